This is an optimization exercise on Yosys and OpenROAD, whose aim is small area, a short achievable clock period and few clock cycles, not a production implementation.
At most, simulation tests tie the RTL to the original design; equivalence was not proved.
Runs are listed by start time; runs that overlapped did not see each other's results, and the first one shown may already differ from the original design.
Not every run is shown, and edits may drop behaviour that the tests do not exercise.
Only the layout flow was run in run 3; the RTL was not checked for function there.
Power is estimated from default activity; no workload was simulated.

File: config.mk
export PLATFORM = sky130hd
export DESIGN_NAME = flappy_cpu
export DESIGN_NICKNAME = flappy_cpu
export VERILOG_FILES = /design/flow/design.v
export SDC_FILE = /design/flow/constraint.sdc
export NUM_CORES = 4
export LEC_CHECK = 0
export CAP_MARGIN = 20
export CORE_MARGIN = 2
export CORE_UTILIZATION = 40
export SLEW_MARGIN = 20
File: constraint.sdc
create_clock -name core_clock -period 25.0 [get_ports {clk}]
set_input_delay 5.0000 -clock core_clock [delete_from_list [all_inputs] [get_ports {clk}]]
set_output_delay 5.0000 -clock core_clock [all_outputs]
set_load 0.01 [all_outputs]
File: design.v
`timescale 1ns/1ps
module ALU( AluOP,
            LOGISIM_CLOCK_TREE_0,
            X,
            Y,
            Equal,
            Result,
            Result_2,
            bigger_equal,
            smaller);
   input[3:0]  AluOP;
   input[4:0]  LOGISIM_CLOCK_TREE_0;
   input[31:0]  X;
   input[31:0]  Y;
   output Equal;
   output[31:0] Result;
   output[31:0] Result_2;
   output bigger_equal;
   output smaller;
   wire[31:0] s_LOGISIM_BUS_0;
   wire[31:0] s_LOGISIM_BUS_1;
   wire[31:0] s_LOGISIM_BUS_10;
   wire[31:0] s_LOGISIM_BUS_11;
   wire[31:0] s_LOGISIM_BUS_12;
   wire[31:0] s_LOGISIM_BUS_14;
   wire[31:0] s_LOGISIM_BUS_17;
   wire[31:0] s_LOGISIM_BUS_18;
   wire[31:0] s_LOGISIM_BUS_19;
   wire[31:0] s_LOGISIM_BUS_2;
   wire[31:0] s_LOGISIM_BUS_22;
   wire[31:0] s_LOGISIM_BUS_24;
   wire[31:0] s_LOGISIM_BUS_25;
   wire[3:0] s_LOGISIM_BUS_26;
   wire[31:0] s_LOGISIM_BUS_6;
   wire[31:0] s_LOGISIM_BUS_7;
   wire[31:0] s_LOGISIM_BUS_8;
   wire[31:0] s_LOGISIM_BUS_9;
   wire[31:0] s_LOGISIM_BUS_1000;
   wire s_LOGISIM_NET_13;
   wire s_LOGISIM_NET_15;
   wire s_LOGISIM_NET_20;
   wire s_LOGISIM_NET_3;
   assign s_LOGISIM_BUS_26[3:0]              = AluOP;
   assign s_LOGISIM_BUS_25[31:0]             = X;
   assign s_LOGISIM_BUS_24[31:0]             = Y;
   assign Result_2                           = s_LOGISIM_BUS_18[31:0];
   assign Equal                              = s_LOGISIM_NET_20;
   assign bigger_equal                       = s_LOGISIM_NET_13;
   assign smaller                            = s_LOGISIM_NET_15;
   assign Result                             = s_LOGISIM_BUS_19[31:0];
   assign s_LOGISIM_BUS_17[31:1] = 31'd0;
   assign s_LOGISIM_BUS_1[31:0] = 32'd0;
   assign s_LOGISIM_BUS_7[31:1] = 31'd0;
   assign s_LOGISIM_NET_3 = 1'd0;
   assign s_LOGISIM_BUS_2[31:0] = 32'd0;
   Multiplexer_bus_16 #(.NrOfBits(32))
      MUX_1 (.Enable(1'b1),
             .MuxIn_0(s_LOGISIM_BUS_22[31:0]),
             .MuxIn_1(s_LOGISIM_BUS_10[31:0]),
             .MuxIn_10(s_LOGISIM_BUS_14[31:0]),
             .MuxIn_11(s_LOGISIM_BUS_7[31:0]),
             .MuxIn_12(s_LOGISIM_BUS_17[31:0]),
             .MuxIn_13(s_LOGISIM_BUS_2[31:0]),
             .MuxIn_14(s_LOGISIM_BUS_2[31:0]),
             .MuxIn_15(s_LOGISIM_BUS_2[31:0]),
             .MuxIn_2(s_LOGISIM_BUS_0[31:0]),
             .MuxIn_3(s_LOGISIM_BUS_1000[31:0]), 
             .MuxIn_4(s_LOGISIM_BUS_25[31:0]),
             .MuxIn_5(s_LOGISIM_BUS_8[31:0]),
             .MuxIn_6(s_LOGISIM_BUS_9[31:0]),
             .MuxIn_7(s_LOGISIM_BUS_6[31:0]),
             .MuxIn_8(s_LOGISIM_BUS_11[31:0]),
             .MuxIn_9(s_LOGISIM_BUS_12[31:0]),
             .MuxOut(s_LOGISIM_BUS_19[31:0]),
             .Sel(s_LOGISIM_BUS_26[3:0]));
   Comparator #(.NrOfBits(32),
                .TwosComplement(1))
      Comparator_1 (.A_EQ_B(s_LOGISIM_NET_20),
                    .A_GT_B(),
                    .A_LT_B(s_LOGISIM_BUS_7[0]),
                    .DataA(s_LOGISIM_BUS_25[31:0]),
                    .DataB(s_LOGISIM_BUS_24[31:0]));
   Comparator #(.NrOfBits(32),
                .TwosComplement(0))
      Comparator_2 (.A_EQ_B(),
                    .A_GT_B(),
                    .A_LT_B(s_LOGISIM_BUS_17[0]),
                    .DataA(s_LOGISIM_BUS_25[31:0]),
                    .DataB(s_LOGISIM_BUS_24[31:0]));
   NOT_GATE      GATE_1 (.Input_1(s_LOGISIM_NET_15),
                         .Result(s_LOGISIM_NET_13));
   AND_GATE_BUS #(.BubblesMask(0),
                  .NrOfBits(32))
      GATE_2 (.Input_1(s_LOGISIM_BUS_25[31:0]),
              .Input_2(s_LOGISIM_BUS_24[31:0]),
              .Result(s_LOGISIM_BUS_6[31:0]));
   Shifter_32_bit #(.ShifterMode(3))
      Shifter_1 (.DataA(s_LOGISIM_BUS_25[31:0]),
                 .Result(s_LOGISIM_BUS_10[31:0]),
                 .ShiftAmount(s_LOGISIM_BUS_24[4:0]));
   Shifter_32_bit #(.ShifterMode(2))
      Shifter_2 (.DataA(s_LOGISIM_BUS_25[31:0]),
                 .Result(s_LOGISIM_BUS_0[31:0]),
                 .ShiftAmount(s_LOGISIM_BUS_24[4:0]));
   Multiplexer_bus_16 #(.NrOfBits(32))
      MUX_2 (.Enable(1'b1),
             .MuxIn_0(s_LOGISIM_BUS_1[31:0]),
             .MuxIn_1(s_LOGISIM_BUS_1[31:0]),
             .MuxIn_10(s_LOGISIM_BUS_1[31:0]),
             .MuxIn_11(s_LOGISIM_BUS_1[31:0]),
             .MuxIn_12(s_LOGISIM_BUS_1[31:0]),
             .MuxIn_13(s_LOGISIM_BUS_1[31:0]),
             .MuxIn_14(s_LOGISIM_BUS_1[31:0]),
             .MuxIn_15(s_LOGISIM_BUS_1[31:0]),
             .MuxIn_2(s_LOGISIM_BUS_1[31:0]),
             .MuxIn_3(s_LOGISIM_BUS_24[31:0]),
             .MuxIn_4(s_LOGISIM_BUS_24[31:0]),
             .MuxIn_5(s_LOGISIM_BUS_1[31:0]),
             .MuxIn_6(s_LOGISIM_BUS_1[31:0]),
             .MuxIn_7(s_LOGISIM_BUS_1[31:0]),
             .MuxIn_8(s_LOGISIM_BUS_1[31:0]),
             .MuxIn_9(s_LOGISIM_BUS_1[31:0]),
             .MuxOut(s_LOGISIM_BUS_18[31:0]),
             .Sel(s_LOGISIM_BUS_26[3:0]));
   Shifter_32_bit #(.ShifterMode(0))
      Shifter_3 (.DataA(s_LOGISIM_BUS_25[31:0]),
                 .Result(s_LOGISIM_BUS_22[31:0]),
                 .ShiftAmount(s_LOGISIM_BUS_24[4:0]));
   Multiplexer_16      MUX_3 (.Enable(1'b1),
                              .MuxIn_0(s_LOGISIM_NET_3),
                              .MuxIn_1(s_LOGISIM_NET_3),
                              .MuxIn_10(s_LOGISIM_NET_3),
                              .MuxIn_11(s_LOGISIM_BUS_7[0]),
                              .MuxIn_12(s_LOGISIM_BUS_17[0]),
                              .MuxIn_13(s_LOGISIM_NET_3),
                              .MuxIn_14(s_LOGISIM_NET_3),
                              .MuxIn_15(s_LOGISIM_NET_3),
                              .MuxIn_2(s_LOGISIM_NET_3),
                              .MuxIn_3(s_LOGISIM_NET_3),
                              .MuxIn_4(s_LOGISIM_NET_3),
                              .MuxIn_5(s_LOGISIM_NET_3),
                              .MuxIn_6(s_LOGISIM_NET_3),
                              .MuxIn_7(s_LOGISIM_NET_3),
                              .MuxIn_8(s_LOGISIM_NET_3),
                              .MuxIn_9(s_LOGISIM_NET_3),
                              .MuxOut(s_LOGISIM_NET_15),
                              .Sel(s_LOGISIM_BUS_26[3:0]));
   XOR_GATE_BUS #(.BubblesMask(0),
                  .NrOfBits(32))
      GATE_3 (.Input_1(s_LOGISIM_BUS_25[31:0]),
              .Input_2(s_LOGISIM_BUS_24[31:0]),
              .Result(s_LOGISIM_BUS_12[31:0]));
   Adder #(.ExtendedBits(33),
           .NrOfBits(32))
      ADDER2C_1 (.CarryIn(1'b0),
                 .CarryOut(),
                 .DataA(s_LOGISIM_BUS_25[31:0]),
                 .DataB(s_LOGISIM_BUS_24[31:0]),
                 .Result(s_LOGISIM_BUS_8[31:0]));
   Subtractor #(.ExtendedBits(33),
                .NrOfBits(32))
      SUBTRACTOR2C_1 (.BorrowIn(1'b0),
                      .BorrowOut(),
                      .DataA(s_LOGISIM_BUS_25[31:0]),
                      .DataB(s_LOGISIM_BUS_24[31:0]),
                      .Result(s_LOGISIM_BUS_9[31:0]));
   NOR_GATE_BUS #(.BubblesMask(0),
                  .NrOfBits(32))
      GATE_4 (.Input_1(s_LOGISIM_BUS_25[31:0]),
              .Input_2(s_LOGISIM_BUS_24[31:0]),
              .Result(s_LOGISIM_BUS_14[31:0]));
   OR_GATE_BUS #(.BubblesMask(0),
                 .NrOfBits(32))
      GATE_5 (.Input_1(s_LOGISIM_BUS_25[31:0]),
              .Input_2(s_LOGISIM_BUS_24[31:0]),
              .Result(s_LOGISIM_BUS_11[31:0]));
   MULL #(.NrOfBits(32))
      Muler (.DataA(s_LOGISIM_BUS_25[31:0]),
             .DataB(s_LOGISIM_BUS_24[31:0]),
             .Result(s_LOGISIM_BUS_1000[31:0]));
endmodule
`timescale 1ns/1ps
module AND_GATE( Input_1,
                 Input_2,
                 Result);
   parameter BubblesMask = 1;
   input  Input_1;
   input  Input_2;
   output Result;
   wire s_real_input_1;
   wire s_real_input_2;
   wire[1:0] s_signal_invert_mask;
   assign s_signal_invert_mask = BubblesMask;
   assign s_real_input_1 = (s_signal_invert_mask[0]) ? ~Input_1: Input_1;
   assign s_real_input_2 = (s_signal_invert_mask[1]) ? ~Input_2: Input_2;
   assign Result = s_real_input_1 &
                   s_real_input_2;
endmodule
`timescale 1ns/1ps
module AND_GATE_10_INPUTS( Input_1,
                           Input_10,
                           Input_2,
                           Input_3,
                           Input_4,
                           Input_5,
                           Input_6,
                           Input_7,
                           Input_8,
                           Input_9,
                           Result);
   parameter BubblesMask = 1;
   input  Input_1;
   input  Input_10;
   input  Input_2;
   input  Input_3;
   input  Input_4;
   input  Input_5;
   input  Input_6;
   input  Input_7;
   input  Input_8;
   input  Input_9;
   output Result;
   wire s_real_input_1;
   wire s_real_input_10;
   wire s_real_input_2;
   wire s_real_input_3;
   wire s_real_input_4;
   wire s_real_input_5;
   wire s_real_input_6;
   wire s_real_input_7;
   wire s_real_input_8;
   wire s_real_input_9;
   wire[9:0] s_signal_invert_mask;
   assign s_signal_invert_mask = BubblesMask;
   assign s_real_input_1 = (s_signal_invert_mask[0]) ? ~Input_1: Input_1;
   assign s_real_input_2 = (s_signal_invert_mask[1]) ? ~Input_2: Input_2;
   assign s_real_input_3 = (s_signal_invert_mask[2]) ? ~Input_3: Input_3;
   assign s_real_input_4 = (s_signal_invert_mask[3]) ? ~Input_4: Input_4;
   assign s_real_input_5 = (s_signal_invert_mask[4]) ? ~Input_5: Input_5;
   assign s_real_input_6 = (s_signal_invert_mask[5]) ? ~Input_6: Input_6;
   assign s_real_input_7 = (s_signal_invert_mask[6]) ? ~Input_7: Input_7;
   assign s_real_input_8 = (s_signal_invert_mask[7]) ? ~Input_8: Input_8;
   assign s_real_input_9 = (s_signal_invert_mask[8]) ? ~Input_9: Input_9;
   assign s_real_input_10 = (s_signal_invert_mask[9]) ? ~Input_10: Input_10;
   assign Result = s_real_input_1 &
                   s_real_input_2 &
                   s_real_input_3 &
                   s_real_input_4 &
                   s_real_input_5 &
                   s_real_input_6 &
                   s_real_input_7 &
                   s_real_input_8 &
                   s_real_input_9 &
                   s_real_input_10;
endmodule
`timescale 1ns/1ps
module AND_GATE_5_INPUTS( Input_1,
                          Input_2,
                          Input_3,
                          Input_4,
                          Input_5,
                          Result);
   parameter BubblesMask = 1;
   input  Input_1;
   input  Input_2;
   input  Input_3;
   input  Input_4;
   input  Input_5;
   output Result;
   wire s_real_input_1;
   wire s_real_input_2;
   wire s_real_input_3;
   wire s_real_input_4;
   wire s_real_input_5;
   wire[4:0] s_signal_invert_mask;
   assign s_signal_invert_mask = BubblesMask;
   assign s_real_input_1 = (s_signal_invert_mask[0]) ? ~Input_1: Input_1;
   assign s_real_input_2 = (s_signal_invert_mask[1]) ? ~Input_2: Input_2;
   assign s_real_input_3 = (s_signal_invert_mask[2]) ? ~Input_3: Input_3;
   assign s_real_input_4 = (s_signal_invert_mask[3]) ? ~Input_4: Input_4;
   assign s_real_input_5 = (s_signal_invert_mask[4]) ? ~Input_5: Input_5;
   assign Result = s_real_input_1 &
                   s_real_input_2 &
                   s_real_input_3 &
                   s_real_input_4 &
                   s_real_input_5;
endmodule
`timescale 1ns/1ps
module AND_GATE_6_INPUTS( Input_1,
                          Input_2,
                          Input_3,
                          Input_4,
                          Input_5,
                          Input_6,
                          Result);
   parameter BubblesMask = 1;
   input  Input_1;
   input  Input_2;
   input  Input_3;
   input  Input_4;
   input  Input_5;
   input  Input_6;
   output Result;
   wire s_real_input_1;
   wire s_real_input_2;
   wire s_real_input_3;
   wire s_real_input_4;
   wire s_real_input_5;
   wire s_real_input_6;
   wire[5:0] s_signal_invert_mask;
   assign s_signal_invert_mask = BubblesMask;
   assign s_real_input_1 = (s_signal_invert_mask[0]) ? ~Input_1: Input_1;
   assign s_real_input_2 = (s_signal_invert_mask[1]) ? ~Input_2: Input_2;
   assign s_real_input_3 = (s_signal_invert_mask[2]) ? ~Input_3: Input_3;
   assign s_real_input_4 = (s_signal_invert_mask[3]) ? ~Input_4: Input_4;
   assign s_real_input_5 = (s_signal_invert_mask[4]) ? ~Input_5: Input_5;
   assign s_real_input_6 = (s_signal_invert_mask[5]) ? ~Input_6: Input_6;
   assign Result = s_real_input_1 &
                   s_real_input_2 &
                   s_real_input_3 &
                   s_real_input_4 &
                   s_real_input_5 &
                   s_real_input_6;
endmodule
`timescale 1ns/1ps
module AND_GATE_7_INPUTS( Input_1,
                          Input_2,
                          Input_3,
                          Input_4,
                          Input_5,
                          Input_6,
                          Input_7,
                          Result);
   parameter BubblesMask = 1;
   input  Input_1;
   input  Input_2;
   input  Input_3;
   input  Input_4;
   input  Input_5;
   input  Input_6;
   input  Input_7;
   output Result;
   wire s_real_input_1;
   wire s_real_input_2;
   wire s_real_input_3;
   wire s_real_input_4;
   wire s_real_input_5;
   wire s_real_input_6;
   wire s_real_input_7;
   wire[6:0] s_signal_invert_mask;
   assign s_signal_invert_mask = BubblesMask;
   assign s_real_input_1 = (s_signal_invert_mask[0]) ? ~Input_1: Input_1;
   assign s_real_input_2 = (s_signal_invert_mask[1]) ? ~Input_2: Input_2;
   assign s_real_input_3 = (s_signal_invert_mask[2]) ? ~Input_3: Input_3;
   assign s_real_input_4 = (s_signal_invert_mask[3]) ? ~Input_4: Input_4;
   assign s_real_input_5 = (s_signal_invert_mask[4]) ? ~Input_5: Input_5;
   assign s_real_input_6 = (s_signal_invert_mask[5]) ? ~Input_6: Input_6;
   assign s_real_input_7 = (s_signal_invert_mask[6]) ? ~Input_7: Input_7;
   assign Result = s_real_input_1 &
                   s_real_input_2 &
                   s_real_input_3 &
                   s_real_input_4 &
                   s_real_input_5 &
                   s_real_input_6 &
                   s_real_input_7;
endmodule
`timescale 1ns/1ps
module AND_GATE_8_INPUTS( Input_1,
                          Input_2,
                          Input_3,
                          Input_4,
                          Input_5,
                          Input_6,
                          Input_7,
                          Input_8,
                          Result);
   parameter BubblesMask = 1;
   input  Input_1;
   input  Input_2;
   input  Input_3;
   input  Input_4;
   input  Input_5;
   input  Input_6;
   input  Input_7;
   input  Input_8;
   output Result;
   wire s_real_input_1;
   wire s_real_input_2;
   wire s_real_input_3;
   wire s_real_input_4;
   wire s_real_input_5;
   wire s_real_input_6;
   wire s_real_input_7;
   wire s_real_input_8;
   wire[7:0] s_signal_invert_mask;
   assign s_signal_invert_mask = BubblesMask;
   assign s_real_input_1 = (s_signal_invert_mask[0]) ? ~Input_1: Input_1;
   assign s_real_input_2 = (s_signal_invert_mask[1]) ? ~Input_2: Input_2;
   assign s_real_input_3 = (s_signal_invert_mask[2]) ? ~Input_3: Input_3;
   assign s_real_input_4 = (s_signal_invert_mask[3]) ? ~Input_4: Input_4;
   assign s_real_input_5 = (s_signal_invert_mask[4]) ? ~Input_5: Input_5;
   assign s_real_input_6 = (s_signal_invert_mask[5]) ? ~Input_6: Input_6;
   assign s_real_input_7 = (s_signal_invert_mask[6]) ? ~Input_7: Input_7;
   assign s_real_input_8 = (s_signal_invert_mask[7]) ? ~Input_8: Input_8;
   assign Result = s_real_input_1 &
                   s_real_input_2 &
                   s_real_input_3 &
                   s_real_input_4 &
                   s_real_input_5 &
                   s_real_input_6 &
                   s_real_input_7 &
                   s_real_input_8;
endmodule
`timescale 1ns/1ps
module AND_GATE_9_INPUTS( Input_1,
                          Input_2,
                          Input_3,
                          Input_4,
                          Input_5,
                          Input_6,
                          Input_7,
                          Input_8,
                          Input_9,
                          Result);
   parameter BubblesMask = 1;
   input  Input_1;
   input  Input_2;
   input  Input_3;
   input  Input_4;
   input  Input_5;
   input  Input_6;
   input  Input_7;
   input  Input_8;
   input  Input_9;
   output Result;
   wire s_real_input_1;
   wire s_real_input_2;
   wire s_real_input_3;
   wire s_real_input_4;
   wire s_real_input_5;
   wire s_real_input_6;
   wire s_real_input_7;
   wire s_real_input_8;
   wire s_real_input_9;
   wire[8:0] s_signal_invert_mask;
   assign s_signal_invert_mask = BubblesMask;
   assign s_real_input_1 = (s_signal_invert_mask[0]) ? ~Input_1: Input_1;
   assign s_real_input_2 = (s_signal_invert_mask[1]) ? ~Input_2: Input_2;
   assign s_real_input_3 = (s_signal_invert_mask[2]) ? ~Input_3: Input_3;
   assign s_real_input_4 = (s_signal_invert_mask[3]) ? ~Input_4: Input_4;
   assign s_real_input_5 = (s_signal_invert_mask[4]) ? ~Input_5: Input_5;
   assign s_real_input_6 = (s_signal_invert_mask[5]) ? ~Input_6: Input_6;
   assign s_real_input_7 = (s_signal_invert_mask[6]) ? ~Input_7: Input_7;
   assign s_real_input_8 = (s_signal_invert_mask[7]) ? ~Input_8: Input_8;
   assign s_real_input_9 = (s_signal_invert_mask[8]) ? ~Input_9: Input_9;
   assign Result = s_real_input_1 &
                   s_real_input_2 &
                   s_real_input_3 &
                   s_real_input_4 &
                   s_real_input_5 &
                   s_real_input_6 &
                   s_real_input_7 &
                   s_real_input_8 &
                   s_real_input_9;
endmodule
`timescale 1ns/1ps
module AND_GATE_BUS( Input_1,
                     Input_2,
                     Result);
   parameter BubblesMask = 1;
   parameter NrOfBits = 1;
   input[NrOfBits-1:0]  Input_1;
   input[NrOfBits-1:0]  Input_2;
   output[NrOfBits-1:0] Result;
   wire[NrOfBits-1:0] s_real_input_1;
   wire[NrOfBits-1:0] s_real_input_2;
   wire[1:0] s_signal_invert_mask;
   assign s_signal_invert_mask = BubblesMask;
   assign s_real_input_1 = (s_signal_invert_mask[0]) ? ~Input_1: Input_1;
   assign s_real_input_2 = (s_signal_invert_mask[1]) ? ~Input_2: Input_2;
   assign Result = s_real_input_1 &
                   s_real_input_2;
endmodule
`timescale 1ns/1ps
module Adder( CarryIn,
              DataA,
              DataB,
              CarryOut,
              Result);
   parameter ExtendedBits = 1;
   parameter NrOfBits = 1;
   input  CarryIn;
   input[NrOfBits-1:0]  DataA;
   input[NrOfBits-1:0]  DataB;
   output CarryOut;
   output[NrOfBits-1:0] Result;
   wire[ExtendedBits-1:0] s_extended_dataA;
   wire[ExtendedBits-1:0] s_extended_dataB;
   wire[ExtendedBits-1:0] s_sum_result;
    assign   {CarryOut,Result} = DataA + DataB + CarryIn;
endmodule
`timescale 1ns/1ps
module Bit_Extender_12_32_SIGN( imm_in,
                                imm_out);
   input[11:0]  imm_in;
   output reg [31:0] imm_out;
	always @(*) begin
		imm_out = {{(20){imm_in[11]}}, imm_in};
	end
endmodule
`timescale 1ns/1ps
module Bit_Extender_20_32_SIGN( imm_in,
                                imm_out);
   input[19:0]  imm_in;
   output reg [31:0] imm_out;
	always @(*) begin
		imm_out = {{(12){imm_in[19]}}, imm_in};
	end
endmodule
`timescale 1ns/1ps
module Bit_Extender_8_32( imm_in,
                          imm_out);
   input[7:0]  imm_in;
   output reg [31:0] imm_out;
	always @(*) begin
		imm_out = {{(24){1'b0}}, imm_in};
	end
endmodule
`timescale 1ns/1ps
module Comparator( DataA,
                   DataB,
                   A_EQ_B,
                   A_GT_B,
                   A_LT_B);
   parameter TwosComplement = 1;
   parameter NrOfBits = 1;
   input[NrOfBits-1:0]  DataA;
   input[NrOfBits-1:0]  DataB;
   output A_EQ_B;
   output A_GT_B;
   output A_LT_B;
   wire s_signed_greater;
   wire s_signed_less;
   wire s_unsigned_greater;
   wire s_unsigned_less;
   assign s_signed_less      = ($signed(DataA) < $signed(DataB));
   assign s_unsigned_less    = (DataA < DataB);
   assign s_signed_greater   = ($signed(DataA) > $signed(DataB));
   assign s_unsigned_greater = (DataA > DataB);
   assign A_EQ_B = (DataA == DataB);
   assign A_GT_B = (TwosComplement==1) ? s_signed_greater : s_unsigned_greater;
   assign A_LT_B = (TwosComplement==1) ? s_signed_less : s_unsigned_less;
endmodule
`timescale 1ns / 1ps
module MULL(
              DataA,
              DataB,
              Result);
   parameter NrOfBits = 1;
   input[NrOfBits-1:0]  DataA;
   input[NrOfBits-1:0]  DataB;
   output[NrOfBits-1:0] Result;
    assign   Result = DataA * DataB ;
endmodule
`timescale 1ns/1ps
module Multiplexer_16( Enable,
                       MuxIn_0,
                       MuxIn_1,
                       MuxIn_10,
                       MuxIn_11,
                       MuxIn_12,
                       MuxIn_13,
                       MuxIn_14,
                       MuxIn_15,
                       MuxIn_2,
                       MuxIn_3,
                       MuxIn_4,
                       MuxIn_5,
                       MuxIn_6,
                       MuxIn_7,
                       MuxIn_8,
                       MuxIn_9,
                       Sel,
                       MuxOut);
   input  Enable;
   input  MuxIn_0;
   input  MuxIn_1;
   input  MuxIn_10;
   input  MuxIn_11;
   input  MuxIn_12;
   input  MuxIn_13;
   input  MuxIn_14;
   input  MuxIn_15;
   input  MuxIn_2;
   input  MuxIn_3;
   input  MuxIn_4;
   input  MuxIn_5;
   input  MuxIn_6;
   input  MuxIn_7;
   input  MuxIn_8;
   input  MuxIn_9;
   input[3:0]  Sel;
   output MuxOut;
   reg s_selected_vector;
   assign MuxOut = s_selected_vector;
   always @(*)
   begin
      if (~Enable) s_selected_vector <= 0;
      else case (Sel)
         4'b0000:
            s_selected_vector <= MuxIn_0;
         4'b0001:
            s_selected_vector <= MuxIn_1;
         4'b0010:
            s_selected_vector <= MuxIn_2;
         4'b0011:
            s_selected_vector <= MuxIn_3;
         4'b0100:
            s_selected_vector <= MuxIn_4;
         4'b0101:
            s_selected_vector <= MuxIn_5;
         4'b0110:
            s_selected_vector <= MuxIn_6;
         4'b0111:
            s_selected_vector <= MuxIn_7;
         4'b1000:
            s_selected_vector <= MuxIn_8;
         4'b1001:
            s_selected_vector <= MuxIn_9;
         4'b1010:
            s_selected_vector <= MuxIn_10;
         4'b1011:
            s_selected_vector <= MuxIn_11;
         4'b1100:
            s_selected_vector <= MuxIn_12;
         4'b1101:
            s_selected_vector <= MuxIn_13;
         4'b1110:
            s_selected_vector <= MuxIn_14;
         default:
            s_selected_vector <= MuxIn_15;
      endcase
   end
endmodule
`timescale 1ns/1ps
module Multiplexer_bus_16( Enable,
                           MuxIn_0,
                           MuxIn_1,
                           MuxIn_10,
                           MuxIn_11,
                           MuxIn_12,
                           MuxIn_13,
                           MuxIn_14,
                           MuxIn_15,
                           MuxIn_2,
                           MuxIn_3,
                           MuxIn_4,
                           MuxIn_5,
                           MuxIn_6,
                           MuxIn_7,
                           MuxIn_8,
                           MuxIn_9,
                           Sel,
                           MuxOut);
   parameter NrOfBits = 1;
   input  Enable;
   input[NrOfBits-1:0]  MuxIn_0;
   input[NrOfBits-1:0]  MuxIn_1;
   input[NrOfBits-1:0]  MuxIn_10;
   input[NrOfBits-1:0]  MuxIn_11;
   input[NrOfBits-1:0]  MuxIn_12;
   input[NrOfBits-1:0]  MuxIn_13;
   input[NrOfBits-1:0]  MuxIn_14;
   input[NrOfBits-1:0]  MuxIn_15;
   input[NrOfBits-1:0]  MuxIn_2;
   input[NrOfBits-1:0]  MuxIn_3;
   input[NrOfBits-1:0]  MuxIn_4;
   input[NrOfBits-1:0]  MuxIn_5;
   input[NrOfBits-1:0]  MuxIn_6;
   input[NrOfBits-1:0]  MuxIn_7;
   input[NrOfBits-1:0]  MuxIn_8;
   input[NrOfBits-1:0]  MuxIn_9;
   input[3:0]  Sel;
   output[NrOfBits-1:0] MuxOut;
   reg[NrOfBits-1:0] s_selected_vector;
   assign MuxOut = s_selected_vector;
   always @(*)
   begin
      if (~Enable) s_selected_vector <= 0;
      else case (Sel)
         4'b0000:
            s_selected_vector <= MuxIn_0;
         4'b0001:
            s_selected_vector <= MuxIn_1;
         4'b0010:
            s_selected_vector <= MuxIn_2;
         4'b0011:
            s_selected_vector <= MuxIn_3;
         4'b0100:
            s_selected_vector <= MuxIn_4;
         4'b0101:
            s_selected_vector <= MuxIn_5;
         4'b0110:
            s_selected_vector <= MuxIn_6;
         4'b0111:
            s_selected_vector <= MuxIn_7;
         4'b1000:
            s_selected_vector <= MuxIn_8;
         4'b1001:
            s_selected_vector <= MuxIn_9;
         4'b1010:
            s_selected_vector <= MuxIn_10;
         4'b1011:
            s_selected_vector <= MuxIn_11;
         4'b1100:
            s_selected_vector <= MuxIn_12;
         4'b1101:
            s_selected_vector <= MuxIn_13;
         4'b1110:
            s_selected_vector <= MuxIn_14;
         default:
            s_selected_vector <= MuxIn_15;
      endcase
   end
endmodule
`timescale 1ns/1ps
module Multiplexer_bus_2( Enable,
                          MuxIn_0,
                          MuxIn_1,
                          Sel,
                          MuxOut);
   parameter NrOfBits = 1;
   input  Enable;
   input[NrOfBits-1:0]  MuxIn_0;
   input[NrOfBits-1:0]  MuxIn_1;
   input  Sel;
   output[NrOfBits-1:0] MuxOut;
   reg[NrOfBits-1:0] s_selected_vector;
   assign MuxOut = s_selected_vector;
   always @(*)
   begin
      if (~Enable) s_selected_vector <= 0;
      else case (Sel)
         1'b0:
            s_selected_vector <= MuxIn_0;
         default:
            s_selected_vector <= MuxIn_1;
      endcase
   end
endmodule
`timescale 1ns/1ps
module Multiplexer_bus_32( Enable,
                           MuxIn_0,
                           MuxIn_1,
                           MuxIn_10,
                           MuxIn_11,
                           MuxIn_12,
                           MuxIn_13,
                           MuxIn_14,
                           MuxIn_15,
                           MuxIn_16,
                           MuxIn_17,
                           MuxIn_18,
                           MuxIn_19,
                           MuxIn_2,
                           MuxIn_20,
                           MuxIn_21,
                           MuxIn_22,
                           MuxIn_23,
                           MuxIn_24,
                           MuxIn_25,
                           MuxIn_26,
                           MuxIn_27,
                           MuxIn_28,
                           MuxIn_29,
                           MuxIn_3,
                           MuxIn_30,
                           MuxIn_31,
                           MuxIn_4,
                           MuxIn_5,
                           MuxIn_6,
                           MuxIn_7,
                           MuxIn_8,
                           MuxIn_9,
                           Sel,
                           MuxOut);
   parameter NrOfBits = 1;
   input  Enable;
   input[NrOfBits-1:0]  MuxIn_0;
   input[NrOfBits-1:0]  MuxIn_1;
   input[NrOfBits-1:0]  MuxIn_10;
   input[NrOfBits-1:0]  MuxIn_11;
   input[NrOfBits-1:0]  MuxIn_12;
   input[NrOfBits-1:0]  MuxIn_13;
   input[NrOfBits-1:0]  MuxIn_14;
   input[NrOfBits-1:0]  MuxIn_15;
   input[NrOfBits-1:0]  MuxIn_16;
   input[NrOfBits-1:0]  MuxIn_17;
   input[NrOfBits-1:0]  MuxIn_18;
   input[NrOfBits-1:0]  MuxIn_19;
   input[NrOfBits-1:0]  MuxIn_2;
   input[NrOfBits-1:0]  MuxIn_20;
   input[NrOfBits-1:0]  MuxIn_21;
   input[NrOfBits-1:0]  MuxIn_22;
   input[NrOfBits-1:0]  MuxIn_23;
   input[NrOfBits-1:0]  MuxIn_24;
   input[NrOfBits-1:0]  MuxIn_25;
   input[NrOfBits-1:0]  MuxIn_26;
   input[NrOfBits-1:0]  MuxIn_27;
   input[NrOfBits-1:0]  MuxIn_28;
   input[NrOfBits-1:0]  MuxIn_29;
   input[NrOfBits-1:0]  MuxIn_3;
   input[NrOfBits-1:0]  MuxIn_30;
   input[NrOfBits-1:0]  MuxIn_31;
   input[NrOfBits-1:0]  MuxIn_4;
   input[NrOfBits-1:0]  MuxIn_5;
   input[NrOfBits-1:0]  MuxIn_6;
   input[NrOfBits-1:0]  MuxIn_7;
   input[NrOfBits-1:0]  MuxIn_8;
   input[NrOfBits-1:0]  MuxIn_9;
   input[4:0]  Sel;
   output[NrOfBits-1:0] MuxOut;
   reg[NrOfBits-1:0] s_selected_vector;
   assign MuxOut = s_selected_vector;
   always @(*)
   begin
      if (~Enable) s_selected_vector <= 0;
      else case (Sel)
         5'b00000:
            s_selected_vector <= MuxIn_0;
         5'b00001:
            s_selected_vector <= MuxIn_1;
         5'b00010:
            s_selected_vector <= MuxIn_2;
         5'b00011:
            s_selected_vector <= MuxIn_3;
         5'b00100:
            s_selected_vector <= MuxIn_4;
         5'b00101:
            s_selected_vector <= MuxIn_5;
         5'b00110:
            s_selected_vector <= MuxIn_6;
         5'b00111:
            s_selected_vector <= MuxIn_7;
         5'b01000:
            s_selected_vector <= MuxIn_8;
         5'b01001:
            s_selected_vector <= MuxIn_9;
         5'b01010:
            s_selected_vector <= MuxIn_10;
         5'b01011:
            s_selected_vector <= MuxIn_11;
         5'b01100:
            s_selected_vector <= MuxIn_12;
         5'b01101:
            s_selected_vector <= MuxIn_13;
         5'b01110:
            s_selected_vector <= MuxIn_14;
         5'b01111:
            s_selected_vector <= MuxIn_15;
         5'b10000:
            s_selected_vector <= MuxIn_16;
         5'b10001:
            s_selected_vector <= MuxIn_17;
         5'b10010:
            s_selected_vector <= MuxIn_18;
         5'b10011:
            s_selected_vector <= MuxIn_19;
         5'b10100:
            s_selected_vector <= MuxIn_20;
         5'b10101:
            s_selected_vector <= MuxIn_21;
         5'b10110:
            s_selected_vector <= MuxIn_22;
         5'b10111:
            s_selected_vector <= MuxIn_23;
         5'b11000:
            s_selected_vector <= MuxIn_24;
         5'b11001:
            s_selected_vector <= MuxIn_25;
         5'b11010:
            s_selected_vector <= MuxIn_26;
         5'b11011:
            s_selected_vector <= MuxIn_27;
         5'b11100:
            s_selected_vector <= MuxIn_28;
         5'b11101:
            s_selected_vector <= MuxIn_29;
         5'b11110:
            s_selected_vector <= MuxIn_30;
         default:
            s_selected_vector <= MuxIn_31;
      endcase
   end
endmodule
`timescale 1ns/1ps
module Multiplexer_bus_4( Enable,
                          MuxIn_0,
                          MuxIn_1,
                          MuxIn_2,
                          MuxIn_3,
                          Sel,
                          MuxOut);
   parameter NrOfBits = 1;
   input  Enable;
   input[NrOfBits-1:0]  MuxIn_0;
   input[NrOfBits-1:0]  MuxIn_1;
   input[NrOfBits-1:0]  MuxIn_2;
   input[NrOfBits-1:0]  MuxIn_3;
   input[1:0]  Sel;
   output[NrOfBits-1:0] MuxOut;
   reg[NrOfBits-1:0] s_selected_vector;
   assign MuxOut = s_selected_vector;
   always @(*)
   begin
      if (~Enable) s_selected_vector <= 0;
      else case (Sel)
         2'b00:
            s_selected_vector <= MuxIn_0;
         2'b01:
            s_selected_vector <= MuxIn_1;
         2'b10:
            s_selected_vector <= MuxIn_2;
         default:
            s_selected_vector <= MuxIn_3;
      endcase
   end
endmodule
`timescale 1ns/1ps
module NOR_GATE_BUS( Input_1,
                     Input_2,
                     Result);
   parameter BubblesMask = 1;
   parameter NrOfBits = 1;
   input[NrOfBits-1:0]  Input_1;
   input[NrOfBits-1:0]  Input_2;
   output[NrOfBits-1:0] Result;
   wire[NrOfBits-1:0] s_real_input_1;
   wire[NrOfBits-1:0] s_real_input_2;
   wire[1:0] s_signal_invert_mask;
   assign s_signal_invert_mask = BubblesMask;
   assign s_real_input_1 = (s_signal_invert_mask[0]) ? ~Input_1: Input_1;
   assign s_real_input_2 = (s_signal_invert_mask[1]) ? ~Input_2: Input_2;
   assign Result = ~(s_real_input_1 |
                     s_real_input_2);
endmodule
`timescale 1ns/1ps
module NOT_GATE( Input_1,
                 Result);
   input  Input_1;
   output Result;
   assign Result = ~(Input_1);
endmodule
`timescale 1ns/1ps
module OR_GATE( Input_1,
                Input_2,
                Result);
   parameter BubblesMask = 1;
   input  Input_1;
   input  Input_2;
   output Result;
   wire s_real_input_1;
   wire s_real_input_2;
   wire[1:0] s_signal_invert_mask;
   assign s_signal_invert_mask = BubblesMask;
   assign s_real_input_1 = (s_signal_invert_mask[0]) ? ~Input_1: Input_1;
   assign s_real_input_2 = (s_signal_invert_mask[1]) ? ~Input_2: Input_2;
   assign Result = s_real_input_1 |
                   s_real_input_2;
endmodule
`timescale 1ns/1ps
module OR_GATE_10_INPUTS( Input_1,
                          Input_10,
                          Input_2,
                          Input_3,
                          Input_4,
                          Input_5,
                          Input_6,
                          Input_7,
                          Input_8,
                          Input_9,
                          Result);
   parameter BubblesMask = 1;
   input  Input_1;
   input  Input_10;
   input  Input_2;
   input  Input_3;
   input  Input_4;
   input  Input_5;
   input  Input_6;
   input  Input_7;
   input  Input_8;
   input  Input_9;
   output Result;
   wire s_real_input_1;
   wire s_real_input_10;
   wire s_real_input_2;
   wire s_real_input_3;
   wire s_real_input_4;
   wire s_real_input_5;
   wire s_real_input_6;
   wire s_real_input_7;
   wire s_real_input_8;
   wire s_real_input_9;
   wire[9:0] s_signal_invert_mask;
   assign s_signal_invert_mask = BubblesMask;
   assign s_real_input_1 = (s_signal_invert_mask[0]) ? ~Input_1: Input_1;
   assign s_real_input_2 = (s_signal_invert_mask[1]) ? ~Input_2: Input_2;
   assign s_real_input_3 = (s_signal_invert_mask[2]) ? ~Input_3: Input_3;
   assign s_real_input_4 = (s_signal_invert_mask[3]) ? ~Input_4: Input_4;
   assign s_real_input_5 = (s_signal_invert_mask[4]) ? ~Input_5: Input_5;
   assign s_real_input_6 = (s_signal_invert_mask[5]) ? ~Input_6: Input_6;
   assign s_real_input_7 = (s_signal_invert_mask[6]) ? ~Input_7: Input_7;
   assign s_real_input_8 = (s_signal_invert_mask[7]) ? ~Input_8: Input_8;
   assign s_real_input_9 = (s_signal_invert_mask[8]) ? ~Input_9: Input_9;
   assign s_real_input_10 = (s_signal_invert_mask[9]) ? ~Input_10: Input_10;
   assign Result = s_real_input_1 |
                   s_real_input_2 |
                   s_real_input_3 |
                   s_real_input_4 |
                   s_real_input_5 |
                   s_real_input_6 |
                   s_real_input_7 |
                   s_real_input_8 |
                   s_real_input_9 |
                   s_real_input_10;
endmodule
`timescale 1ns/1ps
module OR_GATE_11_INPUTS( Input_1,
                          Input_10,
                          Input_11,
                          Input_2,
                          Input_3,
                          Input_4,
                          Input_5,
                          Input_6,
                          Input_7,
                          Input_8,
                          Input_9,
                          Result);
   parameter BubblesMask = 1;
   input  Input_1;
   input  Input_10;
   input  Input_11;
   input  Input_2;
   input  Input_3;
   input  Input_4;
   input  Input_5;
   input  Input_6;
   input  Input_7;
   input  Input_8;
   input  Input_9;
   output Result;
   wire s_real_input_1;
   wire s_real_input_10;
   wire s_real_input_11;
   wire s_real_input_2;
   wire s_real_input_3;
   wire s_real_input_4;
   wire s_real_input_5;
   wire s_real_input_6;
   wire s_real_input_7;
   wire s_real_input_8;
   wire s_real_input_9;
   wire[10:0] s_signal_invert_mask;
   assign s_signal_invert_mask = BubblesMask;
   assign s_real_input_1 = (s_signal_invert_mask[0]) ? ~Input_1: Input_1;
   assign s_real_input_2 = (s_signal_invert_mask[1]) ? ~Input_2: Input_2;
   assign s_real_input_3 = (s_signal_invert_mask[2]) ? ~Input_3: Input_3;
   assign s_real_input_4 = (s_signal_invert_mask[3]) ? ~Input_4: Input_4;
   assign s_real_input_5 = (s_signal_invert_mask[4]) ? ~Input_5: Input_5;
   assign s_real_input_6 = (s_signal_invert_mask[5]) ? ~Input_6: Input_6;
   assign s_real_input_7 = (s_signal_invert_mask[6]) ? ~Input_7: Input_7;
   assign s_real_input_8 = (s_signal_invert_mask[7]) ? ~Input_8: Input_8;
   assign s_real_input_9 = (s_signal_invert_mask[8]) ? ~Input_9: Input_9;
   assign s_real_input_10 = (s_signal_invert_mask[9]) ? ~Input_10: Input_10;
   assign s_real_input_11 = (s_signal_invert_mask[10]) ? ~Input_11: Input_11;
   assign Result = s_real_input_1 |
                   s_real_input_2 |
                   s_real_input_3 |
                   s_real_input_4 |
                   s_real_input_5 |
                   s_real_input_6 |
                   s_real_input_7 |
                   s_real_input_8 |
                   s_real_input_9 |
                   s_real_input_10 |
                   s_real_input_11;
endmodule
`timescale 1ns/1ps
module OR_GATE_15_INPUTS( Input_1,
                          Input_10,
                          Input_11,
                          Input_12,
                          Input_13,
                          Input_14,
                          Input_15,
                          Input_2,
                          Input_3,
                          Input_4,
                          Input_5,
                          Input_6,
                          Input_7,
                          Input_8,
                          Input_9,
                          Result);
   parameter BubblesMask = 1;
   input  Input_1;
   input  Input_10;
   input  Input_11;
   input  Input_12;
   input  Input_13;
   input  Input_14;
   input  Input_15;
   input  Input_2;
   input  Input_3;
   input  Input_4;
   input  Input_5;
   input  Input_6;
   input  Input_7;
   input  Input_8;
   input  Input_9;
   output Result;
   wire s_real_input_1;
   wire s_real_input_10;
   wire s_real_input_11;
   wire s_real_input_12;
   wire s_real_input_13;
   wire s_real_input_14;
   wire s_real_input_15;
   wire s_real_input_2;
   wire s_real_input_3;
   wire s_real_input_4;
   wire s_real_input_5;
   wire s_real_input_6;
   wire s_real_input_7;
   wire s_real_input_8;
   wire s_real_input_9;
   wire[14:0] s_signal_invert_mask;
   assign s_signal_invert_mask = BubblesMask;
   assign s_real_input_1 = (s_signal_invert_mask[0]) ? ~Input_1: Input_1;
   assign s_real_input_2 = (s_signal_invert_mask[1]) ? ~Input_2: Input_2;
   assign s_real_input_3 = (s_signal_invert_mask[2]) ? ~Input_3: Input_3;
   assign s_real_input_4 = (s_signal_invert_mask[3]) ? ~Input_4: Input_4;
   assign s_real_input_5 = (s_signal_invert_mask[4]) ? ~Input_5: Input_5;
   assign s_real_input_6 = (s_signal_invert_mask[5]) ? ~Input_6: Input_6;
   assign s_real_input_7 = (s_signal_invert_mask[6]) ? ~Input_7: Input_7;
   assign s_real_input_8 = (s_signal_invert_mask[7]) ? ~Input_8: Input_8;
   assign s_real_input_9 = (s_signal_invert_mask[8]) ? ~Input_9: Input_9;
   assign s_real_input_10 = (s_signal_invert_mask[9]) ? ~Input_10: Input_10;
   assign s_real_input_11 = (s_signal_invert_mask[10]) ? ~Input_11: Input_11;
   assign s_real_input_12 = (s_signal_invert_mask[11]) ? ~Input_12: Input_12;
   assign s_real_input_13 = (s_signal_invert_mask[12]) ? ~Input_13: Input_13;
   assign s_real_input_14 = (s_signal_invert_mask[13]) ? ~Input_14: Input_14;
   assign s_real_input_15 = (s_signal_invert_mask[14]) ? ~Input_15: Input_15;
   assign Result = s_real_input_1 |
                   s_real_input_2 |
                   s_real_input_3 |
                   s_real_input_4 |
                   s_real_input_5 |
                   s_real_input_6 |
                   s_real_input_7 |
                   s_real_input_8 |
                   s_real_input_9 |
                   s_real_input_10 |
                   s_real_input_11 |
                   s_real_input_12 |
                   s_real_input_13 |
                   s_real_input_14 |
                   s_real_input_15;
endmodule
`timescale 1ns/1ps
module OR_GATE_21_INPUTS( Input_1,
                          Input_10,
                          Input_11,
                          Input_12,
                          Input_13,
                          Input_14,
                          Input_15,
                          Input_16,
                          Input_17,
                          Input_18,
                          Input_19,
                          Input_2,
                          Input_20,
                          Input_21,
                          Input_3,
                          Input_4,
                          Input_5,
                          Input_6,
                          Input_7,
                          Input_8,
                          Input_9,
                          Result);
   parameter BubblesMask = 1;
   input  Input_1;
   input  Input_10;
   input  Input_11;
   input  Input_12;
   input  Input_13;
   input  Input_14;
   input  Input_15;
   input  Input_16;
   input  Input_17;
   input  Input_18;
   input  Input_19;
   input  Input_2;
   input  Input_20;
   input  Input_21;
   input  Input_3;
   input  Input_4;
   input  Input_5;
   input  Input_6;
   input  Input_7;
   input  Input_8;
   input  Input_9;
   output Result;
   wire s_real_input_1;
   wire s_real_input_10;
   wire s_real_input_11;
   wire s_real_input_12;
   wire s_real_input_13;
   wire s_real_input_14;
   wire s_real_input_15;
   wire s_real_input_16;
   wire s_real_input_17;
   wire s_real_input_18;
   wire s_real_input_19;
   wire s_real_input_2;
   wire s_real_input_20;
   wire s_real_input_21;
   wire s_real_input_3;
   wire s_real_input_4;
   wire s_real_input_5;
   wire s_real_input_6;
   wire s_real_input_7;
   wire s_real_input_8;
   wire s_real_input_9;
   wire[20:0] s_signal_invert_mask;
   assign s_signal_invert_mask = BubblesMask;
   assign s_real_input_1 = (s_signal_invert_mask[0]) ? ~Input_1: Input_1;
   assign s_real_input_2 = (s_signal_invert_mask[1]) ? ~Input_2: Input_2;
   assign s_real_input_3 = (s_signal_invert_mask[2]) ? ~Input_3: Input_3;
   assign s_real_input_4 = (s_signal_invert_mask[3]) ? ~Input_4: Input_4;
   assign s_real_input_5 = (s_signal_invert_mask[4]) ? ~Input_5: Input_5;
   assign s_real_input_6 = (s_signal_invert_mask[5]) ? ~Input_6: Input_6;
   assign s_real_input_7 = (s_signal_invert_mask[6]) ? ~Input_7: Input_7;
   assign s_real_input_8 = (s_signal_invert_mask[7]) ? ~Input_8: Input_8;
   assign s_real_input_9 = (s_signal_invert_mask[8]) ? ~Input_9: Input_9;
   assign s_real_input_10 = (s_signal_invert_mask[9]) ? ~Input_10: Input_10;
   assign s_real_input_11 = (s_signal_invert_mask[10]) ? ~Input_11: Input_11;
   assign s_real_input_12 = (s_signal_invert_mask[11]) ? ~Input_12: Input_12;
   assign s_real_input_13 = (s_signal_invert_mask[12]) ? ~Input_13: Input_13;
   assign s_real_input_14 = (s_signal_invert_mask[13]) ? ~Input_14: Input_14;
   assign s_real_input_15 = (s_signal_invert_mask[14]) ? ~Input_15: Input_15;
   assign s_real_input_16 = (s_signal_invert_mask[15]) ? ~Input_16: Input_16;
   assign s_real_input_17 = (s_signal_invert_mask[16]) ? ~Input_17: Input_17;
   assign s_real_input_18 = (s_signal_invert_mask[17]) ? ~Input_18: Input_18;
   assign s_real_input_19 = (s_signal_invert_mask[18]) ? ~Input_19: Input_19;
   assign s_real_input_20 = (s_signal_invert_mask[19]) ? ~Input_20: Input_20;
   assign s_real_input_21 = (s_signal_invert_mask[20]) ? ~Input_21: Input_21;
   assign Result = s_real_input_1 |
                   s_real_input_2 |
                   s_real_input_3 |
                   s_real_input_4 |
                   s_real_input_5 |
                   s_real_input_6 |
                   s_real_input_7 |
                   s_real_input_8 |
                   s_real_input_9 |
                   s_real_input_10 |
                   s_real_input_11 |
                   s_real_input_12 |
                   s_real_input_13 |
                   s_real_input_14 |
                   s_real_input_15 |
                   s_real_input_16 |
                   s_real_input_17 |
                   s_real_input_18 |
                   s_real_input_19 |
                   s_real_input_20 |
                   s_real_input_21;
endmodule
`timescale 1ns/1ps
module OR_GATE_3_INPUTS( Input_1,
                         Input_2,
                         Input_3,
                         Result);
   parameter BubblesMask = 1;
   input  Input_1;
   input  Input_2;
   input  Input_3;
   output Result;
   wire s_real_input_1;
   wire s_real_input_2;
   wire s_real_input_3;
   wire[2:0] s_signal_invert_mask;
   assign s_signal_invert_mask = BubblesMask;
   assign s_real_input_1 = (s_signal_invert_mask[0]) ? ~Input_1: Input_1;
   assign s_real_input_2 = (s_signal_invert_mask[1]) ? ~Input_2: Input_2;
   assign s_real_input_3 = (s_signal_invert_mask[2]) ? ~Input_3: Input_3;
   assign Result = s_real_input_1 |
                   s_real_input_2 |
                   s_real_input_3;
endmodule
`timescale 1ns/1ps
module OR_GATE_6_INPUTS( Input_1,
                         Input_2,
                         Input_3,
                         Input_4,
                         Input_5,
                         Input_6,
                         Result);
   parameter BubblesMask = 1;
   input  Input_1;
   input  Input_2;
   input  Input_3;
   input  Input_4;
   input  Input_5;
   input  Input_6;
   output Result;
   wire s_real_input_1;
   wire s_real_input_2;
   wire s_real_input_3;
   wire s_real_input_4;
   wire s_real_input_5;
   wire s_real_input_6;
   wire[5:0] s_signal_invert_mask;
   assign s_signal_invert_mask = BubblesMask;
   assign s_real_input_1 = (s_signal_invert_mask[0]) ? ~Input_1: Input_1;
   assign s_real_input_2 = (s_signal_invert_mask[1]) ? ~Input_2: Input_2;
   assign s_real_input_3 = (s_signal_invert_mask[2]) ? ~Input_3: Input_3;
   assign s_real_input_4 = (s_signal_invert_mask[3]) ? ~Input_4: Input_4;
   assign s_real_input_5 = (s_signal_invert_mask[4]) ? ~Input_5: Input_5;
   assign s_real_input_6 = (s_signal_invert_mask[5]) ? ~Input_6: Input_6;
   assign Result = s_real_input_1 |
                   s_real_input_2 |
                   s_real_input_3 |
                   s_real_input_4 |
                   s_real_input_5 |
                   s_real_input_6;
endmodule
`timescale 1ns/1ps
module OR_GATE_7_INPUTS( Input_1,
                         Input_2,
                         Input_3,
                         Input_4,
                         Input_5,
                         Input_6,
                         Input_7,
                         Result);
   parameter BubblesMask = 1;
   input  Input_1;
   input  Input_2;
   input  Input_3;
   input  Input_4;
   input  Input_5;
   input  Input_6;
   input  Input_7;
   output Result;
   wire s_real_input_1;
   wire s_real_input_2;
   wire s_real_input_3;
   wire s_real_input_4;
   wire s_real_input_5;
   wire s_real_input_6;
   wire s_real_input_7;
   wire[6:0] s_signal_invert_mask;
   assign s_signal_invert_mask = BubblesMask;
   assign s_real_input_1 = (s_signal_invert_mask[0]) ? ~Input_1: Input_1;
   assign s_real_input_2 = (s_signal_invert_mask[1]) ? ~Input_2: Input_2;
   assign s_real_input_3 = (s_signal_invert_mask[2]) ? ~Input_3: Input_3;
   assign s_real_input_4 = (s_signal_invert_mask[3]) ? ~Input_4: Input_4;
   assign s_real_input_5 = (s_signal_invert_mask[4]) ? ~Input_5: Input_5;
   assign s_real_input_6 = (s_signal_invert_mask[5]) ? ~Input_6: Input_6;
   assign s_real_input_7 = (s_signal_invert_mask[6]) ? ~Input_7: Input_7;
   assign Result = s_real_input_1 |
                   s_real_input_2 |
                   s_real_input_3 |
                   s_real_input_4 |
                   s_real_input_5 |
                   s_real_input_6 |
                   s_real_input_7;
endmodule
`timescale 1ns/1ps
module OR_GATE_8_INPUTS( Input_1,
                         Input_2,
                         Input_3,
                         Input_4,
                         Input_5,
                         Input_6,
                         Input_7,
                         Input_8,
                         Result);
   parameter BubblesMask = 1;
   input  Input_1;
   input  Input_2;
   input  Input_3;
   input  Input_4;
   input  Input_5;
   input  Input_6;
   input  Input_7;
   input  Input_8;
   output Result;
   wire s_real_input_1;
   wire s_real_input_2;
   wire s_real_input_3;
   wire s_real_input_4;
   wire s_real_input_5;
   wire s_real_input_6;
   wire s_real_input_7;
   wire s_real_input_8;
   wire[7:0] s_signal_invert_mask;
   assign s_signal_invert_mask = BubblesMask;
   assign s_real_input_1 = (s_signal_invert_mask[0]) ? ~Input_1: Input_1;
   assign s_real_input_2 = (s_signal_invert_mask[1]) ? ~Input_2: Input_2;
   assign s_real_input_3 = (s_signal_invert_mask[2]) ? ~Input_3: Input_3;
   assign s_real_input_4 = (s_signal_invert_mask[3]) ? ~Input_4: Input_4;
   assign s_real_input_5 = (s_signal_invert_mask[4]) ? ~Input_5: Input_5;
   assign s_real_input_6 = (s_signal_invert_mask[5]) ? ~Input_6: Input_6;
   assign s_real_input_7 = (s_signal_invert_mask[6]) ? ~Input_7: Input_7;
   assign s_real_input_8 = (s_signal_invert_mask[7]) ? ~Input_8: Input_8;
   assign Result = s_real_input_1 |
                   s_real_input_2 |
                   s_real_input_3 |
                   s_real_input_4 |
                   s_real_input_5 |
                   s_real_input_6 |
                   s_real_input_7 |
                   s_real_input_8;
endmodule
`timescale 1ns/1ps
module OR_GATE_BUS( Input_1,
                    Input_2,
                    Result);
   parameter BubblesMask = 1;
   parameter NrOfBits = 1;
   input[NrOfBits-1:0]  Input_1;
   input[NrOfBits-1:0]  Input_2;
   output[NrOfBits-1:0] Result;
   wire[NrOfBits-1:0] s_real_input_1;
   wire[NrOfBits-1:0] s_real_input_2;
   wire[1:0] s_signal_invert_mask;
   assign s_signal_invert_mask = BubblesMask;
   assign s_real_input_1 = (s_signal_invert_mask[0]) ? ~Input_1: Input_1;
   assign s_real_input_2 = (s_signal_invert_mask[1]) ? ~Input_2: Input_2;
   assign Result = s_real_input_1 |
                   s_real_input_2;
endmodule
`timescale 1ns/1ps
module REGISTER_FLIP_FLOP( Clock,
                           ClockEnable,
                           D,
                           Reset,
                           Tick,
                           cs,
                           pre,
                           Q);
   parameter ActiveLevel = 1;
   parameter NrOfBits = 1;
   input  Clock;
   input  ClockEnable;
   input[NrOfBits-1:0]  D;
   input  Reset;
   input  Tick;
   input  cs;
   input  pre;
   output[NrOfBits-1:0] Q;
   reg[NrOfBits-1:0] s_state_reg;
   assign Q = s_state_reg;
   always @(posedge Clock)
   begin
      if (Reset) s_state_reg <= 0;
      else if(pre) s_state_reg <= {NrOfBits{1'b1}};
      else if (ClockEnable&Tick) s_state_reg <= D;
   end
endmodule
`timescale 1ns/1ps
module REGISTER_FLIP_FLOP_PC( Clock,
                              ClockEnable,
                              D,
                              Reset,
                              Tick,
                              cs,
                              pre,
                              Q);
   parameter ActiveLevel = 1;
   parameter NrOfBits = 1;
   input  Clock;
   input  ClockEnable;
   input[NrOfBits-1:0]  D;
   input  Reset;
   input  Tick;
   input  cs;
   input  pre;
   output[NrOfBits-1:0] Q;
   reg[NrOfBits-1:0] s_state_reg;
   assign Q = s_state_reg;
   always @(posedge Clock)
   begin
      if (Reset) s_state_reg <= 0;
      else if(pre) s_state_reg <= {NrOfBits{1'b1}};
      else if (ClockEnable&Tick) s_state_reg <= D;
   end
endmodule
`timescale 1ns/1ps
module Shifter_32_bit( DataA,
                       ShiftAmount,
                       Result);
   parameter ShifterMode = 1;
   input[31:0]  DataA;
   input[4:0]  ShiftAmount;
   output reg [31:0] Result;
   always @* begin
       case(ShifterMode)
	       0: Result = DataA << ShiftAmount;
		   1: Result = {DataA[30:0],DataA[31]};
		   2: Result = DataA >> ShiftAmount;
		   3: Result = ($signed(DataA)) >>> ShiftAmount;
		   4: Result = {DataA[0],DataA[31:1]};
		   default: Result = DataA;
	   endcase
   end
endmodule
`timescale 1ns/1ps
module Subtractor( BorrowIn,
                   DataA,
                   DataB,
                   BorrowOut,
                   Result);
   parameter ExtendedBits = 1;
   parameter NrOfBits = 1;
   input  BorrowIn;
   input[NrOfBits-1:0]  DataA;
   input[NrOfBits-1:0]  DataB;
   output BorrowOut;
   output[NrOfBits-1:0] Result;
   wire[ExtendedBits-1:0] s_extended_dataA;
   wire[ExtendedBits-1:0] s_extended_dataB;
   wire[NrOfBits-1:0] s_inverted_dataB;
   wire[ExtendedBits-1:0] s_sum_result;
     assign Result=DataA-DataB-BorrowIn;
     assign BorrowOut=(DataA<(DataB+1));
endmodule
`timescale 1ns/1ps
module XOR_GATE_BUS( Input_1,
                     Input_2,
                     Result);
   parameter BubblesMask = 1;
   parameter NrOfBits = 1;
   input[NrOfBits-1:0]  Input_1;
   input[NrOfBits-1:0]  Input_2;
   output[NrOfBits-1:0] Result;
   wire[NrOfBits-1:0] s_real_input_1;
   wire[NrOfBits-1:0] s_real_input_2;
   wire[1:0] s_signal_invert_mask;
   assign s_signal_invert_mask = BubblesMask;
   assign s_real_input_1 = (s_signal_invert_mask[0]) ? ~Input_1: Input_1;
   assign s_real_input_2 = (s_signal_invert_mask[1]) ? ~Input_2: Input_2;
   genvar n;
   generate
      for (n = 0 ; n < NrOfBits ; n = n + 1)
         begin: gen_bit
            assign Result[n] = s_real_input_1[n]^
                               s_real_input_2[n];
         end
   endgenerate
endmodule
`timescale 1ns/1ps
module arithmetic_controller( F12,
                              F13,
                              F14,
                              F25,
                              F30,
                              LOGISIM_CLOCK_TREE_0,
                              OP2,
                              OP3,
                              OP4,
                              OP5,
                              OP6,
                              S0,
                              S1,
                              S2,
                              S3);
   input  F12;
   input  F13;
   input  F14;
   input  F25;
   input  F30;
   input[4:0]  LOGISIM_CLOCK_TREE_0;
   input  OP2;
   input  OP3;
   input  OP4;
   input  OP5;
   input  OP6;
   output S0;
   output S1;
   output S2;
   output S3;
   wire s_LOGISIM_NET_0;
   wire s_LOGISIM_NET_1;
   wire s_LOGISIM_NET_10;
   wire s_LOGISIM_NET_100;
   wire s_LOGISIM_NET_101;
   wire s_LOGISIM_NET_102;
   wire s_LOGISIM_NET_103;
   wire s_LOGISIM_NET_104;
   wire s_LOGISIM_NET_105;
   wire s_LOGISIM_NET_106;
   wire s_LOGISIM_NET_107;
   wire s_LOGISIM_NET_108;
   wire s_LOGISIM_NET_109;
   wire s_LOGISIM_NET_11;
   wire s_LOGISIM_NET_110;
   wire s_LOGISIM_NET_111;
   wire s_LOGISIM_NET_112;
   wire s_LOGISIM_NET_113;
   wire s_LOGISIM_NET_114;
   wire s_LOGISIM_NET_115;
   wire s_LOGISIM_NET_116;
   wire s_LOGISIM_NET_117;
   wire s_LOGISIM_NET_118;
   wire s_LOGISIM_NET_119;
   wire s_LOGISIM_NET_12;
   wire s_LOGISIM_NET_120;
   wire s_LOGISIM_NET_121;
   wire s_LOGISIM_NET_122;
   wire s_LOGISIM_NET_123;
   wire s_LOGISIM_NET_124;
   wire s_LOGISIM_NET_125;
   wire s_LOGISIM_NET_126;
   wire s_LOGISIM_NET_127;
   wire s_LOGISIM_NET_128;
   wire s_LOGISIM_NET_129;
   wire s_LOGISIM_NET_13;
   wire s_LOGISIM_NET_130;
   wire s_LOGISIM_NET_131;
   wire s_LOGISIM_NET_132;
   wire s_LOGISIM_NET_133;
   wire s_LOGISIM_NET_134;
   wire s_LOGISIM_NET_135;
   wire s_LOGISIM_NET_136;
   wire s_LOGISIM_NET_137;
   wire s_LOGISIM_NET_138;
   wire s_LOGISIM_NET_139;
   wire s_LOGISIM_NET_14;
   wire s_LOGISIM_NET_140;
   wire s_LOGISIM_NET_141;
   wire s_LOGISIM_NET_142;
   wire s_LOGISIM_NET_143;
   wire s_LOGISIM_NET_144;
   wire s_LOGISIM_NET_145;
   wire s_LOGISIM_NET_146;
   wire s_LOGISIM_NET_147;
   wire s_LOGISIM_NET_148;
   wire s_LOGISIM_NET_149;
   wire s_LOGISIM_NET_15;
   wire s_LOGISIM_NET_150;
   wire s_LOGISIM_NET_151;
   wire s_LOGISIM_NET_152;
   wire s_LOGISIM_NET_153;
   wire s_LOGISIM_NET_154;
   wire s_LOGISIM_NET_155;
   wire s_LOGISIM_NET_156;
   wire s_LOGISIM_NET_157;
   wire s_LOGISIM_NET_158;
   wire s_LOGISIM_NET_159;
   wire s_LOGISIM_NET_16;
   wire s_LOGISIM_NET_160;
   wire s_LOGISIM_NET_161;
   wire s_LOGISIM_NET_162;
   wire s_LOGISIM_NET_163;
   wire s_LOGISIM_NET_164;
   wire s_LOGISIM_NET_165;
   wire s_LOGISIM_NET_166;
   wire s_LOGISIM_NET_167;
   wire s_LOGISIM_NET_168;
   wire s_LOGISIM_NET_169;
   wire s_LOGISIM_NET_17;
   wire s_LOGISIM_NET_170;
   wire s_LOGISIM_NET_171;
   wire s_LOGISIM_NET_172;
   wire s_LOGISIM_NET_173;
   wire s_LOGISIM_NET_174;
   wire s_LOGISIM_NET_175;
   wire s_LOGISIM_NET_176;
   wire s_LOGISIM_NET_177;
   wire s_LOGISIM_NET_178;
   wire s_LOGISIM_NET_179;
   wire s_LOGISIM_NET_18;
   wire s_LOGISIM_NET_180;
   wire s_LOGISIM_NET_181;
   wire s_LOGISIM_NET_182;
   wire s_LOGISIM_NET_183;
   wire s_LOGISIM_NET_184;
   wire s_LOGISIM_NET_185;
   wire s_LOGISIM_NET_186;
   wire s_LOGISIM_NET_187;
   wire s_LOGISIM_NET_188;
   wire s_LOGISIM_NET_189;
   wire s_LOGISIM_NET_19;
   wire s_LOGISIM_NET_190;
   wire s_LOGISIM_NET_191;
   wire s_LOGISIM_NET_192;
   wire s_LOGISIM_NET_193;
   wire s_LOGISIM_NET_194;
   wire s_LOGISIM_NET_195;
   wire s_LOGISIM_NET_196;
   wire s_LOGISIM_NET_197;
   wire s_LOGISIM_NET_198;
   wire s_LOGISIM_NET_199;
   wire s_LOGISIM_NET_2;
   wire s_LOGISIM_NET_20;
   wire s_LOGISIM_NET_200;
   wire s_LOGISIM_NET_201;
   wire s_LOGISIM_NET_202;
   wire s_LOGISIM_NET_203;
   wire s_LOGISIM_NET_204;
   wire s_LOGISIM_NET_205;
   wire s_LOGISIM_NET_206;
   wire s_LOGISIM_NET_207;
   wire s_LOGISIM_NET_208;
   wire s_LOGISIM_NET_209;
   wire s_LOGISIM_NET_21;
   wire s_LOGISIM_NET_210;
   wire s_LOGISIM_NET_211;
   wire s_LOGISIM_NET_212;
   wire s_LOGISIM_NET_213;
   wire s_LOGISIM_NET_214;
   wire s_LOGISIM_NET_215;
   wire s_LOGISIM_NET_216;
   wire s_LOGISIM_NET_217;
   wire s_LOGISIM_NET_218;
   wire s_LOGISIM_NET_219;
   wire s_LOGISIM_NET_22;
   wire s_LOGISIM_NET_220;
   wire s_LOGISIM_NET_221;
   wire s_LOGISIM_NET_222;
   wire s_LOGISIM_NET_223;
   wire s_LOGISIM_NET_224;
   wire s_LOGISIM_NET_225;
   wire s_LOGISIM_NET_226;
   wire s_LOGISIM_NET_227;
   wire s_LOGISIM_NET_228;
   wire s_LOGISIM_NET_229;
   wire s_LOGISIM_NET_23;
   wire s_LOGISIM_NET_230;
   wire s_LOGISIM_NET_231;
   wire s_LOGISIM_NET_232;
   wire s_LOGISIM_NET_233;
   wire s_LOGISIM_NET_234;
   wire s_LOGISIM_NET_235;
   wire s_LOGISIM_NET_236;
   wire s_LOGISIM_NET_237;
   wire s_LOGISIM_NET_238;
   wire s_LOGISIM_NET_239;
   wire s_LOGISIM_NET_24;
   wire s_LOGISIM_NET_240;
   wire s_LOGISIM_NET_241;
   wire s_LOGISIM_NET_242;
   wire s_LOGISIM_NET_243;
   wire s_LOGISIM_NET_244;
   wire s_LOGISIM_NET_245;
   wire s_LOGISIM_NET_246;
   wire s_LOGISIM_NET_247;
   wire s_LOGISIM_NET_248;
   wire s_LOGISIM_NET_249;
   wire s_LOGISIM_NET_25;
   wire s_LOGISIM_NET_250;
   wire s_LOGISIM_NET_251;
   wire s_LOGISIM_NET_252;
   wire s_LOGISIM_NET_253;
   wire s_LOGISIM_NET_254;
   wire s_LOGISIM_NET_255;
   wire s_LOGISIM_NET_256;
   wire s_LOGISIM_NET_257;
   wire s_LOGISIM_NET_258;
   wire s_LOGISIM_NET_259;
   wire s_LOGISIM_NET_26;
   wire s_LOGISIM_NET_260;
   wire s_LOGISIM_NET_261;
   wire s_LOGISIM_NET_262;
   wire s_LOGISIM_NET_263;
   wire s_LOGISIM_NET_264;
   wire s_LOGISIM_NET_265;
   wire s_LOGISIM_NET_266;
   wire s_LOGISIM_NET_267;
   wire s_LOGISIM_NET_268;
   wire s_LOGISIM_NET_269;
   wire s_LOGISIM_NET_27;
   wire s_LOGISIM_NET_270;
   wire s_LOGISIM_NET_271;
   wire s_LOGISIM_NET_272;
   wire s_LOGISIM_NET_273;
   wire s_LOGISIM_NET_274;
   wire s_LOGISIM_NET_275;
   wire s_LOGISIM_NET_276;
   wire s_LOGISIM_NET_277;
   wire s_LOGISIM_NET_278;
   wire s_LOGISIM_NET_279;
   wire s_LOGISIM_NET_28;
   wire s_LOGISIM_NET_280;
   wire s_LOGISIM_NET_281;
   wire s_LOGISIM_NET_282;
   wire s_LOGISIM_NET_283;
   wire s_LOGISIM_NET_284;
   wire s_LOGISIM_NET_285;
   wire s_LOGISIM_NET_286;
   wire s_LOGISIM_NET_287;
   wire s_LOGISIM_NET_288;
   wire s_LOGISIM_NET_289;
   wire s_LOGISIM_NET_29;
   wire s_LOGISIM_NET_290;
   wire s_LOGISIM_NET_291;
   wire s_LOGISIM_NET_292;
   wire s_LOGISIM_NET_293;
   wire s_LOGISIM_NET_294;
   wire s_LOGISIM_NET_295;
   wire s_LOGISIM_NET_3;
   wire s_LOGISIM_NET_30;
   wire s_LOGISIM_NET_31;
   wire s_LOGISIM_NET_32;
   wire s_LOGISIM_NET_33;
   wire s_LOGISIM_NET_34;
   wire s_LOGISIM_NET_35;
   wire s_LOGISIM_NET_36;
   wire s_LOGISIM_NET_37;
   wire s_LOGISIM_NET_38;
   wire s_LOGISIM_NET_39;
   wire s_LOGISIM_NET_4;
   wire s_LOGISIM_NET_40;
   wire s_LOGISIM_NET_41;
   wire s_LOGISIM_NET_42;
   wire s_LOGISIM_NET_43;
   wire s_LOGISIM_NET_44;
   wire s_LOGISIM_NET_45;
   wire s_LOGISIM_NET_46;
   wire s_LOGISIM_NET_47;
   wire s_LOGISIM_NET_48;
   wire s_LOGISIM_NET_49;
   wire s_LOGISIM_NET_5;
   wire s_LOGISIM_NET_50;
   wire s_LOGISIM_NET_51;
   wire s_LOGISIM_NET_52;
   wire s_LOGISIM_NET_53;
   wire s_LOGISIM_NET_54;
   wire s_LOGISIM_NET_55;
   wire s_LOGISIM_NET_56;
   wire s_LOGISIM_NET_57;
   wire s_LOGISIM_NET_58;
   wire s_LOGISIM_NET_59;
   wire s_LOGISIM_NET_6;
   wire s_LOGISIM_NET_60;
   wire s_LOGISIM_NET_61;
   wire s_LOGISIM_NET_62;
   wire s_LOGISIM_NET_63;
   wire s_LOGISIM_NET_64;
   wire s_LOGISIM_NET_65;
   wire s_LOGISIM_NET_66;
   wire s_LOGISIM_NET_67;
   wire s_LOGISIM_NET_68;
   wire s_LOGISIM_NET_69;
   wire s_LOGISIM_NET_7;
   wire s_LOGISIM_NET_70;
   wire s_LOGISIM_NET_71;
   wire s_LOGISIM_NET_72;
   wire s_LOGISIM_NET_73;
   wire s_LOGISIM_NET_74;
   wire s_LOGISIM_NET_75;
   wire s_LOGISIM_NET_76;
   wire s_LOGISIM_NET_77;
   wire s_LOGISIM_NET_78;
   wire s_LOGISIM_NET_79;
   wire s_LOGISIM_NET_8;
   wire s_LOGISIM_NET_80;
   wire s_LOGISIM_NET_81;
   wire s_LOGISIM_NET_82;
   wire s_LOGISIM_NET_83;
   wire s_LOGISIM_NET_84;
   wire s_LOGISIM_NET_85;
   wire s_LOGISIM_NET_86;
   wire s_LOGISIM_NET_87;
   wire s_LOGISIM_NET_88;
   wire s_LOGISIM_NET_89;
   wire s_LOGISIM_NET_9;
   wire s_LOGISIM_NET_90;
   wire s_LOGISIM_NET_91;
   wire s_LOGISIM_NET_92;
   wire s_LOGISIM_NET_93;
   wire s_LOGISIM_NET_94;
   wire s_LOGISIM_NET_95;
   wire s_LOGISIM_NET_96;
   wire s_LOGISIM_NET_97;
   wire s_LOGISIM_NET_98;
   wire s_LOGISIM_NET_99;
   assign s_LOGISIM_NET_9                    = OP4;
   assign s_LOGISIM_NET_35                   = OP6;
   assign s_LOGISIM_NET_10                   = F30;
   assign s_LOGISIM_NET_8                    = F14;
   assign s_LOGISIM_NET_11                   = F25;
   assign s_LOGISIM_NET_25                   = OP3;
   assign s_LOGISIM_NET_18                   = F12;
   assign s_LOGISIM_NET_13                   = OP2;
   assign s_LOGISIM_NET_2                    = OP5;
   assign s_LOGISIM_NET_17                   = F13;
   assign S1                                 = s_LOGISIM_NET_180;
   assign S3                                 = s_LOGISIM_NET_198;
   assign S2                                 = s_LOGISIM_NET_139;
   assign S0                                 = s_LOGISIM_NET_235;
   NOT_GATE      GATE_1 (.Input_1(s_LOGISIM_NET_35),
                         .Result(s_LOGISIM_NET_207));
   NOT_GATE      GATE_2 (.Input_1(s_LOGISIM_NET_9),
                         .Result(s_LOGISIM_NET_0));
   NOT_GATE      GATE_3 (.Input_1(s_LOGISIM_NET_35),
                         .Result(s_LOGISIM_NET_288));
   AND_GATE_8_INPUTS #(.BubblesMask(0))
      GATE_4 (.Input_1(s_LOGISIM_NET_155),
              .Input_2(s_LOGISIM_NET_192),
              .Input_3(s_LOGISIM_NET_50),
              .Input_4(s_LOGISIM_NET_75),
              .Input_5(s_LOGISIM_NET_275),
              .Input_6(s_LOGISIM_NET_9),
              .Input_7(s_LOGISIM_NET_226),
              .Input_8(s_LOGISIM_NET_67),
              .Result(s_LOGISIM_NET_110));
   NOT_GATE      GATE_5 (.Input_1(s_LOGISIM_NET_17),
                         .Result(s_LOGISIM_NET_98));
   NOT_GATE      GATE_6 (.Input_1(s_LOGISIM_NET_10),
                         .Result(s_LOGISIM_NET_33));
   NOT_GATE      GATE_7 (.Input_1(s_LOGISIM_NET_35),
                         .Result(s_LOGISIM_NET_21));
   NOT_GATE      GATE_8 (.Input_1(s_LOGISIM_NET_13),
                         .Result(s_LOGISIM_NET_73));
   NOT_GATE      GATE_9 (.Input_1(s_LOGISIM_NET_2),
                         .Result(s_LOGISIM_NET_5));
   NOT_GATE      GATE_10 (.Input_1(s_LOGISIM_NET_18),
                          .Result(s_LOGISIM_NET_267));
   NOT_GATE      GATE_11 (.Input_1(s_LOGISIM_NET_18),
                          .Result(s_LOGISIM_NET_213));
   NOT_GATE      GATE_12 (.Input_1(s_LOGISIM_NET_35),
                          .Result(s_LOGISIM_NET_86));
   NOT_GATE      GATE_13 (.Input_1(s_LOGISIM_NET_2),
                          .Result(s_LOGISIM_NET_204));
   NOT_GATE      GATE_14 (.Input_1(s_LOGISIM_NET_8),
                          .Result(s_LOGISIM_NET_29));
   AND_GATE_8_INPUTS #(.BubblesMask(0))
      GATE_15 (.Input_1(s_LOGISIM_NET_8),
               .Input_2(s_LOGISIM_NET_98),
               .Input_3(s_LOGISIM_NET_213),
               .Input_4(s_LOGISIM_NET_293),
               .Input_5(s_LOGISIM_NET_215),
               .Input_6(s_LOGISIM_NET_9),
               .Input_7(s_LOGISIM_NET_149),
               .Input_8(s_LOGISIM_NET_31),
               .Result(s_LOGISIM_NET_34));
   NOT_GATE      GATE_16 (.Input_1(s_LOGISIM_NET_25),
                          .Result(s_LOGISIM_NET_131));
   NOT_GATE      GATE_17 (.Input_1(s_LOGISIM_NET_35),
                          .Result(s_LOGISIM_NET_203));
   NOT_GATE      GATE_18 (.Input_1(s_LOGISIM_NET_13),
                          .Result(s_LOGISIM_NET_72));
   NOT_GATE      GATE_19 (.Input_1(s_LOGISIM_NET_35),
                          .Result(s_LOGISIM_NET_176));
   NOT_GATE      GATE_20 (.Input_1(s_LOGISIM_NET_11),
                          .Result(s_LOGISIM_NET_12));
   AND_GATE_8_INPUTS #(.BubblesMask(0))
      GATE_21 (.Input_1(s_LOGISIM_NET_6),
               .Input_2(s_LOGISIM_NET_70),
               .Input_3(s_LOGISIM_NET_190),
               .Input_4(s_LOGISIM_NET_290),
               .Input_5(s_LOGISIM_NET_197),
               .Input_6(s_LOGISIM_NET_9),
               .Input_7(s_LOGISIM_NET_131),
               .Input_8(s_LOGISIM_NET_258),
               .Result(s_LOGISIM_NET_252));
   NOT_GATE      GATE_22 (.Input_1(s_LOGISIM_NET_11),
                          .Result(s_LOGISIM_NET_76));
   NOT_GATE      GATE_23 (.Input_1(s_LOGISIM_NET_25),
                          .Result(s_LOGISIM_NET_253));
   NOT_GATE      GATE_24 (.Input_1(s_LOGISIM_NET_17),
                          .Result(s_LOGISIM_NET_70));
   NOT_GATE      GATE_25 (.Input_1(s_LOGISIM_NET_35),
                          .Result(s_LOGISIM_NET_240));
   NOT_GATE      GATE_26 (.Input_1(s_LOGISIM_NET_35),
                          .Result(s_LOGISIM_NET_293));
   NOT_GATE      GATE_27 (.Input_1(s_LOGISIM_NET_25),
                          .Result(s_LOGISIM_NET_226));
   NOT_GATE      GATE_28 (.Input_1(s_LOGISIM_NET_13),
                          .Result(s_LOGISIM_NET_147));
   NOT_GATE      GATE_29 (.Input_1(s_LOGISIM_NET_13),
                          .Result(s_LOGISIM_NET_77));
   NOT_GATE      GATE_30 (.Input_1(s_LOGISIM_NET_13),
                          .Result(s_LOGISIM_NET_40));
   NOT_GATE      GATE_31 (.Input_1(s_LOGISIM_NET_2),
                          .Result(s_LOGISIM_NET_148));
   NOT_GATE      GATE_32 (.Input_1(s_LOGISIM_NET_25),
                          .Result(s_LOGISIM_NET_101));
   NOT_GATE      GATE_33 (.Input_1(s_LOGISIM_NET_11),
                          .Result(s_LOGISIM_NET_166));
   NOT_GATE      GATE_34 (.Input_1(s_LOGISIM_NET_10),
                          .Result(s_LOGISIM_NET_170));
   NOT_GATE      GATE_35 (.Input_1(s_LOGISIM_NET_13),
                          .Result(s_LOGISIM_NET_65));
   NOT_GATE      GATE_36 (.Input_1(s_LOGISIM_NET_13),
                          .Result(s_LOGISIM_NET_32));
   NOT_GATE      GATE_37 (.Input_1(s_LOGISIM_NET_18),
                          .Result(s_LOGISIM_NET_248));
   NOT_GATE      GATE_38 (.Input_1(s_LOGISIM_NET_8),
                          .Result(s_LOGISIM_NET_28));
   NOT_GATE      GATE_39 (.Input_1(s_LOGISIM_NET_13),
                          .Result(s_LOGISIM_NET_105));
   NOT_GATE      GATE_40 (.Input_1(s_LOGISIM_NET_25),
                          .Result(s_LOGISIM_NET_137));
   NOT_GATE      GATE_41 (.Input_1(s_LOGISIM_NET_2),
                          .Result(s_LOGISIM_NET_107));
   NOT_GATE      GATE_42 (.Input_1(s_LOGISIM_NET_17),
                          .Result(s_LOGISIM_NET_3));
   NOT_GATE      GATE_43 (.Input_1(s_LOGISIM_NET_8),
                          .Result(s_LOGISIM_NET_23));
   NOT_GATE      GATE_44 (.Input_1(s_LOGISIM_NET_35),
                          .Result(s_LOGISIM_NET_152));
   NOT_GATE      GATE_45 (.Input_1(s_LOGISIM_NET_18),
                          .Result(s_LOGISIM_NET_43));
   AND_GATE_10_INPUTS #(.BubblesMask(0))
      GATE_46 (.Input_1(s_LOGISIM_NET_10),
               .Input_10(s_LOGISIM_NET_105),
               .Input_2(s_LOGISIM_NET_160),
               .Input_3(s_LOGISIM_NET_54),
               .Input_4(s_LOGISIM_NET_218),
               .Input_5(s_LOGISIM_NET_238),
               .Input_6(s_LOGISIM_NET_146),
               .Input_7(s_LOGISIM_NET_2),
               .Input_8(s_LOGISIM_NET_9),
               .Input_9(s_LOGISIM_NET_199),
               .Result(s_LOGISIM_NET_171));
   NOT_GATE      GATE_47 (.Input_1(s_LOGISIM_NET_13),
                          .Result(s_LOGISIM_NET_245));
   NOT_GATE      GATE_48 (.Input_1(s_LOGISIM_NET_10),
                          .Result(s_LOGISIM_NET_153));
   AND_GATE_10_INPUTS #(.BubblesMask(0))
      GATE_49 (.Input_1(s_LOGISIM_NET_189),
               .Input_10(s_LOGISIM_NET_82),
               .Input_2(s_LOGISIM_NET_53),
               .Input_3(s_LOGISIM_NET_29),
               .Input_4(s_LOGISIM_NET_17),
               .Input_5(s_LOGISIM_NET_18),
               .Input_6(s_LOGISIM_NET_284),
               .Input_7(s_LOGISIM_NET_2),
               .Input_8(s_LOGISIM_NET_9),
               .Input_9(s_LOGISIM_NET_247),
               .Result(s_LOGISIM_NET_109));
   NOT_GATE      GATE_50 (.Input_1(s_LOGISIM_NET_17),
                          .Result(s_LOGISIM_NET_79));
   NOT_GATE      GATE_51 (.Input_1(s_LOGISIM_NET_11),
                          .Result(s_LOGISIM_NET_89));
   NOT_GATE      GATE_52 (.Input_1(s_LOGISIM_NET_25),
                          .Result(s_LOGISIM_NET_88));
   NOT_GATE      GATE_53 (.Input_1(s_LOGISIM_NET_9),
                          .Result(s_LOGISIM_NET_138));
   NOT_GATE      GATE_54 (.Input_1(s_LOGISIM_NET_10),
                          .Result(s_LOGISIM_NET_61));
   NOT_GATE      GATE_55 (.Input_1(s_LOGISIM_NET_18),
                          .Result(s_LOGISIM_NET_292));
   NOT_GATE      GATE_56 (.Input_1(s_LOGISIM_NET_11),
                          .Result(s_LOGISIM_NET_106));
   NOT_GATE      GATE_57 (.Input_1(s_LOGISIM_NET_8),
                          .Result(s_LOGISIM_NET_169));
   NOT_GATE      GATE_58 (.Input_1(s_LOGISIM_NET_18),
                          .Result(s_LOGISIM_NET_219));
   NOT_GATE      GATE_59 (.Input_1(s_LOGISIM_NET_2),
                          .Result(s_LOGISIM_NET_187));
   NOT_GATE      GATE_60 (.Input_1(s_LOGISIM_NET_8),
                          .Result(s_LOGISIM_NET_262));
   NOT_GATE      GATE_61 (.Input_1(s_LOGISIM_NET_17),
                          .Result(s_LOGISIM_NET_113));
   NOT_GATE      GATE_62 (.Input_1(s_LOGISIM_NET_25),
                          .Result(s_LOGISIM_NET_216));
   NOT_GATE      GATE_63 (.Input_1(s_LOGISIM_NET_25),
                          .Result(s_LOGISIM_NET_120));
   NOT_GATE      GATE_64 (.Input_1(s_LOGISIM_NET_18),
                          .Result(s_LOGISIM_NET_190));
   NOT_GATE      GATE_65 (.Input_1(s_LOGISIM_NET_13),
                          .Result(s_LOGISIM_NET_243));
   NOT_GATE      GATE_66 (.Input_1(s_LOGISIM_NET_13),
                          .Result(s_LOGISIM_NET_268));
   NOT_GATE      GATE_67 (.Input_1(s_LOGISIM_NET_13),
                          .Result(s_LOGISIM_NET_178));
   NOT_GATE      GATE_68 (.Input_1(s_LOGISIM_NET_2),
                          .Result(s_LOGISIM_NET_275));
   NOT_GATE      GATE_69 (.Input_1(s_LOGISIM_NET_25),
                          .Result(s_LOGISIM_NET_225));
   AND_GATE_8_INPUTS #(.BubblesMask(0))
      GATE_70 (.Input_1(s_LOGISIM_NET_263),
               .Input_2(s_LOGISIM_NET_17),
               .Input_3(s_LOGISIM_NET_231),
               .Input_4(s_LOGISIM_NET_250),
               .Input_5(s_LOGISIM_NET_2),
               .Input_6(s_LOGISIM_NET_241),
               .Input_7(s_LOGISIM_NET_121),
               .Input_8(s_LOGISIM_NET_78),
               .Result(s_LOGISIM_NET_188));
   NOT_GATE      GATE_71 (.Input_1(s_LOGISIM_NET_11),
                          .Result(s_LOGISIM_NET_51));
   NOT_GATE      GATE_72 (.Input_1(s_LOGISIM_NET_35),
                          .Result(s_LOGISIM_NET_186));
   NOT_GATE      GATE_73 (.Input_1(s_LOGISIM_NET_25),
                          .Result(s_LOGISIM_NET_119));
   NOT_GATE      GATE_74 (.Input_1(s_LOGISIM_NET_9),
                          .Result(s_LOGISIM_NET_281));
   NOT_GATE      GATE_75 (.Input_1(s_LOGISIM_NET_18),
                          .Result(s_LOGISIM_NET_294));
   NOT_GATE      GATE_76 (.Input_1(s_LOGISIM_NET_25),
                          .Result(s_LOGISIM_NET_111));
   NOT_GATE      GATE_77 (.Input_1(s_LOGISIM_NET_9),
                          .Result(s_LOGISIM_NET_69));
   AND_GATE_8_INPUTS #(.BubblesMask(0))
      GATE_78 (.Input_1(s_LOGISIM_NET_8),
               .Input_2(s_LOGISIM_NET_114),
               .Input_3(s_LOGISIM_NET_248),
               .Input_4(s_LOGISIM_NET_35),
               .Input_5(s_LOGISIM_NET_2),
               .Input_6(s_LOGISIM_NET_138),
               .Input_7(s_LOGISIM_NET_156),
               .Input_8(s_LOGISIM_NET_40),
               .Result(s_LOGISIM_NET_104));
   NOT_GATE      GATE_79 (.Input_1(s_LOGISIM_NET_8),
                          .Result(s_LOGISIM_NET_102));
   NOT_GATE      GATE_80 (.Input_1(s_LOGISIM_NET_11),
                          .Result(s_LOGISIM_NET_242));
   NOT_GATE      GATE_81 (.Input_1(s_LOGISIM_NET_13),
                          .Result(s_LOGISIM_NET_82));
   NOT_GATE      GATE_82 (.Input_1(s_LOGISIM_NET_25),
                          .Result(s_LOGISIM_NET_141));
   NOT_GATE      GATE_83 (.Input_1(s_LOGISIM_NET_8),
                          .Result(s_LOGISIM_NET_115));
   NOT_GATE      GATE_84 (.Input_1(s_LOGISIM_NET_18),
                          .Result(s_LOGISIM_NET_287));
   NOT_GATE      GATE_85 (.Input_1(s_LOGISIM_NET_13),
                          .Result(s_LOGISIM_NET_55));
   NOT_GATE      GATE_86 (.Input_1(s_LOGISIM_NET_9),
                          .Result(s_LOGISIM_NET_49));
   NOT_GATE      GATE_87 (.Input_1(s_LOGISIM_NET_2),
                          .Result(s_LOGISIM_NET_197));
   NOT_GATE      GATE_88 (.Input_1(s_LOGISIM_NET_18),
                          .Result(s_LOGISIM_NET_231));
   NOT_GATE      GATE_89 (.Input_1(s_LOGISIM_NET_13),
                          .Result(s_LOGISIM_NET_211));
   NOT_GATE      GATE_90 (.Input_1(s_LOGISIM_NET_18),
                          .Result(s_LOGISIM_NET_163));
   NOT_GATE      GATE_91 (.Input_1(s_LOGISIM_NET_18),
                          .Result(s_LOGISIM_NET_276));
   NOT_GATE      GATE_92 (.Input_1(s_LOGISIM_NET_25),
                          .Result(s_LOGISIM_NET_124));
   AND_GATE_10_INPUTS #(.BubblesMask(0))
      GATE_93 (.Input_1(s_LOGISIM_NET_61),
               .Input_10(s_LOGISIM_NET_72),
               .Input_2(s_LOGISIM_NET_106),
               .Input_3(s_LOGISIM_NET_8),
               .Input_4(s_LOGISIM_NET_17),
               .Input_5(s_LOGISIM_NET_18),
               .Input_6(s_LOGISIM_NET_289),
               .Input_7(s_LOGISIM_NET_2),
               .Input_8(s_LOGISIM_NET_9),
               .Input_9(s_LOGISIM_NET_4),
               .Result(s_LOGISIM_NET_80));
   NOT_GATE      GATE_94 (.Input_1(s_LOGISIM_NET_18),
                          .Result(s_LOGISIM_NET_209));
   NOT_GATE      GATE_95 (.Input_1(s_LOGISIM_NET_13),
                          .Result(s_LOGISIM_NET_52));
   NOT_GATE      GATE_96 (.Input_1(s_LOGISIM_NET_11),
                          .Result(s_LOGISIM_NET_160));
   NOT_GATE      GATE_97 (.Input_1(s_LOGISIM_NET_10),
                          .Result(s_LOGISIM_NET_193));
   NOT_GATE      GATE_98 (.Input_1(s_LOGISIM_NET_17),
                          .Result(s_LOGISIM_NET_183));
   AND_GATE_8_INPUTS #(.BubblesMask(0))
      GATE_99 (.Input_1(s_LOGISIM_NET_8),
               .Input_2(s_LOGISIM_NET_96),
               .Input_3(s_LOGISIM_NET_219),
               .Input_4(s_LOGISIM_NET_239),
               .Input_5(s_LOGISIM_NET_173),
               .Input_6(s_LOGISIM_NET_224),
               .Input_7(s_LOGISIM_NET_100),
               .Input_8(s_LOGISIM_NET_147),
               .Result(s_LOGISIM_NET_191));
   AND_GATE_8_INPUTS #(.BubblesMask(0))
      GATE_100 (.Input_1(s_LOGISIM_NET_123),
                .Input_2(s_LOGISIM_NET_17),
                .Input_3(s_LOGISIM_NET_97),
                .Input_4(s_LOGISIM_NET_282),
                .Input_5(s_LOGISIM_NET_107),
                .Input_6(s_LOGISIM_NET_281),
                .Input_7(s_LOGISIM_NET_111),
                .Input_8(s_LOGISIM_NET_245),
                .Result(s_LOGISIM_NET_44));
   NOT_GATE      GATE_101 (.Input_1(s_LOGISIM_NET_17),
                           .Result(s_LOGISIM_NET_182));
   NOT_GATE      GATE_102 (.Input_1(s_LOGISIM_NET_35),
                           .Result(s_LOGISIM_NET_184));
   AND_GATE_8_INPUTS #(.BubblesMask(0))
      GATE_103 (.Input_1(s_LOGISIM_NET_8),
                .Input_2(s_LOGISIM_NET_79),
                .Input_3(s_LOGISIM_NET_163),
                .Input_4(s_LOGISIM_NET_35),
                .Input_5(s_LOGISIM_NET_2),
                .Input_6(s_LOGISIM_NET_283),
                .Input_7(s_LOGISIM_NET_36),
                .Input_8(s_LOGISIM_NET_206),
                .Result(s_LOGISIM_NET_19));
   NOT_GATE      GATE_104 (.Input_1(s_LOGISIM_NET_17),
                           .Result(s_LOGISIM_NET_192));
   NOT_GATE      GATE_105 (.Input_1(s_LOGISIM_NET_25),
                           .Result(s_LOGISIM_NET_15));
   NOT_GATE      GATE_106 (.Input_1(s_LOGISIM_NET_17),
                           .Result(s_LOGISIM_NET_200));
   NOT_GATE      GATE_107 (.Input_1(s_LOGISIM_NET_2),
                           .Result(s_LOGISIM_NET_215));
   NOT_GATE      GATE_108 (.Input_1(s_LOGISIM_NET_11),
                           .Result(s_LOGISIM_NET_14));
   NOT_GATE      GATE_109 (.Input_1(s_LOGISIM_NET_18),
                           .Result(s_LOGISIM_NET_37));
   NOT_GATE      GATE_110 (.Input_1(s_LOGISIM_NET_8),
                           .Result(s_LOGISIM_NET_66));
   NOT_GATE      GATE_111 (.Input_1(s_LOGISIM_NET_18),
                           .Result(s_LOGISIM_NET_238));
   NOT_GATE      GATE_112 (.Input_1(s_LOGISIM_NET_17),
                           .Result(s_LOGISIM_NET_92));
   NOT_GATE      GATE_113 (.Input_1(s_LOGISIM_NET_8),
                           .Result(s_LOGISIM_NET_221));
   NOT_GATE      GATE_114 (.Input_1(s_LOGISIM_NET_2),
                           .Result(s_LOGISIM_NET_174));
   NOT_GATE      GATE_115 (.Input_1(s_LOGISIM_NET_11),
                           .Result(s_LOGISIM_NET_208));
   NOT_GATE      GATE_116 (.Input_1(s_LOGISIM_NET_25),
                           .Result(s_LOGISIM_NET_38));
   NOT_GATE      GATE_117 (.Input_1(s_LOGISIM_NET_25),
                           .Result(s_LOGISIM_NET_71));
   OR_GATE_7_INPUTS #(.BubblesMask(0))
      GATE_118 (.Input_1(s_LOGISIM_NET_181),
                .Input_2(s_LOGISIM_NET_85),
                .Input_3(s_LOGISIM_NET_109),
                .Input_4(s_LOGISIM_NET_269),
                .Input_5(s_LOGISIM_NET_42),
                .Input_6(s_LOGISIM_NET_236),
                .Input_7(s_LOGISIM_NET_104),
                .Result(s_LOGISIM_NET_198));
   NOT_GATE      GATE_119 (.Input_1(s_LOGISIM_NET_25),
                           .Result(s_LOGISIM_NET_272));
   NOT_GATE      GATE_120 (.Input_1(s_LOGISIM_NET_25),
                           .Result(s_LOGISIM_NET_156));
   NOT_GATE      GATE_121 (.Input_1(s_LOGISIM_NET_25),
                           .Result(s_LOGISIM_NET_232));
   NOT_GATE      GATE_122 (.Input_1(s_LOGISIM_NET_25),
                           .Result(s_LOGISIM_NET_150));
   NOT_GATE      GATE_123 (.Input_1(s_LOGISIM_NET_35),
                           .Result(s_LOGISIM_NET_289));
   NOT_GATE      GATE_124 (.Input_1(s_LOGISIM_NET_2),
                           .Result(s_LOGISIM_NET_173));
   NOT_GATE      GATE_125 (.Input_1(s_LOGISIM_NET_25),
                           .Result(s_LOGISIM_NET_144));
   AND_GATE_10_INPUTS #(.BubblesMask(0))
      GATE_126 (.Input_1(s_LOGISIM_NET_266),
                .Input_10(s_LOGISIM_NET_126),
                .Input_2(s_LOGISIM_NET_166),
                .Input_3(s_LOGISIM_NET_112),
                .Input_4(s_LOGISIM_NET_17),
                .Input_5(s_LOGISIM_NET_287),
                .Input_6(s_LOGISIM_NET_117),
                .Input_7(s_LOGISIM_NET_2),
                .Input_8(s_LOGISIM_NET_9),
                .Input_9(s_LOGISIM_NET_119),
                .Result(s_LOGISIM_NET_85));
   AND_GATE_8_INPUTS #(.BubblesMask(0))
      GATE_127 (.Input_1(s_LOGISIM_NET_8),
                .Input_2(s_LOGISIM_NET_183),
                .Input_3(s_LOGISIM_NET_39),
                .Input_4(s_LOGISIM_NET_35),
                .Input_5(s_LOGISIM_NET_2),
                .Input_6(s_LOGISIM_NET_47),
                .Input_7(s_LOGISIM_NET_222),
                .Input_8(s_LOGISIM_NET_55),
                .Result(s_LOGISIM_NET_108));
   NOT_GATE      GATE_128 (.Input_1(s_LOGISIM_NET_25),
                           .Result(s_LOGISIM_NET_121));
   NOT_GATE      GATE_129 (.Input_1(s_LOGISIM_NET_25),
                           .Result(s_LOGISIM_NET_16));
   AND_GATE_10_INPUTS #(.BubblesMask(0))
      GATE_130 (.Input_1(s_LOGISIM_NET_193),
                .Input_10(s_LOGISIM_NET_84),
                .Input_2(s_LOGISIM_NET_51),
                .Input_3(s_LOGISIM_NET_134),
                .Input_4(s_LOGISIM_NET_265),
                .Input_5(s_LOGISIM_NET_274),
                .Input_6(s_LOGISIM_NET_201),
                .Input_7(s_LOGISIM_NET_2),
                .Input_8(s_LOGISIM_NET_9),
                .Input_9(s_LOGISIM_NET_246),
                .Result(s_LOGISIM_NET_94));
   NOT_GATE      GATE_131 (.Input_1(s_LOGISIM_NET_13),
                           .Result(s_LOGISIM_NET_260));
   NOT_GATE      GATE_132 (.Input_1(s_LOGISIM_NET_18),
                           .Result(s_LOGISIM_NET_50));
   NOT_GATE      GATE_133 (.Input_1(s_LOGISIM_NET_35),
                           .Result(s_LOGISIM_NET_185));
   NOT_GATE      GATE_134 (.Input_1(s_LOGISIM_NET_13),
                           .Result(s_LOGISIM_NET_84));
   NOT_GATE      GATE_135 (.Input_1(s_LOGISIM_NET_10),
                           .Result(s_LOGISIM_NET_20));
   NOT_GATE      GATE_136 (.Input_1(s_LOGISIM_NET_2),
                           .Result(s_LOGISIM_NET_135));
   NOT_GATE      GATE_137 (.Input_1(s_LOGISIM_NET_18),
                           .Result(s_LOGISIM_NET_230));
   NOT_GATE      GATE_138 (.Input_1(s_LOGISIM_NET_35),
                           .Result(s_LOGISIM_NET_68));
   AND_GATE_8_INPUTS #(.BubblesMask(0))
      GATE_139 (.Input_1(s_LOGISIM_NET_8),
                .Input_2(s_LOGISIM_NET_17),
                .Input_3(s_LOGISIM_NET_18),
                .Input_4(s_LOGISIM_NET_86),
                .Input_5(s_LOGISIM_NET_279),
                .Input_6(s_LOGISIM_NET_9),
                .Input_7(s_LOGISIM_NET_233),
                .Input_8(s_LOGISIM_NET_74),
                .Result(s_LOGISIM_NET_30));
   AND_GATE_8_INPUTS #(.BubblesMask(0))
      GATE_140 (.Input_1(s_LOGISIM_NET_234),
                .Input_2(s_LOGISIM_NET_17),
                .Input_3(s_LOGISIM_NET_209),
                .Input_4(s_LOGISIM_NET_217),
                .Input_5(s_LOGISIM_NET_2),
                .Input_6(s_LOGISIM_NET_212),
                .Input_7(s_LOGISIM_NET_71),
                .Input_8(s_LOGISIM_NET_24),
                .Result(s_LOGISIM_NET_175));
   NOT_GATE      GATE_141 (.Input_1(s_LOGISIM_NET_8),
                           .Result(s_LOGISIM_NET_134));
   NOT_GATE      GATE_142 (.Input_1(s_LOGISIM_NET_35),
                           .Result(s_LOGISIM_NET_282));
   NOT_GATE      GATE_143 (.Input_1(s_LOGISIM_NET_25),
                           .Result(s_LOGISIM_NET_222));
   NOT_GATE      GATE_144 (.Input_1(s_LOGISIM_NET_10),
                           .Result(s_LOGISIM_NET_177));
   NOT_GATE      GATE_145 (.Input_1(s_LOGISIM_NET_25),
                           .Result(s_LOGISIM_NET_41));
   NOT_GATE      GATE_146 (.Input_1(s_LOGISIM_NET_8),
                           .Result(s_LOGISIM_NET_130));
   NOT_GATE      GATE_147 (.Input_1(s_LOGISIM_NET_35),
                           .Result(s_LOGISIM_NET_201));
   NOT_GATE      GATE_148 (.Input_1(s_LOGISIM_NET_18),
                           .Result(s_LOGISIM_NET_125));
   AND_GATE_8_INPUTS #(.BubblesMask(0))
      GATE_149 (.Input_1(s_LOGISIM_NET_8),
                .Input_2(s_LOGISIM_NET_182),
                .Input_3(s_LOGISIM_NET_37),
                .Input_4(s_LOGISIM_NET_68),
                .Input_5(s_LOGISIM_NET_270),
                .Input_6(s_LOGISIM_NET_49),
                .Input_7(s_LOGISIM_NET_272),
                .Input_8(s_LOGISIM_NET_57),
                .Result(s_LOGISIM_NET_27));
   NOT_GATE      GATE_150 (.Input_1(s_LOGISIM_NET_35),
                           .Result(s_LOGISIM_NET_75));
   NOT_GATE      GATE_151 (.Input_1(s_LOGISIM_NET_13),
                           .Result(s_LOGISIM_NET_195));
   NOT_GATE      GATE_152 (.Input_1(s_LOGISIM_NET_13),
                           .Result(s_LOGISIM_NET_57));
   AND_GATE_8_INPUTS #(.BubblesMask(0))
      GATE_153 (.Input_1(s_LOGISIM_NET_8),
                .Input_2(s_LOGISIM_NET_17),
                .Input_3(s_LOGISIM_NET_168),
                .Input_4(s_LOGISIM_NET_185),
                .Input_5(s_LOGISIM_NET_118),
                .Input_6(s_LOGISIM_NET_9),
                .Input_7(s_LOGISIM_NET_16),
                .Input_8(s_LOGISIM_NET_179),
                .Result(s_LOGISIM_NET_269));
   AND_GATE_10_INPUTS #(.BubblesMask(0))
      GATE_154 (.Input_1(s_LOGISIM_NET_154),
                .Input_10(s_LOGISIM_NET_259),
                .Input_2(s_LOGISIM_NET_95),
                .Input_3(s_LOGISIM_NET_8),
                .Input_4(s_LOGISIM_NET_45),
                .Input_5(s_LOGISIM_NET_18),
                .Input_6(s_LOGISIM_NET_159),
                .Input_7(s_LOGISIM_NET_81),
                .Input_8(s_LOGISIM_NET_9),
                .Input_9(s_LOGISIM_NET_144),
                .Result(s_LOGISIM_NET_140));
   NOT_GATE      GATE_155 (.Input_1(s_LOGISIM_NET_25),
                           .Result(s_LOGISIM_NET_63));
   AND_GATE_8_INPUTS #(.BubblesMask(0))
      GATE_156 (.Input_1(s_LOGISIM_NET_46),
                .Input_2(s_LOGISIM_NET_17),
                .Input_3(s_LOGISIM_NET_145),
                .Input_4(s_LOGISIM_NET_286),
                .Input_5(s_LOGISIM_NET_148),
                .Input_6(s_LOGISIM_NET_26),
                .Input_7(s_LOGISIM_NET_150),
                .Input_8(s_LOGISIM_NET_268),
                .Result(s_LOGISIM_NET_196));
   NOT_GATE      GATE_157 (.Input_1(s_LOGISIM_NET_35),
                           .Result(s_LOGISIM_NET_116));
   NOT_GATE      GATE_158 (.Input_1(s_LOGISIM_NET_8),
                           .Result(s_LOGISIM_NET_46));
   NOT_GATE      GATE_159 (.Input_1(s_LOGISIM_NET_35),
                           .Result(s_LOGISIM_NET_164));
   NOT_GATE      GATE_160 (.Input_1(s_LOGISIM_NET_2),
                           .Result(s_LOGISIM_NET_279));
   NOT_GATE      GATE_161 (.Input_1(s_LOGISIM_NET_8),
                           .Result(s_LOGISIM_NET_6));
   NOT_GATE      GATE_162 (.Input_1(s_LOGISIM_NET_18),
                           .Result(s_LOGISIM_NET_202));
   NOT_GATE      GATE_163 (.Input_1(s_LOGISIM_NET_13),
                           .Result(s_LOGISIM_NET_273));
   NOT_GATE      GATE_164 (.Input_1(s_LOGISIM_NET_8),
                           .Result(s_LOGISIM_NET_254));
   NOT_GATE      GATE_165 (.Input_1(s_LOGISIM_NET_17),
                           .Result(s_LOGISIM_NET_265));
   NOT_GATE      GATE_166 (.Input_1(s_LOGISIM_NET_25),
                           .Result(s_LOGISIM_NET_149));
   OR_GATE_10_INPUTS #(.BubblesMask(0))
      GATE_167 (.Input_1(s_LOGISIM_NET_94),
                .Input_10(s_LOGISIM_NET_191),
                .Input_2(s_LOGISIM_NET_171),
                .Input_3(s_LOGISIM_NET_7),
                .Input_4(s_LOGISIM_NET_99),
                .Input_5(s_LOGISIM_NET_252),
                .Input_6(s_LOGISIM_NET_30),
                .Input_7(s_LOGISIM_NET_44),
                .Input_8(s_LOGISIM_NET_175),
                .Input_9(s_LOGISIM_NET_128),
                .Result(s_LOGISIM_NET_139));
   NOT_GATE      GATE_168 (.Input_1(s_LOGISIM_NET_8),
                           .Result(s_LOGISIM_NET_162));
   NOT_GATE      GATE_169 (.Input_1(s_LOGISIM_NET_25),
                           .Result(s_LOGISIM_NET_60));
   NOT_GATE      GATE_170 (.Input_1(s_LOGISIM_NET_18),
                           .Result(s_LOGISIM_NET_274));
   NOT_GATE      GATE_171 (.Input_1(s_LOGISIM_NET_8),
                           .Result(s_LOGISIM_NET_112));
   NOT_GATE      GATE_172 (.Input_1(s_LOGISIM_NET_13),
                           .Result(s_LOGISIM_NET_31));
   AND_GATE_10_INPUTS #(.BubblesMask(0))
      GATE_173 (.Input_1(s_LOGISIM_NET_170),
                .Input_10(s_LOGISIM_NET_52),
                .Input_2(s_LOGISIM_NET_14),
                .Input_3(s_LOGISIM_NET_102),
                .Input_4(s_LOGISIM_NET_251),
                .Input_5(s_LOGISIM_NET_264),
                .Input_6(s_LOGISIM_NET_176),
                .Input_7(s_LOGISIM_NET_2),
                .Input_8(s_LOGISIM_NET_9),
                .Input_9(s_LOGISIM_NET_225),
                .Result(s_LOGISIM_NET_151));
   NOT_GATE      GATE_174 (.Input_1(s_LOGISIM_NET_13),
                           .Result(s_LOGISIM_NET_278));
   NOT_GATE      GATE_175 (.Input_1(s_LOGISIM_NET_25),
                           .Result(s_LOGISIM_NET_247));
   NOT_GATE      GATE_176 (.Input_1(s_LOGISIM_NET_18),
                           .Result(s_LOGISIM_NET_132));
   OR_GATE_15_INPUTS #(.BubblesMask(0))
      GATE_177 (.Input_1(s_LOGISIM_NET_151),
                .Input_10(s_LOGISIM_NET_188),
                .Input_11(s_LOGISIM_NET_127),
                .Input_12(s_LOGISIM_NET_223),
                .Input_13(s_LOGISIM_NET_27),
                .Input_14(s_LOGISIM_NET_19),
                .Input_15(s_LOGISIM_NET_56),
                .Input_2(s_LOGISIM_NET_261),
                .Input_3(s_LOGISIM_NET_157),
                .Input_4(s_LOGISIM_NET_110),
                .Input_5(s_LOGISIM_NET_227),
                .Input_6(s_LOGISIM_NET_34),
                .Input_7(s_LOGISIM_NET_91),
                .Input_8(s_LOGISIM_NET_271),
                .Input_9(s_LOGISIM_NET_196),
                .Result(s_LOGISIM_NET_235));
   NOT_GATE      GATE_178 (.Input_1(s_LOGISIM_NET_2),
                           .Result(s_LOGISIM_NET_136));
   NOT_GATE      GATE_179 (.Input_1(s_LOGISIM_NET_13),
                           .Result(s_LOGISIM_NET_255));
   NOT_GATE      GATE_180 (.Input_1(s_LOGISIM_NET_13),
                           .Result(s_LOGISIM_NET_258));
   NOT_GATE      GATE_181 (.Input_1(s_LOGISIM_NET_35),
                           .Result(s_LOGISIM_NET_286));
   NOT_GATE      GATE_182 (.Input_1(s_LOGISIM_NET_9),
                           .Result(s_LOGISIM_NET_224));
   NOT_GATE      GATE_183 (.Input_1(s_LOGISIM_NET_17),
                           .Result(s_LOGISIM_NET_83));
   NOT_GATE      GATE_184 (.Input_1(s_LOGISIM_NET_35),
                           .Result(s_LOGISIM_NET_172));
   NOT_GATE      GATE_185 (.Input_1(s_LOGISIM_NET_18),
                           .Result(s_LOGISIM_NET_220));
   NOT_GATE      GATE_186 (.Input_1(s_LOGISIM_NET_35),
                           .Result(s_LOGISIM_NET_117));
   NOT_GATE      GATE_187 (.Input_1(s_LOGISIM_NET_11),
                           .Result(s_LOGISIM_NET_143));
   AND_GATE_8_INPUTS #(.BubblesMask(0))
      GATE_188 (.Input_1(s_LOGISIM_NET_254),
                .Input_2(s_LOGISIM_NET_17),
                .Input_3(s_LOGISIM_NET_220),
                .Input_4(s_LOGISIM_NET_237),
                .Input_5(s_LOGISIM_NET_174),
                .Input_6(s_LOGISIM_NET_9),
                .Input_7(s_LOGISIM_NET_101),
                .Input_8(s_LOGISIM_NET_58),
                .Result(s_LOGISIM_NET_236));
   NOT_GATE      GATE_189 (.Input_1(s_LOGISIM_NET_25),
                           .Result(s_LOGISIM_NET_100));
   NOT_GATE      GATE_190 (.Input_1(s_LOGISIM_NET_25),
                           .Result(s_LOGISIM_NET_36));
   AND_GATE_8_INPUTS #(.BubblesMask(0))
      GATE_191 (.Input_1(s_LOGISIM_NET_23),
                .Input_2(s_LOGISIM_NET_17),
                .Input_3(s_LOGISIM_NET_132),
                .Input_4(s_LOGISIM_NET_285),
                .Input_5(s_LOGISIM_NET_136),
                .Input_6(s_LOGISIM_NET_9),
                .Input_7(s_LOGISIM_NET_38),
                .Input_8(s_LOGISIM_NET_205),
                .Result(s_LOGISIM_NET_1));
   AND_GATE_10_INPUTS #(.BubblesMask(0))
      GATE_192 (.Input_1(s_LOGISIM_NET_10),
                .Input_10(s_LOGISIM_NET_73),
                .Input_2(s_LOGISIM_NET_133),
                .Input_3(s_LOGISIM_NET_8),
                .Input_4(s_LOGISIM_NET_113),
                .Input_5(s_LOGISIM_NET_18),
                .Input_6(s_LOGISIM_NET_288),
                .Input_7(s_LOGISIM_NET_280),
                .Input_8(s_LOGISIM_NET_9),
                .Input_9(s_LOGISIM_NET_120),
                .Result(s_LOGISIM_NET_271));
   NOT_GATE      GATE_193 (.Input_1(s_LOGISIM_NET_13),
                           .Result(s_LOGISIM_NET_179));
   NOT_GATE      GATE_194 (.Input_1(s_LOGISIM_NET_13),
                           .Result(s_LOGISIM_NET_126));
   AND_GATE_10_INPUTS #(.BubblesMask(0))
      GATE_195 (.Input_1(s_LOGISIM_NET_10),
                .Input_10(s_LOGISIM_NET_277),
                .Input_2(s_LOGISIM_NET_143),
                .Input_3(s_LOGISIM_NET_8),
                .Input_4(s_LOGISIM_NET_93),
                .Input_5(s_LOGISIM_NET_18),
                .Input_6(s_LOGISIM_NET_194),
                .Input_7(s_LOGISIM_NET_2),
                .Input_8(s_LOGISIM_NET_9),
                .Input_9(s_LOGISIM_NET_59),
                .Result(s_LOGISIM_NET_223));
   NOT_GATE      GATE_196 (.Input_1(s_LOGISIM_NET_2),
                           .Result(s_LOGISIM_NET_280));
   NOT_GATE      GATE_197 (.Input_1(s_LOGISIM_NET_13),
                           .Result(s_LOGISIM_NET_206));
   NOT_GATE      GATE_198 (.Input_1(s_LOGISIM_NET_11),
                           .Result(s_LOGISIM_NET_167));
   AND_GATE_8_INPUTS #(.BubblesMask(0))
      GATE_199 (.Input_1(s_LOGISIM_NET_66),
                .Input_2(s_LOGISIM_NET_200),
                .Input_3(s_LOGISIM_NET_62),
                .Input_4(s_LOGISIM_NET_35),
                .Input_5(s_LOGISIM_NET_2),
                .Input_6(s_LOGISIM_NET_69),
                .Input_7(s_LOGISIM_NET_232),
                .Input_8(s_LOGISIM_NET_13),
                .Result(s_LOGISIM_NET_127));
   NOT_GATE      GATE_200 (.Input_1(s_LOGISIM_NET_13),
                           .Result(s_LOGISIM_NET_74));
   NOT_GATE      GATE_201 (.Input_1(s_LOGISIM_NET_35),
                           .Result(s_LOGISIM_NET_159));
   AND_GATE_10_INPUTS #(.BubblesMask(0))
      GATE_202 (.Input_1(s_LOGISIM_NET_33),
                .Input_10(s_LOGISIM_NET_142),
                .Input_2(s_LOGISIM_NET_76),
                .Input_3(s_LOGISIM_NET_28),
                .Input_4(s_LOGISIM_NET_17),
                .Input_5(s_LOGISIM_NET_18),
                .Input_6(s_LOGISIM_NET_295),
                .Input_7(s_LOGISIM_NET_2),
                .Input_8(s_LOGISIM_NET_9),
                .Input_9(s_LOGISIM_NET_88),
                .Result(s_LOGISIM_NET_99));
   NOT_GATE      GATE_203 (.Input_1(s_LOGISIM_NET_35),
                           .Result(s_LOGISIM_NET_290));
   NOT_GATE      GATE_204 (.Input_1(s_LOGISIM_NET_35),
                           .Result(s_LOGISIM_NET_291));
   NOT_GATE      GATE_205 (.Input_1(s_LOGISIM_NET_10),
                           .Result(s_LOGISIM_NET_189));
   NOT_GATE      GATE_206 (.Input_1(s_LOGISIM_NET_10),
                           .Result(s_LOGISIM_NET_244));
   NOT_GATE      GATE_207 (.Input_1(s_LOGISIM_NET_18),
                           .Result(s_LOGISIM_NET_39));
   NOT_GATE      GATE_208 (.Input_1(s_LOGISIM_NET_9),
                           .Result(s_LOGISIM_NET_47));
   NOT_GATE      GATE_209 (.Input_1(s_LOGISIM_NET_17),
                           .Result(s_LOGISIM_NET_218));
   NOT_GATE      GATE_210 (.Input_1(s_LOGISIM_NET_17),
                           .Result(s_LOGISIM_NET_165));
   AND_GATE_8_INPUTS #(.BubblesMask(0))
      GATE_211 (.Input_1(s_LOGISIM_NET_8),
                .Input_2(s_LOGISIM_NET_17),
                .Input_3(s_LOGISIM_NET_18),
                .Input_4(s_LOGISIM_NET_116),
                .Input_5(s_LOGISIM_NET_5),
                .Input_6(s_LOGISIM_NET_9),
                .Input_7(s_LOGISIM_NET_253),
                .Input_8(s_LOGISIM_NET_103),
                .Result(s_LOGISIM_NET_64));
   NOT_GATE      GATE_212 (.Input_1(s_LOGISIM_NET_25),
                           .Result(s_LOGISIM_NET_210));
   AND_GATE_8_INPUTS #(.BubblesMask(0))
      GATE_213 (.Input_1(s_LOGISIM_NET_8),
                .Input_2(s_LOGISIM_NET_83),
                .Input_3(s_LOGISIM_NET_202),
                .Input_4(s_LOGISIM_NET_291),
                .Input_5(s_LOGISIM_NET_204),
                .Input_6(s_LOGISIM_NET_9),
                .Input_7(s_LOGISIM_NET_137),
                .Input_8(s_LOGISIM_NET_260),
                .Result(s_LOGISIM_NET_42));
   NOT_GATE      GATE_214 (.Input_1(s_LOGISIM_NET_18),
                           .Result(s_LOGISIM_NET_168));
   NOT_GATE      GATE_215 (.Input_1(s_LOGISIM_NET_35),
                           .Result(s_LOGISIM_NET_217));
   OR_GATE_8_INPUTS #(.BubblesMask(0))
      GATE_216 (.Input_1(s_LOGISIM_NET_228),
                .Input_2(s_LOGISIM_NET_80),
                .Input_3(s_LOGISIM_NET_90),
                .Input_4(s_LOGISIM_NET_64),
                .Input_5(s_LOGISIM_NET_1),
                .Input_6(s_LOGISIM_NET_140),
                .Input_7(s_LOGISIM_NET_108),
                .Input_8(s_LOGISIM_NET_22),
                .Result(s_LOGISIM_NET_180));
   NOT_GATE      GATE_217 (.Input_1(s_LOGISIM_NET_17),
                           .Result(s_LOGISIM_NET_114));
   NOT_GATE      GATE_218 (.Input_1(s_LOGISIM_NET_9),
                           .Result(s_LOGISIM_NET_212));
   NOT_GATE      GATE_219 (.Input_1(s_LOGISIM_NET_17),
                           .Result(s_LOGISIM_NET_93));
   AND_GATE_10_INPUTS #(.BubblesMask(0))
      GATE_220 (.Input_1(s_LOGISIM_NET_20),
                .Input_10(s_LOGISIM_NET_211),
                .Input_2(s_LOGISIM_NET_129),
                .Input_3(s_LOGISIM_NET_130),
                .Input_4(s_LOGISIM_NET_17),
                .Input_5(s_LOGISIM_NET_294),
                .Input_6(s_LOGISIM_NET_207),
                .Input_7(s_LOGISIM_NET_2),
                .Input_8(s_LOGISIM_NET_9),
                .Input_9(s_LOGISIM_NET_63),
                .Result(s_LOGISIM_NET_157));
   AND_GATE_10_INPUTS #(.BubblesMask(0))
      GATE_221 (.Input_1(s_LOGISIM_NET_10),
                .Input_10(s_LOGISIM_NET_243),
                .Input_2(s_LOGISIM_NET_89),
                .Input_3(s_LOGISIM_NET_169),
                .Input_4(s_LOGISIM_NET_3),
                .Input_5(s_LOGISIM_NET_43),
                .Input_6(s_LOGISIM_NET_240),
                .Input_7(s_LOGISIM_NET_2),
                .Input_8(s_LOGISIM_NET_9),
                .Input_9(s_LOGISIM_NET_122),
                .Result(s_LOGISIM_NET_228));
   NOT_GATE      GATE_222 (.Input_1(s_LOGISIM_NET_17),
                           .Result(s_LOGISIM_NET_257));
   NOT_GATE      GATE_223 (.Input_1(s_LOGISIM_NET_17),
                           .Result(s_LOGISIM_NET_96));
   NOT_GATE      GATE_224 (.Input_1(s_LOGISIM_NET_11),
                           .Result(s_LOGISIM_NET_53));
   NOT_GATE      GATE_225 (.Input_1(s_LOGISIM_NET_35),
                           .Result(s_LOGISIM_NET_194));
   NOT_GATE      GATE_226 (.Input_1(s_LOGISIM_NET_10),
                           .Result(s_LOGISIM_NET_214));
   NOT_GATE      GATE_227 (.Input_1(s_LOGISIM_NET_9),
                           .Result(s_LOGISIM_NET_283));
   NOT_GATE      GATE_228 (.Input_1(s_LOGISIM_NET_2),
                           .Result(s_LOGISIM_NET_81));
   AND_GATE_10_INPUTS #(.BubblesMask(0))
      GATE_229 (.Input_1(s_LOGISIM_NET_214),
                .Input_10(s_LOGISIM_NET_255),
                .Input_2(s_LOGISIM_NET_167),
                .Input_3(s_LOGISIM_NET_8),
                .Input_4(s_LOGISIM_NET_17),
                .Input_5(s_LOGISIM_NET_18),
                .Input_6(s_LOGISIM_NET_152),
                .Input_7(s_LOGISIM_NET_2),
                .Input_8(s_LOGISIM_NET_9),
                .Input_9(s_LOGISIM_NET_141),
                .Result(s_LOGISIM_NET_7));
   NOT_GATE      GATE_230 (.Input_1(s_LOGISIM_NET_13),
                           .Result(s_LOGISIM_NET_277));
   NOT_GATE      GATE_231 (.Input_1(s_LOGISIM_NET_13),
                           .Result(s_LOGISIM_NET_142));
   NOT_GATE      GATE_232 (.Input_1(s_LOGISIM_NET_17),
                           .Result(s_LOGISIM_NET_45));
   AND_GATE_10_INPUTS #(.BubblesMask(0))
      GATE_233 (.Input_1(s_LOGISIM_NET_244),
                .Input_10(s_LOGISIM_NET_273),
                .Input_2(s_LOGISIM_NET_208),
                .Input_3(s_LOGISIM_NET_8),
                .Input_4(s_LOGISIM_NET_17),
                .Input_5(s_LOGISIM_NET_18),
                .Input_6(s_LOGISIM_NET_186),
                .Input_7(s_LOGISIM_NET_2),
                .Input_8(s_LOGISIM_NET_9),
                .Input_9(s_LOGISIM_NET_48),
                .Result(s_LOGISIM_NET_261));
   NOT_GATE      GATE_234 (.Input_1(s_LOGISIM_NET_17),
                           .Result(s_LOGISIM_NET_251));
   NOT_GATE      GATE_235 (.Input_1(s_LOGISIM_NET_8),
                           .Result(s_LOGISIM_NET_123));
   NOT_GATE      GATE_236 (.Input_1(s_LOGISIM_NET_25),
                           .Result(s_LOGISIM_NET_233));
   NOT_GATE      GATE_237 (.Input_1(s_LOGISIM_NET_25),
                           .Result(s_LOGISIM_NET_122));
   NOT_GATE      GATE_238 (.Input_1(s_LOGISIM_NET_35),
                           .Result(s_LOGISIM_NET_285));
   NOT_GATE      GATE_239 (.Input_1(s_LOGISIM_NET_13),
                           .Result(s_LOGISIM_NET_24));
   NOT_GATE      GATE_240 (.Input_1(s_LOGISIM_NET_18),
                           .Result(s_LOGISIM_NET_264));
   NOT_GATE      GATE_241 (.Input_1(s_LOGISIM_NET_2),
                           .Result(s_LOGISIM_NET_118));
   NOT_GATE      GATE_242 (.Input_1(s_LOGISIM_NET_13),
                           .Result(s_LOGISIM_NET_259));
   NOT_GATE      GATE_243 (.Input_1(s_LOGISIM_NET_35),
                           .Result(s_LOGISIM_NET_295));
   NOT_GATE      GATE_244 (.Input_1(s_LOGISIM_NET_11),
                           .Result(s_LOGISIM_NET_95));
   NOT_GATE      GATE_245 (.Input_1(s_LOGISIM_NET_10),
                           .Result(s_LOGISIM_NET_154));
   NOT_GATE      GATE_246 (.Input_1(s_LOGISIM_NET_18),
                           .Result(s_LOGISIM_NET_62));
   AND_GATE_8_INPUTS #(.BubblesMask(0))
      GATE_247 (.Input_1(s_LOGISIM_NET_262),
                .Input_2(s_LOGISIM_NET_17),
                .Input_3(s_LOGISIM_NET_230),
                .Input_4(s_LOGISIM_NET_249),
                .Input_5(s_LOGISIM_NET_187),
                .Input_6(s_LOGISIM_NET_9),
                .Input_7(s_LOGISIM_NET_124),
                .Input_8(s_LOGISIM_NET_77),
                .Result(s_LOGISIM_NET_91));
   NOT_GATE      GATE_248 (.Input_1(s_LOGISIM_NET_18),
                           .Result(s_LOGISIM_NET_145));
   NOT_GATE      GATE_249 (.Input_1(s_LOGISIM_NET_35),
                           .Result(s_LOGISIM_NET_146));
   NOT_GATE      GATE_250 (.Input_1(s_LOGISIM_NET_10),
                           .Result(s_LOGISIM_NET_266));
   NOT_GATE      GATE_251 (.Input_1(s_LOGISIM_NET_25),
                           .Result(s_LOGISIM_NET_199));
   NOT_GATE      GATE_252 (.Input_1(s_LOGISIM_NET_8),
                           .Result(s_LOGISIM_NET_155));
   NOT_GATE      GATE_253 (.Input_1(s_LOGISIM_NET_35),
                           .Result(s_LOGISIM_NET_284));
   NOT_GATE      GATE_254 (.Input_1(s_LOGISIM_NET_13),
                           .Result(s_LOGISIM_NET_205));
   NOT_GATE      GATE_255 (.Input_1(s_LOGISIM_NET_25),
                           .Result(s_LOGISIM_NET_59));
   NOT_GATE      GATE_256 (.Input_1(s_LOGISIM_NET_13),
                           .Result(s_LOGISIM_NET_78));
   AND_GATE_10_INPUTS #(.BubblesMask(0))
      GATE_257 (.Input_1(s_LOGISIM_NET_87),
                .Input_10(s_LOGISIM_NET_178),
                .Input_2(s_LOGISIM_NET_12),
                .Input_3(s_LOGISIM_NET_8),
                .Input_4(s_LOGISIM_NET_17),
                .Input_5(s_LOGISIM_NET_292),
                .Input_6(s_LOGISIM_NET_172),
                .Input_7(s_LOGISIM_NET_2),
                .Input_8(s_LOGISIM_NET_9),
                .Input_9(s_LOGISIM_NET_15),
                .Result(s_LOGISIM_NET_181));
   NOT_GATE      GATE_258 (.Input_1(s_LOGISIM_NET_25),
                           .Result(s_LOGISIM_NET_229));
   NOT_GATE      GATE_259 (.Input_1(s_LOGISIM_NET_35),
                           .Result(s_LOGISIM_NET_249));
   NOT_GATE      GATE_260 (.Input_1(s_LOGISIM_NET_18),
                           .Result(s_LOGISIM_NET_256));
   NOT_GATE      GATE_261 (.Input_1(s_LOGISIM_NET_35),
                           .Result(s_LOGISIM_NET_250));
   NOT_GATE      GATE_262 (.Input_1(s_LOGISIM_NET_9),
                           .Result(s_LOGISIM_NET_241));
   NOT_GATE      GATE_263 (.Input_1(s_LOGISIM_NET_11),
                           .Result(s_LOGISIM_NET_129));
   NOT_GATE      GATE_264 (.Input_1(s_LOGISIM_NET_25),
                           .Result(s_LOGISIM_NET_4));
   NOT_GATE      GATE_265 (.Input_1(s_LOGISIM_NET_8),
                           .Result(s_LOGISIM_NET_54));
   AND_GATE_10_INPUTS #(.BubblesMask(0))
      GATE_266 (.Input_1(s_LOGISIM_NET_153),
                .Input_10(s_LOGISIM_NET_278),
                .Input_2(s_LOGISIM_NET_11),
                .Input_3(s_LOGISIM_NET_221),
                .Input_4(s_LOGISIM_NET_92),
                .Input_5(s_LOGISIM_NET_125),
                .Input_6(s_LOGISIM_NET_21),
                .Input_7(s_LOGISIM_NET_2),
                .Input_8(s_LOGISIM_NET_9),
                .Input_9(s_LOGISIM_NET_60),
                .Result(s_LOGISIM_NET_56));
   NOT_GATE      GATE_267 (.Input_1(s_LOGISIM_NET_11),
                           .Result(s_LOGISIM_NET_133));
   NOT_GATE      GATE_268 (.Input_1(s_LOGISIM_NET_8),
                           .Result(s_LOGISIM_NET_161));
   NOT_GATE      GATE_269 (.Input_1(s_LOGISIM_NET_18),
                           .Result(s_LOGISIM_NET_97));
   NOT_GATE      GATE_270 (.Input_1(s_LOGISIM_NET_8),
                           .Result(s_LOGISIM_NET_234));
   NOT_GATE      GATE_271 (.Input_1(s_LOGISIM_NET_2),
                           .Result(s_LOGISIM_NET_270));
   NOT_GATE      GATE_272 (.Input_1(s_LOGISIM_NET_13),
                           .Result(s_LOGISIM_NET_103));
   AND_GATE_10_INPUTS #(.BubblesMask(0))
      GATE_273 (.Input_1(s_LOGISIM_NET_158),
                .Input_10(s_LOGISIM_NET_32),
                .Input_2(s_LOGISIM_NET_242),
                .Input_3(s_LOGISIM_NET_162),
                .Input_4(s_LOGISIM_NET_17),
                .Input_5(s_LOGISIM_NET_256),
                .Input_6(s_LOGISIM_NET_164),
                .Input_7(s_LOGISIM_NET_2),
                .Input_8(s_LOGISIM_NET_9),
                .Input_9(s_LOGISIM_NET_216),
                .Result(s_LOGISIM_NET_90));
   NOT_GATE      GATE_274 (.Input_1(s_LOGISIM_NET_35),
                           .Result(s_LOGISIM_NET_237));
   NOT_GATE      GATE_275 (.Input_1(s_LOGISIM_NET_25),
                           .Result(s_LOGISIM_NET_246));
   NOT_GATE      GATE_276 (.Input_1(s_LOGISIM_NET_9),
                           .Result(s_LOGISIM_NET_26));
   AND_GATE_8_INPUTS #(.BubblesMask(0))
      GATE_277 (.Input_1(s_LOGISIM_NET_161),
                .Input_2(s_LOGISIM_NET_165),
                .Input_3(s_LOGISIM_NET_276),
                .Input_4(s_LOGISIM_NET_35),
                .Input_5(s_LOGISIM_NET_2),
                .Input_6(s_LOGISIM_NET_0),
                .Input_7(s_LOGISIM_NET_210),
                .Input_8(s_LOGISIM_NET_13),
                .Result(s_LOGISIM_NET_128));
   AND_GATE_8_INPUTS #(.BubblesMask(0))
      GATE_278 (.Input_1(s_LOGISIM_NET_8),
                .Input_2(s_LOGISIM_NET_17),
                .Input_3(s_LOGISIM_NET_18),
                .Input_4(s_LOGISIM_NET_203),
                .Input_5(s_LOGISIM_NET_135),
                .Input_6(s_LOGISIM_NET_9),
                .Input_7(s_LOGISIM_NET_41),
                .Input_8(s_LOGISIM_NET_195),
                .Result(s_LOGISIM_NET_227));
   AND_GATE_10_INPUTS #(.BubblesMask(0))
      GATE_279 (.Input_1(s_LOGISIM_NET_177),
                .Input_10(s_LOGISIM_NET_65),
                .Input_2(s_LOGISIM_NET_11),
                .Input_3(s_LOGISIM_NET_115),
                .Input_4(s_LOGISIM_NET_257),
                .Input_5(s_LOGISIM_NET_267),
                .Input_6(s_LOGISIM_NET_184),
                .Input_7(s_LOGISIM_NET_2),
                .Input_8(s_LOGISIM_NET_9),
                .Input_9(s_LOGISIM_NET_229),
                .Result(s_LOGISIM_NET_22));
   NOT_GATE      GATE_280 (.Input_1(s_LOGISIM_NET_10),
                           .Result(s_LOGISIM_NET_87));
   NOT_GATE      GATE_281 (.Input_1(s_LOGISIM_NET_13),
                           .Result(s_LOGISIM_NET_58));
   NOT_GATE      GATE_282 (.Input_1(s_LOGISIM_NET_13),
                           .Result(s_LOGISIM_NET_67));
   NOT_GATE      GATE_283 (.Input_1(s_LOGISIM_NET_10),
                           .Result(s_LOGISIM_NET_158));
   NOT_GATE      GATE_284 (.Input_1(s_LOGISIM_NET_25),
                           .Result(s_LOGISIM_NET_48));
   NOT_GATE      GATE_285 (.Input_1(s_LOGISIM_NET_35),
                           .Result(s_LOGISIM_NET_239));
   NOT_GATE      GATE_286 (.Input_1(s_LOGISIM_NET_8),
                           .Result(s_LOGISIM_NET_263));
endmodule
`timescale 1ns/1ps
module hardwired_controller( Funct,
                             IR21,
                             LOGISIM_CLOCK_TREE_0,
                             OP,
                             ALU_OP,
                             ALU_SRC,
                             AUIPC,
                             BLT,
                             Beq,
                             Bne,
                             CSRRCI,
                             CSRRSI,
                             JAL,
                             Jalr,
                             LBU,
                             MemToReg,
                             MemWrite,
                             RegWrite,
                             SRA,
                             S_type,
                             ecall,
                             rs1_used,
                             rs2_used,
                             uret);
   input[4:0]  Funct;
   input  IR21;
   input[4:0]  LOGISIM_CLOCK_TREE_0;
   input[4:0]  OP;
   output[3:0] ALU_OP;
   output ALU_SRC;
   output AUIPC;
   output BLT;
   output Beq;
   output Bne;
   output CSRRCI;
   output CSRRSI;
   output JAL;
   output Jalr;
   output LBU;
   output MemToReg;
   output MemWrite;
   output RegWrite;
   output SRA;
   output S_type;
   output ecall;
   output rs1_used;
   output rs2_used;
   output uret;
   wire[3:0] s_LOGISIM_BUS_33;
   wire[4:0] s_LOGISIM_BUS_34;
   wire[4:0] s_LOGISIM_BUS_37;
   wire s_LOGISIM_NET_10;
   wire s_LOGISIM_NET_11;
   wire s_LOGISIM_NET_12;
   wire s_LOGISIM_NET_13;
   wire s_LOGISIM_NET_14;
   wire s_LOGISIM_NET_17;
   wire s_LOGISIM_NET_18;
   wire s_LOGISIM_NET_19;
   wire s_LOGISIM_NET_20;
   wire s_LOGISIM_NET_21;
   wire s_LOGISIM_NET_22;
   wire s_LOGISIM_NET_35;
   wire s_LOGISIM_NET_36;
   wire s_LOGISIM_NET_38;
   wire s_LOGISIM_NET_39;
   wire s_LOGISIM_NET_42;
   wire s_LOGISIM_NET_43;
   wire s_LOGISIM_NET_44;
   wire s_LOGISIM_NET_45;
   wire s_LOGISIM_NET_46;
   wire s_LOGISIM_NET_47;
   assign s_LOGISIM_BUS_34[4:0]              = Funct;
   assign s_LOGISIM_NET_43                   = IR21;
   assign s_LOGISIM_BUS_37[4:0]              = OP;
   assign rs1_used                           = s_LOGISIM_NET_19;
   assign S_type                             = s_LOGISIM_NET_12;
   assign JAL                                = s_LOGISIM_NET_17;
   assign uret                               = s_LOGISIM_NET_39;
   assign Beq                                = s_LOGISIM_NET_44;
   assign ecall                              = s_LOGISIM_NET_14;
   assign MemWrite                           = s_LOGISIM_NET_20;
   assign rs2_used                           = s_LOGISIM_NET_11;
   assign SRA                                = s_LOGISIM_NET_18;
   assign Jalr                               = s_LOGISIM_NET_35;
   assign RegWrite                           = s_LOGISIM_NET_36;
   assign Bne                                = s_LOGISIM_NET_21;
   assign ALU_OP                             = s_LOGISIM_BUS_33[3:0];
   assign MemToReg                           = s_LOGISIM_NET_46;
   assign ALU_SRC                            = s_LOGISIM_NET_22;
   assign CSRRSI                             = s_LOGISIM_NET_47;
   assign AUIPC                              = s_LOGISIM_NET_42;
   assign BLT                                = s_LOGISIM_NET_10;
   assign CSRRCI                             = s_LOGISIM_NET_45;
   assign LBU                                = s_LOGISIM_NET_38;
   AND_GATE #(.BubblesMask(0))
      GATE_1 (.Input_1(s_LOGISIM_NET_43),
              .Input_2(s_LOGISIM_NET_13),
              .Result(s_LOGISIM_NET_39));
   AND_GATE #(.BubblesMask(1))
      GATE_2 (.Input_1(s_LOGISIM_NET_43),
              .Input_2(s_LOGISIM_NET_13),
              .Result(s_LOGISIM_NET_14));
   arithmetic_controller      arithmetic_controller_1 (.F12(s_LOGISIM_BUS_34[0]),
                                                       .F13(s_LOGISIM_BUS_34[1]),
                                                       .F14(s_LOGISIM_BUS_34[2]),
                                                       .F25(s_LOGISIM_BUS_34[3]),
                                                       .F30(s_LOGISIM_BUS_34[4]),
                                                       .LOGISIM_CLOCK_TREE_0(LOGISIM_CLOCK_TREE_0),
                                                       .OP2(s_LOGISIM_BUS_37[0]),
                                                       .OP3(s_LOGISIM_BUS_37[1]),
                                                       .OP4(s_LOGISIM_BUS_37[2]),
                                                       .OP5(s_LOGISIM_BUS_37[3]),
                                                       .OP6(s_LOGISIM_BUS_37[4]),
                                                       .S0(s_LOGISIM_BUS_33[0]),
                                                       .S1(s_LOGISIM_BUS_33[1]),
                                                       .S2(s_LOGISIM_BUS_33[2]),
                                                       .S3(s_LOGISIM_BUS_33[3]));
   signal_generator      signal_generator_1 (.ALU_SRC(s_LOGISIM_NET_22),
                                             .AUIPC(s_LOGISIM_NET_42),
                                             .BEQ(s_LOGISIM_NET_44),
                                             .BLT(s_LOGISIM_NET_10),
                                             .BNE(s_LOGISIM_NET_21),
                                             .CSRRCI(),
                                             .CSRRSI(),
                                             .F12(s_LOGISIM_BUS_34[0]),
                                             .F13(s_LOGISIM_BUS_34[1]),
                                             .F14(s_LOGISIM_BUS_34[2]),
                                             .F25(s_LOGISIM_BUS_34[3]),
                                             .F30(s_LOGISIM_BUS_34[4]),
                                             .JAL(s_LOGISIM_NET_17),
                                             .JALR(s_LOGISIM_NET_35),
                                             .LBU(s_LOGISIM_NET_38),
                                             .LOGISIM_CLOCK_TREE_0(LOGISIM_CLOCK_TREE_0),
                                             .MemToReg(s_LOGISIM_NET_46),
                                             .MemWrite(s_LOGISIM_NET_20),
                                             .OP2(s_LOGISIM_BUS_37[0]),
                                             .OP3(s_LOGISIM_BUS_37[1]),
                                             .OP4(s_LOGISIM_BUS_37[2]),
                                             .OP5(s_LOGISIM_BUS_37[3]),
                                             .OP6(s_LOGISIM_BUS_37[4]),
                                             .RegWrite(s_LOGISIM_NET_36),
                                             .SRA(s_LOGISIM_NET_18),
                                             .S_Type(s_LOGISIM_NET_12),
                                             .ecall(s_LOGISIM_NET_13),
                                             .r1_used(s_LOGISIM_NET_19),
                                             .r2_used(s_LOGISIM_NET_11));
endmodule
`timescale 1ns / 1ps
module regfile1(
    input             clk,
    input             wen, 
    input            tick,
    input      [4 :0] raddr1, 
    input      [4 :0] raddr2,
    input      [4 :0] waddr, 
    input      [31:0] wdata,
    output     [31:0] rdata1, 
    output     [31:0] rdata2,
    input             butOn);
    reg [31:0] rf[30:0];
    reg [31:0] rf31;
    integer i;
    always @(posedge clk)
    if(wen && tick && waddr!=5'd0 && waddr!=5'd31)
    begin
          rf[waddr] <= wdata;
    end
    always @(posedge clk)
    if(wen && tick && waddr==5'd31)
        rf31 <= wdata ;
    else if(butOn)
        rf31<=32'd1;
    assign rdata1 = (raddr1==5'd0) ? 32'd0 : ((raddr1==5'd31) ?rf31:rf[raddr1]);
    assign rdata2 = (raddr2==5'd0) ? 32'd0 :  ((raddr2==5'd31) ?rf31:rf[raddr2]);
endmodule
`timescale 1ns/1ps
module signal_generator( F12,
                         F13,
                         F14,
                         F25,
                         F30,
                         LOGISIM_CLOCK_TREE_0,
                         OP2,
                         OP3,
                         OP4,
                         OP5,
                         OP6,
                         ALU_SRC,
                         AUIPC,
                         BEQ,
                         BLT,
                         BNE,
                         CSRRCI,
                         CSRRSI,
                         JAL,
                         JALR,
                         LBU,
                         MemToReg,
                         MemWrite,
                         RegWrite,
                         SRA,
                         S_Type,
                         ecall,
                         r1_used,
                         r2_used);
   input  F12;
   input  F13;
   input  F14;
   input  F25;
   input  F30;
   input[4:0]  LOGISIM_CLOCK_TREE_0;
   input  OP2;
   input  OP3;
   input  OP4;
   input  OP5;
   input  OP6;
   output ALU_SRC;
   output AUIPC;
   output BEQ;
   output BLT;
   output BNE;
   output CSRRCI;
   output CSRRSI;
   output JAL;
   output JALR;
   output LBU;
   output MemToReg;
   output MemWrite;
   output RegWrite;
   output SRA;
   output S_Type;
   output ecall;
   output r1_used;
   output r2_used;
   wire s_LOGISIM_NET_0;
   wire s_LOGISIM_NET_1;
   wire s_LOGISIM_NET_10;
   wire s_LOGISIM_NET_100;
   wire s_LOGISIM_NET_101;
   wire s_LOGISIM_NET_102;
   wire s_LOGISIM_NET_103;
   wire s_LOGISIM_NET_104;
   wire s_LOGISIM_NET_105;
   wire s_LOGISIM_NET_106;
   wire s_LOGISIM_NET_107;
   wire s_LOGISIM_NET_108;
   wire s_LOGISIM_NET_109;
   wire s_LOGISIM_NET_11;
   wire s_LOGISIM_NET_110;
   wire s_LOGISIM_NET_111;
   wire s_LOGISIM_NET_112;
   wire s_LOGISIM_NET_113;
   wire s_LOGISIM_NET_114;
   wire s_LOGISIM_NET_115;
   wire s_LOGISIM_NET_116;
   wire s_LOGISIM_NET_117;
   wire s_LOGISIM_NET_118;
   wire s_LOGISIM_NET_119;
   wire s_LOGISIM_NET_12;
   wire s_LOGISIM_NET_120;
   wire s_LOGISIM_NET_121;
   wire s_LOGISIM_NET_122;
   wire s_LOGISIM_NET_123;
   wire s_LOGISIM_NET_124;
   wire s_LOGISIM_NET_125;
   wire s_LOGISIM_NET_126;
   wire s_LOGISIM_NET_127;
   wire s_LOGISIM_NET_128;
   wire s_LOGISIM_NET_129;
   wire s_LOGISIM_NET_13;
   wire s_LOGISIM_NET_130;
   wire s_LOGISIM_NET_131;
   wire s_LOGISIM_NET_132;
   wire s_LOGISIM_NET_133;
   wire s_LOGISIM_NET_134;
   wire s_LOGISIM_NET_135;
   wire s_LOGISIM_NET_136;
   wire s_LOGISIM_NET_137;
   wire s_LOGISIM_NET_138;
   wire s_LOGISIM_NET_139;
   wire s_LOGISIM_NET_14;
   wire s_LOGISIM_NET_140;
   wire s_LOGISIM_NET_141;
   wire s_LOGISIM_NET_142;
   wire s_LOGISIM_NET_143;
   wire s_LOGISIM_NET_144;
   wire s_LOGISIM_NET_145;
   wire s_LOGISIM_NET_146;
   wire s_LOGISIM_NET_147;
   wire s_LOGISIM_NET_148;
   wire s_LOGISIM_NET_149;
   wire s_LOGISIM_NET_15;
   wire s_LOGISIM_NET_150;
   wire s_LOGISIM_NET_151;
   wire s_LOGISIM_NET_152;
   wire s_LOGISIM_NET_153;
   wire s_LOGISIM_NET_154;
   wire s_LOGISIM_NET_155;
   wire s_LOGISIM_NET_156;
   wire s_LOGISIM_NET_157;
   wire s_LOGISIM_NET_158;
   wire s_LOGISIM_NET_159;
   wire s_LOGISIM_NET_16;
   wire s_LOGISIM_NET_160;
   wire s_LOGISIM_NET_161;
   wire s_LOGISIM_NET_162;
   wire s_LOGISIM_NET_163;
   wire s_LOGISIM_NET_164;
   wire s_LOGISIM_NET_165;
   wire s_LOGISIM_NET_166;
   wire s_LOGISIM_NET_167;
   wire s_LOGISIM_NET_168;
   wire s_LOGISIM_NET_169;
   wire s_LOGISIM_NET_17;
   wire s_LOGISIM_NET_170;
   wire s_LOGISIM_NET_171;
   wire s_LOGISIM_NET_172;
   wire s_LOGISIM_NET_173;
   wire s_LOGISIM_NET_174;
   wire s_LOGISIM_NET_175;
   wire s_LOGISIM_NET_176;
   wire s_LOGISIM_NET_177;
   wire s_LOGISIM_NET_178;
   wire s_LOGISIM_NET_179;
   wire s_LOGISIM_NET_18;
   wire s_LOGISIM_NET_180;
   wire s_LOGISIM_NET_181;
   wire s_LOGISIM_NET_182;
   wire s_LOGISIM_NET_183;
   wire s_LOGISIM_NET_184;
   wire s_LOGISIM_NET_185;
   wire s_LOGISIM_NET_186;
   wire s_LOGISIM_NET_187;
   wire s_LOGISIM_NET_188;
   wire s_LOGISIM_NET_189;
   wire s_LOGISIM_NET_19;
   wire s_LOGISIM_NET_190;
   wire s_LOGISIM_NET_191;
   wire s_LOGISIM_NET_192;
   wire s_LOGISIM_NET_193;
   wire s_LOGISIM_NET_194;
   wire s_LOGISIM_NET_195;
   wire s_LOGISIM_NET_196;
   wire s_LOGISIM_NET_197;
   wire s_LOGISIM_NET_198;
   wire s_LOGISIM_NET_199;
   wire s_LOGISIM_NET_2;
   wire s_LOGISIM_NET_20;
   wire s_LOGISIM_NET_200;
   wire s_LOGISIM_NET_201;
   wire s_LOGISIM_NET_202;
   wire s_LOGISIM_NET_203;
   wire s_LOGISIM_NET_204;
   wire s_LOGISIM_NET_205;
   wire s_LOGISIM_NET_206;
   wire s_LOGISIM_NET_207;
   wire s_LOGISIM_NET_208;
   wire s_LOGISIM_NET_209;
   wire s_LOGISIM_NET_21;
   wire s_LOGISIM_NET_210;
   wire s_LOGISIM_NET_211;
   wire s_LOGISIM_NET_212;
   wire s_LOGISIM_NET_213;
   wire s_LOGISIM_NET_214;
   wire s_LOGISIM_NET_215;
   wire s_LOGISIM_NET_216;
   wire s_LOGISIM_NET_217;
   wire s_LOGISIM_NET_218;
   wire s_LOGISIM_NET_219;
   wire s_LOGISIM_NET_22;
   wire s_LOGISIM_NET_220;
   wire s_LOGISIM_NET_221;
   wire s_LOGISIM_NET_222;
   wire s_LOGISIM_NET_223;
   wire s_LOGISIM_NET_224;
   wire s_LOGISIM_NET_225;
   wire s_LOGISIM_NET_226;
   wire s_LOGISIM_NET_227;
   wire s_LOGISIM_NET_228;
   wire s_LOGISIM_NET_229;
   wire s_LOGISIM_NET_23;
   wire s_LOGISIM_NET_230;
   wire s_LOGISIM_NET_231;
   wire s_LOGISIM_NET_232;
   wire s_LOGISIM_NET_233;
   wire s_LOGISIM_NET_234;
   wire s_LOGISIM_NET_235;
   wire s_LOGISIM_NET_236;
   wire s_LOGISIM_NET_237;
   wire s_LOGISIM_NET_238;
   wire s_LOGISIM_NET_239;
   wire s_LOGISIM_NET_24;
   wire s_LOGISIM_NET_240;
   wire s_LOGISIM_NET_241;
   wire s_LOGISIM_NET_242;
   wire s_LOGISIM_NET_243;
   wire s_LOGISIM_NET_244;
   wire s_LOGISIM_NET_245;
   wire s_LOGISIM_NET_246;
   wire s_LOGISIM_NET_247;
   wire s_LOGISIM_NET_248;
   wire s_LOGISIM_NET_249;
   wire s_LOGISIM_NET_25;
   wire s_LOGISIM_NET_250;
   wire s_LOGISIM_NET_251;
   wire s_LOGISIM_NET_252;
   wire s_LOGISIM_NET_253;
   wire s_LOGISIM_NET_254;
   wire s_LOGISIM_NET_255;
   wire s_LOGISIM_NET_256;
   wire s_LOGISIM_NET_257;
   wire s_LOGISIM_NET_258;
   wire s_LOGISIM_NET_259;
   wire s_LOGISIM_NET_26;
   wire s_LOGISIM_NET_260;
   wire s_LOGISIM_NET_261;
   wire s_LOGISIM_NET_262;
   wire s_LOGISIM_NET_263;
   wire s_LOGISIM_NET_264;
   wire s_LOGISIM_NET_265;
   wire s_LOGISIM_NET_266;
   wire s_LOGISIM_NET_267;
   wire s_LOGISIM_NET_268;
   wire s_LOGISIM_NET_269;
   wire s_LOGISIM_NET_27;
   wire s_LOGISIM_NET_270;
   wire s_LOGISIM_NET_271;
   wire s_LOGISIM_NET_272;
   wire s_LOGISIM_NET_273;
   wire s_LOGISIM_NET_274;
   wire s_LOGISIM_NET_275;
   wire s_LOGISIM_NET_276;
   wire s_LOGISIM_NET_277;
   wire s_LOGISIM_NET_278;
   wire s_LOGISIM_NET_279;
   wire s_LOGISIM_NET_28;
   wire s_LOGISIM_NET_280;
   wire s_LOGISIM_NET_281;
   wire s_LOGISIM_NET_282;
   wire s_LOGISIM_NET_283;
   wire s_LOGISIM_NET_284;
   wire s_LOGISIM_NET_285;
   wire s_LOGISIM_NET_286;
   wire s_LOGISIM_NET_287;
   wire s_LOGISIM_NET_288;
   wire s_LOGISIM_NET_289;
   wire s_LOGISIM_NET_29;
   wire s_LOGISIM_NET_290;
   wire s_LOGISIM_NET_291;
   wire s_LOGISIM_NET_292;
   wire s_LOGISIM_NET_293;
   wire s_LOGISIM_NET_294;
   wire s_LOGISIM_NET_295;
   wire s_LOGISIM_NET_296;
   wire s_LOGISIM_NET_297;
   wire s_LOGISIM_NET_298;
   wire s_LOGISIM_NET_299;
   wire s_LOGISIM_NET_3;
   wire s_LOGISIM_NET_30;
   wire s_LOGISIM_NET_300;
   wire s_LOGISIM_NET_301;
   wire s_LOGISIM_NET_302;
   wire s_LOGISIM_NET_303;
   wire s_LOGISIM_NET_304;
   wire s_LOGISIM_NET_305;
   wire s_LOGISIM_NET_306;
   wire s_LOGISIM_NET_307;
   wire s_LOGISIM_NET_308;
   wire s_LOGISIM_NET_309;
   wire s_LOGISIM_NET_31;
   wire s_LOGISIM_NET_310;
   wire s_LOGISIM_NET_311;
   wire s_LOGISIM_NET_312;
   wire s_LOGISIM_NET_313;
   wire s_LOGISIM_NET_314;
   wire s_LOGISIM_NET_315;
   wire s_LOGISIM_NET_316;
   wire s_LOGISIM_NET_317;
   wire s_LOGISIM_NET_318;
   wire s_LOGISIM_NET_319;
   wire s_LOGISIM_NET_32;
   wire s_LOGISIM_NET_320;
   wire s_LOGISIM_NET_321;
   wire s_LOGISIM_NET_322;
   wire s_LOGISIM_NET_323;
   wire s_LOGISIM_NET_324;
   wire s_LOGISIM_NET_325;
   wire s_LOGISIM_NET_326;
   wire s_LOGISIM_NET_327;
   wire s_LOGISIM_NET_328;
   wire s_LOGISIM_NET_329;
   wire s_LOGISIM_NET_33;
   wire s_LOGISIM_NET_330;
   wire s_LOGISIM_NET_331;
   wire s_LOGISIM_NET_332;
   wire s_LOGISIM_NET_333;
   wire s_LOGISIM_NET_334;
   wire s_LOGISIM_NET_335;
   wire s_LOGISIM_NET_336;
   wire s_LOGISIM_NET_337;
   wire s_LOGISIM_NET_338;
   wire s_LOGISIM_NET_339;
   wire s_LOGISIM_NET_34;
   wire s_LOGISIM_NET_340;
   wire s_LOGISIM_NET_341;
   wire s_LOGISIM_NET_342;
   wire s_LOGISIM_NET_343;
   wire s_LOGISIM_NET_344;
   wire s_LOGISIM_NET_345;
   wire s_LOGISIM_NET_346;
   wire s_LOGISIM_NET_347;
   wire s_LOGISIM_NET_348;
   wire s_LOGISIM_NET_349;
   wire s_LOGISIM_NET_35;
   wire s_LOGISIM_NET_350;
   wire s_LOGISIM_NET_351;
   wire s_LOGISIM_NET_352;
   wire s_LOGISIM_NET_353;
   wire s_LOGISIM_NET_354;
   wire s_LOGISIM_NET_355;
   wire s_LOGISIM_NET_356;
   wire s_LOGISIM_NET_357;
   wire s_LOGISIM_NET_358;
   wire s_LOGISIM_NET_359;
   wire s_LOGISIM_NET_36;
   wire s_LOGISIM_NET_360;
   wire s_LOGISIM_NET_361;
   wire s_LOGISIM_NET_362;
   wire s_LOGISIM_NET_363;
   wire s_LOGISIM_NET_364;
   wire s_LOGISIM_NET_365;
   wire s_LOGISIM_NET_366;
   wire s_LOGISIM_NET_367;
   wire s_LOGISIM_NET_368;
   wire s_LOGISIM_NET_369;
   wire s_LOGISIM_NET_37;
   wire s_LOGISIM_NET_370;
   wire s_LOGISIM_NET_371;
   wire s_LOGISIM_NET_372;
   wire s_LOGISIM_NET_373;
   wire s_LOGISIM_NET_374;
   wire s_LOGISIM_NET_375;
   wire s_LOGISIM_NET_376;
   wire s_LOGISIM_NET_377;
   wire s_LOGISIM_NET_378;
   wire s_LOGISIM_NET_379;
   wire s_LOGISIM_NET_38;
   wire s_LOGISIM_NET_380;
   wire s_LOGISIM_NET_381;
   wire s_LOGISIM_NET_382;
   wire s_LOGISIM_NET_383;
   wire s_LOGISIM_NET_384;
   wire s_LOGISIM_NET_385;
   wire s_LOGISIM_NET_386;
   wire s_LOGISIM_NET_387;
   wire s_LOGISIM_NET_388;
   wire s_LOGISIM_NET_389;
   wire s_LOGISIM_NET_39;
   wire s_LOGISIM_NET_390;
   wire s_LOGISIM_NET_391;
   wire s_LOGISIM_NET_392;
   wire s_LOGISIM_NET_393;
   wire s_LOGISIM_NET_394;
   wire s_LOGISIM_NET_395;
   wire s_LOGISIM_NET_396;
   wire s_LOGISIM_NET_397;
   wire s_LOGISIM_NET_398;
   wire s_LOGISIM_NET_399;
   wire s_LOGISIM_NET_4;
   wire s_LOGISIM_NET_40;
   wire s_LOGISIM_NET_400;
   wire s_LOGISIM_NET_401;
   wire s_LOGISIM_NET_402;
   wire s_LOGISIM_NET_403;
   wire s_LOGISIM_NET_41;
   wire s_LOGISIM_NET_42;
   wire s_LOGISIM_NET_43;
   wire s_LOGISIM_NET_44;
   wire s_LOGISIM_NET_45;
   wire s_LOGISIM_NET_46;
   wire s_LOGISIM_NET_47;
   wire s_LOGISIM_NET_48;
   wire s_LOGISIM_NET_49;
   wire s_LOGISIM_NET_5;
   wire s_LOGISIM_NET_50;
   wire s_LOGISIM_NET_51;
   wire s_LOGISIM_NET_52;
   wire s_LOGISIM_NET_53;
   wire s_LOGISIM_NET_54;
   wire s_LOGISIM_NET_55;
   wire s_LOGISIM_NET_56;
   wire s_LOGISIM_NET_57;
   wire s_LOGISIM_NET_58;
   wire s_LOGISIM_NET_59;
   wire s_LOGISIM_NET_6;
   wire s_LOGISIM_NET_60;
   wire s_LOGISIM_NET_61;
   wire s_LOGISIM_NET_62;
   wire s_LOGISIM_NET_63;
   wire s_LOGISIM_NET_64;
   wire s_LOGISIM_NET_65;
   wire s_LOGISIM_NET_66;
   wire s_LOGISIM_NET_67;
   wire s_LOGISIM_NET_68;
   wire s_LOGISIM_NET_69;
   wire s_LOGISIM_NET_7;
   wire s_LOGISIM_NET_70;
   wire s_LOGISIM_NET_71;
   wire s_LOGISIM_NET_72;
   wire s_LOGISIM_NET_73;
   wire s_LOGISIM_NET_74;
   wire s_LOGISIM_NET_75;
   wire s_LOGISIM_NET_76;
   wire s_LOGISIM_NET_77;
   wire s_LOGISIM_NET_78;
   wire s_LOGISIM_NET_79;
   wire s_LOGISIM_NET_8;
   wire s_LOGISIM_NET_80;
   wire s_LOGISIM_NET_81;
   wire s_LOGISIM_NET_82;
   wire s_LOGISIM_NET_83;
   wire s_LOGISIM_NET_84;
   wire s_LOGISIM_NET_85;
   wire s_LOGISIM_NET_86;
   wire s_LOGISIM_NET_87;
   wire s_LOGISIM_NET_88;
   wire s_LOGISIM_NET_89;
   wire s_LOGISIM_NET_9;
   wire s_LOGISIM_NET_90;
   wire s_LOGISIM_NET_91;
   wire s_LOGISIM_NET_92;
   wire s_LOGISIM_NET_93;
   wire s_LOGISIM_NET_94;
   wire s_LOGISIM_NET_95;
   wire s_LOGISIM_NET_96;
   wire s_LOGISIM_NET_97;
   wire s_LOGISIM_NET_98;
   wire s_LOGISIM_NET_99;
   assign s_LOGISIM_NET_18                   = F30;
   assign s_LOGISIM_NET_7                    = F13;
   assign s_LOGISIM_NET_5                    = F14;
   assign s_LOGISIM_NET_22                   = OP3;
   assign s_LOGISIM_NET_10                   = F25;
   assign s_LOGISIM_NET_35                   = F12;
   assign s_LOGISIM_NET_31                   = OP6;
   assign s_LOGISIM_NET_9                    = OP4;
   assign s_LOGISIM_NET_14                   = OP2;
   assign s_LOGISIM_NET_32                   = OP5;
   assign RegWrite                           = s_LOGISIM_NET_389;
   assign CSRRCI                             = s_LOGISIM_NET_394;
   assign ALU_SRC                            = s_LOGISIM_NET_359;
   assign JAL                                = s_LOGISIM_NET_381;
   assign CSRRSI                             = s_LOGISIM_NET_373;
   assign SRA                                = s_LOGISIM_NET_399;
   assign S_Type                             = s_LOGISIM_NET_392;
   assign BLT                                = s_LOGISIM_NET_369;
   assign r2_used                            = s_LOGISIM_NET_383;
   assign LBU                                = s_LOGISIM_NET_26;
   assign r1_used                            = s_LOGISIM_NET_372;
   assign BEQ                                = s_LOGISIM_NET_284;
   assign MemToReg                           = s_LOGISIM_NET_377;
   assign AUIPC                              = s_LOGISIM_NET_401;
   assign MemWrite                           = s_LOGISIM_NET_386;
   assign JALR                               = s_LOGISIM_NET_268;
   assign BNE                                = s_LOGISIM_NET_2;
   assign ecall                              = s_LOGISIM_NET_184;
   NOT_GATE      GATE_1 (.Input_1(s_LOGISIM_NET_7),
                         .Result(s_LOGISIM_NET_54));
   AND_GATE_8_INPUTS #(.BubblesMask(0))
      GATE_2 (.Input_1(s_LOGISIM_NET_14),
              .Input_2(s_LOGISIM_NET_279),
              .Input_3(s_LOGISIM_NET_93),
              .Input_4(s_LOGISIM_NET_32),
              .Input_5(s_LOGISIM_NET_31),
              .Input_6(s_LOGISIM_NET_102),
              .Input_7(s_LOGISIM_NET_320),
              .Input_8(s_LOGISIM_NET_114),
              .Result(s_LOGISIM_NET_268));
   NOT_GATE      GATE_3 (.Input_1(s_LOGISIM_NET_14),
                         .Result(s_LOGISIM_NET_92));
   NOT_GATE      GATE_4 (.Input_1(s_LOGISIM_NET_14),
                         .Result(s_LOGISIM_NET_110));
   AND_GATE_10_INPUTS #(.BubblesMask(0))
      GATE_5 (.Input_1(s_LOGISIM_NET_156),
              .Input_10(s_LOGISIM_NET_18),
              .Input_2(s_LOGISIM_NET_339),
              .Input_3(s_LOGISIM_NET_9),
              .Input_4(s_LOGISIM_NET_32),
              .Input_5(s_LOGISIM_NET_300),
              .Input_6(s_LOGISIM_NET_35),
              .Input_7(s_LOGISIM_NET_240),
              .Input_8(s_LOGISIM_NET_5),
              .Input_9(s_LOGISIM_NET_244),
              .Result(s_LOGISIM_NET_399));
   AND_GATE_5_INPUTS #(.BubblesMask(0))
      GATE_6 (.Input_1(s_LOGISIM_NET_40),
              .Input_2(s_LOGISIM_NET_325),
              .Input_3(s_LOGISIM_NET_9),
              .Input_4(s_LOGISIM_NET_86),
              .Input_5(s_LOGISIM_NET_14),
              .Result(s_LOGISIM_NET_361));
   NOT_GATE      GATE_7 (.Input_1(s_LOGISIM_NET_35),
                         .Result(s_LOGISIM_NET_171));
   NOT_GATE      GATE_8 (.Input_1(s_LOGISIM_NET_14),
                         .Result(s_LOGISIM_NET_76));
   AND_GATE_7_INPUTS #(.BubblesMask(0))
      GATE_9 (.Input_1(s_LOGISIM_NET_192),
              .Input_2(s_LOGISIM_NET_6),
              .Input_3(s_LOGISIM_NET_124),
              .Input_4(s_LOGISIM_NET_32),
              .Input_5(s_LOGISIM_NET_31),
              .Input_6(s_LOGISIM_NET_351),
              .Input_7(s_LOGISIM_NET_70),
              .Result(s_LOGISIM_NET_158));
   NOT_GATE      GATE_10 (.Input_1(s_LOGISIM_NET_31),
                          .Result(s_LOGISIM_NET_328));
   NOT_GATE      GATE_11 (.Input_1(s_LOGISIM_NET_14),
                          .Result(s_LOGISIM_NET_224));
   NOT_GATE      GATE_12 (.Input_1(s_LOGISIM_NET_35),
                          .Result(s_LOGISIM_NET_338));
   NOT_GATE      GATE_13 (.Input_1(s_LOGISIM_NET_14),
                          .Result(s_LOGISIM_NET_21));
   NOT_GATE      GATE_14 (.Input_1(s_LOGISIM_NET_7),
                          .Result(s_LOGISIM_NET_185));
   NOT_GATE      GATE_15 (.Input_1(s_LOGISIM_NET_22),
                          .Result(s_LOGISIM_NET_122));
   NOT_GATE      GATE_16 (.Input_1(s_LOGISIM_NET_35),
                          .Result(s_LOGISIM_NET_62));
   AND_GATE_8_INPUTS #(.BubblesMask(0))
      GATE_17 (.Input_1(s_LOGISIM_NET_5),
               .Input_2(s_LOGISIM_NET_172),
               .Input_3(s_LOGISIM_NET_312),
               .Input_4(s_LOGISIM_NET_327),
               .Input_5(s_LOGISIM_NET_262),
               .Input_6(s_LOGISIM_NET_319),
               .Input_7(s_LOGISIM_NET_169),
               .Input_8(s_LOGISIM_NET_224),
               .Result(s_LOGISIM_NET_41));
   NOT_GATE      GATE_18 (.Input_1(s_LOGISIM_NET_35),
                          .Result(s_LOGISIM_NET_89));
   AND_GATE_7_INPUTS #(.BubblesMask(0))
      GATE_19 (.Input_1(s_LOGISIM_NET_337),
               .Input_2(s_LOGISIM_NET_219),
               .Input_3(s_LOGISIM_NET_340),
               .Input_4(s_LOGISIM_NET_285),
               .Input_5(s_LOGISIM_NET_134),
               .Input_6(s_LOGISIM_NET_273),
               .Input_7(s_LOGISIM_NET_5),
               .Result(s_LOGISIM_NET_164));
   NOT_GATE      GATE_20 (.Input_1(s_LOGISIM_NET_14),
                          .Result(s_LOGISIM_NET_23));
   NOT_GATE      GATE_21 (.Input_1(s_LOGISIM_NET_9),
                          .Result(s_LOGISIM_NET_334));
   NOT_GATE      GATE_22 (.Input_1(s_LOGISIM_NET_31),
                          .Result(s_LOGISIM_NET_384));
   NOT_GATE      GATE_23 (.Input_1(s_LOGISIM_NET_7),
                          .Result(s_LOGISIM_NET_203));
   NOT_GATE      GATE_24 (.Input_1(s_LOGISIM_NET_22),
                          .Result(s_LOGISIM_NET_84));
   NOT_GATE      GATE_25 (.Input_1(s_LOGISIM_NET_31),
                          .Result(s_LOGISIM_NET_403));
   NOT_GATE      GATE_26 (.Input_1(s_LOGISIM_NET_32),
                          .Result(s_LOGISIM_NET_402));
   NOT_GATE      GATE_27 (.Input_1(s_LOGISIM_NET_22),
                          .Result(s_LOGISIM_NET_219));
   NOT_GATE      GATE_28 (.Input_1(s_LOGISIM_NET_22),
                          .Result(s_LOGISIM_NET_135));
   OR_GATE_7_INPUTS #(.BubblesMask(0))
      GATE_29 (.Input_1(s_LOGISIM_NET_188),
               .Input_2(s_LOGISIM_NET_290),
               .Input_3(s_LOGISIM_NET_104),
               .Input_4(s_LOGISIM_NET_333),
               .Input_5(s_LOGISIM_NET_3),
               .Input_6(s_LOGISIM_NET_207),
               .Input_7(s_LOGISIM_NET_87),
               .Result(s_LOGISIM_NET_359));
   NOT_GATE      GATE_30 (.Input_1(s_LOGISIM_NET_22),
                          .Result(s_LOGISIM_NET_37));
   NOT_GATE      GATE_31 (.Input_1(s_LOGISIM_NET_10),
                          .Result(s_LOGISIM_NET_1));
   NOT_GATE      GATE_32 (.Input_1(s_LOGISIM_NET_14),
                          .Result(s_LOGISIM_NET_258));
   NOT_GATE      GATE_33 (.Input_1(s_LOGISIM_NET_14),
                          .Result(s_LOGISIM_NET_45));
   NOT_GATE      GATE_34 (.Input_1(s_LOGISIM_NET_9),
                          .Result(s_LOGISIM_NET_296));
   AND_GATE_8_INPUTS #(.BubblesMask(0))
      GATE_35 (.Input_1(s_LOGISIM_NET_162),
               .Input_2(s_LOGISIM_NET_7),
               .Input_3(s_LOGISIM_NET_83),
               .Input_4(s_LOGISIM_NET_115),
               .Input_5(s_LOGISIM_NET_357),
               .Input_6(s_LOGISIM_NET_9),
               .Input_7(s_LOGISIM_NET_311),
               .Input_8(s_LOGISIM_NET_99),
               .Result(s_LOGISIM_NET_398));
   NOT_GATE      GATE_36 (.Input_1(s_LOGISIM_NET_31),
                          .Result(s_LOGISIM_NET_378));
   NOT_GATE      GATE_37 (.Input_1(s_LOGISIM_NET_32),
                          .Result(s_LOGISIM_NET_229));
   NOT_GATE      GATE_38 (.Input_1(s_LOGISIM_NET_35),
                          .Result(s_LOGISIM_NET_29));
   NOT_GATE      GATE_39 (.Input_1(s_LOGISIM_NET_9),
                          .Result(s_LOGISIM_NET_289));
   NOT_GATE      GATE_40 (.Input_1(s_LOGISIM_NET_5),
                          .Result(s_LOGISIM_NET_59));
   NOT_GATE      GATE_41 (.Input_1(s_LOGISIM_NET_9),
                          .Result(s_LOGISIM_NET_319));
   NOT_GATE      GATE_42 (.Input_1(s_LOGISIM_NET_7),
                          .Result(s_LOGISIM_NET_106));
   NOT_GATE      GATE_43 (.Input_1(s_LOGISIM_NET_31),
                          .Result(s_LOGISIM_NET_395));
   NOT_GATE      GATE_44 (.Input_1(s_LOGISIM_NET_18),
                          .Result(s_LOGISIM_NET_209));
   NOT_GATE      GATE_45 (.Input_1(s_LOGISIM_NET_7),
                          .Result(s_LOGISIM_NET_68));
   NOT_GATE      GATE_46 (.Input_1(s_LOGISIM_NET_9),
                          .Result(s_LOGISIM_NET_121));
   AND_GATE_8_INPUTS #(.BubblesMask(0))
      GATE_47 (.Input_1(s_LOGISIM_NET_144),
               .Input_2(s_LOGISIM_NET_36),
               .Input_3(s_LOGISIM_NET_182),
               .Input_4(s_LOGISIM_NET_31),
               .Input_5(s_LOGISIM_NET_32),
               .Input_6(s_LOGISIM_NET_362),
               .Input_7(s_LOGISIM_NET_123),
               .Input_8(s_LOGISIM_NET_14),
               .Result(s_LOGISIM_NET_356));
   AND_GATE_10_INPUTS #(.BubblesMask(0))
      GATE_48 (.Input_1(s_LOGISIM_NET_237),
               .Input_10(s_LOGISIM_NET_77),
               .Input_2(s_LOGISIM_NET_12),
               .Input_3(s_LOGISIM_NET_5),
               .Input_4(s_LOGISIM_NET_28),
               .Input_5(s_LOGISIM_NET_35),
               .Input_6(s_LOGISIM_NET_371),
               .Input_7(s_LOGISIM_NET_305),
               .Input_8(s_LOGISIM_NET_9),
               .Input_9(s_LOGISIM_NET_306),
               .Result(s_LOGISIM_NET_69));
   NOT_GATE      GATE_49 (.Input_1(s_LOGISIM_NET_9),
                          .Result(s_LOGISIM_NET_343));
   AND_GATE_7_INPUTS #(.BubblesMask(0))
      GATE_50 (.Input_1(s_LOGISIM_NET_303),
               .Input_2(s_LOGISIM_NET_145),
               .Input_3(s_LOGISIM_NET_334),
               .Input_4(s_LOGISIM_NET_32),
               .Input_5(s_LOGISIM_NET_31),
               .Input_6(s_LOGISIM_NET_201),
               .Input_7(s_LOGISIM_NET_353),
               .Result(s_LOGISIM_NET_177));
   NOT_GATE      GATE_51 (.Input_1(s_LOGISIM_NET_32),
                          .Result(s_LOGISIM_NET_325));
   AND_GATE_9_INPUTS #(.BubblesMask(0))
      GATE_52 (.Input_1(s_LOGISIM_NET_215),
               .Input_2(s_LOGISIM_NET_74),
               .Input_3(s_LOGISIM_NET_9),
               .Input_4(s_LOGISIM_NET_32),
               .Input_5(s_LOGISIM_NET_238),
               .Input_6(s_LOGISIM_NET_62),
               .Input_7(s_LOGISIM_NET_181),
               .Input_8(s_LOGISIM_NET_376),
               .Input_9(s_LOGISIM_NET_80),
               .Result(s_LOGISIM_NET_127));
   NOT_GATE      GATE_53 (.Input_1(s_LOGISIM_NET_31),
                          .Result(s_LOGISIM_NET_246));
   NOT_GATE      GATE_54 (.Input_1(s_LOGISIM_NET_31),
                          .Result(s_LOGISIM_NET_302));
   NOT_GATE      GATE_55 (.Input_1(s_LOGISIM_NET_9),
                          .Result(s_LOGISIM_NET_8));
   NOT_GATE      GATE_56 (.Input_1(s_LOGISIM_NET_31),
                          .Result(s_LOGISIM_NET_238));
   NOT_GATE      GATE_57 (.Input_1(s_LOGISIM_NET_31),
                          .Result(s_LOGISIM_NET_226));
   NOT_GATE      GATE_58 (.Input_1(s_LOGISIM_NET_14),
                          .Result(s_LOGISIM_NET_282));
   NOT_GATE      GATE_59 (.Input_1(s_LOGISIM_NET_35),
                          .Result(s_LOGISIM_NET_264));
   AND_GATE_10_INPUTS #(.BubblesMask(0))
      GATE_60 (.Input_1(s_LOGISIM_NET_150),
               .Input_10(s_LOGISIM_NET_332),
               .Input_2(s_LOGISIM_NET_10),
               .Input_3(s_LOGISIM_NET_254),
               .Input_4(s_LOGISIM_NET_50),
               .Input_5(s_LOGISIM_NET_89),
               .Input_6(s_LOGISIM_NET_328),
               .Input_7(s_LOGISIM_NET_32),
               .Input_8(s_LOGISIM_NET_9),
               .Input_9(s_LOGISIM_NET_190),
               .Result(s_LOGISIM_NET_34));
   NOT_GATE      GATE_61 (.Input_1(s_LOGISIM_NET_14),
                          .Result(s_LOGISIM_NET_337));
   AND_GATE_7_INPUTS #(.BubblesMask(0))
      GATE_62 (.Input_1(s_LOGISIM_NET_101),
               .Input_2(s_LOGISIM_NET_314),
               .Input_3(s_LOGISIM_NET_13),
               .Input_4(s_LOGISIM_NET_350),
               .Input_5(s_LOGISIM_NET_29),
               .Input_6(s_LOGISIM_NET_341),
               .Input_7(s_LOGISIM_NET_5),
               .Result(s_LOGISIM_NET_188));
   NOT_GATE      GATE_63 (.Input_1(s_LOGISIM_NET_18),
                          .Result(s_LOGISIM_NET_222));
   NOT_GATE      GATE_64 (.Input_1(s_LOGISIM_NET_18),
                          .Result(s_LOGISIM_NET_278));
   NOT_GATE      GATE_65 (.Input_1(s_LOGISIM_NET_31),
                          .Result(s_LOGISIM_NET_307));
   NOT_GATE      GATE_66 (.Input_1(s_LOGISIM_NET_31),
                          .Result(s_LOGISIM_NET_299));
   AND_GATE_10_INPUTS #(.BubblesMask(0))
      GATE_67 (.Input_1(s_LOGISIM_NET_21),
               .Input_10(s_LOGISIM_NET_140),
               .Input_2(s_LOGISIM_NET_175),
               .Input_3(s_LOGISIM_NET_9),
               .Input_4(s_LOGISIM_NET_32),
               .Input_5(s_LOGISIM_NET_31),
               .Input_6(s_LOGISIM_NET_400),
               .Input_7(s_LOGISIM_NET_364),
               .Input_8(s_LOGISIM_NET_56),
               .Input_9(s_LOGISIM_NET_277),
               .Result(s_LOGISIM_NET_184));
   AND_GATE_8_INPUTS #(.BubblesMask(0))
      GATE_68 (.Input_1(s_LOGISIM_NET_14),
               .Input_2(s_LOGISIM_NET_179),
               .Input_3(s_LOGISIM_NET_289),
               .Input_4(s_LOGISIM_NET_32),
               .Input_5(s_LOGISIM_NET_31),
               .Input_6(s_LOGISIM_NET_292),
               .Input_7(s_LOGISIM_NET_108),
               .Input_8(s_LOGISIM_NET_51),
               .Result(s_LOGISIM_NET_87));
   NOT_GATE      GATE_69 (.Input_1(s_LOGISIM_NET_31),
                          .Result(s_LOGISIM_NET_73));
   NOT_GATE      GATE_70 (.Input_1(s_LOGISIM_NET_31),
                          .Result(s_LOGISIM_NET_147));
   NOT_GATE      GATE_71 (.Input_1(s_LOGISIM_NET_14),
                          .Result(s_LOGISIM_NET_308));
   NOT_GATE      GATE_72 (.Input_1(s_LOGISIM_NET_14),
                          .Result(s_LOGISIM_NET_130));
   NOT_GATE      GATE_73 (.Input_1(s_LOGISIM_NET_32),
                          .Result(s_LOGISIM_NET_396));
   NOT_GATE      GATE_74 (.Input_1(s_LOGISIM_NET_5),
                          .Result(s_LOGISIM_NET_78));
   NOT_GATE      GATE_75 (.Input_1(s_LOGISIM_NET_35),
                          .Result(s_LOGISIM_NET_223));
   NOT_GATE      GATE_76 (.Input_1(s_LOGISIM_NET_7),
                          .Result(s_LOGISIM_NET_28));
   NOT_GATE      GATE_77 (.Input_1(s_LOGISIM_NET_22),
                          .Result(s_LOGISIM_NET_24));
   NOT_GATE      GATE_78 (.Input_1(s_LOGISIM_NET_5),
                          .Result(s_LOGISIM_NET_376));
   AND_GATE_10_INPUTS #(.BubblesMask(0))
      GATE_79 (.Input_1(s_LOGISIM_NET_278),
               .Input_10(s_LOGISIM_NET_143),
               .Input_2(s_LOGISIM_NET_95),
               .Input_3(s_LOGISIM_NET_5),
               .Input_4(s_LOGISIM_NET_7),
               .Input_5(s_LOGISIM_NET_360),
               .Input_6(s_LOGISIM_NET_291),
               .Input_7(s_LOGISIM_NET_32),
               .Input_8(s_LOGISIM_NET_9),
               .Input_9(s_LOGISIM_NET_336),
               .Result(s_LOGISIM_NET_91));
   NOT_GATE      GATE_80 (.Input_1(s_LOGISIM_NET_9),
                          .Result(s_LOGISIM_NET_142));
   NOT_GATE      GATE_81 (.Input_1(s_LOGISIM_NET_31),
                          .Result(s_LOGISIM_NET_371));
   NOT_GATE      GATE_82 (.Input_1(s_LOGISIM_NET_31),
                          .Result(s_LOGISIM_NET_199));
   NOT_GATE      GATE_83 (.Input_1(s_LOGISIM_NET_14),
                          .Result(s_LOGISIM_NET_216));
   NOT_GATE      GATE_84 (.Input_1(s_LOGISIM_NET_22),
                          .Result(s_LOGISIM_NET_86));
   NOT_GATE      GATE_85 (.Input_1(s_LOGISIM_NET_5),
                          .Result(s_LOGISIM_NET_144));
   NOT_GATE      GATE_86 (.Input_1(s_LOGISIM_NET_5),
                          .Result(s_LOGISIM_NET_212));
   NOT_GATE      GATE_87 (.Input_1(s_LOGISIM_NET_22),
                          .Result(s_LOGISIM_NET_248));
   NOT_GATE      GATE_88 (.Input_1(s_LOGISIM_NET_31),
                          .Result(s_LOGISIM_NET_397));
   NOT_GATE      GATE_89 (.Input_1(s_LOGISIM_NET_14),
                          .Result(s_LOGISIM_NET_25));
   AND_GATE_8_INPUTS #(.BubblesMask(0))
      GATE_90 (.Input_1(s_LOGISIM_NET_5),
               .Input_2(s_LOGISIM_NET_7),
               .Input_3(s_LOGISIM_NET_35),
               .Input_4(s_LOGISIM_NET_355),
               .Input_5(s_LOGISIM_NET_65),
               .Input_6(s_LOGISIM_NET_9),
               .Input_7(s_LOGISIM_NET_71),
               .Input_8(s_LOGISIM_NET_195),
               .Result(s_LOGISIM_NET_17));
   NOT_GATE      GATE_91 (.Input_1(s_LOGISIM_NET_22),
                          .Result(s_LOGISIM_NET_169));
   NOT_GATE      GATE_92 (.Input_1(s_LOGISIM_NET_22),
                          .Result(s_LOGISIM_NET_367));
   NOT_GATE      GATE_93 (.Input_1(s_LOGISIM_NET_32),
                          .Result(s_LOGISIM_NET_193));
   NOT_GATE      GATE_94 (.Input_1(s_LOGISIM_NET_7),
                          .Result(s_LOGISIM_NET_233));
   NOT_GATE      GATE_95 (.Input_1(s_LOGISIM_NET_32),
                          .Result(s_LOGISIM_NET_340));
   NOT_GATE      GATE_96 (.Input_1(s_LOGISIM_NET_14),
                          .Result(s_LOGISIM_NET_370));
   NOT_GATE      GATE_97 (.Input_1(s_LOGISIM_NET_10),
                          .Result(s_LOGISIM_NET_382));
   NOT_GATE      GATE_98 (.Input_1(s_LOGISIM_NET_7),
                          .Result(s_LOGISIM_NET_231));
   NOT_GATE      GATE_99 (.Input_1(s_LOGISIM_NET_7),
                          .Result(s_LOGISIM_NET_243));
   NOT_GATE      GATE_100 (.Input_1(s_LOGISIM_NET_10),
                           .Result(s_LOGISIM_NET_80));
   NOT_GATE      GATE_101 (.Input_1(s_LOGISIM_NET_22),
                           .Result(s_LOGISIM_NET_280));
   NOT_GATE      GATE_102 (.Input_1(s_LOGISIM_NET_22),
                           .Result(s_LOGISIM_NET_71));
   NOT_GATE      GATE_103 (.Input_1(s_LOGISIM_NET_9),
                           .Result(s_LOGISIM_NET_194));
   NOT_GATE      GATE_104 (.Input_1(s_LOGISIM_NET_10),
                           .Result(s_LOGISIM_NET_345));
   NOT_GATE      GATE_105 (.Input_1(s_LOGISIM_NET_7),
                           .Result(s_LOGISIM_NET_160));
   NOT_GATE      GATE_106 (.Input_1(s_LOGISIM_NET_5),
                           .Result(s_LOGISIM_NET_120));
   NOT_GATE      GATE_107 (.Input_1(s_LOGISIM_NET_10),
                           .Result(s_LOGISIM_NET_380));
   NOT_GATE      GATE_108 (.Input_1(s_LOGISIM_NET_22),
                           .Result(s_LOGISIM_NET_60));
   NOT_GATE      GATE_109 (.Input_1(s_LOGISIM_NET_18),
                           .Result(s_LOGISIM_NET_189));
   NOT_GATE      GATE_110 (.Input_1(s_LOGISIM_NET_22),
                           .Result(s_LOGISIM_NET_176));
   NOT_GATE      GATE_111 (.Input_1(s_LOGISIM_NET_31),
                           .Result(s_LOGISIM_NET_98));
   NOT_GATE      GATE_112 (.Input_1(s_LOGISIM_NET_22),
                           .Result(s_LOGISIM_NET_4));
   NOT_GATE      GATE_113 (.Input_1(s_LOGISIM_NET_31),
                           .Result(s_LOGISIM_NET_250));
   NOT_GATE      GATE_114 (.Input_1(s_LOGISIM_NET_22),
                           .Result(s_LOGISIM_NET_159));
   NOT_GATE      GATE_115 (.Input_1(s_LOGISIM_NET_22),
                           .Result(s_LOGISIM_NET_145));
   AND_GATE_8_INPUTS #(.BubblesMask(0))
      GATE_116 (.Input_1(s_LOGISIM_NET_130),
                .Input_2(s_LOGISIM_NET_297),
                .Input_3(s_LOGISIM_NET_121),
                .Input_4(s_LOGISIM_NET_32),
                .Input_5(s_LOGISIM_NET_31),
                .Input_6(s_LOGISIM_NET_132),
                .Input_7(s_LOGISIM_NET_330),
                .Input_8(s_LOGISIM_NET_148),
                .Result(s_LOGISIM_NET_284));
   NOT_GATE      GATE_117 (.Input_1(s_LOGISIM_NET_35),
                           .Result(s_LOGISIM_NET_344));
   NOT_GATE      GATE_118 (.Input_1(s_LOGISIM_NET_5),
                           .Result(s_LOGISIM_NET_118));
   NOT_GATE      GATE_119 (.Input_1(s_LOGISIM_NET_32),
                           .Result(s_LOGISIM_NET_305));
   NOT_GATE      GATE_120 (.Input_1(s_LOGISIM_NET_22),
                           .Result(s_LOGISIM_NET_16));
   AND_GATE_7_INPUTS #(.BubblesMask(0))
      GATE_121 (.Input_1(s_LOGISIM_NET_298),
                .Input_2(s_LOGISIM_NET_161),
                .Input_3(s_LOGISIM_NET_8),
                .Input_4(s_LOGISIM_NET_395),
                .Input_5(s_LOGISIM_NET_264),
                .Input_6(s_LOGISIM_NET_7),
                .Input_7(s_LOGISIM_NET_212),
                .Result(s_LOGISIM_NET_323));
   NOT_GATE      GATE_122 (.Input_1(s_LOGISIM_NET_22),
                           .Result(s_LOGISIM_NET_288));
   NOT_GATE      GATE_123 (.Input_1(s_LOGISIM_NET_7),
                           .Result(s_LOGISIM_NET_214));
   NOT_GATE      GATE_124 (.Input_1(s_LOGISIM_NET_32),
                           .Result(s_LOGISIM_NET_163));
   NOT_GATE      GATE_125 (.Input_1(s_LOGISIM_NET_9),
                           .Result(s_LOGISIM_NET_274));
   NOT_GATE      GATE_126 (.Input_1(s_LOGISIM_NET_32),
                           .Result(s_LOGISIM_NET_109));
   NOT_GATE      GATE_127 (.Input_1(s_LOGISIM_NET_14),
                           .Result(s_LOGISIM_NET_61));
   NOT_GATE      GATE_128 (.Input_1(s_LOGISIM_NET_5),
                           .Result(s_LOGISIM_NET_51));
   NOT_GATE      GATE_129 (.Input_1(s_LOGISIM_NET_22),
                           .Result(s_LOGISIM_NET_313));
   NOT_GATE      GATE_130 (.Input_1(s_LOGISIM_NET_7),
                           .Result(s_LOGISIM_NET_273));
   AND_GATE_7_INPUTS #(.BubblesMask(0))
      GATE_131 (.Input_1(s_LOGISIM_NET_155),
                .Input_2(s_LOGISIM_NET_256),
                .Input_3(s_LOGISIM_NET_9),
                .Input_4(s_LOGISIM_NET_396),
                .Input_5(s_LOGISIM_NET_265),
                .Input_6(s_LOGISIM_NET_7),
                .Input_7(s_LOGISIM_NET_5),
                .Result(s_LOGISIM_NET_335));
   NOT_GATE      GATE_132 (.Input_1(s_LOGISIM_NET_22),
                           .Result(s_LOGISIM_NET_314));
   NOT_GATE      GATE_133 (.Input_1(s_LOGISIM_NET_22),
                           .Result(s_LOGISIM_NET_272));
   AND_GATE_10_INPUTS #(.BubblesMask(0))
      GATE_134 (.Input_1(s_LOGISIM_NET_286),
                .Input_10(s_LOGISIM_NET_18),
                .Input_2(s_LOGISIM_NET_227),
                .Input_3(s_LOGISIM_NET_9),
                .Input_4(s_LOGISIM_NET_32),
                .Input_5(s_LOGISIM_NET_147),
                .Input_6(s_LOGISIM_NET_35),
                .Input_7(s_LOGISIM_NET_48),
                .Input_8(s_LOGISIM_NET_5),
                .Input_9(s_LOGISIM_NET_53),
                .Result(s_LOGISIM_NET_257));
   NOT_GATE      GATE_135 (.Input_1(s_LOGISIM_NET_5),
                           .Result(s_LOGISIM_NET_276));
   NOT_GATE      GATE_136 (.Input_1(s_LOGISIM_NET_10),
                           .Result(s_LOGISIM_NET_277));
   NOT_GATE      GATE_137 (.Input_1(s_LOGISIM_NET_10),
                           .Result(s_LOGISIM_NET_221));
   NOT_GATE      GATE_138 (.Input_1(s_LOGISIM_NET_35),
                           .Result(s_LOGISIM_NET_400));
   NOT_GATE      GATE_139 (.Input_1(s_LOGISIM_NET_31),
                           .Result(s_LOGISIM_NET_40));
   NOT_GATE      GATE_140 (.Input_1(s_LOGISIM_NET_32),
                           .Result(s_LOGISIM_NET_27));
   NOT_GATE      GATE_141 (.Input_1(s_LOGISIM_NET_5),
                           .Result(s_LOGISIM_NET_310));
   NOT_GATE      GATE_142 (.Input_1(s_LOGISIM_NET_7),
                           .Result(s_LOGISIM_NET_48));
   NOT_GATE      GATE_143 (.Input_1(s_LOGISIM_NET_14),
                           .Result(s_LOGISIM_NET_143));
   NOT_GATE      GATE_144 (.Input_1(s_LOGISIM_NET_35),
                           .Result(s_LOGISIM_NET_102));
   NOT_GATE      GATE_145 (.Input_1(s_LOGISIM_NET_14),
                           .Result(s_LOGISIM_NET_332));
   NOT_GATE      GATE_146 (.Input_1(s_LOGISIM_NET_31),
                           .Result(s_LOGISIM_NET_88));
   NOT_GATE      GATE_147 (.Input_1(s_LOGISIM_NET_10),
                           .Result(s_LOGISIM_NET_154));
   NOT_GATE      GATE_148 (.Input_1(s_LOGISIM_NET_14),
                           .Result(s_LOGISIM_NET_20));
   NOT_GATE      GATE_149 (.Input_1(s_LOGISIM_NET_7),
                           .Result(s_LOGISIM_NET_172));
   NOT_GATE      GATE_150 (.Input_1(s_LOGISIM_NET_35),
                           .Result(s_LOGISIM_NET_94));
   NOT_GATE      GATE_151 (.Input_1(s_LOGISIM_NET_9),
                           .Result(s_LOGISIM_NET_362));
   NOT_GATE      GATE_152 (.Input_1(s_LOGISIM_NET_22),
                           .Result(s_LOGISIM_NET_137));
   NOT_GATE      GATE_153 (.Input_1(s_LOGISIM_NET_9),
                           .Result(s_LOGISIM_NET_186));
   NOT_GATE      GATE_154 (.Input_1(s_LOGISIM_NET_14),
                           .Result(s_LOGISIM_NET_111));
   NOT_GATE      GATE_155 (.Input_1(s_LOGISIM_NET_10),
                           .Result(s_LOGISIM_NET_352));
   NOT_GATE      GATE_156 (.Input_1(s_LOGISIM_NET_14),
                           .Result(s_LOGISIM_NET_303));
   NOT_GATE      GATE_157 (.Input_1(s_LOGISIM_NET_31),
                           .Result(s_LOGISIM_NET_47));
   NOT_GATE      GATE_158 (.Input_1(s_LOGISIM_NET_22),
                           .Result(s_LOGISIM_NET_179));
   NOT_GATE      GATE_159 (.Input_1(s_LOGISIM_NET_22),
                           .Result(s_LOGISIM_NET_39));
   AND_GATE_10_INPUTS #(.BubblesMask(0))
      GATE_160 (.Input_1(s_LOGISIM_NET_18),
                .Input_10(s_LOGISIM_NET_20),
                .Input_2(s_LOGISIM_NET_234),
                .Input_3(s_LOGISIM_NET_5),
                .Input_4(s_LOGISIM_NET_185),
                .Input_5(s_LOGISIM_NET_35),
                .Input_6(s_LOGISIM_NET_299),
                .Input_7(s_LOGISIM_NET_139),
                .Input_8(s_LOGISIM_NET_9),
                .Input_9(s_LOGISIM_NET_146),
                .Result(s_LOGISIM_NET_331));
   NOT_GATE      GATE_161 (.Input_1(s_LOGISIM_NET_31),
                           .Result(s_LOGISIM_NET_355));
   NOT_GATE      GATE_162 (.Input_1(s_LOGISIM_NET_35),
                           .Result(s_LOGISIM_NET_309));
   NOT_GATE      GATE_163 (.Input_1(s_LOGISIM_NET_14),
                           .Result(s_LOGISIM_NET_100));
   NOT_GATE      GATE_164 (.Input_1(s_LOGISIM_NET_7),
                           .Result(s_LOGISIM_NET_181));
   NOT_GATE      GATE_165 (.Input_1(s_LOGISIM_NET_32),
                           .Result(s_LOGISIM_NET_368));
   AND_GATE_7_INPUTS #(.BubblesMask(0))
      GATE_166 (.Input_1(s_LOGISIM_NET_135),
                .Input_2(s_LOGISIM_NET_247),
                .Input_3(s_LOGISIM_NET_32),
                .Input_4(s_LOGISIM_NET_31),
                .Input_5(s_LOGISIM_NET_202),
                .Input_6(s_LOGISIM_NET_379),
                .Input_7(s_LOGISIM_NET_205),
                .Result(s_LOGISIM_NET_217));
   NOT_GATE      GATE_167 (.Input_1(s_LOGISIM_NET_22),
                           .Result(s_LOGISIM_NET_157));
   NOT_GATE      GATE_168 (.Input_1(s_LOGISIM_NET_35),
                           .Result(s_LOGISIM_NET_178));
   NOT_GATE      GATE_169 (.Input_1(s_LOGISIM_NET_18),
                           .Result(s_LOGISIM_NET_237));
   AND_GATE_10_INPUTS #(.BubblesMask(0))
      GATE_170 (.Input_1(s_LOGISIM_NET_189),
                .Input_10(s_LOGISIM_NET_149),
                .Input_2(s_LOGISIM_NET_221),
                .Input_3(s_LOGISIM_NET_78),
                .Input_4(s_LOGISIM_NET_301),
                .Input_5(s_LOGISIM_NET_316),
                .Input_6(s_LOGISIM_NET_198),
                .Input_7(s_LOGISIM_NET_32),
                .Input_8(s_LOGISIM_NET_9),
                .Input_9(s_LOGISIM_NET_270),
                .Result(s_LOGISIM_NET_293));
   NOT_GATE      GATE_171 (.Input_1(s_LOGISIM_NET_32),
                           .Result(s_LOGISIM_NET_393));
   AND_GATE_7_INPUTS #(.BubblesMask(0))
      GATE_172 (.Input_1(s_LOGISIM_NET_42),
                .Input_2(s_LOGISIM_NET_197),
                .Input_3(s_LOGISIM_NET_9),
                .Input_4(s_LOGISIM_NET_267),
                .Input_5(s_LOGISIM_NET_103),
                .Input_6(s_LOGISIM_NET_5),
                .Input_7(s_LOGISIM_NET_380),
                .Result(s_LOGISIM_NET_3));
   NOT_GATE      GATE_173 (.Input_1(s_LOGISIM_NET_35),
                           .Result(s_LOGISIM_NET_321));
   AND_GATE_9_INPUTS #(.BubblesMask(0))
      GATE_174 (.Input_1(s_LOGISIM_NET_216),
                .Input_2(s_LOGISIM_NET_137),
                .Input_3(s_LOGISIM_NET_9),
                .Input_4(s_LOGISIM_NET_246),
                .Input_5(s_LOGISIM_NET_35),
                .Input_6(s_LOGISIM_NET_203),
                .Input_7(s_LOGISIM_NET_5),
                .Input_8(s_LOGISIM_NET_82),
                .Input_9(s_LOGISIM_NET_18),
                .Result(s_LOGISIM_NET_44));
   NOT_GATE      GATE_175 (.Input_1(s_LOGISIM_NET_14),
                           .Result(s_LOGISIM_NET_52));
   AND_GATE_6_INPUTS #(.BubblesMask(0))
      GATE_176 (.Input_1(s_LOGISIM_NET_72),
                .Input_2(s_LOGISIM_NET_170),
                .Input_3(s_LOGISIM_NET_9),
                .Input_4(s_LOGISIM_NET_283),
                .Input_5(s_LOGISIM_NET_226),
                .Input_6(s_LOGISIM_NET_375),
                .Result(s_LOGISIM_NET_104));
   NOT_GATE      GATE_177 (.Input_1(s_LOGISIM_NET_31),
                           .Result(s_LOGISIM_NET_350));
   AND_GATE_8_INPUTS #(.BubblesMask(0))
      GATE_178 (.Input_1(s_LOGISIM_NET_105),
                .Input_2(s_LOGISIM_NET_248),
                .Input_3(s_LOGISIM_NET_9),
                .Input_4(s_LOGISIM_NET_79),
                .Input_5(s_LOGISIM_NET_342),
                .Input_6(s_LOGISIM_NET_54),
                .Input_7(s_LOGISIM_NET_345),
                .Input_8(s_LOGISIM_NET_67),
                .Result(s_LOGISIM_NET_295));
   NOT_GATE      GATE_179 (.Input_1(s_LOGISIM_NET_22),
                           .Result(s_LOGISIM_NET_74));
   NOT_GATE      GATE_180 (.Input_1(s_LOGISIM_NET_7),
                           .Result(s_LOGISIM_NET_50));
   NOT_GATE      GATE_181 (.Input_1(s_LOGISIM_NET_10),
                           .Result(s_LOGISIM_NET_141));
   NOT_GATE      GATE_182 (.Input_1(s_LOGISIM_NET_22),
                           .Result(s_LOGISIM_NET_253));
   NOT_GATE      GATE_183 (.Input_1(s_LOGISIM_NET_7),
                           .Result(s_LOGISIM_NET_230));
   NOT_GATE      GATE_184 (.Input_1(s_LOGISIM_NET_31),
                           .Result(s_LOGISIM_NET_63));
   NOT_GATE      GATE_185 (.Input_1(s_LOGISIM_NET_35),
                           .Result(s_LOGISIM_NET_55));
   NOT_GATE      GATE_186 (.Input_1(s_LOGISIM_NET_14),
                           .Result(s_LOGISIM_NET_187));
   NOT_GATE      GATE_187 (.Input_1(s_LOGISIM_NET_9),
                           .Result(s_LOGISIM_NET_167));
   NOT_GATE      GATE_188 (.Input_1(s_LOGISIM_NET_14),
                           .Result(s_LOGISIM_NET_125));
   NOT_GATE      GATE_189 (.Input_1(s_LOGISIM_NET_18),
                           .Result(s_LOGISIM_NET_58));
   NOT_GATE      GATE_190 (.Input_1(s_LOGISIM_NET_35),
                           .Result(s_LOGISIM_NET_292));
   NOT_GATE      GATE_191 (.Input_1(s_LOGISIM_NET_22),
                           .Result(s_LOGISIM_NET_336));
   NOT_GATE      GATE_192 (.Input_1(s_LOGISIM_NET_31),
                           .Result(s_LOGISIM_NET_103));
   NOT_GATE      GATE_193 (.Input_1(s_LOGISIM_NET_5),
                           .Result(s_LOGISIM_NET_225));
   NOT_GATE      GATE_194 (.Input_1(s_LOGISIM_NET_7),
                           .Result(s_LOGISIM_NET_341));
   NOT_GATE      GATE_195 (.Input_1(s_LOGISIM_NET_14),
                           .Result(s_LOGISIM_NET_156));
   NOT_GATE      GATE_196 (.Input_1(s_LOGISIM_NET_18),
                           .Result(s_LOGISIM_NET_64));
   NOT_GATE      GATE_197 (.Input_1(s_LOGISIM_NET_31),
                           .Result(s_LOGISIM_NET_294));
   NOT_GATE      GATE_198 (.Input_1(s_LOGISIM_NET_18),
                           .Result(s_LOGISIM_NET_75));
   AND_GATE_10_INPUTS #(.BubblesMask(0))
      GATE_199 (.Input_1(s_LOGISIM_NET_18),
                .Input_10(s_LOGISIM_NET_111),
                .Input_2(s_LOGISIM_NET_1),
                .Input_3(s_LOGISIM_NET_5),
                .Input_4(s_LOGISIM_NET_168),
                .Input_5(s_LOGISIM_NET_35),
                .Input_6(s_LOGISIM_NET_397),
                .Input_7(s_LOGISIM_NET_32),
                .Input_8(s_LOGISIM_NET_9),
                .Input_9(s_LOGISIM_NET_24),
                .Result(s_LOGISIM_NET_131));
   NOT_GATE      GATE_200 (.Input_1(s_LOGISIM_NET_14),
                           .Result(s_LOGISIM_NET_15));
   NOT_GATE      GATE_201 (.Input_1(s_LOGISIM_NET_22),
                           .Result(s_LOGISIM_NET_33));
   NOT_GATE      GATE_202 (.Input_1(s_LOGISIM_NET_35),
                           .Result(s_LOGISIM_NET_316));
   NOT_GATE      GATE_203 (.Input_1(s_LOGISIM_NET_32),
                           .Result(s_LOGISIM_NET_267));
   NOT_GATE      GATE_204 (.Input_1(s_LOGISIM_NET_9),
                           .Result(s_LOGISIM_NET_30));
   NOT_GATE      GATE_205 (.Input_1(s_LOGISIM_NET_7),
                           .Result(s_LOGISIM_NET_43));
   NOT_GATE      GATE_206 (.Input_1(s_LOGISIM_NET_22),
                           .Result(s_LOGISIM_NET_146));
   NOT_GATE      GATE_207 (.Input_1(s_LOGISIM_NET_22),
                           .Result(s_LOGISIM_NET_196));
   NOT_GATE      GATE_208 (.Input_1(s_LOGISIM_NET_35),
                           .Result(s_LOGISIM_NET_11));
   NOT_GATE      GATE_209 (.Input_1(s_LOGISIM_NET_22),
                           .Result(s_LOGISIM_NET_197));
   NOT_GATE      GATE_210 (.Input_1(s_LOGISIM_NET_22),
                           .Result(s_LOGISIM_NET_306));
   NOT_GATE      GATE_211 (.Input_1(s_LOGISIM_NET_35),
                           .Result(s_LOGISIM_NET_202));
   AND_GATE_5_INPUTS #(.BubblesMask(0))
      GATE_212 (.Input_1(s_LOGISIM_NET_31),
                .Input_2(s_LOGISIM_NET_32),
                .Input_3(s_LOGISIM_NET_261),
                .Input_4(s_LOGISIM_NET_22),
                .Input_5(s_LOGISIM_NET_14),
                .Result(s_LOGISIM_NET_66));
   NOT_GATE      GATE_213 (.Input_1(s_LOGISIM_NET_32),
                           .Result(s_LOGISIM_NET_151));
   NOT_GATE      GATE_214 (.Input_1(s_LOGISIM_NET_35),
                           .Result(s_LOGISIM_NET_317));
   NOT_GATE      GATE_215 (.Input_1(s_LOGISIM_NET_5),
                           .Result(s_LOGISIM_NET_363));
   NOT_GATE      GATE_216 (.Input_1(s_LOGISIM_NET_32),
                           .Result(s_LOGISIM_NET_324));
   NOT_GATE      GATE_217 (.Input_1(s_LOGISIM_NET_35),
                           .Result(s_LOGISIM_NET_326));
   NOT_GATE      GATE_218 (.Input_1(s_LOGISIM_NET_22),
                           .Result(s_LOGISIM_NET_275));
   NOT_GATE      GATE_219 (.Input_1(s_LOGISIM_NET_5),
                           .Result(s_LOGISIM_NET_162));
   NOT_GATE      GATE_220 (.Input_1(s_LOGISIM_NET_35),
                           .Result(s_LOGISIM_NET_83));
   AND_GATE_7_INPUTS #(.BubblesMask(0))
      GATE_221 (.Input_1(s_LOGISIM_NET_281),
                .Input_2(s_LOGISIM_NET_126),
                .Input_3(s_LOGISIM_NET_9),
                .Input_4(s_LOGISIM_NET_368),
                .Input_5(s_LOGISIM_NET_136),
                .Input_6(s_LOGISIM_NET_7),
                .Input_7(s_LOGISIM_NET_5),
                .Result(s_LOGISIM_NET_207));
   NOT_GATE      GATE_222 (.Input_1(s_LOGISIM_NET_31),
                           .Result(s_LOGISIM_NET_349));
   NOT_GATE      GATE_223 (.Input_1(s_LOGISIM_NET_14),
                           .Result(s_LOGISIM_NET_255));
   NOT_GATE      GATE_224 (.Input_1(s_LOGISIM_NET_10),
                           .Result(s_LOGISIM_NET_12));
   NOT_GATE      GATE_225 (.Input_1(s_LOGISIM_NET_35),
                           .Result(s_LOGISIM_NET_245));
   NOT_GATE      GATE_226 (.Input_1(s_LOGISIM_NET_22),
                           .Result(s_LOGISIM_NET_365));
   NOT_GATE      GATE_227 (.Input_1(s_LOGISIM_NET_7),
                           .Result(s_LOGISIM_NET_108));
   AND_GATE_8_INPUTS #(.BubblesMask(0))
      GATE_228 (.Input_1(s_LOGISIM_NET_25),
                .Input_2(s_LOGISIM_NET_39),
                .Input_3(s_LOGISIM_NET_274),
                .Input_4(s_LOGISIM_NET_32),
                .Input_5(s_LOGISIM_NET_31),
                .Input_6(s_LOGISIM_NET_35),
                .Input_7(s_LOGISIM_NET_231),
                .Input_8(s_LOGISIM_NET_232),
                .Result(s_LOGISIM_NET_2));
   AND_GATE_8_INPUTS #(.BubblesMask(0))
      GATE_229 (.Input_1(s_LOGISIM_NET_255),
                .Input_2(s_LOGISIM_NET_60),
                .Input_3(s_LOGISIM_NET_236),
                .Input_4(s_LOGISIM_NET_393),
                .Input_5(s_LOGISIM_NET_241),
                .Input_6(s_LOGISIM_NET_94),
                .Input_7(s_LOGISIM_NET_242),
                .Input_8(s_LOGISIM_NET_5),
                .Result(s_LOGISIM_NET_26));
   NOT_GATE      GATE_230 (.Input_1(s_LOGISIM_NET_7),
                           .Result(s_LOGISIM_NET_168));
   NOT_GATE      GATE_231 (.Input_1(s_LOGISIM_NET_35),
                           .Result(s_LOGISIM_NET_360));
   NOT_GATE      GATE_232 (.Input_1(s_LOGISIM_NET_31),
                           .Result(s_LOGISIM_NET_300));
   AND_GATE_5_INPUTS #(.BubblesMask(0))
      GATE_233 (.Input_1(s_LOGISIM_NET_14),
                .Input_2(s_LOGISIM_NET_22),
                .Input_3(s_LOGISIM_NET_153),
                .Input_4(s_LOGISIM_NET_32),
                .Input_5(s_LOGISIM_NET_31),
                .Result(s_LOGISIM_NET_381));
   AND_GATE_8_INPUTS #(.BubblesMask(0))
      GATE_234 (.Input_1(s_LOGISIM_NET_276),
                .Input_2(s_LOGISIM_NET_7),
                .Input_3(s_LOGISIM_NET_228),
                .Input_4(s_LOGISIM_NET_250),
                .Input_5(s_LOGISIM_NET_151),
                .Input_6(s_LOGISIM_NET_235),
                .Input_7(s_LOGISIM_NET_387),
                .Input_8(s_LOGISIM_NET_92),
                .Result(s_LOGISIM_NET_318));
   NOT_GATE      GATE_235 (.Input_1(s_LOGISIM_NET_35),
                           .Result(s_LOGISIM_NET_132));
   NOT_GATE      GATE_236 (.Input_1(s_LOGISIM_NET_14),
                           .Result(s_LOGISIM_NET_149));
   NOT_GATE      GATE_237 (.Input_1(s_LOGISIM_NET_5),
                           .Result(s_LOGISIM_NET_232));
   NOT_GATE      GATE_238 (.Input_1(s_LOGISIM_NET_31),
                           .Result(s_LOGISIM_NET_390));
   NOT_GATE      GATE_239 (.Input_1(s_LOGISIM_NET_31),
                           .Result(s_LOGISIM_NET_391));
   NOT_GATE      GATE_240 (.Input_1(s_LOGISIM_NET_14),
                           .Result(s_LOGISIM_NET_174));
   AND_GATE_10_INPUTS #(.BubblesMask(0))
      GATE_241 (.Input_1(s_LOGISIM_NET_38),
                .Input_10(s_LOGISIM_NET_370),
                .Input_2(s_LOGISIM_NET_252),
                .Input_3(s_LOGISIM_NET_120),
                .Input_4(s_LOGISIM_NET_7),
                .Input_5(s_LOGISIM_NET_35),
                .Input_6(s_LOGISIM_NET_307),
                .Input_7(s_LOGISIM_NET_32),
                .Input_8(s_LOGISIM_NET_9),
                .Input_9(s_LOGISIM_NET_166),
                .Result(s_LOGISIM_NET_133));
   NOT_GATE      GATE_242 (.Input_1(s_LOGISIM_NET_35),
                           .Result(s_LOGISIM_NET_375));
   NOT_GATE      GATE_243 (.Input_1(s_LOGISIM_NET_22),
                           .Result(s_LOGISIM_NET_270));
   NOT_GATE      GATE_244 (.Input_1(s_LOGISIM_NET_5),
                           .Result(s_LOGISIM_NET_148));
   NOT_GATE      GATE_245 (.Input_1(s_LOGISIM_NET_7),
                           .Result(s_LOGISIM_NET_240));
   NOT_GATE      GATE_246 (.Input_1(s_LOGISIM_NET_7),
                           .Result(s_LOGISIM_NET_220));
   NOT_GATE      GATE_247 (.Input_1(s_LOGISIM_NET_7),
                           .Result(s_LOGISIM_NET_353));
   NOT_GATE      GATE_248 (.Input_1(s_LOGISIM_NET_31),
                           .Result(s_LOGISIM_NET_198));
   NOT_GATE      GATE_249 (.Input_1(s_LOGISIM_NET_5),
                           .Result(s_LOGISIM_NET_70));
   AND_GATE_7_INPUTS #(.BubblesMask(0))
      GATE_250 (.Input_1(s_LOGISIM_NET_322),
                .Input_2(s_LOGISIM_NET_183),
                .Input_3(s_LOGISIM_NET_343),
                .Input_4(s_LOGISIM_NET_32),
                .Input_5(s_LOGISIM_NET_31),
                .Input_6(s_LOGISIM_NET_230),
                .Input_7(s_LOGISIM_NET_363),
                .Result(s_LOGISIM_NET_269));
   NOT_GATE      GATE_251 (.Input_1(s_LOGISIM_NET_31),
                           .Result(s_LOGISIM_NET_291));
   NOT_GATE      GATE_252 (.Input_1(s_LOGISIM_NET_7),
                           .Result(s_LOGISIM_NET_330));
   AND_GATE_8_INPUTS #(.BubblesMask(0))
      GATE_253 (.Input_1(s_LOGISIM_NET_358),
                .Input_2(s_LOGISIM_NET_4),
                .Input_3(s_LOGISIM_NET_9),
                .Input_4(s_LOGISIM_NET_32),
                .Input_5(s_LOGISIM_NET_31),
                .Input_6(s_LOGISIM_NET_317),
                .Input_7(s_LOGISIM_NET_7),
                .Input_8(s_LOGISIM_NET_5),
                .Result(s_LOGISIM_NET_373));
   NOT_GATE      GATE_254 (.Input_1(s_LOGISIM_NET_9),
                           .Result(s_LOGISIM_NET_261));
   NOT_GATE      GATE_255 (.Input_1(s_LOGISIM_NET_9),
                           .Result(s_LOGISIM_NET_124));
   NOT_GATE      GATE_256 (.Input_1(s_LOGISIM_NET_5),
                           .Result(s_LOGISIM_NET_56));
   NOT_GATE      GATE_257 (.Input_1(s_LOGISIM_NET_22),
                           .Result(s_LOGISIM_NET_297));
   OR_GATE #(.BubblesMask(0))
      GATE_258 (.Input_1(s_LOGISIM_NET_128),
                .Input_2(s_LOGISIM_NET_388),
                .Result(s_LOGISIM_NET_377));
   NOT_GATE      GATE_259 (.Input_1(s_LOGISIM_NET_22),
                           .Result(s_LOGISIM_NET_117));
   AND_GATE_8_INPUTS #(.BubblesMask(0))
      GATE_260 (.Input_1(s_LOGISIM_NET_23),
                .Input_2(s_LOGISIM_NET_176),
                .Input_3(s_LOGISIM_NET_9),
                .Input_4(s_LOGISIM_NET_32),
                .Input_5(s_LOGISIM_NET_31),
                .Input_6(s_LOGISIM_NET_35),
                .Input_7(s_LOGISIM_NET_7),
                .Input_8(s_LOGISIM_NET_5),
                .Result(s_LOGISIM_NET_394));
   NOT_GATE      GATE_261 (.Input_1(s_LOGISIM_NET_7),
                           .Result(s_LOGISIM_NET_379));
   NOT_GATE      GATE_262 (.Input_1(s_LOGISIM_NET_5),
                           .Result(s_LOGISIM_NET_200));
   AND_GATE_7_INPUTS #(.BubblesMask(0))
      GATE_263 (.Input_1(s_LOGISIM_NET_125),
                .Input_2(s_LOGISIM_NET_280),
                .Input_3(s_LOGISIM_NET_194),
                .Input_4(s_LOGISIM_NET_32),
                .Input_5(s_LOGISIM_NET_31),
                .Input_6(s_LOGISIM_NET_171),
                .Input_7(s_LOGISIM_NET_243),
                .Result(s_LOGISIM_NET_348));
   NOT_GATE      GATE_264 (.Input_1(s_LOGISIM_NET_22),
                           .Result(s_LOGISIM_NET_6));
   NOT_GATE      GATE_265 (.Input_1(s_LOGISIM_NET_22),
                           .Result(s_LOGISIM_NET_287));
   NOT_GATE      GATE_266 (.Input_1(s_LOGISIM_NET_14),
                           .Result(s_LOGISIM_NET_358));
   NOT_GATE      GATE_267 (.Input_1(s_LOGISIM_NET_14),
                           .Result(s_LOGISIM_NET_155));
   NOT_GATE      GATE_268 (.Input_1(s_LOGISIM_NET_7),
                           .Result(s_LOGISIM_NET_374));
   NOT_GATE      GATE_269 (.Input_1(s_LOGISIM_NET_14),
                           .Result(s_LOGISIM_NET_99));
   NOT_GATE      GATE_270 (.Input_1(s_LOGISIM_NET_31),
                           .Result(s_LOGISIM_NET_327));
   NOT_GATE      GATE_271 (.Input_1(s_LOGISIM_NET_9),
                           .Result(s_LOGISIM_NET_153));
   NOT_GATE      GATE_272 (.Input_1(s_LOGISIM_NET_7),
                           .Result(s_LOGISIM_NET_242));
   NOT_GATE      GATE_273 (.Input_1(s_LOGISIM_NET_22),
                           .Result(s_LOGISIM_NET_227));
   NOT_GATE      GATE_274 (.Input_1(s_LOGISIM_NET_9),
                           .Result(s_LOGISIM_NET_49));
   NOT_GATE      GATE_275 (.Input_1(s_LOGISIM_NET_9),
                           .Result(s_LOGISIM_NET_93));
   AND_GATE_6_INPUTS #(.BubblesMask(0))
      GATE_276 (.Input_1(s_LOGISIM_NET_208),
                .Input_2(s_LOGISIM_NET_365),
                .Input_3(s_LOGISIM_NET_9),
                .Input_4(s_LOGISIM_NET_163),
                .Input_5(s_LOGISIM_NET_73),
                .Input_6(s_LOGISIM_NET_329),
                .Result(s_LOGISIM_NET_46));
   AND_GATE_10_INPUTS #(.BubblesMask(0))
      GATE_277 (.Input_1(s_LOGISIM_NET_222),
                .Input_10(s_LOGISIM_NET_282),
                .Input_2(s_LOGISIM_NET_154),
                .Input_3(s_LOGISIM_NET_5),
                .Input_4(s_LOGISIM_NET_7),
                .Input_5(s_LOGISIM_NET_35),
                .Input_6(s_LOGISIM_NET_113),
                .Input_7(s_LOGISIM_NET_32),
                .Input_8(s_LOGISIM_NET_9),
                .Input_9(s_LOGISIM_NET_84),
                .Result(s_LOGISIM_NET_211));
   NOT_GATE      GATE_278 (.Input_1(s_LOGISIM_NET_35),
                           .Result(s_LOGISIM_NET_182));
   NOT_GATE      GATE_279 (.Input_1(s_LOGISIM_NET_32),
                           .Result(s_LOGISIM_NET_173));
   NOT_GATE      GATE_280 (.Input_1(s_LOGISIM_NET_14),
                           .Result(s_LOGISIM_NET_90));
   NOT_GATE      GATE_281 (.Input_1(s_LOGISIM_NET_7),
                           .Result(s_LOGISIM_NET_320));
   NOT_GATE      GATE_282 (.Input_1(s_LOGISIM_NET_5),
                           .Result(s_LOGISIM_NET_213));
   NOT_GATE      GATE_283 (.Input_1(s_LOGISIM_NET_10),
                           .Result(s_LOGISIM_NET_252));
   NOT_GATE      GATE_284 (.Input_1(s_LOGISIM_NET_14),
                           .Result(s_LOGISIM_NET_77));
   NOT_GATE      GATE_285 (.Input_1(s_LOGISIM_NET_32),
                           .Result(s_LOGISIM_NET_346));
   NOT_GATE      GATE_286 (.Input_1(s_LOGISIM_NET_14),
                           .Result(s_LOGISIM_NET_96));
   NOT_GATE      GATE_287 (.Input_1(s_LOGISIM_NET_32),
                           .Result(s_LOGISIM_NET_79));
   NOT_GATE      GATE_288 (.Input_1(s_LOGISIM_NET_14),
                           .Result(s_LOGISIM_NET_72));
   NOT_GATE      GATE_289 (.Input_1(s_LOGISIM_NET_31),
                           .Result(s_LOGISIM_NET_210));
   NOT_GATE      GATE_290 (.Input_1(s_LOGISIM_NET_31),
                           .Result(s_LOGISIM_NET_342));
   NOT_GATE      GATE_291 (.Input_1(s_LOGISIM_NET_22),
                           .Result(s_LOGISIM_NET_161));
   NOT_GATE      GATE_292 (.Input_1(s_LOGISIM_NET_18),
                           .Result(s_LOGISIM_NET_304));
   NOT_GATE      GATE_293 (.Input_1(s_LOGISIM_NET_31),
                           .Result(s_LOGISIM_NET_285));
   AND_GATE_8_INPUTS #(.BubblesMask(0))
      GATE_294 (.Input_1(s_LOGISIM_NET_96),
                .Input_2(s_LOGISIM_NET_287),
                .Input_3(s_LOGISIM_NET_142),
                .Input_4(s_LOGISIM_NET_32),
                .Input_5(s_LOGISIM_NET_384),
                .Input_6(s_LOGISIM_NET_354),
                .Input_7(s_LOGISIM_NET_7),
                .Input_8(s_LOGISIM_NET_152),
                .Result(s_LOGISIM_NET_392));
   NOT_GATE      GATE_295 (.Input_1(s_LOGISIM_NET_14),
                           .Result(s_LOGISIM_NET_259));
   NOT_GATE      GATE_296 (.Input_1(s_LOGISIM_NET_14),
                           .Result(s_LOGISIM_NET_19));
   AND_GATE_8_INPUTS #(.BubblesMask(0))
      GATE_297 (.Input_1(s_LOGISIM_NET_5),
                .Input_2(s_LOGISIM_NET_220),
                .Input_3(s_LOGISIM_NET_11),
                .Input_4(s_LOGISIM_NET_349),
                .Input_5(s_LOGISIM_NET_27),
                .Input_6(s_LOGISIM_NET_9),
                .Input_7(s_LOGISIM_NET_33),
                .Input_8(s_LOGISIM_NET_174),
                .Result(s_LOGISIM_NET_191));
   NOT_GATE      GATE_298 (.Input_1(s_LOGISIM_NET_31),
                           .Result(s_LOGISIM_NET_241));
   NOT_GATE      GATE_299 (.Input_1(s_LOGISIM_NET_14),
                           .Result(s_LOGISIM_NET_298));
   NOT_GATE      GATE_300 (.Input_1(s_LOGISIM_NET_22),
                           .Result(s_LOGISIM_NET_206));
   NOT_GATE      GATE_301 (.Input_1(s_LOGISIM_NET_22),
                           .Result(s_LOGISIM_NET_170));
   NOT_GATE      GATE_302 (.Input_1(s_LOGISIM_NET_31),
                           .Result(s_LOGISIM_NET_218));
   NOT_GATE      GATE_303 (.Input_1(s_LOGISIM_NET_14),
                           .Result(s_LOGISIM_NET_322));
   NOT_GATE      GATE_304 (.Input_1(s_LOGISIM_NET_22),
                           .Result(s_LOGISIM_NET_123));
   OR_GATE_6_INPUTS #(.BubblesMask(0))
      GATE_305 (.Input_1(s_LOGISIM_NET_138),
                .Input_2(s_LOGISIM_NET_348),
                .Input_3(s_LOGISIM_NET_269),
                .Input_4(s_LOGISIM_NET_127),
                .Input_5(s_LOGISIM_NET_385),
                .Input_6(s_LOGISIM_NET_257),
                .Result(s_LOGISIM_NET_383));
   NOT_GATE      GATE_306 (.Input_1(s_LOGISIM_NET_22),
                           .Result(s_LOGISIM_NET_256));
   NOT_GATE      GATE_307 (.Input_1(s_LOGISIM_NET_18),
                           .Result(s_LOGISIM_NET_150));
   NOT_GATE      GATE_308 (.Input_1(s_LOGISIM_NET_9),
                           .Result(s_LOGISIM_NET_107));
   NOT_GATE      GATE_309 (.Input_1(s_LOGISIM_NET_10),
                           .Result(s_LOGISIM_NET_82));
   NOT_GATE      GATE_310 (.Input_1(s_LOGISIM_NET_5),
                           .Result(s_LOGISIM_NET_271));
   OR_GATE_21_INPUTS #(.BubblesMask(0))
      GATE_311 (.Input_1(s_LOGISIM_NET_293),
                .Input_10(s_LOGISIM_NET_191),
                .Input_11(s_LOGISIM_NET_398),
                .Input_12(s_LOGISIM_NET_366),
                .Input_13(s_LOGISIM_NET_69),
                .Input_14(s_LOGISIM_NET_331),
                .Input_15(s_LOGISIM_NET_318),
                .Input_16(s_LOGISIM_NET_66),
                .Input_17(s_LOGISIM_NET_356),
                .Input_18(s_LOGISIM_NET_131),
                .Input_19(s_LOGISIM_NET_361),
                .Input_2(s_LOGISIM_NET_85),
                .Input_20(s_LOGISIM_NET_41),
                .Input_21(s_LOGISIM_NET_34),
                .Input_3(s_LOGISIM_NET_211),
                .Input_4(s_LOGISIM_NET_91),
                .Input_5(s_LOGISIM_NET_116),
                .Input_6(s_LOGISIM_NET_133),
                .Input_7(s_LOGISIM_NET_239),
                .Input_8(s_LOGISIM_NET_17),
                .Input_9(s_LOGISIM_NET_112),
                .Result(s_LOGISIM_NET_389));
   NOT_GATE      GATE_312 (.Input_1(s_LOGISIM_NET_32),
                           .Result(s_LOGISIM_NET_262));
   AND_GATE_8_INPUTS #(.BubblesMask(0))
      GATE_313 (.Input_1(s_LOGISIM_NET_308),
                .Input_2(s_LOGISIM_NET_206),
                .Input_3(s_LOGISIM_NET_49),
                .Input_4(s_LOGISIM_NET_32),
                .Input_5(s_LOGISIM_NET_31),
                .Input_6(s_LOGISIM_NET_309),
                .Input_7(s_LOGISIM_NET_160),
                .Input_8(s_LOGISIM_NET_5),
                .Result(s_LOGISIM_NET_369));
   NOT_GATE      GATE_314 (.Input_1(s_LOGISIM_NET_9),
                           .Result(s_LOGISIM_NET_235));
   NOT_GATE      GATE_315 (.Input_1(s_LOGISIM_NET_5),
                           .Result(s_LOGISIM_NET_57));
   NOT_GATE      GATE_316 (.Input_1(s_LOGISIM_NET_35),
                           .Result(s_LOGISIM_NET_134));
   NOT_GATE      GATE_317 (.Input_1(s_LOGISIM_NET_14),
                           .Result(s_LOGISIM_NET_42));
   NOT_GATE      GATE_318 (.Input_1(s_LOGISIM_NET_22),
                           .Result(s_LOGISIM_NET_311));
   NOT_GATE      GATE_319 (.Input_1(s_LOGISIM_NET_10),
                           .Result(s_LOGISIM_NET_129));
   NOT_GATE      GATE_320 (.Input_1(s_LOGISIM_NET_5),
                           .Result(s_LOGISIM_NET_152));
   NOT_GATE      GATE_321 (.Input_1(s_LOGISIM_NET_7),
                           .Result(s_LOGISIM_NET_301));
   NOT_GATE      GATE_322 (.Input_1(s_LOGISIM_NET_22),
                           .Result(s_LOGISIM_NET_190));
   NOT_GATE      GATE_323 (.Input_1(s_LOGISIM_NET_31),
                           .Result(s_LOGISIM_NET_119));
   NOT_GATE      GATE_324 (.Input_1(s_LOGISIM_NET_14),
                           .Result(s_LOGISIM_NET_281));
   AND_GATE_10_INPUTS #(.BubblesMask(0))
      GATE_325 (.Input_1(s_LOGISIM_NET_209),
                .Input_10(s_LOGISIM_NET_15),
                .Input_2(s_LOGISIM_NET_315),
                .Input_3(s_LOGISIM_NET_213),
                .Input_4(s_LOGISIM_NET_7),
                .Input_5(s_LOGISIM_NET_326),
                .Input_6(s_LOGISIM_NET_218),
                .Input_7(s_LOGISIM_NET_32),
                .Input_8(s_LOGISIM_NET_9),
                .Input_9(s_LOGISIM_NET_288),
                .Result(s_LOGISIM_NET_116));
   NOT_GATE      GATE_326 (.Input_1(s_LOGISIM_NET_18),
                           .Result(s_LOGISIM_NET_38));
   NOT_GATE      GATE_327 (.Input_1(s_LOGISIM_NET_7),
                           .Result(s_LOGISIM_NET_36));
   NOT_GATE      GATE_328 (.Input_1(s_LOGISIM_NET_5),
                           .Result(s_LOGISIM_NET_205));
   NOT_GATE      GATE_329 (.Input_1(s_LOGISIM_NET_14),
                           .Result(s_LOGISIM_NET_101));
   AND_GATE_8_INPUTS #(.BubblesMask(0))
      GATE_330 (.Input_1(s_LOGISIM_NET_258),
                .Input_2(s_LOGISIM_NET_122),
                .Input_3(s_LOGISIM_NET_9),
                .Input_4(s_LOGISIM_NET_229),
                .Input_5(s_LOGISIM_NET_119),
                .Input_6(s_LOGISIM_NET_214),
                .Input_7(s_LOGISIM_NET_382),
                .Input_8(s_LOGISIM_NET_64),
                .Result(s_LOGISIM_NET_333));
   OR_GATE_11_INPUTS #(.BubblesMask(0))
      GATE_331 (.Input_1(s_LOGISIM_NET_164),
                .Input_10(s_LOGISIM_NET_44),
                .Input_11(s_LOGISIM_NET_251),
                .Input_2(s_LOGISIM_NET_323),
                .Input_3(s_LOGISIM_NET_177),
                .Input_4(s_LOGISIM_NET_158),
                .Input_5(s_LOGISIM_NET_217),
                .Input_6(s_LOGISIM_NET_46),
                .Input_7(s_LOGISIM_NET_295),
                .Input_8(s_LOGISIM_NET_204),
                .Input_9(s_LOGISIM_NET_335),
                .Result(s_LOGISIM_NET_372));
   NOT_GATE      GATE_332 (.Input_1(s_LOGISIM_NET_5),
                           .Result(s_LOGISIM_NET_114));
   NOT_GATE      GATE_333 (.Input_1(s_LOGISIM_NET_10),
                           .Result(s_LOGISIM_NET_263));
   NOT_GATE      GATE_334 (.Input_1(s_LOGISIM_NET_5),
                           .Result(s_LOGISIM_NET_254));
   NOT_GATE      GATE_335 (.Input_1(s_LOGISIM_NET_22),
                           .Result(s_LOGISIM_NET_126));
   NOT_GATE      GATE_336 (.Input_1(s_LOGISIM_NET_5),
                           .Result(s_LOGISIM_NET_347));
   AND_GATE_8_INPUTS #(.BubblesMask(0))
      GATE_337 (.Input_1(s_LOGISIM_NET_100),
                .Input_2(s_LOGISIM_NET_313),
                .Input_3(s_LOGISIM_NET_167),
                .Input_4(s_LOGISIM_NET_193),
                .Input_5(s_LOGISIM_NET_63),
                .Input_6(s_LOGISIM_NET_178),
                .Input_7(s_LOGISIM_NET_374),
                .Input_8(s_LOGISIM_NET_5),
                .Result(s_LOGISIM_NET_128));
   NOT_GATE      GATE_338 (.Input_1(s_LOGISIM_NET_14),
                           .Result(s_LOGISIM_NET_81));
   NOT_GATE      GATE_339 (.Input_1(s_LOGISIM_NET_31),
                           .Result(s_LOGISIM_NET_266));
   NOT_GATE      GATE_340 (.Input_1(s_LOGISIM_NET_10),
                           .Result(s_LOGISIM_NET_315));
   NOT_GATE      GATE_341 (.Input_1(s_LOGISIM_NET_9),
                           .Result(s_LOGISIM_NET_236));
   AND_GATE_7_INPUTS #(.BubblesMask(0))
      GATE_342 (.Input_1(s_LOGISIM_NET_180),
                .Input_2(s_LOGISIM_NET_275),
                .Input_3(s_LOGISIM_NET_186),
                .Input_4(s_LOGISIM_NET_47),
                .Input_5(s_LOGISIM_NET_338),
                .Input_6(s_LOGISIM_NET_7),
                .Input_7(s_LOGISIM_NET_310),
                .Result(s_LOGISIM_NET_290));
   NOT_GATE      GATE_343 (.Input_1(s_LOGISIM_NET_32),
                           .Result(s_LOGISIM_NET_139));
   AND_GATE_8_INPUTS #(.BubblesMask(0))
      GATE_344 (.Input_1(s_LOGISIM_NET_45),
                .Input_2(s_LOGISIM_NET_249),
                .Input_3(s_LOGISIM_NET_30),
                .Input_4(s_LOGISIM_NET_32),
                .Input_5(s_LOGISIM_NET_199),
                .Input_6(s_LOGISIM_NET_55),
                .Input_7(s_LOGISIM_NET_7),
                .Input_8(s_LOGISIM_NET_57),
                .Result(s_LOGISIM_NET_138));
   NOT_GATE      GATE_345 (.Input_1(s_LOGISIM_NET_14),
                           .Result(s_LOGISIM_NET_286));
   AND_GATE_8_INPUTS #(.BubblesMask(0))
      GATE_346 (.Input_1(s_LOGISIM_NET_81),
                .Input_2(s_LOGISIM_NET_157),
                .Input_3(s_LOGISIM_NET_296),
                .Input_4(s_LOGISIM_NET_402),
                .Input_5(s_LOGISIM_NET_302),
                .Input_6(s_LOGISIM_NET_97),
                .Input_7(s_LOGISIM_NET_7),
                .Input_8(s_LOGISIM_NET_59),
                .Result(s_LOGISIM_NET_388));
   NOT_GATE      GATE_347 (.Input_1(s_LOGISIM_NET_35),
                           .Result(s_LOGISIM_NET_260));
   NOT_GATE      GATE_348 (.Input_1(s_LOGISIM_NET_22),
                           .Result(s_LOGISIM_NET_279));
   NOT_GATE      GATE_349 (.Input_1(s_LOGISIM_NET_35),
                           .Result(s_LOGISIM_NET_329));
   NOT_GATE      GATE_350 (.Input_1(s_LOGISIM_NET_10),
                           .Result(s_LOGISIM_NET_234));
   NOT_GATE      GATE_351 (.Input_1(s_LOGISIM_NET_14),
                           .Result(s_LOGISIM_NET_105));
   NOT_GATE      GATE_352 (.Input_1(s_LOGISIM_NET_9),
                           .Result(s_LOGISIM_NET_247));
   NOT_GATE      GATE_353 (.Input_1(s_LOGISIM_NET_10),
                           .Result(s_LOGISIM_NET_53));
   AND_GATE_10_INPUTS #(.BubblesMask(0))
      GATE_354 (.Input_1(s_LOGISIM_NET_304),
                .Input_10(s_LOGISIM_NET_61),
                .Input_2(s_LOGISIM_NET_141),
                .Input_3(s_LOGISIM_NET_271),
                .Input_4(s_LOGISIM_NET_106),
                .Input_5(s_LOGISIM_NET_35),
                .Input_6(s_LOGISIM_NET_391),
                .Input_7(s_LOGISIM_NET_346),
                .Input_8(s_LOGISIM_NET_9),
                .Input_9(s_LOGISIM_NET_117),
                .Result(s_LOGISIM_NET_366));
   NOT_GATE      GATE_355 (.Input_1(s_LOGISIM_NET_35),
                           .Result(s_LOGISIM_NET_312));
   NOT_GATE      GATE_356 (.Input_1(s_LOGISIM_NET_32),
                           .Result(s_LOGISIM_NET_13));
   NOT_GATE      GATE_357 (.Input_1(s_LOGISIM_NET_14),
                           .Result(s_LOGISIM_NET_215));
   NOT_GATE      GATE_358 (.Input_1(s_LOGISIM_NET_14),
                           .Result(s_LOGISIM_NET_192));
   NOT_GATE      GATE_359 (.Input_1(s_LOGISIM_NET_10),
                           .Result(s_LOGISIM_NET_165));
   NOT_GATE      GATE_360 (.Input_1(s_LOGISIM_NET_14),
                           .Result(s_LOGISIM_NET_208));
   AND_GATE_5_INPUTS #(.BubblesMask(0))
      GATE_361 (.Input_1(s_LOGISIM_NET_14),
                .Input_2(s_LOGISIM_NET_367),
                .Input_3(s_LOGISIM_NET_9),
                .Input_4(s_LOGISIM_NET_109),
                .Input_5(s_LOGISIM_NET_294),
                .Result(s_LOGISIM_NET_401));
   NOT_GATE      GATE_362 (.Input_1(s_LOGISIM_NET_14),
                           .Result(s_LOGISIM_NET_180));
   NOT_GATE      GATE_363 (.Input_1(s_LOGISIM_NET_32),
                           .Result(s_LOGISIM_NET_283));
   NOT_GATE      GATE_364 (.Input_1(s_LOGISIM_NET_35),
                           .Result(s_LOGISIM_NET_201));
   NOT_GATE      GATE_365 (.Input_1(s_LOGISIM_NET_35),
                           .Result(s_LOGISIM_NET_97));
   NOT_GATE      GATE_366 (.Input_1(s_LOGISIM_NET_35),
                           .Result(s_LOGISIM_NET_354));
   NOT_GATE      GATE_367 (.Input_1(s_LOGISIM_NET_32),
                           .Result(s_LOGISIM_NET_65));
   NOT_GATE      GATE_368 (.Input_1(s_LOGISIM_NET_31),
                           .Result(s_LOGISIM_NET_136));
   AND_GATE_8_INPUTS #(.BubblesMask(0))
      GATE_369 (.Input_1(s_LOGISIM_NET_52),
                .Input_2(s_LOGISIM_NET_159),
                .Input_3(s_LOGISIM_NET_9),
                .Input_4(s_LOGISIM_NET_32),
                .Input_5(s_LOGISIM_NET_88),
                .Input_6(s_LOGISIM_NET_7),
                .Input_7(s_LOGISIM_NET_165),
                .Input_8(s_LOGISIM_NET_58),
                .Result(s_LOGISIM_NET_385));
   NOT_GATE      GATE_370 (.Input_1(s_LOGISIM_NET_31),
                           .Result(s_LOGISIM_NET_265));
   NOT_GATE      GATE_371 (.Input_1(s_LOGISIM_NET_22),
                           .Result(s_LOGISIM_NET_166));
   NOT_GATE      GATE_372 (.Input_1(s_LOGISIM_NET_22),
                           .Result(s_LOGISIM_NET_183));
   NOT_GATE      GATE_373 (.Input_1(s_LOGISIM_NET_22),
                           .Result(s_LOGISIM_NET_175));
   NOT_GATE      GATE_374 (.Input_1(s_LOGISIM_NET_18),
                           .Result(s_LOGISIM_NET_140));
   NOT_GATE      GATE_375 (.Input_1(s_LOGISIM_NET_22),
                           .Result(s_LOGISIM_NET_387));
   NOT_GATE      GATE_376 (.Input_1(s_LOGISIM_NET_22),
                           .Result(s_LOGISIM_NET_249));
   NOT_GATE      GATE_377 (.Input_1(s_LOGISIM_NET_10),
                           .Result(s_LOGISIM_NET_95));
   AND_GATE_8_INPUTS #(.BubblesMask(0))
      GATE_378 (.Input_1(s_LOGISIM_NET_200),
                .Input_2(s_LOGISIM_NET_43),
                .Input_3(s_LOGISIM_NET_245),
                .Input_4(s_LOGISIM_NET_266),
                .Input_5(s_LOGISIM_NET_173),
                .Input_6(s_LOGISIM_NET_9),
                .Input_7(s_LOGISIM_NET_37),
                .Input_8(s_LOGISIM_NET_259),
                .Result(s_LOGISIM_NET_239));
   NOT_GATE      GATE_379 (.Input_1(s_LOGISIM_NET_7),
                           .Result(s_LOGISIM_NET_364));
   NOT_GATE      GATE_380 (.Input_1(s_LOGISIM_NET_31),
                           .Result(s_LOGISIM_NET_115));
   NOT_GATE      GATE_381 (.Input_1(s_LOGISIM_NET_32),
                           .Result(s_LOGISIM_NET_357));
   NOT_GATE      GATE_382 (.Input_1(s_LOGISIM_NET_7),
                           .Result(s_LOGISIM_NET_351));
   NOT_GATE      GATE_383 (.Input_1(s_LOGISIM_NET_18),
                           .Result(s_LOGISIM_NET_67));
   NOT_GATE      GATE_384 (.Input_1(s_LOGISIM_NET_31),
                           .Result(s_LOGISIM_NET_113));
   NOT_GATE      GATE_385 (.Input_1(s_LOGISIM_NET_14),
                           .Result(s_LOGISIM_NET_195));
   NOT_GATE      GATE_386 (.Input_1(s_LOGISIM_NET_10),
                           .Result(s_LOGISIM_NET_244));
   AND_GATE_8_INPUTS #(.BubblesMask(0))
      GATE_387 (.Input_1(s_LOGISIM_NET_187),
                .Input_2(s_LOGISIM_NET_0),
                .Input_3(s_LOGISIM_NET_9),
                .Input_4(s_LOGISIM_NET_32),
                .Input_5(s_LOGISIM_NET_210),
                .Input_6(s_LOGISIM_NET_7),
                .Input_7(s_LOGISIM_NET_263),
                .Input_8(s_LOGISIM_NET_75),
                .Result(s_LOGISIM_NET_251));
   NOT_GATE      GATE_388 (.Input_1(s_LOGISIM_NET_22),
                           .Result(s_LOGISIM_NET_0));
   AND_GATE_8_INPUTS #(.BubblesMask(0))
      GATE_389 (.Input_1(s_LOGISIM_NET_90),
                .Input_2(s_LOGISIM_NET_16),
                .Input_3(s_LOGISIM_NET_9),
                .Input_4(s_LOGISIM_NET_390),
                .Input_5(s_LOGISIM_NET_223),
                .Input_6(s_LOGISIM_NET_68),
                .Input_7(s_LOGISIM_NET_225),
                .Input_8(s_LOGISIM_NET_352),
                .Result(s_LOGISIM_NET_204));
   AND_GATE_8_INPUTS #(.BubblesMask(0))
      GATE_390 (.Input_1(s_LOGISIM_NET_5),
                .Input_2(s_LOGISIM_NET_7),
                .Input_3(s_LOGISIM_NET_321),
                .Input_4(s_LOGISIM_NET_403),
                .Input_5(s_LOGISIM_NET_324),
                .Input_6(s_LOGISIM_NET_9),
                .Input_7(s_LOGISIM_NET_253),
                .Input_8(s_LOGISIM_NET_110),
                .Result(s_LOGISIM_NET_112));
   NOT_GATE      GATE_391 (.Input_1(s_LOGISIM_NET_22),
                           .Result(s_LOGISIM_NET_339));
   AND_GATE_10_INPUTS #(.BubblesMask(0))
      GATE_392 (.Input_1(s_LOGISIM_NET_18),
                .Input_10(s_LOGISIM_NET_19),
                .Input_2(s_LOGISIM_NET_129),
                .Input_3(s_LOGISIM_NET_347),
                .Input_4(s_LOGISIM_NET_233),
                .Input_5(s_LOGISIM_NET_260),
                .Input_6(s_LOGISIM_NET_98),
                .Input_7(s_LOGISIM_NET_32),
                .Input_8(s_LOGISIM_NET_9),
                .Input_9(s_LOGISIM_NET_196),
                .Result(s_LOGISIM_NET_85));
   NOT_GATE      GATE_393 (.Input_1(s_LOGISIM_NET_35),
                           .Result(s_LOGISIM_NET_228));
   AND_GATE_8_INPUTS #(.BubblesMask(0))
      GATE_394 (.Input_1(s_LOGISIM_NET_76),
                .Input_2(s_LOGISIM_NET_272),
                .Input_3(s_LOGISIM_NET_107),
                .Input_4(s_LOGISIM_NET_32),
                .Input_5(s_LOGISIM_NET_378),
                .Input_6(s_LOGISIM_NET_344),
                .Input_7(s_LOGISIM_NET_7),
                .Input_8(s_LOGISIM_NET_118),
                .Result(s_LOGISIM_NET_386));
endmodule
`timescale 1ns/1ps
module flappy_cpu( clk,
                   rst,
                   button,
                   imem_addr,
                   imem_rdata,
                   dmem_addr,
                   dmem_wdata,
                   dmem_we,
                   dmem_rdata,
                   led,
                   halted);
   input  clk;
   input  rst;
   input  button;
   output[19:0] imem_addr;
   input[31:0]  imem_rdata;
   output[11:0] dmem_addr;
   output[31:0] dmem_wdata;
   output dmem_we;
   input[31:0]  dmem_rdata;
   output[31:0] led;
   output halted;
   wire[4:0] LOGISIM_CLOCK_TREE_0;
   assign LOGISIM_CLOCK_TREE_0 = {clk, 1'b1, 1'b1, 2'b00};
   wire RST = rst;
   wire[3:0] s_LOGISIM_BUS_0;
   wire[11:0] s_LOGISIM_BUS_1;
   wire[31:0] s_LOGISIM_BUS_102;
   wire[31:0] s_LOGISIM_BUS_103;
   wire[4:0] s_LOGISIM_BUS_106;
   wire[31:0] s_LOGISIM_BUS_107;
   wire[19:0] s_LOGISIM_BUS_108;
   wire[31:0] s_LOGISIM_BUS_113;
   wire[4:0] s_LOGISIM_BUS_114;
   wire[4:0] s_LOGISIM_BUS_115;
   wire[31:0] s_LOGISIM_BUS_116;
   wire[2:0] s_LOGISIM_BUS_118;
   wire[4:0] s_LOGISIM_BUS_122;
   wire[6:0] s_LOGISIM_BUS_123;
   wire[5:0] s_LOGISIM_BUS_124;
   wire[3:0] s_LOGISIM_BUS_125;
   wire[31:0] s_LOGISIM_BUS_2;
   wire[31:0] s_LOGISIM_BUS_3;
   wire[31:0] s_LOGISIM_BUS_33;
   wire[11:0] s_LOGISIM_BUS_36;
   wire[4:0] s_LOGISIM_BUS_38;
   wire[31:0] s_LOGISIM_BUS_39;
   wire[31:0] s_LOGISIM_BUS_4;
   wire[31:0] s_LOGISIM_BUS_40;
   wire[4:0] s_LOGISIM_BUS_48;
   wire[31:0] s_LOGISIM_BUS_49;
   wire[31:0] s_LOGISIM_BUS_5;
   wire[31:0] s_LOGISIM_BUS_51;
   wire[31:0] s_LOGISIM_BUS_54;
   wire[31:0] s_LOGISIM_BUS_57;
   wire[7:0] s_LOGISIM_BUS_59;
   wire[31:0] s_LOGISIM_BUS_6;
   wire[4:0] s_LOGISIM_BUS_60;
   wire[31:0] s_LOGISIM_BUS_61;
   wire[31:0] s_LOGISIM_BUS_63;
   wire[15:0] s_LOGISIM_BUS_64;
   wire[31:0] s_LOGISIM_BUS_65;
   wire[31:0] s_LOGISIM_BUS_66;
   wire[31:0] s_LOGISIM_BUS_70;
   wire[11:0] s_LOGISIM_BUS_71;
   wire[7:0] s_LOGISIM_BUS_74;
   wire[31:0] s_LOGISIM_BUS_78;
   wire[31:0] s_LOGISIM_BUS_79;
   wire[7:0] s_LOGISIM_BUS_8;
   wire[9:0] s_LOGISIM_BUS_80;
   wire[31:0] s_LOGISIM_BUS_81;
   wire[31:0] s_LOGISIM_BUS_82;
   wire[31:0] s_LOGISIM_BUS_85;
   wire[31:0] s_LOGISIM_BUS_88;
   wire[4:0] s_LOGISIM_BUS_89;
   wire[19:0] s_LOGISIM_BUS_91;
   wire[31:0] s_LOGISIM_BUS_92;
   wire[31:0] s_LOGISIM_BUS_95;
   wire[15:0] s_LOGISIM_BUS_96;
   wire[7:0] s_LOGISIM_BUS_98;
   wire s_LOGISIM_NET_10;
   wire s_LOGISIM_NET_100;
   wire s_LOGISIM_NET_101;
   wire s_LOGISIM_NET_104;
   wire s_LOGISIM_NET_105;
   wire s_LOGISIM_NET_109;
   wire s_LOGISIM_NET_11;
   wire s_LOGISIM_NET_110;
   wire s_LOGISIM_NET_111;
   wire s_LOGISIM_NET_119;
   wire s_LOGISIM_NET_12;
   wire s_LOGISIM_NET_121;
   wire s_LOGISIM_NET_13;
   wire s_LOGISIM_NET_15;
   wire s_LOGISIM_NET_16;
   wire s_LOGISIM_NET_17;
   wire s_LOGISIM_NET_18;
   wire s_LOGISIM_NET_19;
   wire s_LOGISIM_NET_20;
   wire s_LOGISIM_NET_21;
   wire s_LOGISIM_NET_23;
   wire s_LOGISIM_NET_24;
   wire s_LOGISIM_NET_25;
   wire s_LOGISIM_NET_27;
   wire s_LOGISIM_NET_28;
   wire s_LOGISIM_NET_29;
   wire s_LOGISIM_NET_30;
   wire s_LOGISIM_NET_31;
   wire s_LOGISIM_NET_32;
   wire s_LOGISIM_NET_34;
   wire s_LOGISIM_NET_37;
   wire s_LOGISIM_NET_43;
   wire s_LOGISIM_NET_44;
   wire s_LOGISIM_NET_45;
   wire s_LOGISIM_NET_46;
   wire s_LOGISIM_NET_50;
   wire s_LOGISIM_NET_52;
   wire s_LOGISIM_NET_55;
   wire s_LOGISIM_NET_56;
   wire s_LOGISIM_NET_62;
   wire s_LOGISIM_NET_67;
   wire s_LOGISIM_NET_68;
   wire s_LOGISIM_NET_7;
   wire s_LOGISIM_NET_72;
   wire s_LOGISIM_NET_73;
   wire s_LOGISIM_NET_75;
   wire s_LOGISIM_NET_76;
   wire s_LOGISIM_NET_77;
   wire s_LOGISIM_NET_83;
   wire s_LOGISIM_NET_84;
   wire s_LOGISIM_NET_86;
   wire s_LOGISIM_NET_87;
   wire s_LOGISIM_NET_90;
   wire s_LOGISIM_NET_94;
   wire s_LOGISIM_NET_97;
   wire s_LOGISIM_NET_99;
   assign s_LOGISIM_NET_13                   = s_LOGISIM_BUS_2[20];
   assign s_LOGISIM_BUS_108[10]              = s_LOGISIM_NET_13;
   assign s_LOGISIM_NET_43                   = s_LOGISIM_BUS_2[31];
   assign s_LOGISIM_BUS_1[11]                = s_LOGISIM_NET_43;
   assign s_LOGISIM_BUS_59[0]                = s_LOGISIM_BUS_2[12];
   assign s_LOGISIM_BUS_108[11]              = s_LOGISIM_BUS_59[0];
   assign s_LOGISIM_BUS_59[1]                = s_LOGISIM_BUS_2[13];
   assign s_LOGISIM_BUS_108[12]              = s_LOGISIM_BUS_59[1];
   assign s_LOGISIM_BUS_59[2]                = s_LOGISIM_BUS_2[14];
   assign s_LOGISIM_BUS_108[13]              = s_LOGISIM_BUS_59[2];
   assign s_LOGISIM_BUS_59[3]                = s_LOGISIM_BUS_2[15];
   assign s_LOGISIM_BUS_108[14]              = s_LOGISIM_BUS_59[3];
   assign s_LOGISIM_BUS_59[4]                = s_LOGISIM_BUS_2[16];
   assign s_LOGISIM_BUS_108[15]              = s_LOGISIM_BUS_59[4];
   assign s_LOGISIM_BUS_59[5]                = s_LOGISIM_BUS_2[17];
   assign s_LOGISIM_BUS_108[16]              = s_LOGISIM_BUS_59[5];
   assign s_LOGISIM_BUS_59[6]                = s_LOGISIM_BUS_2[18];
   assign s_LOGISIM_BUS_108[17]              = s_LOGISIM_BUS_59[6];
   assign s_LOGISIM_BUS_59[7]                = s_LOGISIM_BUS_2[19];
   assign s_LOGISIM_BUS_108[18]              = s_LOGISIM_BUS_59[7];
   assign s_LOGISIM_BUS_80[0]                = s_LOGISIM_BUS_2[21];
   assign s_LOGISIM_BUS_108[0]               = s_LOGISIM_BUS_80[0];
   assign s_LOGISIM_BUS_80[1]                = s_LOGISIM_BUS_2[22];
   assign s_LOGISIM_BUS_108[1]               = s_LOGISIM_BUS_80[1];
   assign s_LOGISIM_BUS_80[2]                = s_LOGISIM_BUS_2[23];
   assign s_LOGISIM_BUS_108[2]               = s_LOGISIM_BUS_80[2];
   assign s_LOGISIM_BUS_80[3]                = s_LOGISIM_BUS_2[24];
   assign s_LOGISIM_BUS_108[3]               = s_LOGISIM_BUS_80[3];
   assign s_LOGISIM_BUS_80[4]                = s_LOGISIM_BUS_2[25];
   assign s_LOGISIM_BUS_108[4]               = s_LOGISIM_BUS_80[4];
   assign s_LOGISIM_BUS_80[5]                = s_LOGISIM_BUS_2[26];
   assign s_LOGISIM_BUS_108[5]               = s_LOGISIM_BUS_80[5];
   assign s_LOGISIM_BUS_80[6]                = s_LOGISIM_BUS_2[27];
   assign s_LOGISIM_BUS_108[6]               = s_LOGISIM_BUS_80[6];
   assign s_LOGISIM_BUS_80[7]                = s_LOGISIM_BUS_2[28];
   assign s_LOGISIM_BUS_108[7]               = s_LOGISIM_BUS_80[7];
   assign s_LOGISIM_BUS_80[8]                = s_LOGISIM_BUS_2[29];
   assign s_LOGISIM_BUS_108[8]               = s_LOGISIM_BUS_80[8];
   assign s_LOGISIM_BUS_80[9]                = s_LOGISIM_BUS_2[30];
   assign s_LOGISIM_BUS_108[9]               = s_LOGISIM_BUS_80[9];
   assign s_LOGISIM_NET_90                   = s_LOGISIM_BUS_2[31];
   assign s_LOGISIM_BUS_108[19]              = s_LOGISIM_NET_90;
   assign s_LOGISIM_BUS_91[0]                = s_LOGISIM_BUS_2[12];
   assign s_LOGISIM_BUS_78[12]               = s_LOGISIM_BUS_91[0];
   assign s_LOGISIM_BUS_91[1]                = s_LOGISIM_BUS_2[13];
   assign s_LOGISIM_BUS_78[13]               = s_LOGISIM_BUS_91[1];
   assign s_LOGISIM_BUS_91[2]                = s_LOGISIM_BUS_2[14];
   assign s_LOGISIM_BUS_78[14]               = s_LOGISIM_BUS_91[2];
   assign s_LOGISIM_BUS_91[3]                = s_LOGISIM_BUS_2[15];
   assign s_LOGISIM_BUS_78[15]               = s_LOGISIM_BUS_91[3];
   assign s_LOGISIM_BUS_91[4]                = s_LOGISIM_BUS_2[16];
   assign s_LOGISIM_BUS_78[16]               = s_LOGISIM_BUS_91[4];
   assign s_LOGISIM_BUS_91[5]                = s_LOGISIM_BUS_2[17];
   assign s_LOGISIM_BUS_78[17]               = s_LOGISIM_BUS_91[5];
   assign s_LOGISIM_BUS_91[6]                = s_LOGISIM_BUS_2[18];
   assign s_LOGISIM_BUS_78[18]               = s_LOGISIM_BUS_91[6];
   assign s_LOGISIM_BUS_91[7]                = s_LOGISIM_BUS_2[19];
   assign s_LOGISIM_BUS_78[19]               = s_LOGISIM_BUS_91[7];
   assign s_LOGISIM_BUS_91[8]                = s_LOGISIM_BUS_2[20];
   assign s_LOGISIM_BUS_78[20]               = s_LOGISIM_BUS_91[8];
   assign s_LOGISIM_BUS_91[9]                = s_LOGISIM_BUS_2[21];
   assign s_LOGISIM_BUS_78[21]               = s_LOGISIM_BUS_91[9];
   assign s_LOGISIM_BUS_91[10]               = s_LOGISIM_BUS_2[22];
   assign s_LOGISIM_BUS_78[22]               = s_LOGISIM_BUS_91[10];
   assign s_LOGISIM_BUS_91[11]               = s_LOGISIM_BUS_2[23];
   assign s_LOGISIM_BUS_78[23]               = s_LOGISIM_BUS_91[11];
   assign s_LOGISIM_BUS_91[12]               = s_LOGISIM_BUS_2[24];
   assign s_LOGISIM_BUS_78[24]               = s_LOGISIM_BUS_91[12];
   assign s_LOGISIM_BUS_91[13]               = s_LOGISIM_BUS_2[25];
   assign s_LOGISIM_BUS_78[25]               = s_LOGISIM_BUS_91[13];
   assign s_LOGISIM_BUS_91[14]               = s_LOGISIM_BUS_2[26];
   assign s_LOGISIM_BUS_78[26]               = s_LOGISIM_BUS_91[14];
   assign s_LOGISIM_BUS_91[15]               = s_LOGISIM_BUS_2[27];
   assign s_LOGISIM_BUS_78[27]               = s_LOGISIM_BUS_91[15];
   assign s_LOGISIM_BUS_91[16]               = s_LOGISIM_BUS_2[28];
   assign s_LOGISIM_BUS_78[28]               = s_LOGISIM_BUS_91[16];
   assign s_LOGISIM_BUS_91[17]               = s_LOGISIM_BUS_2[29];
   assign s_LOGISIM_BUS_78[29]               = s_LOGISIM_BUS_91[17];
   assign s_LOGISIM_BUS_91[18]               = s_LOGISIM_BUS_2[30];
   assign s_LOGISIM_BUS_78[30]               = s_LOGISIM_BUS_91[18];
   assign s_LOGISIM_BUS_91[19]               = s_LOGISIM_BUS_2[31];
   assign s_LOGISIM_BUS_78[31]               = s_LOGISIM_BUS_91[19];
   assign s_LOGISIM_NET_99                   = s_LOGISIM_BUS_2[7];
   assign s_LOGISIM_BUS_1[10]                = s_LOGISIM_NET_99;
   assign s_LOGISIM_BUS_118[0]               = s_LOGISIM_BUS_2[12];
   assign s_LOGISIM_BUS_38[0]                = s_LOGISIM_BUS_118[0];
   assign s_LOGISIM_BUS_118[1]               = s_LOGISIM_BUS_2[13];
   assign s_LOGISIM_BUS_38[1]                = s_LOGISIM_BUS_118[1];
   assign s_LOGISIM_BUS_118[2]               = s_LOGISIM_BUS_2[14];
   assign s_LOGISIM_BUS_38[2]                = s_LOGISIM_BUS_118[2];
   assign s_LOGISIM_NET_119                  = s_LOGISIM_BUS_2[25];
   assign s_LOGISIM_BUS_38[3]                = s_LOGISIM_NET_119;
   assign s_LOGISIM_NET_121                  = s_LOGISIM_BUS_2[30];
   assign s_LOGISIM_BUS_38[4]                = s_LOGISIM_NET_121;
   assign s_LOGISIM_BUS_122[0]               = s_LOGISIM_BUS_2[7];
   assign s_LOGISIM_BUS_71[0]                = s_LOGISIM_BUS_122[0];
   assign s_LOGISIM_BUS_122[1]               = s_LOGISIM_BUS_2[8];
   assign s_LOGISIM_BUS_71[1]                = s_LOGISIM_BUS_122[1];
   assign s_LOGISIM_BUS_122[2]               = s_LOGISIM_BUS_2[9];
   assign s_LOGISIM_BUS_71[2]                = s_LOGISIM_BUS_122[2];
   assign s_LOGISIM_BUS_122[3]               = s_LOGISIM_BUS_2[10];
   assign s_LOGISIM_BUS_71[3]                = s_LOGISIM_BUS_122[3];
   assign s_LOGISIM_BUS_122[4]               = s_LOGISIM_BUS_2[11];
   assign s_LOGISIM_BUS_71[4]                = s_LOGISIM_BUS_122[4];
   assign s_LOGISIM_BUS_123[0]               = s_LOGISIM_BUS_2[25];
   assign s_LOGISIM_BUS_71[5]                = s_LOGISIM_BUS_123[0];
   assign s_LOGISIM_BUS_123[1]               = s_LOGISIM_BUS_2[26];
   assign s_LOGISIM_BUS_71[6]                = s_LOGISIM_BUS_123[1];
   assign s_LOGISIM_BUS_123[2]               = s_LOGISIM_BUS_2[27];
   assign s_LOGISIM_BUS_71[7]                = s_LOGISIM_BUS_123[2];
   assign s_LOGISIM_BUS_123[3]               = s_LOGISIM_BUS_2[28];
   assign s_LOGISIM_BUS_71[8]                = s_LOGISIM_BUS_123[3];
   assign s_LOGISIM_BUS_123[4]               = s_LOGISIM_BUS_2[29];
   assign s_LOGISIM_BUS_71[9]                = s_LOGISIM_BUS_123[4];
   assign s_LOGISIM_BUS_123[5]               = s_LOGISIM_BUS_2[30];
   assign s_LOGISIM_BUS_71[10]               = s_LOGISIM_BUS_123[5];
   assign s_LOGISIM_BUS_123[6]               = s_LOGISIM_BUS_2[31];
   assign s_LOGISIM_BUS_71[11]               = s_LOGISIM_BUS_123[6];
   assign s_LOGISIM_BUS_124[0]               = s_LOGISIM_BUS_2[25];
   assign s_LOGISIM_BUS_1[4]                 = s_LOGISIM_BUS_124[0];
   assign s_LOGISIM_BUS_124[1]               = s_LOGISIM_BUS_2[26];
   assign s_LOGISIM_BUS_1[5]                 = s_LOGISIM_BUS_124[1];
   assign s_LOGISIM_BUS_124[2]               = s_LOGISIM_BUS_2[27];
   assign s_LOGISIM_BUS_1[6]                 = s_LOGISIM_BUS_124[2];
   assign s_LOGISIM_BUS_124[3]               = s_LOGISIM_BUS_2[28];
   assign s_LOGISIM_BUS_1[7]                 = s_LOGISIM_BUS_124[3];
   assign s_LOGISIM_BUS_124[4]               = s_LOGISIM_BUS_2[29];
   assign s_LOGISIM_BUS_1[8]                 = s_LOGISIM_BUS_124[4];
   assign s_LOGISIM_BUS_124[5]               = s_LOGISIM_BUS_2[30];
   assign s_LOGISIM_BUS_1[9]                 = s_LOGISIM_BUS_124[5];
   assign s_LOGISIM_BUS_125[0]               = s_LOGISIM_BUS_2[8];
   assign s_LOGISIM_BUS_1[0]                 = s_LOGISIM_BUS_125[0];
   assign s_LOGISIM_BUS_125[1]               = s_LOGISIM_BUS_2[9];
   assign s_LOGISIM_BUS_1[1]                 = s_LOGISIM_BUS_125[1];
   assign s_LOGISIM_BUS_125[2]               = s_LOGISIM_BUS_2[10];
   assign s_LOGISIM_BUS_1[2]                 = s_LOGISIM_BUS_125[2];
   assign s_LOGISIM_BUS_125[3]               = s_LOGISIM_BUS_2[11];
   assign s_LOGISIM_BUS_1[3]                 = s_LOGISIM_BUS_125[3];
   assign s_LOGISIM_NET_87                   = RST;
   assign s_LOGISIM_BUS_2[31:0]              = imem_rdata;
   assign imem_addr                          = s_LOGISIM_BUS_107[21:2];
   assign s_LOGISIM_BUS_57[31:0]             = dmem_rdata;
   assign dmem_addr                          = s_LOGISIM_BUS_61[13:2];
   assign dmem_wdata                         = s_LOGISIM_BUS_88[31:0];
   assign dmem_we                            = s_LOGISIM_NET_15 & ~s_LOGISIM_NET_75 & ~rst;
   assign led                                = s_LOGISIM_BUS_81[31:0];
   assign halted                             = s_LOGISIM_NET_75;
   assign s_LOGISIM_NET_72 = 1'd0;
   assign s_LOGISIM_BUS_106[4:0] = 5'd10;
   assign s_LOGISIM_BUS_85[31:0] = 32'd34;
   assign s_LOGISIM_NET_44 = 1'd1;
   assign s_LOGISIM_BUS_115[4:0] = 5'd1;
   assign s_LOGISIM_NET_86 = 1'd1;
   assign s_LOGISIM_NET_84 = 1'd0;
   assign s_LOGISIM_NET_100 = 1'd0;
   assign s_LOGISIM_NET_109 = 1'd1;
   assign s_LOGISIM_BUS_78[11:0] = 12'd0;
   assign s_LOGISIM_NET_68 = 1'd0;
   assign s_LOGISIM_BUS_116[31:0] = 32'd4;
   assign s_LOGISIM_NET_73 = 1'd0;
   assign s_LOGISIM_BUS_82[31:0] = 32'h fffffffe;
   assign s_LOGISIM_NET_52 = 1'd0;
   assign s_LOGISIM_BUS_96[15:0] = 16'd0;
   assign s_LOGISIM_NET_37 = 1'd0;
   assign s_LOGISIM_NET_27 = 1'd0;
   assign s_LOGISIM_NET_28 = 1'd0;
   assign s_LOGISIM_BUS_89[4:0] = 5'd17;
   assign s_LOGISIM_BUS_114[4:0] = 5'd1;
   assign s_LOGISIM_NET_76 = 1'd0;
   assign s_LOGISIM_NET_56 = 1'd1;
   assign s_LOGISIM_NET_46 = 1'd0;
   assign s_LOGISIM_NET_45 = 1'd0;
   assign s_LOGISIM_NET_94 = 1'd0;
   Comparator #(.NrOfBits(32),
                .TwosComplement(1))
      Comparator_1 (.A_EQ_B(s_LOGISIM_NET_16),
                    .A_GT_B(),
                    .A_LT_B(),
                    .DataA(s_LOGISIM_BUS_95[31:0]),
                    .DataB(s_LOGISIM_BUS_85[31:0]));
   Multiplexer_bus_2 #(.NrOfBits(32))
      MUX_1 (.Enable(1'b1),
             .MuxIn_0(s_LOGISIM_BUS_49[31:0]),
             .MuxIn_1(s_LOGISIM_BUS_51[31:0]),
             .MuxOut(s_LOGISIM_BUS_63[31:0]),
             .Sel(s_LOGISIM_NET_19));
   OR_GATE #(.BubblesMask(0))
      GATE_1 (.Input_1(s_LOGISIM_NET_11),
              .Input_2(s_LOGISIM_NET_19),
              .Result(s_LOGISIM_NET_50));
   Bit_Extender_8_32      BitExtender_1 (.imm_in(s_LOGISIM_BUS_8[7:0]),
                                         .imm_out(s_LOGISIM_BUS_70[31:0]));
   Adder #(.ExtendedBits(33),
           .NrOfBits(32))
      ADDER2C_1 (.CarryIn(s_LOGISIM_NET_27),
                 .CarryOut(),
                 .DataA(s_LOGISIM_BUS_107[31:0]),
                 .DataB(s_LOGISIM_BUS_116[31:0]),
                 .Result(s_LOGISIM_BUS_66[31:0]));
   Multiplexer_bus_2 #(.NrOfBits(32))
      MUX_2 (.Enable(1'b1),
             .MuxIn_0(s_LOGISIM_BUS_4[31:0]),
             .MuxIn_1(s_LOGISIM_BUS_66[31:0]),
             .MuxOut(s_LOGISIM_BUS_79[31:0]),
             .Sel(s_LOGISIM_NET_50));
   Multiplexer_bus_4 #(.NrOfBits(8))
      MUX_3 (.Enable(1'b1),
             .MuxIn_0(s_LOGISIM_BUS_57[7:0]),
             .MuxIn_1(s_LOGISIM_BUS_57[15:8]),
             .MuxIn_2(s_LOGISIM_BUS_57[23:16]),
             .MuxIn_3(s_LOGISIM_BUS_57[31:24]),
             .MuxOut(s_LOGISIM_BUS_8[7:0]),
             .Sel(s_LOGISIM_BUS_61[1:0]));
   AND_GATE_BUS #(.BubblesMask(0),
                  .NrOfBits(32))
      GATE_2 (.Input_1(s_LOGISIM_BUS_61[31:0]),
              .Input_2(s_LOGISIM_BUS_82[31:0]),
              .Result(s_LOGISIM_BUS_51[31:0]));
   OR_GATE_3_INPUTS #(.BubblesMask(0))
      GATE_3 (.Input_1(s_LOGISIM_NET_67),
              .Input_2(s_LOGISIM_NET_7),
              .Input_3(s_LOGISIM_NET_25),
              .Result(s_LOGISIM_NET_104));
   Multiplexer_bus_2 #(.NrOfBits(32))
      MUX_4 (.Enable(1'b1),
             .MuxIn_0(s_LOGISIM_BUS_66[31:0]),
             .MuxIn_1(s_LOGISIM_BUS_40[31:0]),
             .MuxOut(s_LOGISIM_BUS_92[31:0]),
             .Sel(s_LOGISIM_NET_104));
   Multiplexer_bus_2 #(.NrOfBits(32))
      MUX_5 (.Enable(1'b1),
             .MuxIn_0(s_LOGISIM_BUS_61[31:0]),
             .MuxIn_1(s_LOGISIM_BUS_57[31:0]),
             .MuxOut(s_LOGISIM_BUS_4[31:0]),
             .Sel(s_LOGISIM_NET_21));
   AND_GATE #(.BubblesMask(1))
      GATE_4 (.Input_1(s_LOGISIM_NET_10),
              .Input_2(s_LOGISIM_NET_17),
              .Result(s_LOGISIM_NET_7));
   Multiplexer_bus_2 #(.NrOfBits(5))
      MUX_6 (.Enable(1'b1),
             .MuxIn_0(s_LOGISIM_BUS_2[24:20]),
             .MuxIn_1(s_LOGISIM_BUS_106[4:0]),
             .MuxOut(s_LOGISIM_BUS_60[4:0]),
             .Sel(s_LOGISIM_NET_29));
   NOT_GATE      GATE_5 (.Input_1(s_LOGISIM_NET_75),
                         .Result(s_LOGISIM_NET_30));
   Multiplexer_bus_2 #(.NrOfBits(32))
      MUX_7 (.Enable(1'b1),
             .MuxIn_0(s_LOGISIM_BUS_79[31:0]),
             .MuxIn_1(s_LOGISIM_BUS_70[31:0]),
             .MuxOut(s_LOGISIM_BUS_33[31:0]),
             .Sel(s_LOGISIM_NET_55));
   REGISTER_FLIP_FLOP_PC #(.ActiveLevel(1),
                           .NrOfBits(32))
      REGISTER_FILE_1 (.Clock(LOGISIM_CLOCK_TREE_0[4]),
                       .ClockEnable(s_LOGISIM_NET_30),
                       .D(s_LOGISIM_BUS_63[31:0]),
                       .Q(s_LOGISIM_BUS_107[31:0]),
                       .Reset(s_LOGISIM_NET_87),
                       .Tick(LOGISIM_CLOCK_TREE_0[2]),
                       .cs(s_LOGISIM_NET_94),
                       .pre(s_LOGISIM_NET_28));
   AND_GATE #(.BubblesMask(0))
      GATE_6 (.Input_1(s_LOGISIM_NET_83),
              .Input_2(s_LOGISIM_NET_77),
              .Result(s_LOGISIM_NET_25));
   AND_GATE #(.BubblesMask(0))
      GATE_7 (.Input_1(s_LOGISIM_NET_16),
              .Input_2(s_LOGISIM_NET_29),
              .Result(s_LOGISIM_NET_18));
   Bit_Extender_12_32_SIGN      BitExtender_2 (.imm_in(s_LOGISIM_BUS_36[11:0]),
                                               .imm_out(s_LOGISIM_BUS_54[31:0]));
   AND_GATE #(.BubblesMask(0))
      GATE_8 (.Input_1(s_LOGISIM_NET_10),
              .Input_2(s_LOGISIM_NET_101),
              .Result(s_LOGISIM_NET_67));
   Multiplexer_bus_2 #(.NrOfBits(32))
      MUX_8 (.Enable(1'b1),
             .MuxIn_0(s_LOGISIM_BUS_33[31:0]),
             .MuxIn_1(s_LOGISIM_BUS_65[31:0]),
             .MuxOut(s_LOGISIM_BUS_113[31:0]),
             .Sel(s_LOGISIM_NET_62));
   Multiplexer_bus_2 #(.NrOfBits(5))
      MUX_9 (.Enable(1'b1),
             .MuxIn_0(s_LOGISIM_BUS_2[19:15]),
             .MuxIn_1(s_LOGISIM_BUS_89[4:0]),
             .MuxOut(s_LOGISIM_BUS_48[4:0]),
             .Sel(s_LOGISIM_NET_29));
   Bit_Extender_20_32_SIGN      BitExtender_3 (.imm_in(s_LOGISIM_BUS_108[19:0]),
                                               .imm_out(s_LOGISIM_BUS_102[31:0]));
   REGISTER_FLIP_FLOP #(.ActiveLevel(1),
                        .NrOfBits(32))
      REGISTER_FILE_2 (.Clock(LOGISIM_CLOCK_TREE_0[4]),
                       .ClockEnable(s_LOGISIM_NET_18 & ~s_LOGISIM_NET_75),
                       .D(s_LOGISIM_BUS_88[31:0]),
                       .Q(s_LOGISIM_BUS_81[31:0]),
                       .Reset(s_LOGISIM_NET_87),
                       .Tick(LOGISIM_CLOCK_TREE_0[2]),
                       .cs(s_LOGISIM_NET_68),
                       .pre(s_LOGISIM_NET_100));
   Adder #(.ExtendedBits(33),
           .NrOfBits(32))
      ADDER2C_2 (.CarryIn(s_LOGISIM_NET_73),
                 .CarryOut(),
                 .DataA(s_LOGISIM_BUS_6[31:0]),
                 .DataB(s_LOGISIM_BUS_107[31:0]),
                 .Result(s_LOGISIM_BUS_40[31:0]));
   Bit_Extender_12_32_SIGN      BitExtender_4 (.imm_in(s_LOGISIM_BUS_1[11:0]),
                                               .imm_out(s_LOGISIM_BUS_103[31:0]));
   REGISTER_FLIP_FLOP_PC #(.ActiveLevel(1),
                           .NrOfBits(1))
      REGISTER_FILE_3 (.Clock(LOGISIM_CLOCK_TREE_0[4]),
                       .ClockEnable(s_LOGISIM_NET_20),
                       .D(s_LOGISIM_NET_109),
                       .Q(s_LOGISIM_NET_75),
                       .Reset(s_LOGISIM_NET_34),
                       .Tick(LOGISIM_CLOCK_TREE_0[3]),
                       .cs(s_LOGISIM_NET_46),
                       .pre(s_LOGISIM_NET_76));
   Adder #(.ExtendedBits(33),
           .NrOfBits(32))
      ADDER2C_3 (.CarryIn(s_LOGISIM_NET_84),
                 .CarryOut(),
                 .DataA(s_LOGISIM_BUS_78[31:0]),
                 .DataB(s_LOGISIM_BUS_107[31:0]),
                 .Result(s_LOGISIM_BUS_65[31:0]));
   Adder #(.ExtendedBits(33),
           .NrOfBits(32))
      ADDER2C_4 (.CarryIn(s_LOGISIM_NET_72),
                 .CarryOut(),
                 .DataA(s_LOGISIM_BUS_5[31:0]),
                 .DataB(s_LOGISIM_BUS_107[31:0]),
                 .Result(s_LOGISIM_BUS_3[31:0]));
   Multiplexer_bus_2 #(.NrOfBits(32))
      MUX_10 (.Enable(1'b1),
              .MuxIn_0(s_LOGISIM_BUS_92[31:0]),
              .MuxIn_1(s_LOGISIM_BUS_3[31:0]),
              .MuxOut(s_LOGISIM_BUS_49[31:0]),
              .Sel(s_LOGISIM_NET_11));
   Shifter_32_bit #(.ShifterMode(0))
      Shifter_1 (.DataA(s_LOGISIM_BUS_102[31:0]),
                 .Result(s_LOGISIM_BUS_5[31:0]),
                 .ShiftAmount(s_LOGISIM_BUS_114[4:0]));
   Multiplexer_bus_2 #(.NrOfBits(12))
      MUX_11 (.Enable(1'b1),
              .MuxIn_0(s_LOGISIM_BUS_2[31:20]),
              .MuxIn_1(s_LOGISIM_BUS_71[11:0]),
              .MuxOut(s_LOGISIM_BUS_36[11:0]),
              .Sel(s_LOGISIM_NET_12));
   OR_GATE #(.BubblesMask(0))
      GATE_9 (.Input_1(1'b0),
              .Input_2(s_LOGISIM_NET_87),
              .Result(s_LOGISIM_NET_34));
   Multiplexer_bus_2 #(.NrOfBits(32))
      MUX_12 (.Enable(1'b1),
              .MuxIn_0(s_LOGISIM_BUS_88[31:0]),
              .MuxIn_1(s_LOGISIM_BUS_54[31:0]),
              .MuxOut(s_LOGISIM_BUS_39[31:0]),
              .Sel(s_LOGISIM_NET_24));
   NOT_GATE      GATE_10 (.Input_1(s_LOGISIM_NET_75),
                          .Result(s_LOGISIM_NET_31));
   NOT_GATE      GATE_11 (.Input_1(s_LOGISIM_NET_16),
                          .Result(s_LOGISIM_NET_111));
   AND_GATE #(.BubblesMask(0))
      GATE_12 (.Input_1(s_LOGISIM_NET_29),
               .Input_2(s_LOGISIM_NET_111),
               .Result(s_LOGISIM_NET_20));
   Shifter_32_bit #(.ShifterMode(0))
      Shifter_2 (.DataA(s_LOGISIM_BUS_103[31:0]),
                 .Result(s_LOGISIM_BUS_6[31:0]),
                 .ShiftAmount(s_LOGISIM_BUS_115[4:0]));
   ALU      ALU_1 (.AluOP(s_LOGISIM_BUS_0[3:0]),
                   .Equal(s_LOGISIM_NET_10),
                   .LOGISIM_CLOCK_TREE_0(LOGISIM_CLOCK_TREE_0),
                   .Result(s_LOGISIM_BUS_61[31:0]),
                   .Result_2(),
                   .X(s_LOGISIM_BUS_95[31:0]),
                   .Y(s_LOGISIM_BUS_39[31:0]),
                   .bigger_equal(),
                   .smaller(s_LOGISIM_NET_77));
   hardwired_controller      hardwired_controller_1 (.ALU_OP(s_LOGISIM_BUS_0[3:0]),
                                                     .ALU_SRC(s_LOGISIM_NET_24),
                                                     .AUIPC(s_LOGISIM_NET_62),
                                                     .BLT(s_LOGISIM_NET_83),
                                                     .Beq(s_LOGISIM_NET_101),
                                                     .Bne(s_LOGISIM_NET_17),
                                                     .CSRRCI(),
                                                     .CSRRSI(),
                                                     .Funct(s_LOGISIM_BUS_38[4:0]),
                                                     .IR21(s_LOGISIM_BUS_2[21]),
                                                     .JAL(s_LOGISIM_NET_11),
                                                     .Jalr(s_LOGISIM_NET_19),
                                                     .LBU(s_LOGISIM_NET_55),
                                                     .LOGISIM_CLOCK_TREE_0(LOGISIM_CLOCK_TREE_0),
                                                     .MemToReg(s_LOGISIM_NET_21),
                                                     .MemWrite(s_LOGISIM_NET_15),
                                                     .OP(s_LOGISIM_BUS_2[6:2]),
                                                     .RegWrite(s_LOGISIM_NET_23),
                                                     .SRA(s_LOGISIM_NET_97),
                                                     .S_type(s_LOGISIM_NET_12),
                                                     .ecall(s_LOGISIM_NET_29),
                                                     .rs1_used(),
                                                     .rs2_used(),
                                                     .uret(s_LOGISIM_NET_32));
 regfile1      regfile0(.clk(LOGISIM_CLOCK_TREE_0[4]),
                           .wdata(s_LOGISIM_BUS_113[31:0]),
                           .wen(s_LOGISIM_NET_23 & ~s_LOGISIM_NET_75 & ~rst),
                           .tick(LOGISIM_CLOCK_TREE_0[2]),
                           .rdata1(s_LOGISIM_BUS_95[31:0]),
                           .raddr1(s_LOGISIM_BUS_48[4:0]),
                           .rdata2(s_LOGISIM_BUS_88[31:0]),
                           .raddr2(s_LOGISIM_BUS_60[4:0]),
                           .waddr(s_LOGISIM_BUS_2[11:7]),
                           .butOn(button));
endmodule
File: run.sh
#!/bin/bash
# synth_recipe.tcl (not shown) runs the flow's synth.tcl, then flattens the netlist and writes it again
# the make line also repeats each setting of config.mk as NAME=value (left out here)
make -C /OpenROAD-flow-scripts/flow DESIGN_CONFIG=/design/flow/config.mk WORK_HOME=/design/flow/orfs CLKGATE_MAP_FILE= SYNTH_SCRIPT=/design/flow/synth_recipe.tcl finish
==> reports/qor.txt, run 1 <==
initial DRC count - 15.22k
CP arrival - 17.71 ns
CP max stage delay - 1.08 ns
CTS Buf Count - 109
commonest cells after routing, fill and taps aside - edfxtp_1, nand2_1, nor2_1
Post-CTS Resized - 0
async set-reset flop share out of synthesis - 0%
TritonRoute pass-1 iters - 7
commonest non-fill, non-tap cell in the layout - edfxtp_1
RSZ-0062 raised after global routing - false
first-pass GRT wire length - 617.9 mm
initial antenna violation count - 47
cells after synthesis - 8497
Initial Util - 40.27%
count of cell types in the netlist - 115
# IOs - 165
adder-cell area share of the yosys netlist - 14.03%
xor/xnor cell area share of the yosys netlist - 1.878%
clk slew on worst S/H paths - 0.06 ns
Required @ worst endpoint - 20.00 ns
worst path bufs/invs - 11
layout cell share with drive strength beyond 1 - 11.06%
synthesized cell area - 83470 sq um
vias in the first global route - 75.16k
DRC viols - 0
Routed wire per std cell - 39.86 microns
Syn-to-layout area delta - 11.94%
final clock skew - 0.05405 ns
Simple-Gate Fraction of Synth Area - 12.97%
Overflow after GRT - 0
outcome - timing/DRC/antenna clean
Hold WC Path Type - reg2reg
Hold Violations, Final - 0
final wirelength - 458.4 mm
Seq/Total Area, Yosys - 38.37%
# Post-CTS Setup Buffers - 0
Die W - 460.8 microns
row count - 167
main combinational cell family by area after synthesis - compound AO/OA/AOI/OAI gates
IO Port Bufs - 162
fin nets - 9323
Synth Register Bits - 1088
Longest Clk Path Bufs - 3
Rel. slew slack - 6.215%
number of synthesized flops with an enable pin - 1024
vias - 80.95k
Clock Sinks - 1088
synthesis warning total - 16
Crit path max-delay family - adder cells
CP Max Fanout - 21
Slew Viols, Final - 0
max reg flops - 992
Startpoint Class - primary input
Die Footprint - 212300 sq um
hold buffer count at CTS - 0
DP HPWL - 303.1 mm
Final TNS setup - 0 ns
Worst setup EP type - output port
total of max-cap violations - 0
compound-cell area share of the yosys netlist - 19.36%
Root Driver - clkbuf_16
minimum clock period - 22.71 ns
Antenna Violating Nets Remaining - 0
Die Ht - 460.8 microns
Clock Latency Late Sink - 0.80 ns
most used cell, CP - fa_1
Fmax - 44.03 MHz
total core area - 207300 sq um
vias per inst - 7.039
Final period util - 90.84%
synthesized area per cell - 9.823 sq um
Slowest-stage cell, CP - a211oi_2
Max H-tree Level - 3
fraction of synthesized area in multiplexers - 6.877%
GR Util All Layers - 42.00%
CTS tree - yes
Final setup viols - 0
top_reg_cell synth - edfxtp_1
crit path kind - in2out
pin count of the biggest net entering global routing - 88
gpl congestion - 1.034
Tightest Pin Transition - 1.404 ns
[worst paths after layout]
check	start	endpoint	slack, ns	cells past startpoint
max reg2reg	regfile0.rf[24][11]	regfile0.rf[9][31]	12.09	35
max	imem_rdata[5]	dmem_addr[11]	2.29	34
min	REGISTER_FILE_2.s_state_reg[30]	REGISTER_FILE_2.s_state_reg[30]	0.49	2
min reg2reg	REGISTER_FILE_2.s_state_reg[30]	REGISTER_FILE_2.s_state_reg[30]	0.49	2
[logic make-up after synthesis]
family / Yosys count
flip-flops: 1088
buffers and inverters: 1298
AND/OR/NAND/NOR: 2366
multiplexers: 534
XOR/XNOR: 166
AO/OA/AOI/OAI: 2356
adder cells (fa/ha/maj): 688
other: 1
[Yosys cell counts (59+ instances only)]
library cell  instances  area share (%)
a211oi_1            121             1.1
a21o_1               71            0.64
a21oi_1             525             3.1
a221oi_1            139             1.5
a22oi_1             119             1.1
a31oi_1              90            0.67
and2_1               59            0.44
buf_1                65            0.29
buf_2               172             1.0
buf_4                74            0.67
clkbuf_1            318             1.4
dfxtp_1              64             1.5
edfxtp_1           1024              37
fa_1                413             9.9
ha_1                275             4.1
inv_1               636             2.9
mux2_2              132             1.8
mux2i_1             382             4.6
nand2_1             716             3.2
nand3_1             264             1.6
nor2_1              748             3.4
nor2b_1              62            0.46
nor3_1              171             1.0
o211ai_1            126             1.1
o21ai_0             425             2.5
o221ai_1             69            0.72
o22ai_1             127            0.95
xnor2_1             100             1.0
[through the flow]
step	cell area [sq um]	worst slack [ns]	utilization [%]	instances	hold slack, ns
5_1_grt	93320	2.559	45.02	11450	0.5318
3_5_place_dp	89740	2.980	43.29	11240	0.4886
3_3_place_gp	89700	3.006	43.27	11240	0.4749
4_1_cts	93210	2.920	44.97	11440	0.5033
2_1_floorplan	83590	5.948	-	8528	0.4991
6_report	93430	2.290	45.08	11500	0.4949
[final cells by class]
class	instances	area (sq um)
multi-input combinational	6142	47020
fill	19660	113800
timing repair buffer	568	4807
clock buffer	139	2923
inverter	659	2479
clock inverter	60	546.8
tap	2788	3488
antenna	56	140.1
sequential	1088	32030
[worst min-delay path: cells and delay by family, from the launching register on]
kind / cells / cell delay, ns
flops: 1 / 0.32
mux: 1 / 0.07
simple gates: 1 / 0.07
[metal layers]
metal | GRT usage (%) | routed length [microns]
met1 | 50.59 | 158300
met2 | 58.59 | 184200
met3 | 16.76 | 68790
met4 | 34.63 | 46620
met5 | 0.6889 | 416
Testbench counts, summed over its fixed seeds: cycles 129,762.
Power of run 1 is not shown: default switching activity piles up to over one toggle a cycle in this logic, so the estimate is an artifact.
==> run 2, diff against run 1 <==
==> design.v (replaced) <==
module mul_pp(
    input  [31:0] a,
    input  [31:0] b,
    output [31:0] r0,
    output [31:0] r1,
    output [31:0] r2,
    output [31:0] r3);
   wire one0 = b[0] ^ 1'b0;
   wire two0 = (b[1] & ~b[0] & ~1'b0) | (~b[1] & b[0] & 1'b0);
   wire neg0 = b[1];
   wire p0_0 = (one0 & a[0]) ^ neg0;
   wire p0_1 = ((one0 & a[1]) | (two0 & a[0])) ^ neg0;
   wire p0_2 = ((one0 & a[2]) | (two0 & a[1])) ^ neg0;
   wire p0_3 = ((one0 & a[3]) | (two0 & a[2])) ^ neg0;
   wire p0_4 = ((one0 & a[4]) | (two0 & a[3])) ^ neg0;
   wire p0_5 = ((one0 & a[5]) | (two0 & a[4])) ^ neg0;
   wire p0_6 = ((one0 & a[6]) | (two0 & a[5])) ^ neg0;
   wire p0_7 = ((one0 & a[7]) | (two0 & a[6])) ^ neg0;
   wire p0_8 = ((one0 & a[8]) | (two0 & a[7])) ^ neg0;
   wire p0_9 = ((one0 & a[9]) | (two0 & a[8])) ^ neg0;
   wire p0_10 = ((one0 & a[10]) | (two0 & a[9])) ^ neg0;
   wire p0_11 = ((one0 & a[11]) | (two0 & a[10])) ^ neg0;
   wire p0_12 = ((one0 & a[12]) | (two0 & a[11])) ^ neg0;
   wire p0_13 = ((one0 & a[13]) | (two0 & a[12])) ^ neg0;
   wire p0_14 = ((one0 & a[14]) | (two0 & a[13])) ^ neg0;
   wire p0_15 = ((one0 & a[15]) | (two0 & a[14])) ^ neg0;
   wire p0_16 = ((one0 & a[16]) | (two0 & a[15])) ^ neg0;
   wire p0_17 = ((one0 & a[17]) | (two0 & a[16])) ^ neg0;
   wire p0_18 = ((one0 & a[18]) | (two0 & a[17])) ^ neg0;
   wire p0_19 = ((one0 & a[19]) | (two0 & a[18])) ^ neg0;
   wire p0_20 = ((one0 & a[20]) | (two0 & a[19])) ^ neg0;
   wire p0_21 = ((one0 & a[21]) | (two0 & a[20])) ^ neg0;
   wire p0_22 = ((one0 & a[22]) | (two0 & a[21])) ^ neg0;
   wire p0_23 = ((one0 & a[23]) | (two0 & a[22])) ^ neg0;
   wire p0_24 = ((one0 & a[24]) | (two0 & a[23])) ^ neg0;
   wire p0_25 = ((one0 & a[25]) | (two0 & a[24])) ^ neg0;
   wire p0_26 = ((one0 & a[26]) | (two0 & a[25])) ^ neg0;
   wire p0_27 = ((one0 & a[27]) | (two0 & a[26])) ^ neg0;
   wire p0_28 = ((one0 & a[28]) | (two0 & a[27])) ^ neg0;
   wire p0_29 = ((one0 & a[29]) | (two0 & a[28])) ^ neg0;
   wire p0_30 = ((one0 & a[30]) | (two0 & a[29])) ^ neg0;
   wire p0_31 = ((one0 & a[31]) | (two0 & a[30])) ^ neg0;
   wire one1 = b[2] ^ b[1];
   wire two1 = (b[3] & ~b[2] & ~b[1]) | (~b[3] & b[2] & b[1]);
   wire neg1 = b[3];
   wire p1_0 = (one1 & a[0]) ^ neg1;
   wire p1_1 = ((one1 & a[1]) | (two1 & a[0])) ^ neg1;
   wire p1_2 = ((one1 & a[2]) | (two1 & a[1])) ^ neg1;
   wire p1_3 = ((one1 & a[3]) | (two1 & a[2])) ^ neg1;
   wire p1_4 = ((one1 & a[4]) | (two1 & a[3])) ^ neg1;
   wire p1_5 = ((one1 & a[5]) | (two1 & a[4])) ^ neg1;
   wire p1_6 = ((one1 & a[6]) | (two1 & a[5])) ^ neg1;
   wire p1_7 = ((one1 & a[7]) | (two1 & a[6])) ^ neg1;
   wire p1_8 = ((one1 & a[8]) | (two1 & a[7])) ^ neg1;
   wire p1_9 = ((one1 & a[9]) | (two1 & a[8])) ^ neg1;
   wire p1_10 = ((one1 & a[10]) | (two1 & a[9])) ^ neg1;
   wire p1_11 = ((one1 & a[11]) | (two1 & a[10])) ^ neg1;
   wire p1_12 = ((one1 & a[12]) | (two1 & a[11])) ^ neg1;
   wire p1_13 = ((one1 & a[13]) | (two1 & a[12])) ^ neg1;
   wire p1_14 = ((one1 & a[14]) | (two1 & a[13])) ^ neg1;
   wire p1_15 = ((one1 & a[15]) | (two1 & a[14])) ^ neg1;
   wire p1_16 = ((one1 & a[16]) | (two1 & a[15])) ^ neg1;
   wire p1_17 = ((one1 & a[17]) | (two1 & a[16])) ^ neg1;
   wire p1_18 = ((one1 & a[18]) | (two1 & a[17])) ^ neg1;
   wire p1_19 = ((one1 & a[19]) | (two1 & a[18])) ^ neg1;
   wire p1_20 = ((one1 & a[20]) | (two1 & a[19])) ^ neg1;
   wire p1_21 = ((one1 & a[21]) | (two1 & a[20])) ^ neg1;
   wire p1_22 = ((one1 & a[22]) | (two1 & a[21])) ^ neg1;
   wire p1_23 = ((one1 & a[23]) | (two1 & a[22])) ^ neg1;
   wire p1_24 = ((one1 & a[24]) | (two1 & a[23])) ^ neg1;
   wire p1_25 = ((one1 & a[25]) | (two1 & a[24])) ^ neg1;
   wire p1_26 = ((one1 & a[26]) | (two1 & a[25])) ^ neg1;
   wire p1_27 = ((one1 & a[27]) | (two1 & a[26])) ^ neg1;
   wire p1_28 = ((one1 & a[28]) | (two1 & a[27])) ^ neg1;
   wire p1_29 = ((one1 & a[29]) | (two1 & a[28])) ^ neg1;
   wire one2 = b[4] ^ b[3];
   wire two2 = (b[5] & ~b[4] & ~b[3]) | (~b[5] & b[4] & b[3]);
   wire neg2 = b[5];
   wire p2_0 = (one2 & a[0]) ^ neg2;
   wire p2_1 = ((one2 & a[1]) | (two2 & a[0])) ^ neg2;
   wire p2_2 = ((one2 & a[2]) | (two2 & a[1])) ^ neg2;
   wire p2_3 = ((one2 & a[3]) | (two2 & a[2])) ^ neg2;
   wire p2_4 = ((one2 & a[4]) | (two2 & a[3])) ^ neg2;
   wire p2_5 = ((one2 & a[5]) | (two2 & a[4])) ^ neg2;
   wire p2_6 = ((one2 & a[6]) | (two2 & a[5])) ^ neg2;
   wire p2_7 = ((one2 & a[7]) | (two2 & a[6])) ^ neg2;
   wire p2_8 = ((one2 & a[8]) | (two2 & a[7])) ^ neg2;
   wire p2_9 = ((one2 & a[9]) | (two2 & a[8])) ^ neg2;
   wire p2_10 = ((one2 & a[10]) | (two2 & a[9])) ^ neg2;
   wire p2_11 = ((one2 & a[11]) | (two2 & a[10])) ^ neg2;
   wire p2_12 = ((one2 & a[12]) | (two2 & a[11])) ^ neg2;
   wire p2_13 = ((one2 & a[13]) | (two2 & a[12])) ^ neg2;
   wire p2_14 = ((one2 & a[14]) | (two2 & a[13])) ^ neg2;
   wire p2_15 = ((one2 & a[15]) | (two2 & a[14])) ^ neg2;
   wire p2_16 = ((one2 & a[16]) | (two2 & a[15])) ^ neg2;
   wire p2_17 = ((one2 & a[17]) | (two2 & a[16])) ^ neg2;
   wire p2_18 = ((one2 & a[18]) | (two2 & a[17])) ^ neg2;
   wire p2_19 = ((one2 & a[19]) | (two2 & a[18])) ^ neg2;
   wire p2_20 = ((one2 & a[20]) | (two2 & a[19])) ^ neg2;
   wire p2_21 = ((one2 & a[21]) | (two2 & a[20])) ^ neg2;
   wire p2_22 = ((one2 & a[22]) | (two2 & a[21])) ^ neg2;
   wire p2_23 = ((one2 & a[23]) | (two2 & a[22])) ^ neg2;
   wire p2_24 = ((one2 & a[24]) | (two2 & a[23])) ^ neg2;
   wire p2_25 = ((one2 & a[25]) | (two2 & a[24])) ^ neg2;
   wire p2_26 = ((one2 & a[26]) | (two2 & a[25])) ^ neg2;
   wire p2_27 = ((one2 & a[27]) | (two2 & a[26])) ^ neg2;
   wire one3 = b[6] ^ b[5];
   wire two3 = (b[7] & ~b[6] & ~b[5]) | (~b[7] & b[6] & b[5]);
   wire neg3 = b[7];
   wire p3_0 = (one3 & a[0]) ^ neg3;
   wire p3_1 = ((one3 & a[1]) | (two3 & a[0])) ^ neg3;
   wire p3_2 = ((one3 & a[2]) | (two3 & a[1])) ^ neg3;
   wire p3_3 = ((one3 & a[3]) | (two3 & a[2])) ^ neg3;
   wire p3_4 = ((one3 & a[4]) | (two3 & a[3])) ^ neg3;
   wire p3_5 = ((one3 & a[5]) | (two3 & a[4])) ^ neg3;
   wire p3_6 = ((one3 & a[6]) | (two3 & a[5])) ^ neg3;
   wire p3_7 = ((one3 & a[7]) | (two3 & a[6])) ^ neg3;
   wire p3_8 = ((one3 & a[8]) | (two3 & a[7])) ^ neg3;
   wire p3_9 = ((one3 & a[9]) | (two3 & a[8])) ^ neg3;
   wire p3_10 = ((one3 & a[10]) | (two3 & a[9])) ^ neg3;
   wire p3_11 = ((one3 & a[11]) | (two3 & a[10])) ^ neg3;
   wire p3_12 = ((one3 & a[12]) | (two3 & a[11])) ^ neg3;
   wire p3_13 = ((one3 & a[13]) | (two3 & a[12])) ^ neg3;
   wire p3_14 = ((one3 & a[14]) | (two3 & a[13])) ^ neg3;
   wire p3_15 = ((one3 & a[15]) | (two3 & a[14])) ^ neg3;
   wire p3_16 = ((one3 & a[16]) | (two3 & a[15])) ^ neg3;
   wire p3_17 = ((one3 & a[17]) | (two3 & a[16])) ^ neg3;
   wire p3_18 = ((one3 & a[18]) | (two3 & a[17])) ^ neg3;
   wire p3_19 = ((one3 & a[19]) | (two3 & a[18])) ^ neg3;
   wire p3_20 = ((one3 & a[20]) | (two3 & a[19])) ^ neg3;
   wire p3_21 = ((one3 & a[21]) | (two3 & a[20])) ^ neg3;
   wire p3_22 = ((one3 & a[22]) | (two3 & a[21])) ^ neg3;
   wire p3_23 = ((one3 & a[23]) | (two3 & a[22])) ^ neg3;
   wire p3_24 = ((one3 & a[24]) | (two3 & a[23])) ^ neg3;
   wire p3_25 = ((one3 & a[25]) | (two3 & a[24])) ^ neg3;
   wire one4 = b[8] ^ b[7];
   wire two4 = (b[9] & ~b[8] & ~b[7]) | (~b[9] & b[8] & b[7]);
   wire neg4 = b[9];
   wire p4_0 = (one4 & a[0]) ^ neg4;
   wire p4_1 = ((one4 & a[1]) | (two4 & a[0])) ^ neg4;
   wire p4_2 = ((one4 & a[2]) | (two4 & a[1])) ^ neg4;
   wire p4_3 = ((one4 & a[3]) | (two4 & a[2])) ^ neg4;
   wire p4_4 = ((one4 & a[4]) | (two4 & a[3])) ^ neg4;
   wire p4_5 = ((one4 & a[5]) | (two4 & a[4])) ^ neg4;
   wire p4_6 = ((one4 & a[6]) | (two4 & a[5])) ^ neg4;
   wire p4_7 = ((one4 & a[7]) | (two4 & a[6])) ^ neg4;
   wire p4_8 = ((one4 & a[8]) | (two4 & a[7])) ^ neg4;
   wire p4_9 = ((one4 & a[9]) | (two4 & a[8])) ^ neg4;
   wire p4_10 = ((one4 & a[10]) | (two4 & a[9])) ^ neg4;
   wire p4_11 = ((one4 & a[11]) | (two4 & a[10])) ^ neg4;
   wire p4_12 = ((one4 & a[12]) | (two4 & a[11])) ^ neg4;
   wire p4_13 = ((one4 & a[13]) | (two4 & a[12])) ^ neg4;
   wire p4_14 = ((one4 & a[14]) | (two4 & a[13])) ^ neg4;
   wire p4_15 = ((one4 & a[15]) | (two4 & a[14])) ^ neg4;
   wire p4_16 = ((one4 & a[16]) | (two4 & a[15])) ^ neg4;
   wire p4_17 = ((one4 & a[17]) | (two4 & a[16])) ^ neg4;
   wire p4_18 = ((one4 & a[18]) | (two4 & a[17])) ^ neg4;
   wire p4_19 = ((one4 & a[19]) | (two4 & a[18])) ^ neg4;
   wire p4_20 = ((one4 & a[20]) | (two4 & a[19])) ^ neg4;
   wire p4_21 = ((one4 & a[21]) | (two4 & a[20])) ^ neg4;
   wire p4_22 = ((one4 & a[22]) | (two4 & a[21])) ^ neg4;
   wire p4_23 = ((one4 & a[23]) | (two4 & a[22])) ^ neg4;
   wire one5 = b[10] ^ b[9];
   wire two5 = (b[11] & ~b[10] & ~b[9]) | (~b[11] & b[10] & b[9]);
   wire neg5 = b[11];
   wire p5_0 = (one5 & a[0]) ^ neg5;
   wire p5_1 = ((one5 & a[1]) | (two5 & a[0])) ^ neg5;
   wire p5_2 = ((one5 & a[2]) | (two5 & a[1])) ^ neg5;
   wire p5_3 = ((one5 & a[3]) | (two5 & a[2])) ^ neg5;
   wire p5_4 = ((one5 & a[4]) | (two5 & a[3])) ^ neg5;
   wire p5_5 = ((one5 & a[5]) | (two5 & a[4])) ^ neg5;
   wire p5_6 = ((one5 & a[6]) | (two5 & a[5])) ^ neg5;
   wire p5_7 = ((one5 & a[7]) | (two5 & a[6])) ^ neg5;
   wire p5_8 = ((one5 & a[8]) | (two5 & a[7])) ^ neg5;
   wire p5_9 = ((one5 & a[9]) | (two5 & a[8])) ^ neg5;
   wire p5_10 = ((one5 & a[10]) | (two5 & a[9])) ^ neg5;
   wire p5_11 = ((one5 & a[11]) | (two5 & a[10])) ^ neg5;
   wire p5_12 = ((one5 & a[12]) | (two5 & a[11])) ^ neg5;
   wire p5_13 = ((one5 & a[13]) | (two5 & a[12])) ^ neg5;
   wire p5_14 = ((one5 & a[14]) | (two5 & a[13])) ^ neg5;
   wire p5_15 = ((one5 & a[15]) | (two5 & a[14])) ^ neg5;
   wire p5_16 = ((one5 & a[16]) | (two5 & a[15])) ^ neg5;
   wire p5_17 = ((one5 & a[17]) | (two5 & a[16])) ^ neg5;
   wire p5_18 = ((one5 & a[18]) | (two5 & a[17])) ^ neg5;
   wire p5_19 = ((one5 & a[19]) | (two5 & a[18])) ^ neg5;
   wire p5_20 = ((one5 & a[20]) | (two5 & a[19])) ^ neg5;
   wire p5_21 = ((one5 & a[21]) | (two5 & a[20])) ^ neg5;
   wire one6 = b[12] ^ b[11];
   wire two6 = (b[13] & ~b[12] & ~b[11]) | (~b[13] & b[12] & b[11]);
   wire neg6 = b[13];
   wire p6_0 = (one6 & a[0]) ^ neg6;
   wire p6_1 = ((one6 & a[1]) | (two6 & a[0])) ^ neg6;
   wire p6_2 = ((one6 & a[2]) | (two6 & a[1])) ^ neg6;
   wire p6_3 = ((one6 & a[3]) | (two6 & a[2])) ^ neg6;
   wire p6_4 = ((one6 & a[4]) | (two6 & a[3])) ^ neg6;
   wire p6_5 = ((one6 & a[5]) | (two6 & a[4])) ^ neg6;
   wire p6_6 = ((one6 & a[6]) | (two6 & a[5])) ^ neg6;
   wire p6_7 = ((one6 & a[7]) | (two6 & a[6])) ^ neg6;
   wire p6_8 = ((one6 & a[8]) | (two6 & a[7])) ^ neg6;
   wire p6_9 = ((one6 & a[9]) | (two6 & a[8])) ^ neg6;
   wire p6_10 = ((one6 & a[10]) | (two6 & a[9])) ^ neg6;
   wire p6_11 = ((one6 & a[11]) | (two6 & a[10])) ^ neg6;
   wire p6_12 = ((one6 & a[12]) | (two6 & a[11])) ^ neg6;
   wire p6_13 = ((one6 & a[13]) | (two6 & a[12])) ^ neg6;
   wire p6_14 = ((one6 & a[14]) | (two6 & a[13])) ^ neg6;
   wire p6_15 = ((one6 & a[15]) | (two6 & a[14])) ^ neg6;
   wire p6_16 = ((one6 & a[16]) | (two6 & a[15])) ^ neg6;
   wire p6_17 = ((one6 & a[17]) | (two6 & a[16])) ^ neg6;
   wire p6_18 = ((one6 & a[18]) | (two6 & a[17])) ^ neg6;
   wire p6_19 = ((one6 & a[19]) | (two6 & a[18])) ^ neg6;
   wire one7 = b[14] ^ b[13];
   wire two7 = (b[15] & ~b[14] & ~b[13]) | (~b[15] & b[14] & b[13]);
   wire neg7 = b[15];
   wire p7_0 = (one7 & a[0]) ^ neg7;
   wire p7_1 = ((one7 & a[1]) | (two7 & a[0])) ^ neg7;
   wire p7_2 = ((one7 & a[2]) | (two7 & a[1])) ^ neg7;
   wire p7_3 = ((one7 & a[3]) | (two7 & a[2])) ^ neg7;
   wire p7_4 = ((one7 & a[4]) | (two7 & a[3])) ^ neg7;
   wire p7_5 = ((one7 & a[5]) | (two7 & a[4])) ^ neg7;
   wire p7_6 = ((one7 & a[6]) | (two7 & a[5])) ^ neg7;
   wire p7_7 = ((one7 & a[7]) | (two7 & a[6])) ^ neg7;
   wire p7_8 = ((one7 & a[8]) | (two7 & a[7])) ^ neg7;
   wire p7_9 = ((one7 & a[9]) | (two7 & a[8])) ^ neg7;
   wire p7_10 = ((one7 & a[10]) | (two7 & a[9])) ^ neg7;
   wire p7_11 = ((one7 & a[11]) | (two7 & a[10])) ^ neg7;
   wire p7_12 = ((one7 & a[12]) | (two7 & a[11])) ^ neg7;
   wire p7_13 = ((one7 & a[13]) | (two7 & a[12])) ^ neg7;
   wire p7_14 = ((one7 & a[14]) | (two7 & a[13])) ^ neg7;
   wire p7_15 = ((one7 & a[15]) | (two7 & a[14])) ^ neg7;
   wire p7_16 = ((one7 & a[16]) | (two7 & a[15])) ^ neg7;
   wire p7_17 = ((one7 & a[17]) | (two7 & a[16])) ^ neg7;
   wire one8 = b[16] ^ b[15];
   wire two8 = (b[17] & ~b[16] & ~b[15]) | (~b[17] & b[16] & b[15]);
   wire neg8 = b[17];
   wire p8_0 = (one8 & a[0]) ^ neg8;
   wire p8_1 = ((one8 & a[1]) | (two8 & a[0])) ^ neg8;
   wire p8_2 = ((one8 & a[2]) | (two8 & a[1])) ^ neg8;
   wire p8_3 = ((one8 & a[3]) | (two8 & a[2])) ^ neg8;
   wire p8_4 = ((one8 & a[4]) | (two8 & a[3])) ^ neg8;
   wire p8_5 = ((one8 & a[5]) | (two8 & a[4])) ^ neg8;
   wire p8_6 = ((one8 & a[6]) | (two8 & a[5])) ^ neg8;
   wire p8_7 = ((one8 & a[7]) | (two8 & a[6])) ^ neg8;
   wire p8_8 = ((one8 & a[8]) | (two8 & a[7])) ^ neg8;
   wire p8_9 = ((one8 & a[9]) | (two8 & a[8])) ^ neg8;
   wire p8_10 = ((one8 & a[10]) | (two8 & a[9])) ^ neg8;
   wire p8_11 = ((one8 & a[11]) | (two8 & a[10])) ^ neg8;
   wire p8_12 = ((one8 & a[12]) | (two8 & a[11])) ^ neg8;
   wire p8_13 = ((one8 & a[13]) | (two8 & a[12])) ^ neg8;
   wire p8_14 = ((one8 & a[14]) | (two8 & a[13])) ^ neg8;
   wire p8_15 = ((one8 & a[15]) | (two8 & a[14])) ^ neg8;
   wire one9 = b[18] ^ b[17];
   wire two9 = (b[19] & ~b[18] & ~b[17]) | (~b[19] & b[18] & b[17]);
   wire neg9 = b[19];
   wire p9_0 = (one9 & a[0]) ^ neg9;
   wire p9_1 = ((one9 & a[1]) | (two9 & a[0])) ^ neg9;
   wire p9_2 = ((one9 & a[2]) | (two9 & a[1])) ^ neg9;
   wire p9_3 = ((one9 & a[3]) | (two9 & a[2])) ^ neg9;
   wire p9_4 = ((one9 & a[4]) | (two9 & a[3])) ^ neg9;
   wire p9_5 = ((one9 & a[5]) | (two9 & a[4])) ^ neg9;
   wire p9_6 = ((one9 & a[6]) | (two9 & a[5])) ^ neg9;
   wire p9_7 = ((one9 & a[7]) | (two9 & a[6])) ^ neg9;
   wire p9_8 = ((one9 & a[8]) | (two9 & a[7])) ^ neg9;
   wire p9_9 = ((one9 & a[9]) | (two9 & a[8])) ^ neg9;
   wire p9_10 = ((one9 & a[10]) | (two9 & a[9])) ^ neg9;
   wire p9_11 = ((one9 & a[11]) | (two9 & a[10])) ^ neg9;
   wire p9_12 = ((one9 & a[12]) | (two9 & a[11])) ^ neg9;
   wire p9_13 = ((one9 & a[13]) | (two9 & a[12])) ^ neg9;
   wire one10 = b[20] ^ b[19];
   wire two10 = (b[21] & ~b[20] & ~b[19]) | (~b[21] & b[20] & b[19]);
   wire neg10 = b[21];
   wire p10_0 = (one10 & a[0]) ^ neg10;
   wire p10_1 = ((one10 & a[1]) | (two10 & a[0])) ^ neg10;
   wire p10_2 = ((one10 & a[2]) | (two10 & a[1])) ^ neg10;
   wire p10_3 = ((one10 & a[3]) | (two10 & a[2])) ^ neg10;
   wire p10_4 = ((one10 & a[4]) | (two10 & a[3])) ^ neg10;
   wire p10_5 = ((one10 & a[5]) | (two10 & a[4])) ^ neg10;
   wire p10_6 = ((one10 & a[6]) | (two10 & a[5])) ^ neg10;
   wire p10_7 = ((one10 & a[7]) | (two10 & a[6])) ^ neg10;
   wire p10_8 = ((one10 & a[8]) | (two10 & a[7])) ^ neg10;
   wire p10_9 = ((one10 & a[9]) | (two10 & a[8])) ^ neg10;
   wire p10_10 = ((one10 & a[10]) | (two10 & a[9])) ^ neg10;
   wire p10_11 = ((one10 & a[11]) | (two10 & a[10])) ^ neg10;
   wire one11 = b[22] ^ b[21];
   wire two11 = (b[23] & ~b[22] & ~b[21]) | (~b[23] & b[22] & b[21]);
   wire neg11 = b[23];
   wire p11_0 = (one11 & a[0]) ^ neg11;
   wire p11_1 = ((one11 & a[1]) | (two11 & a[0])) ^ neg11;
   wire p11_2 = ((one11 & a[2]) | (two11 & a[1])) ^ neg11;
   wire p11_3 = ((one11 & a[3]) | (two11 & a[2])) ^ neg11;
   wire p11_4 = ((one11 & a[4]) | (two11 & a[3])) ^ neg11;
   wire p11_5 = ((one11 & a[5]) | (two11 & a[4])) ^ neg11;
   wire p11_6 = ((one11 & a[6]) | (two11 & a[5])) ^ neg11;
   wire p11_7 = ((one11 & a[7]) | (two11 & a[6])) ^ neg11;
   wire p11_8 = ((one11 & a[8]) | (two11 & a[7])) ^ neg11;
   wire p11_9 = ((one11 & a[9]) | (two11 & a[8])) ^ neg11;
   wire one12 = b[24] ^ b[23];
   wire two12 = (b[25] & ~b[24] & ~b[23]) | (~b[25] & b[24] & b[23]);
   wire neg12 = b[25];
   wire p12_0 = (one12 & a[0]) ^ neg12;
   wire p12_1 = ((one12 & a[1]) | (two12 & a[0])) ^ neg12;
   wire p12_2 = ((one12 & a[2]) | (two12 & a[1])) ^ neg12;
   wire p12_3 = ((one12 & a[3]) | (two12 & a[2])) ^ neg12;
   wire p12_4 = ((one12 & a[4]) | (two12 & a[3])) ^ neg12;
   wire p12_5 = ((one12 & a[5]) | (two12 & a[4])) ^ neg12;
   wire p12_6 = ((one12 & a[6]) | (two12 & a[5])) ^ neg12;
   wire p12_7 = ((one12 & a[7]) | (two12 & a[6])) ^ neg12;
   wire one13 = b[26] ^ b[25];
   wire two13 = (b[27] & ~b[26] & ~b[25]) | (~b[27] & b[26] & b[25]);
   wire neg13 = b[27];
   wire p13_0 = (one13 & a[0]) ^ neg13;
   wire p13_1 = ((one13 & a[1]) | (two13 & a[0])) ^ neg13;
   wire p13_2 = ((one13 & a[2]) | (two13 & a[1])) ^ neg13;
   wire p13_3 = ((one13 & a[3]) | (two13 & a[2])) ^ neg13;
   wire p13_4 = ((one13 & a[4]) | (two13 & a[3])) ^ neg13;
   wire p13_5 = ((one13 & a[5]) | (two13 & a[4])) ^ neg13;
   wire one14 = b[28] ^ b[27];
   wire two14 = (b[29] & ~b[28] & ~b[27]) | (~b[29] & b[28] & b[27]);
   wire neg14 = b[29];
   wire p14_0 = (one14 & a[0]) ^ neg14;
   wire p14_1 = ((one14 & a[1]) | (two14 & a[0])) ^ neg14;
   wire p14_2 = ((one14 & a[2]) | (two14 & a[1])) ^ neg14;
   wire p14_3 = ((one14 & a[3]) | (two14 & a[2])) ^ neg14;
   wire one15 = b[30] ^ b[29];
   wire two15 = (b[31] & ~b[30] & ~b[29]) | (~b[31] & b[30] & b[29]);
   wire neg15 = b[31];
   wire p15_0 = (one15 & a[0]) ^ neg15;
   wire p15_1 = ((one15 & a[1]) | (two15 & a[0])) ^ neg15;
   wire s1 = p0_24 ^ p1_22;
   wire c2 = p0_24 & p1_22;
   wire s3 = p0_25 ^ p1_23;
   wire c4 = p0_25 & p1_23;
   wire s5 = p0_26 ^ p1_24 ^ p2_22;
   wire c6 = (p0_26 & p1_24) | (p0_26 & p2_22) | (p1_24 & p2_22);
   wire s7 = p3_20 ^ p4_18;
   wire c8 = p3_20 & p4_18;
   wire s9 = p0_27 ^ p1_25 ^ p2_23;
   wire c10 = (p0_27 & p1_25) | (p0_27 & p2_23) | (p1_25 & p2_23);
   wire s11 = p3_21 ^ p4_19;
   wire c12 = p3_21 & p4_19;
   wire s13 = p0_28 ^ p1_26 ^ p2_24;
   wire c14 = (p0_28 & p1_26) | (p0_28 & p2_24) | (p1_26 & p2_24);
   wire s15 = p3_22 ^ p4_20 ^ p5_18;
   wire c16 = (p3_22 & p4_20) | (p3_22 & p5_18) | (p4_20 & p5_18);
   wire s17 = p6_16 ^ p7_14;
   wire c18 = p6_16 & p7_14;
   wire s19 = p0_29 ^ p1_27 ^ p2_25;
   wire c20 = (p0_29 & p1_27) | (p0_29 & p2_25) | (p1_27 & p2_25);
   wire s21 = p3_23 ^ p4_21 ^ p5_19;
   wire c22 = (p3_23 & p4_21) | (p3_23 & p5_19) | (p4_21 & p5_19);
   wire s23 = p6_17 ^ p7_15;
   wire c24 = p6_17 & p7_15;
   wire s25 = p0_30 ^ p1_28 ^ p2_26;
   wire c26 = (p0_30 & p1_28) | (p0_30 & p2_26) | (p1_28 & p2_26);
   wire s27 = p3_24 ^ p4_22 ^ p5_20;
   wire c28 = (p3_24 & p4_22) | (p3_24 & p5_20) | (p4_22 & p5_20);
   wire s29 = p6_18 ^ p7_16 ^ p8_14;
   wire c30 = (p6_18 & p7_16) | (p6_18 & p8_14) | (p7_16 & p8_14);
   wire s31 = p9_12 ^ p10_10;
   wire c32 = p9_12 & p10_10;
   wire s33 = p0_31 ^ p1_29 ^ p2_27;
   wire c34 = (p0_31 & p1_29) | (p0_31 & p2_27) | (p1_29 & p2_27);
   wire s35 = p3_25 ^ p4_23 ^ p5_21;
   wire c36 = (p3_25 & p4_23) | (p3_25 & p5_21) | (p4_23 & p5_21);
   wire s37 = p6_19 ^ p7_17 ^ p8_15;
   wire c38 = (p6_19 & p7_17) | (p6_19 & p8_15) | (p7_17 & p8_15);
   wire s39 = p9_13 ^ p10_11;
   wire c40 = p9_13 & p10_11;
   wire s41 = p0_16 ^ p1_14;
   wire c42 = p0_16 & p1_14;
   wire s43 = p0_17 ^ p1_15;
   wire c44 = p0_17 & p1_15;
   wire s45 = p0_18 ^ p1_16 ^ p2_14;
   wire c46 = (p0_18 & p1_16) | (p0_18 & p2_14) | (p1_16 & p2_14);
   wire s47 = p3_12 ^ p4_10;
   wire c48 = p3_12 & p4_10;
   wire s49 = p0_19 ^ p1_17 ^ p2_15;
   wire c50 = (p0_19 & p1_17) | (p0_19 & p2_15) | (p1_17 & p2_15);
   wire s51 = p3_13 ^ p4_11;
   wire c52 = p3_13 & p4_11;
   wire s53 = p0_20 ^ p1_18 ^ p2_16;
   wire c54 = (p0_20 & p1_18) | (p0_20 & p2_16) | (p1_18 & p2_16);
   wire s55 = p3_14 ^ p4_12 ^ p5_10;
   wire c56 = (p3_14 & p4_12) | (p3_14 & p5_10) | (p4_12 & p5_10);
   wire s57 = p6_8 ^ p7_6;
   wire c58 = p6_8 & p7_6;
   wire s59 = p0_21 ^ p1_19 ^ p2_17;
   wire c60 = (p0_21 & p1_19) | (p0_21 & p2_17) | (p1_19 & p2_17);
   wire s61 = p3_15 ^ p4_13 ^ p5_11;
   wire c62 = (p3_15 & p4_13) | (p3_15 & p5_11) | (p4_13 & p5_11);
   wire s63 = p6_9 ^ p7_7;
   wire c64 = p6_9 & p7_7;
   wire s65 = p0_22 ^ p1_20 ^ p2_18;
   wire c66 = (p0_22 & p1_20) | (p0_22 & p2_18) | (p1_20 & p2_18);
   wire s67 = p3_16 ^ p4_14 ^ p5_12;
   wire c68 = (p3_16 & p4_14) | (p3_16 & p5_12) | (p4_14 & p5_12);
   wire s69 = p6_10 ^ p7_8 ^ p8_6;
   wire c70 = (p6_10 & p7_8) | (p6_10 & p8_6) | (p7_8 & p8_6);
   wire s71 = p9_4 ^ p10_2;
   wire c72 = p9_4 & p10_2;
   wire s73 = p0_23 ^ p1_21 ^ p2_19;
   wire c74 = (p0_23 & p1_21) | (p0_23 & p2_19) | (p1_21 & p2_19);
   wire s75 = p3_17 ^ p4_15 ^ p5_13;
   wire c76 = (p3_17 & p4_15) | (p3_17 & p5_13) | (p4_15 & p5_13);
   wire s77 = p6_11 ^ p7_9 ^ p8_7;
   wire c78 = (p6_11 & p7_9) | (p6_11 & p8_7) | (p7_9 & p8_7);
   wire s79 = p9_5 ^ p10_3;
   wire c80 = p9_5 & p10_3;
   wire s81 = p2_20 ^ p3_18 ^ p4_16;
   wire c82 = (p2_20 & p3_18) | (p2_20 & p4_16) | (p3_18 & p4_16);
   wire s83 = p5_14 ^ p6_12 ^ p7_10;
   wire c84 = (p5_14 & p6_12) | (p5_14 & p7_10) | (p6_12 & p7_10);
   wire s85 = p8_8 ^ p9_6 ^ p10_4;
   wire c86 = (p8_8 & p9_6) | (p8_8 & p10_4) | (p9_6 & p10_4);
   wire s87 = p11_2 ^ p12_0 ^ neg12;
   wire c88 = (p11_2 & p12_0) | (p11_2 & neg12) | (p12_0 & neg12);
   wire s89 = p2_21 ^ p3_19 ^ p4_17;
   wire c90 = (p2_21 & p3_19) | (p2_21 & p4_17) | (p3_19 & p4_17);
   wire s91 = p5_15 ^ p6_13 ^ p7_11;
   wire c92 = (p5_15 & p6_13) | (p5_15 & p7_11) | (p6_13 & p7_11);
   wire s93 = p8_9 ^ p9_7 ^ p10_5;
   wire c94 = (p8_9 & p9_7) | (p8_9 & p10_5) | (p9_7 & p10_5);
   wire s95 = p11_3 ^ p12_1 ^ s3;
   wire c96 = (p11_3 & p12_1) | (p11_3 & s3) | (p12_1 & s3);
   wire s97 = p5_16 ^ p6_14 ^ p7_12;
   wire c98 = (p5_16 & p6_14) | (p5_16 & p7_12) | (p6_14 & p7_12);
   wire s99 = p8_10 ^ p9_8 ^ p10_6;
   wire c100 = (p8_10 & p9_8) | (p8_10 & p10_6) | (p9_8 & p10_6);
   wire s101 = p11_4 ^ p12_2 ^ p13_0;
   wire c102 = (p11_4 & p12_2) | (p11_4 & p13_0) | (p12_2 & p13_0);
   wire s103 = neg13 ^ s5 ^ s7;
   wire c104 = (neg13 & s5) | (neg13 & s7) | (s5 & s7);
   wire s105 = p5_17 ^ p6_15 ^ p7_13;
   wire c106 = (p5_17 & p6_15) | (p5_17 & p7_13) | (p6_15 & p7_13);
   wire s107 = p8_11 ^ p9_9 ^ p10_7;
   wire c108 = (p8_11 & p9_9) | (p8_11 & p10_7) | (p9_9 & p10_7);
   wire s109 = p11_5 ^ p12_3 ^ p13_1;
   wire c110 = (p11_5 & p12_3) | (p11_5 & p13_1) | (p12_3 & p13_1);
   wire s111 = s9 ^ s11 ^ c6;
   wire c112 = (s9 & s11) | (s9 & c6) | (s11 & c6);
   wire s113 = p8_12 ^ p9_10 ^ p10_8;
   wire c114 = (p8_12 & p9_10) | (p8_12 & p10_8) | (p9_10 & p10_8);
   wire s115 = p11_6 ^ p12_4 ^ p13_2;
   wire c116 = (p11_6 & p12_4) | (p11_6 & p13_2) | (p12_4 & p13_2);
   wire s117 = p14_0 ^ neg14 ^ s13;
   wire c118 = (p14_0 & neg14) | (p14_0 & s13) | (neg14 & s13);
   wire s119 = s15 ^ s17 ^ c10;
   wire c120 = (s15 & s17) | (s15 & c10) | (s17 & c10);
   wire s121 = p8_13 ^ p9_11 ^ p10_9;
   wire c122 = (p8_13 & p9_11) | (p8_13 & p10_9) | (p9_11 & p10_9);
   wire s123 = p11_7 ^ p12_5 ^ p13_3;
   wire c124 = (p11_7 & p12_5) | (p11_7 & p13_3) | (p12_5 & p13_3);
   wire s125 = p14_1 ^ s19 ^ s21;
   wire c126 = (p14_1 & s19) | (p14_1 & s21) | (s19 & s21);
   wire s127 = s23 ^ c14 ^ c16;
   wire c128 = (s23 & c14) | (s23 & c16) | (c14 & c16);
   wire s129 = p11_8 ^ p12_6 ^ p13_4;
   wire c130 = (p11_8 & p12_6) | (p11_8 & p13_4) | (p12_6 & p13_4);
   wire s131 = p14_2 ^ p15_0 ^ neg15;
   wire c132 = (p14_2 & p15_0) | (p14_2 & neg15) | (p15_0 & neg15);
   wire s133 = s25 ^ s27 ^ s29;
   wire c134 = (s25 & s27) | (s25 & s29) | (s27 & s29);
   wire s135 = s31 ^ c20 ^ c22;
   wire c136 = (s31 & c20) | (s31 & c22) | (c20 & c22);
   wire s137 = p11_9 ^ p12_7 ^ p13_5;
   wire c138 = (p11_9 & p12_7) | (p11_9 & p13_5) | (p12_7 & p13_5);
   wire s139 = p14_3 ^ p15_1 ^ s33;
   wire c140 = (p14_3 & p15_1) | (p14_3 & s33) | (p15_1 & s33);
   wire s141 = s35 ^ s37 ^ s39;
   wire c142 = (s35 & s37) | (s35 & s39) | (s37 & s39);
   wire s143 = c26 ^ c28 ^ c30;
   wire c144 = (c26 & c28) | (c26 & c30) | (c28 & c30);
   wire s145 = p0_10 ^ p1_8;
   wire c146 = p0_10 & p1_8;
   wire s147 = p0_11 ^ p1_9;
   wire c148 = p0_11 & p1_9;
   wire s149 = p0_12 ^ p1_10 ^ p2_8;
   wire c150 = (p0_12 & p1_10) | (p0_12 & p2_8) | (p1_10 & p2_8);
   wire s151 = p3_6 ^ p4_4;
   wire c152 = p3_6 & p4_4;
   wire s153 = p0_13 ^ p1_11 ^ p2_9;
   wire c154 = (p0_13 & p1_11) | (p0_13 & p2_9) | (p1_11 & p2_9);
   wire s155 = p3_7 ^ p4_5;
   wire c156 = p3_7 & p4_5;
   wire s157 = p0_14 ^ p1_12 ^ p2_10;
   wire c158 = (p0_14 & p1_12) | (p0_14 & p2_10) | (p1_12 & p2_10);
   wire s159 = p3_8 ^ p4_6 ^ p5_4;
   wire c160 = (p3_8 & p4_6) | (p3_8 & p5_4) | (p4_6 & p5_4);
   wire s161 = p6_2 ^ p7_0;
   wire c162 = p6_2 & p7_0;
   wire s163 = p0_15 ^ p1_13 ^ p2_11;
   wire c164 = (p0_15 & p1_13) | (p0_15 & p2_11) | (p1_13 & p2_11);
   wire s165 = p3_9 ^ p4_7 ^ p5_5;
   wire c166 = (p3_9 & p4_7) | (p3_9 & p5_5) | (p4_7 & p5_5);
   wire s167 = p6_3 ^ p7_1;
   wire c168 = p6_3 & p7_1;
   wire s169 = p2_12 ^ p3_10 ^ p4_8;
   wire c170 = (p2_12 & p3_10) | (p2_12 & p4_8) | (p3_10 & p4_8);
   wire s171 = p5_6 ^ p6_4 ^ p7_2;
   wire c172 = (p5_6 & p6_4) | (p5_6 & p7_2) | (p6_4 & p7_2);
   wire s173 = p8_0 ^ neg8 ^ s41;
   wire c174 = (p8_0 & neg8) | (p8_0 & s41) | (neg8 & s41);
   wire s175 = p2_13 ^ p3_11 ^ p4_9;
   wire c176 = (p2_13 & p3_11) | (p2_13 & p4_9) | (p3_11 & p4_9);
   wire s177 = p5_7 ^ p6_5 ^ p7_3;
   wire c178 = (p5_7 & p6_5) | (p5_7 & p7_3) | (p6_5 & p7_3);
   wire s179 = p8_1 ^ s43 ^ c42;
   wire c180 = (p8_1 & s43) | (p8_1 & c42) | (s43 & c42);
   wire s181 = p5_8 ^ p6_6 ^ p7_4;
   wire c182 = (p5_8 & p6_6) | (p5_8 & p7_4) | (p6_6 & p7_4);
   wire s183 = p8_2 ^ p9_0 ^ neg9;
   wire c184 = (p8_2 & p9_0) | (p8_2 & neg9) | (p9_0 & neg9);
   wire s185 = s45 ^ s47 ^ c44;
   wire c186 = (s45 & s47) | (s45 & c44) | (s47 & c44);
   wire s187 = p5_9 ^ p6_7 ^ p7_5;
   wire c188 = (p5_9 & p6_7) | (p5_9 & p7_5) | (p6_7 & p7_5);
   wire s189 = p8_3 ^ p9_1 ^ s49;
   wire c190 = (p8_3 & p9_1) | (p8_3 & s49) | (p9_1 & s49);
   wire s191 = s51 ^ c46 ^ c48;
   wire c192 = (s51 & c46) | (s51 & c48) | (c46 & c48);
   wire s193 = p8_4 ^ p9_2 ^ p10_0;
   wire c194 = (p8_4 & p9_2) | (p8_4 & p10_0) | (p9_2 & p10_0);
   wire s195 = neg10 ^ s53 ^ s55;
   wire c196 = (neg10 & s53) | (neg10 & s55) | (s53 & s55);
   wire s197 = s57 ^ c50 ^ c52;
   wire c198 = (s57 & c50) | (s57 & c52) | (c50 & c52);
   wire s199 = p8_5 ^ p9_3 ^ p10_1;
   wire c200 = (p8_5 & p9_3) | (p8_5 & p10_1) | (p9_3 & p10_1);
   wire s201 = s59 ^ s61 ^ s63;
   wire c202 = (s59 & s61) | (s59 & s63) | (s61 & s63);
   wire s203 = c54 ^ c56 ^ c58;
   wire c204 = (c54 & c56) | (c54 & c58) | (c56 & c58);
   wire s205 = p11_0 ^ neg11 ^ s65;
   wire c206 = (p11_0 & neg11) | (p11_0 & s65) | (neg11 & s65);
   wire s207 = s67 ^ s69 ^ s71;
   wire c208 = (s67 & s69) | (s67 & s71) | (s69 & s71);
   wire s209 = c60 ^ c62 ^ c64;
   wire c210 = (c60 & c62) | (c60 & c64) | (c62 & c64);
   wire s211 = p11_1 ^ s73 ^ s75;
   wire c212 = (p11_1 & s73) | (p11_1 & s75) | (s73 & s75);
   wire s213 = s77 ^ s79 ^ c66;
   wire c214 = (s77 & s79) | (s77 & c66) | (s79 & c66);
   wire s215 = c68 ^ c70 ^ c72;
   wire c216 = (c68 & c70) | (c68 & c72) | (c70 & c72);
   wire s217 = s1 ^ s81 ^ s83;
   wire c218 = (s1 & s81) | (s1 & s83) | (s81 & s83);
   wire s219 = s85 ^ s87 ^ c74;
   wire c220 = (s85 & s87) | (s85 & c74) | (s87 & c74);
   wire s221 = c76 ^ c78 ^ c80;
   wire c222 = (c76 & c78) | (c76 & c80) | (c78 & c80);
   wire s223 = c2 ^ s89 ^ s91;
   wire c224 = (c2 & s89) | (c2 & s91) | (s89 & s91);
   wire s225 = s93 ^ s95 ^ c82;
   wire c226 = (s93 & s95) | (s93 & c82) | (s95 & c82);
   wire s227 = c84 ^ c86 ^ c88;
   wire c228 = (c84 & c86) | (c84 & c88) | (c86 & c88);
   wire s229 = c4 ^ s97 ^ s99;
   wire c230 = (c4 & s97) | (c4 & s99) | (s97 & s99);
   wire s231 = s101 ^ s103 ^ c90;
   wire c232 = (s101 & s103) | (s101 & c90) | (s103 & c90);
   wire s233 = c92 ^ c94 ^ c96;
   wire c234 = (c92 & c94) | (c92 & c96) | (c94 & c96);
   wire s235 = c8 ^ s105 ^ s107;
   wire c236 = (c8 & s105) | (c8 & s107) | (s105 & s107);
   wire s237 = s109 ^ s111 ^ c98;
   wire c238 = (s109 & s111) | (s109 & c98) | (s111 & c98);
   wire s239 = c100 ^ c102 ^ c104;
   wire c240 = (c100 & c102) | (c100 & c104) | (c102 & c104);
   wire s241 = c12 ^ s113 ^ s115;
   wire c242 = (c12 & s113) | (c12 & s115) | (s113 & s115);
   wire s243 = s117 ^ s119 ^ c106;
   wire c244 = (s117 & s119) | (s117 & c106) | (s119 & c106);
   wire s245 = c108 ^ c110 ^ c112;
   wire c246 = (c108 & c110) | (c108 & c112) | (c110 & c112);
   wire s247 = c18 ^ s121 ^ s123;
   wire c248 = (c18 & s121) | (c18 & s123) | (s121 & s123);
   wire s249 = s125 ^ s127 ^ c114;
   wire c250 = (s125 & s127) | (s125 & c114) | (s127 & c114);
   wire s251 = c116 ^ c118 ^ c120;
   wire c252 = (c116 & c118) | (c116 & c120) | (c118 & c120);
   wire s253 = c24 ^ s129 ^ s131;
   wire c254 = (c24 & s129) | (c24 & s131) | (s129 & s131);
   wire s255 = s133 ^ s135 ^ c122;
   wire c256 = (s133 & s135) | (s133 & c122) | (s135 & c122);
   wire s257 = c124 ^ c126 ^ c128;
   wire c258 = (c124 & c126) | (c124 & c128) | (c126 & c128);
   wire s259 = c32 ^ s137 ^ s139;
   wire c260 = (c32 & s137) | (c32 & s139) | (s137 & s139);
   wire s261 = s141 ^ s143 ^ c130;
   wire c262 = (s141 & s143) | (s141 & c130) | (s143 & c130);
   wire s263 = c132 ^ c134 ^ c136;
   wire c264 = (c132 & c134) | (c132 & c136) | (c134 & c136);
   wire s265 = p0_6 ^ p1_4;
   wire c266 = p0_6 & p1_4;
   wire s267 = p0_7 ^ p1_5;
   wire c268 = p0_7 & p1_5;
   wire s269 = p0_8 ^ p1_6 ^ p2_4;
   wire c270 = (p0_8 & p1_6) | (p0_8 & p2_4) | (p1_6 & p2_4);
   wire s271 = p3_2 ^ p4_0;
   wire c272 = p3_2 & p4_0;
   wire s273 = p0_9 ^ p1_7 ^ p2_5;
   wire c274 = (p0_9 & p1_7) | (p0_9 & p2_5) | (p1_7 & p2_5);
   wire s275 = p3_3 ^ p4_1;
   wire c276 = p3_3 & p4_1;
   wire s277 = p2_6 ^ p3_4 ^ p4_2;
   wire c278 = (p2_6 & p3_4) | (p2_6 & p4_2) | (p3_4 & p4_2);
   wire s279 = p5_0 ^ neg5 ^ s145;
   wire c280 = (p5_0 & neg5) | (p5_0 & s145) | (neg5 & s145);
   wire s281 = p2_7 ^ p3_5 ^ p4_3;
   wire c282 = (p2_7 & p3_5) | (p2_7 & p4_3) | (p3_5 & p4_3);
   wire s283 = p5_1 ^ s147 ^ c146;
   wire c284 = (p5_1 & s147) | (p5_1 & c146) | (s147 & c146);
   wire s285 = p5_2 ^ p6_0 ^ neg6;
   wire c286 = (p5_2 & p6_0) | (p5_2 & neg6) | (p6_0 & neg6);
   wire s287 = s149 ^ s151 ^ c148;
   wire c288 = (s149 & s151) | (s149 & c148) | (s151 & c148);
   wire s289 = p5_3 ^ p6_1 ^ s153;
   wire c290 = (p5_3 & p6_1) | (p5_3 & s153) | (p6_1 & s153);
   wire s291 = s155 ^ c150 ^ c152;
   wire c292 = (s155 & c150) | (s155 & c152) | (c150 & c152);
   wire s293 = neg7 ^ s157 ^ s159;
   wire c294 = (neg7 & s157) | (neg7 & s159) | (s157 & s159);
   wire s295 = s161 ^ c154 ^ c156;
   wire c296 = (s161 & c154) | (s161 & c156) | (c154 & c156);
   wire s297 = s163 ^ s165 ^ s167;
   wire c298 = (s163 & s165) | (s163 & s167) | (s165 & s167);
   wire s299 = c158 ^ c160 ^ c162;
   wire c300 = (c158 & c160) | (c158 & c162) | (c160 & c162);
   wire s301 = s169 ^ s171 ^ s173;
   wire c302 = (s169 & s171) | (s169 & s173) | (s171 & s173);
   wire s303 = c164 ^ c166 ^ c168;
   wire c304 = (c164 & c166) | (c164 & c168) | (c166 & c168);
   wire s305 = s175 ^ s177 ^ s179;
   wire c306 = (s175 & s177) | (s175 & s179) | (s177 & s179);
   wire s307 = c170 ^ c172 ^ c174;
   wire c308 = (c170 & c172) | (c170 & c174) | (c172 & c174);
   wire s309 = s181 ^ s183 ^ s185;
   wire c310 = (s181 & s183) | (s181 & s185) | (s183 & s185);
   wire s311 = c176 ^ c178 ^ c180;
   wire c312 = (c176 & c178) | (c176 & c180) | (c178 & c180);
   wire s313 = s187 ^ s189 ^ s191;
   wire c314 = (s187 & s189) | (s187 & s191) | (s189 & s191);
   wire s315 = c182 ^ c184 ^ c186;
   wire c316 = (c182 & c184) | (c182 & c186) | (c184 & c186);
   wire s317 = s193 ^ s195 ^ s197;
   wire c318 = (s193 & s195) | (s193 & s197) | (s195 & s197);
   wire s319 = c188 ^ c190 ^ c192;
   wire c320 = (c188 & c190) | (c188 & c192) | (c190 & c192);
   wire s321 = s199 ^ s201 ^ s203;
   wire c322 = (s199 & s201) | (s199 & s203) | (s201 & s203);
   wire s323 = c194 ^ c196 ^ c198;
   wire c324 = (c194 & c196) | (c194 & c198) | (c196 & c198);
   wire s325 = s205 ^ s207 ^ s209;
   wire c326 = (s205 & s207) | (s205 & s209) | (s207 & s209);
   wire s327 = c200 ^ c202 ^ c204;
   wire c328 = (c200 & c202) | (c200 & c204) | (c202 & c204);
   wire s329 = s211 ^ s213 ^ s215;
   wire c330 = (s211 & s213) | (s211 & s215) | (s213 & s215);
   wire s331 = c206 ^ c208 ^ c210;
   wire c332 = (c206 & c208) | (c206 & c210) | (c208 & c210);
   wire s333 = s217 ^ s219 ^ s221;
   wire c334 = (s217 & s219) | (s217 & s221) | (s219 & s221);
   wire s335 = c212 ^ c214 ^ c216;
   wire c336 = (c212 & c214) | (c212 & c216) | (c214 & c216);
   wire s337 = s223 ^ s225 ^ s227;
   wire c338 = (s223 & s225) | (s223 & s227) | (s225 & s227);
   wire s339 = c218 ^ c220 ^ c222;
   wire c340 = (c218 & c220) | (c218 & c222) | (c220 & c222);
   wire s341 = s229 ^ s231 ^ s233;
   wire c342 = (s229 & s231) | (s229 & s233) | (s231 & s233);
   wire s343 = c224 ^ c226 ^ c228;
   wire c344 = (c224 & c226) | (c224 & c228) | (c226 & c228);
   wire s345 = s235 ^ s237 ^ s239;
   wire c346 = (s235 & s237) | (s235 & s239) | (s237 & s239);
   wire s347 = c230 ^ c232 ^ c234;
   wire c348 = (c230 & c232) | (c230 & c234) | (c232 & c234);
   wire s349 = s241 ^ s243 ^ s245;
   wire c350 = (s241 & s243) | (s241 & s245) | (s243 & s245);
   wire s351 = c236 ^ c238 ^ c240;
   wire c352 = (c236 & c238) | (c236 & c240) | (c238 & c240);
   wire s353 = s247 ^ s249 ^ s251;
   wire c354 = (s247 & s249) | (s247 & s251) | (s249 & s251);
   wire s355 = c242 ^ c244 ^ c246;
   wire c356 = (c242 & c244) | (c242 & c246) | (c244 & c246);
   wire s357 = s253 ^ s255 ^ s257;
   wire c358 = (s253 & s255) | (s253 & s257) | (s255 & s257);
   wire s359 = c248 ^ c250 ^ c252;
   wire c360 = (c248 & c250) | (c248 & c252) | (c250 & c252);
   wire s361 = s259 ^ s261 ^ s263;
   wire c362 = (s259 & s261) | (s259 & s263) | (s261 & s263);
   wire s363 = c254 ^ c256 ^ c258;
   wire c364 = (c254 & c256) | (c254 & c258) | (c256 & c258);
   assign r0[0] = p0_0;
   assign r0[1] = p0_1;
   assign r0[2] = p0_2;
   assign r0[3] = p0_3;
   assign r0[4] = p0_4;
   assign r0[5] = p0_5;
   assign r0[6] = p2_2;
   assign r0[7] = p2_3;
   assign r0[8] = neg4;
   assign r0[9] = s273;
   assign r0[10] = s277;
   assign r0[11] = s281;
   assign r0[12] = s285;
   assign r0[13] = s289;
   assign r0[14] = s293;
   assign r0[15] = s297;
   assign r0[16] = s301;
   assign r0[17] = s305;
   assign r0[18] = s309;
   assign r0[19] = s313;
   assign r0[20] = s317;
   assign r0[21] = s321;
   assign r0[22] = s325;
   assign r0[23] = s329;
   assign r0[24] = s333;
   assign r0[25] = s337;
   assign r0[26] = s341;
   assign r0[27] = s345;
   assign r0[28] = s349;
   assign r0[29] = s353;
   assign r0[30] = s357;
   assign r0[31] = s361;
   assign r1[0] = neg0;
   assign r1[1] = 1'b0;
   assign r1[2] = p1_0;
   assign r1[3] = p1_1;
   assign r1[4] = p1_2;
   assign r1[5] = p1_3;
   assign r1[6] = p3_0;
   assign r1[7] = p3_1;
   assign r1[8] = s269;
   assign r1[9] = s275;
   assign r1[10] = s279;
   assign r1[11] = s283;
   assign r1[12] = s287;
   assign r1[13] = s291;
   assign r1[14] = s295;
   assign r1[15] = s299;
   assign r1[16] = s303;
   assign r1[17] = s307;
   assign r1[18] = s311;
   assign r1[19] = s315;
   assign r1[20] = s319;
   assign r1[21] = s323;
   assign r1[22] = s327;
   assign r1[23] = s331;
   assign r1[24] = s335;
   assign r1[25] = s339;
   assign r1[26] = s343;
   assign r1[27] = s347;
   assign r1[28] = s351;
   assign r1[29] = s355;
   assign r1[30] = s359;
   assign r1[31] = s363;
   assign r2[0] = 1'b0;
   assign r2[1] = 1'b0;
   assign r2[2] = neg1;
   assign r2[3] = 1'b0;
   assign r2[4] = p2_0;
   assign r2[5] = p2_1;
   assign r2[6] = neg3;
   assign r2[7] = s267;
   assign r2[8] = s271;
   assign r2[9] = c270;
   assign r2[10] = c274;
   assign r2[11] = c278;
   assign r2[12] = c282;
   assign r2[13] = c286;
   assign r2[14] = c290;
   assign r2[15] = c294;
   assign r2[16] = c298;
   assign r2[17] = c302;
   assign r2[18] = c306;
   assign r2[19] = c310;
   assign r2[20] = c314;
   assign r2[21] = c318;
   assign r2[22] = c322;
   assign r2[23] = c326;
   assign r2[24] = c330;
   assign r2[25] = c334;
   assign r2[26] = c338;
   assign r2[27] = c342;
   assign r2[28] = c346;
   assign r2[29] = c350;
   assign r2[30] = c354;
   assign r2[31] = c358;
   assign r3[0] = 1'b0;
   assign r3[1] = 1'b0;
   assign r3[2] = 1'b0;
   assign r3[3] = 1'b0;
   assign r3[4] = neg2;
   assign r3[5] = 1'b0;
   assign r3[6] = s265;
   assign r3[7] = c266;
   assign r3[8] = c268;
   assign r3[9] = c272;
   assign r3[10] = c276;
   assign r3[11] = c280;
   assign r3[12] = c284;
   assign r3[13] = c288;
   assign r3[14] = c292;
   assign r3[15] = c296;
   assign r3[16] = c300;
   assign r3[17] = c304;
   assign r3[18] = c308;
   assign r3[19] = c312;
   assign r3[20] = c316;
   assign r3[21] = c320;
   assign r3[22] = c324;
   assign r3[23] = c328;
   assign r3[24] = c332;
   assign r3[25] = c336;
   assign r3[26] = c340;
   assign r3[27] = c344;
   assign r3[28] = c348;
   assign r3[29] = c352;
   assign r3[30] = c356;
   assign r3[31] = c360;
endmodule
`timescale 1ns/1ps
module flappy_cpu(
    input         clk,
    input         rst,
    input         button,
    output [19:0] imem_addr,
    input  [31:0] imem_rdata,
    output [11:0] dmem_addr,
    output [31:0] dmem_wdata,
    output        dmem_we,
    input  [31:0] dmem_rdata,
    output [31:0] led,
    output        halted);
   reg [31:2] pc;         
   reg [31:0] ir;         
   reg        ec_e;       
   reg        v_e;        
   reg        halted_r;
   reg [31:0] led_r;
   reg [31:0] res_m;      
   reg [31:0] sd_m;       
   reg [31:0] m2_m;       
   reg [31:0] m3_m;
   reg [4:0]  rd_m;
   reg        wb_m;       
   reg        ld_m;
   reg        lbu_m;
   reg        st_m;
   reg        mul_m;
   wire [4:0] opc = ir[6:2];
   wire [2:0] f3  = ir[14:12];
   wire is_load  = opc == 5'b00000;
   wire is_opi   = opc == 5'b00100;
   wire is_auipc = opc == 5'b00101;
   wire is_store = opc == 5'b01000;
   wire is_op    = opc == 5'b01100;
   wire is_lui   = opc == 5'b01101;
   wire is_br    = opc == 5'b11000;
   wire is_jalr  = opc == 5'b11001;
   wire is_jal   = opc == 5'b11011;
   wire is_ecall = ec_e;
   wire is_mul   = is_op & ir[25];
   wire [4:0] ra1 = ir[19:15];
   wire [4:0] ra2 = ir[24:20];
   wire [4:0] rd  = ir[11:7];
   wire use1 = ~(is_lui | is_auipc | is_jal);
   wire use2 = is_op | is_store | is_br | is_ecall;
   wire writes_rd = is_load | is_opi | is_op | is_auipc | is_lui | is_jal | is_jalr;
   wire [31:0] imm_i = {{20{ir[31]}}, ir[31:20]};
   wire [31:0] imm_s = {{20{ir[31]}}, ir[31:25], ir[11:7]};
   wire [31:0] imm_b = {{19{ir[31]}}, ir[31], ir[7], ir[30:25], ir[11:8], 1'b0};
   wire [31:0] imm_u = {ir[31:12], 12'b0};
   wire [31:0] imm_j = {{11{ir[31]}}, ir[31], ir[19:12], ir[20], ir[30:21], 1'b0};
   wire        rf_we = wb_m;
   wire [31:0] wd;
   wire [31:0] rv [0:31];
   assign rv[0] = 32'd0;
   genvar gi;
   generate
      for (gi = 1; gi < 32; gi = gi + 1) begin : g_rf
         reg [31:0] q;
         always @(posedge clk)
            if (gi == 31 && button)
               q <= 32'd1;
            else if (rf_we && rd_m == gi)
               q <= wd;
         assign rv[gi] = q;
      end
   endgenerate
   wire [31:0] r1 = rv[ra1];
   wire [31:0] r2 = rv[ra2];
   wire [31:0] a  = (wb_m && rd_m == ra1) ? res_m : r1;
   wire [31:0] b2 = (wb_m && rd_m == ra2) ? res_m : r2;
   wire stall = v_e & wb_m & (ld_m | mul_m) &
                ((use1 & (rd_m == ra1)) | (use2 & (rd_m == ra2)));
   wire [31:0] b = (is_op | is_br) ? b2 : (is_store ? imm_s : imm_i);
   wire sub = is_br | ((is_op | is_opi) & (f3[2:1] == 2'b01)) | (is_op & ir[30] & (f3 == 3'b000));
   wire [31:0] sum = a + (sub ? ~b : b) + {31'd0, sub};
   wire lt_s = (a[31] ^ b[31]) ? a[31] : sum[31];
   wire lt_u = (a[31] ^ b[31]) ? b[31] : sum[31];
   wire eq   = (a == b);
   wire        left = ~f3[2];
   wire [31:0] a_rev;
   wire [31:0] sh_r;
   wire [31:0] sh;
   generate
      for (gi = 0; gi < 32; gi = gi + 1) begin : g_rev
         assign a_rev[gi] = a[31 - gi];
         assign sh[gi] = left ? sh_r[31 - gi] : sh_r[gi];
      end
   endgenerate
   wire [31:0] sh_in = left ? a_rev : a;
   wire [32:0] sh_x  = {ir[30] & sh_in[31], sh_in};
   wire [32:0] sh_o  = $signed(sh_x) >>> b[4:0];
   assign sh_r = sh_o[31:0];
   reg [31:0] alu;
   always @(*) begin
      case (f3)
         3'b000: alu = sum;
         3'b001: alu = sh;
         3'b010: alu = {31'd0, lt_s};
         3'b011: alu = {31'd0, lt_u};
         3'b100: alu = a ^ b;
         3'b101: alu = sh;
         3'b110: alu = a | b;
         default: alu = a & b;
      endcase
   end
   wire [31:2] pc_e = pc - 30'd1;
   wire [31:0] tgt  = {pc_e, 2'b00} + (is_jal ? imm_j : (is_br ? imm_b : imm_u));
   wire [31:2] link = pc;
   wire [31:0] res = is_lui ? imm_u :
                     is_auipc ? tgt :
                     (is_jal | is_jalr) ? {link, 2'b00} :
                     is_mul ? mul_r0 :
                     (is_op | is_opi) ? alu : sum;
   wire [31:0] mul_r0, mul_r1, mul_r2, mul_r3;
   mul_pp u_mul(.a(a), .b(b2), .r0(mul_r0), .r1(mul_r1), .r2(mul_r2), .r3(mul_r3));
   wire cond = f3[2] ? ((f3[1] ? lt_u : lt_s) ^ f3[0]) : (eq ^ f3[0]);
   wire go    = v_e & ~stall;
   wire taken = go & (is_jal | is_jalr | (is_br & cond));
   wire [31:2] target = is_jalr ? sum[31:2] : tgt[31:2];
   wire a7_34    = (a == 32'd34);
   wire halt_now = go & is_ecall & ~a7_34;
   wire led_now  = go & is_ecall & a7_34;
   wire if_ec = (imem_rdata[6:2] == 5'b11100) & ~imem_rdata[21];
   always @(posedge clk) begin
      if (rst) begin
         pc       <= 30'd0;
         v_e      <= 1'b0;
         halted_r <= 1'b0;
         led_r    <= 32'd0;
      end else if (!halted_r) begin
         if (halt_now) begin
            halted_r <= 1'b1;
            v_e      <= 1'b0;
         end else if (!stall) begin
            pc  <= taken ? target : pc + 30'd1;
            v_e <= ~taken;
         end
         if (led_now)
            led_r <= b2;
      end
      if (!stall) begin
         ir   <= imem_rdata | {8'd0, if_ec, 1'b0, if_ec, 1'b0, if_ec, 3'd0, if_ec, 15'd0};
         ec_e <= if_ec;
      end
   end
   wire issue = go & ~halted_r & ~rst;
   always @(posedge clk) begin
      res_m <= res;
      sd_m  <= is_mul ? mul_r1 : b2;
      m2_m  <= mul_r2;
      m3_m  <= mul_r3;
      rd_m  <= rd;
      wb_m  <= issue & writes_rd & (rd != 5'd0);
      ld_m  <= is_load;
      lbu_m <= f3[2];
      st_m  <= issue & is_store;
      mul_m <= is_mul;
   end
   reg [7:0] lbyte;
   always @(*) begin
      case (res_m[1:0])
         2'd0: lbyte = dmem_rdata[7:0];
         2'd1: lbyte = dmem_rdata[15:8];
         2'd2: lbyte = dmem_rdata[23:16];
         default: lbyte = dmem_rdata[31:24];
      endcase
   end
   wire [31:0] p1s = res_m ^ sd_m ^ m2_m;
   wire [31:0] p1c = (res_m & sd_m) | (res_m & m2_m) | (sd_m & m2_m);
   wire [31:0] p2s = p1s ^ {p1c[30:0], 1'b0} ^ m3_m;
   wire [31:0] p2c = (p1s & {p1c[30:0], 1'b0}) | (p1s & m3_m) | ({p1c[30:0], 1'b0} & m3_m);
   wire [31:0] prod = p2s + {p2c[30:0], 1'b0};
   assign wd = ld_m ? (lbu_m ? {24'd0, lbyte} : dmem_rdata) :
               mul_m ? prod : res_m;
   assign imem_addr  = pc[21:2];
   assign dmem_addr  = res_m[13:2];
   assign dmem_wdata = sd_m;
   assign dmem_we    = st_m;
   assign led        = led_r;
   assign halted     = halted_r;
endmodule
==> run 2 against run 1 <==
Still clean. Die area decreased by 3.1%. Via count increased by 3.1%. First-iteration DRC count rose by 19%. Core utilization grew 0.063 points. Register-to-register slack better by 2.3 ns. Worst hold slack got worse by 0.067 ns.
==> reports/qor.txt, run 2 <==
Post-CTS Resized - 0 (unchanged)
top_reg_cell synth - edfxtp_1 (unchanged)
area occupied by multi-input gates - 43230 sq um (was 47020 sq um)
maximum vdd ir drop - 0.1669 mV
Seq/Total Area, Yosys - 42.41% (was 38.37%)
commonest cells in the netlist - edfxtp_1, and3_1, clkbuf_1 (was edfxtp_1, nor2_1, nand2_1)
placed cells - 10.59k (was 11.24k)
commonest cells after routing, fill and taps aside - edfxtp_1, and3_1, a22oi_1 (was edfxtp_1, nand2_1, nor2_1)
vias per inst - 7.651 (was 7.039)
CTS Buf Count - 139 (was 109)
Final setup viols - 0 (unchanged)
FF-to-FF setup slack - 14.38 ns (was 12.09 ns)
gpl congestion - 1.044 (was 1.034)
Syn-to-layout area delta - 12.52% (was 11.94%)
CP max stage delay - 1.06 ns (was 1.08 ns)
Worst setup EP type - flop (was output port)
Final TNS setup - 0 ns (unchanged)
PwrDens - 112.5 nW/um^2
FF/Latch Area - 34290 sq um (was 32030 sq um)
global routing usage on met3 - 19.93% (was 16.76%)
reg2reg start - ir[19] (was regfile0.rf[24][11])
synthesized cell area - 80830 sq um (was 83470 sq um)
commonest non-fill, non-tap cell in the layout - edfxtp_1 (unchanged)
total core area - 201500 sq um (was 207300 sq um)
Clock Latency Late Sink - 0.85 ns (was 0.80 ns)
minimum clock period - 10.62 ns (was 22.71 ns)
Slowest-stage cell, CP - nor4_1 (was a211oi_2)
Routed wire per std cell - 42.25 microns (was 39.86 microns)
Final Non-Filler Cells - 10.91k (was 11.50k)
fin nets - 8506 (was 9323)
# Post-CTS Setup Buffers - 0 (unchanged)
row count - 165 (was 167)
count of cell types in the netlist - 112 (was 115)
Die Footprint - 205700 sq um (was 212300 sq um)
CP Max Fanout - 34 (was 21)
Most flops, register - g_rf.q
Hold WC Path Type - reg2reg (unchanged)
Initial Util - 40.12% (was 40.27%)
clk slew on worst S/H paths - 0.06 ns (about the same)
vias - 83.45k (was 80.95k)
fillcell total - 19.05k (was 19.66k)
critical path endpoint - res_m[23] (was dmem_addr[11])
cells after synthesis - 8236 (was 8497)
Most Crowded Layer GR - met2 (unchanged)
Synth Register Bits - 1217 (was 1088)
final wirelength - 460.8 mm (was 458.4 mm)
number of synthesized flops with an enable pin - 991 (was 1024)
crit path kind - reg2reg (was in2out)
Antenna Violating Nets Remaining - 0 (unchanged)
total of max-cap violations - 0 (unchanged)
Fmax - 94.19 MHz (was 44.03 MHz)
share of the synthesized area in the top cell type - 36.82% (was 36.84%)
most numerous cell in the Yosys netlist - edfxtp_1 (unchanged)
IO Port Bufs - 162 (unchanged)
final clock skew - 0.06823 ns (was 0.05405 ns)
initial antenna violation count - 51 (was 47)
TritonRoute pass-1 iters - 12 (was 7)
Clock Sinks - 1217 (was 1088)
Tightest Pin Transition - 1.386 ns (was 1.404 ns)
Die W - 453.5 microns (was 460.8 microns)
first-pass GRT wire length - 619.0 mm (was 617.9 mm)
layout cell share with drive strength beyond 1 - 11.36% (was 11.06%)
synthesized area per cell - 9.815 sq um (was 9.823 sq um)
Rel. slew slack - 7.396% (was 6.215%)
largest area contributor in the netlist - edfxtp_1 (unchanged)
# IOs - 165 (unchanged)
GR Util All Layers - 43.12% (was 42.00%)
top area cells in the synthesized netlist - edfxtp_1, dfxtp_1, a22oi_1, fa_1, and3_1 (was edfxtp_1, fa_1, mux2i_1, ha_1, nor2_1)
Hold Violations, Final - 0 (unchanged)
pin count of the biggest net entering global routing - 87 (was 88)
CTS tree - yes (unchanged)
Startpoint Class - flop (was primary input)
vias in the first global route - 74.78k (was 75.16k)
Die Ht - 453.5 microns (was 460.8 microns)
initial DRC count - 18.10k (was 15.22k)
Root Driver - clkbuf_16 (unchanged)
Lkg Pwr - 0.03335 uW
Final period util - 42.47% (was 90.84%)
RSZ-0062 raised after global routing - false (unchanged)
Max H-tree Level - 4 (was 3)
Slew Viols, Final - 0 (unchanged)
met2 usage - 59.66% (was 58.59%)
hold buffer count at CTS - 0 (unchanged)
met1 Usage GRT - 50.77% (was 50.59%)
max reg flops - 992 (unchanged)
reg-to-reg endpoint - res_m[23] (was regfile0.rf[9][31])
DRC viols - 0 (unchanged)
outcome - timing/DRC/antenna clean (unchanged)
Overflow after GRT - 0 (unchanged)
synthesis warning total - 1 (was 16)
Reg2Reg Depth - 25 (was 35)
Critical Path Start - ir[19] (was imem_rdata[5])
CP arrival - 11.19 ns (was 17.71 ns)
Required @ worst endpoint - 25.58 ns (was 20.00 ns)
Longest Clk Path Bufs - 3 (unchanged)
async set-reset flop share out of synthesis - 0% (unchanged)
DP HPWL - 286.8 mm (was 303.1 mm)
[run 2: layout make-up]
type	instances	area share, %
Multi-Input combinational cell	5965	47.53
Clock inverter	92	1.249
Timing Repair Buffer	537	4.894
Antenna cell	61	0.1678
Sequential cell	1217	37.70
Tap cell	2672	3.676
Clock buffer	164	3.960
Inverter	200	0.8309
[run 2: metrics by stage]
step | total power (uW) | hold WS, ns | util (%) | instance area (sq um) | setup WS (ns)
2_1_floorplan | 5490 | 0.3462 | - | 80830 | 18.43
4_1_cts | 9883 | 0.4394 | 45.02 | 90720 | 15.25
3_3_place_gp | 7723 | 0.4007 | 42.66 | 85950 | 15.38
3_5_place_dp | 7707 | 0.3937 | 42.67 | 85980 | 15.34
5_1_grt | 10450 | 0.4609 | 45.07 | 90810 | 14.75
6_report | 10240 | 0.4281 | 45.14 | 90950 | 14.38
[run 2: worst max-delay path: cells and delay by family, from the launching register on]
kind / cells / cell delay [ns]
compound gates: 9 / 3.16
buf+inv: 8 / 2.48
simple gates: 5 / 2.45
fa+ha+maj: 3 / 1.71
flops: 1 / 0.32
[run 2: worst min-delay path by stage]
stage	startpoint	to	depth (start not counted)
2_1_floorplan	ir[14]	lbu_m	0
3_3_place_gp	ir[8]	rd_m[1]	0
3_5_place_dp	ir[8]	rd_m[1]	0
4_1_cts	ir[8]	rd_m[1]	0
5_1_grt	ir[8]	rd_m[1]	0
6_report	ir[8]	rd_m[1]	0
[run 2: logic make-up after synthesis]
logic type	synth area share [%]
simple gates	15.55
fa+ha+maj	8.204
buf+inv	5.456
mux	2.939
flops	42.41
compound gates	22.98
xor+xnor	2.464
[run 2: routing by layer]
layer	routed length (microns)	vias to the layer above
met5	157	-
met4	49580	18
met3	78390	2727
met2	181900	9353
met1	150800	39720
li1	-	31640
[run 2: power by group]
| part | total [uW] | switching, uW | internal [uW] |
|---|---|---|---|
| Clock | 2180 | 964 | 1220 |
| Combinational | 5350 | 3570 | 1770 |
| Sequential | 2710 | 181 | 2530 |
Testbench counts for the RTL of run 2, summed over its fixed seeds: cycles 142,907.
==> run 3, diff against run 2 <==
==> design.v (replaced) <==
module mul_pp(
    input  [31:0] a,
    input  [31:0] b,
    output [31:0] r0,
    output [31:0] r1,
    output [31:0] r2,
    output [31:0] r3,
    output [13:0] t31);
   wire one0 = b[0] ^ 1'b0;
   wire two0 = (b[1] & ~b[0] & ~1'b0) | (~b[1] & b[0] & 1'b0);
   wire neg0 = b[1];
   wire p0_0 = (one0 & a[0]) ^ neg0;
   wire p0_1 = ((one0 & a[1]) | (two0 & a[0])) ^ neg0;
   wire p0_2 = ((one0 & a[2]) | (two0 & a[1])) ^ neg0;
   wire p0_3 = ((one0 & a[3]) | (two0 & a[2])) ^ neg0;
   wire p0_4 = ((one0 & a[4]) | (two0 & a[3])) ^ neg0;
   wire p0_5 = ((one0 & a[5]) | (two0 & a[4])) ^ neg0;
   wire p0_6 = ((one0 & a[6]) | (two0 & a[5])) ^ neg0;
   wire p0_7 = ((one0 & a[7]) | (two0 & a[6])) ^ neg0;
   wire p0_8 = ((one0 & a[8]) | (two0 & a[7])) ^ neg0;
   wire p0_9 = ((one0 & a[9]) | (two0 & a[8])) ^ neg0;
   wire p0_10 = ((one0 & a[10]) | (two0 & a[9])) ^ neg0;
   wire p0_11 = ((one0 & a[11]) | (two0 & a[10])) ^ neg0;
   wire p0_12 = ((one0 & a[12]) | (two0 & a[11])) ^ neg0;
   wire p0_13 = ((one0 & a[13]) | (two0 & a[12])) ^ neg0;
   wire p0_14 = ((one0 & a[14]) | (two0 & a[13])) ^ neg0;
   wire p0_15 = ((one0 & a[15]) | (two0 & a[14])) ^ neg0;
   wire p0_16 = ((one0 & a[16]) | (two0 & a[15])) ^ neg0;
   wire p0_17 = ((one0 & a[17]) | (two0 & a[16])) ^ neg0;
   wire p0_18 = ((one0 & a[18]) | (two0 & a[17])) ^ neg0;
   wire p0_19 = ((one0 & a[19]) | (two0 & a[18])) ^ neg0;
   wire p0_20 = ((one0 & a[20]) | (two0 & a[19])) ^ neg0;
   wire p0_21 = ((one0 & a[21]) | (two0 & a[20])) ^ neg0;
   wire p0_22 = ((one0 & a[22]) | (two0 & a[21])) ^ neg0;
   wire p0_23 = ((one0 & a[23]) | (two0 & a[22])) ^ neg0;
   wire p0_24 = ((one0 & a[24]) | (two0 & a[23])) ^ neg0;
   wire p0_25 = ((one0 & a[25]) | (two0 & a[24])) ^ neg0;
   wire p0_26 = ((one0 & a[26]) | (two0 & a[25])) ^ neg0;
   wire p0_27 = ((one0 & a[27]) | (two0 & a[26])) ^ neg0;
   wire p0_28 = ((one0 & a[28]) | (two0 & a[27])) ^ neg0;
   wire p0_29 = ((one0 & a[29]) | (two0 & a[28])) ^ neg0;
   wire p0_30 = ((one0 & a[30]) | (two0 & a[29])) ^ neg0;
   wire p0_31 = ((one0 & a[31]) | (two0 & a[30])) ^ neg0;
   wire one1 = b[2] ^ b[1];
   wire two1 = (b[3] & ~b[2] & ~b[1]) | (~b[3] & b[2] & b[1]);
   wire neg1 = b[3];
   wire p1_0 = (one1 & a[0]) ^ neg1;
   wire p1_1 = ((one1 & a[1]) | (two1 & a[0])) ^ neg1;
   wire p1_2 = ((one1 & a[2]) | (two1 & a[1])) ^ neg1;
   wire p1_3 = ((one1 & a[3]) | (two1 & a[2])) ^ neg1;
   wire p1_4 = ((one1 & a[4]) | (two1 & a[3])) ^ neg1;
   wire p1_5 = ((one1 & a[5]) | (two1 & a[4])) ^ neg1;
   wire p1_6 = ((one1 & a[6]) | (two1 & a[5])) ^ neg1;
   wire p1_7 = ((one1 & a[7]) | (two1 & a[6])) ^ neg1;
   wire p1_8 = ((one1 & a[8]) | (two1 & a[7])) ^ neg1;
   wire p1_9 = ((one1 & a[9]) | (two1 & a[8])) ^ neg1;
   wire p1_10 = ((one1 & a[10]) | (two1 & a[9])) ^ neg1;
   wire p1_11 = ((one1 & a[11]) | (two1 & a[10])) ^ neg1;
   wire p1_12 = ((one1 & a[12]) | (two1 & a[11])) ^ neg1;
   wire p1_13 = ((one1 & a[13]) | (two1 & a[12])) ^ neg1;
   wire p1_14 = ((one1 & a[14]) | (two1 & a[13])) ^ neg1;
   wire p1_15 = ((one1 & a[15]) | (two1 & a[14])) ^ neg1;
   wire p1_16 = ((one1 & a[16]) | (two1 & a[15])) ^ neg1;
   wire p1_17 = ((one1 & a[17]) | (two1 & a[16])) ^ neg1;
   wire p1_18 = ((one1 & a[18]) | (two1 & a[17])) ^ neg1;
   wire p1_19 = ((one1 & a[19]) | (two1 & a[18])) ^ neg1;
   wire p1_20 = ((one1 & a[20]) | (two1 & a[19])) ^ neg1;
   wire p1_21 = ((one1 & a[21]) | (two1 & a[20])) ^ neg1;
   wire p1_22 = ((one1 & a[22]) | (two1 & a[21])) ^ neg1;
   wire p1_23 = ((one1 & a[23]) | (two1 & a[22])) ^ neg1;
   wire p1_24 = ((one1 & a[24]) | (two1 & a[23])) ^ neg1;
   wire p1_25 = ((one1 & a[25]) | (two1 & a[24])) ^ neg1;
   wire p1_26 = ((one1 & a[26]) | (two1 & a[25])) ^ neg1;
   wire p1_27 = ((one1 & a[27]) | (two1 & a[26])) ^ neg1;
   wire p1_28 = ((one1 & a[28]) | (two1 & a[27])) ^ neg1;
   wire p1_29 = ((one1 & a[29]) | (two1 & a[28])) ^ neg1;
   wire one2 = b[4] ^ b[3];
   wire two2 = (b[5] & ~b[4] & ~b[3]) | (~b[5] & b[4] & b[3]);
   wire neg2 = b[5];
   wire p2_0 = (one2 & a[0]) ^ neg2;
   wire p2_1 = ((one2 & a[1]) | (two2 & a[0])) ^ neg2;
   wire p2_2 = ((one2 & a[2]) | (two2 & a[1])) ^ neg2;
   wire p2_3 = ((one2 & a[3]) | (two2 & a[2])) ^ neg2;
   wire p2_4 = ((one2 & a[4]) | (two2 & a[3])) ^ neg2;
   wire p2_5 = ((one2 & a[5]) | (two2 & a[4])) ^ neg2;
   wire p2_6 = ((one2 & a[6]) | (two2 & a[5])) ^ neg2;
   wire p2_7 = ((one2 & a[7]) | (two2 & a[6])) ^ neg2;
   wire p2_8 = ((one2 & a[8]) | (two2 & a[7])) ^ neg2;
   wire p2_9 = ((one2 & a[9]) | (two2 & a[8])) ^ neg2;
   wire p2_10 = ((one2 & a[10]) | (two2 & a[9])) ^ neg2;
   wire p2_11 = ((one2 & a[11]) | (two2 & a[10])) ^ neg2;
   wire p2_12 = ((one2 & a[12]) | (two2 & a[11])) ^ neg2;
   wire p2_13 = ((one2 & a[13]) | (two2 & a[12])) ^ neg2;
   wire p2_14 = ((one2 & a[14]) | (two2 & a[13])) ^ neg2;
   wire p2_15 = ((one2 & a[15]) | (two2 & a[14])) ^ neg2;
   wire p2_16 = ((one2 & a[16]) | (two2 & a[15])) ^ neg2;
   wire p2_17 = ((one2 & a[17]) | (two2 & a[16])) ^ neg2;
   wire p2_18 = ((one2 & a[18]) | (two2 & a[17])) ^ neg2;
   wire p2_19 = ((one2 & a[19]) | (two2 & a[18])) ^ neg2;
   wire p2_20 = ((one2 & a[20]) | (two2 & a[19])) ^ neg2;
   wire p2_21 = ((one2 & a[21]) | (two2 & a[20])) ^ neg2;
   wire p2_22 = ((one2 & a[22]) | (two2 & a[21])) ^ neg2;
   wire p2_23 = ((one2 & a[23]) | (two2 & a[22])) ^ neg2;
   wire p2_24 = ((one2 & a[24]) | (two2 & a[23])) ^ neg2;
   wire p2_25 = ((one2 & a[25]) | (two2 & a[24])) ^ neg2;
   wire p2_26 = ((one2 & a[26]) | (two2 & a[25])) ^ neg2;
   wire p2_27 = ((one2 & a[27]) | (two2 & a[26])) ^ neg2;
   wire one3 = b[6] ^ b[5];
   wire two3 = (b[7] & ~b[6] & ~b[5]) | (~b[7] & b[6] & b[5]);
   wire neg3 = b[7];
   wire p3_0 = (one3 & a[0]) ^ neg3;
   wire p3_1 = ((one3 & a[1]) | (two3 & a[0])) ^ neg3;
   wire p3_2 = ((one3 & a[2]) | (two3 & a[1])) ^ neg3;
   wire p3_3 = ((one3 & a[3]) | (two3 & a[2])) ^ neg3;
   wire p3_4 = ((one3 & a[4]) | (two3 & a[3])) ^ neg3;
   wire p3_5 = ((one3 & a[5]) | (two3 & a[4])) ^ neg3;
   wire p3_6 = ((one3 & a[6]) | (two3 & a[5])) ^ neg3;
   wire p3_7 = ((one3 & a[7]) | (two3 & a[6])) ^ neg3;
   wire p3_8 = ((one3 & a[8]) | (two3 & a[7])) ^ neg3;
   wire p3_9 = ((one3 & a[9]) | (two3 & a[8])) ^ neg3;
   wire p3_10 = ((one3 & a[10]) | (two3 & a[9])) ^ neg3;
   wire p3_11 = ((one3 & a[11]) | (two3 & a[10])) ^ neg3;
   wire p3_12 = ((one3 & a[12]) | (two3 & a[11])) ^ neg3;
   wire p3_13 = ((one3 & a[13]) | (two3 & a[12])) ^ neg3;
   wire p3_14 = ((one3 & a[14]) | (two3 & a[13])) ^ neg3;
   wire p3_15 = ((one3 & a[15]) | (two3 & a[14])) ^ neg3;
   wire p3_16 = ((one3 & a[16]) | (two3 & a[15])) ^ neg3;
   wire p3_17 = ((one3 & a[17]) | (two3 & a[16])) ^ neg3;
   wire p3_18 = ((one3 & a[18]) | (two3 & a[17])) ^ neg3;
   wire p3_19 = ((one3 & a[19]) | (two3 & a[18])) ^ neg3;
   wire p3_20 = ((one3 & a[20]) | (two3 & a[19])) ^ neg3;
   wire p3_21 = ((one3 & a[21]) | (two3 & a[20])) ^ neg3;
   wire p3_22 = ((one3 & a[22]) | (two3 & a[21])) ^ neg3;
   wire p3_23 = ((one3 & a[23]) | (two3 & a[22])) ^ neg3;
   wire p3_24 = ((one3 & a[24]) | (two3 & a[23])) ^ neg3;
   wire p3_25 = ((one3 & a[25]) | (two3 & a[24])) ^ neg3;
   wire one4 = b[8] ^ b[7];
   wire two4 = (b[9] & ~b[8] & ~b[7]) | (~b[9] & b[8] & b[7]);
   wire neg4 = b[9];
   wire p4_0 = (one4 & a[0]) ^ neg4;
   wire p4_1 = ((one4 & a[1]) | (two4 & a[0])) ^ neg4;
   wire p4_2 = ((one4 & a[2]) | (two4 & a[1])) ^ neg4;
   wire p4_3 = ((one4 & a[3]) | (two4 & a[2])) ^ neg4;
   wire p4_4 = ((one4 & a[4]) | (two4 & a[3])) ^ neg4;
   wire p4_5 = ((one4 & a[5]) | (two4 & a[4])) ^ neg4;
   wire p4_6 = ((one4 & a[6]) | (two4 & a[5])) ^ neg4;
   wire p4_7 = ((one4 & a[7]) | (two4 & a[6])) ^ neg4;
   wire p4_8 = ((one4 & a[8]) | (two4 & a[7])) ^ neg4;
   wire p4_9 = ((one4 & a[9]) | (two4 & a[8])) ^ neg4;
   wire p4_10 = ((one4 & a[10]) | (two4 & a[9])) ^ neg4;
   wire p4_11 = ((one4 & a[11]) | (two4 & a[10])) ^ neg4;
   wire p4_12 = ((one4 & a[12]) | (two4 & a[11])) ^ neg4;
   wire p4_13 = ((one4 & a[13]) | (two4 & a[12])) ^ neg4;
   wire p4_14 = ((one4 & a[14]) | (two4 & a[13])) ^ neg4;
   wire p4_15 = ((one4 & a[15]) | (two4 & a[14])) ^ neg4;
   wire p4_16 = ((one4 & a[16]) | (two4 & a[15])) ^ neg4;
   wire p4_17 = ((one4 & a[17]) | (two4 & a[16])) ^ neg4;
   wire p4_18 = ((one4 & a[18]) | (two4 & a[17])) ^ neg4;
   wire p4_19 = ((one4 & a[19]) | (two4 & a[18])) ^ neg4;
   wire p4_20 = ((one4 & a[20]) | (two4 & a[19])) ^ neg4;
   wire p4_21 = ((one4 & a[21]) | (two4 & a[20])) ^ neg4;
   wire p4_22 = ((one4 & a[22]) | (two4 & a[21])) ^ neg4;
   wire p4_23 = ((one4 & a[23]) | (two4 & a[22])) ^ neg4;
   wire one5 = b[10] ^ b[9];
   wire two5 = (b[11] & ~b[10] & ~b[9]) | (~b[11] & b[10] & b[9]);
   wire neg5 = b[11];
   wire p5_0 = (one5 & a[0]) ^ neg5;
   wire p5_1 = ((one5 & a[1]) | (two5 & a[0])) ^ neg5;
   wire p5_2 = ((one5 & a[2]) | (two5 & a[1])) ^ neg5;
   wire p5_3 = ((one5 & a[3]) | (two5 & a[2])) ^ neg5;
   wire p5_4 = ((one5 & a[4]) | (two5 & a[3])) ^ neg5;
   wire p5_5 = ((one5 & a[5]) | (two5 & a[4])) ^ neg5;
   wire p5_6 = ((one5 & a[6]) | (two5 & a[5])) ^ neg5;
   wire p5_7 = ((one5 & a[7]) | (two5 & a[6])) ^ neg5;
   wire p5_8 = ((one5 & a[8]) | (two5 & a[7])) ^ neg5;
   wire p5_9 = ((one5 & a[9]) | (two5 & a[8])) ^ neg5;
   wire p5_10 = ((one5 & a[10]) | (two5 & a[9])) ^ neg5;
   wire p5_11 = ((one5 & a[11]) | (two5 & a[10])) ^ neg5;
   wire p5_12 = ((one5 & a[12]) | (two5 & a[11])) ^ neg5;
   wire p5_13 = ((one5 & a[13]) | (two5 & a[12])) ^ neg5;
   wire p5_14 = ((one5 & a[14]) | (two5 & a[13])) ^ neg5;
   wire p5_15 = ((one5 & a[15]) | (two5 & a[14])) ^ neg5;
   wire p5_16 = ((one5 & a[16]) | (two5 & a[15])) ^ neg5;
   wire p5_17 = ((one5 & a[17]) | (two5 & a[16])) ^ neg5;
   wire p5_18 = ((one5 & a[18]) | (two5 & a[17])) ^ neg5;
   wire p5_19 = ((one5 & a[19]) | (two5 & a[18])) ^ neg5;
   wire p5_20 = ((one5 & a[20]) | (two5 & a[19])) ^ neg5;
   wire p5_21 = ((one5 & a[21]) | (two5 & a[20])) ^ neg5;
   wire one6 = b[12] ^ b[11];
   wire two6 = (b[13] & ~b[12] & ~b[11]) | (~b[13] & b[12] & b[11]);
   wire neg6 = b[13];
   wire p6_0 = (one6 & a[0]) ^ neg6;
   wire p6_1 = ((one6 & a[1]) | (two6 & a[0])) ^ neg6;
   wire p6_2 = ((one6 & a[2]) | (two6 & a[1])) ^ neg6;
   wire p6_3 = ((one6 & a[3]) | (two6 & a[2])) ^ neg6;
   wire p6_4 = ((one6 & a[4]) | (two6 & a[3])) ^ neg6;
   wire p6_5 = ((one6 & a[5]) | (two6 & a[4])) ^ neg6;
   wire p6_6 = ((one6 & a[6]) | (two6 & a[5])) ^ neg6;
   wire p6_7 = ((one6 & a[7]) | (two6 & a[6])) ^ neg6;
   wire p6_8 = ((one6 & a[8]) | (two6 & a[7])) ^ neg6;
   wire p6_9 = ((one6 & a[9]) | (two6 & a[8])) ^ neg6;
   wire p6_10 = ((one6 & a[10]) | (two6 & a[9])) ^ neg6;
   wire p6_11 = ((one6 & a[11]) | (two6 & a[10])) ^ neg6;
   wire p6_12 = ((one6 & a[12]) | (two6 & a[11])) ^ neg6;
   wire p6_13 = ((one6 & a[13]) | (two6 & a[12])) ^ neg6;
   wire p6_14 = ((one6 & a[14]) | (two6 & a[13])) ^ neg6;
   wire p6_15 = ((one6 & a[15]) | (two6 & a[14])) ^ neg6;
   wire p6_16 = ((one6 & a[16]) | (two6 & a[15])) ^ neg6;
   wire p6_17 = ((one6 & a[17]) | (two6 & a[16])) ^ neg6;
   wire p6_18 = ((one6 & a[18]) | (two6 & a[17])) ^ neg6;
   wire p6_19 = ((one6 & a[19]) | (two6 & a[18])) ^ neg6;
   wire one7 = b[14] ^ b[13];
   wire two7 = (b[15] & ~b[14] & ~b[13]) | (~b[15] & b[14] & b[13]);
   wire neg7 = b[15];
   wire p7_0 = (one7 & a[0]) ^ neg7;
   wire p7_1 = ((one7 & a[1]) | (two7 & a[0])) ^ neg7;
   wire p7_2 = ((one7 & a[2]) | (two7 & a[1])) ^ neg7;
   wire p7_3 = ((one7 & a[3]) | (two7 & a[2])) ^ neg7;
   wire p7_4 = ((one7 & a[4]) | (two7 & a[3])) ^ neg7;
   wire p7_5 = ((one7 & a[5]) | (two7 & a[4])) ^ neg7;
   wire p7_6 = ((one7 & a[6]) | (two7 & a[5])) ^ neg7;
   wire p7_7 = ((one7 & a[7]) | (two7 & a[6])) ^ neg7;
   wire p7_8 = ((one7 & a[8]) | (two7 & a[7])) ^ neg7;
   wire p7_9 = ((one7 & a[9]) | (two7 & a[8])) ^ neg7;
   wire p7_10 = ((one7 & a[10]) | (two7 & a[9])) ^ neg7;
   wire p7_11 = ((one7 & a[11]) | (two7 & a[10])) ^ neg7;
   wire p7_12 = ((one7 & a[12]) | (two7 & a[11])) ^ neg7;
   wire p7_13 = ((one7 & a[13]) | (two7 & a[12])) ^ neg7;
   wire p7_14 = ((one7 & a[14]) | (two7 & a[13])) ^ neg7;
   wire p7_15 = ((one7 & a[15]) | (two7 & a[14])) ^ neg7;
   wire p7_16 = ((one7 & a[16]) | (two7 & a[15])) ^ neg7;
   wire p7_17 = ((one7 & a[17]) | (two7 & a[16])) ^ neg7;
   wire one8 = b[16] ^ b[15];
   wire two8 = (b[17] & ~b[16] & ~b[15]) | (~b[17] & b[16] & b[15]);
   wire neg8 = b[17];
   wire p8_0 = (one8 & a[0]) ^ neg8;
   wire p8_1 = ((one8 & a[1]) | (two8 & a[0])) ^ neg8;
   wire p8_2 = ((one8 & a[2]) | (two8 & a[1])) ^ neg8;
   wire p8_3 = ((one8 & a[3]) | (two8 & a[2])) ^ neg8;
   wire p8_4 = ((one8 & a[4]) | (two8 & a[3])) ^ neg8;
   wire p8_5 = ((one8 & a[5]) | (two8 & a[4])) ^ neg8;
   wire p8_6 = ((one8 & a[6]) | (two8 & a[5])) ^ neg8;
   wire p8_7 = ((one8 & a[7]) | (two8 & a[6])) ^ neg8;
   wire p8_8 = ((one8 & a[8]) | (two8 & a[7])) ^ neg8;
   wire p8_9 = ((one8 & a[9]) | (two8 & a[8])) ^ neg8;
   wire p8_10 = ((one8 & a[10]) | (two8 & a[9])) ^ neg8;
   wire p8_11 = ((one8 & a[11]) | (two8 & a[10])) ^ neg8;
   wire p8_12 = ((one8 & a[12]) | (two8 & a[11])) ^ neg8;
   wire p8_13 = ((one8 & a[13]) | (two8 & a[12])) ^ neg8;
   wire p8_14 = ((one8 & a[14]) | (two8 & a[13])) ^ neg8;
   wire p8_15 = ((one8 & a[15]) | (two8 & a[14])) ^ neg8;
   wire one9 = b[18] ^ b[17];
   wire two9 = (b[19] & ~b[18] & ~b[17]) | (~b[19] & b[18] & b[17]);
   wire neg9 = b[19];
   wire p9_0 = (one9 & a[0]) ^ neg9;
   wire p9_1 = ((one9 & a[1]) | (two9 & a[0])) ^ neg9;
   wire p9_2 = ((one9 & a[2]) | (two9 & a[1])) ^ neg9;
   wire p9_3 = ((one9 & a[3]) | (two9 & a[2])) ^ neg9;
   wire p9_4 = ((one9 & a[4]) | (two9 & a[3])) ^ neg9;
   wire p9_5 = ((one9 & a[5]) | (two9 & a[4])) ^ neg9;
   wire p9_6 = ((one9 & a[6]) | (two9 & a[5])) ^ neg9;
   wire p9_7 = ((one9 & a[7]) | (two9 & a[6])) ^ neg9;
   wire p9_8 = ((one9 & a[8]) | (two9 & a[7])) ^ neg9;
   wire p9_9 = ((one9 & a[9]) | (two9 & a[8])) ^ neg9;
   wire p9_10 = ((one9 & a[10]) | (two9 & a[9])) ^ neg9;
   wire p9_11 = ((one9 & a[11]) | (two9 & a[10])) ^ neg9;
   wire p9_12 = ((one9 & a[12]) | (two9 & a[11])) ^ neg9;
   wire p9_13 = ((one9 & a[13]) | (two9 & a[12])) ^ neg9;
   wire one10 = b[20] ^ b[19];
   wire two10 = (b[21] & ~b[20] & ~b[19]) | (~b[21] & b[20] & b[19]);
   wire neg10 = b[21];
   wire p10_0 = (one10 & a[0]) ^ neg10;
   wire p10_1 = ((one10 & a[1]) | (two10 & a[0])) ^ neg10;
   wire p10_2 = ((one10 & a[2]) | (two10 & a[1])) ^ neg10;
   wire p10_3 = ((one10 & a[3]) | (two10 & a[2])) ^ neg10;
   wire p10_4 = ((one10 & a[4]) | (two10 & a[3])) ^ neg10;
   wire p10_5 = ((one10 & a[5]) | (two10 & a[4])) ^ neg10;
   wire p10_6 = ((one10 & a[6]) | (two10 & a[5])) ^ neg10;
   wire p10_7 = ((one10 & a[7]) | (two10 & a[6])) ^ neg10;
   wire p10_8 = ((one10 & a[8]) | (two10 & a[7])) ^ neg10;
   wire p10_9 = ((one10 & a[9]) | (two10 & a[8])) ^ neg10;
   wire p10_10 = ((one10 & a[10]) | (two10 & a[9])) ^ neg10;
   wire p10_11 = ((one10 & a[11]) | (two10 & a[10])) ^ neg10;
   wire one11 = b[22] ^ b[21];
   wire two11 = (b[23] & ~b[22] & ~b[21]) | (~b[23] & b[22] & b[21]);
   wire neg11 = b[23];
   wire p11_0 = (one11 & a[0]) ^ neg11;
   wire p11_1 = ((one11 & a[1]) | (two11 & a[0])) ^ neg11;
   wire p11_2 = ((one11 & a[2]) | (two11 & a[1])) ^ neg11;
   wire p11_3 = ((one11 & a[3]) | (two11 & a[2])) ^ neg11;
   wire p11_4 = ((one11 & a[4]) | (two11 & a[3])) ^ neg11;
   wire p11_5 = ((one11 & a[5]) | (two11 & a[4])) ^ neg11;
   wire p11_6 = ((one11 & a[6]) | (two11 & a[5])) ^ neg11;
   wire p11_7 = ((one11 & a[7]) | (two11 & a[6])) ^ neg11;
   wire p11_8 = ((one11 & a[8]) | (two11 & a[7])) ^ neg11;
   wire p11_9 = ((one11 & a[9]) | (two11 & a[8])) ^ neg11;
   wire one12 = b[24] ^ b[23];
   wire two12 = (b[25] & ~b[24] & ~b[23]) | (~b[25] & b[24] & b[23]);
   wire neg12 = b[25];
   wire p12_0 = (one12 & a[0]) ^ neg12;
   wire p12_1 = ((one12 & a[1]) | (two12 & a[0])) ^ neg12;
   wire p12_2 = ((one12 & a[2]) | (two12 & a[1])) ^ neg12;
   wire p12_3 = ((one12 & a[3]) | (two12 & a[2])) ^ neg12;
   wire p12_4 = ((one12 & a[4]) | (two12 & a[3])) ^ neg12;
   wire p12_5 = ((one12 & a[5]) | (two12 & a[4])) ^ neg12;
   wire p12_6 = ((one12 & a[6]) | (two12 & a[5])) ^ neg12;
   wire p12_7 = ((one12 & a[7]) | (two12 & a[6])) ^ neg12;
   wire one13 = b[26] ^ b[25];
   wire two13 = (b[27] & ~b[26] & ~b[25]) | (~b[27] & b[26] & b[25]);
   wire neg13 = b[27];
   wire p13_0 = (one13 & a[0]) ^ neg13;
   wire p13_1 = ((one13 & a[1]) | (two13 & a[0])) ^ neg13;
   wire p13_2 = ((one13 & a[2]) | (two13 & a[1])) ^ neg13;
   wire p13_3 = ((one13 & a[3]) | (two13 & a[2])) ^ neg13;
   wire p13_4 = ((one13 & a[4]) | (two13 & a[3])) ^ neg13;
   wire p13_5 = ((one13 & a[5]) | (two13 & a[4])) ^ neg13;
   wire one14 = b[28] ^ b[27];
   wire two14 = (b[29] & ~b[28] & ~b[27]) | (~b[29] & b[28] & b[27]);
   wire neg14 = b[29];
   wire p14_0 = (one14 & a[0]) ^ neg14;
   wire p14_1 = ((one14 & a[1]) | (two14 & a[0])) ^ neg14;
   wire p14_2 = ((one14 & a[2]) | (two14 & a[1])) ^ neg14;
   wire p14_3 = ((one14 & a[3]) | (two14 & a[2])) ^ neg14;
   wire one15 = b[30] ^ b[29];
   wire two15 = (b[31] & ~b[30] & ~b[29]) | (~b[31] & b[30] & b[29]);
   wire neg15 = b[31];
   wire p15_0 = (one15 & a[0]) ^ neg15;
   wire p15_1 = ((one15 & a[1]) | (two15 & a[0])) ^ neg15;
   wire x1 = p0_31 ^ p1_29;
   wire x2 = p2_27 ^ p3_25;
   wire x3 = p4_23 ^ p5_21;
   wire x4 = p6_19 ^ p7_17;
   wire x5 = p8_15 ^ p9_13;
   wire x6 = p10_11 ^ p11_9;
   wire x7 = p12_7 ^ p13_5;
   wire x8 = p14_3 ^ p15_1;
   wire x9 = x1 ^ x2;
   wire x10 = x3 ^ x4;
   wire x11 = x5 ^ x6;
   wire x12 = x7 ^ x8;
   wire x13 = x9 ^ x10;
   wire x14 = x11 ^ x12;
   wire x15 = x13 ^ x14;
   wire s16 = p0_24 ^ p1_22;
   wire c17 = p0_24 & p1_22;
   wire s18 = p0_25 ^ p1_23;
   wire c19 = p0_25 & p1_23;
   wire s20 = p0_26 ^ p1_24 ^ p2_22;
   wire c21 = (p0_26 & p1_24) | (p0_26 & p2_22) | (p1_24 & p2_22);
   wire s22 = p3_20 ^ p4_18;
   wire c23 = p3_20 & p4_18;
   wire s24 = p0_27 ^ p1_25 ^ p2_23;
   wire c25 = (p0_27 & p1_25) | (p0_27 & p2_23) | (p1_25 & p2_23);
   wire s26 = p3_21 ^ p4_19;
   wire c27 = p3_21 & p4_19;
   wire s28 = p0_28 ^ p1_26 ^ p2_24;
   wire c29 = (p0_28 & p1_26) | (p0_28 & p2_24) | (p1_26 & p2_24);
   wire s30 = p3_22 ^ p4_20 ^ p5_18;
   wire c31 = (p3_22 & p4_20) | (p3_22 & p5_18) | (p4_20 & p5_18);
   wire s32 = p6_16 ^ p7_14;
   wire c33 = p6_16 & p7_14;
   wire s34 = p0_29 ^ p1_27 ^ p2_25;
   wire c35 = (p0_29 & p1_27) | (p0_29 & p2_25) | (p1_27 & p2_25);
   wire s36 = p3_23 ^ p4_21 ^ p5_19;
   wire c37 = (p3_23 & p4_21) | (p3_23 & p5_19) | (p4_21 & p5_19);
   wire s38 = p6_17 ^ p7_15;
   wire c39 = p6_17 & p7_15;
   wire s40 = p0_30 ^ p1_28 ^ p2_26;
   wire c41 = (p0_30 & p1_28) | (p0_30 & p2_26) | (p1_28 & p2_26);
   wire s42 = p3_24 ^ p4_22 ^ p5_20;
   wire c43 = (p3_24 & p4_22) | (p3_24 & p5_20) | (p4_22 & p5_20);
   wire s44 = p6_18 ^ p7_16 ^ p8_14;
   wire c45 = (p6_18 & p7_16) | (p6_18 & p8_14) | (p7_16 & p8_14);
   wire s46 = p9_12 ^ p10_10;
   wire c47 = p9_12 & p10_10;
   wire s48 = p0_16 ^ p1_14;
   wire c49 = p0_16 & p1_14;
   wire s50 = p0_17 ^ p1_15;
   wire c51 = p0_17 & p1_15;
   wire s52 = p0_18 ^ p1_16 ^ p2_14;
   wire c53 = (p0_18 & p1_16) | (p0_18 & p2_14) | (p1_16 & p2_14);
   wire s54 = p3_12 ^ p4_10;
   wire c55 = p3_12 & p4_10;
   wire s56 = p0_19 ^ p1_17 ^ p2_15;
   wire c57 = (p0_19 & p1_17) | (p0_19 & p2_15) | (p1_17 & p2_15);
   wire s58 = p3_13 ^ p4_11;
   wire c59 = p3_13 & p4_11;
   wire s60 = p0_20 ^ p1_18 ^ p2_16;
   wire c61 = (p0_20 & p1_18) | (p0_20 & p2_16) | (p1_18 & p2_16);
   wire s62 = p3_14 ^ p4_12 ^ p5_10;
   wire c63 = (p3_14 & p4_12) | (p3_14 & p5_10) | (p4_12 & p5_10);
   wire s64 = p6_8 ^ p7_6;
   wire c65 = p6_8 & p7_6;
   wire s66 = p0_21 ^ p1_19 ^ p2_17;
   wire c67 = (p0_21 & p1_19) | (p0_21 & p2_17) | (p1_19 & p2_17);
   wire s68 = p3_15 ^ p4_13 ^ p5_11;
   wire c69 = (p3_15 & p4_13) | (p3_15 & p5_11) | (p4_13 & p5_11);
   wire s70 = p6_9 ^ p7_7;
   wire c71 = p6_9 & p7_7;
   wire s72 = p0_22 ^ p1_20 ^ p2_18;
   wire c73 = (p0_22 & p1_20) | (p0_22 & p2_18) | (p1_20 & p2_18);
   wire s74 = p3_16 ^ p4_14 ^ p5_12;
   wire c75 = (p3_16 & p4_14) | (p3_16 & p5_12) | (p4_14 & p5_12);
   wire s76 = p6_10 ^ p7_8 ^ p8_6;
   wire c77 = (p6_10 & p7_8) | (p6_10 & p8_6) | (p7_8 & p8_6);
   wire s78 = p9_4 ^ p10_2;
   wire c79 = p9_4 & p10_2;
   wire s80 = p0_23 ^ p1_21 ^ p2_19;
   wire c81 = (p0_23 & p1_21) | (p0_23 & p2_19) | (p1_21 & p2_19);
   wire s82 = p3_17 ^ p4_15 ^ p5_13;
   wire c83 = (p3_17 & p4_15) | (p3_17 & p5_13) | (p4_15 & p5_13);
   wire s84 = p6_11 ^ p7_9 ^ p8_7;
   wire c85 = (p6_11 & p7_9) | (p6_11 & p8_7) | (p7_9 & p8_7);
   wire s86 = p9_5 ^ p10_3;
   wire c87 = p9_5 & p10_3;
   wire s88 = p2_20 ^ p3_18 ^ p4_16;
   wire c89 = (p2_20 & p3_18) | (p2_20 & p4_16) | (p3_18 & p4_16);
   wire s90 = p5_14 ^ p6_12 ^ p7_10;
   wire c91 = (p5_14 & p6_12) | (p5_14 & p7_10) | (p6_12 & p7_10);
   wire s92 = p8_8 ^ p9_6 ^ p10_4;
   wire c93 = (p8_8 & p9_6) | (p8_8 & p10_4) | (p9_6 & p10_4);
   wire s94 = p11_2 ^ p12_0 ^ neg12;
   wire c95 = (p11_2 & p12_0) | (p11_2 & neg12) | (p12_0 & neg12);
   wire s96 = p2_21 ^ p3_19 ^ p4_17;
   wire c97 = (p2_21 & p3_19) | (p2_21 & p4_17) | (p3_19 & p4_17);
   wire s98 = p5_15 ^ p6_13 ^ p7_11;
   wire c99 = (p5_15 & p6_13) | (p5_15 & p7_11) | (p6_13 & p7_11);
   wire s100 = p8_9 ^ p9_7 ^ p10_5;
   wire c101 = (p8_9 & p9_7) | (p8_9 & p10_5) | (p9_7 & p10_5);
   wire s102 = p11_3 ^ p12_1 ^ s18;
   wire c103 = (p11_3 & p12_1) | (p11_3 & s18) | (p12_1 & s18);
   wire s104 = p5_16 ^ p6_14 ^ p7_12;
   wire c105 = (p5_16 & p6_14) | (p5_16 & p7_12) | (p6_14 & p7_12);
   wire s106 = p8_10 ^ p9_8 ^ p10_6;
   wire c107 = (p8_10 & p9_8) | (p8_10 & p10_6) | (p9_8 & p10_6);
   wire s108 = p11_4 ^ p12_2 ^ p13_0;
   wire c109 = (p11_4 & p12_2) | (p11_4 & p13_0) | (p12_2 & p13_0);
   wire s110 = neg13 ^ s20 ^ s22;
   wire c111 = (neg13 & s20) | (neg13 & s22) | (s20 & s22);
   wire s112 = p5_17 ^ p6_15 ^ p7_13;
   wire c113 = (p5_17 & p6_15) | (p5_17 & p7_13) | (p6_15 & p7_13);
   wire s114 = p8_11 ^ p9_9 ^ p10_7;
   wire c115 = (p8_11 & p9_9) | (p8_11 & p10_7) | (p9_9 & p10_7);
   wire s116 = p11_5 ^ p12_3 ^ p13_1;
   wire c117 = (p11_5 & p12_3) | (p11_5 & p13_1) | (p12_3 & p13_1);
   wire s118 = s24 ^ s26 ^ c21;
   wire c119 = (s24 & s26) | (s24 & c21) | (s26 & c21);
   wire s120 = p8_12 ^ p9_10 ^ p10_8;
   wire c121 = (p8_12 & p9_10) | (p8_12 & p10_8) | (p9_10 & p10_8);
   wire s122 = p11_6 ^ p12_4 ^ p13_2;
   wire c123 = (p11_6 & p12_4) | (p11_6 & p13_2) | (p12_4 & p13_2);
   wire s124 = p14_0 ^ neg14 ^ s28;
   wire c125 = (p14_0 & neg14) | (p14_0 & s28) | (neg14 & s28);
   wire s126 = s30 ^ s32 ^ c25;
   wire c127 = (s30 & s32) | (s30 & c25) | (s32 & c25);
   wire s128 = p8_13 ^ p9_11 ^ p10_9;
   wire c129 = (p8_13 & p9_11) | (p8_13 & p10_9) | (p9_11 & p10_9);
   wire s130 = p11_7 ^ p12_5 ^ p13_3;
   wire c131 = (p11_7 & p12_5) | (p11_7 & p13_3) | (p12_5 & p13_3);
   wire s132 = p14_1 ^ s34 ^ s36;
   wire c133 = (p14_1 & s34) | (p14_1 & s36) | (s34 & s36);
   wire s134 = s38 ^ c29 ^ c31;
   wire c135 = (s38 & c29) | (s38 & c31) | (c29 & c31);
   wire s136 = p11_8 ^ p12_6 ^ p13_4;
   wire c137 = (p11_8 & p12_6) | (p11_8 & p13_4) | (p12_6 & p13_4);
   wire s138 = p14_2 ^ p15_0 ^ neg15;
   wire c139 = (p14_2 & p15_0) | (p14_2 & neg15) | (p15_0 & neg15);
   wire s140 = s40 ^ s42 ^ s44;
   wire c141 = (s40 & s42) | (s40 & s44) | (s42 & s44);
   wire s142 = s46 ^ c35 ^ c37;
   wire c143 = (s46 & c35) | (s46 & c37) | (c35 & c37);
   wire s144 = p0_10 ^ p1_8;
   wire c145 = p0_10 & p1_8;
   wire s146 = p0_11 ^ p1_9;
   wire c147 = p0_11 & p1_9;
   wire s148 = p0_12 ^ p1_10 ^ p2_8;
   wire c149 = (p0_12 & p1_10) | (p0_12 & p2_8) | (p1_10 & p2_8);
   wire s150 = p3_6 ^ p4_4;
   wire c151 = p3_6 & p4_4;
   wire s152 = p0_13 ^ p1_11 ^ p2_9;
   wire c153 = (p0_13 & p1_11) | (p0_13 & p2_9) | (p1_11 & p2_9);
   wire s154 = p3_7 ^ p4_5;
   wire c155 = p3_7 & p4_5;
   wire s156 = p0_14 ^ p1_12 ^ p2_10;
   wire c157 = (p0_14 & p1_12) | (p0_14 & p2_10) | (p1_12 & p2_10);
   wire s158 = p3_8 ^ p4_6 ^ p5_4;
   wire c159 = (p3_8 & p4_6) | (p3_8 & p5_4) | (p4_6 & p5_4);
   wire s160 = p6_2 ^ p7_0;
   wire c161 = p6_2 & p7_0;
   wire s162 = p0_15 ^ p1_13 ^ p2_11;
   wire c163 = (p0_15 & p1_13) | (p0_15 & p2_11) | (p1_13 & p2_11);
   wire s164 = p3_9 ^ p4_7 ^ p5_5;
   wire c165 = (p3_9 & p4_7) | (p3_9 & p5_5) | (p4_7 & p5_5);
   wire s166 = p6_3 ^ p7_1;
   wire c167 = p6_3 & p7_1;
   wire s168 = p2_12 ^ p3_10 ^ p4_8;
   wire c169 = (p2_12 & p3_10) | (p2_12 & p4_8) | (p3_10 & p4_8);
   wire s170 = p5_6 ^ p6_4 ^ p7_2;
   wire c171 = (p5_6 & p6_4) | (p5_6 & p7_2) | (p6_4 & p7_2);
   wire s172 = p8_0 ^ neg8 ^ s48;
   wire c173 = (p8_0 & neg8) | (p8_0 & s48) | (neg8 & s48);
   wire s174 = p2_13 ^ p3_11 ^ p4_9;
   wire c175 = (p2_13 & p3_11) | (p2_13 & p4_9) | (p3_11 & p4_9);
   wire s176 = p5_7 ^ p6_5 ^ p7_3;
   wire c177 = (p5_7 & p6_5) | (p5_7 & p7_3) | (p6_5 & p7_3);
   wire s178 = p8_1 ^ s50 ^ c49;
   wire c179 = (p8_1 & s50) | (p8_1 & c49) | (s50 & c49);
   wire s180 = p5_8 ^ p6_6 ^ p7_4;
   wire c181 = (p5_8 & p6_6) | (p5_8 & p7_4) | (p6_6 & p7_4);
   wire s182 = p8_2 ^ p9_0 ^ neg9;
   wire c183 = (p8_2 & p9_0) | (p8_2 & neg9) | (p9_0 & neg9);
   wire s184 = s52 ^ s54 ^ c51;
   wire c185 = (s52 & s54) | (s52 & c51) | (s54 & c51);
   wire s186 = p5_9 ^ p6_7 ^ p7_5;
   wire c187 = (p5_9 & p6_7) | (p5_9 & p7_5) | (p6_7 & p7_5);
   wire s188 = p8_3 ^ p9_1 ^ s56;
   wire c189 = (p8_3 & p9_1) | (p8_3 & s56) | (p9_1 & s56);
   wire s190 = s58 ^ c53 ^ c55;
   wire c191 = (s58 & c53) | (s58 & c55) | (c53 & c55);
   wire s192 = p8_4 ^ p9_2 ^ p10_0;
   wire c193 = (p8_4 & p9_2) | (p8_4 & p10_0) | (p9_2 & p10_0);
   wire s194 = neg10 ^ s60 ^ s62;
   wire c195 = (neg10 & s60) | (neg10 & s62) | (s60 & s62);
   wire s196 = s64 ^ c57 ^ c59;
   wire c197 = (s64 & c57) | (s64 & c59) | (c57 & c59);
   wire s198 = p8_5 ^ p9_3 ^ p10_1;
   wire c199 = (p8_5 & p9_3) | (p8_5 & p10_1) | (p9_3 & p10_1);
   wire s200 = s66 ^ s68 ^ s70;
   wire c201 = (s66 & s68) | (s66 & s70) | (s68 & s70);
   wire s202 = c61 ^ c63 ^ c65;
   wire c203 = (c61 & c63) | (c61 & c65) | (c63 & c65);
   wire s204 = p11_0 ^ neg11 ^ s72;
   wire c205 = (p11_0 & neg11) | (p11_0 & s72) | (neg11 & s72);
   wire s206 = s74 ^ s76 ^ s78;
   wire c207 = (s74 & s76) | (s74 & s78) | (s76 & s78);
   wire s208 = c67 ^ c69 ^ c71;
   wire c209 = (c67 & c69) | (c67 & c71) | (c69 & c71);
   wire s210 = p11_1 ^ s80 ^ s82;
   wire c211 = (p11_1 & s80) | (p11_1 & s82) | (s80 & s82);
   wire s212 = s84 ^ s86 ^ c73;
   wire c213 = (s84 & s86) | (s84 & c73) | (s86 & c73);
   wire s214 = c75 ^ c77 ^ c79;
   wire c215 = (c75 & c77) | (c75 & c79) | (c77 & c79);
   wire s216 = s16 ^ s88 ^ s90;
   wire c217 = (s16 & s88) | (s16 & s90) | (s88 & s90);
   wire s218 = s92 ^ s94 ^ c81;
   wire c219 = (s92 & s94) | (s92 & c81) | (s94 & c81);
   wire s220 = c83 ^ c85 ^ c87;
   wire c221 = (c83 & c85) | (c83 & c87) | (c85 & c87);
   wire s222 = c17 ^ s96 ^ s98;
   wire c223 = (c17 & s96) | (c17 & s98) | (s96 & s98);
   wire s224 = s100 ^ s102 ^ c89;
   wire c225 = (s100 & s102) | (s100 & c89) | (s102 & c89);
   wire s226 = c91 ^ c93 ^ c95;
   wire c227 = (c91 & c93) | (c91 & c95) | (c93 & c95);
   wire s228 = c19 ^ s104 ^ s106;
   wire c229 = (c19 & s104) | (c19 & s106) | (s104 & s106);
   wire s230 = s108 ^ s110 ^ c97;
   wire c231 = (s108 & s110) | (s108 & c97) | (s110 & c97);
   wire s232 = c99 ^ c101 ^ c103;
   wire c233 = (c99 & c101) | (c99 & c103) | (c101 & c103);
   wire s234 = c23 ^ s112 ^ s114;
   wire c235 = (c23 & s112) | (c23 & s114) | (s112 & s114);
   wire s236 = s116 ^ s118 ^ c105;
   wire c237 = (s116 & s118) | (s116 & c105) | (s118 & c105);
   wire s238 = c107 ^ c109 ^ c111;
   wire c239 = (c107 & c109) | (c107 & c111) | (c109 & c111);
   wire s240 = c27 ^ s120 ^ s122;
   wire c241 = (c27 & s120) | (c27 & s122) | (s120 & s122);
   wire s242 = s124 ^ s126 ^ c113;
   wire c243 = (s124 & s126) | (s124 & c113) | (s126 & c113);
   wire s244 = c115 ^ c117 ^ c119;
   wire c245 = (c115 & c117) | (c115 & c119) | (c117 & c119);
   wire s246 = c33 ^ s128 ^ s130;
   wire c247 = (c33 & s128) | (c33 & s130) | (s128 & s130);
   wire s248 = s132 ^ s134 ^ c121;
   wire c249 = (s132 & s134) | (s132 & c121) | (s134 & c121);
   wire s250 = c123 ^ c125 ^ c127;
   wire c251 = (c123 & c125) | (c123 & c127) | (c125 & c127);
   wire s252 = c39 ^ s136 ^ s138;
   wire c253 = (c39 & s136) | (c39 & s138) | (s136 & s138);
   wire s254 = s140 ^ s142 ^ c129;
   wire c255 = (s140 & s142) | (s140 & c129) | (s142 & c129);
   wire s256 = c131 ^ c133 ^ c135;
   wire c257 = (c131 & c133) | (c131 & c135) | (c133 & c135);
   wire s258 = p0_6 ^ p1_4;
   wire c259 = p0_6 & p1_4;
   wire s260 = p0_7 ^ p1_5;
   wire c261 = p0_7 & p1_5;
   wire s262 = p0_8 ^ p1_6 ^ p2_4;
   wire c263 = (p0_8 & p1_6) | (p0_8 & p2_4) | (p1_6 & p2_4);
   wire s264 = p3_2 ^ p4_0;
   wire c265 = p3_2 & p4_0;
   wire s266 = p0_9 ^ p1_7 ^ p2_5;
   wire c267 = (p0_9 & p1_7) | (p0_9 & p2_5) | (p1_7 & p2_5);
   wire s268 = p3_3 ^ p4_1;
   wire c269 = p3_3 & p4_1;
   wire s270 = p2_6 ^ p3_4 ^ p4_2;
   wire c271 = (p2_6 & p3_4) | (p2_6 & p4_2) | (p3_4 & p4_2);
   wire s272 = p5_0 ^ neg5 ^ s144;
   wire c273 = (p5_0 & neg5) | (p5_0 & s144) | (neg5 & s144);
   wire s274 = p2_7 ^ p3_5 ^ p4_3;
   wire c275 = (p2_7 & p3_5) | (p2_7 & p4_3) | (p3_5 & p4_3);
   wire s276 = p5_1 ^ s146 ^ c145;
   wire c277 = (p5_1 & s146) | (p5_1 & c145) | (s146 & c145);
   wire s278 = p5_2 ^ p6_0 ^ neg6;
   wire c279 = (p5_2 & p6_0) | (p5_2 & neg6) | (p6_0 & neg6);
   wire s280 = s148 ^ s150 ^ c147;
   wire c281 = (s148 & s150) | (s148 & c147) | (s150 & c147);
   wire s282 = p5_3 ^ p6_1 ^ s152;
   wire c283 = (p5_3 & p6_1) | (p5_3 & s152) | (p6_1 & s152);
   wire s284 = s154 ^ c149 ^ c151;
   wire c285 = (s154 & c149) | (s154 & c151) | (c149 & c151);
   wire s286 = neg7 ^ s156 ^ s158;
   wire c287 = (neg7 & s156) | (neg7 & s158) | (s156 & s158);
   wire s288 = s160 ^ c153 ^ c155;
   wire c289 = (s160 & c153) | (s160 & c155) | (c153 & c155);
   wire s290 = s162 ^ s164 ^ s166;
   wire c291 = (s162 & s164) | (s162 & s166) | (s164 & s166);
   wire s292 = c157 ^ c159 ^ c161;
   wire c293 = (c157 & c159) | (c157 & c161) | (c159 & c161);
   wire s294 = s168 ^ s170 ^ s172;
   wire c295 = (s168 & s170) | (s168 & s172) | (s170 & s172);
   wire s296 = c163 ^ c165 ^ c167;
   wire c297 = (c163 & c165) | (c163 & c167) | (c165 & c167);
   wire s298 = s174 ^ s176 ^ s178;
   wire c299 = (s174 & s176) | (s174 & s178) | (s176 & s178);
   wire s300 = c169 ^ c171 ^ c173;
   wire c301 = (c169 & c171) | (c169 & c173) | (c171 & c173);
   wire s302 = s180 ^ s182 ^ s184;
   wire c303 = (s180 & s182) | (s180 & s184) | (s182 & s184);
   wire s304 = c175 ^ c177 ^ c179;
   wire c305 = (c175 & c177) | (c175 & c179) | (c177 & c179);
   wire s306 = s186 ^ s188 ^ s190;
   wire c307 = (s186 & s188) | (s186 & s190) | (s188 & s190);
   wire s308 = c181 ^ c183 ^ c185;
   wire c309 = (c181 & c183) | (c181 & c185) | (c183 & c185);
   wire s310 = s192 ^ s194 ^ s196;
   wire c311 = (s192 & s194) | (s192 & s196) | (s194 & s196);
   wire s312 = c187 ^ c189 ^ c191;
   wire c313 = (c187 & c189) | (c187 & c191) | (c189 & c191);
   wire s314 = s198 ^ s200 ^ s202;
   wire c315 = (s198 & s200) | (s198 & s202) | (s200 & s202);
   wire s316 = c193 ^ c195 ^ c197;
   wire c317 = (c193 & c195) | (c193 & c197) | (c195 & c197);
   wire s318 = s204 ^ s206 ^ s208;
   wire c319 = (s204 & s206) | (s204 & s208) | (s206 & s208);
   wire s320 = c199 ^ c201 ^ c203;
   wire c321 = (c199 & c201) | (c199 & c203) | (c201 & c203);
   wire s322 = s210 ^ s212 ^ s214;
   wire c323 = (s210 & s212) | (s210 & s214) | (s212 & s214);
   wire s324 = c205 ^ c207 ^ c209;
   wire c325 = (c205 & c207) | (c205 & c209) | (c207 & c209);
   wire s326 = s216 ^ s218 ^ s220;
   wire c327 = (s216 & s218) | (s216 & s220) | (s218 & s220);
   wire s328 = c211 ^ c213 ^ c215;
   wire c329 = (c211 & c213) | (c211 & c215) | (c213 & c215);
   wire s330 = s222 ^ s224 ^ s226;
   wire c331 = (s222 & s224) | (s222 & s226) | (s224 & s226);
   wire s332 = c217 ^ c219 ^ c221;
   wire c333 = (c217 & c219) | (c217 & c221) | (c219 & c221);
   wire s334 = s228 ^ s230 ^ s232;
   wire c335 = (s228 & s230) | (s228 & s232) | (s230 & s232);
   wire s336 = c223 ^ c225 ^ c227;
   wire c337 = (c223 & c225) | (c223 & c227) | (c225 & c227);
   wire s338 = s234 ^ s236 ^ s238;
   wire c339 = (s234 & s236) | (s234 & s238) | (s236 & s238);
   wire s340 = c229 ^ c231 ^ c233;
   wire c341 = (c229 & c231) | (c229 & c233) | (c231 & c233);
   wire s342 = s240 ^ s242 ^ s244;
   wire c343 = (s240 & s242) | (s240 & s244) | (s242 & s244);
   wire s344 = c235 ^ c237 ^ c239;
   wire c345 = (c235 & c237) | (c235 & c239) | (c237 & c239);
   wire s346 = s246 ^ s248 ^ s250;
   wire c347 = (s246 & s248) | (s246 & s250) | (s248 & s250);
   wire s348 = c241 ^ c243 ^ c245;
   wire c349 = (c241 & c243) | (c241 & c245) | (c243 & c245);
   wire s350 = s252 ^ s254 ^ s256;
   wire c351 = (s252 & s254) | (s252 & s256) | (s254 & s256);
   wire s352 = c247 ^ c249 ^ c251;
   wire c353 = (c247 & c249) | (c247 & c251) | (c249 & c251);
   assign r0[0] = p0_0;
   assign r0[1] = p0_1;
   assign r0[2] = p0_2;
   assign r0[3] = p0_3;
   assign r0[4] = p0_4;
   assign r0[5] = p0_5;
   assign r0[6] = p2_2;
   assign r0[7] = p2_3;
   assign r0[8] = neg4;
   assign r0[9] = s266;
   assign r0[10] = s270;
   assign r0[11] = s274;
   assign r0[12] = s278;
   assign r0[13] = s282;
   assign r0[14] = s286;
   assign r0[15] = s290;
   assign r0[16] = s294;
   assign r0[17] = s298;
   assign r0[18] = s302;
   assign r0[19] = s306;
   assign r0[20] = s310;
   assign r0[21] = s314;
   assign r0[22] = s318;
   assign r0[23] = s322;
   assign r0[24] = s326;
   assign r0[25] = s330;
   assign r0[26] = s334;
   assign r0[27] = s338;
   assign r0[28] = s342;
   assign r0[29] = s346;
   assign r0[30] = s350;
   assign r0[31] = 1'b0;
   assign r1[0] = neg0;
   assign r1[1] = 1'b0;
   assign r1[2] = p1_0;
   assign r1[3] = p1_1;
   assign r1[4] = p1_2;
   assign r1[5] = p1_3;
   assign r1[6] = p3_0;
   assign r1[7] = p3_1;
   assign r1[8] = s262;
   assign r1[9] = s268;
   assign r1[10] = s272;
   assign r1[11] = s276;
   assign r1[12] = s280;
   assign r1[13] = s284;
   assign r1[14] = s288;
   assign r1[15] = s292;
   assign r1[16] = s296;
   assign r1[17] = s300;
   assign r1[18] = s304;
   assign r1[19] = s308;
   assign r1[20] = s312;
   assign r1[21] = s316;
   assign r1[22] = s320;
   assign r1[23] = s324;
   assign r1[24] = s328;
   assign r1[25] = s332;
   assign r1[26] = s336;
   assign r1[27] = s340;
   assign r1[28] = s344;
   assign r1[29] = s348;
   assign r1[30] = s352;
   assign r1[31] = 1'b0;
   assign r2[0] = 1'b0;
   assign r2[1] = 1'b0;
   assign r2[2] = neg1;
   assign r2[3] = 1'b0;
   assign r2[4] = p2_0;
   assign r2[5] = p2_1;
   assign r2[6] = neg3;
   assign r2[7] = s260;
   assign r2[8] = s264;
   assign r2[9] = c263;
   assign r2[10] = c267;
   assign r2[11] = c271;
   assign r2[12] = c275;
   assign r2[13] = c279;
   assign r2[14] = c283;
   assign r2[15] = c287;
   assign r2[16] = c291;
   assign r2[17] = c295;
   assign r2[18] = c299;
   assign r2[19] = c303;
   assign r2[20] = c307;
   assign r2[21] = c311;
   assign r2[22] = c315;
   assign r2[23] = c319;
   assign r2[24] = c323;
   assign r2[25] = c327;
   assign r2[26] = c331;
   assign r2[27] = c335;
   assign r2[28] = c339;
   assign r2[29] = c343;
   assign r2[30] = c347;
   assign r2[31] = 1'b0;
   assign r3[0] = 1'b0;
   assign r3[1] = 1'b0;
   assign r3[2] = 1'b0;
   assign r3[3] = 1'b0;
   assign r3[4] = neg2;
   assign r3[5] = 1'b0;
   assign r3[6] = s258;
   assign r3[7] = c259;
   assign r3[8] = c261;
   assign r3[9] = c265;
   assign r3[10] = c269;
   assign r3[11] = c273;
   assign r3[12] = c277;
   assign r3[13] = c281;
   assign r3[14] = c285;
   assign r3[15] = c289;
   assign r3[16] = c293;
   assign r3[17] = c297;
   assign r3[18] = c301;
   assign r3[19] = c305;
   assign r3[20] = c309;
   assign r3[21] = c313;
   assign r3[22] = c317;
   assign r3[23] = c321;
   assign r3[24] = c325;
   assign r3[25] = c329;
   assign r3[26] = c333;
   assign r3[27] = c337;
   assign r3[28] = c341;
   assign r3[29] = c345;
   assign r3[30] = c349;
   assign r3[31] = 1'b0;
   assign t31[0] = x15;
   assign t31[1] = c41;
   assign t31[2] = c43;
   assign t31[3] = c45;
   assign t31[4] = c47;
   assign t31[5] = c137;
   assign t31[6] = c139;
   assign t31[7] = c141;
   assign t31[8] = c143;
   assign t31[9] = c253;
   assign t31[10] = c255;
   assign t31[11] = c257;
   assign t31[12] = c351;
   assign t31[13] = c353;
endmodule
`timescale 1ns/1ps
module flappy_cpu(
    input         clk,
    input         rst,
    input         button,
    output [19:0] imem_addr,
    input  [31:0] imem_rdata,
    output [11:0] dmem_addr,
    output [31:0] dmem_wdata,
    output        dmem_we,
    input  [31:0] dmem_rdata,
    output [31:0] led,
    output        halted);
   reg [31:2] pc;         
   reg [31:0] ir;         
   reg        ec_e;       
   reg [31:2] pc_e;       
   reg        pred_e;     
   reg        v_e;        
   reg        halted_r;
   reg [31:0] led_r;
   reg [31:0] res_m;      
   reg [31:0] sd_m;       
   reg [31:0] m2_m;       
   reg [31:0] m3_m;
   reg [13:0] t31_m;      
   reg [4:0]  rd_m;
   reg        wb_m;       
   reg        ld_m;
   reg        lbu_m;
   reg        st_m;
   reg        mul_m;
   wire [4:0] opc = ir[6:2];
   wire [2:0] f3  = ir[14:12];
   wire is_load  = opc == 5'b00000;
   wire is_opi   = opc == 5'b00100;
   wire is_auipc = opc == 5'b00101;
   wire is_store = opc == 5'b01000;
   wire is_op    = opc == 5'b01100;
   wire is_lui   = opc == 5'b01101;
   wire is_br    = opc == 5'b11000;
   wire is_jalr  = opc == 5'b11001;
   wire is_jal   = opc == 5'b11011;
   wire is_ecall = ec_e;
   wire is_mul   = is_op & ir[25];
   wire [4:0] ra1 = ir[19:15];
   wire [4:0] ra2 = ir[24:20];
   wire [4:0] rd  = ir[11:7];
   wire use1 = ~(is_lui | is_auipc | is_jal);
   wire use2 = is_op | is_store | is_br | is_ecall;
   wire writes_rd = is_load | is_opi | is_op | is_auipc | is_lui | is_jal | is_jalr;
   wire [31:0] imm_i = {{20{ir[31]}}, ir[31:20]};
   wire [31:0] imm_s = {{20{ir[31]}}, ir[31:25], ir[11:7]};
   wire [31:0] imm_b = {{19{ir[31]}}, ir[31], ir[7], ir[30:25], ir[11:8], 1'b0};
   wire [31:0] imm_u = {ir[31:12], 12'b0};
   wire [31:0] imm_j = {{11{ir[31]}}, ir[31], ir[19:12], ir[20], ir[30:21], 1'b0};
   wire        rf_we = wb_m;
   wire [31:0] wd;
   wire [31:0] rv [0:31];
   assign rv[0] = 32'd0;
   genvar gi;
   generate
      for (gi = 1; gi < 32; gi = gi + 1) begin : g_rf
         reg [31:0] q;
         always @(posedge clk)
            if (gi == 31 && button)
               q <= 32'd1;
            else if (rf_we && rd_m == gi)
               q <= wd;
         assign rv[gi] = q;
      end
   endgenerate
   reg [31:1] s1_e, s2_e;
   reg [31:0] r1, r2;
   integer k;
   always @(*) begin
      r1 = 32'd0;
      r2 = 32'd0;
      for (k = 1; k < 32; k = k + 1) begin
         r1 = r1 | (rv[k] & {32{s1_e[k]}});
         r2 = r2 | (rv[k] & {32{s2_e[k]}});
      end
   end
   wire [31:0] a  = (wb_m && rd_m == ra1) ? res_m : r1;
   wire [31:0] b2 = (wb_m && rd_m == ra2) ? res_m : r2;
   wire stall = v_e & wb_m & (ld_m | mul_m) &
                ((use1 & (rd_m == ra1)) | (use2 & (rd_m == ra2)));
   wire [31:0] b = (is_op | is_br) ? b2 : (is_store ? imm_s : imm_i);
   wire sub = is_br | ((is_op | is_opi) & (f3[2:1] == 2'b01)) | (is_op & ir[30] & (f3 == 3'b000));
   wire [31:0] sum = a + (sub ? ~b : b) + {31'd0, sub};
   wire lt_s = (a[31] ^ b[31]) ? a[31] : sum[31];
   wire lt_u = (a[31] ^ b[31]) ? b[31] : sum[31];
   wire eq   = (a == b);
   wire        left = ~f3[2];
   wire [31:0] a_rev;
   wire [31:0] sh_r;
   wire [31:0] sh;
   generate
      for (gi = 0; gi < 32; gi = gi + 1) begin : g_rev
         assign a_rev[gi] = a[31 - gi];
         assign sh[gi] = left ? sh_r[31 - gi] : sh_r[gi];
      end
   endgenerate
   wire [31:0] sh_in = left ? a_rev : a;
   wire [32:0] sh_x  = {ir[30] & sh_in[31], sh_in};
   wire [32:0] sh_o  = $signed(sh_x) >>> b[4:0];
   assign sh_r = sh_o[31:0];
   reg [31:0] alu;
   always @(*) begin
      case (f3)
         3'b000: alu = sum;
         3'b001: alu = sh;
         3'b010: alu = {31'd0, lt_s};
         3'b011: alu = {31'd0, lt_u};
         3'b100: alu = a ^ b;
         3'b101: alu = sh;
         3'b110: alu = a | b;
         default: alu = a & b;
      endcase
   end
   wire [31:0] tgt  = {pc_e, 2'b00} + (is_jal ? imm_j : (is_br ? imm_b : imm_u));
   wire [31:2] link = pc_e + 30'd1;
   wire [31:0] res = is_lui ? imm_u :
                     is_auipc ? tgt :
                     (is_jal | is_jalr) ? {link, 2'b00} :
                     is_mul ? mul_r0 :
                     (is_op | is_opi) ? alu : sum;
   wire [31:0] mul_r0, mul_r1, mul_r2, mul_r3;
   wire [13:0] mul_t31;
   mul_pp u_mul(.a(a), .b(b2), .r0(mul_r0), .r1(mul_r1), .r2(mul_r2), .r3(mul_r3), .t31(mul_t31));
   wire cond = f3[2] ? ((f3[1] ? lt_u : lt_s) ^ f3[0]) : (eq ^ f3[0]);
   wire go    = v_e & ~stall;
   wire taken    = is_jal | is_jalr | (is_br & cond);
   wire redirect = go & (pred_e ? ~taken : taken);
   wire [31:2] target = pred_e ? link : (is_jalr ? sum[31:2] : tgt[31:2]);
   wire a7_34    = (a == 32'd34);
   wire halt_now = go & is_ecall & ~a7_34;
   wire led_now  = go & is_ecall & a7_34;
   wire if_ec = (imem_rdata[6:2] == 5'b11100) & ~imem_rdata[21];
   wire [31:0] if_ir = imem_rdata | {8'd0, if_ec, 1'b0, if_ec, 1'b0, if_ec, 3'd0, if_ec, 15'd0};
   wire [31:0] if_s1 = 32'd1 << if_ir[19:15];
   wire [31:0] if_s2 = 32'd1 << if_ir[24:20];
   wire        if_pred = (imem_rdata[6:2] == 5'b11000) & (&{imem_rdata[31:28], imem_rdata[7]});
   wire [6:0]  if_lo   = {1'b0, pc[7:2]} + {1'b0, imem_rdata[27:25], imem_rdata[11:9]};
   wire [31:8] pc_hi_m1 = pc[31:8] - 24'd1;
   wire [31:2] if_tgt  = {if_lo[6] ? pc[31:8] : pc_hi_m1, if_lo[5:0]};
   always @(posedge clk) begin
      if (rst) begin
         pc       <= 30'd0;
         v_e      <= 1'b0;
         halted_r <= 1'b0;
         led_r    <= 32'd0;
      end else if (!halted_r) begin
         if (halt_now) begin
            halted_r <= 1'b1;
            v_e      <= 1'b0;
         end else if (!stall) begin
            pc  <= redirect ? target : (if_pred ? if_tgt : pc + 30'd1);
            v_e <= ~redirect;
         end
         if (led_now)
            led_r <= b2;
      end
      if (!stall) begin
         ir     <= if_ir;
         ec_e   <= if_ec;
         pc_e   <= pc;
         pred_e <= if_pred;
         s1_e <= if_s1[31:1];
         s2_e <= if_s2[31:1];
      end
   end
   wire issue = go & ~halted_r & ~rst;
   always @(posedge clk) begin
      res_m <= res;
      sd_m  <= is_mul ? mul_r1 : b2;
      m2_m  <= mul_r2;
      m3_m  <= mul_r3;
      t31_m <= mul_t31;
      rd_m  <= rd;
      wb_m  <= issue & writes_rd & (rd != 5'd0);
      ld_m  <= is_load;
      lbu_m <= f3[2];
      st_m  <= issue & is_store;
      mul_m <= is_mul;
   end
   reg [7:0] lbyte;
   always @(*) begin
      case (res_m[1:0])
         2'd0: lbyte = dmem_rdata[7:0];
         2'd1: lbyte = dmem_rdata[15:8];
         2'd2: lbyte = dmem_rdata[23:16];
         default: lbyte = dmem_rdata[31:24];
      endcase
   end
   wire [31:0] m3x = {m3_m[31] ^ (^t31_m), m3_m[30:0]};
   wire [31:0] p1s = res_m ^ sd_m ^ m2_m;
   wire [31:0] p1c = (res_m & sd_m) | (res_m & m2_m) | (sd_m & m2_m);
   wire [31:0] p2s = p1s ^ {p1c[30:0], 1'b0} ^ m3x;
   wire [31:0] p2c = (p1s & {p1c[30:0], 1'b0}) | (p1s & m3x) | ({p1c[30:0], 1'b0} & m3x);
   wire [31:0] prod = p2s + {p2c[30:0], 1'b0};
   assign wd = ld_m ? (lbu_m ? {24'd0, lbyte} : dmem_rdata) :
               mul_m ? prod : res_m;
   assign imem_addr  = pc[21:2];
   assign dmem_addr  = res_m[13:2];
   assign dmem_wdata = sd_m;
   assign dmem_we    = st_m;
   assign led        = led_r;
   assign halted     = halted_r;
endmodule
==> flow/run.sh (new file) <==
#!/bin/bash
set -euo pipefail
bash standard.sh SETUP_SLACK_MARGIN=18.4 finish > standard_flow.log 2>&1
==> standard.sh (new file) <==
#!/bin/bash
# synth_recipe.tcl (not shown) runs the flow's synth.tcl, then flattens the netlist and writes it again
# the make line also repeats each setting of config.mk as NAME=value (left out here)
make -C /OpenROAD-flow-scripts/flow DESIGN_CONFIG=/design/flow/config.mk WORK_HOME=/design/flow/orfs CLKGATE_MAP_FILE= SYNTH_SCRIPT=/design/flow/synth_recipe.tcl "${@:-finish}"
removed: run.sh
==> run 3 against run 2 <==
Now fails the layout checks on capacitance limit, slew limit. Global-route usage is 1.6 points lower. Synthesized cell count down 6.0%. Critical path depth shrank 9. Core utilization is 2.4 points higher. Highest routed layer unchanged. Critical path type unchanged. Total power increased by 1.1%. Maximum frequency is 54% higher. Cell area up 4.4%. Register-to-register slack better by 3.7 ns. First-iteration DRC count shrank 8.4%.
==> reports/qor.txt, run 3 <==
outcome - complete, but fails checks (was timing/DRC/antenna clean)
Failed Checks - capacitance limit, slew limit
clock network fraction of design power - 22.1% (was 21.3%)
crit path kind - reg2reg (unchanged)
initial antenna violation count - 22 (was 51)
row count - 164 (was 165)
top_reg_cell synth - edfxtp_1 (unchanged)
count of cell types in the netlist - 97 (was 112)
max reg flops - 992 (unchanged)
async set-reset flop share out of synthesis - 0% (unchanged)
switch share - 44.28% (was 46.11%)
top area cells in the synthesized netlist - edfxtp_1, dfxtp_1, a22oi_1, fa_1, a21oi_1 (was edfxtp_1, dfxtp_1, a22oi_1, fa_1, and3_1)
Syn-to-layout area delta - 18.16% (was 12.52%)
commonest cells in the netlist - edfxtp_1, a21oi_1, a22oi_1 (was edfxtp_1, and3_1, clkbuf_1)
first-pass GRT wire length - 593.9 mm (was 619.0 mm)
Die W - 452.3 microns (was 453.5 microns)
Seq/Total Area, Yosys - 46.42% (was 42.41%)
vias in the first global route - 72.98k (was 74.78k)
maximum vdd ir drop - 0.1302 mV (was 0.1669 mV)
cells after synthesis - 7745 (was 8236)
vias per inst - 7.400 (was 7.651)
adder-cell area share of the yosys netlist - 8.274% (was 8.204%)
Max H-tree Level - 4 (unchanged)
RSZ-0062 raised after global routing - true (was false)
reg2reg start - s1_e[18] (was ir[19])
pin count of the biggest net entering global routing - 79 (was 87)
Worst setup EP type - flop (unchanged)
Clock Sinks - 1322 (was 1217)
minimum clock period - 6.880 ns (was 10.62 ns)
Die Footprint - 204600 sq um (was 205700 sq um)
largest area contributor in the netlist - edfxtp_1 (unchanged)
Rel. slew slack - -83.09% (was 7.396%)
compound-cell area share of the yosys netlist - 24.95% (was 22.98%)
internal power - 5763 uW (was 5517 uW)
PwrDens - 108.9 nW/um^2 (was 112.5 nW/um^2)
Startpoint Class - flop (unchanged)
Slew Viols, Final - 3 (was 0)
Lkg Pwr - 0.03370 uW (was 0.03335 uW)
CP Max Fanout - 32 (was 34)
final clock skew - 0.08527 ns (was 0.06823 ns)
most numerous cell in the Yosys netlist - edfxtp_1 (unchanged)
Root Driver - clkbuf_16 (unchanged)
synthesis warning total - 1 (unchanged)
power share of the sequential group - 28.5% (was 26.5%)
Most flops, register - g_rf.q (unchanged)
Final TNS setup - 0 ns (unchanged)
hold buffer count at CTS - 0 (unchanged)
CP max stage delay - 0.76 ns (was 1.06 ns)
Routed wire per std cell - 41.62 microns (was 42.25 microns)
Psw - 4581 uW (was 4720 uW)
fin nets - 8326 (was 8506)
Overflow after GRT - 0 (unchanged)
clk slew on worst S/H paths - 0.06 ns (about the same)
Clock Latency Late Sink - 0.85 ns (about the same)
TritonRoute pass-1 iters - 12 (unchanged)
Required @ worst endpoint - 25.63 ns (was 25.58 ns)
Logic pwr share - 49.4% (was 52.2%)
Fmax - 145.4 MHz (was 94.19 MHz)
synthesized cell area - 80380 sq um (was 80830 sq um)
Antenna Violating Nets Remaining - 0 (unchanged)
CP arrival - 7.51 ns (was 11.19 ns)
Slowest-stage cell, CP - edfxtp_1 (was nor4_1)
IO Port Bufs - 162 (unchanged)
xor/xnor cell area share of the yosys netlist - 2.810% (was 2.464%)
hold wc startpoint - pc[10] (was ir[8])
Longest Clk Path Bufs - 3 (unchanged)
Tightest Pin Transition - 2.730 ns (was 1.386 ns)
Synth Register Bits - 1322 (was 1217)
Critical Path Start - s1_e[18] (was ir[19])
share of the synthesized area in the top cell type - 40.49% (was 36.82%)
main combinational cell family by area after synthesis - compound AO/OA/AOI/OAI gates (unchanged)
Hold WC Path Type - reg2reg (unchanged)
CTS Buf Count - 148 (was 139)
Final setup viols - 0 (unchanged)
GR Util All Layers - 41.55% (was 43.12%)
Final period util - 27.52% (was 42.47%)
Initial Util - 40.26% (was 40.12%)
most used cell, CP - fa_1
FF-to-FF setup slack - 18.12 ns (was 14.38 ns)
gpl congestion - 1.029 (was 1.044)
synthesized area per cell - 10.38 sq um (was 9.815 sq um)
Hold Violations, Final - 0 (unchanged)
final worst slack - 18.12 ns (was 14.38 ns)
CTS tree - yes (unchanged)
# IOs - 165 (unchanged)
total of max-cap violations - 1 (was 0)
number of synthesized flops with an enable pin - 1084 (was 991)
total core area - 199700 sq um (was 201500 sq um)
layout cell share with drive strength beyond 1 - 15.18% (was 11.36%)
dpl ws - 15.61 ns (was 15.34 ns)
final wirelength - 443.8 mm (was 460.8 mm)
commonest non-fill, non-tap cell in the layout - edfxtp_1 (unchanged)
Simple-Gate Fraction of Synth Area - 9.689% (was 15.55%)
initial DRC count - 16.57k (was 18.10k)
DP HPWL - 269.2 mm (was 286.8 mm)
vias - 78.90k (was 83.45k)
crit-path cells - buf_6 > a22oi_1 > nand4_1 > nor2_1 > a31oi_4 > buf_12 > inv_1 > buf_6 > maj3_1 > a22oi_1 > fa_1 > fa_1 > inv_1 > fa_1 > o21ai_0 > o211ai_1
fin util - 47.57% (was 45.14%)
commonest cells after routing, fill and taps aside - edfxtp_1, a21oi_1, a22oi_1 (was edfxtp_1, and3_1, a22oi_1)
DRC viols - 0 (unchanged)
fillcell total - 18.20k (was 19.05k)
Die Ht - 452.3 microns (was 453.5 microns)
fraction of synthesized area in multiplexers - 3.074% (was 2.939%)
## run 3: changes by cell type after synthesis, sizes merged, moves of 94 or more
cell / change
a21oi: +117
and3: -543
a22o: +178
a221oi: +196
a2111oi: -174
nand3: -155
o21ai: -94
## run 3: power groups by stage
stage / Clock (uW) / Sequential, uW / Combinational (uW)
after floorplan: 0 / 2890 / 2600
after global placement: 0 / 3000 / 4570
after detailed placement: 0 / 3000 / 4580
after CTS: 2270 / 2930 / 4750
after global routing: 2360 / 2940 / 5270
final: 2280 / 2950 / 5110
## run 3: final cells by class
| cell class | instances | area (sq um) | area share, % |
|---|---|---|---|
| multi-input cells | 5467 | 41440 | 43.63 |
| flip-flops and latches | 1322 | 37470 | 39.45 |
| repair buffers | 688 | 6787 | 7.145 |
| clock buffers | 201 | 4066 | 4.281 |
| well taps | 2656 | 3323 | 3.499 |
| inverters | 243 | 959.7 | 1.010 |
| clock inverters | 69 | 888.4 | 0.9353 |
| diodes | 16 | 40.04 | 0.04215 |
| repair inverters | 1 | 8.758 | 0.009221 |
## run 3: final timing paths
path         cells after the start         to
min                              0   pc_e[10]
max reg2reg                     16  res_m[25]
min reg2reg                      0   pc_e[10]
max                             16  res_m[25]
## run 3: through the flow
step	cell area [sq um]	hold WS, ns	total power (uW)	instances
detailed placement	85880	0.4578	7577	10160
CTS	93150	0.4426	9953	10550
finish	94980	0.4542	10340	10660
global route	94940	0.4569	10570	10650
floorplan	80470	0.3581	5495	7745
global placement	85870	0.4447	7572	10160
## run 3: layer usage
layer	vias to the layer above	track usage [%]	routed length, microns
met5	-	1.119	533
met4	32	33.69	47760
met3	2544	17.83	72920
met2	8035	58.31	177100
met1	37840	49.21	145500
li1	30460	-	-
## run 3: cell families (layout without fill, tap and decap cells)
group	after synthesis	count (layout)
AOI/OAI and AO/OA	2887	2889
and+or+nand+nor	1666	1670
DFF	1322	1322
buffers and inverters	962	1202
adders and majority gates	422	422
xor gates and xnor gates	257	257
muxes	229	229
other	0	16
## run 3: critical path: cells and delay by family, from the launching register on
kind,cells,cell delay [ns]
AOI/OAI and AO/OA,5,1.91
adders and majority gates,4,2.28
buffers and inverters,5,1.32
DFF,1,0.76
and+or+nand+nor,2,0.29
## run 3: what timing repair did
action,in CTS,in global routing
setup endpoints to repair,190,76
pin swaps,53,76
cloned,13,11
resized for setup,485,179
buffers inserted,99,89
==> run 4, diff against run 3 <==
--- a/design.v
+++ b/design.v
@@ -905,10 +905,10 @@
          r2 = r2 | (rv[k] & {32{s2_e[k]}});
       end
    end
-   wire [31:0] a  = (wb_m && rd_m == ra1) ? res_m : r1;
-   wire [31:0] b2 = (wb_m && rd_m == ra2) ? res_m : r2;
-   wire stall = v_e & wb_m & (ld_m | mul_m) &
-                ((use1 & (rd_m == ra1)) | (use2 & (rd_m == ra2)));
+   reg fw1_e, fw2_e, dep_e;
+   wire [31:0] a  = fw1_e ? res_m : r1;
+   wire [31:0] b2 = fw2_e ? res_m : r2;
+   wire stall = v_e & dep_e;
    wire [31:0] b = (is_op | is_br) ? b2 : (is_store ? imm_s : imm_i);
    wire sub = is_br | ((is_op | is_opi) & (f3[2:1] == 2'b01)) | (is_op & ir[30] & (f3 == 3'b000));
    wire [31:0] sum = a + (sub ? ~b : b) + {31'd0, sub};
@@ -964,6 +964,13 @@
    wire [31:0] if_ir = imem_rdata | {8'd0, if_ec, 1'b0, if_ec, 1'b0, if_ec, 3'd0, if_ec, 15'd0};
    wire [31:0] if_s1 = 32'd1 << if_ir[19:15];
    wire [31:0] if_s2 = 32'd1 << if_ir[24:20];
+   wire [4:0] if_op  = imem_rdata[6:2];
+   wire if_use1 = ~((if_op == 5'b01101) | (if_op == 5'b00101) | (if_op == 5'b11011));
+   wire if_use2 = (if_op == 5'b01100) | (if_op == 5'b01000) | (if_op == 5'b11000) | if_ec;
+   wire wb_next = go & writes_rd & (rd != 5'd0);
+   wire if_m1   = wb_next & (if_ir[19:15] == rd);
+   wire if_m2   = wb_next & (if_ir[24:20] == rd);
+   wire if_dep  = (is_load | is_mul) & ((if_use1 & if_m1) | (if_use2 & if_m2));
    wire        if_pred = (imem_rdata[6:2] == 5'b11000) & (&{imem_rdata[31:28], imem_rdata[7]});
    wire [6:0]  if_lo   = {1'b0, pc[7:2]} + {1'b0, imem_rdata[27:25], imem_rdata[11:9]};
    wire [31:8] pc_hi_m1 = pc[31:8] - 24'd1;
@@ -992,6 +999,13 @@
          pred_e <= if_pred;
          s1_e <= if_s1[31:1];
          s2_e <= if_s2[31:1];
+         fw1_e  <= if_m1;
+         fw2_e  <= if_m2;
+         dep_e  <= if_dep;
+      end else begin
+         fw1_e  <= 1'b0;
+         fw2_e  <= 1'b0;
+         dep_e  <= 1'b0;
       end
    end
    wire issue = go & ~halted_r & ~rst;
==> flow/run.sh (replaced) <==
#!/bin/bash
set -euo pipefail
bash standard.sh SETUP_SLACK_MARGIN=18.4 cts > standard_to_cts.log 2>&1
bash standard.sh SETUP_SLACK_MARGIN=18.4 SKIP_GATE_CLONING=1 finish > standard_finish.log 2>&1
==> run 4 against run 3 <==
Now clean on timing, DRC and antenna. Critical path depth is 1 lower. Maximum frequency is 0.35% higher. Sequential cell count is 3 higher. Critical path type unchanged.
==> reports/qor.txt, run 4 <==
Die Footprint - 203900 sq um (was 204600 sq um)
vias - 79.66k (was 78.90k)
max reg flops - 992 (unchanged)
DP HPWL - 270.2 mm (was 269.2 mm)
xor/xnor cell area share of the yosys netlist - 2.897% (was 2.810%)
minimum clock period - 6.855 ns (was 6.880 ns)
Slew Viols, Final - 0 (was 3)
IO Port Bufs - 162 (unchanged)
FF/Latch Area - 37530 sq um (was 37470 sq um)
synthesized cell area - 80120 sq um (was 80380 sq um)
maximum vdd ir drop - 0.1830 mV (was 0.1302 mV)
gpl congestion - 1.049 (was 1.029)
hold wc startpoint - led_r[16] (was pc[10])
vias in the first global route - 72.09k (was 72.98k)
Final period util - 27.42% (was 27.52%)
Routed wire per std cell - 41.47 microns (was 41.62 microns)
vias per inst - 7.431 (was 7.400)
Antenna Violating Nets Remaining - 0 (unchanged)
final clock skew - 0.08327 ns (was 0.08527 ns)
initial antenna violation count - 27 (was 22)
Initial Util - 40.17% (was 40.26%)
hold path endpoint - led_r[16] (was pc_e[10])
share of the synthesized area in the top cell type - 40.63% (was 40.49%)
Fmax - 145.9 MHz (was 145.4 MHz)
synthesis warning total - 1 (unchanged)
Clock Latency Late Sink - 0.87 ns (was 0.85 ns)
Reg2Reg Depth - 15 (was 16)
Max H-tree Level - 4 (unchanged)
FF-to-FF setup slack - 18.14 ns (was 18.12 ns)
Most flops, register - g_rf.q (unchanged)
GR Util All Layers - 41.66% (was 41.55%)
Seq/Total Area, Yosys - 46.65% (was 46.42%)
initial DRC count - 16.35k (was 16.57k)
top area cells in the synthesized netlist - edfxtp_1, dfxtp_1, a22oi_1, fa_1, a21oi_1 (unchanged)
adder-cell area share of the yosys netlist - 8.064% (was 8.274%)
number of synthesized flops with an enable pin - 1084 (unchanged)
top_reg_cell synth - edfxtp_1 (unchanged)
most numerous cell in the Yosys netlist - edfxtp_1 (unchanged)
CP Max Fanout - 28 (was 32)
Hold WC Path Type - reg2reg (unchanged)
count of cell types in the netlist - 95 (was 97)
synthesized area per cell - 10.26 sq um (was 10.38 sq um)
Worst setup EP type - flop (unchanged)
CTS Buf Count - 150 (was 148)
Overflow after GRT - 0 (unchanged)
crit path kind - reg2reg (unchanged)
Hold Violations, Final - 0 (unchanged)
DRC viols - 0 (unchanged)
PwrDens - 109.9 nW/um^2 (was 108.9 nW/um^2)
worst hold stages - 2 (was 0)
Final TNS setup - 0 ns (unchanged)
fin nets - 8368 (was 8326)
total core area - 199500 sq um (was 199700 sq um)
layout cell share with drive strength beyond 1 - 14.38% (was 15.18%)
CTS tree - yes (unchanged)
first-pass GRT wire length - 592.4 mm (was 593.9 mm)
pin count of the biggest net entering global routing - 79 (unchanged)
Critical Path Start - fw1_e (was s1_e[18])
row count - 164 (unchanged)
largest area contributor in the netlist - edfxtp_1 (unchanged)
reg-to-reg endpoint - res_m[22] (was res_m[25])
total of max-cap violations - 0 (was 1)
final wirelength - 444.6 mm (was 443.8 mm)
Simple-Gate Fraction of Synth Area - 9.601% (was 9.689%)
Required @ worst endpoint - 25.71 ns (was 25.63 ns)
Final Hold Slack - 0.4730 ns (was 0.4542 ns)
reg2reg start - fw1_e (was s1_e[18])
Die Ht - 451.5 microns (was 452.3 microns)
Clock Sinks - 1325 (was 1322)
main combinational cell family by area after synthesis - compound AO/OA/AOI/OAI gates (unchanged)
Startpoint Class - flop (unchanged)
async set-reset flop share out of synthesis - 0% (unchanged)
Syn-to-layout area delta - 17.60% (was 18.16%)
# IOs - 165 (unchanged)
Synth Register Bits - 1325 (was 1322)
clk slew on worst S/H paths - 0.06 ns (about the same)
Lkg Pwr - 0.03360 uW (was 0.03370 uW)
fraction of synthesized area in multiplexers - 2.616% (was 3.074%)
Die W - 451.5 microns (was 452.3 microns)
fillcell total - 18.30k (was 18.20k)
TritonRoute pass-1 iters - 14 (was 12)
Power Total - 10350 uW (was 10340 uW)
RSZ-0062 raised after global routing - true (unchanged)
area occupied by multi-input gates - 40890 sq um (was 41440 sq um)
commonest non-fill, non-tap cell in the layout - edfxtp_1 (unchanged)
Longest Clk Path Bufs - 3 (unchanged)
outcome - timing/DRC/antenna clean (was complete, but fails checks)
CP arrival - 7.57 ns (was 7.51 ns)
Rel. slew slack - 16.14% (was -83.09%)
Root Driver - clkbuf_16 (unchanged)
commonest cells in the netlist - edfxtp_1, a21oi_1, nand2_1 (was edfxtp_1, a21oi_1, a22oi_1)
compound-cell area share of the yosys netlist - 25.53% (was 24.95%)
commonest cells after routing, fill and taps aside - edfxtp_1, a21oi_1, nand2_1 (was edfxtp_1, a21oi_1, a22oi_1)
Final setup viols - 0 (unchanged)
Tightest Pin Transition - 1.245 ns (was 2.730 ns)
cells after synthesis - 7809 (was 7745)
-- run 4: repair_timing --
item                                    in CTS  in global routing
setup buffers                               61                 83
gates resized for setup                    404                241
hold buffers                                 0                  0
pin swaps                                   26                 77
endpoints found under the setup margin     231                175
cloned                                      13                  0
-- run 4: final cells by class --
class                      count  area share, %
antenna                       24        0.06374
clock buffer                 210          4.463
clock inverter                69         0.9468
inverter                     221         0.9548
multi-input combinational   5546          43.40
sequential                  1325          39.83
tap                         2656          3.527
timing repair buffer         668          6.816
timing repair inverter         1       0.005312
-- run 4: report_power, final --
part | leakage, uW | internal [uW] | switching, uW
sequential | 0.0121 | 2750 | 137
clock | 0.00247 | 1310 | 1020
combinational | 0.0190 | 1690 | 3450
-- run 4: per-layer routing --
layer | GRT usage [%] | wire (microns) | up-vias
li1 | - | - | 30500
met1 | 51.70 | 151000 | 38390
met2 | 55.14 | 168700 | 8461
met3 | 19.77 | 78770 | 2290
met4 | 31.94 | 45730 | 16
met5 | 1.119 | 362 | -
-- run 4: logic make-up after synthesis --
family / count (synthesis)
AOI/OAI and AO/OA: 2996
DFF: 1325
buffers and inverters: 942
adders and majority gates: 403
muxes: 194
xor gates and xnor gates: 265
and+or+nand+nor: 1684
-- run 4: stage by stage --
step	setup slack, ns	instances	cell area [sq um]	utilization, %
3_3_place_gp	16.65	10260	85710	42.97
5_1_grt	18.14	10700	94170	47.22
6_report	18.14	10720	94220	47.24
3_5_place_dp	16.59	10260	85760	43.00
2_1_floorplan	17.92	7809	80250	-
4_1_cts	18.19	10610	92480	46.37
-- run 4: how the worst max path moves through the flow --
stage | to | slack (ns) | cells past startpoint
after detailed placement | pc[10] | 16.59 | 30
after CTS | pc[23] | 18.19 | 30
final | res_m[22] | 18.14 | 15
after global routing | pc[23] | 18.14 | 31
after global placement | pc[14] | 16.65 | 15
after floorplan | pc[31] | 17.92 | 14
-- run 4: worst max-delay path, stage by stage, from the launching register on --
cell and delay (ns):
dfxtp_2 0.31, buf_4 0.25, inv_1 0.40, buf_6 0.45, nor2_1 0.32, a21oi_4 0.21, buf_4 0.49, clkinvlp_2 0.87
a21oi_1 0.36, o21ai_0 0.19, fa_1 0.43, inv_1 0.12, fa_1 0.50, fa_1 1.00, o211ai_1 0.28, a21oi_1 0.31
Testbench counts for the RTL of run 4, summed over its fixed seeds: cycles 135,073.
==> run 5, diff against run 4 <==
==> flow/run.sh (replaced) <==
#!/bin/bash
set -euo pipefail
ARGS=(SETUP_SLACK_MARGIN=18.4 "BUFFER_PORTS_ARGS=-buffer_cell sky130_fd_sc_hd__buf_4")
bash standard.sh "${ARGS[@]}" cts > standard_to_cts.log 2>&1
bash standard.sh "${ARGS[@]}" SKIP_GATE_CLONING=1 finish > standard_finish.log 2>&1
--- a/config.mk
+++ b/config.mk
@@ -7,5 +7,5 @@
 export LEC_CHECK = 0
 export CAP_MARGIN = 20
 export CORE_MARGIN = 2
-export CORE_UTILIZATION = 40
+export CORE_UTILIZATION = 55
 export SLEW_MARGIN = 20
==> run 5 against run 4 <==
Largest power group unchanged. Core utilization up 16 points. Still clean. Clock-buffer cell count down 20. Worst hold slack better by 0.011 ns. Cell count down 7.4%. Worst setup slack better by 0.045 ns. Combinational power up 1%. Non-clock buffer count down 46. Global-route usage up 13 points. Via count up 0.82%. Register-to-register slack better by 0.04 ns.
==> reports/qor.txt, run 5 <==
dpl ws - 16.86 ns (was 16.59 ns)
FF-to-FF setup slack - 18.19 ns (was 18.14 ns)
area occupied by multi-input gates - 40730 sq um (was 40890 sq um)
RSZ-0062 raised after global routing - true (unchanged)
reg2reg start - s1_e[27] (was fw1_e)
synthesis warning total - 1 (unchanged)
Seq/Total Area, Yosys - 46.65% (unchanged)
Worst setup EP type - flop (unchanged)
total core area - 145200 sq um (was 199500 sq um)
max reg flops - 992 (unchanged)
Lkg Pwr - 0.03320 uW (was 0.03360 uW)
PwrDens - 113.2 nW/um^2 (was 109.9 nW/um^2)
final wirelength - 424.4 mm (was 444.6 mm)
total of max-cap violations - 0 (unchanged)
cells after synthesis - 7809 (unchanged)
fillcell total - 11.69k (was 18.30k)
Longest Clk Path Bufs - 3 (unchanged)
GR Util All Layers - 54.82% (was 41.66%)
initial DRC count - 16.77k (was 16.35k)
Initial Util - 55.17% (was 40.17%)
Startpoint Class - flop (unchanged)
minimum clock period - 6.811 ns (was 6.855 ns)
met2 usage - 70.44% (was 55.14%)
Hold Violations, Final - 0 (unchanged)
crit path kind - reg2reg (unchanged)
Root Driver - clkbuf_16 (unchanged)
Slew Viols, Final - 0 (unchanged)
number of synthesized flops with an enable pin - 1084 (unchanged)
layout cell share with drive strength beyond 1 - 14.96% (was 14.38%)
CP arrival - 7.45 ns (was 7.57 ns)
TritonRoute pass-1 iters - 14 (unchanged)
Fmax - 146.8 MHz (was 145.9 MHz)
Required @ worst endpoint - 25.64 ns (was 25.71 ns)
Overflow after GRT - 0 (unchanged)
Final setup viols - 0 (unchanged)
vias in the first global route - 71.66k (was 72.09k)
CTS Buf Count - 144 (was 150)
Die W - 385.7 microns (was 451.5 microns)
commonest cells after routing, fill and taps aside - edfxtp_1, a21oi_1, nand2_1 (unchanged)
FF/Latch Area - 37410 sq um (was 37530 sq um)
vias per inst - 8.090 (was 7.431)
global routing usage on met3 - 30.93% (was 19.77%)
Die Footprint - 148700 sq um (was 203900 sq um)
clk slew on worst S/H paths - 0.06 ns (about the same)
CTS tree - yes (unchanged)
row count - 140 (was 164)
# IOs - 165 (unchanged)
share of the synthesized area in the top cell type - 40.63% (unchanged)
gpl congestion - 1.042 (was 1.049)
pin count of the biggest net entering global routing - 91 (was 79)
CP Max Fanout - 18 (was 28)
Hold WC Path Type - reg2reg (unchanged)
Final period util - 27.24% (was 27.42%)
first-pass GRT wire length - 564.7 mm (was 592.4 mm)
most numerous cell in the Yosys netlist - edfxtp_1 (unchanged)
maximum vdd ir drop - 0.1518 mV (was 0.1830 mV)
met1 Usage GRT - 68.39% (was 51.70%)
count of cell types in the netlist - 95 (unchanged)
fin util - 63.57% (was 47.24%)
Critical Path Start - s1_e[27] (was fw1_e)
Most Crowded Layer GR - met2 (unchanged)
final clock skew - 0.06044 ns (was 0.08327 ns)
Routed wire per std cell - 42.75 microns (was 41.47 microns)
Syn-to-layout area delta - 15.23% (was 17.60%)
commonest non-fill, non-tap cell in the layout - edfxtp_1 (unchanged)
Tightest Pin Transition - 1.284 ns (was 1.245 ns)
async set-reset flop share out of synthesis - 0% (unchanged)
synthesized area per cell - 10.26 sq um (unchanged)
synthesized cell area - 80120 sq um (unchanged)
Final TNS setup - 0 ns (unchanged)
final worst slack - 18.19 ns (was 18.14 ns)
Clock Sinks - 1325 (unchanged)
Clock Latency Late Sink - 0.82 ns (was 0.87 ns)
largest area contributor in the netlist - edfxtp_1 (unchanged)
fin nets - 8313 (was 8368)
DP HPWL - 256.1 mm (was 270.2 mm)
Antenna Violating Nets Remaining - 0 (unchanged)
Rel. slew slack - 14.28% (was 16.14%)
IO Port Bufs - 162 (unchanged)
DRC viols - 0 (unchanged)
placed cells - 9497 (was 10.26k)
Synth Register Bits - 1325 (unchanged)
hold buffer count at CTS - 0 (unchanged)
commonest cells in the netlist - edfxtp_1, a21oi_1, nand2_1 (unchanged)
top_reg_cell synth - edfxtp_1 (unchanged)
Most flops, register - g_rf.q (unchanged)
Final Non-Filler Cells - 9927 (was 10.72k)
hold wc startpoint - g_rf[31].q[3] (was led_r[16])
outcome - timing/DRC/antenna clean (unchanged)
vias - 80.31k (was 79.66k)
Max H-tree Level - 4 (unchanged)
Die Ht - 385.7 microns (was 451.5 microns)
top area cells in the synthesized netlist - edfxtp_1, dfxtp_1, a22oi_1, fa_1, a21oi_1 (unchanged)
initial antenna violation count - 20 (was 27)
Power Total - 10450 uW (was 10350 uW)
-- run 5: per-stage QoR --
step	cell area (sq um)	hold WS, ns
2_1_floorplan	80250	0.3462
3_3_place_gp	84260	0.4585
3_5_place_dp	84290	0.4700
4_1_cts	90600	0.4786
5_1_grt	92250	0.5023
6_report	92320	0.4839
-- run 5: logic make-up (layout without fill, tap and decap cells) --
family / count (synthesis) / in the layout / synth area share, %
AND/OR/NAND/NOR: 1684 / 1685 / 9.601
XOR/XNOR: 265 / 265 / 2.897
AO/OA/AOI/OAI: 2996 / 2997 / 25.53
adder cells (fa/ha/maj): 403 / 403 / 8.064
flip-flops: 1325 / 1325 / 46.65
buffers and inverters: 942 / 1111 / 4.638
multiplexers: 194 / 194 / 2.616
other: 0 / 30 / 0
-- run 5: area by class of cell --
class                           instances  area share [%]
Inverter                              221          0.9501
Tap cell                             1917           2.598
Timing Repair Buffer                  622           6.134
Clock inverter                         78           1.269
Antenna cell                           30         0.08132
Multi-Input combinational cell       5544           44.12
Sequential cell                      1325           40.52
Clock buffer                          190           4.323
-- run 5: per-layer routing --
metal / vias up / routed length [microns]
li1: 30380 / -
met1: 38200 / 139100
met2: 9221 / 157900
met3: 2477 / 86960
met4: 33 / 39880
met5: - / 534
-- run 5: worst paths after layout --
check                   to  cells past startpoint
max                 pc[23]                     21
min          g_rf[31].q[3]                      2
max reg2reg         pc[23]                     21
min reg2reg  g_rf[31].q[3]                      2
-- run 5: power by group --
group          total, uW  internal [uW]  switching (uW)
logic               5180           1620            3560
registers           2930           2750             179
clock network       2350           1350             994
-- run 5: timing repair --
| item | CTS | global route |
|---|---|---|
| setup buffers | 39 | 86 |
| cloned | 6 | 0 |
| endpoints found under the setup margin | 334 | 143 |
| resized for setup | 166 | 178 |
| pin swaps | 10 | 42 |
-- run 5: critical path, stage by stage, from the launching register on --
cell	delay (ns)
edfxtp_1	0.58
buf_4	0.52
buf_6	0.41
a22o_1	0.19
a221oi_1	0.05
and4_1	0.28
a21oi_4	0.39
clkinv_1	0.44
ha_1	0.54
nor4_4	0.42
nand4_1	0.24
nor3_4	0.37
nor2_1	0.09
nand3_1	0.10
o21ai_1	0.17
o211a_1	0.31
o31a_1	0.32
or3_4	0.43
buf_12	0.18
mux2_1	0.33
a22oi_2	0.18
nor2_1	0.06
==> run 6, diff against run 5 <==
==> flow/run.sh (replaced) <==
#!/bin/bash
set -euo pipefail
ARGS=(SETUP_SLACK_MARGIN=18.8 "BUFFER_PORTS_ARGS=-buffer_cell sky130_fd_sc_hd__buf_4")
bash standard.sh "${ARGS[@]}" cts > standard_to_cts.log 2>&1
bash standard.sh "${ARGS[@]}" SKIP_GATE_CLONING=1 finish > standard_finish.log 2>&1
==> run 6 against run 5 <==
Register-to-register slack better by 0.05 ns. Core utilization up 2.7 points. Sequential cell count unchanged. Synthesized cell count unchanged. Clock skew up 0.015 ns. Critical path type unchanged. Critical endpoint is now pc[8]. Largest power group unchanged. Combinational power up 4.6%. Non-clock buffer count up 213. Die area unchanged. Sequential power about the same.
==> reports/qor.txt, run 6 <==
outcome - timing/DRC/antenna clean (unchanged)
most numerous cell in the Yosys netlist - edfxtp_1 (unchanged)
max reg flops - 992 (unchanged)
Clock Sinks - 1325 (unchanged)
reg-to-reg endpoint - pc[8] (was pc[23])
Power Total - 10640 uW (was 10450 uW)
TritonRoute pass-1 iters - 11 (was 14)
initial DRC count - 18.01k (was 16.77k)
final wirelength - 441.8 mm (was 424.4 mm)
DRC viols - 0 (unchanged)
Routed wire per std cell - 43.54 microns (was 42.75 microns)
DP HPWL - 261.1 mm (was 256.1 mm)
Rel. slew slack - 12.20% (was 14.28%)
pin count of the biggest net entering global routing - 73 (was 91)
number of synthesized flops with an enable pin - 1084 (unchanged)
Die Ht - 385.7 microns (unchanged)
Die Footprint - 148700 sq um (unchanged)
area occupied by multi-input gates - 41400 sq um (was 40730 sq um)
vias per inst - 8.142 (was 8.090)
share of the synthesized area in the top cell type - 40.63% (unchanged)
Final Non-Filler Cells - 10.15k (was 9927)
crit-path cells - buf_4 > buf_4 > a22oi_1 > nand2_1 > nor3_1 > a21oi_4 > clkinv_4 > ha_1 > nor4_4 > nand4_1 > nor3_4 > nor2_1 > nand2_1 > mux2i_4 > o211a_1 > o31a_1 > or3_4 > bufbuf_16 > a211oi_4 > o21ai_4 > a21oi_2 (was buf_4 > buf_6 > a22o_1 > a221oi_1 > and4_1 > a21oi_4 > clkinv_1 > ha_1 > nor4_4 > nand4_1 > nor3_4 > nor2_1 > nand3_1 > o21ai_1 > o211a_1 > o31a_1 > or3_4 > buf_12 > mux2_1 > a22oi_2 > nor2_1)
row count - 140 (unchanged)
async set-reset flop share out of synthesis - 0% (unchanged)
Reg2Reg Depth - 21 (unchanged)
Lkg Pwr - 0.03482 uW (was 0.03320 uW)
synthesized area per cell - 10.26 sq um (unchanged)
Worst setup EP type - flop (unchanged)
Most flops, register - g_rf.q (unchanged)
largest area contributor in the netlist - edfxtp_1 (unchanged)
Final setup viols - 0 (unchanged)
CP Max Fanout - 22 (was 18)
clk slew on worst S/H paths - 0.06 ns (about the same)
placed cells - 9494 (was 9497)
synthesized cell area - 80120 sq um (unchanged)
PwrDens - 110.5 nW/um^2 (was 113.2 nW/um^2)
initial antenna violation count - 32 (was 20)
count of cell types in the netlist - 95 (unchanged)
maximum vdd ir drop - 0.1787 mV (was 0.1518 mV)
commonest cells in the netlist - edfxtp_1, a21oi_1, nand2_1 (unchanged)
synthesis warning total - 1 (unchanged)
worst hold stages - 0 (was 2)
Longest Clk Path Bufs - 3 (unchanged)
total of max-cap violations - 0 (unchanged)
Final period util - 27.05% (was 27.24%)
gpl congestion - 1.065 (was 1.042)
Tightest Pin Transition - 1.315 ns (was 1.284 ns)
Slew Viols, Final - 0 (unchanged)
worst path bufs/invs - 4 (unchanged)
Seq/Total Area, Yosys - 46.65% (unchanged)
fillcell total - 11.12k (was 11.69k)
total core area - 145200 sq um (unchanged)
cells after synthesis - 7809 (unchanged)
RSZ-0062 raised after global routing - true (unchanged)
Hold WC Path Type - reg2reg (unchanged)
top area cells in the synthesized netlist - edfxtp_1, dfxtp_1, a22oi_1, fa_1, a21oi_1 (unchanged)
Clock Latency Late Sink - 0.85 ns (was 0.82 ns)
GR Util All Layers - 56.86% (was 54.82%)
IO Port Bufs - 162 (unchanged)
CP max stage delay - 0.67 ns (was 0.58 ns)
vias in the first global route - 73.17k (was 71.66k)
FF/Latch Area - 37630 sq um (was 37410 sq um)
vias - 82.62k (was 80.31k)
Die W - 385.7 microns (unchanged)
Required @ worst endpoint - 25.74 ns (was 25.64 ns)
Crit path max-delay family - compound AO/OA/AOI/OAI gates (was simple AND/OR/NAND/NOR gates)
Startpoint Class - flop (unchanged)
commonest cells after routing, fill and taps aside - edfxtp_1, a21oi_1, nand2_1 (unchanged)
first-pass GRT wire length - 583.1 mm (was 564.7 mm)
Root Driver - clkbuf_16 (unchanged)
commonest non-fill, non-tap cell in the layout - edfxtp_1 (unchanged)
minimum clock period - 6.763 ns (was 6.811 ns)
Max H-tree Level - 4 (unchanged)
fin nets - 8529 (was 8313)
Overflow after GRT - 0 (unchanged)
Antenna Violating Nets Remaining - 0 (unchanged)
hold wc startpoint - pc[31] (was g_rf[31].q[3])
Final TNS setup - 0 ns (unchanged)
# IOs - 165 (unchanged)
hold path endpoint - pc_e[31] (was g_rf[31].q[3])
FF-to-FF setup slack - 18.24 ns (was 18.19 ns)
CTS tree - yes (unchanged)
reg2reg start - s1_e[16] (was s1_e[27])
Slowest-stage cell, CP - a21oi_4 (was edfxtp_1)
CP arrival - 7.51 ns (was 7.45 ns)
Synth Register Bits - 1325 (unchanged)
Syn-to-layout area delta - 20.13% (was 15.23%)
Final Hold Slack - 0.4716 ns (was 0.4839 ns)
Fmax - 147.9 MHz (was 146.8 MHz)
layout cell share with drive strength beyond 1 - 19.56% (was 14.96%)
Hold Violations, Final - 0 (unchanged)
final clock skew - 0.07563 ns (was 0.06044 ns)
Initial Util - 55.17% (unchanged)
top_reg_cell synth - edfxtp_1 (unchanged)
CTS Buf Count - 143 (was 144)
hold buffer count at CTS - 0 (unchanged)
crit path kind - reg2reg (unchanged)
-- run 6: how the worst max path moves through the flow --
stage,from,endpoint,slack [ns],depth (start not counted)
global placement,s1_e[18],pc[10],16.84,21
finish,s1_e[16],pc[8],18.24,21
global route,imem_rdata[9],pc[11],18.33,16
detailed placement,s2_e[9],pc[10],16.85,24
CTS,imem_rdata[11],pc[14],18.49,14
floorplan,imem_rdata[9],pc[31],17.92,14
-- run 6: logic make-up (layout without fill, tap and decap cells) --
family,count (synthesis),after routing,share of synthesized area (%)
flip-flops,1325,1325,46.65
adder cells (fa/ha/maj),403,403,8.064
AO/OA/AOI/OAI,2996,2997,25.53
other,0,39,0
buffers and inverters,942,1322,4.638
multiplexers,194,194,2.616
AND/OR/NAND/NOR,1684,1685,9.601
XOR/XNOR,265,265,2.897
-- run 6: worst reg2reg max path, delay by kind of cell, from the launching register on --
family	cells	cell delay (ns)
flip-flops	1	0.32
buffers and inverters	4	1.92
AND/OR/NAND/NOR	8	1.82
adder cells (fa/ha/maj)	1	0.55
multiplexers	1	0.12
AO/OA/AOI/OAI	7	1.99
-- run 6: per-stage QoR --
| stage | setup slack, ns | util [%] | cell area (sq um) |
|---|---|---|---|
| global route | 18.33 | 66.22 | 96160 |
| CTS | 18.49 | 64.52 | 93690 |
| detailed placement | 16.85 | 58.08 | 84340 |
| floorplan | 17.92 | - | 80330 |
| finish | 18.24 | 66.28 | 96250 |
| global placement | 16.84 | 58.07 | 84330 |
-- run 6: what timing repair did --
action / 4_1_cts / 5_1_grt
pin swaps: 85 / 100
gates cloned: 22 / 0
gates resized for setup: 597 / 245
setup endpoints to repair: 319 / 388
hold endpoints to repair: 0 / 0
buffers inserted: 202 / 126
-- run 6: power by group --
part / leakage, uW / internal, uW / switching, uW
sequential: 0.0122 / 2750 / 165
combinational: 0.0203 / 1850 / 3580
clock: 0.00237 / 1280 / 1010
-- run 6: cell type report --
class	count	area share [%]
repair inverters	4	0.02990
clock buffers	176	3.952
repair buffers	835	9.030
multi-input cells	5544	43.01
clock inverters	86	1.284
flip-flops and latches	1325	39.10
inverters	221	0.9971
well taps	1917	2.492
diodes	39	0.1014
-- run 6: routing by layer --
layer	track usage [%]	vias to the layer above	share of wire, %
li1	-	30830	-
met1	70.31	39020	32
met2	72.20	9915	36
met3	33.97	2831	21
met4	40.52	32	10
met5	0	-	0.17
==> run 7, diff against run 6 <==
==> run.sh (new file) <==
#!/bin/bash
# synth_recipe.tcl (not shown) runs the flow's synth.tcl, then flattens the netlist and writes it again
# the make line also repeats each setting of config.mk as NAME=value (left out here)
make -C /OpenROAD-flow-scripts/flow DESIGN_CONFIG=/design/flow/config.mk WORK_HOME=/design/flow/orfs CLKGATE_MAP_FILE= SYNTH_SCRIPT=/design/flow/synth_recipe.tcl finish
removed: flow/run.sh
removed: standard.sh
==> run 7 against run 6 <==
Combinational power down 9.2%. Area after synthesis unchanged. Cell count down 3.7%. Clock skew up 0.019 ns. Sequential cell count unchanged. Critical path depth unchanged. Sequential share of layout area up 2.6 points. Via count down 4.5%.
==> reports/qor.txt, run 7 <==
Clock Sinks - 1325 (unchanged)
commonest cells in the netlist - edfxtp_1, a21oi_1, nand2_1 (unchanged)
Hold WC Path Type - reg2reg (unchanged)
Tightest Pin Transition - 1.348 ns (was 1.315 ns)
Synth Register Bits - 1325 (unchanged)
# IOs - 165 (unchanged)
power share of the sequential group - 29.2% (was 27.4%)
Longest Clk Path Bufs - 3 (unchanged)
Slew Viols, Final - 0 (unchanged)
row count - 140 (unchanged)
async set-reset flop share out of synthesis - 0% (unchanged)
commonest cells after routing, fill and taps aside - edfxtp_1, a21oi_1, nand2_1 (unchanged)
Most flops, register - g_rf.q (unchanged)
most numerous cell in the Yosys netlist - edfxtp_1 (unchanged)
GR Util All Layers - 54.37% (was 56.86%)
total of max-cap violations - 0 (unchanged)
layout cell share with drive strength beyond 1 - 9.425% (was 19.56%)
Seq/Total Area, Yosys - 46.65% (unchanged)
Logic pwr share - 48.6% (was 51.0%)
final clock skew - 0.09472 ns (was 0.07563 ns)
# Post-CTS Setup Buffers - 0 (was 202)
initial DRC count - 16.17k (was 18.01k)
max reg flops - 992 (unchanged)
clock network fraction of design power - 22.1% (was 21.6%)
hold buffer count at CTS - 0 (unchanged)
Routed wire per std cell - 42.36 microns (was 43.54 microns)
Antenna Violating Nets Remaining - 0 (unchanged)
Final Non-Filler Cells - 9776 (was 10.15k)
DRC viols - 0 (unchanged)
gpl congestion - 1.027 (was 1.065)
Root Driver - clkbuf_16 (unchanged)
internal power - 5550 uW (was 5883 uW)
Worst setup EP type - flop (unchanged)
Overflow after GRT - 0 (unchanged)
TritonRoute pass-1 iters - 10 (was 11)
largest area contributor in the netlist - edfxtp_1 (unchanged)
placed cells - 9491 (was 9494)
Die Ht - 385.7 microns (unchanged)
crit path kind - reg2reg (unchanged)
switch share - 45.18% (was 44.70%)
fin nets - 8175 (was 8529)
Syn-to-layout area delta - 11.93% (was 20.13%)
IO Port Bufs - 162 (unchanged)
hold path endpoint - g_rf[31].q[27] (was pc_e[31])
maximum vdd ir drop - 0.1238 mV (was 0.1787 mV)
share of the synthesized area in the top cell type - 40.63% (unchanged)
FF-to-FF setup slack - 16.41 ns (was 18.24 ns)
Final period util - 34.35% (was 27.05%)
Die Footprint - 148700 sq um (unchanged)
Initial Util - 55.17% (unchanged)
DP HPWL - 257.4 mm (was 261.1 mm)
initial antenna violation count - 25 (was 32)
Final TNS setup - 0 ns (unchanged)
Reg2Reg Depth - 21 (unchanged)
Post-CTS Resized - 0 (was 597)
reg2reg start - s2_e[2] (was s1_e[16])
total core area - 145200 sq um (unchanged)
reg-to-reg endpoint - pc[10] (was pc[8])
Rel. slew slack - 9.455% (was 12.20%)
outcome - timing/DRC/antenna clean (unchanged)
Startpoint Class - flop (unchanged)
CP Max Fanout - 22 (unchanged)
synthesized area per cell - 10.26 sq um (unchanged)
CP arrival - 9.26 ns (was 7.51 ns)
pin count of the biggest net entering global routing - 74 (was 73)
first-pass GRT wire length - 562.5 mm (was 583.1 mm)
fillcell total - 11.91k (was 11.12k)
Max H-tree Level - 4 (unchanged)
Required @ worst endpoint - 25.67 ns (was 25.74 ns)
hold wc startpoint - g_rf[31].q[27] (was pc[31])
commonest non-fill, non-tap cell in the layout - edfxtp_1 (unchanged)
number of synthesized flops with an enable pin - 1084 (unchanged)
vias per inst - 8.068 (was 8.142)
Psw - 4574 uW (was 4755 uW)
Lkg Pwr - 0.03171 uW (was 0.03482 uW)
Hold Violations, Final - 0 (unchanged)
RSZ-0062 raised after global routing - false (was true)
top_reg_cell synth - edfxtp_1 (unchanged)
Die W - 385.7 microns (unchanged)
minimum clock period - 8.586 ns (was 6.763 ns)
Clock Latency Late Sink - 0.85 ns (about the same)
CTS tree - yes (unchanged)
worst hold stages - 2 (was 0)
synthesized cell area - 80120 sq um (unchanged)
synthesis warning total - 1 (unchanged)
Fmax - 116.5 MHz (was 147.9 MHz)
cells after synthesis - 7809 (unchanged)
vias in the first global route - 71.93k (was 73.17k)
PwrDens - 112.9 nW/um^2 (was 110.5 nW/um^2)
CTS Buf Count - 143 (unchanged)
clk slew on worst S/H paths - 0.06 ns (about the same)
vias - 78.87k (was 82.62k)
Final setup viols - 0 (unchanged)
final wirelength - 414.2 mm (was 441.8 mm)
count of cell types in the netlist - 95 (unchanged)
top area cells in the synthesized netlist - edfxtp_1, dfxtp_1, a22oi_1, fa_1, a21oi_1 (unchanged)
-- run 7: cell count changes in the layout (fill, tap and decap cells not counted), sizes merged --
cell	previous run	this run
bufbuf	13	0
clkinv	61	73
buf	818	327
clkbuf	180	190
diode	39	18
o311ai	21	20
bufinv	17	11
or4	14	13
inv	195	209
clkdlybuf4s50	0	160
clkinvlp	38	4
-- run 7: layer usage --
layer / global-route usage, % / wire length (microns)
met1: 69.68 / 140100
met2: 69.74 / 153000
met3: 28.50 / 82110
met4: 37.51 / 38610
met5: 0.5848 / 381
-- run 7: kinds of logic (layout without fill, tap and decap cells) --
kind of cell    Yosys count  after routing  share of synthesized area (%)
flops                  1325           1325                          46.65
fa+ha+maj               403            403                          8.064
simple gates           1684           1684                          9.601
mux                     194            194                          2.616
buf+inv                 942            974                          4.638
xor+xnor                265            265                          2.897
other cells               0             18                              0
compound gates         2996           2996                          25.53
-- run 7: through the flow --
step,setup WS [ns],hold slack (ns),utilization (%),area (sq um),power [uW]
finish,16.41,0.4810,61.76,89680,10120
global route,16.17,0.5040,61.73,89630,10290
CTS,17.00,0.4818,61.65,89530,9665
detailed placement,16.29,0.4703,58.25,84580,7456
global placement,16.30,0.4621,58.22,84550,7409
floorplan,17.71,0.3462,-,80120,5399
-- run 7: power groups by stage --
stage | logic, uW | clock network [uW] | registers [uW]
after global routing | 5040 | 2310 | 2950
after floorplan | 2520 | 0 | 2880
after detailed placement | 4480 | 0 | 2980
final | 4920 | 2240 | 2960
after global placement | 4430 | 0 | 2980
after CTS | 4520 | 2220 | 2930
-- run 7: worst max path at each step --
| stage | start | to | slack (ns) | cells after the start |
|---|---|---|---|---|
| floorplan | imem_rdata[9] | pc[22] | 17.71 | 15 |
| global placement | imem_rdata[3] | pc[30] | 16.30 | 14 |
| detailed placement | imem_rdata[3] | pc[30] | 16.29 | 14 |
| CTS | s2_e[30] | pc[10] | 17.00 | 22 |
| global route | s2_e[25] | pc[10] | 16.17 | 24 |
| finish | s2_e[2] | pc[10] | 16.41 | 21 |
-- run 7: layout make-up --
class                           count  area (sq um)  area share, %
Antenna cell                       18         45.04        0.05023
Clock inverter                     76          1007          1.123
Inverter                          221         832.0         0.9278
Clock buffer                      190          3938          4.391
Timing Repair Buffer              487          4080          4.550
Multi-Input combinational cell   5542         40000          44.60
Sequential cell                  1325         37380          41.69
Tap cell                         1917          2399          2.675
-- run 7: critical path, stage by stage, from the launching register on --
cell and delay (ns):
edfxtp_1 1.00, buf_4 0.74, a22o_1 0.26, a221oi_1 0.05, nand4_1 0.42, o22ai_4 0.31
a21boi_4 0.21, clkinv_1 0.75, ha_1 0.67, nor4_1 0.37, nand4_1 0.17, nor3_1 0.72
nor2_1 0.12, nand3_1 0.11, o21ai_0 0.20, o211a_1 0.34, nor4_1 0.33, or3_1 0.55
buf_4 0.42, mux2_1 0.35, a22oi_1 0.18, nor2_1 0.05
==> run 8, diff against run 7 <==
--- a/design.v
+++ b/design.v
@@ -951,8 +951,11 @@
                      (is_op | is_opi) ? alu : sum;
    wire [31:0] mul_r0, mul_r1, mul_r2, mul_r3;
    wire [13:0] mul_t31;
-   mul_pp u_mul(.a(a), .b(b2), .r0(mul_r0), .r1(mul_r1), .r2(mul_r2), .r3(mul_r3), .t31(mul_t31));
-   wire cond = f3[2] ? ((f3[1] ? lt_u : lt_s) ^ f3[0]) : (eq ^ f3[0]);
+   mul_pp u_mul(.a(r1), .b(r2), .r0(mul_r0), .r1(mul_r1), .r2(mul_r2), .r3(mul_r3), .t31(mul_t31));
+   wire        br_sgn = ~f3[1];
+   wire        br_lt  = {a[31] ^ br_sgn, a[30:0]} < {b2[31] ^ br_sgn, b2[30:0]};
+   wire        br_eq  = (a == b2);
+   wire cond = f3[2] ? (br_lt ^ f3[0]) : (br_eq ^ f3[0]);
    wire go    = v_e & ~stall;
    wire taken    = is_jal | is_jalr | (is_br & cond);
    wire redirect = go & (pred_e ? ~taken : taken);
@@ -970,7 +973,9 @@
    wire wb_next = go & writes_rd & (rd != 5'd0);
    wire if_m1   = wb_next & (if_ir[19:15] == rd);
    wire if_m2   = wb_next & (if_ir[24:20] == rd);
-   wire if_dep  = (is_load | is_mul) & ((if_use1 & if_m1) | (if_use2 & if_m2));
+   wire if_mul  = (if_op == 5'b01100) & imem_rdata[25];
+   wire if_dep  = ((is_load | is_mul) & ((if_use1 & if_m1) | (if_use2 & if_m2))) |
+                  (if_mul & (if_m1 | if_m2));
    wire        if_pred = (imem_rdata[6:2] == 5'b11000) & (&{imem_rdata[31:28], imem_rdata[7]});
    wire [6:0]  if_lo   = {1'b0, pc[7:2]} + {1'b0, imem_rdata[27:25], imem_rdata[11:9]};
    wire [31:8] pc_hi_m1 = pc[31:8] - 24'd1;
==> flow/run.sh (new file) <==
#!/bin/bash
set -euo pipefail
ARGS=(SETUP_SLACK_MARGIN=18.4 "BUFFER_PORTS_ARGS=-buffer_cell sky130_fd_sc_hd__buf_4")
bash standard.sh "${ARGS[@]}" cts > standard_to_cts.log 2>&1
bash standard.sh "${ARGS[@]}" SKIP_GATE_CLONING=1 finish > standard_finish.log 2>&1
==> standard.sh (new file) <==
#!/bin/bash
# synth_recipe.tcl (not shown) runs the flow's synth.tcl, then flattens the netlist and writes it again
# the make line also repeats each setting of config.mk as NAME=value (left out here)
make -C /OpenROAD-flow-scripts/flow DESIGN_CONFIG=/design/flow/config.mk WORK_HOME=/design/flow/orfs CLKGATE_MAP_FILE= SYNTH_SCRIPT=/design/flow/synth_recipe.tcl "${@:-finish}"
removed: run.sh
==> run 8 against run 7 <==
Largest cell class unchanged. Register-to-register slack improved by 1.8 ns. Still clean. Global-route usage is 1.1 points higher. Combinational power grew 1%. Critical endpoint is now res_m[29].
==> reports/qor.txt, run 8 <==
row count - 141 (was 140)
Slowest-stage cell, CP - fa_1 (was edfxtp_1)
outcome - timing/DRC/antenna clean (unchanged)
async set-reset flop share out of synthesis - 0% (unchanged)
Max H-tree Level - 4 (unchanged)
max reg flops - 992 (unchanged)
layout cell share with drive strength beyond 1 - 14.41% (was 9.425%)
Psw - 4478 uW (was 4574 uW)
Lkg Pwr - 0.03289 uW (was 0.03171 uW)
Root Driver - clkbuf_16 (unchanged)
total core area - 147800 sq um (was 145200 sq um)
Rel. slew slack - 12.84% (was 9.455%)
dpl ws - 16.70 ns (was 16.29 ns)
hold buffer count at CTS - 0 (unchanged)
initial DRC count - 17.45k (was 16.17k)
Slew Viols, Final - 0 (unchanged)
RSZ-0062 raised after global routing - true (was false)
top_reg_cell synth - edfxtp_1 (unchanged)
hold wc startpoint - led_r[18] (was g_rf[31].q[27])
clock network fraction of design power - 22.7% (was 22.1%)
Initial Util - 55.44% (was 55.17%)
Hold Violations, Final - 0 (unchanged)
CP arrival - 7.47 ns (was 9.26 ns)
WL met2 - 166.2 mm (was 153.0 mm)
CP Max Fanout - 27 (was 22)
Tightest Pin Transition - 1.294 ns (was 1.348 ns)
Syn-to-layout area delta - 12.94% (was 11.93%)
TritonRoute pass-1 iters - 15 (was 10)
vias per inst - 8.154 (was 8.068)
DRC viols - 0 (unchanged)
final clock skew - 0.08574 ns (was 0.09472 ns)
Worst setup EP type - flop (unchanged)
Critical Path Start - s1_e[5] (was s2_e[2])
most used cell, CP - fa_1
synthesized cell area - 81960 sq um (was 80120 sq um)
Final TNS setup - 0 ns (unchanged)
FF-to-FF setup slack - 18.17 ns (was 16.41 ns)
Required @ worst endpoint - 25.65 ns (was 25.67 ns)
total of max-cap violations - 0 (unchanged)
Final setup viols - 0 (unchanged)
reg2reg start - s1_e[5] (was s2_e[2])
switch share - 43.93% (was 45.18%)
maximum vdd ir drop - 0.1431 mV (was 0.1238 mV)
Clock Latency Late Sink - 0.85 ns (about the same)
Die W - 390.0 microns (was 385.7 microns)
minimum clock period - 6.825 ns (was 8.586 ns)
final worst slack - 18.17 ns (was 16.41 ns)
DP HPWL - 278.8 mm (was 257.4 mm)
Die Ht - 390.0 microns (was 385.7 microns)
commonest non-fill, non-tap cell in the layout - edfxtp_1 (unchanged)
count of cell types in the netlist - 106 (was 95)
commonest cells after routing, fill and taps aside - edfxtp_1, a22oi_1, a21oi_1 (was edfxtp_1, a21oi_1, nand2_1)
clk slew on worst S/H paths - 0.06 ns (about the same)
first-pass GRT wire length - 587.7 mm (was 562.5 mm)
CTS Buf Count - 144 (was 143)
Antenna Violating Nets Remaining - 0 (unchanged)
pin count of the biggest net entering global routing - 80 (was 74)
Die Footprint - 152100 sq um (was 148700 sq um)
crit-path cells - buf_6 > a22o_1 > a221oi_1 > and4_1 > and2_1 > o21ai_0 > o221ai_1 > a21oi_1 > fa_1 > fa_1 > fa_1 > inv_1 > fa_1 > a211oi_1 > a21oi_1 > nor2_1 > nand3_1 > a2111oi_2 > a211oi_2 (was buf_4 > a22o_1 > a221oi_1 > nand4_1 > o22ai_4 > a21boi_4 > clkinv_1 > ha_1 > nor4_1 > nand4_1 > nor3_1 > nor2_1 > nand3_1 > o21ai_0 > o211a_1 > nor4_1 > or3_1 > buf_4 > mux2_1 > a22oi_1 > nor2_1)
vias in the first global route - 73.96k (was 71.93k)
largest area contributor in the netlist - edfxtp_1 (unchanged)
synthesized area per cell - 10.32 sq um (was 10.26 sq um)
most numerous cell in the Yosys netlist - edfxtp_1 (unchanged)
Fmax - 146.5 MHz (was 116.5 MHz)
Logic pwr share - 48.8% (was 48.6%)
Startpoint Class - flop (unchanged)
Clock Sinks - 1325 (unchanged)
Longest Clk Path Bufs - 3 (unchanged)
final wirelength - 435.3 mm (was 414.2 mm)
wl on met1 - 139.4 mm (was 140.1 mm)
met3 WL - 81.76 mm (was 82.11 mm)
initial antenna violation count - 26 (was 25)
Routed wire per std cell - 43.51 microns (was 42.36 microns)
Most flops, register - g_rf.q (unchanged)
GR Util All Layers - 55.52% (was 54.37%)
Synth Register Bits - 1325 (unchanged)
power share of the sequential group - 28.6% (was 29.2%)
top area cells in the synthesized netlist - edfxtp_1, a22oi_1, dfxtp_1, fa_1, ha_1 (was edfxtp_1, dfxtp_1, a22oi_1, fa_1, a21oi_1)
vias - 81.59k (was 78.87k)
cells after synthesis - 7940 (was 7809)
share of the synthesized area in the top cell type - 39.71% (was 40.63%)
CP max stage delay - 0.80 ns (was 1.00 ns)
fin nets - 8422 (was 8175)
gpl congestion - 1.069 (was 1.027)
PwrDens - 110.1 nW/um^2 (was 112.9 nW/um^2)
synthesis warning total - 1 (unchanged)
crit path kind - reg2reg (unchanged)
Highest Signal Layer - met5 (unchanged)
IO Port Bufs - 162 (unchanged)
# IOs - 165 (unchanged)
CTS tree - yes (unchanged)
Seq/Total Area, Yosys - 45.60% (was 46.65%)
fillcell total - 12.05k (was 11.91k)
Overflow after GRT - 0 (unchanged)
commonest cells in the netlist - edfxtp_1, a22oi_1, a21oi_1 (was edfxtp_1, a21oi_1, nand2_1)
Final period util - 27.30% (was 34.35%)
internal power - 5716 uW (was 5550 uW)
number of synthesized flops with an enable pin - 1084 (unchanged)
Hold WC Path Type - reg2reg (unchanged)
## run 8: changes by cell type after synthesis, sizes merged, moves of 44 or more
cell	previous run	this run
nand3	136	180
a22oi	566	742
mux2i	170	126
a222oi	5	69
and2	16	61
a22o	263	109
clkbuf	547	467
a21oi	718	560
buf	174	240
a221oi	307	157
o221ai	80	163
nand4	122	168
## run 8: per-layer routing
layer	vias up	GRT usage, %
met1	38600	66.77
met3	2855	29.30
met4	30	43.10
li1	30920	-
met5	-	0.9569
met2	9181	73.85
## run 8: through the flow
| step | power (uW) | hold WS [ns] | instances | area, sq um | utilization [%] |
|---|---|---|---|---|---|
| after CTS | 9783 | 0.4715 | 9952 | 91590 | 61.95 |
| after global routing | 10370 | 0.4914 | 9984 | 92510 | 62.58 |
| final | 10190 | 0.4703 | 10010 | 92570 | 62.61 |
| after global placement | 7448 | 0.4537 | 9669 | 85750 | 58.01 |
| after detailed placement | 7483 | 0.4607 | 9669 | 85760 | 58.01 |
| after floorplan | 5483 | 0.4029 | 7940 | 82100 | - |
## run 8: kinds of logic (layout without fill, tap and decap cells)
kind of cell / Yosys count / after routing / synth area share (%)
compound gates: 2920 / 2920 / 24.53
xor+xnor: 240 / 240 / 2.591
simple gates: 1841 / 1841 / 10.57
fa+ha+maj: 457 / 457 / 8.640
buf+inv: 953 / 1063 / 4.836
mux: 204 / 204 / 3.235
other cells: 0 / 26 / 0
flops: 1325 / 1325 / 45.60
## run 8: final timing paths
| kind | to | cells past startpoint |
|---|---|---|
| min | led_r[18] | 2 |
| min reg2reg | led_r[18] | 2 |
| max | res_m[29] | 19 |
| max reg2reg | res_m[29] | 19 |
## run 8: layout make-up
class	count	area [sq um]	share of cell area, %
timing repair buffer	555	4654	5.028
antenna	26	65.06	0.07029
timing repair inverter	1	7.507	0.008110
tap	1930	2415	2.609
clock inverter	68	1150	1.242
sequential	1325	37410	40.41
inverter	246	935.9	1.011
clock buffer	193	3918	4.232
multi-input combinational	5662	42020	45.39
## run 8: power groups by stage
| stage | logic [uW] | registers [uW] | clock network (uW) |
|---|---|---|---|
| global placement | 4510 | 2940 | 0 |
| CTS | 4600 | 2890 | 2290 |
| floorplan | 2620 | 2860 | 0 |
| finish | 4970 | 2910 | 2310 |
| detailed placement | 4550 | 2940 | 0 |
| global route | 5090 | 2900 | 2380 |
## run 8: critical path: cells and delay by family (launching register included)
kind | cells | cell delay, ns
fa+ha+maj | 4 | 2.31
simple gates | 4 | 1.27
buf+inv | 2 | 0.43
compound gates | 9 | 1.86
flops | 1 | 0.67
## run 8: repair_timing
action                     CTS  global route
cloned                       2             0
setup endpoints to repair   93            94
resized for setup          152           161
buffers inserted            20            25
pin swaps                   25            39
Testbench counts for the RTL of run 8, summed over its fixed seeds: cycles 135,304.
==> run 9, diff against run 8 <==
--- a/design.v
+++ b/design.v
@@ -951,11 +951,8 @@
                      (is_op | is_opi) ? alu : sum;
    wire [31:0] mul_r0, mul_r1, mul_r2, mul_r3;
    wire [13:0] mul_t31;
-   mul_pp u_mul(.a(r1), .b(r2), .r0(mul_r0), .r1(mul_r1), .r2(mul_r2), .r3(mul_r3), .t31(mul_t31));
-   wire        br_sgn = ~f3[1];
-   wire        br_lt  = {a[31] ^ br_sgn, a[30:0]} < {b2[31] ^ br_sgn, b2[30:0]};
-   wire        br_eq  = (a == b2);
-   wire cond = f3[2] ? (br_lt ^ f3[0]) : (br_eq ^ f3[0]);
+   mul_pp u_mul(.a(a), .b(b2), .r0(mul_r0), .r1(mul_r1), .r2(mul_r2), .r3(mul_r3), .t31(mul_t31));
+   wire cond = f3[2] ? ((f3[1] ? lt_u : lt_s) ^ f3[0]) : (eq ^ f3[0]);
    wire go    = v_e & ~stall;
    wire taken    = is_jal | is_jalr | (is_br & cond);
    wire redirect = go & (pred_e ? ~taken : taken);
@@ -973,13 +970,11 @@
    wire wb_next = go & writes_rd & (rd != 5'd0);
    wire if_m1   = wb_next & (if_ir[19:15] == rd);
    wire if_m2   = wb_next & (if_ir[24:20] == rd);
-   wire if_mul  = (if_op == 5'b01100) & imem_rdata[25];
-   wire if_dep  = ((is_load | is_mul) & ((if_use1 & if_m1) | (if_use2 & if_m2))) |
-                  (if_mul & (if_m1 | if_m2));
-   wire        if_pred = (imem_rdata[6:2] == 5'b11000) & (&{imem_rdata[31:28], imem_rdata[7]});
-   wire [6:0]  if_lo   = {1'b0, pc[7:2]} + {1'b0, imem_rdata[27:25], imem_rdata[11:9]};
-   wire [31:8] pc_hi_m1 = pc[31:8] - 24'd1;
-   wire [31:2] if_tgt  = {if_lo[6] ? pc[31:8] : pc_hi_m1, if_lo[5:0]};
+   wire if_dep  = (is_load | is_mul) & ((if_use1 & if_m1) | (if_use2 & if_m2));
+   wire        if_pred = (imem_rdata[6:2] == 5'b11000) & (&{imem_rdata[31:26], imem_rdata[7]});
+   wire [4:0]  if_lo   = {1'b0, pc[5:2]} + {1'b0, imem_rdata[25], imem_rdata[11:9]};
+   wire [31:6] pc_hi_m1 = pc[31:6] - 26'd1;
+   wire [31:2] if_tgt  = {if_lo[4] ? pc[31:6] : pc_hi_m1, if_lo[3:0]};
    always @(posedge clk) begin
       if (rst) begin
          pc       <= 30'd0;
@@ -990,28 +985,22 @@
          if (halt_now) begin
             halted_r <= 1'b1;
             v_e      <= 1'b0;
-         end else if (!stall) begin
-            pc  <= redirect ? target : (if_pred ? if_tgt : pc + 30'd1);
-            v_e <= ~redirect;
+         end else begin
+            pc  <= redirect ? target : (stall ? pc_e : (if_pred ? if_tgt : pc + 30'd1));
+            v_e <= ~(redirect | stall);
          end
          if (led_now)
             led_r <= b2;
       end
-      if (!stall) begin
-         ir     <= if_ir;
-         ec_e   <= if_ec;
-         pc_e   <= pc;
-         pred_e <= if_pred;
-         s1_e <= if_s1[31:1];
-         s2_e <= if_s2[31:1];
-         fw1_e  <= if_m1;
-         fw2_e  <= if_m2;
-         dep_e  <= if_dep;
-      end else begin
-         fw1_e  <= 1'b0;
-         fw2_e  <= 1'b0;
-         dep_e  <= 1'b0;
-      end
+      ir     <= if_ir;
+      ec_e   <= if_ec;
+      pc_e   <= pc;
+      pred_e <= if_pred;
+      s1_e   <= if_s1[31:1];
+      s2_e   <= if_s2[31:1];
+      fw1_e  <= if_m1;
+      fw2_e  <= if_m2;
+      dep_e  <= if_dep;
    end
    wire issue = go & ~halted_r & ~rst;
    always @(posedge clk) begin
==> run 9 against run 8 <==
Still clean on timing, DRC and antenna. Global-route usage is 1.1 points lower. Core utilization rose by 0.28 points. First-iteration DRC count down 3.3%. Via count is 2.5% lower. Sequential cell count is the same. Largest power group unchanged. Highest routed layer unchanged.
==> reports/qor.txt, run 9 <==
most numerous cell in the Yosys netlist - edfxtp_1 (unchanged)
final wirelength - 414.3 mm (was 435.3 mm)
fin nets - 8281 (was 8422)
Power Total - 10220 uW (was 10190 uW)
Final TNS setup - 0 ns (unchanged)
async set-reset flop share out of synthesis - 0% (unchanged)
synthesis warning total - 1 (unchanged)
Die W - 383.7 microns (was 390.0 microns)
minimum clock period - 6.868 ns (was 6.825 ns)
FF-to-FF setup slack - 18.13 ns (was 18.17 ns)
vias in the first global route - 71.88k (was 73.96k)
largest area contributor in the netlist - edfxtp_1 (unchanged)
synthesized area per cell - 10.06 sq um (was 10.32 sq um)
Clock Latency Late Sink - 0.84 ns (was 0.85 ns)
CP max stage delay - 0.40 ns (was 0.80 ns)
IO Port Bufs - 162 (unchanged)
outcome - timing/DRC/antenna clean (unchanged)
Fmax - 145.6 MHz (was 146.5 MHz)
vias per inst - 8.044 (was 8.154)
Rel. slew slack - 8.992% (was 12.84%)
total core area - 143300 sq um (was 147800 sq um)
max reg flops - 992 (unchanged)
final clock skew - 0.08156 ns (was 0.08574 ns)
Max H-tree Level - 4 (unchanged)
row count - 139 (was 141)
clk slew on worst S/H paths - 0.06 ns (about the same)
number of synthesized flops with an enable pin - 960 (was 1084)
CTS Buf Count - 144 (unchanged)
Syn-to-layout area delta - 13.68% (was 12.94%)
total of max-cap violations - 0 (unchanged)
synthesized cell area - 79280 sq um (was 81960 sq um)
most used cell, CP - buf_12 (was fa_1)
count of cell types in the netlist - 91 (was 106)
initial DRC count - 16.88k (was 17.45k)
Seq/Total Area, Yosys - 45.58% (was 45.60%)
CTS tree - yes (unchanged)
commonest cells in the netlist - edfxtp_1, a21oi_1, nand2_1 (was edfxtp_1, a22oi_1, a21oi_1)
Antenna Violating Nets Remaining - 0 (unchanged)
hold buffer count at CTS - 0 (unchanged)
first-pass GRT wire length - 559.9 mm (was 587.7 mm)
Lkg Pwr - 0.03233 uW (was 0.03289 uW)
Reg2Reg Depth - 30 (was 19)
RSZ-0062 raised after global routing - true (unchanged)
top_reg_cell synth - edfxtp_1 (unchanged)
Clock Sinks - 1325 (unchanged)
maximum vdd ir drop - 0.1892 mV (was 0.1431 mV)
initial antenna violation count - 33 (was 26)
met1 Usage GRT - 69.05% (was 66.77%)
reg-to-reg endpoint - pc[21] (was res_m[29])
cells after synthesis - 7882 (was 7940)
Hold Violations, Final - 0 (unchanged)
DP HPWL - 254.5 mm (was 278.8 mm)
Final Hold Slack - 0.3808 ns (was 0.4703 ns)
Slew Viols, Final - 0 (unchanged)
Initial Util - 55.32% (was 55.44%)
Overflow after GRT - 0 (unchanged)
Synth Register Bits - 1325 (unchanged)
global routing usage on met3 - 30.41% (was 29.30%)
Final setup viols - 0 (unchanged)
vias - 79.54k (was 81.59k)
pin count of the biggest net entering global routing - 93 (was 80)
Required @ worst endpoint - 25.66 ns (was 25.65 ns)
Worst setup EP type - flop (unchanged)
GR Util All Layers - 54.40% (was 55.52%)
share of the synthesized area in the top cell type - 36.36% (was 39.71%)
fin util - 62.89% (was 62.61%)
hold wc startpoint - pc[31] (was led_r[18])
top area cells in the synthesized netlist - edfxtp_1, dfxtp_1, a22oi_1, fa_1, a21oi_1 (was edfxtp_1, a22oi_1, dfxtp_1, fa_1, ha_1)
crit path kind - reg2reg (unchanged)
Final period util - 27.47% (was 27.30%)
hold path endpoint - pc_e[31] (was led_r[18])
Most Crowded Layer GR - met2 (unchanged)
Tightest Pin Transition - 1.357 ns (was 1.294 ns)
commonest cells after routing, fill and taps aside - edfxtp_1, a21oi_1, nand2_1 (was edfxtp_1, a22oi_1, a21oi_1)
worst hold stages - 0 (was 2)
PwrDens - 113.4 nW/um^2 (was 110.1 nW/um^2)
Root Driver - clkbuf_16 (unchanged)
reg2reg start - fw2_e (was s1_e[5])
Most flops, register - g_rf.q (unchanged)
met2 usage - 69.45% (was 73.85%)
Slowest-stage cell, CP - or3_4 (was fa_1)
Startpoint Class - flop (unchanged)
Die Ht - 383.7 microns (was 390.0 microns)
CP Max Fanout - 28 (was 27)
# IOs - 165 (unchanged)
TritonRoute pass-1 iters - 15 (unchanged)
layout cell share with drive strength beyond 1 - 14.26% (was 14.41%)
Die Footprint - 147200 sq um (was 152100 sq um)
Routed wire per std cell - 41.90 microns (was 43.51 microns)
CP arrival - 7.53 ns (was 7.47 ns)
Longest Clk Path Bufs - 3 (unchanged)
commonest non-fill, non-tap cell in the layout - edfxtp_1 (unchanged)
DRC viols - 0 (unchanged)
gpl congestion - 1.033 (was 1.069)
Hold WC Path Type - reg2reg (unchanged)
-- run 9: cell types whose count changed after synthesis, moves of 88 or more --
cell      change
a22oi_1     -135
dfxtp_1     +124
a221oi_1    +128
a22o_1      +120
edfxtp_1    -124
a21oi_1     +141
o221ai_1     -88
-- run 9: cell type report --
class / count / area [sq um]
Antenna cell: 38 / 95.09
Clock buffer: 184 / 3911
Clock inverter: 81 / 1035
Fill cell: 11740 / 53180
Inverter: 228 / 907.1
Multi-Input combinational cell: 5602 / 40790
Sequential cell: 1325 / 36290
Tap cell: 1903 / 2381
Timing Repair Buffer: 526 / 4715
Timing Repair inverter: 1 / 5.005
-- run 9: worst max-delay path by stage --
stage | startpoint | endpoint | slack [ns] | cells past startpoint
after CTS | s2_e[4] | pc[31] | 18.40 | 26
final | fw2_e | pc[21] | 18.13 | 30
after global routing | s2_e[5] | pc[21] | 18.07 | 31
after floorplan | imem_rdata[3] | pc[31] | 18.16 | 12
after detailed placement | fw2_e | pc[30] | 16.88 | 29
after global placement | fw2_e | pc[21] | 16.92 | 29
-- run 9: logic make-up after synthesis --
kind of cell    synth area share, %
compound gates                25.08
xor+xnor                      3.193
fa+ha+maj                     8.245
buf+inv                       4.763
flops                         45.58
mux                           2.969
simple gates                  10.18
-- run 9: per-stage QoR --
stage | setup WS [ns] | instances | area (sq um)
final | 18.13 | 9888 | 90130
after global placement | 16.92 | 9525 | 83200
after CTS | 18.40 | 9801 | 88890
after floorplan | 18.16 | 7882 | 79380
after detailed placement | 16.88 | 9525 | 83200
after global routing | 18.07 | 9851 | 90030
-- run 9: per-layer routing --
layer,wire length (microns),share of wire [%]
met1,139300,34
met2,152400,37
met3,83090,20
met5,444,0.11
met4,39130,9.4
-- run 9: what timing repair did --
action / 4_1_cts / 5_1_grt
endpoints found under the setup margin: 138 / 134
setup buffers: 8 / 49
endpoints found under the hold margin: 0 / 0
gates cloned: 3 / 0
resized for setup: 168 / 149
pin swaps: 3 / 26
-- run 9: report_power, final --
group	switching [uW]	internal, uW
Clock	1010	1250
Sequential	214	2720
Combinational	3390	1640
-- run 9: worst max-delay path: cells and delay by family (launching register included) --
kind,cells,cell delay (ns)
adder cells (fa/ha/maj),1,0.37
AO/OA/AOI/OAI,12,2.33
buffers and inverters,10,1.85
XOR/XNOR,1,0.14
multiplexers,2,0.66
AND/OR/NAND/NOR,4,0.88
flip-flops,1,0.34
Testbench counts for the RTL of run 9, summed over its fixed seeds: cycles 135,499.
==> run 10, diff against run 9 <==
--- a/config.mk
+++ b/config.mk
@@ -8,4 +8,5 @@
 export CAP_MARGIN = 20
 export CORE_MARGIN = 2
 export CORE_UTILIZATION = 55
+export PLACE_DENSITY = 0.7
 export SLEW_MARGIN = 20
==> run 10 against run 9 <==
Combinational power shrank 2%. Sequential cell count unchanged. Sequential power about the same. Area after synthesis did not move. Cell area fell by 0.21%. Total power fell by 0.97%. Clock-buffer cell count grew 6. Worst setup slack lost 0.026 ns. Routed wire length decreased by 2.6%. Largest power group unchanged. Highest routed layer unchanged.
==> reports/qor.txt, run 10 <==
fillcell total - 11.56k (was 11.74k)
DP HPWL - 252.7 mm (was 254.5 mm)
vias - 79.49k (was 79.54k)
Most Crowded Layer GR - met2 (unchanged)
Hold Violations, Final - 0 (unchanged)
Fmax - 145.1 MHz (was 145.6 MHz)
count of cell types in the netlist - 91 (unchanged)
Placement Cell Area - 83250 sq um (was 83200 sq um)
Final period util - 27.57% (was 27.47%)
adder-cell area share of the yosys netlist - 8.245% (unchanged)
crit-path cells - buf_4 > a22oi_1 > nand2_1 > nor3_1 > a2bb2oi_2 > buf_4 > ha_2 > a21o_1 > a21o_1 > a21oi_1 > inv_1 > o21ai_0 > a21oi_1 > o31a_1 > or3_1 > a31oi_4 > mux2i_4 > a211oi_1 > nor3_2 > mux2i_1 > o211ai_4 > buf_12 > o21ba_2 > a221oi_1
commonest cells after routing, fill and taps aside - edfxtp_1, a21oi_1, nand2_1 (unchanged)
max reg flops - 992 (unchanged)
commonest cells in the netlist - edfxtp_1, a21oi_1, nand2_1 (unchanged)
synthesized cell area - 79280 sq um (unchanged)
Seq/Total Area, Yosys - 45.58% (unchanged)
fraction of synthesized area in multiplexers - 2.969% (unchanged)
Antenna Violating Nets Remaining - 0 (unchanged)
final clock skew - 0.05957 ns (was 0.08156 ns)
CTS tree - yes (unchanged)
async set-reset flop share out of synthesis - 0% (unchanged)
Design Area, Final - 89930 sq um (was 90130 sq um)
Slowest-stage cell, CP - dfxtp_2 (was or3_4)
RSZ-0062 raised after global routing - true (unchanged)
total of max-cap violations - 0 (unchanged)
Max H-tree Level - 4 (unchanged)
placed cells - 9533 (was 9525)
met2 usage - 67.05% (was 69.45%)
synthesis warning total - 1 (unchanged)
outcome - timing/DRC/antenna clean (unchanged)
Syn-to-layout area delta - 13.44% (was 13.68%)
# IOs - 165 (unchanged)
Hold WC Path Type - reg2reg (unchanged)
CTS Buf Count - 142 (was 144)
Tightest Pin Transition - 1.308 ns (was 1.357 ns)
xor/xnor cell area share of the yosys netlist - 3.193% (unchanged)
crit path kind - reg2reg (unchanged)
top_reg_cell synth - edfxtp_1 (unchanged)
Crit path max-delay family - compound AO/OA/AOI/OAI gates (unchanged)
Die Ht - 383.7 microns (unchanged)
GR Util All Layers - 52.93% (was 54.40%)
worst path bufs/invs - 4 (was 10)
IO Port Bufs - 162 (unchanged)
most numerous cell in the Yosys netlist - edfxtp_1 (unchanged)
Slew Viols, Final - 0 (unchanged)
Final Non-Filler Cells - 9864 (was 9888)
vias per inst - 8.058 (was 8.044)
Required @ worst endpoint - 25.63 ns (was 25.66 ns)
fin util - 62.76% (was 62.89%)
CP arrival - 7.52 ns (was 7.53 ns)
final wirelength - 403.7 mm (was 414.3 mm)
TritonRoute pass-1 iters - 15 (unchanged)
Routed wire per std cell - 40.92 microns (was 41.90 microns)
compound-cell area share of the yosys netlist - 25.08% (unchanged)
area occupied by multi-input gates - 40730 sq um (was 40790 sq um)
Root Driver - clkbuf_16 (unchanged)
number of synthesized flops with an enable pin - 960 (unchanged)
Longest Clk Path Bufs - 3 (unchanged)
initial antenna violation count - 18 (was 33)
layout cell share with drive strength beyond 1 - 14.06% (was 14.26%)
Die Footprint - 147200 sq um (unchanged)
Overflow after GRT - 0 (unchanged)
FF/Latch Area - 36300 sq um (was 36290 sq um)
minimum clock period - 6.893 ns (was 6.868 ns)
total core area - 143300 sq um (unchanged)
main combinational cell family by area after synthesis - compound AO/OA/AOI/OAI gates (unchanged)
Startpoint Class - flop (unchanged)
Die W - 383.7 microns (unchanged)
Initial Util - 55.32% (unchanged)
clk slew on worst S/H paths - 0.06 ns (about the same)
initial DRC count - 17.01k (was 16.88k)
gpl congestion - 1.058 (was 1.033)
DRC viols - 0 (unchanged)
largest area contributor in the netlist - edfxtp_1 (unchanged)
global routing usage on met3 - 32.11% (was 30.41%)
commonest non-fill, non-tap cell in the layout - edfxtp_1 (unchanged)
Final TNS setup - 0 ns (unchanged)
fin nets - 8275 (was 8281)
hold buffer count at CTS - 0 (unchanged)
Clock Latency Late Sink - 0.83 ns (was 0.84 ns)
vias in the first global route - 71.80k (was 71.88k)
pin count of the biggest net entering global routing - 83 (was 93)
synthesized area per cell - 10.06 sq um (unchanged)
Worst setup EP type - flop (unchanged)
Rel. slew slack - 12.57% (was 8.992%)
Final setup viols - 0 (unchanged)
row count - 139 (unchanged)
top area cells in the synthesized netlist - edfxtp_1, dfxtp_1, a22oi_1, fa_1, a21oi_1 (unchanged)
Simple-Gate Fraction of Synth Area - 10.18% (unchanged)
Synth Register Bits - 1325 (unchanged)
CP Max Fanout - 41 (was 28)
maximum vdd ir drop - 0.1330 mV (was 0.1892 mV)
cells after synthesis - 7882 (unchanged)
CP max stage delay - 0.83 ns (was 0.40 ns)
first-pass GRT wire length - 546.8 mm (was 559.9 mm)
met1 Usage GRT - 65.90% (was 69.05%)
Clock Sinks - 1325 (unchanged)
PwrDens - 112.5 nW/um^2 (was 113.4 nW/um^2)
Most flops, register - g_rf.q (unchanged)
Lkg Pwr - 0.03229 uW (was 0.03233 uW)
share of the synthesized area in the top cell type - 36.36% (unchanged)
run 10: logic make-up (layout without fill, tap and decap cells):
logic type,count (synthesis),in the layout
fa+ha+maj,411,411
mux,218,218
xor+xnor,289,289
compound gates,2908,2910
simple gates,1776,1776
other cells,0,21
buf+inv,955,1011
flops,1325,1325
run 10: metal layers:
layer	vias up	wire length [microns]
met5	-	1161
met4	60	39070
met3	2729	84200
met2	9189	146000
met1	37360	133200
li1	30150	-
run 10: cell type report:
type / count / share of cell area (%)
sequential: 1325 / 40.37
clock buffer: 190 / 4.389
antenna: 21 / 0.05843
multi-input combinational: 5604 / 45.29
timing repair buffer: 521 / 5.117
tap: 1903 / 2.648
inverter: 228 / 1.013
clock inverter: 72 / 1.117
run 10: timing repair:
item | in CTS | in global routing
setup buffers | 7 | 36
endpoints found under the setup margin | 141 | 151
cloned | 4 | 0
pin swaps | 7 | 10
gates resized for setup | 170 | 136
run 10: worst paths after layout:
path / startpoint / end / slack [ns] / depth (start not counted)
worst min-delay path: pc[31] / pc_e[31] / 0.38 / 0
worst max register to register: s1_e[28] / pc[30] / 18.11 / 24
worst min register to register: pc[31] / pc_e[31] / 0.38 / 0
worst max-delay path: s1_e[28] / pc[30] / 18.11 / 24
run 10: metrics by stage:
| stage | setup WS [ns] | total power [uW] | hold slack, ns |
|---|---|---|---|
| 5_1_grt | 18.22 | 10310 | 0.3964 |
| 4_1_cts | 18.40 | 9653 | 0.3852 |
| 2_1_floorplan | 18.16 | 5413 | 0.3290 |
| 3_5_place_dp | 17.14 | 7371 | 0.3762 |
| 6_report | 18.11 | 10120 | 0.3836 |
| 3_3_place_gp | 17.28 | 7333 | 0.3702 |
run 10: power by group:
part / leakage [uW] / switching, uW / internal (uW)
logic: 0.0182 / 3300 / 1610
clock network: 0.00240 / 969 / 1310
registers: 0.0117 / 208 / 2720
total: 0.0323 / 4480 / 5640

static timing again, ports no longer ideal:
How much do the figures lean on ideal ports? The routed layouts below were timed once more, with nothing changed but the port constraints.
Step 1: set_driving_cell puts a clkbuf_16 on clk and a buf_2 on each other input, an assumption about the parent block.
Step 2 adds t to the input delays and takes it off the output delays; t is the mean of the earliest and latest rising clock arrival at the registers after step 1. Input paths then give back, and output paths get back, about the clock's delay inside the block.
Slacks: ideal ports / drivers / drivers and shift; pairs: ideal ports / drivers.
| run | t (ns) | setup WS [ns] | worst setup path at the end |
|---|---|---|---|
| run 1 | 0.857 | 2.290 / 2.259 / 2.259 | input to output |
| run 2 | 0.907 | 14.384 / 14.384 / 14.384 | register to register |
| run 3 | 0.891 | 18.121 / 18.121 / 17.558 | input to register |
| run 4 | 0.924 | 18.145 / 18.145 / 17.527 | input to register |
| run 5 | 0.879 | 18.189 / 18.189 / 17.540 | input to register |
| run 6 | 0.908 | 18.237 / 18.237 / 17.566 | input to register |
| run 7 | 0.881 | 16.414 / 16.414 / 16.262 | input to register |
| run 8 | 0.899 | 18.175 / 18.175 / 17.354 | input to register |
| run 9 | 0.883 | 18.133 / 18.132 / 17.645 | input to register |
| run 10 | 0.893 | 18.107 / 18.107 / 17.519 | input to register |
The setup slack of run 8, which loses most, moves by 0.000 ns with the drivers and by -0.821 ns with both steps.
